What follows belongs to an exercise in optimizing a design on an open flow for small area; a production flow would make more cautious choices. At most, simulation tests tie the RTL to the original design; equivalence was not proved. The runs stand in the order in which they began. Some may have run side by side, so a run need not build on the results above it, and the first need not be the original design. Not every run is shown, and edits may drop behaviour that the tests do not exercise. No functional check of the RTL was part of runs 3 to 12. No driver is modelled on the clock port, so clocking that relies on it looks cheaper here than on a real chip. Power is estimated from default activity; no workload was simulated.

**design/flow/run.sh**
```bash
#!/bin/bash
# synth_recipe.tcl (not shown) runs the flow's synth.tcl, then flattens the netlist and writes it again
# the make line also repeats each setting of config.mk as NAME=value (left out here)
make -C /OpenROAD-flow-scripts/flow DESIGN_CONFIG=/design/flow/config.mk WORK_HOME=/design/flow/orfs CLKGATE_MAP_FILE= SYNTH_SCRIPT=/design/flow/synth_recipe.tcl finish
```
**design/flow/config.mk**
```make
export PLATFORM = sky130hd
export DESIGN_NAME = calc2_top
export DESIGN_NICKNAME = calc2_top
export VERILOG_FILES = /design/flow/design.v
export SDC_FILE = /design/flow/constraint.sdc
export NUM_CORES = 8
export LEC_CHECK = 0
export CAP_MARGIN = 20
export CORE_MARGIN = 2
export CORE_UTILIZATION = 40
export SLEW_MARGIN = 20
```
**design/flow/constraint.sdc**
```tcl
create_clock -name core_clock -period 7.0 [get_ports {c_clk}]
set_input_delay 1.4000 -clock core_clock [delete_from_list [all_inputs] [get_ports {c_clk}]]
set_output_delay 1.4000 -clock core_clock [all_outputs]
set_load 0.01 [all_outputs]
```
**design/flow/design.v**
```verilog
module adder (bin_ovfl, bin_sum, alu_cmd, fxu_areg_q,fxu_breg_q);
   output bin_ovfl;
   output [0:63] bin_sum;
   wire 		 bin_ovfl;
   wire[0:63] 	 bin_sum;
   input [0:3] 	 alu_cmd;
   input [0:63]  fxu_areg_q, fxu_breg_q;
   wire [0:63] 	 p, p_n, g, h_n, d, a, a_n, b, b_n;
   wire [0:63] 	 fxu_areg_n_q, fxu_breg_n_q;
   wire [0:64] 	 c, c_n;
   wire [0:31] 	 G2, P2;
   wire [0:15] 	 Gn, Pn;
   wire [0:7] 	 Gb, Pb, d8;
   wire [0:5] 	 G2b, P2b;
   wire 	 ds;
   wire 		 bin_a_z_q, bin_add_45_q;
   wire [0:7] 	 bin_by_f_e_q;
   wire 		 bin_cin_q, bin_ex_sign_q, bin_ex_sign_op_q;
   wire 		 bin_sub_45_q, bin_sub_q;
   wire 			 bin_c_0;
   wire 			 bin_c_32;
   wire		 bin_sum_0_63_z, bin_sum_32_63_z, bin_sum_33_63_z;
   wire [0:63] 	 bruce_bin_sum;
   integer 	 A, B, C, D, E, F, G, H, I, J, K, L, M, N, O, P, Q, R, S;
   assign 	 bin_a_z_q = 1'b0;
   assign 	 bin_add_45_q = (alu_cmd[0:3] == 4'b0001) ? 1'b1: 1'b0;
   assign 	 bin_by_f_e_q = 8'b0;
   assign 	 bin_cin_q = 1'b0;
   assign 	 bin_ex_sign_q = 1'b0;
   assign 	 bin_ex_sign_op_q = 1'b0;
   assign 	 bin_sub_45_q = ( alu_cmd[0:3] == 4'b0010) ? 1'b1 : 1'b0;
   assign 	 bin_sub_q = (alu_cmd[0:3] == 4'b0010) ? 1'b1 : 1'b0;
   assign 	 fxu_areg_n_q[0] = ~fxu_areg_q[0];
   assign 	 fxu_breg_n_q[0] = ~fxu_breg_q[0];
   assign 	 fxu_areg_n_q[1] = ~fxu_areg_q[1];
   assign 	 fxu_breg_n_q[1] = ~fxu_breg_q[1];
   assign 	 fxu_areg_n_q[2] = ~fxu_areg_q[2];
   assign 	 fxu_breg_n_q[2] = ~fxu_breg_q[2];
   assign 	 fxu_areg_n_q[3] = ~fxu_areg_q[3];
   assign 	 fxu_breg_n_q[3] = ~fxu_breg_q[3];
   assign 	 fxu_areg_n_q[4] = ~fxu_areg_q[4];
   assign 	 fxu_breg_n_q[4] = ~fxu_breg_q[4];
   assign 	 fxu_areg_n_q[5] = ~fxu_areg_q[5];
   assign 	 fxu_breg_n_q[5] = ~fxu_breg_q[5];
   assign 	 fxu_areg_n_q[6] = ~fxu_areg_q[6];
   assign 	 fxu_breg_n_q[6] = ~fxu_breg_q[6];
   assign 	 fxu_areg_n_q[7] = ~fxu_areg_q[7];
   assign 	 fxu_breg_n_q[7] = ~fxu_breg_q[7];
   assign 	 fxu_areg_n_q[8] = ~fxu_areg_q[8];
   assign 	 fxu_breg_n_q[8] = ~fxu_breg_q[8];
   assign 	 fxu_areg_n_q[9] = ~fxu_areg_q[9];
   assign 	 fxu_breg_n_q[9] = ~fxu_breg_q[9];
   assign 	 fxu_areg_n_q[10] = ~fxu_areg_q[10];
   assign 	 fxu_breg_n_q[10] = ~fxu_breg_q[10];
   assign 	 fxu_areg_n_q[11] = ~fxu_areg_q[11];
   assign 	 fxu_breg_n_q[11] = ~fxu_breg_q[1];
   assign 	 fxu_areg_n_q[12] = ~fxu_areg_q[12];
   assign 	 fxu_breg_n_q[12] = ~fxu_breg_q[12];
   assign 	 fxu_areg_n_q[13] = ~fxu_areg_q[13];
   assign 	 fxu_breg_n_q[13] = ~fxu_breg_q[13];
   assign 	 fxu_areg_n_q[14] = ~fxu_areg_q[14];
   assign 	 fxu_breg_n_q[14] = ~fxu_breg_q[14];
   assign 	 fxu_areg_n_q[15] = ~fxu_areg_q[15];
   assign 	 fxu_breg_n_q[15] = ~fxu_breg_q[15];
   assign 	 fxu_areg_n_q[16] = ~fxu_areg_q[16];
   assign 	 fxu_breg_n_q[16] = ~fxu_breg_q[16];
   assign 	 fxu_areg_n_q[17] = ~fxu_areg_q[17];
   assign 	 fxu_breg_n_q[17] = ~fxu_breg_q[17];
   assign 	 fxu_areg_n_q[18] = ~fxu_areg_q[18];
   assign 	 fxu_breg_n_q[18] = ~fxu_breg_q[18];
   assign 	 fxu_areg_n_q[19] = ~fxu_areg_q[19];
   assign 	 fxu_breg_n_q[19] = ~fxu_breg_q[19];
   assign 	 fxu_areg_n_q[20] = ~fxu_areg_q[20];
   assign 	 fxu_breg_n_q[20] = ~fxu_breg_q[20];
   assign 	 fxu_areg_n_q[21] = ~fxu_areg_q[21];
   assign 	 fxu_breg_n_q[21] = ~fxu_breg_q[21];
   assign 	 fxu_areg_n_q[22] = ~fxu_areg_q[22];
   assign 	 fxu_breg_n_q[22] = ~fxu_breg_q[22];
   assign 	 fxu_areg_n_q[23] = ~fxu_areg_q[23];
   assign 	 fxu_breg_n_q[23] = ~fxu_breg_q[23];
   assign 	 fxu_areg_n_q[24] = ~fxu_areg_q[24];
   assign 	 fxu_breg_n_q[24] = ~fxu_breg_q[24];
   assign 	 fxu_areg_n_q[25] = ~fxu_areg_q[25];
   assign 	 fxu_breg_n_q[25] = ~fxu_breg_q[25];
   assign 	 fxu_areg_n_q[26] = ~fxu_areg_q[26];
   assign 	 fxu_breg_n_q[26] = ~fxu_breg_q[26];
   assign 	 fxu_areg_n_q[27] = ~fxu_areg_q[27];
   assign 	 fxu_breg_n_q[27] = ~fxu_breg_q[27];
   assign 	 fxu_areg_n_q[28] = ~fxu_areg_q[28];
   assign 	 fxu_breg_n_q[28] = ~fxu_breg_q[28];
   assign 	 fxu_areg_n_q[29] = ~fxu_areg_q[29];
   assign 	 fxu_breg_n_q[29] = ~fxu_breg_q[29];
   assign 	 fxu_areg_n_q[30] = ~fxu_areg_q[30];
   assign 	 fxu_breg_n_q[30] = ~fxu_breg_q[30];
   assign 	 fxu_areg_n_q[31] = ~fxu_areg_q[31];
   assign 	 fxu_breg_n_q[31] = ~fxu_breg_q[31];
   assign 	 fxu_areg_n_q[32] = ~fxu_areg_q[32];
   assign 	 fxu_breg_n_q[32] = ~fxu_breg_q[32];
   assign 	 fxu_areg_n_q[33] = ~fxu_areg_q[33];
   assign 	 fxu_breg_n_q[33] = ~fxu_breg_q[33];
   assign 	 fxu_areg_n_q[34] = ~fxu_areg_q[34];
   assign 	 fxu_breg_n_q[34] = ~fxu_breg_q[34];
   assign 	 fxu_areg_n_q[35] = ~fxu_areg_q[35];
   assign 	 fxu_breg_n_q[35] = ~fxu_breg_q[35];
   assign 	 fxu_areg_n_q[36] = ~fxu_areg_q[36];
   assign 	 fxu_breg_n_q[36] = ~fxu_breg_q[36];
   assign 	 fxu_areg_n_q[37] = ~fxu_areg_q[37];
   assign 	 fxu_breg_n_q[37] = ~fxu_breg_q[37];
   assign 	 fxu_areg_n_q[38] = ~fxu_areg_q[38];
   assign 	 fxu_breg_n_q[38] = ~fxu_breg_q[38];
   assign 	 fxu_areg_n_q[39] = ~fxu_areg_q[39];
   assign 	 fxu_breg_n_q[39] = ~fxu_breg_q[39];
   assign 	 fxu_areg_n_q[40] = ~fxu_areg_q[40];
   assign 	 fxu_breg_n_q[40] = ~fxu_breg_q[40];
   assign 	 fxu_areg_n_q[41] = ~fxu_areg_q[41];
   assign 	 fxu_breg_n_q[41] = ~fxu_breg_q[41];
   assign 	 fxu_areg_n_q[42] = ~fxu_areg_q[42];
   assign 	 fxu_breg_n_q[42] = ~fxu_breg_q[42];
   assign 	 fxu_areg_n_q[43] = ~fxu_areg_q[43];
   assign 	 fxu_breg_n_q[43] = ~fxu_breg_q[43];
   assign 	 fxu_areg_n_q[44] = ~fxu_areg_q[44];
   assign 	 fxu_breg_n_q[44] = ~fxu_breg_q[44];
   assign 	 fxu_areg_n_q[45] = ~fxu_areg_q[45];
   assign 	 fxu_breg_n_q[45] = ~fxu_breg_q[45];
   assign 	 fxu_areg_n_q[46] = ~fxu_areg_q[46];
   assign 	 fxu_breg_n_q[46] = ~fxu_breg_q[46];
   assign 	 fxu_areg_n_q[47] = ~fxu_areg_q[47];
   assign 	 fxu_breg_n_q[47] = ~fxu_breg_q[47];
   assign 	 fxu_areg_n_q[48] = ~fxu_areg_q[48];
   assign 	 fxu_breg_n_q[48] = ~fxu_breg_q[48];
   assign 	 fxu_areg_n_q[49] = ~fxu_areg_q[49];
   assign 	 fxu_breg_n_q[49] = ~fxu_breg_q[49];
   assign 	 fxu_areg_n_q[50] = ~fxu_areg_q[50];
   assign 	 fxu_breg_n_q[50] = ~fxu_breg_q[50];
   assign 	 fxu_areg_n_q[51] = ~fxu_areg_q[51];
   assign 	 fxu_breg_n_q[51] = ~fxu_breg_q[51];
   assign 	 fxu_areg_n_q[52] = ~fxu_areg_q[52];
   assign 	 fxu_breg_n_q[52] = ~fxu_breg_q[52];
   assign 	 fxu_areg_n_q[53] = ~fxu_areg_q[53];
   assign 	 fxu_breg_n_q[53] = ~fxu_breg_q[53];
   assign 	 fxu_areg_n_q[54] = ~fxu_areg_q[54];
   assign 	 fxu_breg_n_q[54] = ~fxu_breg_q[54];
   assign 	 fxu_areg_n_q[55] = ~fxu_areg_q[55];
   assign 	 fxu_breg_n_q[55] = ~fxu_breg_q[55];
   assign 	 fxu_areg_n_q[56] = ~fxu_areg_q[56];
   assign 	 fxu_breg_n_q[56] = ~fxu_breg_q[56];
   assign 	 fxu_areg_n_q[57] = ~fxu_areg_q[57];
   assign 	 fxu_breg_n_q[57] = ~fxu_breg_q[57];
   assign 	 fxu_areg_n_q[58] = ~fxu_areg_q[58];
   assign 	 fxu_breg_n_q[58] = ~fxu_breg_q[58];
   assign 	 fxu_areg_n_q[59] = ~fxu_areg_q[59];
   assign 	 fxu_breg_n_q[59] = ~fxu_breg_q[59];
   assign 	 fxu_areg_n_q[60] = ~fxu_areg_q[60];
   assign 	 fxu_breg_n_q[60] = ~fxu_breg_q[60];
   assign 	 fxu_areg_n_q[61] = ~fxu_areg_q[61];
   assign 	 fxu_breg_n_q[61] = ~fxu_breg_q[61];
   assign 	 fxu_areg_n_q[62] = ~fxu_areg_q[62];
   assign 	 fxu_breg_n_q[62] = ~fxu_breg_q[62];
   assign 	 fxu_areg_n_q[63] = ~fxu_areg_q[63];
   assign 	 fxu_breg_n_q[63] = ~fxu_breg_q[63];
   assign 	 a[8*0] = (bin_a_z_q || bin_by_f_e_q[0]) ? 1'b0 : fxu_areg_q[8*0];
   assign 	 a[8*0+1] = (bin_a_z_q || bin_by_f_e_q[0]) ? 1'b0 : fxu_areg_q[8*0+1];
   assign 	 a[8*0+2] = (bin_a_z_q || bin_by_f_e_q[0]) ? 1'b0 : fxu_areg_q[8*0+2];
   assign 	 a[8*0+3] = (bin_a_z_q || bin_by_f_e_q[0]) ? 1'b0 : fxu_areg_q[8*0+3];
   assign 	 a[8*0+4] = (bin_a_z_q || bin_by_f_e_q[0]) ? 1'b0 : fxu_areg_q[8*0+4];
   assign 	 a[8*0+5] = (bin_a_z_q || bin_by_f_e_q[0]) ? 1'b0 : fxu_areg_q[8*0+5];
   assign 	 a[8*0+6] = (bin_a_z_q || bin_by_f_e_q[0]) ? 1'b0 : fxu_areg_q[8*0+6];
   assign 	 a[8*0+7] = (bin_a_z_q || bin_by_f_e_q[0]) ? 1'b0 : fxu_areg_q[8*0+7];
   assign 	 a_n[8*0] = (bin_a_z_q || bin_by_f_e_q[0]) ? 1'b1 : fxu_areg_n_q[8*0];
   assign 	 a_n[8*0+1] = (bin_a_z_q || bin_by_f_e_q[0]) ? 1'b1 : fxu_areg_n_q[8*0+1];
   assign 	 a_n[8*0+2] = (bin_a_z_q || bin_by_f_e_q[0]) ? 1'b1 : fxu_areg_n_q[8*0+2];
   assign 	 a_n[8*0+3] = (bin_a_z_q || bin_by_f_e_q[0]) ? 1'b1 : fxu_areg_n_q[8*0+3];
   assign 	 a_n[8*0+4] = (bin_a_z_q || bin_by_f_e_q[0]) ? 1'b1 : fxu_areg_n_q[8*0+4];
   assign 	 a_n[8*0+5] = (bin_a_z_q || bin_by_f_e_q[0]) ? 1'b1 : fxu_areg_n_q[8*0+5];
   assign 	 a_n[8*0+6] = (bin_a_z_q || bin_by_f_e_q[0]) ? 1'b1 : fxu_areg_n_q[8*0+6];
   assign 	 a_n[8*0+7] = (bin_a_z_q || bin_by_f_e_q[0]) ? 1'b1 : fxu_areg_n_q[8*0+7];
   assign 	 a[8*1] = (bin_a_z_q || bin_by_f_e_q[1]) ? 1'b0 : fxu_areg_q[8*1];
   assign 	 a[8*1+1] = (bin_a_z_q || bin_by_f_e_q[1]) ? 1'b0 : fxu_areg_q[8*1+1];
   assign 	 a[8*1+2] = (bin_a_z_q || bin_by_f_e_q[1]) ? 1'b0 : fxu_areg_q[8*1+2];
   assign 	 a[8*1+3] = (bin_a_z_q || bin_by_f_e_q[1]) ? 1'b0 : fxu_areg_q[8*1+3];
   assign 	 a[8*1+4] = (bin_a_z_q || bin_by_f_e_q[1]) ? 1'b0 : fxu_areg_q[8*1+4];
   assign 	 a[8*1+5] = (bin_a_z_q || bin_by_f_e_q[1]) ? 1'b0 : fxu_areg_q[8*1+5];
   assign 	 a[8*1+6] = (bin_a_z_q || bin_by_f_e_q[1]) ? 1'b0 : fxu_areg_q[8*1+6];
   assign 	 a[8*1+7] = (bin_a_z_q || bin_by_f_e_q[1]) ? 1'b0 : fxu_areg_q[8*1+7];
   assign 	 a_n[8*1] = (bin_a_z_q || bin_by_f_e_q[1]) ? 1'b1 : fxu_areg_n_q[8*1];
   assign 	 a_n[8*1+1] = (bin_a_z_q || bin_by_f_e_q[1]) ? 1'b1 : fxu_areg_n_q[8*1+1];
   assign 	 a_n[8*1+2] = (bin_a_z_q || bin_by_f_e_q[1]) ? 1'b1 : fxu_areg_n_q[8*1+2];
   assign 	 a_n[8*1+3] = (bin_a_z_q || bin_by_f_e_q[1]) ? 1'b1 : fxu_areg_n_q[8*1+3];
   assign 	 a_n[8*1+4] = (bin_a_z_q || bin_by_f_e_q[1]) ? 1'b1 : fxu_areg_n_q[8*1+4];
   assign 	 a_n[8*1+5] = (bin_a_z_q || bin_by_f_e_q[1]) ? 1'b1 : fxu_areg_n_q[8*1+5];
   assign 	 a_n[8*1+6] = (bin_a_z_q || bin_by_f_e_q[1]) ? 1'b1 : fxu_areg_n_q[8*1+6];
   assign 	 a_n[8*1+7] = (bin_a_z_q || bin_by_f_e_q[1]) ? 1'b1 : fxu_areg_n_q[8*1+7];
   assign 	 a[8*2] = (bin_a_z_q || bin_by_f_e_q[2]) ? 1'b0 : fxu_areg_q[8*2];
   assign 	 a[8*2+1] = (bin_a_z_q || bin_by_f_e_q[2]) ? 1'b0 : fxu_areg_q[8*2+1];
   assign 	 a[8*2+2] = (bin_a_z_q || bin_by_f_e_q[2]) ? 1'b0 : fxu_areg_q[8*2+2];
   assign 	 a[8*2+3] = (bin_a_z_q || bin_by_f_e_q[2]) ? 1'b0 : fxu_areg_q[8*2+3];
   assign 	 a[8*2+4] = (bin_a_z_q || bin_by_f_e_q[2]) ? 1'b0 : fxu_areg_q[8*2+4];
   assign 	 a[8*2+5] = (bin_a_z_q || bin_by_f_e_q[2]) ? 1'b0 : fxu_areg_q[8*2+5];
   assign 	 a[8*2+6] = (bin_a_z_q || bin_by_f_e_q[2]) ? 1'b0 : fxu_areg_q[8*2+6];
   assign 	 a[8*2+7] = (bin_a_z_q || bin_by_f_e_q[2]) ? 1'b0 : fxu_areg_q[8*2+7];
   assign 	 a_n[8*2] = (bin_a_z_q || bin_by_f_e_q[2]) ? 1'b1 : fxu_areg_n_q[8*2];
   assign 	 a_n[8*2+1] = (bin_a_z_q || bin_by_f_e_q[2]) ? 1'b1 : fxu_areg_n_q[8*2+1];
   assign 	 a_n[8*2+2] = (bin_a_z_q || bin_by_f_e_q[2]) ? 1'b1 : fxu_areg_n_q[8*2+2];
   assign 	 a_n[8*2+3] = (bin_a_z_q || bin_by_f_e_q[2]) ? 1'b1 : fxu_areg_n_q[8*2+3];
   assign 	 a_n[8*2+4] = (bin_a_z_q || bin_by_f_e_q[2]) ? 1'b1 : fxu_areg_n_q[8*2+4];
   assign 	 a_n[8*2+5] = (bin_a_z_q || bin_by_f_e_q[2]) ? 1'b1 : fxu_areg_n_q[8*2+5];
   assign 	 a_n[8*2+6] = (bin_a_z_q || bin_by_f_e_q[2]) ? 1'b1 : fxu_areg_n_q[8*2+6];
   assign 	 a_n[8*2+7] = (bin_a_z_q || bin_by_f_e_q[2]) ? 1'b1 : fxu_areg_n_q[8*2+7];
   assign 	 a[8*3] = (bin_a_z_q || bin_by_f_e_q[3]) ? 1'b0 : fxu_areg_q[8*3];
   assign 	 a[8*3+1] = (bin_a_z_q || bin_by_f_e_q[3]) ? 1'b0 : fxu_areg_q[8*3+1];
   assign 	 a[8*3+2] = (bin_a_z_q || bin_by_f_e_q[3]) ? 1'b0 : fxu_areg_q[8*3+2];
   assign 	 a[8*3+3] = (bin_a_z_q || bin_by_f_e_q[3]) ? 1'b0 : fxu_areg_q[8*3+3];
   assign 	 a[8*3+4] = (bin_a_z_q || bin_by_f_e_q[3]) ? 1'b0 : fxu_areg_q[8*3+4];
   assign 	 a[8*3+5] = (bin_a_z_q || bin_by_f_e_q[3]) ? 1'b0 : fxu_areg_q[8*3+5];
   assign 	 a[8*3+6] = (bin_a_z_q || bin_by_f_e_q[3]) ? 1'b0 : fxu_areg_q[8*3+6];
   assign 	 a[8*3+7] = (bin_a_z_q || bin_by_f_e_q[3]) ? 1'b0 : fxu_areg_q[8*3+7];
   assign 	 a_n[8*3] = (bin_a_z_q || bin_by_f_e_q[3]) ? 1'b1 : fxu_areg_n_q[8*3];
   assign 	 a_n[8*3+1] = (bin_a_z_q || bin_by_f_e_q[3]) ? 1'b1 : fxu_areg_n_q[8*3+1];
   assign 	 a_n[8*3+2] = (bin_a_z_q || bin_by_f_e_q[3]) ? 1'b1 : fxu_areg_n_q[8*3+2];
   assign 	 a_n[8*3+3] = (bin_a_z_q || bin_by_f_e_q[3]) ? 1'b1 : fxu_areg_n_q[8*3+3];
   assign 	 a_n[8*3+4] = (bin_a_z_q || bin_by_f_e_q[3]) ? 1'b1 : fxu_areg_n_q[8*3+4];
   assign 	 a_n[8*3+5] = (bin_a_z_q || bin_by_f_e_q[3]) ? 1'b1 : fxu_areg_n_q[8*3+5];
   assign 	 a_n[8*3+6] = (bin_a_z_q || bin_by_f_e_q[3]) ? 1'b1 : fxu_areg_n_q[8*3+6];
   assign 	 a_n[8*3+7] = (bin_a_z_q || bin_by_f_e_q[3]) ? 1'b1 : fxu_areg_n_q[8*3+7];
   assign 	 a[8*4] = (bin_a_z_q || bin_by_f_e_q[4]) ? 1'b0 : fxu_areg_q[8*4];
   assign 	 a[8*4+1] = (bin_a_z_q || bin_by_f_e_q[4]) ? 1'b0 : fxu_areg_q[8*4+1];
   assign 	 a[8*4+2] = (bin_a_z_q || bin_by_f_e_q[4]) ? 1'b0 : fxu_areg_q[8*4+2];
   assign 	 a[8*4+3] = (bin_a_z_q || bin_by_f_e_q[4]) ? 1'b0 : fxu_areg_q[8*4+3];
   assign 	 a[8*4+4] = (bin_a_z_q || bin_by_f_e_q[4]) ? 1'b0 : fxu_areg_q[8*4+4];
   assign 	 a[8*4+5] = (bin_a_z_q || bin_by_f_e_q[4]) ? 1'b0 : fxu_areg_q[8*4+5];
   assign 	 a[8*4+6] = (bin_a_z_q || bin_by_f_e_q[4]) ? 1'b0 : fxu_areg_q[8*4+6];
   assign 	 a[8*4+7] = (bin_a_z_q || bin_by_f_e_q[4]) ? 1'b0 : fxu_areg_q[8*4+7];
   assign 	 a_n[8*4] = (bin_a_z_q || bin_by_f_e_q[4]) ? 1'b1 : fxu_areg_n_q[8*4];
   assign 	 a_n[8*4+1] = (bin_a_z_q || bin_by_f_e_q[4]) ? 1'b1 : fxu_areg_n_q[8*4+1];
   assign 	 a_n[8*4+2] = (bin_a_z_q || bin_by_f_e_q[4]) ? 1'b1 : fxu_areg_n_q[8*4+2];
   assign 	 a_n[8*4+3] = (bin_a_z_q || bin_by_f_e_q[4]) ? 1'b1 : fxu_areg_n_q[8*4+3];
   assign 	 a_n[8*4+4] = (bin_a_z_q || bin_by_f_e_q[4]) ? 1'b1 : fxu_areg_n_q[8*4+4];
   assign 	 a_n[8*4+5] = (bin_a_z_q || bin_by_f_e_q[4]) ? 1'b1 : fxu_areg_n_q[8*4+5];
   assign 	 a_n[8*4+6] = (bin_a_z_q || bin_by_f_e_q[4]) ? 1'b1 : fxu_areg_n_q[8*4+6];
   assign 	 a_n[8*4+7] = (bin_a_z_q || bin_by_f_e_q[4]) ? 1'b1 : fxu_areg_n_q[8*4+7];
   assign 	 a[8*5] = (bin_a_z_q || bin_by_f_e_q[5]) ? 1'b0 : fxu_areg_q[8*5];
   assign 	 a[8*5+1] = (bin_a_z_q || bin_by_f_e_q[5]) ? 1'b0 : fxu_areg_q[8*5+1];
   assign 	 a[8*5+2] = (bin_a_z_q || bin_by_f_e_q[5]) ? 1'b0 : fxu_areg_q[8*5+2];
   assign 	 a[8*5+3] = (bin_a_z_q || bin_by_f_e_q[5]) ? 1'b0 : fxu_areg_q[8*5+3];
   assign 	 a[8*5+4] = (bin_a_z_q || bin_by_f_e_q[5]) ? 1'b0 : fxu_areg_q[8*5+4];
   assign 	 a[8*5+5] = (bin_a_z_q || bin_by_f_e_q[5]) ? 1'b0 : fxu_areg_q[8*5+5];
   assign 	 a[8*5+6] = (bin_a_z_q || bin_by_f_e_q[5]) ? 1'b0 : fxu_areg_q[8*5+6];
   assign 	 a[8*5+7] = (bin_a_z_q || bin_by_f_e_q[5]) ? 1'b0 : fxu_areg_q[8*5+7];
   assign 	 a_n[8*5] = (bin_a_z_q || bin_by_f_e_q[5]) ? 1'b1 : fxu_areg_n_q[8*5];
   assign 	 a_n[8*5+1] = (bin_a_z_q || bin_by_f_e_q[5]) ? 1'b1 : fxu_areg_n_q[8*5+1];
   assign 	 a_n[8*5+2] = (bin_a_z_q || bin_by_f_e_q[5]) ? 1'b1 : fxu_areg_n_q[8*5+2];
   assign 	 a_n[8*5+3] = (bin_a_z_q || bin_by_f_e_q[5]) ? 1'b1 : fxu_areg_n_q[8*5+3];
   assign 	 a_n[8*5+4] = (bin_a_z_q || bin_by_f_e_q[5]) ? 1'b1 : fxu_areg_n_q[8*5+4];
   assign 	 a_n[8*5+5] = (bin_a_z_q || bin_by_f_e_q[5]) ? 1'b1 : fxu_areg_n_q[8*5+5];
   assign 	 a_n[8*5+6] = (bin_a_z_q || bin_by_f_e_q[5]) ? 1'b1 : fxu_areg_n_q[8*5+6];
   assign 	 a_n[8*5+7] = (bin_a_z_q || bin_by_f_e_q[5]) ? 1'b1 : fxu_areg_n_q[8*5+7];
   assign 	 a[8*6] = (bin_a_z_q || bin_by_f_e_q[6]) ? 1'b0 : fxu_areg_q[8*6];
   assign 	 a[8*6+1] = (bin_a_z_q || bin_by_f_e_q[6]) ? 1'b0 : fxu_areg_q[8*6+1];
   assign 	 a[8*6+2] = (bin_a_z_q || bin_by_f_e_q[6]) ? 1'b0 : fxu_areg_q[8*6+2];
   assign 	 a[8*6+3] = (bin_a_z_q || bin_by_f_e_q[6]) ? 1'b0 : fxu_areg_q[8*6+3];
   assign 	 a[8*6+4] = (bin_a_z_q || bin_by_f_e_q[6]) ? 1'b0 : fxu_areg_q[8*6+4];
   assign 	 a[8*6+5] = (bin_a_z_q || bin_by_f_e_q[6]) ? 1'b0 : fxu_areg_q[8*6+5];
   assign 	 a[8*6+6] = (bin_a_z_q || bin_by_f_e_q[6]) ? 1'b0 : fxu_areg_q[8*6+6];
   assign 	 a[8*6+7] = (bin_a_z_q || bin_by_f_e_q[6]) ? 1'b0 : fxu_areg_q[8*6+7];
   assign 	 a_n[8*6] = (bin_a_z_q || bin_by_f_e_q[6]) ? 1'b1 : fxu_areg_n_q[8*6];
   assign 	 a_n[8*6+1] = (bin_a_z_q || bin_by_f_e_q[6]) ? 1'b1 : fxu_areg_n_q[8*6+1];
   assign 	 a_n[8*6+2] = (bin_a_z_q || bin_by_f_e_q[6]) ? 1'b1 : fxu_areg_n_q[8*6+2];
   assign 	 a_n[8*6+3] = (bin_a_z_q || bin_by_f_e_q[6]) ? 1'b1 : fxu_areg_n_q[8*6+3];
   assign 	 a_n[8*6+4] = (bin_a_z_q || bin_by_f_e_q[6]) ? 1'b1 : fxu_areg_n_q[8*6+4];
   assign 	 a_n[8*6+5] = (bin_a_z_q || bin_by_f_e_q[6]) ? 1'b1 : fxu_areg_n_q[8*6+5];
   assign 	 a_n[8*6+6] = (bin_a_z_q || bin_by_f_e_q[6]) ? 1'b1 : fxu_areg_n_q[8*6+6];
   assign 	 a_n[8*6+7] = (bin_a_z_q || bin_by_f_e_q[6]) ? 1'b1 : fxu_areg_n_q[8*6+7];
   assign 	 a[8*7] = (bin_a_z_q || bin_by_f_e_q[7]) ? 1'b0 : fxu_areg_q[8*7];
   assign 	 a[8*7+1] = (bin_a_z_q || bin_by_f_e_q[7]) ? 1'b0 : fxu_areg_q[8*7+1];
   assign 	 a[8*7+2] = (bin_a_z_q || bin_by_f_e_q[7]) ? 1'b0 : fxu_areg_q[8*7+2];
   assign 	 a[8*7+3] = (bin_a_z_q || bin_by_f_e_q[7]) ? 1'b0 : fxu_areg_q[8*7+3];
   assign 	 a[8*7+4] = (bin_a_z_q || bin_by_f_e_q[7]) ? 1'b0 : fxu_areg_q[8*7+4];
   assign 	 a[8*7+5] = (bin_a_z_q || bin_by_f_e_q[7]) ? 1'b0 : fxu_areg_q[8*7+5];
   assign 	 a[8*7+6] = (bin_a_z_q || bin_by_f_e_q[7]) ? 1'b0 : fxu_areg_q[8*7+6];
   assign 	 a[8*7+7] = (bin_a_z_q || bin_by_f_e_q[7]) ? 1'b0 : fxu_areg_q[8*7+7];
   assign 	 a_n[8*7] = (bin_a_z_q || bin_by_f_e_q[7]) ? 1'b1 : fxu_areg_n_q[8*7];
   assign 	 a_n[8*7+1] = (bin_a_z_q || bin_by_f_e_q[7]) ? 1'b1 : fxu_areg_n_q[8*7+1];
   assign 	 a_n[8*7+2] = (bin_a_z_q || bin_by_f_e_q[7]) ? 1'b1 : fxu_areg_n_q[8*7+2];
   assign 	 a_n[8*7+3] = (bin_a_z_q || bin_by_f_e_q[7]) ? 1'b1 : fxu_areg_n_q[8*7+3];
   assign 	 a_n[8*7+4] = (bin_a_z_q || bin_by_f_e_q[7]) ? 1'b1 : fxu_areg_n_q[8*7+4];
   assign 	 a_n[8*7+5] = (bin_a_z_q || bin_by_f_e_q[7]) ? 1'b1 : fxu_areg_n_q[8*7+5];
   assign 	 a_n[8*7+6] = (bin_a_z_q || bin_by_f_e_q[7]) ? 1'b1 : fxu_areg_n_q[8*7+6];
   assign 	 a_n[8*7+7] = (bin_a_z_q || bin_by_f_e_q[7]) ? 1'b1 : fxu_areg_n_q[8*7+7];
   assign 	 b[8*0] = (bin_by_f_e_q[0]) ? 1'b1 : (bin_sub_q) ? fxu_breg_n_q[8*0] : fxu_breg_q[8*0];
   assign 	 b[8*0+1] = (bin_by_f_e_q[0]) ? 1'b1 : (bin_sub_q) ? fxu_breg_n_q[8*0+1] : fxu_breg_q[8*0+1];
   assign 	 b[8*0+2] = (bin_by_f_e_q[0]) ? 1'b1 : (bin_sub_q) ? fxu_breg_n_q[8*0+2] : fxu_breg_q[8*0+2];
   assign 	 b[8*0+3] = (bin_by_f_e_q[0]) ? 1'b1 : (bin_sub_q) ? fxu_breg_n_q[8*0+3] : fxu_breg_q[8*0+3];
   assign 	 b[8*0+4] = (bin_by_f_e_q[0]) ? 1'b1 : (bin_sub_q) ? fxu_breg_n_q[8*0+4] : fxu_breg_q[8*0+4];
   assign 	 b[8*0+5] = (bin_by_f_e_q[0]) ? 1'b1 : (bin_sub_q) ? fxu_breg_n_q[8*0+5] : fxu_breg_q[8*0+5];
   assign 	 b[8*0+6] = (bin_by_f_e_q[0]) ? 1'b1 : (bin_sub_q) ? fxu_breg_n_q[8*0+6] : fxu_breg_q[8*0+6];
   assign 	 b[8*0+7] = (bin_by_f_e_q[0]) ? 1'b1 : (bin_sub_q) ? fxu_breg_n_q[8*0+7] : fxu_breg_q[8*0+7];
   assign  	 b_n[8*0] = (bin_by_f_e_q[0]) ? 1'b0 : (bin_sub_q) ? fxu_breg_q[8*0] : fxu_breg_n_q[8*0];
   assign 	 b_n[8*0+1] = (bin_by_f_e_q[0]) ? 1'b0 : (bin_sub_q) ? fxu_breg_q[8*0+1] : fxu_breg_n_q[8*0+1];
   assign 	 b_n[8*0+2] = (bin_by_f_e_q[0]) ? 1'b0 : (bin_sub_q) ? fxu_breg_q[8*0+2] : fxu_breg_n_q[8*0+2];
   assign 	 b_n[8*0+3] = (bin_by_f_e_q[0]) ? 1'b0 : (bin_sub_q) ? fxu_breg_q[8*0+3] : fxu_breg_n_q[8*0+3];
   assign 	 b_n[8*0+4] = (bin_by_f_e_q[0]) ? 1'b0 : (bin_sub_q) ? fxu_breg_q[8*0+4] : fxu_breg_n_q[8*0+4];
   assign 	 b_n[8*0+5] = (bin_by_f_e_q[0]) ? 1'b0 : (bin_sub_q) ? fxu_breg_q[8*0+5] : fxu_breg_n_q[8*0+5];
   assign 	 b_n[8*0+6] = (bin_by_f_e_q[0]) ? 1'b0 : (bin_sub_q) ? fxu_breg_q[8*0+6] : fxu_breg_n_q[8*0+6];
   assign 	 b_n[8*0+7] = (bin_by_f_e_q[0]) ? 1'b0 : (bin_sub_q) ? fxu_breg_q[8*0+7] : fxu_breg_n_q[8*0+7];
   assign 	 b[8*1] = (bin_by_f_e_q[1]) ? 1'b1 : (bin_sub_q) ? fxu_breg_n_q[8*1] : fxu_breg_q[8*1];
   assign 	 b[8*1+1] = (bin_by_f_e_q[1]) ? 1'b1 : (bin_sub_q) ? fxu_breg_n_q[8*1+1] : fxu_breg_q[8*1+1];
   assign 	 b[8*1+2] = (bin_by_f_e_q[1]) ? 1'b1 : (bin_sub_q) ? fxu_breg_n_q[8*1+2] : fxu_breg_q[8*1+2];
   assign 	 b[8*1+3] = (bin_by_f_e_q[1]) ? 1'b1 : (bin_sub_q) ? fxu_breg_n_q[8*1+3] : fxu_breg_q[8*1+3];
   assign 	 b[8*1+4] = (bin_by_f_e_q[1]) ? 1'b1 : (bin_sub_q) ? fxu_breg_n_q[8*1+4] : fxu_breg_q[8*1+4];
   assign 	 b[8*1+5] = (bin_by_f_e_q[1]) ? 1'b1 : (bin_sub_q) ? fxu_breg_n_q[8*1+5] : fxu_breg_q[8*1+5];
   assign 	 b[8*1+6] = (bin_by_f_e_q[1]) ? 1'b1 : (bin_sub_q) ? fxu_breg_n_q[8*1+6] : fxu_breg_q[8*1+6];
   assign 	 b[8*1+7] = (bin_by_f_e_q[1]) ? 1'b1 : (bin_sub_q) ? fxu_breg_n_q[8*1+7] : fxu_breg_q[8*1+7];
   assign  	 b_n[8*1] = (bin_by_f_e_q[1]) ? 1'b0 : (bin_sub_q) ? fxu_breg_q[8*1] : fxu_breg_n_q[8*1];
   assign 	 b_n[8*1+1] = (bin_by_f_e_q[1]) ? 1'b0 : (bin_sub_q) ? fxu_breg_q[8*1+1] : fxu_breg_n_q[8*1+1];
   assign 	 b_n[8*1+2] = (bin_by_f_e_q[1]) ? 1'b0 : (bin_sub_q) ? fxu_breg_q[8*1+2] : fxu_breg_n_q[8*1+2];
   assign 	 b_n[8*1+3] = (bin_by_f_e_q[1]) ? 1'b0 : (bin_sub_q) ? fxu_breg_q[8*1+3] : fxu_breg_n_q[8*1+3];
   assign 	 b_n[8*1+4] = (bin_by_f_e_q[1]) ? 1'b0 : (bin_sub_q) ? fxu_breg_q[8*1+4] : fxu_breg_n_q[8*1+4];
   assign 	 b_n[8*1+5] = (bin_by_f_e_q[1]) ? 1'b0 : (bin_sub_q) ? fxu_breg_q[8*1+5] : fxu_breg_n_q[8*1+5];
   assign 	 b_n[8*1+6] = (bin_by_f_e_q[1]) ? 1'b0 : (bin_sub_q) ? fxu_breg_q[8*1+6] : fxu_breg_n_q[8*1+6];
   assign 	 b_n[8*1+7] = (bin_by_f_e_q[1]) ? 1'b0 : (bin_sub_q) ? fxu_breg_q[8*1+7] : fxu_breg_n_q[8*1+7];
   assign 	 b[8*2] = (bin_by_f_e_q[2]) ? 1'b1 : (bin_sub_q) ? fxu_breg_n_q[8*2] : fxu_breg_q[8*2];
   assign 	 b[8*2+1] = (bin_by_f_e_q[2]) ? 1'b1 : (bin_sub_q) ? fxu_breg_n_q[8*2+1] : fxu_breg_q[8*2+1];
   assign 	 b[8*2+2] = (bin_by_f_e_q[2]) ? 1'b1 : (bin_sub_q) ? fxu_breg_n_q[8*2+2] : fxu_breg_q[8*2+2];
   assign 	 b[8*2+3] = (bin_by_f_e_q[2]) ? 1'b1 : (bin_sub_q) ? fxu_breg_n_q[8*2+3] : fxu_breg_q[8*2+3];
   assign 	 b[8*2+4] = (bin_by_f_e_q[2]) ? 1'b1 : (bin_sub_q) ? fxu_breg_n_q[8*2+4] : fxu_breg_q[8*2+4];
   assign 	 b[8*2+5] = (bin_by_f_e_q[2]) ? 1'b1 : (bin_sub_q) ? fxu_breg_n_q[8*2+5] : fxu_breg_q[8*2+5];
   assign 	 b[8*2+6] = (bin_by_f_e_q[2]) ? 1'b1 : (bin_sub_q) ? fxu_breg_n_q[8*2+6] : fxu_breg_q[8*2+6];
   assign 	 b[8*2+7] = (bin_by_f_e_q[2]) ? 1'b1 : (bin_sub_q) ? fxu_breg_n_q[8*2+7] : fxu_breg_q[8*2+7];
   assign  	 b_n[8*2] = (bin_by_f_e_q[2]) ? 1'b0 : (bin_sub_q) ? fxu_breg_q[8*2] : fxu_breg_n_q[8*2];
   assign 	 b_n[8*2+1] = (bin_by_f_e_q[2]) ? 1'b0 : (bin_sub_q) ? fxu_breg_q[8*2+1] : fxu_breg_n_q[8*2+1];
   assign 	 b_n[8*2+2] = (bin_by_f_e_q[2]) ? 1'b0 : (bin_sub_q) ? fxu_breg_q[8*2+2] : fxu_breg_n_q[8*2+2];
   assign 	 b_n[8*2+3] = (bin_by_f_e_q[2]) ? 1'b0 : (bin_sub_q) ? fxu_breg_q[8*2+3] : fxu_breg_n_q[8*2+3];
   assign 	 b_n[8*2+4] = (bin_by_f_e_q[2]) ? 1'b0 : (bin_sub_q) ? fxu_breg_q[8*2+4] : fxu_breg_n_q[8*2+4];
   assign 	 b_n[8*2+5] = (bin_by_f_e_q[2]) ? 1'b0 : (bin_sub_q) ? fxu_breg_q[8*2+5] : fxu_breg_n_q[8*2+5];
   assign 	 b_n[8*2+6] = (bin_by_f_e_q[2]) ? 1'b0 : (bin_sub_q) ? fxu_breg_q[8*2+6] : fxu_breg_n_q[8*2+6];
   assign 	 b_n[8*2+7] = (bin_by_f_e_q[2]) ? 1'b0 : (bin_sub_q) ? fxu_breg_q[8*2+7] : fxu_breg_n_q[8*2+7];
   assign 	 b[8*3] = (bin_by_f_e_q[3]) ? 1'b1 : (bin_sub_q) ? fxu_breg_n_q[8*3] : fxu_breg_q[8*3];
   assign 	 b[8*3+1] = (bin_by_f_e_q[3]) ? 1'b1 : (bin_sub_q) ? fxu_breg_n_q[8*3+1] : fxu_breg_q[8*3+1];
   assign 	 b[8*3+2] = (bin_by_f_e_q[3]) ? 1'b1 : (bin_sub_q) ? fxu_breg_n_q[8*3+2] : fxu_breg_q[8*3+2];
   assign 	 b[8*3+3] = (bin_by_f_e_q[3]) ? 1'b1 : (bin_sub_q) ? fxu_breg_n_q[8*3+3] : fxu_breg_q[8*3+3];
   assign 	 b[8*3+4] = (bin_by_f_e_q[3]) ? 1'b1 : (bin_sub_q) ? fxu_breg_n_q[8*3+4] : fxu_breg_q[8*3+4];
   assign 	 b[8*3+5] = (bin_by_f_e_q[3]) ? 1'b1 : (bin_sub_q) ? fxu_breg_n_q[8*3+5] : fxu_breg_q[8*3+5];
   assign 	 b[8*3+6] = (bin_by_f_e_q[3]) ? 1'b1 : (bin_sub_q) ? fxu_breg_n_q[8*3+6] : fxu_breg_q[8*3+6];
   assign 	 b[8*3+7] = (bin_by_f_e_q[3]) ? 1'b1 : (bin_sub_q) ? fxu_breg_n_q[8*3+7] : fxu_breg_q[8*3+7];
   assign  	 b_n[8*3] = (bin_by_f_e_q[3]) ? 1'b0 : (bin_sub_q) ? fxu_breg_q[8*3] : fxu_breg_n_q[8*3];
   assign 	 b_n[8*3+1] = (bin_by_f_e_q[3]) ? 1'b0 : (bin_sub_q) ? fxu_breg_q[8*3+1] : fxu_breg_n_q[8*3+1];
   assign 	 b_n[8*3+2] = (bin_by_f_e_q[3]) ? 1'b0 : (bin_sub_q) ? fxu_breg_q[8*3+2] : fxu_breg_n_q[8*3+2];
   assign 	 b_n[8*3+3] = (bin_by_f_e_q[3]) ? 1'b0 : (bin_sub_q) ? fxu_breg_q[8*3+3] : fxu_breg_n_q[8*3+3];
   assign 	 b_n[8*3+4] = (bin_by_f_e_q[3]) ? 1'b0 : (bin_sub_q) ? fxu_breg_q[8*3+4] : fxu_breg_n_q[8*3+4];
   assign 	 b_n[8*3+5] = (bin_by_f_e_q[3]) ? 1'b0 : (bin_sub_q) ? fxu_breg_q[8*3+5] : fxu_breg_n_q[8*3+5];
   assign 	 b_n[8*3+6] = (bin_by_f_e_q[3]) ? 1'b0 : (bin_sub_q) ? fxu_breg_q[8*3+6] : fxu_breg_n_q[8*3+6];
   assign 	 b_n[8*3+7] = (bin_by_f_e_q[3]) ? 1'b0 : (bin_sub_q) ? fxu_breg_q[8*3+7] : fxu_breg_n_q[8*3+7];
   assign 	 b[8*6] = (bin_by_f_e_q[6]) ? 1'b1 : (bin_sub_q) ? fxu_breg_n_q[8*6] : fxu_breg_q[8*6];
   assign  	 b[8*6+1] = (bin_by_f_e_q[6]) ? 1'b1 : (bin_sub_q) ? fxu_breg_n_q[8*6+1] : fxu_breg_q[8*6+1];
   assign 	 b[8*6+2] = (bin_by_f_e_q[6]) ? 1'b1 : (bin_sub_q) ? fxu_breg_n_q[8*6+2] : fxu_breg_q[8*6+2];
   assign 	 b[8*6+3] = (bin_by_f_e_q[6]) ? 1'b1 : (bin_sub_q) ? fxu_breg_n_q[8*6+3] : fxu_breg_q[8*6+3];
   assign 	 b[8*6+4] = (bin_by_f_e_q[6]) ? 1'b1 : (bin_sub_q) ? fxu_breg_n_q[8*6+4] : fxu_breg_q[8*6+4];
   assign 	 b[8*6+5] = (bin_by_f_e_q[6]) ? 1'b1 : (bin_sub_q) ? fxu_breg_n_q[8*6+5] : fxu_breg_q[8*6+5];
   assign 	 b[8*6+6] = (bin_by_f_e_q[6]) ? 1'b1 : (bin_sub_q) ? fxu_breg_n_q[8*6+6] : fxu_breg_q[8*6+6];
   assign 	 b[8*6+7] = (bin_by_f_e_q[6]) ? 1'b1 : (bin_sub_q) ? fxu_breg_n_q[8*6+7] : fxu_breg_q[8*6+7];
   assign 	 b_n[8*6] = (bin_by_f_e_q[6]) ? 1'b0 : (bin_sub_q) ? fxu_breg_q[8*6] : fxu_breg_n_q[8*6];
   assign 	 b_n[8*6+1] = (bin_by_f_e_q[6]) ? 1'b0 : (bin_sub_q) ? fxu_breg_q[8*6+1] : fxu_breg_n_q[8*6+1];
   assign 	 b_n[8*6+2] = (bin_by_f_e_q[6]) ? 1'b0 : (bin_sub_q) ? fxu_breg_q[8*6+2] : fxu_breg_n_q[8*6+2];
   assign 	 b_n[8*6+3] = (bin_by_f_e_q[6]) ? 1'b0 : (bin_sub_q) ? fxu_breg_q[8*6+3] : fxu_breg_n_q[8*6+3];
   assign 	 b_n[8*6+4] = (bin_by_f_e_q[6]) ? 1'b0 : (bin_sub_q) ? fxu_breg_q[8*6+4] : fxu_breg_n_q[8*6+4];
   assign 	 b_n[8*6+5] = (bin_by_f_e_q[6]) ? 1'b0 : (bin_sub_q) ? fxu_breg_q[8*6+5] : fxu_breg_n_q[8*6+5];
   assign 	 b_n[8*6+6] = (bin_by_f_e_q[6]) ? 1'b0 : (bin_sub_q) ? fxu_breg_q[8*6+6] : fxu_breg_n_q[8*6+6];
   assign 	 b_n[8*6+7] = (bin_by_f_e_q[6]) ? 1'b0 : (bin_sub_q) ? fxu_breg_q[8*6+7] : fxu_breg_n_q[8*6+7];
   assign 	 b[8*7+0] = (bin_by_f_e_q[7]) ? 1'b1 : (bin_sub_q) ? fxu_breg_n_q[8*7+0] : fxu_breg_q[8*7+0];
   assign  	 b[8*7+1] = (bin_by_f_e_q[7]) ? 1'b1 : (bin_sub_q) ? fxu_breg_n_q[8*7+1] : fxu_breg_q[8*7+1];
   assign 	 b[8*7+2] = (bin_by_f_e_q[7]) ? 1'b1 : (bin_sub_q) ? fxu_breg_n_q[8*7+2] : fxu_breg_q[8*7+2];
   assign 	 b[8*7+3] = (bin_by_f_e_q[7]) ? 1'b1 : (bin_sub_q) ? fxu_breg_n_q[8*7+3] : fxu_breg_q[8*7+3];
   assign 	 b[8*7+4] = (bin_by_f_e_q[7]) ? 1'b1 : (bin_sub_q) ? fxu_breg_n_q[8*7+4] : fxu_breg_q[8*7+4];
   assign 	 b[8*7+5] = (bin_by_f_e_q[7]) ? 1'b1 : (bin_sub_q) ? fxu_breg_n_q[8*7+5] : fxu_breg_q[8*7+5];
   assign 	 b[8*7+6] = (bin_by_f_e_q[7]) ? 1'b1 : (bin_sub_q) ? fxu_breg_n_q[8*7+6] : fxu_breg_q[8*7+6];
   assign 	 b[8*7+7] = (bin_by_f_e_q[7]) ? 1'b1 : (bin_sub_q) ? fxu_breg_n_q[8*7+7] : fxu_breg_q[8*7+7];
   assign 	 b_n[8*7+0] = (bin_by_f_e_q[7]) ? 1'b0 : (bin_sub_q) ? fxu_breg_q[8*7+0] : fxu_breg_n_q[8*7+0];
   assign 	 b_n[8*7+1] = (bin_by_f_e_q[7]) ? 1'b0 : (bin_sub_q) ? fxu_breg_q[8*7+1] : fxu_breg_n_q[8*7+1];
   assign 	 b_n[8*7+2] = (bin_by_f_e_q[7]) ? 1'b0 : (bin_sub_q) ? fxu_breg_q[8*7+2] : fxu_breg_n_q[8*7+2];
   assign 	 b_n[8*7+3] = (bin_by_f_e_q[7]) ? 1'b0 : (bin_sub_q) ? fxu_breg_q[8*7+3] : fxu_breg_n_q[8*7+3];
   assign 	 b_n[8*7+4] = (bin_by_f_e_q[7]) ? 1'b0 : (bin_sub_q) ? fxu_breg_q[8*7+4] : fxu_breg_n_q[8*7+4];
   assign 	 b_n[8*7+5] = (bin_by_f_e_q[7]) ? 1'b0 : (bin_sub_q) ? fxu_breg_q[8*7+5] : fxu_breg_n_q[8*7+5];
   assign 	 b_n[8*7+6] = (bin_by_f_e_q[7]) ? 1'b0 : (bin_sub_q) ? fxu_breg_q[8*7+6] : fxu_breg_n_q[8*7+6];
   assign 	 b_n[8*7+7] = (bin_by_f_e_q[7]) ? 1'b0 : (bin_sub_q) ? fxu_breg_q[8*7+7] : fxu_breg_n_q[8*7+7];
   assign   	 b[8*4] = (bin_ex_sign_op_q) ? bin_ex_sign_q : (bin_by_f_e_q[4]) ? 1'b1 : (bin_sub_45_q) ? fxu_breg_n_q[8*4] : (bin_add_45_q) ? fxu_breg_q[8*4] : 1'b0;
   assign 	 b[8*4+1] = (bin_ex_sign_op_q) ? bin_ex_sign_q : (bin_by_f_e_q[4]) ? 1'b1 : (bin_sub_45_q) ? fxu_breg_n_q[8*4+1] : (bin_add_45_q) ? fxu_breg_q[8*4+1] : 1'b0;
   assign 	 b[8*4+2] = (bin_ex_sign_op_q) ? bin_ex_sign_q : (bin_by_f_e_q[4]) ? 1'b1 : (bin_sub_45_q) ? fxu_breg_n_q[8*4+2] : (bin_add_45_q) ? fxu_breg_q[8*4+2] : 1'b0;
   assign 	 b[8*4+3] = (bin_ex_sign_op_q) ? bin_ex_sign_q : (bin_by_f_e_q[4]) ? 1'b1 : (bin_sub_45_q) ? fxu_breg_n_q[8*4+3] : (bin_add_45_q) ? fxu_breg_q[8*4+3] : 1'b0;
   assign 	 b[8*4+4] = (bin_ex_sign_op_q) ? bin_ex_sign_q : (bin_by_f_e_q[4]) ? 1'b1 : (bin_sub_45_q) ? fxu_breg_n_q[8*4+4] : (bin_add_45_q) ? fxu_breg_q[8*4+4] : 1'b0;
   assign 	 b[8*4+5] = (bin_ex_sign_op_q) ? bin_ex_sign_q : (bin_by_f_e_q[4]) ? 1'b1 : (bin_sub_45_q) ? fxu_breg_n_q[8*4+5] : (bin_add_45_q) ? fxu_breg_q[8*4+5] : 1'b0;
   assign 	 b[8*4+6] = (bin_ex_sign_op_q) ? bin_ex_sign_q : (bin_by_f_e_q[4]) ? 1'b1 : (bin_sub_45_q) ? fxu_breg_n_q[8*4+6] : (bin_add_45_q) ? fxu_breg_q[8*4+6] : 1'b0;
   assign 	 b[8*4+7] = (bin_ex_sign_op_q) ? bin_ex_sign_q : (bin_by_f_e_q[4]) ? 1'b1 : (bin_sub_45_q) ? fxu_breg_n_q[8*4+7] : (bin_add_45_q) ? fxu_breg_q[8*4+7] : 1'b0;
   assign 	 b_n[8*4] = (bin_ex_sign_op_q) ? ~bin_ex_sign_q : (bin_by_f_e_q[4]) ? 1'b0 : (bin_sub_45_q) ? fxu_breg_q[8*4] : (bin_add_45_q) ? fxu_breg_n_q[8*4] : 1'b0;
   assign 	 b_n[8*4+1] = (bin_ex_sign_op_q) ? ~bin_ex_sign_q : (bin_by_f_e_q[4]) ? 1'b0 : (bin_sub_45_q) ? fxu_breg_q[8*4+1] : (bin_add_45_q) ? fxu_breg_n_q[8*4+1] : 1'b0;
   assign 	 b_n[8*4+2] = (bin_ex_sign_op_q) ? ~bin_ex_sign_q : (bin_by_f_e_q[4]) ? 1'b0 : (bin_sub_45_q) ? fxu_breg_q[8*4+2] : (bin_add_45_q) ? fxu_breg_n_q[8*4+2] : 1'b0;
   assign 	 b_n[8*4+3] = (bin_ex_sign_op_q) ? ~bin_ex_sign_q : (bin_by_f_e_q[4]) ? 1'b0 : (bin_sub_45_q) ? fxu_breg_q[8*4+3] : (bin_add_45_q) ? fxu_breg_n_q[8*4+3] : 1'b0;
   assign 	 b_n[8*4+4] = (bin_ex_sign_op_q) ? ~bin_ex_sign_q : (bin_by_f_e_q[4]) ? 1'b0 : (bin_sub_45_q) ? fxu_breg_q[8*4+4] : (bin_add_45_q) ? fxu_breg_n_q[8*4+4] : 1'b0;
   assign 	 b_n[8*4+5] = (bin_ex_sign_op_q) ? ~bin_ex_sign_q : (bin_by_f_e_q[4]) ? 1'b0 : (bin_sub_45_q) ? fxu_breg_q[8*4+5] : (bin_add_45_q) ? fxu_breg_n_q[8*4+5] : 1'b0;
   assign 	 b_n[8*4+6] = (bin_ex_sign_op_q) ? ~bin_ex_sign_q : (bin_by_f_e_q[4]) ? 1'b0 : (bin_sub_45_q) ? fxu_breg_q[8*4+6] : (bin_add_45_q) ? fxu_breg_n_q[8*4+6] : 1'b0;
   assign 	 b_n[8*4+7] = (bin_ex_sign_op_q) ? ~bin_ex_sign_q : (bin_by_f_e_q[4]) ? 1'b0 : (bin_sub_45_q) ? fxu_breg_q[8*4+7] : (bin_add_45_q) ? fxu_breg_n_q[8*4+7] : 1'b0;
   assign   	 b[8*5] = (bin_ex_sign_op_q) ? bin_ex_sign_q : (bin_by_f_e_q[5]) ? 1'b1 : (bin_sub_45_q) ? fxu_breg_n_q[8*5] : (bin_add_45_q) ? fxu_breg_q[8*5] : 1'b0;
   assign 	 b[8*5+1] = (bin_ex_sign_op_q) ? bin_ex_sign_q : (bin_by_f_e_q[5]) ? 1'b1 : (bin_sub_45_q) ? fxu_breg_n_q[8*5+1] : (bin_add_45_q) ? fxu_breg_q[8*5+1] : 1'b0;
   assign 	 b[8*5+2] = (bin_ex_sign_op_q) ? bin_ex_sign_q : (bin_by_f_e_q[5]) ? 1'b1 : (bin_sub_45_q) ? fxu_breg_n_q[8*5+2] : (bin_add_45_q) ? fxu_breg_q[8*5+2] : 1'b0;
   assign 	 b[8*5+3] = (bin_ex_sign_op_q) ? bin_ex_sign_q : (bin_by_f_e_q[5]) ? 1'b1 : (bin_sub_45_q) ? fxu_breg_n_q[8*5+3] : (bin_add_45_q) ? fxu_breg_q[8*5+3] : 1'b0;
   assign 	 b[8*5+4] = (bin_ex_sign_op_q) ? bin_ex_sign_q : (bin_by_f_e_q[5]) ? 1'b1 : (bin_sub_45_q) ? fxu_breg_n_q[8*5+4] : (bin_add_45_q) ? fxu_breg_q[8*5+4] : 1'b0;
   assign 	 b[8*5+5] = (bin_ex_sign_op_q) ? bin_ex_sign_q : (bin_by_f_e_q[5]) ? 1'b1 : (bin_sub_45_q) ? fxu_breg_n_q[8*5+5] : (bin_add_45_q) ? fxu_breg_q[8*5+5] : 1'b0;
   assign 	 b[8*5+6] = (bin_ex_sign_op_q) ? bin_ex_sign_q : (bin_by_f_e_q[5]) ? 1'b1 : (bin_sub_45_q) ? fxu_breg_n_q[8*5+6] : (bin_add_45_q) ? fxu_breg_q[8*5+6] : 1'b0;
   assign 	 b[8*5+7] = (bin_ex_sign_op_q) ? bin_ex_sign_q : (bin_by_f_e_q[5]) ? 1'b1 : (bin_sub_45_q) ? fxu_breg_n_q[8*5+7] : (bin_add_45_q) ? fxu_breg_q[8*5+7] : 1'b0;
   assign 	 b_n[8*5] = (bin_ex_sign_op_q) ? ~bin_ex_sign_q : (bin_by_f_e_q[5]) ? 1'b0 : (bin_sub_45_q) ? fxu_breg_q[8*5] : (bin_add_45_q) ? fxu_breg_n_q[8*5] : 1'b0;
   assign 	 b_n[8*5+1] = (bin_ex_sign_op_q) ? ~bin_ex_sign_q : (bin_by_f_e_q[5]) ? 1'b0 : (bin_sub_45_q) ? fxu_breg_q[8*5+1] : (bin_add_45_q) ? fxu_breg_n_q[8*5+1] : 1'b0;
   assign 	 b_n[8*5+2] = (bin_ex_sign_op_q) ? ~bin_ex_sign_q : (bin_by_f_e_q[5]) ? 1'b0 : (bin_sub_45_q) ? fxu_breg_q[8*5+2] : (bin_add_45_q) ? fxu_breg_n_q[8*5+2] : 1'b0;
   assign 	 b_n[8*5+3] = (bin_ex_sign_op_q) ? ~bin_ex_sign_q : (bin_by_f_e_q[5]) ? 1'b0 : (bin_sub_45_q) ? fxu_breg_q[8*5+3] : (bin_add_45_q) ? fxu_breg_n_q[8*5+3] : 1'b0;
   assign 	 b_n[8*5+4] = (bin_ex_sign_op_q) ? ~bin_ex_sign_q : (bin_by_f_e_q[5]) ? 1'b0 : (bin_sub_45_q) ? fxu_breg_q[8*5+4] : (bin_add_45_q) ? fxu_breg_n_q[8*5+4] : 1'b0;
   assign 	 b_n[8*5+5] = (bin_ex_sign_op_q) ? ~bin_ex_sign_q : (bin_by_f_e_q[5]) ? 1'b0 : (bin_sub_45_q) ? fxu_breg_q[8*5+5] : (bin_add_45_q) ? fxu_breg_n_q[8*5+5] : 1'b0;
   assign 	 b_n[8*5+6] = (bin_ex_sign_op_q) ? ~bin_ex_sign_q : (bin_by_f_e_q[5]) ? 1'b0 : (bin_sub_45_q) ? fxu_breg_q[8*5+6] : (bin_add_45_q) ? fxu_breg_n_q[8*5+6] : 1'b0;
   assign 	 b_n[8*5+7] = (bin_ex_sign_op_q) ? ~bin_ex_sign_q : (bin_by_f_e_q[5]) ? 1'b0 : (bin_sub_45_q) ? fxu_breg_q[8*5+7] : (bin_add_45_q) ? fxu_breg_n_q[8*5+7] : 1'b0;
   assign 	 c[64] = bin_cin_q;
   assign 	 c_n[64] = (~bin_cin_q);
   assign	 bruce_bin_sum[0] = (b_n[0] & a_n[0] & c[0+1]) | (b_n[0] & a[0] & c_n[0+1]) | (b[0] & a_n[0] & c_n[0+1]) | (b[0] & a[0] & c[0+1]);
   assign 	 p[0] = a[0] | b[0];
   assign	 p_n[0] = ~p[0];
   assign 	 g[0] = a[0] & b[0];
   assign	 h_n[0] = g[0] | p_n[0];
    assign	 bruce_bin_sum[1] = (b_n[1] & a_n[1] & c[1+1]) | (b_n[1] & a[1] & c_n[1+1]) | (b[1] & a_n[1] & c_n[1+1]) | (b[1] & a[1] & c[1+1]);
   assign 	 p[1] = a[1] | b[1];
   assign	 p_n[1] = ~p[1];
   assign 	 g[1] = a[1] & b[1];
   assign	 h_n[1] = g[1] | p_n[1];
    assign	 bruce_bin_sum[2] = (b_n[2] & a_n[2] & c[2+1]) | (b_n[2] & a[2] & c_n[2+1]) | (b[2] & a_n[2] & c_n[2+1]) | (b[2] & a[2] & c[2+1]);
   assign 	 p[2] = a[2] | b[2];
   assign	 p_n[2] = ~p[2];
   assign 	 g[2] = a[2] & b[2];
   assign	 h_n[2] = g[2] | p_n[2];
    assign	 bruce_bin_sum[3] = (b_n[3] & a_n[3] & c[3+1]) | (b_n[3] & a[3] & c_n[3+1]) | (b[3] & a_n[3] & c_n[3+1]) | (b[3] & a[3] & c[3+1]);
   assign 	 p[3] = a[3] | b[3];
   assign	 p_n[3] = ~p[3];
   assign 	 g[3] = a[3] & b[3];
   assign	 h_n[3] = g[3] | p_n[3];
    assign	 bruce_bin_sum[4] = (b_n[4] & a_n[4] & c[4+1]) | (b_n[4] & a[4] & c_n[4+1]) | (b[4] & a_n[4] & c_n[4+1]) | (b[4] & a[4] & c[4+1]);
   assign 	 p[4] = a[4] | b[4];
   assign	 p_n[4] = ~p[4];
   assign 	 g[4] = a[4] & b[4];
   assign	 h_n[4] = g[4] | p_n[4];
   assign	 bruce_bin_sum[5] = (b_n[5] & a_n[5] & c[5+1]) | (b_n[5] & a[5] & c_n[5+1]) | (b[5] & a_n[5] & c_n[5+1]) | (b[5] & a[5] & c[5+1]);
   assign 	 p[5] = a[5] | b[5];
   assign	 p_n[5] = ~p[5];
   assign 	 g[5] = a[5] & b[5];
   assign	 h_n[5] = g[5] | p_n[5];
   assign	 bruce_bin_sum[6] = (b_n[6] & a_n[6] & c[6+1]) | (b_n[6] & a[6] & c_n[6+1]) | (b[6] & a_n[6] & c_n[6+1]) | (b[6] & a[6] & c[6+1]);
   assign 	 p[6] = a[6] | b[6];
   assign	 p_n[6] = ~p[6];
   assign 	 g[6] = a[6] & b[6];
   assign	 h_n[6] = g[6] | p_n[6];
   assign	 bruce_bin_sum[7] = (b_n[7] & a_n[7] & c[7+1]) | (b_n[7] & a[7] & c_n[7+1]) | (b[7] & a_n[7] & c_n[7+1]) | (b[7] & a[7] & c[7+1]);
   assign 	 p[7] = a[7] | b[7];
   assign	 p_n[7] = ~p[7];
   assign 	 g[7] = a[7] & b[7];
   assign	 h_n[7] = g[7] | p_n[7];
   assign	 bruce_bin_sum[8] = (b_n[8] & a_n[8] & c[8+1]) | (b_n[8] & a[8] & c_n[8+1]) | (b[8] & a_n[8] & c_n[8+1]) | (b[8] & a[8] & c[8+1]);
   assign 	 p[8] = a[8] | b[8];
   assign	 p_n[8] = ~p[8];
   assign 	 g[8] = a[8] & b[8];
   assign	 h_n[8] = g[8] | p_n[8];
   assign	 bruce_bin_sum[9] = (b_n[9] & a_n[9] & c[9+1]) | (b_n[9] & a[9] & c_n[9+1]) | (b[9] & a_n[9] & c_n[9+1]) | (b[9] & a[9] & c[9+1]);
   assign 	 p[9] = a[9] | b[9];
   assign	 p_n[9] = ~p[9];
   assign 	 g[9] = a[9] & b[9];
   assign	 h_n[9] = g[9] | p_n[9];
   assign	 bruce_bin_sum[10] = (b_n[10] & a_n[10] & c[10+1]) | (b_n[10] & a[10] & c_n[10+1]) | (b[10] & a_n[10] & c_n[10+1]) | (b[10] & a[10] & c[10+1]);
   assign 	 p[10] = a[10] | b[10];
   assign	 p_n[10] = ~p[10];
   assign 	 g[10] = a[10] & b[10];
   assign	 h_n[10] = g[10] | p_n[10];
   assign	 bruce_bin_sum[11] = (b_n[11] & a_n[11] & c[11+1]) | (b_n[11] & a[11] & c_n[11+1]) | (b[11] & a_n[11] & c_n[11+1]) | (b[11] & a[11] & c[11+1]);
   assign 	 p[11] = a[11] | b[11];
   assign	 p_n[11] = ~p[11];
   assign 	 g[11] = a[11] & b[11];
   assign	 h_n[11] = g[11] | p_n[11];
   assign	 bruce_bin_sum[12] = (b_n[12] & a_n[12] & c[12+1]) | (b_n[12] & a[12] & c_n[12+1]) | (b[12] & a_n[12] & c_n[12+1]) | (b[12] & a[12] & c[12+1]);
   assign 	 p[12] = a[12] | b[12];
   assign	 p_n[12] = ~p[12];
   assign 	 g[12] = a[12] & b[12];
   assign	 h_n[12] = g[12] | p_n[12];
   assign	 bruce_bin_sum[13] = (b_n[13] & a_n[13] & c[13+1]) | (b_n[13] & a[13] & c_n[13+1]) | (b[13] & a_n[13] & c_n[13+1]) | (b[13] & a[13] & c[13+1]);
   assign 	 p[13] = a[13] | b[13];
   assign	 p_n[13] = ~p[13];
   assign 	 g[13] = a[13] & b[13];
   assign	 h_n[13] = g[13] | p_n[13];
   assign	 bruce_bin_sum[14] = (b_n[14] & a_n[14] & c[14+1]) | (b_n[14] & a[14] & c_n[14+1]) | (b[14] & a_n[14] & c_n[14+1]) | (b[14] & a[14] & c[14+1]);
   assign 	 p[14] = a[14] | b[14];
   assign	 p_n[14] = ~p[14];
   assign 	 g[14] = a[14] & b[14];
   assign	 h_n[14] = g[14] | p_n[14];
   assign	 bruce_bin_sum[15] = (b_n[15] & a_n[15] & c[15+1]) | (b_n[15] & a[15] & c_n[15+1]) | (b[15] & a_n[15] & c_n[15+1]) | (b[15] & a[15] & c[15+1]);
   assign 	 p[15] = a[15] | b[15];
   assign	 p_n[15] = ~p[15];
   assign 	 g[15] = a[15] & b[15];
   assign	 h_n[15] = g[15] | p_n[15];
   assign	 bruce_bin_sum[16] = (b_n[16] & a_n[16] & c[16+1]) | (b_n[16] & a[16] & c_n[16+1]) | (b[16] & a_n[16] & c_n[16+1]) | (b[16] & a[16] & c[16+1]);
   assign 	 p[16] = a[16] | b[16];
   assign	 p_n[16] = ~p[16];
   assign 	 g[16] = a[16] & b[16];
   assign	 h_n[16] = g[16] | p_n[16];
   assign	 bruce_bin_sum[17] = (b_n[17] & a_n[17] & c[17+1]) | (b_n[17] & a[17] & c_n[17+1]) | (b[17] & a_n[17] & c_n[17+1]) | (b[17] & a[17] & c[17+1]);
   assign 	 p[17] = a[17] | b[17];
   assign	 p_n[17] = ~p[17];
   assign 	 g[17] = a[17] & b[17];
   assign	 h_n[17] = g[17] | p_n[17];
   assign	 bruce_bin_sum[18] = (b_n[18] & a_n[18] & c[18+1]) | (b_n[18] & a[18] & c_n[18+1]) | (b[18] & a_n[18] & c_n[18+1]) | (b[18] & a[18] & c[18+1]);
   assign 	 p[18] = a[18] | b[18];
   assign	 p_n[18] = ~p[18];
   assign 	 g[18] = a[18] & b[18];
   assign	 h_n[18] = g[18] | p_n[18];
   assign	 bruce_bin_sum[19] = (b_n[19] & a_n[19] & c[19+1]) | (b_n[19] & a[19] & c_n[19+1]) | (b[19] & a_n[19] & c_n[19+1]) | (b[19] & a[19] & c[19+1]);
   assign 	 p[19] = a[19] | b[19];
   assign	 p_n[19] = ~p[19];
   assign 	 g[19] = a[19] & b[19];
   assign	 h_n[19] = g[19] | p_n[19];
   assign	 bruce_bin_sum[20] = (b_n[20] & a_n[20] & c[20+1]) | (b_n[20] & a[20] & c_n[20+1]) | (b[20] & a_n[20] & c_n[20+1]) | (b[20] & a[20] & c[20+1]);
   assign 	 p[20] = a[20] | b[20];
   assign	 p_n[20] = ~p[20];
   assign 	 g[20] = a[20] & b[20];
   assign	 h_n[20] = g[20] | p_n[20];
   assign	 bruce_bin_sum[21] = (b_n[21] & a_n[21] & c[21+1]) | (b_n[21] & a[21] & c_n[21+1]) | (b[21] & a_n[21] & c_n[21+1]) | (b[21] & a[21] & c[21+1]);
   assign 	 p[21] = a[21] | b[21];
   assign	 p_n[21] = ~p[21];
   assign 	 g[21] = a[21] & b[21];
   assign	 h_n[21] = g[21] | p_n[21];
   assign	 bruce_bin_sum[22] = (b_n[22] & a_n[22] & c[22+1]) | (b_n[22] & a[22] & c_n[22+1]) | (b[22] & a_n[22] & c_n[22+1]) | (b[22] & a[22] & c[22+1]);
   assign 	 p[22] = a[22] | b[22];
   assign	 p_n[22] = ~p[22];
   assign 	 g[22] = a[22] & b[22];
   assign	 h_n[22] = g[22] | p_n[22];
   assign	 bruce_bin_sum[23] = (b_n[23] & a_n[23] & c[23+1]) | (b_n[23] & a[23] & c_n[23+1]) | (b[23] & a_n[23] & c_n[23+1]) | (b[23] & a[23] & c[23+1]);
   assign 	 p[23] = a[23] | b[23];
   assign	 p_n[23] = ~p[23];
   assign 	 g[23] = a[23] & b[23];
   assign	 h_n[23] = g[23] | p_n[23];
   assign	 bruce_bin_sum[24] = (b_n[24] & a_n[24] & c[24+1]) | (b_n[24] & a[24] & c_n[24+1]) | (b[24] & a_n[24] & c_n[24+1]) | (b[24] & a[24] & c[24+1]);
   assign 	 p[24] = a[24] | b[24];
   assign	 p_n[24] = ~p[24];
   assign 	 g[24] = a[24] & b[24];
   assign	 h_n[24] = g[24] | p_n[24];
   assign	 bruce_bin_sum[25] = (b_n[25] & a_n[25] & c[25+1]) | (b_n[25] & a[25] & c_n[25+1]) | (b[25] & a_n[25] & c_n[25+1]) | (b[25] & a[25] & c[25+1]);
   assign 	 p[25] = a[25] | b[25];
   assign	 p_n[25] = ~p[25];
   assign 	 g[25] = a[25] & b[25];
   assign	 h_n[25] = g[25] | p_n[25];
   assign	 bruce_bin_sum[26] = (b_n[26] & a_n[26] & c[26+1]) | (b_n[26] & a[26] & c_n[26+1]) | (b[26] & a_n[26] & c_n[26+1]) | (b[26] & a[26] & c[26+1]);
   assign 	 p[26] = a[26] | b[26];
   assign	 p_n[26] = ~p[26];
   assign 	 g[26] = a[26] & b[26];
   assign	 h_n[26] = g[26] | p_n[26];
   assign	 bruce_bin_sum[27] = (b_n[27] & a_n[27] & c[27+1]) | (b_n[27] & a[27] & c_n[27+1]) | (b[27] & a_n[27] & c_n[27+1]) | (b[27] & a[27] & c[27+1]);
   assign 	 p[27] = a[27] | b[27];
   assign	 p_n[27] = ~p[27];
   assign 	 g[27] = a[27] & b[27];
   assign	 h_n[27] = g[27] | p_n[27];
   assign	 bruce_bin_sum[28] = (b_n[28] & a_n[28] & c[28+1]) | (b_n[28] & a[28] & c_n[28+1]) | (b[28] & a_n[28] & c_n[28+1]) | (b[28] & a[28] & c[28+1]);
   assign 	 p[28] = a[28] | b[28];
   assign	 p_n[28] = ~p[28];
   assign 	 g[28] = a[28] & b[28];
   assign	 h_n[28] = g[28] | p_n[28];
   assign	 bruce_bin_sum[29] = (b_n[29] & a_n[29] & c[29+1]) | (b_n[29] & a[29] & c_n[29+1]) | (b[29] & a_n[29] & c_n[29+1]) | (b[29] & a[29] & c[29+1]);
   assign 	 p[29] = a[29] | b[29];
   assign	 p_n[29] = ~p[29];
   assign 	 g[29] = a[29] & b[29];
   assign	 h_n[29] = g[29] | p_n[29];
   assign	 bruce_bin_sum[30] = (b_n[30] & a_n[30] & c[30+1]) | (b_n[30] & a[30] & c_n[30+1]) | (b[30] & a_n[30] & c_n[30+1]) | (b[30] & a[30] & c[30+1]);
   assign 	 p[30] = a[30] | b[30];
   assign	 p_n[30] = ~p[30];
   assign 	 g[30] = a[30] & b[30];
   assign	 h_n[30] = g[30] | p_n[30];
   assign	 bruce_bin_sum[31] = (b_n[31] & a_n[31] & c[31+1]) | (b_n[31] & a[31] & c_n[31+1]) | (b[31] & a_n[31] & c_n[31+1]) | (b[31] & a[31] & c[31+1]);
   assign 	 p[31] = a[31] | b[31];
   assign	 p_n[31] = ~p[31];
   assign 	 g[31] = a[31] & b[31];
   assign	 h_n[31] = g[31] | p_n[31];
   assign	 bruce_bin_sum[32] = (b_n[32] & a_n[32] & c[32+1]) | (b_n[32] & a[32] & c_n[32+1]) | (b[32] & a_n[32] & c_n[32+1]) | (b[32] & a[32] & c[32+1]);
   assign 	 p[32] = a[32] | b[32];
   assign	 p_n[32] = ~p[32];
   assign 	 g[32] = a[32] & b[32];
   assign	 h_n[32] = g[32] | p_n[32];
   assign	 bruce_bin_sum[33] = (b_n[33] & a_n[33] & c[33+1]) | (b_n[33] & a[33] & c_n[33+1]) | (b[33] & a_n[33] & c_n[33+1]) | (b[33] & a[33] & c[33+1]);
   assign 	 p[33] = a[33] | b[33];
   assign	 p_n[33] = ~p[33];
   assign 	 g[33] = a[33] & b[33];
   assign	 h_n[33] = g[33] | p_n[33];
   assign	 bruce_bin_sum[34] = (b_n[34] & a_n[34] & c[34+1]) | (b_n[34] & a[34] & c_n[34+1]) | (b[34] & a_n[34] & c_n[34+1]) | (b[34] & a[34] & c[34+1]);
   assign 	 p[34] = a[34] | b[34];
   assign	 p_n[34] = ~p[34];
   assign 	 g[34] = a[34] & b[34];
   assign	 h_n[34] = g[34] | p_n[34];
   assign	 bruce_bin_sum[35] = (b_n[35] & a_n[35] & c[35+1]) | (b_n[35] & a[35] & c_n[35+1]) | (b[35] & a_n[35] & c_n[35+1]) | (b[35] & a[35] & c[35+1]);
   assign 	 p[35] = a[35] | b[35];
   assign	 p_n[35] = ~p[35];
   assign 	 g[35] = a[35] & b[35];
   assign	 h_n[35] = g[35] | p_n[35];
   assign	 bruce_bin_sum[36] = (b_n[36] & a_n[36] & c[36+1]) | (b_n[36] & a[36] & c_n[36+1]) | (b[36] & a_n[36] & c_n[36+1]) | (b[36] & a[36] & c[36+1]);
   assign 	 p[36] = a[36] | b[36];
   assign	 p_n[36] = ~p[36];
   assign 	 g[36] = a[36] & b[36];
   assign	 h_n[36] = g[36] | p_n[36];
   assign	 bruce_bin_sum[37] = (b_n[37] & a_n[37] & c[37+1]) | (b_n[37] & a[37] & c_n[37+1]) | (b[37] & a_n[37] & c_n[37+1]) | (b[37] & a[37] & c[37+1]);
   assign 	 p[37] = a[37] | b[37];
   assign	 p_n[37] = ~p[37];
   assign 	 g[37] = a[37] & b[37];
   assign	 h_n[37] = g[37] | p_n[37];
   assign	 bruce_bin_sum[38] = (b_n[38] & a_n[38] & c[38+1]) | (b_n[38] & a[38] & c_n[38+1]) | (b[38] & a_n[38] & c_n[38+1]) | (b[38] & a[38] & c[38+1]);
   assign 	 p[38] = a[38] | b[38];
   assign	 p_n[38] = ~p[38];
   assign 	 g[38] = a[38] & b[38];
   assign	 h_n[38] = g[38] | p_n[38];
   assign	 bruce_bin_sum[39] = (b_n[39] & a_n[39] & c[39+1]) | (b_n[39] & a[39] & c_n[39+1]) | (b[39] & a_n[39] & c_n[39+1]) | (b[39] & a[39] & c[39+1]);
   assign 	 p[39] = a[39] | b[39];
   assign	 p_n[39] = ~p[39];
   assign 	 g[39] = a[39] & b[39];
   assign	 h_n[39] = g[39] | p_n[39];
   assign	 bruce_bin_sum[40] = (b_n[40] & a_n[40] & c[40+1]) | (b_n[40] & a[40] & c_n[40+1]) | (b[40] & a_n[40] & c_n[40+1]) | (b[40] & a[40] & c[40+1]);
   assign 	 p[40] = a[40] | b[40];
   assign	 p_n[40] = ~p[40];
   assign 	 g[40] = a[40] & b[40];
   assign	 h_n[40] = g[40] | p_n[40];
   assign	 bruce_bin_sum[41] = (b_n[41] & a_n[41] & c[41+1]) | (b_n[41] & a[41] & c_n[41+1]) | (b[41] & a_n[41] & c_n[41+1]) | (b[41] & a[41] & c[41+1]);
   assign 	 p[41] = a[41] | b[41];
   assign	 p_n[41] = ~p[41];
   assign 	 g[41] = a[41] & b[41];
   assign	 h_n[41] = g[41] | p_n[41];
   assign	 bruce_bin_sum[42] = (b_n[42] & a_n[42] & c[42+1]) | (b_n[42] & a[42] & c_n[42+1]) | (b[42] & a_n[42] & c_n[42+1]) | (b[42] & a[42] & c[42+1]);
   assign 	 p[42] = a[42] | b[42];
   assign	 p_n[42] = ~p[42];
   assign 	 g[42] = a[42] & b[42];
   assign	 h_n[42] = g[42] | p_n[42];
   assign	 bruce_bin_sum[43] = (b_n[43] & a_n[43] & c[43+1]) | (b_n[43] & a[43] & c_n[43+1]) | (b[43] & a_n[43] & c_n[43+1]) | (b[43] & a[43] & c[43+1]);
   assign 	 p[43] = a[43] | b[43];
   assign	 p_n[43] = ~p[43];
   assign 	 g[43] = a[43] & b[43];
   assign	 h_n[43] = g[43] | p_n[43];
   assign	 bruce_bin_sum[44] = (b_n[44] & a_n[44] & c[44+1]) | (b_n[44] & a[44] & c_n[44+1]) | (b[44] & a_n[44] & c_n[44+1]) | (b[44] & a[44] & c[44+1]);
   assign 	 p[44] = a[44] | b[44];
   assign	 p_n[44] = ~p[44];
   assign 	 g[44] = a[44] & b[44];
   assign	 h_n[44] = g[44] | p_n[44];
   assign	 bruce_bin_sum[45] = (b_n[45] & a_n[45] & c[45+1]) | (b_n[45] & a[45] & c_n[45+1]) | (b[45] & a_n[45] & c_n[45+1]) | (b[45] & a[45] & c[45+1]);
   assign 	 p[45] = a[45] | b[45];
   assign	 p_n[45] = ~p[45];
   assign 	 g[45] = a[45] & b[45];
   assign	 h_n[45] = g[45] | p_n[45];
   assign	 bruce_bin_sum[46] = (b_n[46] & a_n[46] & c[46+1]) | (b_n[46] & a[46] & c_n[46+1]) | (b[46] & a_n[46] & c_n[46+1]) | (b[46] & a[46] & c[46+1]);
   assign 	 p[46] = a[46] | b[46];
   assign	 p_n[46] = ~p[46];
   assign 	 g[46] = a[46] & b[46];
   assign	 h_n[46] = g[46] | p_n[46];
   assign	 bruce_bin_sum[47] = (b_n[47] & a_n[47] & c[47+1]) | (b_n[47] & a[47] & c_n[47+1]) | (b[47] & a_n[47] & c_n[47+1]) | (b[47] & a[47] & c[47+1]);
   assign 	 p[47] = a[47] | b[47];
   assign	 p_n[47] = ~p[47];
   assign 	 g[47] = a[47] & b[47];
   assign	 h_n[47] = g[47] | p_n[47];
   assign	 bruce_bin_sum[48] = (b_n[48] & a_n[48] & c[48+1]) | (b_n[48] & a[48] & c_n[48+1]) | (b[48] & a_n[48] & c_n[48+1]) | (b[48] & a[48] & c[48+1]);
   assign 	 p[48] = a[48] | b[48];
   assign	 p_n[48] = ~p[48];
   assign 	 g[48] = a[48] & b[48];
   assign	 h_n[48] = g[48] | p_n[48];
   assign	 bruce_bin_sum[49] = (b_n[49] & a_n[49] & c[49+1]) | (b_n[49] & a[49] & c_n[49+1]) | (b[49] & a_n[49] & c_n[49+1]) | (b[49] & a[49] & c[49+1]);
   assign 	 p[49] = a[49] | b[49];
   assign	 p_n[49] = ~p[49];
   assign 	 g[49] = a[49] & b[49];
   assign	 h_n[49] = g[49] | p_n[49];
   assign	 bruce_bin_sum[50] = (b_n[50] & a_n[50] & c[50+1]) | (b_n[50] & a[50] & c_n[50+1]) | (b[50] & a_n[50] & c_n[50+1]) | (b[50] & a[50] & c[50+1]);
   assign 	 p[50] = a[50] | b[50];
   assign	 p_n[50] = ~p[50];
   assign 	 g[50] = a[50] & b[50];
   assign	 h_n[50] = g[50] | p_n[50];
   assign	 bruce_bin_sum[51] = (b_n[51] & a_n[51] & c[51+1]) | (b_n[51] & a[51] & c_n[51+1]) | (b[51] & a_n[51] & c_n[51+1]) | (b[51] & a[51] & c[51+1]);
   assign 	 p[51] = a[51] | b[51];
   assign	 p_n[51] = ~p[51];
   assign 	 g[51] = a[51] & b[51];
   assign	 h_n[51] = g[51] | p_n[51];
   assign	 bruce_bin_sum[52] = (b_n[52] & a_n[52] & c[52+1]) | (b_n[52] & a[52] & c_n[52+1]) | (b[52] & a_n[52] & c_n[52+1]) | (b[52] & a[52] & c[52+1]);
   assign 	 p[52] = a[52] | b[52];
   assign	 p_n[52] = ~p[52];
   assign 	 g[52] = a[52] & b[52];
   assign	 h_n[52] = g[52] | p_n[52];
   assign	 bruce_bin_sum[53] = (b_n[53] & a_n[53] & c[53+1]) | (b_n[53] & a[53] & c_n[53+1]) | (b[53] & a_n[53] & c_n[53+1]) | (b[53] & a[53] & c[53+1]);
   assign 	 p[53] = a[53] | b[53];
   assign	 p_n[53] = ~p[53];
   assign 	 g[53] = a[53] & b[53];
   assign	 h_n[53] = g[53] | p_n[53];
   assign	 bruce_bin_sum[54] = (b_n[54] & a_n[54] & c[54+1]) | (b_n[54] & a[54] & c_n[54+1]) | (b[54] & a_n[54] & c_n[54+1]) | (b[54] & a[54] & c[54+1]);
   assign 	 p[54] = a[54] | b[54];
   assign	 p_n[54] = ~p[54];
   assign 	 g[54] = a[54] & b[54];
   assign	 h_n[54] = g[54] | p_n[54];
   assign	 bruce_bin_sum[55] = (b_n[55] & a_n[55] & c[55+1]) | (b_n[55] & a[55] & c_n[55+1]) | (b[55] & a_n[55] & c_n[55+1]) | (b[55] & a[55] & c[55+1]);
   assign 	 p[55] = a[55] | b[55];
   assign	 p_n[55] = ~p[55];
   assign 	 g[55] = a[55] & b[55];
   assign	 h_n[55] = g[55] | p_n[55];
   assign	 bruce_bin_sum[56] = (b_n[56] & a_n[56] & c[56+1]) | (b_n[56] & a[56] & c_n[56+1]) | (b[56] & a_n[56] & c_n[56+1]) | (b[56] & a[56] & c[56+1]);
   assign 	 p[56] = a[56] | b[56];
   assign	 p_n[56] = ~p[56];
   assign 	 g[56] = a[56] & b[56];
   assign	 h_n[56] = g[56] | p_n[56];
   assign	 bruce_bin_sum[57] = (b_n[57] & a_n[57] & c[57+1]) | (b_n[57] & a[57] & c_n[57+1]) | (b[57] & a_n[57] & c_n[57+1]) | (b[57] & a[57] & c[57+1]);
   assign 	 p[57] = a[57] | b[57];
   assign	 p_n[57] = ~p[57];
   assign 	 g[57] = a[57] & b[57];
   assign	 h_n[57] = g[57] | p_n[57];
   assign	 bruce_bin_sum[58] = (b_n[58] & a_n[58] & c[58+1]) | (b_n[58] & a[58] & c_n[58+1]) | (b[58] & a_n[58] & c_n[58+1]) | (b[58] & a[58] & c[58+1]);
   assign 	 p[58] = a[58] | b[58];
   assign	 p_n[58] = ~p[58];
   assign 	 g[58] = a[58] & b[58];
   assign	 h_n[58] = g[58] | p_n[58];
   assign	 bruce_bin_sum[59] = (b_n[59] & a_n[59] & c[59+1]) | (b_n[59] & a[59] & c_n[59+1]) | (b[59] & a_n[59] & c_n[59+1]) | (b[59] & a[59] & c[59+1]);
   assign 	 p[59] = a[59] | b[59];
   assign	 p_n[59] = ~p[59];
   assign 	 g[59] = a[59] & b[59];
   assign	 h_n[59] = g[59] | p_n[59];
   assign	 bruce_bin_sum[60] = (b_n[60] & a_n[60] & c[60+1]) | (b_n[60] & a[60] & c_n[60+1]) | (b[60] & a_n[60] & c_n[60+1]) | (b[60] & a[60] & c[60+1]);
   assign 	 p[60] = a[60] | b[60];
   assign	 p_n[60] = ~p[60];
   assign 	 g[60] = a[60] & b[60];
   assign	 h_n[60] = g[60] | p_n[60];
   assign	 bruce_bin_sum[61] = (b_n[61] & a_n[61] & c[61+1]) | (b_n[61] & a[61] & c_n[61+1]) | (b[61] & a_n[61] & c_n[61+1]) | (b[61] & a[61] & c[61+1]);
   assign 	 p[61] = a[61] | b[61];
   assign	 p_n[61] = ~p[61];
   assign 	 g[61] = a[61] & b[61];
   assign	 h_n[61] = g[61] | p_n[61];
   assign	 bruce_bin_sum[62] = (b_n[62] & a_n[62] & c[62+1]) | (b_n[62] & a[62] & c_n[62+1]) | (b[62] & a_n[62] & c_n[62+1]) | (b[62] & a[62] & c[62+1]);
   assign 	 p[62] = a[62] | b[62];
   assign	 p_n[62] = ~p[62];
   assign 	 g[62] = a[62] & b[62];
   assign	 h_n[62] = g[62] | p_n[62];
   assign	 bruce_bin_sum[63] = (b_n[63] & a_n[63] & c[63+1]) | (b_n[63] & a[63] & c_n[63+1]) | (b[63] & a_n[63] & c_n[63+1]) | (b[63] & a[63] & c[63+1]);
   assign 	 p[63] = a[63] | b[63];
   assign	 p_n[63] = ~p[63];
   assign 	 g[63] = a[63] & b[63];
   assign	 h_n[63] = g[63] | p_n[63];
   assign 	 bin_sum[0:63] = (alu_cmd[0:3] == 4'b0010) ? bruce_bin_sum[0:63] + 2'b01 : bruce_bin_sum[0:63];
   assign 	 d[0] = h_n[0] ^ p[0+1];
   assign 	 d[1] = h_n[1] ^ p[1+1];
   assign 	 d[2] = h_n[2] ^ p[2+1];
   assign 	 d[3] = h_n[3] ^ p[3+1];
   assign 	 d[4] = h_n[4] ^ p[4+1];
   assign 	 d[5] = h_n[5] ^ p[5+1];
   assign 	 d[6] = h_n[6] ^ p[6+1];
   assign 	 d[7] = h_n[7] ^ p[7+1];
   assign 	 d[8] = h_n[8] ^ p[8+1];
   assign 	 d[9] = h_n[9] ^ p[9+1];
   assign 	 d[10] = h_n[10] ^ p[10+1];
   assign 	 d[11] = h_n[11] ^ p[11+1];
   assign 	 d[12] = h_n[12] ^ p[12+1];
   assign 	 d[13] = h_n[13] ^ p[13+1];
   assign 	 d[14] = h_n[14] ^ p[14+1];
   assign 	 d[15] = h_n[15] ^ p[15+1];
   assign 	 d[16] = h_n[16] ^ p[16+1];
   assign 	 d[17] = h_n[17] ^ p[17+1];
   assign 	 d[18] = h_n[18] ^ p[18+1];
   assign 	 d[19] = h_n[19] ^ p[19+1];
   assign 	 d[20] = h_n[20] ^ p[20+1];
   assign 	 d[21] = h_n[21] ^ p[21+1];
   assign 	 d[22] = h_n[22] ^ p[22+1];
   assign 	 d[23] = h_n[23] ^ p[23+1];
   assign 	 d[24] = h_n[24] ^ p[24+1];
   assign 	 d[25] = h_n[25] ^ p[25+1];
   assign 	 d[26] = h_n[26] ^ p[26+1];
   assign 	 d[27] = h_n[27] ^ p[27+1];
   assign 	 d[28] = h_n[28] ^ p[28+1];
   assign 	 d[29] = h_n[29] ^ p[29+1];
   assign 	 d[30] = h_n[30] ^ p[30+1];
   assign 	 d[31] = h_n[31] ^ p[31+1];
   assign 	 d[32] = h_n[32] ^ p[32+1];
   assign 	 d[33] = h_n[33] ^ p[33+1];
   assign 	 d[34] = h_n[34] ^ p[34+1];
   assign 	 d[35] = h_n[35] ^ p[35+1];
   assign 	 d[36] = h_n[36] ^ p[36+1];
   assign 	 d[37] = h_n[37] ^ p[37+1];
   assign 	 d[38] = h_n[38] ^ p[38+1];
   assign 	 d[39] = h_n[39] ^ p[39+1];
   assign 	 d[40] = h_n[40] ^ p[40+1];
   assign 	 d[41] = h_n[41] ^ p[41+1];
   assign 	 d[42] = h_n[42] ^ p[42+1];
   assign 	 d[43] = h_n[43] ^ p[43+1];
   assign 	 d[44] = h_n[44] ^ p[44+1];
   assign 	 d[45] = h_n[45] ^ p[45+1];
   assign 	 d[46] = h_n[46] ^ p[46+1];
   assign 	 d[47] = h_n[47] ^ p[47+1];
   assign 	 d[48] = h_n[48] ^ p[48+1];
   assign 	 d[49] = h_n[49] ^ p[49+1];
   assign 	 d[50] = h_n[50] ^ p[50+1];
   assign 	 d[51] = h_n[51] ^ p[51+1];
   assign 	 d[52] = h_n[52] ^ p[52+1];
   assign 	 d[53] = h_n[53] ^ p[53+1];
   assign 	 d[54] = h_n[54] ^ p[54+1];
   assign 	 d[55] = h_n[55] ^ p[55+1];
   assign 	 d[56] = h_n[56] ^ p[56+1];
   assign 	 d[57] = h_n[57] ^ p[57+1];
   assign 	 d[58] = h_n[58] ^ p[58+1];
   assign 	 d[59] = h_n[59] ^ p[59+1];
   assign 	 d[60] = h_n[60] ^ p[60+1];
   assign 	 d[61] = h_n[61] ^ p[61+1];
   assign 	 d[62] = h_n[62] ^ p[62+1];
   assign 	 d[63] = h_n[63] ^ bin_sub_q;
   assign 	 d8[0] = d[8*0] & d[8*0+1] & d[8*0+2] & d[8*0+3] & d[8*0+4] & d[8*0+5] & d[8*0+6] & d[8*0+7];
   assign 	 d8[1] = d[8*1] & d[8*1+1] & d[8*1+2] & d[8*1+3] & d[8*1+4] & d[8*1+5] & d[8*1+6] & d[8*1+7];
   assign 	 d8[2] = d[8*2] & d[8*2+1] & d[8*2+2] & d[8*2+3] & d[8*2+4] & d[8*2+5] & d[8*2+6] & d[8*2+7];
   assign 	 d8[3] = d[8*3] & d[8*3+1] & d[8*3+2] & d[8*3+3] & d[8*3+4] & d[8*3+5] & d[8*3+6] & d[8*3+7];
   assign 	 d8[4] = d[8*4] & d[8*4+1] & d[8*4+2] & d[8*4+3] & d[8*4+4] & d[8*4+5] & d[8*4+6] & d[8*4+7];
   assign 	 d8[5] = d[8*5] & d[8*5+1] & d[8*5+2] & d[8*5+3] & d[8*5+4] & d[8*5+5] & d[8*5+6] & d[8*5+7];
   assign 	 d8[6] = d[8*6] & d[8*6+1] & d[8*6+2] & d[8*6+3] & d[8*6+4] & d[8*6+5] & d[8*6+6] & d[8*6+7];
   assign 	 d8[7] = d[8*7] & d[8*7+1] & d[8*7+2] & d[8*7+3] & d[8*7+4] & d[8*7+5] & d[8*7+6] & d[8*7+7];
   assign 	 ds = d[33] & d[34] & d[35] & d[36] & d[37] & d[38] & d[39];
   assign 	 bin_sum_0_63_z = d8[0] & d8[1] & d8[2] & d8[3] & d8[4] & d8[5] & d8[6] & d8[7];
   assign 	 bin_sum_32_63_z = d8[4] & d8[5] & d8[6] & d8[7];
   assign 	 bin_sum_33_63_z = ds & d8[5] & d8[6] & d8[7];
   assign 	 G2[0] = g[2*0] | (p[2*0] & g[2*0+1]);
   assign 	 P2[0] = p[2*0] & p[2*0+1];
   assign 	 G2[1] = g[2*1] | (p[2*1] & g[2*1+1]);
   assign 	 P2[1] = p[2*1] & p[2*1+1];
   assign 	 G2[2] = g[2*2] | (p[2*2] & g[2*2+1]);
   assign 	 P2[2] = p[2*2] & p[2*2+1];
   assign 	 G2[3] = g[2*3] | (p[2*3] & g[2*3+1]);
   assign 	 P2[3] = p[2*3] & p[2*3+1];
   assign 	 G2[4] = g[2*4] | (p[2*4] & g[2*4+1]);
   assign 	 P2[4] = p[2*4] & p[2*4+1];
   assign 	 G2[5] = g[2*5] | (p[2*5] & g[2*5+1]);
   assign 	 P2[5] = p[2*5] & p[2*5+1];
   assign 	 G2[6] = g[2*6] | (p[2*6] & g[2*6+1]);
   assign 	 P2[6] = p[2*6] & p[2*6+1];
   assign 	 G2[7] = g[2*7] | (p[2*7] & g[2*7+1]);
   assign 	 P2[7] = p[2*7] & p[2*7+1];
   assign 	 G2[8] = g[2*8] | (p[2*8] & g[2*8+1]);
   assign 	 P2[8] = p[2*8] & p[2*8+1];
   assign 	 G2[9] = g[2*9] | (p[2*9] & g[2*9+1]);
   assign 	 P2[9] = p[2*9] & p[2*9+1];
   assign 	 G2[10] = g[2*10] | (p[2*10] & g[2*10+1]);
   assign 	 P2[10] = p[2*10] & p[2*10+1];
   assign 	 G2[11] = g[2*11] | (p[2*11] & g[2*11+1]);
   assign 	 P2[11] = p[2*11] & p[2*11+1];
   assign 	 G2[12] = g[2*12] | (p[2*12] & g[2*12+1]);
   assign 	 P2[12] = p[2*12] & p[2*12+1];
   assign 	 G2[13] = g[2*13] | (p[2*13] & g[2*13+1]);
   assign 	 P2[13] = p[2*13] & p[2*13+1];
   assign 	 G2[14] = g[2*14] | (p[2*14] & g[2*14+1]);
   assign 	 P2[14] = p[2*14] & p[2*14+1];
   assign 	 G2[15] = g[2*15] | (p[2*15] & g[2*15+1]);
   assign 	 P2[15] = p[2*15] & p[2*15+1];
   assign 	 G2[16] = g[2*16] | (p[2*16] & g[2*16+1]);
   assign 	 P2[16] = p[2*16] & p[2*16+1];
   assign 	 G2[17] = g[2*17] | (p[2*17] & g[2*17+1]);
   assign 	 P2[17] = p[2*17] & p[2*17+1];
   assign 	 G2[18] = g[2*18] | (p[2*18] & g[2*18+1]);
   assign 	 P2[18] = p[2*18] & p[2*18+1];
   assign 	 G2[19] = g[2*19] | (p[2*19] & g[2*19+1]);
   assign 	 P2[19] = p[2*19] & p[2*19+1];
   assign 	 G2[20] = g[2*20] | (p[2*20] & g[2*20+1]);
   assign 	 P2[20] = p[2*20] & p[2*20+1];
   assign 	 G2[21] = g[2*21] | (p[2*21] & g[2*21+1]);
   assign 	 P2[21] = p[2*21] & p[2*21+1];
   assign 	 G2[22] = g[2*22] | (p[2*22] & g[2*22+1]);
   assign 	 P2[22] = p[2*22] & p[2*22+1];
   assign 	 G2[23] = g[2*23] | (p[2*23] & g[2*23+1]);
   assign 	 P2[23] = p[2*23] & p[2*23+1];
   assign 	 G2[24] = g[2*24] | (p[2*24] & g[2*24+1]);
   assign 	 P2[24] = p[2*24] & p[2*24+1];
   assign 	 G2[25] = g[2*25] | (p[2*25] & g[2*25+1]);
   assign 	 P2[25] = p[2*25] & p[2*25+1];
   assign 	 G2[26] = g[2*26] | (p[2*26] & g[2*26+1]);
   assign 	 P2[26] = p[2*26] & p[2*26+1];
   assign 	 G2[27] = g[2*27] | (p[2*27] & g[2*27+1]);
   assign 	 P2[27] = p[2*27] & p[2*27+1];
   assign 	 G2[28] = g[2*28] | (p[2*28] & g[2*28+1]);
   assign 	 P2[28] = p[2*28] & p[2*28+1];
   assign 	 G2[29] = g[2*29] | (p[2*29] & g[2*29+1]);
   assign 	 P2[29] = p[2*29] & p[2*29+1];
   assign 	 G2[30] = g[2*30] | (p[2*30] & g[2*30+1]);
   assign 	 P2[30] = p[2*30] & p[2*30+1];
   assign 	 G2[31] = g[2*31] | (p[2*31] & g[2*31+1]);
   assign 	 P2[31] = p[2*31] & p[2*31+1];
   assign 	 Gn[0] = G2[2*0] | (P2[2*0] & G2[2*0+1]);
   assign 	 Pn[0] = P2[2*0] & P2[2*0+1];
   assign 	 Gn[1] = G2[2*1] | (P2[2*1] & G2[2*1+1]);
   assign 	 Pn[1] = P2[2*1] & P2[2*1+1];
   assign 	 Gn[2] = G2[2*2] | (P2[2*2] & G2[2*2+1]);
   assign 	 Pn[2] = P2[2*2] & P2[2*2+1];
   assign 	 Gn[3] = G2[2*3] | (P2[2*3] & G2[2*3+1]);
   assign 	 Pn[3] = P2[2*3] & P2[2*3+1];
   assign 	 Gn[4] = G2[2*4] | (P2[2*4] & G2[2*4+1]);
   assign 	 Pn[4] = P2[2*4] & P2[2*4+1];
   assign 	 Gn[5] = G2[2*5] | (P2[2*5] & G2[2*5+1]);
   assign 	 Pn[5] = P2[2*5] & P2[2*5+1];
   assign 	 Gn[6] = G2[2*6] | (P2[2*6] & G2[2*6+1]);
   assign 	 Pn[6] = P2[2*6] & P2[2*6+1];
   assign 	 Gn[7] = G2[2*7] | (P2[2*7] & G2[2*7+1]);
   assign 	 Pn[7] = P2[2*7] & P2[2*7+1];
   assign 	 Gn[8] = G2[2*8] | (P2[2*8] & G2[2*8+1]);
   assign 	 Pn[8] = P2[2*8] & P2[2*8+1];
   assign 	 Gn[9] = G2[2*9] | (P2[2*9] & G2[2*9+1]);
   assign 	 Pn[9] = P2[2*9] & P2[2*9+1];
   assign 	 Gn[10] = G2[2*10] | (P2[2*10] & G2[2*10+1]);
   assign 	 Pn[10] = P2[2*10] & P2[2*10+1];
   assign 	 Gn[11] = G2[2*11] | (P2[2*11] & G2[2*11+1]);
   assign 	 Pn[11] = P2[2*11] & P2[2*11+1];
   assign 	 Gn[12] = G2[2*12] | (P2[2*12] & G2[2*12+1]);
   assign 	 Pn[12] = P2[2*12] & P2[2*12+1];
   assign 	 Gn[13] = G2[2*13] | (P2[2*13] & G2[2*13+1]);
   assign 	 Pn[13] = P2[2*13] & P2[2*13+1];
   assign 	 Gn[14] = G2[2*14] | (P2[2*14] & G2[2*14+1]);
   assign 	 Pn[14] = P2[2*14] & P2[2*14+1];
   assign 	 Gn[15] = G2[2*15] | (P2[2*15] & G2[2*15+1]);
   assign 	 Pn[15] = P2[2*15] & P2[2*15+1];
   assign 	 Gb[0] = Gn[2*0] | (Pn[2*0] & Gn[2*0+1]);
   assign 	 Pb[0] = Pn[2*0] & Pn[2*0+1];
   assign 	 Gb[1] = Gn[2*1] | (Pn[2*1] & Gn[2*1+1]);
   assign 	 Pb[1] = Pn[2*1] & Pn[2*1+1];
   assign 	 Gb[2] = Gn[2*2] | (Pn[2*2] & Gn[2*2+1]);
   assign 	 Pb[2] = Pn[2*2] & Pn[2*2+1];
   assign 	 Gb[3] = Gn[2*3] | (Pn[2*3] & Gn[2*3+1]);
   assign 	 Pb[3] = Pn[2*3] & Pn[2*3+1];
   assign 	 Gb[4] = Gn[2*4] | (Pn[2*4] & Gn[2*4+1]);
   assign 	 Pb[4] = Pn[2*4] & Pn[2*4+1];
   assign 	 Gb[5] = Gn[2*5] | (Pn[2*5] & Gn[2*5+1]);
   assign 	 Pb[5] = Pn[2*5] & Pn[2*5+1];
   assign 	 Gb[6] = Gn[2*6] | (Pn[2*6] & Gn[2*6+1]);
   assign 	 Pb[6] = Pn[2*6] & Pn[2*6+1];
   assign 	 Gb[7] = Gn[2*7] | (Pn[2*7] & Gn[2*7+1]);
   assign 	 Pb[7] = Pn[2*7] & Pn[2*7+1];
   assign G2b[2] = Gb[2+1] | (Pb[2+1] & Gb[2+2]);
   assign P2b[2] = Pb[2+1] & Pb[2+2];
   assign G2b[3] = Gb[3+1] | (Pb[3+1] & Gb[3+2]);
   assign P2b[3] = Pb[3+1] & Pb[3+2];
   assign G2b[4] = Gb[4+1] | (Pb[4+1] & Gb[4+2]);
   assign P2b[4] = Pb[4+1] & Pb[4+2];
   assign G2b[5] = Gb[5+1] | (Pb[5+1] & Gb[5+2]);
   assign P2b[5] = Pb[5+1] & Pb[5+2];
   assign G2b[0] = Gb[1] | (Pb[1] & Gb[2]);
   assign P2b[0] = Pb[1] & Pb[2]; 	
   assign G2b[1] = Gb[2] | (Pb[2] & Gb[3]);
   assign P2b[1] = Pb[2] & Pb[3];
   assign c[56] = Gb[7] | (Pb[7] & c[64]);
   assign c[48] = G2b[5] | (P2b[5] & c[64]);
   assign c[40] = G2b[4] | (P2b[4] & c[56]);
   assign c[32] = G2b[3] | (P2b[3] & c[48]);
   assign bin_c_32 = Gb[4] | (Pb[4] & c[40]);
   assign c[24] = G2b[2] | (P2b[2] & c[40]);
   assign c[16] = G2b[1] | (P2b[1] & c[24]);
   assign c[8] = G2b[0] | (P2b[0] & c[24]);
   assign c[0] = Gb[0] | (Pb[0] & c[8]);
   assign c[8*0+4] = Gn[2*0+1] | (Pn[2*0+1] & c[8*0+8]);
   assign c[8*1+4] = Gn[2*1+1] | (Pn[2*1+1] & c[8*1+8]);
   assign c[8*2+4] = Gn[2*2+1] | (Pn[2*2+1] & c[8*2+8]);
   assign c[8*3+4] = Gn[2*3+1] | (Pn[2*3+1] & c[8*3+8]);
   assign c[8*4+4] = Gn[2*4+1] | (Pn[2*4+1] & c[8*4+8]);
   assign c[8*5+4] = Gn[2*5+1] | (Pn[2*5+1] & c[8*5+8]);
   assign c[8*6+4] = Gn[2*6+1] | (Pn[2*6+1] & c[8*6+8]);
   assign c[8*7+4] = Gn[2*7+1] | (Pn[2*7+1] & c[8*7+8]);
   assign c[4*0+2] = G2[2*0+1] | (P2[2*0+1] & c[4*0+4]);
   assign c[4*1+2] = G2[2*1+1] | (P2[2*1+1] & c[4*1+4]);
   assign c[4*2+2] = G2[2*2+1] | (P2[2*2+1] & c[4*2+4]);
   assign c[4*3+2] = G2[2*3+1] | (P2[2*3+1] & c[4*3+4]);
   assign c[4*4+2] = G2[2*4+1] | (P2[2*4+1] & c[4*4+4]);
   assign c[4*5+2] = G2[2*5+1] | (P2[2*5+1] & c[4*5+4]);
   assign c[4*6+2] = G2[2*6+1] | (P2[2*6+1] & c[4*6+4]);
   assign c[4*7+2] = G2[2*7+1] | (P2[2*7+1] & c[4*7+4]);
   assign c[4*8+2] = G2[2*8+1] | (P2[2*8+1] & c[4*8+4]);
   assign c[4*9+2] = G2[2*9+1] | (P2[2*9+1] & c[4*9+4]);
   assign c[4*10+2] = G2[2*10+1] | (P2[2*10+1] & c[4*10+4]);
   assign c[4*11+2] = G2[2*11+1] | (P2[2*11+1] & c[4*11+4]);
   assign c[4*12+2] = G2[2*12+1] | (P2[2*12+1] & c[4*12+4]);
   assign c[4*13+2] = G2[2*13+1] | (P2[2*13+1] & c[4*13+4]);
   assign c[4*14+2] = G2[2*14+1] | (P2[2*14+1] & c[4*14+4]);
   assign c[4*15+2] = G2[2*15+1] | (P2[2*15+1] & c[4*15+4]);
   assign c[2*0+1] = g[2*0+1] | (p[2*0+1] & c[2*0+2]);
   assign c[2*1+1] = g[2*1+1] | (p[2*1+1] & c[2*1+2]);
   assign c[2*2+1] = g[2*2+1] | (p[2*2+1] & c[2*2+2]);
   assign c[2*3+1] = g[2*3+1] | (p[2*3+1] & c[2*3+2]);
   assign c[2*4+1] = g[2*4+1] | (p[2*4+1] & c[2*4+2]);
   assign c[2*5+1] = g[2*5+1] | (p[2*5+1] & c[2*5+2]);
   assign c[2*6+1] = g[2*6+1] | (p[2*6+1] & c[2*6+2]);
   assign c[2*7+1] = g[2*7+1] | (p[2*7+1] & c[2*7+2]);
   assign c[2*8+1] = g[2*8+1] | (p[2*8+1] & c[2*8+2]);
   assign c[2*9+1] = g[2*9+1] | (p[2*9+1] & c[2*9+2]);
   assign c[2*10+1] = g[2*10+1] | (p[2*10+1] & c[2*10+2]);
   assign c[2*11+1] = g[2*11+1] | (p[2*11+1] & c[2*11+2]);
   assign c[2*12+1] = g[2*12+1] | (p[2*12+1] & c[2*12+2]);
   assign c[2*13+1] = g[2*13+1] | (p[2*13+1] & c[2*13+2]);
   assign c[2*14+1] = g[2*14+1] | (p[2*14+1] & c[2*14+2]);
   assign c[2*15+1] = g[2*15+1] | (p[2*15+1] & c[2*15+2]);
   assign c[2*16+1] = g[2*16+1] | (p[2*16+1] & c[2*16+2]);
   assign c[2*17+1] = g[2*17+1] | (p[2*17+1] & c[2*17+2]);
   assign c[2*18+1] = g[2*18+1] | (p[2*18+1] & c[2*18+2]);
   assign c[2*19+1] = g[2*19+1] | (p[2*19+1] & c[2*19+2]);
   assign c[2*20+1] = g[2*20+1] | (p[2*20+1] & c[2*20+2]);
   assign c[2*21+1] = g[2*21+1] | (p[2*21+1] & c[2*21+2]);
   assign c[2*22+1] = g[2*22+1] | (p[2*22+1] & c[2*22+2]);
   assign c[2*23+1] = g[2*23+1] | (p[2*23+1] & c[2*23+2]);
   assign c[2*24+1] = g[2*24+1] | (p[2*24+1] & c[2*24+2]);
   assign c[2*25+1] = g[2*25+1] | (p[2*25+1] & c[2*25+2]);
   assign c[2*26+1] = g[2*26+1] | (p[2*26+1] & c[2*26+2]);
   assign c[2*27+1] = g[2*27+1] | (p[2*27+1] & c[2*27+2]);
   assign c[2*28+1] = g[2*28+1] | (p[2*28+1] & c[2*28+2]);
   assign c[2*29+1] = g[2*29+1] | (p[2*29+1] & c[2*29+2]);
   assign c[2*30+1] = g[2*30+1] | (p[2*30+1] & c[2*30+2]);
   assign c[2*31+1] = g[2*31+1] | (p[2*31+1] & c[2*31+2]);
   assign c_n[0] = ~c[0];
   assign c_n[1] = ~c[1];
   assign c_n[2] = ~c[2];
   assign c_n[3] = ~c[3];
   assign c_n[4] = ~c[4];
   assign c_n[5] = ~c[5];
   assign c_n[6] = ~c[6];
   assign c_n[7] = ~c[7];
   assign c_n[8] = ~c[8];
   assign c_n[9] = ~c[9];
   assign c_n[10] = ~c[10];
   assign c_n[11] = ~c[11];
   assign c_n[12] = ~c[12];
   assign c_n[13] = ~c[13];
   assign c_n[14] = ~c[14];
   assign c_n[15] = ~c[15];
   assign c_n[16] = ~c[16];
   assign c_n[17] = ~c[17];
   assign c_n[18] = ~c[18];
   assign c_n[19] = ~c[19];
   assign c_n[20] = ~c[20];
   assign c_n[21] = ~c[21];
   assign c_n[22] = ~c[22];
   assign c_n[23] = ~c[23];
   assign c_n[24] = ~c[24];
   assign c_n[25] = ~c[25];
   assign c_n[26] = ~c[26];
   assign c_n[27] = ~c[27];
   assign c_n[28] = ~c[28];
   assign c_n[29] = ~c[29];
   assign c_n[30] = ~c[30];
   assign c_n[31] = ~c[31];
   assign c_n[32] = ~c[32];
   assign c_n[33] = ~c[33];
   assign c_n[34] = ~c[34];
   assign c_n[35] = ~c[35];
   assign c_n[36] = ~c[36];
   assign c_n[37] = ~c[37];
   assign c_n[38] = ~c[38];
   assign c_n[39] = ~c[39];
   assign c_n[40] = ~c[40];
   assign c_n[41] = ~c[41];
   assign c_n[42] = ~c[42];
   assign c_n[43] = ~c[43];
   assign c_n[44] = ~c[44];
   assign c_n[45] = ~c[45];
   assign c_n[46] = ~c[46];
   assign c_n[47] = ~c[47];
   assign c_n[48] = ~c[48];
   assign c_n[49] = ~c[49];
   assign c_n[50] = ~c[50];
   assign c_n[51] = ~c[51];
   assign c_n[52] = ~c[52];
   assign c_n[53] = ~c[53];
   assign c_n[54] = ~c[54];
   assign c_n[55] = ~c[55];
   assign c_n[56] = ~c[56];
   assign c_n[57] = ~c[57];
   assign c_n[58] = ~c[58];
   assign c_n[59] = ~c[59];
   assign c_n[60] = ~c[60];
   assign c_n[61] = ~c[61];
   assign c_n[62] = ~c[62];
   assign c_n[63] = ~c[63];
   assign bin_c_0 = c[0];
   assign bin_ovfl = (c[32] & c_n[33]) | (c_n[32] & c[33]);
endmodule  
module alu_input_stage (alu_data1, alu_data2, prio_cmd, prio_data1, prio_data2, alu_cmd);
   output [0:63] alu_data1, alu_data2;
   input [0:3] 	 prio_cmd;
   output [0:3]  alu_cmd;
   input [0:31]  prio_data1, prio_data2;
   assign 	 alu_data1[32:63] = prio_data1[0:31];
   assign 	 alu_data2[32:63] = prio_data2[0:31];
   assign 	 alu_data1[0:31] = 32'b0;
   assign 	 alu_data2[0:31] = 32'b0;
   assign 	 alu_cmd[0:3] = prio_cmd[0:3];
endmodule  
module alu_output_stage(out_data1, out_resp1, out_tag1, out_data2, out_resp2, out_tag2, out_data3, out_resp3, out_tag3, out_data4, out_tag4, out_resp4, scan_out, alu_overflow, alu_result, prio_alu_out_vld, prio_alu_tag, reset, scan_in, a_clk, b_clk, c_clk);
   output [0:31] out_data1, out_data2, out_data3, out_data4;
   output [0:1]  out_resp1, out_resp2, out_resp3, out_resp4, out_tag1, out_tag2, out_tag3, out_tag4;
   output 	 scan_out;
   input [0:63]  alu_result;
   input 	 a_clk, alu_overflow, b_clk, c_clk, prio_alu_out_vld, scan_in, reset;
   input [0:3] 	 prio_alu_tag;
   reg [0:31] 	 hold_data;
   reg [0:1] 	 hold_resp;
   reg [0:2] 	 hold_extension;
   reg [0:3] 	 hold_tag;
   always
     @ (posedge c_clk) begin
	hold_tag[0:3] <= (reset || ~prio_alu_out_vld) ? 4'b0 :
			 prio_alu_tag[0:3];
	hold_resp[0:1] <=
			(reset || ~prio_alu_out_vld) ? 2'b0 :
			(alu_result[31]) ? 2'b10 :
			2'b01;
	hold_data[0:31] <= (reset || ~prio_alu_out_vld) ? 32'b0 :
			   alu_result[32:63];
	hold_extension[0] <= (reset) ? 1'b0 : hold_extension[0];
	hold_extension[1:2] <= (reset) ? 2'b0 : hold_tag[2:3];
     end  
   assign out_resp1[0:1] = (hold_tag[0:1] == 2'b00) ? hold_resp[0:1] : 2'b00;
   assign   out_resp2[0:1] = (hold_tag[0:1] == 2'b01) ? hold_resp[0:1] : 2'b00;
   assign   out_resp3[0:1] = (hold_tag[0:1] == 2'b10) ? hold_resp[0:1] : 2'b00;
   assign   out_resp4[0:1] = (hold_tag[0:1] == 2'b11) ? hold_resp[0:1] : 2'b00;
   assign   out_data1[0:31] = (hold_tag[0:1] == 2'b00) ? hold_data[0:31] : 32'b0;
   assign   out_data2[0:31] = (hold_tag[0:1] == 2'b01) ? hold_data[0:31] : 32'b0;
   assign   out_data3[0:31] = (hold_tag[0:1] == 2'b10) ? hold_data[0:31] : 32'b0;
   assign   out_data4[0:31] = (hold_tag[0:1] == 2'b11) ? hold_data[0:31] : 32'b0;
   assign out_tag1[0:1] = 
	  ((hold_tag[0:1] == 2'b00) || (hold_extension[0:2] == 3'b000)) ? hold_tag[2:3] : 2'b00;
   assign out_tag2[0:1] =
	  ((hold_tag[0:1] == 2'b01) || (hold_extension[0:2] == 3'b001)) ? hold_tag[2:3] : 2'b00;
   assign out_tag3[0:1] = 
	  ((hold_tag[0:1] == 2'b10) || (hold_extension[0:2] == 3'b010)) ? hold_tag[2:3] : 2'b00;
   assign out_tag4[0:1] =
	  ((hold_tag[0:1] == 2'b11) || (hold_extension[0:2] == 3'b011)) ? hold_tag[2:3] : 2'b00;
endmodule
module holdreg(hold_data1, hold_data2, hold_prio_req, hold_prio_tag, scan_out, req_cmd_in, req_data_in, req_tag_in, reset, scan_in, a_clk, b_clk, c_clk);
   input a_clk, b_clk, c_clk, scan_in;
   input [0:3] req_cmd_in;
   input       reset;
   input [0:31] req_data_in;
   input [0:1] 	req_tag_in;
   output scan_out;
   output [0:3] hold_prio_req;
   output [0:1] hold_prio_tag;
   output [0:31] hold_data1, hold_data2;
   reg [0:3] 	 cmd_hold, cmd_hold_buf;
   wire [0:3] 	 cmd_hold_q;
   reg [0:31] 	 hold_data1_q, hold_data2_q;
   reg [0:1] 	 tag_hold, tag_hold_buf;
   always 
     @ (posedge c_clk) begin
	   cmd_hold <= (reset) ?  4'b0 : req_cmd_in;
	   cmd_hold_buf <= (reset) ? 4'b0 : cmd_hold;
	   tag_hold <= (reset) ? 2'b0 : req_tag_in;
	   tag_hold_buf <= (reset) ? 2'b0 : tag_hold;
     end
   always
     @ (posedge c_clk) begin
	   hold_data1_q <= 
			   (reset) ? 32'b0 :
			   (req_cmd_in != 4'b0) ? req_data_in :
			   hold_data1_q;
	   hold_data2_q <=
			  (reset) ? 32'b0 :
			  (cmd_hold != 4'b0) ? req_data_in :
			  hold_data2_q;
     end  
   assign hold_data1 = hold_data1_q;
   assign hold_data2 = hold_data2_q;
   assign hold_prio_req = cmd_hold_buf;
   assign hold_prio_tag = tag_hold_buf;
endmodule  
module mux_out(req_data, req_resp, req_tag, adder_data, adder_resp, adder_tag, shift_data, shift_resp, shift_tag, invalid_op, invalid_op_tag, reset, scan_in, a_clk, b_clk, c_clk, scan_out);
   output [0:31] req_data;
   output [0:1]  req_resp;
   output [0:1]  req_tag;
   output 	 scan_out;
   input [0:31]  adder_data, shift_data;
   input [0:1] 	 adder_resp, adder_tag, shift_resp, shift_tag, invalid_op_tag;
   input 	 invalid_op, reset, scan_in, a_clk, b_clk, c_clk;
   reg [0:2] 	 inv_op1_tag, inv_op2_tag;
   wire 	 inv_tag = 1'b0;   
   always @ 
     (posedge c_clk) begin
	inv_op1_tag[0:2] <=
		      (reset) ? 3'b0:
		      (invalid_op && (~inv_op1_tag[0] || ((shift_resp == 'b00) && adder_resp == 'b00))) ? { 1'b1 , invalid_op_tag[0:1] } :
		      ((shift_resp != 'b00) || (adder_resp != 'b00)) ? inv_op1_tag[0:2] :
		      inv_op2_tag[0:2];
	inv_op2_tag <= 
		       (reset) ? 3'b0 :
		       (invalid_op && inv_op1_tag[0] && inv_tag && ((shift_resp != 'b00) || (adder_resp != 'b00))) ? { 1'b1, invalid_op_tag[0:1] } :
		       ((shift_resp != 'b00) || (adder_resp != 'b00)) ? inv_op2_tag[0:2] :
		       3'b0;
     end
   assign req_resp[0:1] = ((adder_resp != 'b00) || (shift_resp != 'b00)) ? adder_resp[0:1] | shift_resp[0:1] :
		     (inv_op1_tag[0]) ? 'b10 :
		     'b00;
   assign req_data = 
	  ((adder_resp != 'b00) || (shift_resp != 'b00)) ? (adder_data | shift_data)  :
	  32'b0;
   assign req_tag =
	  (adder_resp != 'b00) ? adder_tag :
	  (shift_resp != 'b00) ? shift_tag :
	  (inv_op1_tag[0]) ? inv_op1_tag [1:2] :
	  adder_tag | shift_tag;
endmodule  
module priority_1 (prio_adder_cmd, 
prio_adder_tag, 
prio_adder_out_vld, 
prio_adder_data1, prio_adder_data2, prio_shift_cmd, prio_shift_tag, prio_shift_out_vld, prio_shift_data1, prio_shift_data2, port1_invalid_op, port1_invalid_tag, port2_invalid_op, port2_invalid_tag, port3_invalid_op, port3_invalid_tag, port4_invalid_op, port4_invalid_tag, scan_out, hold1_data1, hold1_data2, hold2_data1, hold2_data2, hold3_data1, hold3_data2, hold4_data1, hold4_data2, hold1_tag, hold2_tag, hold3_tag, hold4_tag, hold1_cmd, hold2_cmd, hold3_cmd, hold4_cmd, reset, scan_in, a_clk, b_clk, c_clk);
   output[0:3] prio_adder_cmd, prio_adder_tag;
   output      prio_adder_out_vld, prio_shift_out_vld, port1_invalid_op, port2_invalid_op, port3_invalid_op, port4_invalid_op, scan_out;
   output [0:1] port1_invalid_tag, port2_invalid_tag, port3_invalid_tag, port4_invalid_tag;
   output [0:31] prio_adder_data1, prio_adder_data2, prio_shift_data1, prio_shift_data2;
   output [0:3]  prio_shift_cmd, prio_shift_tag;
   input [0:31]  hold1_data1, hold1_data2, hold2_data1, hold2_data2, hold3_data1, hold3_data2, hold4_data1, hold4_data2;
   input [0:1] 	 hold1_tag, hold2_tag, hold3_tag, hold4_tag;
   input [0:3] 	 hold1_cmd, hold2_cmd, hold3_cmd, hold4_cmd;
   input 	 reset, scan_in, a_clk, b_clk, c_clk;
   reg [0:71] addqueue1, addqueue2, addqueue3, addqueue4, addqueue5, addqueue6, addqueue7, addqueue8, addqueue9, addqueue10, addqueue11, addqueue12, addqueue13, addqueue14, addqueue15, addqueue16, shiftqueue1, shiftqueue2, shiftqueue3, shiftqueue4, shiftqueue5, shiftqueue6, shiftqueue7, shiftqueue8, shiftqueue9, shiftqueue10, shiftqueue11, shiftqueue12, shiftqueue13, shiftqueue14, shiftqueue15, shiftqueue16;
   reg 	      block_add, block_shift, block_none, block_toggle, out_of_order;
   reg [0:1]  hold1_next_tag, hold2_next_tag, hold3_next_tag, hold4_next_tag;
   wire [0:71] hold1_newentry, hold2_newentry, hold3_newentry, hold4_newentry;
   wire [0:4]  hold1_add_pos, hold2_add_pos, hold3_add_pos, hold4_add_pos;
   wire [0:4]  hold1_shift_pos, hold2_shift_pos, hold3_shift_pos, hold4_shift_pos;
   wire        hold_shift_one = 1'b1;   
   wire [0:4]  hold1_add_valid, hold2_add_valid, hold3_add_valid, hold4_add_valid;
   wire [0:4]  hold1_shift_valid, hold2_shift_valid, hold3_shift_valid, hold4_shift_valid;
   reg [0:2]   hold1_invalid, hold2_invalid, hold3_invalid, hold4_invalid;
   reg [0:4]   addqueue_curpos;
   reg [0:4]   shiftqueue_curpos;
   always
     @ (posedge c_clk) begin
	addqueue1[0:71] <= (reset) ? 72'b0 : 
			   (hold1_add_pos[0:4] == 5'b1) ? hold1_newentry[0:71] : 
			   (hold2_add_pos[0:4] == 5'b1) ? hold2_newentry[0:71] : 
			   (hold3_add_pos[0:4] == 5'b1) ? hold3_newentry[0:71] : 
			   (hold4_add_pos[0:4] == 5'b1) ? hold4_newentry[0:71] : 
			   (block_add) ? addqueue1[0:71] : 
			   addqueue2[0:71];
	addqueue2[0:71] <= (reset) ? 72'b0 : 
			   (hold1_add_pos[0:4] == 5'b10) ? hold1_newentry[0:71] : 
			   (hold2_add_pos[0:4] == 5'b10) ? hold2_newentry[0:71] : 
			   (hold3_add_pos[0:4] == 5'b10) ? hold3_newentry[0:71] : 
			   (hold4_add_pos[0:4] == 5'b10) ? hold4_newentry[0:71] : 
			   (block_add) ? addqueue2[0:71] : 
			   addqueue3[0:71];
	addqueue3[0:71] <= (reset) ? 72'b0 : 
			   (hold1_add_pos[0:4] == 5'b11) ? hold1_newentry[0:71] : 
			   (hold2_add_pos[0:4] == 5'b11) ? hold2_newentry[0:71] : 
			   (hold3_add_pos[0:4] == 5'b11) ? hold3_newentry[0:71] : 
			   (hold4_add_pos[0:4] == 5'b11) ? hold4_newentry[0:71] : 
			   (block_add) ? addqueue3[0:71] : 
			   addqueue4[0:71];
	addqueue4[0:71] <= (reset) ? 72'b0 : 
			   (hold1_add_pos[0:4] == 5'b100) ? hold1_newentry[0:71] : 
			   (hold2_add_pos[0:4] == 5'b100) ? hold2_newentry[0:71] : 
			   (hold3_add_pos[0:4] == 5'b100) ? hold3_newentry[0:71] : 
			   (hold4_add_pos[0:4] == 5'b100) ? hold4_newentry[0:71] : 
			   (block_add) ? addqueue4[0:71] : 
			   addqueue5[0:71];
	addqueue5[0:71] <= (reset) ? 72'b0 : 
			   (hold1_add_pos[0:4] == 5'b101) ? hold1_newentry[0:71] : 
			   (hold2_add_pos[0:4] == 5'b101) ? hold2_newentry[0:71] : 
			   (hold3_add_pos[0:4] == 5'b101) ? hold3_newentry[0:71] : 
			   (hold4_add_pos[0:4] == 5'b101) ? hold4_newentry[0:71] : 
			   (block_add) ? addqueue5[0:71] : 
			   addqueue6[0:71];
	addqueue6[0:71] <= (reset) ? 72'b0 : 
			   (hold1_add_pos[0:4] == 5'b110) ? hold1_newentry[0:71] : 
			   (hold2_add_pos[0:4] == 5'b110) ? hold2_newentry[0:71] : 
			   (hold3_add_pos[0:4] == 5'b110) ? hold3_newentry[0:71] : 
			   (hold4_add_pos[0:4] == 5'b110) ? hold4_newentry[0:71] : 
			   (block_add) ? addqueue6[0:71] : 
			   addqueue7[0:71];
	addqueue7[0:71] <= (reset) ? 72'b0 : 
			   (hold1_add_pos[0:4] == 5'b111) ? hold1_newentry[0:71] : 
			   (hold2_add_pos[0:4] == 5'b111) ? hold2_newentry[0:71] : 
			   (hold3_add_pos[0:4] == 5'b111) ? hold3_newentry[0:71] : 
			   (hold4_add_pos[0:4] == 5'b111) ? hold4_newentry[0:71] : 
			   (block_add) ? addqueue7[0:71] : 
			   addqueue8[0:71];
	addqueue8[0:71] <= (reset) ? 72'b0 : 
			   (hold1_add_pos[0:4] == 5'b1000) ? hold1_newentry[0:71] : 
			   (hold2_add_pos[0:4] == 5'b1000) ? hold2_newentry[0:71] : 
			   (hold3_add_pos[0:4] == 5'b1000) ? hold3_newentry[0:71] : 
			   (hold4_add_pos[0:4] == 5'b1000) ? hold4_newentry[0:71] : 
			   (block_add) ? addqueue8[0:71] : 
			   addqueue9[0:71];
	addqueue9[0:71] <= (reset) ? 72'b0 : 
			   (hold1_add_pos[0:4] == 5'b1001) ? hold1_newentry[0:71] : 
			   (hold2_add_pos[0:4] == 5'b1001) ? hold2_newentry[0:71] : 
			   (hold3_add_pos[0:4] == 5'b1001) ? hold3_newentry[0:71] : 
			   (hold4_add_pos[0:4] == 5'b1001) ? hold4_newentry[0:71] : 
			   (block_add) ? addqueue9[0:71] : 
			   addqueue10[0:71];
	addqueue10[0:71] <= (reset) ? 72'b0 : 
			    (hold1_add_pos[0:4] == 5'b1010) ? hold1_newentry[0:71] : 
			    (hold2_add_pos[0:4] == 5'b1010) ? hold2_newentry[0:71] : 
			    (hold3_add_pos[0:4] == 5'b1010) ? hold3_newentry[0:71] : 
			    (hold4_add_pos[0:4] == 5'b1010) ? hold4_newentry[0:71] : 
			    (block_add) ? addqueue10[0:71] : 
			    addqueue11[0:71];
	addqueue11[0:71] <= (reset) ? 72'b0 : 
			    (hold1_add_pos[0:4] == 5'b1011) ? hold1_newentry[0:71] : 
			    (hold2_add_pos[0:4] == 5'b1011) ? hold2_newentry[0:71] : 
			    (hold3_add_pos[0:4] == 5'b1011) ? hold3_newentry[0:71] : 
			    (hold4_add_pos[0:4] == 5'b1011) ? hold4_newentry[0:71] : 
			    (block_add) ? addqueue11[0:71] : 
			    addqueue12[0:71];
	addqueue12[0:71] <= (reset) ? 72'b0 : 
			    (hold1_add_pos[0:4] == 5'b1100) ? hold1_newentry[0:71] : 
			    (hold2_add_pos[0:4] == 5'b1100) ? hold2_newentry[0:71] : 
			    (hold3_add_pos[0:4] == 5'b1100) ? hold3_newentry[0:71] : 
			    (hold4_add_pos[0:4] == 5'b1100) ? hold4_newentry[0:71] : 
			    (block_add) ? addqueue12[0:71] : 
			    addqueue13[0:71];
	addqueue13[0:71] <= (reset) ? 72'b0 : 
			    (hold1_add_pos[0:4] == 5'b1101) ? hold1_newentry[0:71] : 
			    (hold2_add_pos[0:4] == 5'b1101) ? hold2_newentry[0:71] : 
			    (hold3_add_pos[0:4] == 5'b1101) ? hold3_newentry[0:71] : 
			    (hold4_add_pos[0:4] == 5'b1101) ? hold4_newentry[0:71] : 
			    (block_add) ? addqueue13[0:71] : 
			    addqueue14[0:71];
	addqueue14[0:71] <= (reset) ? 72'b0 : 
			    (hold1_add_pos[0:4] == 5'b1110) ? hold1_newentry[0:71] : 
			    (hold2_add_pos[0:4] == 5'b1110) ? hold2_newentry[0:71] : 
			    (hold3_add_pos[0:4] == 5'b1110) ? hold3_newentry[0:71] : 
			    (hold4_add_pos[0:4] == 5'b1110) ? hold4_newentry[0:71] : 
			    (block_add) ? addqueue14[0:71] : 
			    addqueue15[0:71];
	addqueue15[0:71] <= (reset) ? 72'b0 : 
			    (hold1_add_pos[0:4] == 5'b1111) ? hold1_newentry[0:71] : 
			    (hold2_add_pos[0:4] == 5'b1111) ? hold2_newentry[0:71] : 
			    (hold3_add_pos[0:4] == 5'b1111) ? hold3_newentry[0:71] : 
			    (hold4_add_pos[0:4] == 5'b1111) ? hold4_newentry[0:71] : 
			    (block_add) ? addqueue15[0:71] : 
			    addqueue16[0:71];
	addqueue16[0:71] <= (reset) ? 72'b0 : 
			    (hold1_add_pos[0:4] == 5'b10000) ? hold1_newentry[0:71] : 
			    (hold2_add_pos[0:4] == 5'b10000) ? hold2_newentry[0:71] : 
			    (hold3_add_pos[0:4] == 5'b10000) ? hold3_newentry[0:71] : 
			    (hold4_add_pos[0:4] == 5'b10000) ? hold4_newentry[0:71] : 
			    72'b0;
     end
   always 
     @ (posedge c_clk) begin
	shiftqueue1[0:71] <= (reset) ? 72'b0 : 
			     (hold1_shift_pos[0:4] == 5'b1) ? hold1_newentry[0:71] : 
			     (hold2_shift_pos[0:4] == 5'b1) ? hold2_newentry[0:71] : 
			     (hold3_shift_pos[0:4] == 5'b1) ? hold3_newentry[0:71] : 
			     (hold4_shift_pos[0:4] == 5'b1) ? hold4_newentry[0:71] : 
			     (block_shift) ? shiftqueue1[0:71] : 
			     shiftqueue2[0:71];
	shiftqueue2[0:71] <= (reset) ? 72'b0 : 
			     (hold1_shift_pos[0:4] == 5'b10) ? hold1_newentry[0:71] : 
			     (hold2_shift_pos[0:4] == 5'b10) ? hold2_newentry[0:71] : 
			     (hold3_shift_pos[0:4] == 5'b10) ? hold3_newentry[0:71] : 
			     (hold4_shift_pos[0:4] == 5'b10) ? hold4_newentry[0:71] : 
			     (block_shift) ? shiftqueue2[0:71] : 
			     shiftqueue3[0:71];
	shiftqueue3[0:71] <= (reset) ? 72'b0 : 
			     (hold1_shift_pos[0:4] == 5'b11) ? hold1_newentry[0:71] : 
			     (hold2_shift_pos[0:4] == 5'b11) ? hold2_newentry[0:71] : 
			     (hold3_shift_pos[0:4] == 5'b11) ? hold3_newentry[0:71] : 
			     (hold4_shift_pos[0:4] == 5'b11) ? hold4_newentry[0:71] : 
			     (block_shift) ? shiftqueue3[0:71] : 
			     shiftqueue4[0:71];
	shiftqueue4[0:71] <= (reset) ? 72'b0 : 
			     (hold1_shift_pos[0:4] == 5'b100) ? hold1_newentry[0:71] : 
			     (hold2_shift_pos[0:4] == 5'b100) ? hold2_newentry[0:71] : 
			     (hold3_shift_pos[0:4] == 5'b100) ? hold3_newentry[0:71] : 
			     (hold4_shift_pos[0:4] == 5'b100) ? hold4_newentry[0:71] : 
			     (block_shift) ? shiftqueue4[0:71] : 
			     shiftqueue5[0:71];
	shiftqueue5[0:71] <= (reset) ? 72'b0 : 
			     (hold1_shift_pos[0:4] == 5'b101) ? hold1_newentry[0:71] : 
			     (hold2_shift_pos[0:4] == 5'b101) ? hold2_newentry[0:71] : 
			     (hold3_shift_pos[0:4] == 5'b101) ? hold3_newentry[0:71] : 
			     (hold4_shift_pos[0:4] == 5'b101) ? hold4_newentry[0:71] : 
			     (block_shift) ? shiftqueue5[0:71] : 
			     shiftqueue6[0:71];
	shiftqueue6[0:71] <= (reset) ? 72'b0 : 
			     (hold1_shift_pos[0:4] == 5'b110) ? hold1_newentry[0:71] : 
			     (hold2_shift_pos[0:4] == 5'b110) ? hold2_newentry[0:71] : 
			     (hold3_shift_pos[0:4] == 5'b110) ? hold3_newentry[0:71] : 
			     (hold4_shift_pos[0:4] == 5'b110) ? hold4_newentry[0:71] : 
			     (block_shift) ? shiftqueue6[0:71] : 
			     shiftqueue7[0:71];
	shiftqueue7[0:71] <= (reset) ? 72'b0 : 
			     (hold1_shift_pos[0:4] == 5'b111) ? hold1_newentry[0:71] : 
			     (hold2_shift_pos[0:4] == 5'b111) ? hold2_newentry[0:71] : 
			     (hold3_shift_pos[0:4] == 5'b111) ? hold3_newentry[0:71] : 
			     (hold4_shift_pos[0:4] == 5'b111) ? hold4_newentry[0:71] : 
			     (block_shift) ? shiftqueue7[0:71] : 
			     shiftqueue8[0:71];
	shiftqueue8[0:71] <= (reset) ? 72'b0 : 
			     (hold1_shift_pos[0:4] == 5'b1000) ? hold1_newentry[0:71] : 
			     (hold2_shift_pos[0:4] == 5'b1000) ? hold2_newentry[0:71] : 
			     (hold3_shift_pos[0:4] == 5'b1000) ? hold3_newentry[0:71] : 
			     (hold4_shift_pos[0:4] == 5'b1000) ? hold4_newentry[0:71] : 
			     (block_shift) ? shiftqueue8[0:71] : 
			     shiftqueue9[0:71];
	shiftqueue9[0:71] <= (reset) ? 72'b0 : 
			     (hold1_shift_pos[0:4] == 5'b1001) ? hold1_newentry[0:71] : 
			     (hold2_shift_pos[0:4] == 5'b1001) ? hold2_newentry[0:71] : 
			     (hold3_shift_pos[0:4] == 5'b1001) ? hold3_newentry[0:71] : 
			     (hold4_shift_pos[0:4] == 5'b1001) ? hold4_newentry[0:71] : 
			     (block_shift) ? shiftqueue9[0:71] : 
			     shiftqueue10[0:71];
	shiftqueue10[0:71] <= (reset) ? 72'b0 : 
			      (hold1_shift_pos[0:4] == 5'b1010) ? hold1_newentry[0:71] : 
			      (hold2_shift_pos[0:4] == 5'b1010) ? hold2_newentry[0:71] : 
			      (hold3_shift_pos[0:4] == 5'b1010) ? hold3_newentry[0:71] : 
			      (hold4_shift_pos[0:4] == 5'b1010) ? hold4_newentry[0:71] : 
			      (block_shift) ? shiftqueue10[0:71] : 
			      shiftqueue11[0:71];
	shiftqueue11[0:71] <= (reset) ? 72'b0 :
			      (hold1_shift_pos[0:4] == 5'b1011) ? hold1_newentry[0:71] : 
			      (hold2_shift_pos[0:4] == 5'b1011) ? hold2_newentry[0:71] : 
			      (hold3_shift_pos[0:4] == 5'b1011) ? hold3_newentry[0:71] : 
			      (hold4_shift_pos[0:4] == 5'b1011) ? hold4_newentry[0:71] : 
			      (block_shift) ? shiftqueue11[0:71] :
			      (~hold_shift_one) ? shiftqueue11[0:71] :
			      shiftqueue12[0:71];
	shiftqueue12[0:71] <= (reset) ? 72'b0 : 
			      (hold1_shift_pos[0:4] == 5'b1100) ? hold1_newentry[0:71] : 
			      (hold2_shift_pos[0:4] == 5'b1100) ? hold2_newentry[0:71] : 
			      (hold3_shift_pos[0:4] == 5'b1100) ? hold3_newentry[0:71] : 
			      (hold4_shift_pos[0:4] == 5'b1100) ? hold4_newentry[0:71] : 
			      (block_shift) ? shiftqueue12[0:71] : 
			      shiftqueue13[0:71];
	shiftqueue13[0:71] <= (reset) ? 72'b0 : 
			      (hold1_shift_pos[0:4] == 5'b1101) ? hold1_newentry[0:71] : 
			      (hold2_shift_pos[0:4] == 5'b1101) ? hold2_newentry[0:71] : 
			      (hold3_shift_pos[0:4] == 5'b1101) ? hold3_newentry[0:71] : 
			      (hold4_shift_pos[0:4] == 5'b1101) ? hold4_newentry[0:71] : 
			      (block_shift) ? shiftqueue13[0:71] : 
			      shiftqueue14[0:71];
	shiftqueue14[0:71] <= (reset) ? 72'b0 : 
			      (hold1_shift_pos[0:4] == 5'b1110) ? hold1_newentry[0:71] : 
			      (hold2_shift_pos[0:4] == 5'b1110) ? hold2_newentry[0:71] : 
			      (hold3_shift_pos[0:4] == 5'b1110) ? hold3_newentry[0:71] : 
			      (hold4_shift_pos[0:4] == 5'b1110) ? hold4_newentry[0:71] : 
			      (block_shift) ? shiftqueue14[0:71] : 
			      shiftqueue15[0:71];
	shiftqueue15[0:71] <= (reset) ? 72'b0 : 
			      (hold1_shift_pos[0:4] == 5'b1111) ? hold1_newentry[0:71] : 
			      (hold2_shift_pos[0:4] == 5'b1111) ? hold2_newentry[0:71] : 
			      (hold3_shift_pos[0:4] == 5'b1111) ? hold3_newentry[0:71] : 
			      (hold4_shift_pos[0:4] == 5'b1111) ? hold4_newentry[0:71] : 
			      (block_shift) ? shiftqueue15[0:71] : 
			      shiftqueue16[0:71];
	shiftqueue16[0:71] <= (reset) ? 72'b0 : 
			      (hold1_shift_pos[0:4] == 5'b10000) ? hold1_newentry[0:71] : 
			      (hold2_shift_pos[0:4] == 5'b10000) ? hold2_newentry[0:71] : 
			      (hold3_shift_pos[0:4] == 5'b10000) ? hold3_newentry[0:71] : 
			      (hold4_shift_pos[0:4] == 5'b10000) ? hold4_newentry[0:71] : 
			      72'b0;
     end  
   assign hold1_add_valid = ((hold1_cmd == 4'b0001 || hold1_cmd == 4'b0010) && ((hold1_tag[0:1] == hold1_next_tag[0:1]) || (hold1_next_tag[0:1] == 2'b00) || ~out_of_order)) ? 5'b00001 : 5'b0;
   assign hold2_add_valid = ((hold2_cmd == 4'b0001 || hold2_cmd == 4'b0010) && ((hold2_tag[0:1] == hold2_next_tag[0:1]) || (hold2_next_tag[0:1] == 2'b00) || ~out_of_order)) ? 5'b00001 : 5'b0;
   assign hold3_add_valid = ((hold3_cmd == 4'b0001 || hold3_cmd == 4'b0010) && ((hold3_tag[0:1] == hold3_next_tag[0:1]) || (hold3_next_tag[0:1] == 2'b00) || ~out_of_order)) ? 5'b00001 : 5'b0;
   assign hold4_add_valid = ((hold4_cmd == 4'b0001 || hold4_cmd == 4'b0010) && ((hold4_tag[0:1] == hold4_next_tag[0:1]) || (hold4_next_tag[0:1] == 2'b00) || ~out_of_order)) ? 5'b00001 : 5'b0;
   assign hold1_shift_valid = ((hold1_cmd == 4'b0101 || hold1_cmd == 4'b0110) && ((hold1_tag[0:1] == hold1_next_tag[0:1]) || (hold1_next_tag[0:1] == 2'b00) || ~out_of_order)) ? 5'b00001 : 5'b0;
   assign hold2_shift_valid = ((hold2_cmd == 4'b0101 || hold2_cmd == 4'b0110) && ((hold2_tag[0:1] == hold2_next_tag[0:1]) || (hold2_next_tag[0:1] == 2'b00) || ~out_of_order)) ? 5'b00001 : 5'b0;
   assign hold3_shift_valid = ((hold3_cmd == 4'b0101 || hold3_cmd == 4'b0110) && ((hold3_tag[0:1] == hold3_next_tag[0:1]) || (hold3_next_tag[0:1] == 2'b00) || ~out_of_order)) ? 5'b00001 : 5'b0;
   assign hold4_shift_valid = ((hold4_cmd == 4'b0101 || hold4_cmd == 4'b0110) && ((hold4_tag[0:1] == hold4_next_tag[0:1]) || (hold4_next_tag[0:1] == 2'b00) || ~out_of_order)) ? 5'b00001 : 5'b0;
   assign hold1_newentry = {
			    hold1_cmd[0:3] , 
			    2'b00 , 
			    hold1_tag[0:1] , 
			    hold1_data1[0:31] , 
			    hold1_data2[0:31] 
			    };
   assign hold2_newentry = {
			    hold2_cmd[0:3] , 
			    2'b01 ,  
			    hold2_tag[0:1] , 
			    hold2_data1[0:31] , 
			    hold2_data2[0:31] 
			    };
   assign hold3_newentry = { 
			     hold3_cmd[0:3] ,
			     2'b10 ,
			     hold3_tag[0:1] ,
			     hold3_data1[0:31] ,
			     hold3_data2[0:31]
			     };
   assign hold4_newentry = {
			    hold4_cmd[0:3] ,
			    2'b11 ,
			    hold4_tag[0:1] ,
			    hold4_data1[0:31] ,
			    hold4_data2[0:31]
			    };
   assign hold1_add_pos = (hold1_add_valid == 5'b0) ? 5'b0 : 
	  ((addqueue_curpos == 5'b0) || (block_add)) ? addqueue_curpos + 1 : 
	  addqueue_curpos;
   assign hold2_add_pos = (hold2_add_valid == 5'b0) ? 5'b0 : 
	  ((addqueue_curpos == 5'b0) || (block_add)) ? addqueue_curpos + hold1_add_valid + 1 : 
	  addqueue_curpos + hold1_add_valid;
   assign hold3_add_pos = (hold3_add_valid == 5'b0) ? 5'b0 : 
	  ((addqueue_curpos == 5'b0) || (block_add)) ? addqueue_curpos + hold1_add_valid + hold2_add_valid + 1 : 
	  addqueue_curpos + hold1_add_valid + hold2_add_valid;
   assign hold4_add_pos = (hold4_add_valid == 5'b0) ? 5'b0 : 
	  ((addqueue_curpos == 5'b0) || (block_add)) ? addqueue_curpos + hold1_add_valid + hold2_add_valid + hold3_add_valid + 1 : 
	  addqueue_curpos + hold1_add_valid + hold2_add_valid + hold3_add_valid;
   assign hold1_shift_pos = (hold1_shift_valid == 5'b0) ? 5'b0 : 
	  ((shiftqueue_curpos == 5'b0) || (block_shift)) ? shiftqueue_curpos + 1 : 
	  shiftqueue_curpos;
   assign hold2_shift_pos = (hold2_shift_valid == 5'b0) ? 5'b0 : 
	  ((shiftqueue_curpos == 5'b0) || (block_shift)) ? shiftqueue_curpos + hold1_shift_valid + 1 :
	  shiftqueue_curpos + hold1_shift_valid;
   assign hold3_shift_pos = (hold3_shift_valid == 5'b0) ? 5'b0 : 
	  ((shiftqueue_curpos == 5'b0) || (block_shift)) ? shiftqueue_curpos + hold1_shift_valid + hold2_shift_valid + 1 : 
	  shiftqueue_curpos + hold1_shift_valid + hold2_shift_valid;
   assign hold4_shift_pos = (hold4_shift_valid == 5'b0) ? 5'b0 : 
	  ((shiftqueue_curpos == 5'b0) || (block_shift)) ? shiftqueue_curpos + hold1_shift_valid + hold2_shift_valid + hold3_shift_valid + 1 : 
	  shiftqueue_curpos + hold1_shift_valid + hold2_shift_valid + hold3_shift_valid;
   always 
     @ (posedge c_clk) begin
	addqueue_curpos <= (reset) ? 5'b0 : ((addqueue_curpos == 5'b0) || block_add) ? addqueue_curpos + hold1_add_valid + hold2_add_valid + hold3_add_valid + hold4_add_valid : addqueue_curpos + hold1_add_valid + hold2_add_valid + hold3_add_valid + hold4_add_valid -1;
	shiftqueue_curpos <= (reset) ? 5'b0 : ((shiftqueue_curpos == 5'b0) || block_shift) ? shiftqueue_curpos + hold1_shift_valid + hold2_shift_valid + hold3_shift_valid + hold4_shift_valid : shiftqueue_curpos + hold1_shift_valid + hold2_shift_valid + hold3_shift_valid + hold4_shift_valid -1;
	block_add <= ((~block_shift) && (addqueue2[4:5] == shiftqueue2[4:5]) && 
		      (addqueue2[0:3] != 4'b0) && (shiftqueue2[0:3] != 4'b0) && 
		      ~block_add && block_none && block_toggle) ? 
		     1'b1 : 
		     (block_shift && (addqueue2[4:5] == shiftqueue1[4:5])  && 
		      (addqueue2[0:3] != 4'b0) && (shiftqueue1[0:3] != 4'b0) && 
		      ~block_add && block_none && block_toggle) ?
		     1'b1 : 
		     (((hold1_add_pos == 5'b00001) && block_none && 
		       ((shiftqueue2[4:5] == 2'b0 && (shiftqueue2[0:3] != 4'b0) && ~block_shift) || 
			((shiftqueue1[4:5] == 2'b00) && (shiftqueue1[0:3] != 4'b0) && block_shift)))  || 
		      ((hold2_add_pos == 5'b00001) && block_none && 
		       ((shiftqueue2[4:5] == 2'b01 && (shiftqueue2[0:3] != 4'b0) && ~block_shift) || 
			((shiftqueue1[4:5] == 2'b01) && (shiftqueue1[0:3] != 4'b0) && block_shift))) || 
		      ((hold3_add_pos == 5'b00001) && block_none && 
		       ((shiftqueue2[4:5] == 2'b10 && (shiftqueue2[0:3] != 4'b0) && ~block_shift) || 
			((shiftqueue1[4:5] == 2'b10) && (shiftqueue1[0:3] != 4'b0) && block_shift))) || 
		      ((hold4_add_pos == 5'b00001) && block_none && 
		       ((shiftqueue2[4:5] == 2'b11 && (shiftqueue2[0:3] != 4'b0) && ~block_shift) || 
			((shiftqueue1[4:5] == 2'b11) && (shiftqueue1[0:3] != 4'b0) && block_shift)))) ? 
		     1'b1 : 1'b0;
	block_shift <=  ((~block_add) && (addqueue2[4:5] == shiftqueue2[4:5]) && 
			 (addqueue2[0:3] != 4'b0) && (shiftqueue2[0:3] != 4'b0) && 
			 ~block_shift && block_none && ~block_toggle) ? 
			1'b1 : 
			(block_add && (addqueue1[4:5] == shiftqueue2[4:5])  && 
			 (addqueue1[0:3] != 4'b0) && (shiftqueue2[0:3] != 4'b0) && 
			 ~block_shift && block_none && ~block_toggle)  ? 
			1'b1 : 
			(((hold1_shift_pos == 5'b00001) && block_none && 
			  ((addqueue2[4:5] == 2'b0 && (addqueue2[0:3] != 4'b0) && ~block_add) || 
			   ((addqueue1[4:5] == 2'b00) && (addqueue1[0:3] != 4'b0) && block_add)))  || 
			 ((hold2_shift_pos == 5'b00001) && block_none && 
			  ((addqueue2[4:5] == 2'b01 && (addqueue2[0:3] != 4'b0) && ~block_add) || 
			   ((addqueue1[4:5] == 2'b01) && (addqueue1[0:3] != 4'b0) && block_add))) || 
			 ((hold3_shift_pos == 5'b00001) && block_none && 
			  ((addqueue2[4:5] == 2'b10 && (addqueue2[0:3] != 4'b0) && ~block_add) || 
			   ((addqueue1[4:5] == 2'b10) && (addqueue1[0:3] != 4'b0) && block_add))) || 
			 ((hold4_shift_pos == 5'b00001) && block_none && 
			  ((addqueue2[4:5] == 2'b11 && (addqueue2[0:3] != 4'b0) && ~block_add) || 
			   ((addqueue1[4:5] == 2'b11) && (addqueue1[0:3] != 4'b0) && block_add)))) ? 
			1'b1 : 1'b0;
	block_none <= (reset) ? 1'b0 : (block_shift && block_add) ? 1'b1 : block_none;
	block_toggle <= (reset) ? 1'b0 :  
			( ~block_shift  && (addqueue2[4:5] == shiftqueue2[4:5]) && 
			  (addqueue2[0:3] != 4'b0 ) && (shiftqueue2[0:3]  != 4'b0) && 
			  ~block_add && block_toggle  ) ? 
			1'b0 : 
			( block_shift && (addqueue2[4:5] == shiftqueue1[4: 5]) && 
			  (addqueue2[0:3] != 4'b0) && (shiftqueue1[0:3] != 4'b0) && 
			  ~block_add && block_toggle) ? 
			1'b0 :  
			( ~block_add  && (addqueue2[4:5] == shiftqueue2[4:5]) && 
			  (addqueue2[0:3] != 4'b0) && (shiftqueue2[0:3] != 4'b0) && 
			  ~block_shift && ~block_toggle ) ? 
			1'b1 :  
			( block_add  && (addqueue1[4:5] == shiftqueue2[4:5]) && 
			  (addqueue1[0:3] != 4'b0) && (shiftqueue2[0:3] != 4'b0) && 
			  ~block_shift && ~block_toggle ) ? 
			1'b1 : block_toggle;
	hold1_next_tag <= (reset) ? 2'b00 : 
			  ( (hold1_cmd != 4'b0) && (hold1_tag == 2'b00)) ? 2'b01 : 
			  ( (hold1_cmd != 4'b0) && (hold1_tag == 2'b01)) ? 2'b10 : 
			  ( (hold1_cmd != 4'b0) && (hold1_tag == 2'b10) ) ? 2'b11 : 
			  ((hold1_cmd != 4'b0) && (hold1_tag == 2'b11)) ? 2'b00 : 
			  hold1_next_tag;
	hold2_next_tag <= (reset) ? 2'b00 : 
			  ( (hold2_cmd != 4'b0) && (hold2_tag == 2'b00)) ? 2'b01 : 
			  ( (hold2_cmd != 4'b0) && (hold2_tag == 2'b01)) ? 2'b10 : 
			  ( (hold2_cmd != 4'b0) && (hold2_tag == 2'b10) ) ? 2'b11 : 
			  ((hold2_cmd != 4'b0) && (hold2_tag == 2'b11)) ? 2'b00 : 
			  hold2_next_tag;
	hold3_next_tag <= (reset) ? 2'b00 : 
			  ( (hold3_cmd != 4'b0) && (hold3_tag == 2'b00)) ? 2'b01 : 
			  ( (hold3_cmd != 4'b0) && (hold3_tag == 2'b01)) ? 2'b10 : 
			  ( (hold3_cmd != 4'b0) && (hold3_tag == 2'b10) ) ? 2'b11 : 
			  ((hold3_cmd != 4'b0) && (hold3_tag == 2'b11)) ? 2'b00 : 
			  hold3_next_tag;
	hold4_next_tag <= (reset) ? 2'b00 : 
			  ( (hold4_cmd != 4'b0) && (hold4_tag == 2'b00)) ? 2'b01 : 
			  ( (hold4_cmd != 4'b0) && (hold4_tag == 2'b01)) ? 2'b10 : 
			  ( (hold4_cmd != 4'b0) && (hold4_tag == 2'b10) ) ? 2'b11 : 
			  ((hold4_cmd != 4'b0) && (hold4_tag == 2'b11)) ? 2'b00 : 
			  hold4_next_tag;
	out_of_order <= (reset) ? 1'b1 : out_of_order;
	hold1_invalid <= ( ( hold1_add_valid == 5'b0) && 
			   (hold1_shift_valid == 5'b0) && 
			   (hold1_cmd != 4'b0) ) ?  { 1'b1,  hold1_tag[0:1] } : 
			 3'b0;
	hold2_invalid <= ( ( hold2_add_valid == 5'b0) && 
			   (hold2_shift_valid == 5'b0) && 
			   (hold2_cmd != 4'b0) ) ? { 1'b1, hold2_tag[0:1] } : 
			 3'b0;
	hold3_invalid <= ( ( hold3_add_valid == 5'b0) && 
			   (hold3_shift_valid == 5'b0) && 
			   (hold3_cmd != 4'b0) ) ? {1'b1, hold3_tag[0:1] } : 
			 3'b0;
	hold4_invalid <= ( ( hold4_add_valid == 5'b0) && 
			   (hold4_shift_valid == 5'b0) && 
			   (hold4_cmd != 4'b0) ) ? { 1'b1, hold4_tag[0:1] } : 
			 3'b0;
     end  
   assign port1_invalid_op = hold1_invalid[0];
   assign port1_invalid_tag = hold1_invalid[1:2];
   assign port2_invalid_op = hold2_invalid[0];
   assign port2_invalid_tag = hold2_invalid[1:2];
   assign port3_invalid_op = hold3_invalid[0];
   assign port3_invalid_tag = hold3_invalid[1:2];
   assign port4_invalid_op = hold4_invalid[0];
   assign port4_invalid_tag = hold4_invalid[1:2];
   assign prio_adder_cmd = addqueue1[0:3];
   assign prio_adder_tag = addqueue1[4:7];
   assign prio_adder_out_vld = ( (addqueue1[0:3] != 4'b0) && ~block_add) ? 1'b1 : 1'b0;
   assign prio_adder_data1 = addqueue1[8:39];
   assign prio_adder_data2 = addqueue1[40:71];
   assign prio_shift_cmd = shiftqueue1[0:3];
   assign prio_shift_tag = shiftqueue1[4:7];
   assign prio_shift_out_vld = ( (shiftqueue1[0:3] != 4'b0) && ~block_shift) ? 1'b1 : 1'b0;
   assign prio_shift_data1 = shiftqueue1[8:39];
   assign prio_shift_data2 = shiftqueue1[40:71];
endmodule  
module shifter ( bin_ovfl, shift_out, scan_out, shift_cmd, shift_places, shift_val, reset, scan_in, a_clk, b_clk, c_clk);
   output bin_ovfl, scan_out;
   output [0:63] shift_out;
   input [0:3] 	 shift_cmd;
   input [0:63]  shift_places, shift_val;
   input 	 reset, scan_in, a_clk, b_clk, c_clk;
   reg [0:4] 	 pos;
   wire [0:63] 	 shiftleft, shiftright;
   reg [0:63] 	 tempshiftl;
   reg [0:31] 	 tempshift_gate;
   wire 	 bin_ovfl;
   wire [0:63] 	 shift_out;
   always 
     @  (shift_places) begin
	pos[0:4] <= shift_places[59:63];
     end
   always
     @ (shift_val) begin
	tempshiftl[0:31] <= shift_val[32:63];
	tempshiftl[32:63] <= 32'b0;
     end
   always
     @ (posedge c_clk) begin
	tempshift_gate[0:15] <= 
			       (reset) ? { 16{1'b1} } :
			       tempshift_gate[0:15];
	tempshift_gate[16:31] <= 
				(reset) ? {1'b0, {15{1'b1}} } :
				tempshift_gate[16:31];
     end
   assign shiftleft[0] =  
			  ( pos[0:4] == 5'b00000 ) ? tempshiftl[0] :
   			  ( pos[0:4] == 5'b00001 ) ? tempshiftl[0+1]:
			  ( pos[0:4] == 5'b00010 ) ? tempshiftl[0+2]:     
			  ( pos[0:4] == 5'b00011 ) ? tempshiftl[0+3]:
			  ( pos[0:4] == 5'b00100 ) ? tempshiftl[0+4]:
			  ( pos[0:4] == 5'b00101 ) ? tempshiftl[0+5]:
			  ( pos[0:4] == 5'b00110 ) ? tempshiftl[0+6]:
			  ( pos[0:4] == 5'b00111 ) ? tempshiftl[0+7]:
			  ( pos[0:4] == 5'b01000 ) ? tempshiftl[0+8] :
			  ( pos[0:4] == 5'b01001 ) ? tempshiftl[0+9] :
			  ( pos[0:4] == 5'b01010 ) ? tempshiftl[0+10] :
			  ( pos[0:4] == 5'b01011 ) ? tempshiftl[0+11] :
			  ( pos[0:4] == 5'b01100 ) ? tempshiftl[0+12] :
			  ( pos[0:4] == 5'b01101 ) ? tempshiftl[0+13] :
			  ( pos[0:4] == 5'b01110 ) ? tempshiftl[0+14] :
			  ( pos[0:4] == 5'b01111 ) ? tempshiftl[0+15] :
			  ( pos[0:4] == 5'b10000 ) ? tempshiftl[0+16] :
			  ( pos[0:4] == 5'b10001 ) ? tempshiftl[0+17] :
			  ( pos[0:4] == 5'b10010 ) ? tempshiftl[0+18] :   
			  ( pos[0:4] == 5'b10011 ) ? tempshiftl[0+19] :
			  ( pos[0:4] == 5'b10100 ) ? tempshiftl[0+20] :
			  ( pos[0:4] == 5'b10101 ) ? tempshiftl[0+21] :
			  ( pos[0:4] == 5'b10110 ) ? tempshiftl[0+22] :
			  ( pos[0:4] == 5'b10111 ) ? tempshiftl[0+23] :
			  ( pos[0:4] == 5'b11000 ) ? tempshiftl[0+24] :
			  ( pos[0:4] == 5'b11001 ) ? tempshiftl[0+25] :
			  ( pos[0:4] == 5'b11010 ) ? tempshiftl[0+26] :
			  ( pos[0:4] == 5'b11011 ) ? tempshiftl[0+27] :
			  ( pos[0:4] == 5'b11100 ) ? tempshiftl[0+28] :
			  ( pos[0:4] == 5'b11101 ) ? tempshiftl[0+29] :
			  ( pos[0:4] == 5'b11110 ) ? tempshiftl[0+30] :
			  ( pos[0:4] == 5'b11111 ) ? tempshiftl[0+31] :
			  0;
   assign shiftleft[1] = 
	  ( pos[0:4] == 5'b00000) ? tempshiftl[1] :
	  ( pos[0:4] == 5'b00001 ) ? tempshiftl[1+1]:
	  ( pos[0:4] == 5'b00010 ) ? tempshiftl[1+2]:     
	  ( pos[0:4] == 5'b00011 ) ? tempshiftl[1+3]:
	  ( pos[0:4] == 5'b00100 ) ? tempshiftl[1+4]:
	  ( pos[0:4] == 5'b00101 ) ? tempshiftl[1+5]:
	  ( pos[0:4] == 5'b00110 ) ? tempshiftl[1+6]:
	  ( pos[0:4] == 5'b00111 ) ? tempshiftl[1+7]:
	  ( pos[0:4] == 5'b01000 ) ? tempshiftl[1+8] :
	  ( pos[0:4] == 5'b01001 ) ? tempshiftl[1+9] :
	  ( pos[0:4] == 5'b01010 ) ? tempshiftl[1+10] :
	  ( pos[0:4] == 5'b01011 ) ? tempshiftl[1+11] :
	  ( pos[0:4] == 5'b01100 ) ? tempshiftl[1+12] :
	  ( pos[0:4] == 5'b01101 ) ? tempshiftl[1+13] :
	  ( pos[0:4] == 5'b01110 ) ? tempshiftl[1+14] :
	  ( pos[0:4] == 5'b01111 ) ? tempshiftl[1+15] :
	  ( pos[0:4] == 5'b10000 ) ? tempshiftl[1+16] :
	  ( pos[0:4] == 5'b10001 ) ? tempshiftl[1+17] :
	  ( pos[0:4] == 5'b10010 ) ? tempshiftl[1+18] :   
	  ( pos[0:4] == 5'b10011 ) ? tempshiftl[1+19] :
	  ( pos[0:4] == 5'b10100 ) ? tempshiftl[1+20] :
	  ( pos[0:4] == 5'b10101 ) ? tempshiftl[1+21] :
	  ( pos[0:4] == 5'b10110 ) ? tempshiftl[1+22] :
	  ( pos[0:4] == 5'b10111 ) ? tempshiftl[1+23] :
	  ( pos[0:4] == 5'b11000 ) ? tempshiftl[1+24] :
	  ( pos[0:4] == 5'b11001 ) ? tempshiftl[1+25] :
	  ( pos[0:4] == 5'b11010 ) ? tempshiftl[1+26] :
	  ( pos[0:4] == 5'b11011 ) ? tempshiftl[1+27] :
	  ( pos[0:4] == 5'b11100 ) ? tempshiftl[1+28] :
	  ( pos[0:4] == 5'b11101 ) ? tempshiftl[1+29] :
	  ( pos[0:4] == 5'b11110 ) ? tempshiftl[1+30] :
	  ( pos[0:4] == 5'b11111 ) ? tempshiftl[1+31] :
	  0;
   assign shiftleft[2] = 
	  (pos[0:4] == 5'b00000) ? tempshiftl[2] :
	  ( pos[0:4] == 5'b00001 ) ? tempshiftl[2+1]:
	  ( pos[0:4] == 5'b00010 ) ? tempshiftl[2+2]:     
	  ( pos[0:4] == 5'b00011 ) ? tempshiftl[2+3]:
	  ( pos[0:4] == 5'b00100 ) ? tempshiftl[2+4]:
	  ( pos[0:4] == 5'b00101 ) ? tempshiftl[2+5]:
	  ( pos[0:4] == 5'b00110 ) ? tempshiftl[2+6]:
	  ( pos[0:4] == 5'b00111 ) ? tempshiftl[2+7]:
	  ( pos[0:4] == 5'b01000 ) ? tempshiftl[2+8] :
	  ( pos[0:4] == 5'b01001 ) ? tempshiftl[2+9] :
	  ( pos[0:4] == 5'b01010 ) ? tempshiftl[2+10] :
	  ( pos[0:4] == 5'b01011 ) ? tempshiftl[2+11] :
	  ( pos[0:4] == 5'b01100 ) ? tempshiftl[2+12] :
	  ( pos[0:4] == 5'b01101 ) ? tempshiftl[2+13] :
	  ( pos[0:4] == 5'b01110 ) ? tempshiftl[2+14] :
	  ( pos[0:4] == 5'b01111 ) ? tempshiftl[2+15] :
	  ( pos[0:4] == 5'b10000 ) ? tempshiftl[2+16] :
	  ( pos[0:4] == 5'b10001 ) ? tempshiftl[2+17] :
	  ( pos[0:4] == 5'b10010 ) ? tempshiftl[2+18] :   
	  ( pos[0:4] == 5'b10011 ) ? tempshiftl[2+19] :
	  ( pos[0:4] == 5'b10100 ) ? tempshiftl[2+20] :
	  ( pos[0:4] == 5'b10101 ) ? tempshiftl[2+21] :
	  ( pos[0:4] == 5'b10110 ) ? tempshiftl[2+22] :
	  ( pos[0:4] == 5'b10111 ) ? tempshiftl[2+23] :
	  ( pos[0:4] == 5'b11000 ) ? tempshiftl[2+24] :
	  ( pos[0:4] == 5'b11001 ) ? tempshiftl[2+25] :
	  ( pos[0:4] == 5'b11010 ) ? tempshiftl[2+26] :
	  ( pos[0:4] == 5'b11011 ) ? tempshiftl[2+27] :
	  ( pos[0:4] == 5'b11100 ) ? tempshiftl[2+28] :
	  ( pos[0:4] == 5'b11101 ) ? tempshiftl[2+29] :
	  ( pos[0:4] == 5'b11110 ) ? tempshiftl[2+30] :
	  ( pos[0:4] == 5'b11111 ) ? tempshiftl[2+31] :
	  0;
   assign shiftleft[3] = 
	  (pos[0:4] == 5'b00000) ? tempshiftl[3] :
	  ( pos[0:4] == 5'b00001 ) ? tempshiftl[3+1]:
	  ( pos[0:4] == 5'b00010 ) ? tempshiftl[3+2]:     
	  ( pos[0:4] == 5'b00011 ) ? tempshiftl[3+3]:
	  ( pos[0:4] == 5'b00100 ) ? tempshiftl[3+4]:
	  ( pos[0:4] == 5'b00101 ) ? tempshiftl[3+5]:
	  ( pos[0:4] == 5'b00110 ) ? tempshiftl[3+6]:
	  ( pos[0:4] == 5'b00111 ) ? tempshiftl[3+7]:
	  ( pos[0:4] == 5'b01000 ) ? tempshiftl[3+8] :
	  ( pos[0:4] == 5'b01001 ) ? tempshiftl[3+9] :
	  ( pos[0:4] == 5'b01010 ) ? tempshiftl[3+10] :
	  ( pos[0:4] == 5'b01011 ) ? tempshiftl[3+11] :
	  ( pos[0:4] == 5'b01100 ) ? tempshiftl[3+12] :
	  ( pos[0:4] == 5'b01101 ) ? tempshiftl[3+13] :
	  ( pos[0:4] == 5'b01110 ) ? tempshiftl[3+14] :
	  ( pos[0:4] == 5'b01111 ) ? tempshiftl[3+15] :
	  ( pos[0:4] == 5'b10000 ) ? tempshiftl[3+16] :
	  ( pos[0:4] == 5'b10001 ) ? tempshiftl[3+17] :
	  ( pos[0:4] == 5'b10010 ) ? tempshiftl[3+18] :   
	  ( pos[0:4] == 5'b10011 ) ? tempshiftl[3+19] :
	  ( pos[0:4] == 5'b10100 ) ? tempshiftl[3+20] :
	  ( pos[0:4] == 5'b10101 ) ? tempshiftl[3+21] :
	  ( pos[0:4] == 5'b10110 ) ? tempshiftl[3+22] :
	  ( pos[0:4] == 5'b10111 ) ? tempshiftl[3+23] :
	  ( pos[0:4] == 5'b11000 ) ? tempshiftl[3+24] :
	  ( pos[0:4] == 5'b11001 ) ? tempshiftl[3+25] :
	  ( pos[0:4] == 5'b11010 ) ? tempshiftl[3+26] :
	  ( pos[0:4] == 5'b11011 ) ? tempshiftl[3+27] :
	  ( pos[0:4] == 5'b11100 ) ? tempshiftl[3+28] :
	  ( pos[0:4] == 5'b11101 ) ? tempshiftl[3+29] :
	  ( pos[0:4] == 5'b11110 ) ? tempshiftl[3+30] :
	  ( pos[0:4] == 5'b11111 ) ? tempshiftl[3+31] :
	  0;
   assign shiftleft[4] = 
	  (pos[0:4] == 5'b00000) ? tempshiftl[4] :
	  ( pos[0:4] == 5'b00001 ) ? tempshiftl[4+1]:
	  ( pos[0:4] == 5'b00010 ) ? tempshiftl[4+2]:     
	  ( pos[0:4] == 5'b00011 ) ? tempshiftl[4+3]:
	  ( pos[0:4] == 5'b00100 ) ? tempshiftl[4+4]:
	  ( pos[0:4] == 5'b00101 ) ? tempshiftl[4+5]:
	  ( pos[0:4] == 5'b00110 ) ? tempshiftl[4+6]:
	  ( pos[0:4] == 5'b00111 ) ? tempshiftl[4+7]:
	  ( pos[0:4] == 5'b01000 ) ? tempshiftl[4+8] :
	  ( pos[0:4] == 5'b01001 ) ? tempshiftl[4+9] :
	  ( pos[0:4] == 5'b01010 ) ? tempshiftl[4+10] :
	  ( pos[0:4] == 5'b01011 ) ? tempshiftl[4+11] :
	  ( pos[0:4] == 5'b01100 ) ? tempshiftl[4+12] :
	  ( pos[0:4] == 5'b01101 ) ? tempshiftl[4+13] :
	  ( pos[0:4] == 5'b01110 ) ? tempshiftl[4+14] :
	  ( pos[0:4] == 5'b01111 ) ? tempshiftl[4+15] :
	  ( pos[0:4] == 5'b10000 ) ? tempshiftl[4+16] :
	  ( pos[0:4] == 5'b10001 ) ? tempshiftl[4+17] :
	  ( pos[0:4] == 5'b10010 ) ? tempshiftl[4+18] :   
	  ( pos[0:4] == 5'b10011 ) ? tempshiftl[4+19] :
	  ( pos[0:4] == 5'b10100 ) ? tempshiftl[4+20] :
	  ( pos[0:4] == 5'b10101 ) ? tempshiftl[4+21] :
	  ( pos[0:4] == 5'b10110 ) ? tempshiftl[4+22] :
	  ( pos[0:4] == 5'b10111 ) ? tempshiftl[4+23] :
	  ( pos[0:4] == 5'b11000 ) ? tempshiftl[4+24] :
	  ( pos[0:4] == 5'b11001 ) ? tempshiftl[4+25] :
	  ( pos[0:4] == 5'b11010 ) ? tempshiftl[4+26] :
	  ( pos[0:4] == 5'b11011 ) ? tempshiftl[4+27] :
	  ( pos[0:4] == 5'b11100 ) ? tempshiftl[4+28] :
	  ( pos[0:4] == 5'b11101 ) ? tempshiftl[4+29] :
	  ( pos[0:4] == 5'b11110 ) ? tempshiftl[4+30] :
	  ( pos[0:4] == 5'b11111 ) ? tempshiftl[4+31] :
	  0;
   assign shiftleft[5] = 
	  (pos[0:4] == 5'b00000) ? tempshiftl[5] :
	  ( pos[0:4] == 5'b00001 ) ? tempshiftl[5+1]:
	  ( pos[0:4] == 5'b00010 ) ? tempshiftl[5+2]:     
	  ( pos[0:4] == 5'b00011 ) ? tempshiftl[5+3]:
	  ( pos[0:4] == 5'b00100 ) ? tempshiftl[5+4]:
	  ( pos[0:4] == 5'b00101 ) ? tempshiftl[5+5]:
	  ( pos[0:4] == 5'b00110 ) ? tempshiftl[5+6]:
	  ( pos[0:4] == 5'b00111 ) ? tempshiftl[5+7]:
	  ( pos[0:4] == 5'b01000 ) ? tempshiftl[5+8] :
	  ( pos[0:4] == 5'b01001 ) ? tempshiftl[5+9] :
	  ( pos[0:4] == 5'b01010 ) ? tempshiftl[5+10] :
	  ( pos[0:4] == 5'b01011 ) ? tempshiftl[5+11] :
	  ( pos[0:4] == 5'b01100 ) ? tempshiftl[5+12] :
	  ( pos[0:4] == 5'b01101 ) ? tempshiftl[5+13] :
	  ( pos[0:4] == 5'b01110 ) ? tempshiftl[5+14] :
	  ( pos[0:4] == 5'b01111 ) ? tempshiftl[5+15] :
	  ( pos[0:4] == 5'b10000 ) ? tempshiftl[5+16] :
	  ( pos[0:4] == 5'b10001 ) ? tempshiftl[5+17] :
	  ( pos[0:4] == 5'b10010 ) ? tempshiftl[5+18] :   
	  ( pos[0:4] == 5'b10011 ) ? tempshiftl[5+19] :
	  ( pos[0:4] == 5'b10100 ) ? tempshiftl[5+20] :
	  ( pos[0:4] == 5'b10101 ) ? tempshiftl[5+21] :
	  ( pos[0:4] == 5'b10110 ) ? tempshiftl[5+22] :
	  ( pos[0:4] == 5'b10111 ) ? tempshiftl[5+23] :
	  ( pos[0:4] == 5'b11000 ) ? tempshiftl[5+24] :
	  ( pos[0:4] == 5'b11001 ) ? tempshiftl[5+25] :
	  ( pos[0:4] == 5'b11010 ) ? tempshiftl[5+26] :
	  ( pos[0:4] == 5'b11011 ) ? tempshiftl[5+27] :
	  ( pos[0:4] == 5'b11100 ) ? tempshiftl[5+28] :
	  ( pos[0:4] == 5'b11101 ) ? tempshiftl[5+29] :
	  ( pos[0:4] == 5'b11110 ) ? tempshiftl[5+30] :
	  ( pos[0:4] == 5'b11111 ) ? tempshiftl[5+31] :
	  0;
   assign shiftleft[6] = 
	  (pos[0:4] == 5'b00000) ? tempshiftl[6] :
	  ( pos[0:4] == 5'b00001 ) ? tempshiftl[6+1]:
	  ( pos[0:4] == 5'b00010 ) ? tempshiftl[6+2]:     
	  ( pos[0:4] == 5'b00011 ) ? tempshiftl[6+3]:
	  ( pos[0:4] == 5'b00100 ) ? tempshiftl[6+4]:
	  ( pos[0:4] == 5'b00101 ) ? tempshiftl[6+5]:
	  ( pos[0:4] == 5'b00110 ) ? tempshiftl[6+6]:
	  ( pos[0:4] == 5'b00111 ) ? tempshiftl[6+7]:
	  ( pos[0:4] == 5'b01000 ) ? tempshiftl[6+8] :
	  ( pos[0:4] == 5'b01001 ) ? tempshiftl[6+9] :
	  ( pos[0:4] == 5'b01010 ) ? tempshiftl[6+10] :
	  ( pos[0:4] == 5'b01011 ) ? tempshiftl[6+11] :
	  ( pos[0:4] == 5'b01100 ) ? tempshiftl[6+12] :
	  ( pos[0:4] == 5'b01101 ) ? tempshiftl[6+13] :
	  ( pos[0:4] == 5'b01110 ) ? tempshiftl[6+14] :
	  ( pos[0:4] == 5'b01111 ) ? tempshiftl[6+15] :
	  ( pos[0:4] == 5'b10000 ) ? tempshiftl[6+16] :
	  ( pos[0:4] == 5'b10001 ) ? tempshiftl[6+17] :
	  ( pos[0:4] == 5'b10010 ) ? tempshiftl[6+18] :   
	  ( pos[0:4] == 5'b10011 ) ? tempshiftl[6+19] :
	  ( pos[0:4] == 5'b10100 ) ? tempshiftl[6+20] :
	  ( pos[0:4] == 5'b10101 ) ? tempshiftl[6+21] :
	  ( pos[0:4] == 5'b10110 ) ? tempshiftl[6+22] :
	  ( pos[0:4] == 5'b10111 ) ? tempshiftl[6+23] :
	  ( pos[0:4] == 5'b11000 ) ? tempshiftl[6+24] :
	  ( pos[0:4] == 5'b11001 ) ? tempshiftl[6+25] :
	  ( pos[0:4] == 5'b11010 ) ? tempshiftl[6+26] :
	  ( pos[0:4] == 5'b11011 ) ? tempshiftl[6+27] :
	  ( pos[0:4] == 5'b11100 ) ? tempshiftl[6+28] :
	  ( pos[0:4] == 5'b11101 ) ? tempshiftl[6+29] :
	  ( pos[0:4] == 5'b11110 ) ? tempshiftl[6+30] :
	  ( pos[0:4] == 5'b11111 ) ? tempshiftl[6+31] :
	  0;
   assign shiftleft[7] = 
	  (pos[0:4] == 5'b00000) ? tempshiftl[7] :
	  ( pos[0:4] == 5'b00001 ) ? tempshiftl[7+1]:
	  ( pos[0:4] == 5'b00010 ) ? tempshiftl[7+2]:     
	  ( pos[0:4] == 5'b00011 ) ? tempshiftl[7+3]:
	  ( pos[0:4] == 5'b00100 ) ? tempshiftl[7+4]:
	  ( pos[0:4] == 5'b00101 ) ? tempshiftl[7+5]:
	  ( pos[0:4] == 5'b00110 ) ? tempshiftl[7+6]:
	  ( pos[0:4] == 5'b00111 ) ? tempshiftl[7+7]:
	  ( pos[0:4] == 5'b01000 ) ? tempshiftl[7+8] :
	  ( pos[0:4] == 5'b01001 ) ? tempshiftl[7+9] :
	  ( pos[0:4] == 5'b01010 ) ? tempshiftl[7+10] :
	  ( pos[0:4] == 5'b01011 ) ? tempshiftl[7+11] :
	  ( pos[0:4] == 5'b01100 ) ? tempshiftl[7+12] :
	  ( pos[0:4] == 5'b01101 ) ? tempshiftl[7+13] :
	  ( pos[0:4] == 5'b01110 ) ? tempshiftl[7+14] :
	  ( pos[0:4] == 5'b01111 ) ? tempshiftl[7+15] :
	  ( pos[0:4] == 5'b10000 ) ? tempshiftl[7+16] :
	  ( pos[0:4] == 5'b10001 ) ? tempshiftl[7+17] :
	  ( pos[0:4] == 5'b10010 ) ? tempshiftl[7+18] :   
	  ( pos[0:4] == 5'b10011 ) ? tempshiftl[7+19] :
	  ( pos[0:4] == 5'b10100 ) ? tempshiftl[7+20] :
	  ( pos[0:4] == 5'b10101 ) ? tempshiftl[7+21] :
	  ( pos[0:4] == 5'b10110 ) ? tempshiftl[7+22] :
	  ( pos[0:4] == 5'b10111 ) ? tempshiftl[7+23] :
	  ( pos[0:4] == 5'b11000 ) ? tempshiftl[7+24] :
	  ( pos[0:4] == 5'b11001 ) ? tempshiftl[7+25] :
	  ( pos[0:4] == 5'b11010 ) ? tempshiftl[7+26] :
	  ( pos[0:4] == 5'b11011 ) ? tempshiftl[7+27] :
	  ( pos[0:4] == 5'b11100 ) ? tempshiftl[7+28] :
	  ( pos[0:4] == 5'b11101 ) ? tempshiftl[7+29] :
	  ( pos[0:4] == 5'b11110 ) ? tempshiftl[7+30] :
	  ( pos[0:4] == 5'b11111 ) ? tempshiftl[7+31] :
	  0;
   assign shiftleft[8] = 
	  (pos[0:4] == 5'b00000) ? tempshiftl[8] :
	  ( pos[0:4] == 5'b00001 ) ? tempshiftl[8+1]:
	  ( pos[0:4] == 5'b00010 ) ? tempshiftl[8+2]:     
	  ( pos[0:4] == 5'b00011 ) ? tempshiftl[8+3]:
	  ( pos[0:4] == 5'b00100 ) ? tempshiftl[8+4]:
	  ( pos[0:4] == 5'b00101 ) ? tempshiftl[8+5]:
	  ( pos[0:4] == 5'b00110 ) ? tempshiftl[8+6]:
	  ( pos[0:4] == 5'b00111 ) ? tempshiftl[8+7]:
	  ( pos[0:4] == 5'b01000 ) ? tempshiftl[8+8] :
	  ( pos[0:4] == 5'b01001 ) ? tempshiftl[8+9] :
	  ( pos[0:4] == 5'b01010 ) ? tempshiftl[8+10] :
	  ( pos[0:4] == 5'b01011 ) ? tempshiftl[8+11] :
	  ( pos[0:4] == 5'b01100 ) ? tempshiftl[8+12] :
	  ( pos[0:4] == 5'b01101 ) ? tempshiftl[8+13] :
	  ( pos[0:4] == 5'b01110 ) ? tempshiftl[8+14] :
	  ( pos[0:4] == 5'b01111 ) ? tempshiftl[8+15] :
	  ( pos[0:4] == 5'b10000 ) ? tempshiftl[8+16] :
	  ( pos[0:4] == 5'b10001 ) ? tempshiftl[8+17] :
	  ( pos[0:4] == 5'b10010 ) ? tempshiftl[8+18] :   
	  ( pos[0:4] == 5'b10011 ) ? tempshiftl[8+19] :
	  ( pos[0:4] == 5'b10100 ) ? tempshiftl[8+20] :
	  ( pos[0:4] == 5'b10101 ) ? tempshiftl[8+21] :
	  ( pos[0:4] == 5'b10110 ) ? tempshiftl[8+22] :
	  ( pos[0:4] == 5'b10111 ) ? tempshiftl[8+23] :
	  ( pos[0:4] == 5'b11000 ) ? tempshiftl[8+24] :
	  ( pos[0:4] == 5'b11001 ) ? tempshiftl[8+25] :
	  ( pos[0:4] == 5'b11010 ) ? tempshiftl[8+26] :
	  ( pos[0:4] == 5'b11011 ) ? tempshiftl[8+27] :
	  ( pos[0:4] == 5'b11100 ) ? tempshiftl[8+28] :
	  ( pos[0:4] == 5'b11101 ) ? tempshiftl[8+29] :
	  ( pos[0:4] == 5'b11110 ) ? tempshiftl[8+30] :
	  ( pos[0:4] == 5'b11111 ) ? tempshiftl[8+31] :
	  0;
   assign shiftleft[9] = 
	  (pos[0:4] == 5'b00000) ? tempshiftl[9] :
	  ( pos[0:4] == 5'b00001 ) ? tempshiftl[9+1]:
	  ( pos[0:4] == 5'b00010 ) ? tempshiftl[9+2]:     
	  ( pos[0:4] == 5'b00011 ) ? tempshiftl[9+3]:
	  ( pos[0:4] == 5'b00100 ) ? tempshiftl[9+4]:
	  ( pos[0:4] == 5'b00101 ) ? tempshiftl[9+5]:
	  ( pos[0:4] == 5'b00110 ) ? tempshiftl[9+6]:
	  ( pos[0:4] == 5'b00111 ) ? tempshiftl[9+7]:
	  ( pos[0:4] == 5'b01000 ) ? tempshiftl[9+8] :
	  ( pos[0:4] == 5'b01001 ) ? tempshiftl[9+9] :
	  ( pos[0:4] == 5'b01010 ) ? tempshiftl[9+10] :
	  ( pos[0:4] == 5'b01011 ) ? tempshiftl[9+11] :
	  ( pos[0:4] == 5'b01100 ) ? tempshiftl[9+12] :
	  ( pos[0:4] == 5'b01101 ) ? tempshiftl[9+13] :
	  ( pos[0:4] == 5'b01110 ) ? tempshiftl[9+14] :
	  ( pos[0:4] == 5'b01111 ) ? tempshiftl[9+15] :
	  ( pos[0:4] == 5'b10000 ) ? tempshiftl[9+16] :
	  ( pos[0:4] == 5'b10001 ) ? tempshiftl[9+17] :
	  ( pos[0:4] == 5'b10010 ) ? tempshiftl[9+18] :   
	  ( pos[0:4] == 5'b10011 ) ? tempshiftl[9+19] :
	  ( pos[0:4] == 5'b10100 ) ? tempshiftl[9+20] :
	  ( pos[0:4] == 5'b10101 ) ? tempshiftl[9+21] :
	  ( pos[0:4] == 5'b10110 ) ? tempshiftl[9+22] :
	  ( pos[0:4] == 5'b10111 ) ? tempshiftl[9+23] :
	  ( pos[0:4] == 5'b11000 ) ? tempshiftl[9+24] :
	  ( pos[0:4] == 5'b11001 ) ? tempshiftl[9+25] :
	  ( pos[0:4] == 5'b11010 ) ? tempshiftl[9+26] :
	  ( pos[0:4] == 5'b11011 ) ? tempshiftl[9+27] :
	  ( pos[0:4] == 5'b11100 ) ? tempshiftl[9+28] :
	  ( pos[0:4] == 5'b11101 ) ? tempshiftl[9+29] :
	  ( pos[0:4] == 5'b11110 ) ? tempshiftl[9+30] :
	  ( pos[0:4] == 5'b11111 ) ? tempshiftl[9+31] :
	  0;
   assign shiftleft[10] = 
	  (pos[0:4] == 5'b00000) ? tempshiftl[10] :
	  ( pos[0:4] == 5'b00001 ) ? tempshiftl[10+1]:
	  ( pos[0:4] == 5'b00010 ) ? tempshiftl[10+2]:     
	  ( pos[0:4] == 5'b00011 ) ? tempshiftl[10+3]:
	  ( pos[0:4] == 5'b00100 ) ? tempshiftl[10+4]:
	  ( pos[0:4] == 5'b00101 ) ? tempshiftl[10+5]:
	  ( pos[0:4] == 5'b00110 ) ? tempshiftl[10+6]:
	  ( pos[0:4] == 5'b00111 ) ? tempshiftl[10+7]:
	  ( pos[0:4] == 5'b01000 ) ? tempshiftl[10+8] :
	  ( pos[0:4] == 5'b01001 ) ? tempshiftl[10+9] :
	  ( pos[0:4] == 5'b01010 ) ? tempshiftl[10+10] :
	  ( pos[0:4] == 5'b01011 ) ? tempshiftl[10+11] :
	  ( pos[0:4] == 5'b01100 ) ? tempshiftl[10+12] :
	  ( pos[0:4] == 5'b01101 ) ? tempshiftl[10+13] :
	  ( pos[0:4] == 5'b01110 ) ? tempshiftl[10+14] :
	  ( pos[0:4] == 5'b01111 ) ? tempshiftl[10+15] :
	  ( pos[0:4] == 5'b10000 ) ? tempshiftl[10+16] :
	  ( pos[0:4] == 5'b10001 ) ? tempshiftl[10+17] :
	  ( pos[0:4] == 5'b10010 ) ? tempshiftl[10+18] :   
	  ( pos[0:4] == 5'b10011 ) ? tempshiftl[10+19] :
	  ( pos[0:4] == 5'b10100 ) ? tempshiftl[10+20] :
	  ( pos[0:4] == 5'b10101 ) ? tempshiftl[10+21] :
	  ( pos[0:4] == 5'b10110 ) ? tempshiftl[10+22] :
	  ( pos[0:4] == 5'b10111 ) ? tempshiftl[10+23] :
	  ( pos[0:4] == 5'b11000 ) ? tempshiftl[10+24] :
	  ( pos[0:4] == 5'b11001 ) ? tempshiftl[10+25] :
	  ( pos[0:4] == 5'b11010 ) ? tempshiftl[10+26] :
	  ( pos[0:4] == 5'b11011 ) ? tempshiftl[10+27] :
	  ( pos[0:4] == 5'b11100 ) ? tempshiftl[10+28] :
	  ( pos[0:4] == 5'b11101 ) ? tempshiftl[10+29] :
	  ( pos[0:4] == 5'b11110 ) ? tempshiftl[10+30] :
	  ( pos[0:4] == 5'b11111 ) ? tempshiftl[10+31] :
	  0;
   assign shiftleft[11] = 
	  (pos[0:4] == 5'b00000) ? tempshiftl[11] :
	  ( pos[0:4] == 5'b00001 ) ? tempshiftl[11+1]:
	  ( pos[0:4] == 5'b00010 ) ? tempshiftl[11+2]:     
	  ( pos[0:4] == 5'b00011 ) ? tempshiftl[11+3]:
	  ( pos[0:4] == 5'b00100 ) ? tempshiftl[11+4]:
	  ( pos[0:4] == 5'b00101 ) ? tempshiftl[11+5]:
	  ( pos[0:4] == 5'b00110 ) ? tempshiftl[11+6]:
	  ( pos[0:4] == 5'b00111 ) ? tempshiftl[11+7]:
	  ( pos[0:4] == 5'b01000 ) ? tempshiftl[11+8] :
	  ( pos[0:4] == 5'b01001 ) ? tempshiftl[11+9] :
	  ( pos[0:4] == 5'b01010 ) ? tempshiftl[11+10] :
	  ( pos[0:4] == 5'b01011 ) ? tempshiftl[11+11] :
	  ( pos[0:4] == 5'b01100 ) ? tempshiftl[11+12] :
	  ( pos[0:4] == 5'b01101 ) ? tempshiftl[11+13] :
	  ( pos[0:4] == 5'b01110 ) ? tempshiftl[11+14] :
	  ( pos[0:4] == 5'b01111 ) ? tempshiftl[11+15] :
	  ( pos[0:4] == 5'b10000 ) ? tempshiftl[11+16] :
	  ( pos[0:4] == 5'b10001 ) ? tempshiftl[11+17] :
	  ( pos[0:4] == 5'b10010 ) ? tempshiftl[11+18] :   
	  ( pos[0:4] == 5'b10011 ) ? tempshiftl[11+19] :
	  ( pos[0:4] == 5'b10100 ) ? tempshiftl[11+20] :
	  ( pos[0:4] == 5'b10101 ) ? tempshiftl[11+21] :
	  ( pos[0:4] == 5'b10110 ) ? tempshiftl[11+22] :
	  ( pos[0:4] == 5'b10111 ) ? tempshiftl[11+23] :
	  ( pos[0:4] == 5'b11000 ) ? tempshiftl[11+24] :
	  ( pos[0:4] == 5'b11001 ) ? tempshiftl[11+25] :
	  ( pos[0:4] == 5'b11010 ) ? tempshiftl[11+26] :
	  ( pos[0:4] == 5'b11011 ) ? tempshiftl[11+27] :
	  ( pos[0:4] == 5'b11100 ) ? tempshiftl[11+28] :
	  ( pos[0:4] == 5'b11101 ) ? tempshiftl[11+29] :
	  ( pos[0:4] == 5'b11110 ) ? tempshiftl[11+30] :
	  ( pos[0:4] == 5'b11111 ) ? tempshiftl[11+31] :
	  0;
   assign shiftleft[12] = 
	  (pos[0:4] == 5'b00000) ? tempshiftl[12] :
	  ( pos[0:4] == 5'b00001 ) ? tempshiftl[12+1]:
	  ( pos[0:4] == 5'b00010 ) ? tempshiftl[12+2]:     
	  ( pos[0:4] == 5'b00011 ) ? tempshiftl[12+3]:
	  ( pos[0:4] == 5'b00100 ) ? tempshiftl[12+4]:
	  ( pos[0:4] == 5'b00101 ) ? tempshiftl[12+5]:
	  ( pos[0:4] == 5'b00110 ) ? tempshiftl[12+6]:
	  ( pos[0:4] == 5'b00111 ) ? tempshiftl[12+7]:
	  ( pos[0:4] == 5'b01000 ) ? tempshiftl[12+8] :
	  ( pos[0:4] == 5'b01001 ) ? tempshiftl[12+9] :
	  ( pos[0:4] == 5'b01010 ) ? tempshiftl[12+10] :
	  ( pos[0:4] == 5'b01011 ) ? tempshiftl[12+11] :
	  ( pos[0:4] == 5'b01100 ) ? tempshiftl[12+12] :
	  ( pos[0:4] == 5'b01101 ) ? tempshiftl[12+13] :
	  ( pos[0:4] == 5'b01110 ) ? tempshiftl[12+14] :
	  ( pos[0:4] == 5'b01111 ) ? tempshiftl[12+15] :
	  ( pos[0:4] == 5'b10000 ) ? tempshiftl[12+16] :
	  ( pos[0:4] == 5'b10001 ) ? tempshiftl[12+17] :
	  ( pos[0:4] == 5'b10010 ) ? tempshiftl[12+18] :   
	  ( pos[0:4] == 5'b10011 ) ? tempshiftl[12+19] :
	  ( pos[0:4] == 5'b10100 ) ? tempshiftl[12+20] :
	  ( pos[0:4] == 5'b10101 ) ? tempshiftl[12+21] :
	  ( pos[0:4] == 5'b10110 ) ? tempshiftl[12+22] :
	  ( pos[0:4] == 5'b10111 ) ? tempshiftl[12+23] :
	  ( pos[0:4] == 5'b11000 ) ? tempshiftl[12+24] :
	  ( pos[0:4] == 5'b11001 ) ? tempshiftl[12+25] :
	  ( pos[0:4] == 5'b11010 ) ? tempshiftl[12+26] :
	  ( pos[0:4] == 5'b11011 ) ? tempshiftl[12+27] :
	  ( pos[0:4] == 5'b11100 ) ? tempshiftl[12+28] :
	  ( pos[0:4] == 5'b11101 ) ? tempshiftl[12+29] :
	  ( pos[0:4] == 5'b11110 ) ? tempshiftl[12+30] :
	  ( pos[0:4] == 5'b11111 ) ? tempshiftl[12+31] :
	  0;
   assign shiftleft[13] = 
	  (pos[0:4] == 5'b00000) ? tempshiftl[13] :
	  ( pos[0:4] == 5'b00001 ) ? tempshiftl[13+1]:
	  ( pos[0:4] == 5'b00010 ) ? tempshiftl[13+2]:     
	  ( pos[0:4] == 5'b00011 ) ? tempshiftl[13+3]:
	  ( pos[0:4] == 5'b00100 ) ? tempshiftl[13+4]:
	  ( pos[0:4] == 5'b00101 ) ? tempshiftl[13+5]:
	  ( pos[0:4] == 5'b00110 ) ? tempshiftl[13+6]:
	  ( pos[0:4] == 5'b00111 ) ? tempshiftl[13+7]:
	  ( pos[0:4] == 5'b01000 ) ? tempshiftl[13+8] :
	  ( pos[0:4] == 5'b01001 ) ? tempshiftl[13+9] :
	  ( pos[0:4] == 5'b01010 ) ? tempshiftl[13+10] :
	  ( pos[0:4] == 5'b01011 ) ? tempshiftl[13+11] :
	  ( pos[0:4] == 5'b01100 ) ? tempshiftl[13+12] :
	  ( pos[0:4] == 5'b01101 ) ? tempshiftl[13+13] :
	  ( pos[0:4] == 5'b01110 ) ? tempshiftl[13+14] :
	  ( pos[0:4] == 5'b01111 ) ? tempshiftl[13+15] :
	  ( pos[0:4] == 5'b10000 ) ? tempshiftl[13+16] :
	  ( pos[0:4] == 5'b10001 ) ? tempshiftl[13+17] :
	  ( pos[0:4] == 5'b10010 ) ? tempshiftl[13+18] :   
	  ( pos[0:4] == 5'b10011 ) ? tempshiftl[13+19] :
	  ( pos[0:4] == 5'b10100 ) ? tempshiftl[13+20] :
	  ( pos[0:4] == 5'b10101 ) ? tempshiftl[13+21] :
	  ( pos[0:4] == 5'b10110 ) ? tempshiftl[13+22] :
	  ( pos[0:4] == 5'b10111 ) ? tempshiftl[13+23] :
	  ( pos[0:4] == 5'b11000 ) ? tempshiftl[13+24] :
	  ( pos[0:4] == 5'b11001 ) ? tempshiftl[13+25] :
	  ( pos[0:4] == 5'b11010 ) ? tempshiftl[13+26] :
	  ( pos[0:4] == 5'b11011 ) ? tempshiftl[13+27] :
	  ( pos[0:4] == 5'b11100 ) ? tempshiftl[13+28] :
	  ( pos[0:4] == 5'b11101 ) ? tempshiftl[13+29] :
	  ( pos[0:4] == 5'b11110 ) ? tempshiftl[13+30] :
	  ( pos[0:4] == 5'b11111 ) ? tempshiftl[13+31] :
	  0;
   assign shiftleft[14] = 
	  (pos[0:4] == 5'b00000) ? tempshiftl[14] :
	  ( pos[0:4] == 5'b00001 ) ? tempshiftl[14+1]:
	  ( pos[0:4] == 5'b00010 ) ? tempshiftl[14+2]:     
	  ( pos[0:4] == 5'b00011 ) ? tempshiftl[14+3]:
	  ( pos[0:4] == 5'b00100 ) ? tempshiftl[14+4]:
	  ( pos[0:4] == 5'b00101 ) ? tempshiftl[14+5]:
	  ( pos[0:4] == 5'b00110 ) ? tempshiftl[14+6]:
	  ( pos[0:4] == 5'b00111 ) ? tempshiftl[14+7]:
	  ( pos[0:4] == 5'b01000 ) ? tempshiftl[14+8] :
	  ( pos[0:4] == 5'b01001 ) ? tempshiftl[14+9] :
	  ( pos[0:4] == 5'b01010 ) ? tempshiftl[14+10] :
	  ( pos[0:4] == 5'b01011 ) ? tempshiftl[14+11] :
	  ( pos[0:4] == 5'b01100 ) ? tempshiftl[14+12] :
	  ( pos[0:4] == 5'b01101 ) ? tempshiftl[14+13] :
	  ( pos[0:4] == 5'b01110 ) ? tempshiftl[14+14] :
	  ( pos[0:4] == 5'b01111 ) ? tempshiftl[14+15] :
	  ( pos[0:4] == 5'b10000 ) ? tempshiftl[14+16] :
	  ( pos[0:4] == 5'b10001 ) ? tempshiftl[14+17] :
	  ( pos[0:4] == 5'b10010 ) ? tempshiftl[14+18] :   
	  ( pos[0:4] == 5'b10011 ) ? tempshiftl[14+19] :
	  ( pos[0:4] == 5'b10100 ) ? tempshiftl[14+20] :
	  ( pos[0:4] == 5'b10101 ) ? tempshiftl[14+21] :
	  ( pos[0:4] == 5'b10110 ) ? tempshiftl[14+22] :
	  ( pos[0:4] == 5'b10111 ) ? tempshiftl[14+23] :
	  ( pos[0:4] == 5'b11000 ) ? tempshiftl[14+24] :
	  ( pos[0:4] == 5'b11001 ) ? tempshiftl[14+25] :
	  ( pos[0:4] == 5'b11010 ) ? tempshiftl[14+26] :
	  ( pos[0:4] == 5'b11011 ) ? tempshiftl[14+27] :
	  ( pos[0:4] == 5'b11100 ) ? tempshiftl[14+28] :
	  ( pos[0:4] == 5'b11101 ) ? tempshiftl[14+29] :
	  ( pos[0:4] == 5'b11110 ) ? tempshiftl[14+30] :
	  ( pos[0:4] == 5'b11111 ) ? tempshiftl[14+31] :
	  0;
   assign shiftleft[15] = 
	  (pos[0:4] == 5'b00000) ? tempshiftl[15] :
	  ( pos[0:4] == 5'b00001 ) ? tempshiftl[15+1]:
	  ( pos[0:4] == 5'b00010 ) ? tempshiftl[15+2]:     
	  ( pos[0:4] == 5'b00011 ) ? tempshiftl[15+3]:
	  ( pos[0:4] == 5'b00100 ) ? tempshiftl[15+4]:
	  ( pos[0:4] == 5'b00101 ) ? tempshiftl[15+5]:
	  ( pos[0:4] == 5'b00110 ) ? tempshiftl[15+6]:
	  ( pos[0:4] == 5'b00111 ) ? tempshiftl[15+7]:
	  ( pos[0:4] == 5'b01000 ) ? tempshiftl[15+8] :
	  ( pos[0:4] == 5'b01001 ) ? tempshiftl[15+9] :
	  ( pos[0:4] == 5'b01010 ) ? tempshiftl[15+10] :
	  ( pos[0:4] == 5'b01011 ) ? tempshiftl[15+11] :
	  ( pos[0:4] == 5'b01100 ) ? tempshiftl[15+12] :
	  ( pos[0:4] == 5'b01101 ) ? tempshiftl[15+13] :
	  ( pos[0:4] == 5'b01110 ) ? tempshiftl[15+14] :
	  ( pos[0:4] == 5'b01111 ) ? tempshiftl[15+15] :
	  ( pos[0:4] == 5'b10000 ) ? tempshiftl[15+16] :
	  ( pos[0:4] == 5'b10001 ) ? tempshiftl[15+17] :
	  ( pos[0:4] == 5'b10010 ) ? tempshiftl[15+18] :   
	  ( pos[0:4] == 5'b10011 ) ? tempshiftl[15+19] :
	  ( pos[0:4] == 5'b10100 ) ? tempshiftl[15+20] :
	  ( pos[0:4] == 5'b10101 ) ? tempshiftl[15+21] :
	  ( pos[0:4] == 5'b10110 ) ? tempshiftl[15+22] :
	  ( pos[0:4] == 5'b10111 ) ? tempshiftl[15+23] :
	  ( pos[0:4] == 5'b11000 ) ? tempshiftl[15+24] :
	  ( pos[0:4] == 5'b11001 ) ? tempshiftl[15+25] :
	  ( pos[0:4] == 5'b11010 ) ? tempshiftl[15+26] :
	  ( pos[0:4] == 5'b11011 ) ? tempshiftl[15+27] :
	  ( pos[0:4] == 5'b11100 ) ? tempshiftl[15+28] :
	  ( pos[0:4] == 5'b11101 ) ? tempshiftl[15+29] :
	  ( pos[0:4] == 5'b11110 ) ? tempshiftl[15+30] :
	  ( pos[0:4] == 5'b11111 ) ? tempshiftl[15+31] :
	  0;
   assign shiftleft[16] = 
	  (pos[0:4] == 5'b00000) ? tempshiftl[16] :
	  ( pos[0:4] == 5'b00001 ) ? tempshiftl[16+1]:
	  ( pos[0:4] == 5'b00010 ) ? tempshiftl[16+2]:     
	  ( pos[0:4] == 5'b00011 ) ? tempshiftl[16+3]:
	  ( pos[0:4] == 5'b00100 ) ? tempshiftl[16+4]:
	  ( pos[0:4] == 5'b00101 ) ? tempshiftl[16+5]:
	  ( pos[0:4] == 5'b00110 ) ? tempshiftl[16+6]:
	  ( pos[0:4] == 5'b00111 ) ? tempshiftl[16+7]:
	  ( pos[0:4] == 5'b01000 ) ? tempshiftl[16+8] :
	  ( pos[0:4] == 5'b01001 ) ? tempshiftl[16+9] :
	  ( pos[0:4] == 5'b01010 ) ? tempshiftl[16+10] :
	  ( pos[0:4] == 5'b01011 ) ? tempshiftl[16+11] :
	  ( pos[0:4] == 5'b01100 ) ? tempshiftl[16+12] :
	  ( pos[0:4] == 5'b01101 ) ? tempshiftl[16+13] :
	  ( pos[0:4] == 5'b01110 ) ? tempshiftl[16+14] :
	  ( pos[0:4] == 5'b01111 ) ? tempshiftl[16+15] :
	  ( pos[0:4] == 5'b10000 ) ? tempshiftl[16+16] :
	  ( pos[0:4] == 5'b10001 ) ? tempshiftl[16+17] :
	  ( pos[0:4] == 5'b10010 ) ? tempshiftl[16+18] :   
	  ( pos[0:4] == 5'b10011 ) ? tempshiftl[16+19] :
	  ( pos[0:4] == 5'b10100 ) ? tempshiftl[16+20] :
	  ( pos[0:4] == 5'b10101 ) ? tempshiftl[16+21] :
	  ( pos[0:4] == 5'b10110 ) ? tempshiftl[16+22] :
	  ( pos[0:4] == 5'b10111 ) ? tempshiftl[16+23] :
	  ( pos[0:4] == 5'b11000 ) ? tempshiftl[16+24] :
	  ( pos[0:4] == 5'b11001 ) ? tempshiftl[16+25] :
	  ( pos[0:4] == 5'b11010 ) ? tempshiftl[16+26] :
	  ( pos[0:4] == 5'b11011 ) ? tempshiftl[16+27] :
	  ( pos[0:4] == 5'b11100 ) ? tempshiftl[16+28] :
	  ( pos[0:4] == 5'b11101 ) ? tempshiftl[16+29] :
	  ( pos[0:4] == 5'b11110 ) ? tempshiftl[16+30] :
	  ( pos[0:4] == 5'b11111 ) ? tempshiftl[16+31] :
	  0;
   assign shiftleft[17] = 
	  (pos[0:4] == 5'b00000) ? tempshiftl[17] :
	  ( pos[0:4] == 5'b00001 ) ? tempshiftl[17+1]:
	  ( pos[0:4] == 5'b00010 ) ? tempshiftl[17+2]:     
	  ( pos[0:4] == 5'b00011 ) ? tempshiftl[17+3]:
	  ( pos[0:4] == 5'b00100 ) ? tempshiftl[17+4]:
	  ( pos[0:4] == 5'b00101 ) ? tempshiftl[17+5]:
	  ( pos[0:4] == 5'b00110 ) ? tempshiftl[17+6]:
	  ( pos[0:4] == 5'b00111 ) ? tempshiftl[17+7]:
	  ( pos[0:4] == 5'b01000 ) ? tempshiftl[17+8] :
	  ( pos[0:4] == 5'b01001 ) ? tempshiftl[17+9] :
	  ( pos[0:4] == 5'b01010 ) ? tempshiftl[17+10] :
	  ( pos[0:4] == 5'b01011 ) ? tempshiftl[17+11] :
	  ( pos[0:4] == 5'b01100 ) ? tempshiftl[17+12] :
	  ( pos[0:4] == 5'b01101 ) ? tempshiftl[17+13] :
	  ( pos[0:4] == 5'b01110 ) ? tempshiftl[17+14] :
	  ( pos[0:4] == 5'b01111 ) ? tempshiftl[17+15] :
	  ( pos[0:4] == 5'b10000 ) ? tempshiftl[17+16] :
	  ( pos[0:4] == 5'b10001 ) ? tempshiftl[17+17] :
	  ( pos[0:4] == 5'b10010 ) ? tempshiftl[17+18] :   
	  ( pos[0:4] == 5'b10011 ) ? tempshiftl[17+19] :
	  ( pos[0:4] == 5'b10100 ) ? tempshiftl[17+20] :
	  ( pos[0:4] == 5'b10101 ) ? tempshiftl[17+21] :
	  ( pos[0:4] == 5'b10110 ) ? tempshiftl[17+22] :
	  ( pos[0:4] == 5'b10111 ) ? tempshiftl[17+23] :
	  ( pos[0:4] == 5'b11000 ) ? tempshiftl[17+24] :
	  ( pos[0:4] == 5'b11001 ) ? tempshiftl[17+25] :
	  ( pos[0:4] == 5'b11010 ) ? tempshiftl[17+26] :
	  ( pos[0:4] == 5'b11011 ) ? tempshiftl[17+27] :
	  ( pos[0:4] == 5'b11100 ) ? tempshiftl[17+28] :
	  ( pos[0:4] == 5'b11101 ) ? tempshiftl[17+29] :
	  ( pos[0:4] == 5'b11110 ) ? tempshiftl[17+30] :
	  ( pos[0:4] == 5'b11111 ) ? tempshiftl[17+31] :
	  0;
   assign shiftleft[18] = 
	  (pos[0:4] == 5'b00000) ? tempshiftl[18] :
	  ( pos[0:4] == 5'b00001 ) ? tempshiftl[18+1]:
	  ( pos[0:4] == 5'b00010 ) ? tempshiftl[18+2]:     
	  ( pos[0:4] == 5'b00011 ) ? tempshiftl[18+3]:
	  ( pos[0:4] == 5'b00100 ) ? tempshiftl[18+4]:
	  ( pos[0:4] == 5'b00101 ) ? tempshiftl[18+5]:
	  ( pos[0:4] == 5'b00110 ) ? tempshiftl[18+6]:
	  ( pos[0:4] == 5'b00111 ) ? tempshiftl[18+7]:
	  ( pos[0:4] == 5'b01000 ) ? tempshiftl[18+8] :
	  ( pos[0:4] == 5'b01001 ) ? tempshiftl[18+9] :
	  ( pos[0:4] == 5'b01010 ) ? tempshiftl[18+10] :
	  ( pos[0:4] == 5'b01011 ) ? tempshiftl[18+11] :
	  ( pos[0:4] == 5'b01100 ) ? tempshiftl[18+12] :
	  ( pos[0:4] == 5'b01101 ) ? tempshiftl[18+13] :
	  ( pos[0:4] == 5'b01110 ) ? tempshiftl[18+14] :
	  ( pos[0:4] == 5'b01111 ) ? tempshiftl[18+15] :
	  ( pos[0:4] == 5'b10000 ) ? tempshiftl[18+16] :
	  ( pos[0:4] == 5'b10001 ) ? tempshiftl[18+17] :
	  ( pos[0:4] == 5'b10010 ) ? tempshiftl[18+18] :   
	  ( pos[0:4] == 5'b10011 ) ? tempshiftl[18+19] :
	  ( pos[0:4] == 5'b10100 ) ? tempshiftl[18+20] :
	  ( pos[0:4] == 5'b10101 ) ? tempshiftl[18+21] :
	  ( pos[0:4] == 5'b10110 ) ? tempshiftl[18+22] :
	  ( pos[0:4] == 5'b10111 ) ? tempshiftl[18+23] :
	  ( pos[0:4] == 5'b11000 ) ? tempshiftl[18+24] :
	  ( pos[0:4] == 5'b11001 ) ? tempshiftl[18+25] :
	  ( pos[0:4] == 5'b11010 ) ? tempshiftl[18+26] :
	  ( pos[0:4] == 5'b11011 ) ? tempshiftl[18+27] :
	  ( pos[0:4] == 5'b11100 ) ? tempshiftl[18+28] :
	  ( pos[0:4] == 5'b11101 ) ? tempshiftl[18+29] :
	  ( pos[0:4] == 5'b11110 ) ? tempshiftl[18+30] :
	  ( pos[0:4] == 5'b11111 ) ? tempshiftl[18+31] :
	  0;
   assign shiftleft[19] = 
	  (pos[0:4] == 5'b00000) ? tempshiftl[19] :
	  ( pos[0:4] == 5'b00001 ) ? tempshiftl[19+1]:
	  ( pos[0:4] == 5'b00010 ) ? tempshiftl[19+2]:     
	  ( pos[0:4] == 5'b00011 ) ? tempshiftl[19+3]:
	  ( pos[0:4] == 5'b00100 ) ? tempshiftl[19+4]:
	  ( pos[0:4] == 5'b00101 ) ? tempshiftl[19+5]:
	  ( pos[0:4] == 5'b00110 ) ? tempshiftl[19+6]:
	  ( pos[0:4] == 5'b00111 ) ? tempshiftl[19+7]:
	  ( pos[0:4] == 5'b01000 ) ? tempshiftl[19+8] :
	  ( pos[0:4] == 5'b01001 ) ? tempshiftl[19+9] :
	  ( pos[0:4] == 5'b01010 ) ? tempshiftl[19+10] :
	  ( pos[0:4] == 5'b01011 ) ? tempshiftl[19+11] :
	  ( pos[0:4] == 5'b01100 ) ? tempshiftl[19+12] :
	  ( pos[0:4] == 5'b01101 ) ? tempshiftl[19+13] :
	  ( pos[0:4] == 5'b01110 ) ? tempshiftl[19+14] :
	  ( pos[0:4] == 5'b01111 ) ? tempshiftl[19+15] :
	  ( pos[0:4] == 5'b10000 ) ? tempshiftl[19+16] :
	  ( pos[0:4] == 5'b10001 ) ? tempshiftl[19+17] :
	  ( pos[0:4] == 5'b10010 ) ? tempshiftl[19+18] :   
	  ( pos[0:4] == 5'b10011 ) ? tempshiftl[19+19] :
	  ( pos[0:4] == 5'b10100 ) ? tempshiftl[19+20] :
	  ( pos[0:4] == 5'b10101 ) ? tempshiftl[19+21] :
	  ( pos[0:4] == 5'b10110 ) ? tempshiftl[19+22] :
	  ( pos[0:4] == 5'b10111 ) ? tempshiftl[19+23] :
	  ( pos[0:4] == 5'b11000 ) ? tempshiftl[19+24] :
	  ( pos[0:4] == 5'b11001 ) ? tempshiftl[19+25] :
	  ( pos[0:4] == 5'b11010 ) ? tempshiftl[19+26] :
	  ( pos[0:4] == 5'b11011 ) ? tempshiftl[19+27] :
	  ( pos[0:4] == 5'b11100 ) ? tempshiftl[19+28] :
	  ( pos[0:4] == 5'b11101 ) ? tempshiftl[19+29] :
	  ( pos[0:4] == 5'b11110 ) ? tempshiftl[19+30] :
	  ( pos[0:4] == 5'b11111 ) ? tempshiftl[19+31] :
	  0;
   assign shiftleft[20] = 
	  (pos[0:4] == 5'b00000) ? tempshiftl[20] :
	  ( pos[0:4] == 5'b00001 ) ? tempshiftl[20+1]:
	  ( pos[0:4] == 5'b00010 ) ? tempshiftl[20+2]:     
	  ( pos[0:4] == 5'b00011 ) ? tempshiftl[20+3]:
	  ( pos[0:4] == 5'b00100 ) ? tempshiftl[20+4]:
	  ( pos[0:4] == 5'b00101 ) ? tempshiftl[20+5]:
	  ( pos[0:4] == 5'b00110 ) ? tempshiftl[20+6]:
	  ( pos[0:4] == 5'b00111 ) ? tempshiftl[20+7]:
	  ( pos[0:4] == 5'b01000 ) ? tempshiftl[20+8] :
	  ( pos[0:4] == 5'b01001 ) ? tempshiftl[20+9] :
	  ( pos[0:4] == 5'b01010 ) ? tempshiftl[20+10] :
	  ( pos[0:4] == 5'b01011 ) ? tempshiftl[20+11] :
	  ( pos[0:4] == 5'b01100 ) ? tempshiftl[20+12] :
	  ( pos[0:4] == 5'b01101 ) ? tempshiftl[20+13] :
	  ( pos[0:4] == 5'b01110 ) ? tempshiftl[20+14] :
	  ( pos[0:4] == 5'b01111 ) ? tempshiftl[20+15] :
	  ( pos[0:4] == 5'b10000 ) ? tempshiftl[20+16] :
	  ( pos[0:4] == 5'b10001 ) ? tempshiftl[20+17] :
	  ( pos[0:4] == 5'b10010 ) ? tempshiftl[20+18] :   
	  ( pos[0:4] == 5'b10011 ) ? tempshiftl[20+19] :
	  ( pos[0:4] == 5'b10100 ) ? tempshiftl[20+20] :
	  ( pos[0:4] == 5'b10101 ) ? tempshiftl[20+21] :
	  ( pos[0:4] == 5'b10110 ) ? tempshiftl[20+22] :
	  ( pos[0:4] == 5'b10111 ) ? tempshiftl[20+23] :
	  ( pos[0:4] == 5'b11000 ) ? tempshiftl[20+24] :
	  ( pos[0:4] == 5'b11001 ) ? tempshiftl[20+25] :
	  ( pos[0:4] == 5'b11010 ) ? tempshiftl[20+26] :
	  ( pos[0:4] == 5'b11011 ) ? tempshiftl[20+27] :
	  ( pos[0:4] == 5'b11100 ) ? tempshiftl[20+28] :
	  ( pos[0:4] == 5'b11101 ) ? tempshiftl[20+29] :
	  ( pos[0:4] == 5'b11110 ) ? tempshiftl[20+30] :
	  ( pos[0:4] == 5'b11111 ) ? tempshiftl[20+31] :
	  0;
   assign shiftleft[21] = 
	  (pos[0:4] == 5'b00000) ? tempshiftl[21] :
	  ( pos[0:4] == 5'b00001 ) ? tempshiftl[21+1]:
	  ( pos[0:4] == 5'b00010 ) ? tempshiftl[21+2]:     
	  ( pos[0:4] == 5'b00011 ) ? tempshiftl[21+3]:
	  ( pos[0:4] == 5'b00100 ) ? tempshiftl[21+4]:
	  ( pos[0:4] == 5'b00101 ) ? tempshiftl[21+5]:
	  ( pos[0:4] == 5'b00110 ) ? tempshiftl[21+6]:
	  ( pos[0:4] == 5'b00111 ) ? tempshiftl[21+7]:
	  ( pos[0:4] == 5'b01000 ) ? tempshiftl[21+8] :
	  ( pos[0:4] == 5'b01001 ) ? tempshiftl[21+9] :
	  ( pos[0:4] == 5'b01010 ) ? tempshiftl[21+10] :
	  ( pos[0:4] == 5'b01011 ) ? tempshiftl[21+11] :
	  ( pos[0:4] == 5'b01100 ) ? tempshiftl[21+12] :
	  ( pos[0:4] == 5'b01101 ) ? tempshiftl[21+13] :
	  ( pos[0:4] == 5'b01110 ) ? tempshiftl[21+14] :
	  ( pos[0:4] == 5'b01111 ) ? tempshiftl[21+15] :
	  ( pos[0:4] == 5'b10000 ) ? tempshiftl[21+16] :
	  ( pos[0:4] == 5'b10001 ) ? tempshiftl[21+17] :
	  ( pos[0:4] == 5'b10010 ) ? tempshiftl[21+18] :   
	  ( pos[0:4] == 5'b10011 ) ? tempshiftl[21+19] :
	  ( pos[0:4] == 5'b10100 ) ? tempshiftl[21+20] :
	  ( pos[0:4] == 5'b10101 ) ? tempshiftl[21+21] :
	  ( pos[0:4] == 5'b10110 ) ? tempshiftl[21+22] :
	  ( pos[0:4] == 5'b10111 ) ? tempshiftl[21+23] :
	  ( pos[0:4] == 5'b11000 ) ? tempshiftl[21+24] :
	  ( pos[0:4] == 5'b11001 ) ? tempshiftl[21+25] :
	  ( pos[0:4] == 5'b11010 ) ? tempshiftl[21+26] :
	  ( pos[0:4] == 5'b11011 ) ? tempshiftl[21+27] :
	  ( pos[0:4] == 5'b11100 ) ? tempshiftl[21+28] :
	  ( pos[0:4] == 5'b11101 ) ? tempshiftl[21+29] :
	  ( pos[0:4] == 5'b11110 ) ? tempshiftl[21+30] :
	  ( pos[0:4] == 5'b11111 ) ? tempshiftl[21+31] :
	  0;
   assign shiftleft[22] = 
	  (pos[0:4] == 5'b00000) ? tempshiftl[22] :
	  ( pos[0:4] == 5'b00001 ) ? tempshiftl[22+1]:
	  ( pos[0:4] == 5'b00010 ) ? tempshiftl[22+2]:     
	  ( pos[0:4] == 5'b00011 ) ? tempshiftl[22+3]:
	  ( pos[0:4] == 5'b00100 ) ? tempshiftl[22+4]:
	  ( pos[0:4] == 5'b00101 ) ? tempshiftl[22+5]:
	  ( pos[0:4] == 5'b00110 ) ? tempshiftl[22+6]:
	  ( pos[0:4] == 5'b00111 ) ? tempshiftl[22+7]:
	  ( pos[0:4] == 5'b01000 ) ? tempshiftl[22+8] :
	  ( pos[0:4] == 5'b01001 ) ? tempshiftl[22+9] :
	  ( pos[0:4] == 5'b01010 ) ? tempshiftl[22+10] :
	  ( pos[0:4] == 5'b01011 ) ? tempshiftl[22+11] :
	  ( pos[0:4] == 5'b01100 ) ? tempshiftl[22+12] :
	  ( pos[0:4] == 5'b01101 ) ? tempshiftl[22+13] :
	  ( pos[0:4] == 5'b01110 ) ? tempshiftl[22+14] :
	  ( pos[0:4] == 5'b01111 ) ? tempshiftl[22+15] :
	  ( pos[0:4] == 5'b10000 ) ? tempshiftl[22+16] :
	  ( pos[0:4] == 5'b10001 ) ? tempshiftl[22+17] :
	  ( pos[0:4] == 5'b10010 ) ? tempshiftl[22+18] :   
	  ( pos[0:4] == 5'b10011 ) ? tempshiftl[22+19] :
	  ( pos[0:4] == 5'b10100 ) ? tempshiftl[22+20] :
	  ( pos[0:4] == 5'b10101 ) ? tempshiftl[22+21] :
	  ( pos[0:4] == 5'b10110 ) ? tempshiftl[22+22] :
	  ( pos[0:4] == 5'b10111 ) ? tempshiftl[22+23] :
	  ( pos[0:4] == 5'b11000 ) ? tempshiftl[22+24] :
	  ( pos[0:4] == 5'b11001 ) ? tempshiftl[22+25] :
	  ( pos[0:4] == 5'b11010 ) ? tempshiftl[22+26] :
	  ( pos[0:4] == 5'b11011 ) ? tempshiftl[22+27] :
	  ( pos[0:4] == 5'b11100 ) ? tempshiftl[22+28] :
	  ( pos[0:4] == 5'b11101 ) ? tempshiftl[22+29] :
	  ( pos[0:4] == 5'b11110 ) ? tempshiftl[22+30] :
	  ( pos[0:4] == 5'b11111 ) ? tempshiftl[22+31] :
	  0;
   assign shiftleft[23] = 
	  (pos[0:4] == 5'b00000) ? tempshiftl[23] :
	  ( pos[0:4] == 5'b00001 ) ? tempshiftl[23+1]:
	  ( pos[0:4] == 5'b00010 ) ? tempshiftl[23+2]:     
	  ( pos[0:4] == 5'b00011 ) ? tempshiftl[23+3]:
	  ( pos[0:4] == 5'b00100 ) ? tempshiftl[23+4]:
	  ( pos[0:4] == 5'b00101 ) ? tempshiftl[23+5]:
	  ( pos[0:4] == 5'b00110 ) ? tempshiftl[23+6]:
	  ( pos[0:4] == 5'b00111 ) ? tempshiftl[23+7]:
	  ( pos[0:4] == 5'b01000 ) ? tempshiftl[23+8] :
	  ( pos[0:4] == 5'b01001 ) ? tempshiftl[23+9] :
	  ( pos[0:4] == 5'b01010 ) ? tempshiftl[23+10] :
	  ( pos[0:4] == 5'b01011 ) ? tempshiftl[23+11] :
	  ( pos[0:4] == 5'b01100 ) ? tempshiftl[23+12] :
	  ( pos[0:4] == 5'b01101 ) ? tempshiftl[23+13] :
	  ( pos[0:4] == 5'b01110 ) ? tempshiftl[23+14] :
	  ( pos[0:4] == 5'b01111 ) ? tempshiftl[23+15] :
	  ( pos[0:4] == 5'b10000 ) ? tempshiftl[23+16] :
	  ( pos[0:4] == 5'b10001 ) ? tempshiftl[23+17] :
	  ( pos[0:4] == 5'b10010 ) ? tempshiftl[23+18] :   
	  ( pos[0:4] == 5'b10011 ) ? tempshiftl[23+19] :
	  ( pos[0:4] == 5'b10100 ) ? tempshiftl[23+20] :
	  ( pos[0:4] == 5'b10101 ) ? tempshiftl[23+21] :
	  ( pos[0:4] == 5'b10110 ) ? tempshiftl[23+22] :
	  ( pos[0:4] == 5'b10111 ) ? tempshiftl[23+23] :
	  ( pos[0:4] == 5'b11000 ) ? tempshiftl[23+24] :
	  ( pos[0:4] == 5'b11001 ) ? tempshiftl[23+25] :
	  ( pos[0:4] == 5'b11010 ) ? tempshiftl[23+26] :
	  ( pos[0:4] == 5'b11011 ) ? tempshiftl[23+27] :
	  ( pos[0:4] == 5'b11100 ) ? tempshiftl[23+28] :
	  ( pos[0:4] == 5'b11101 ) ? tempshiftl[23+29] :
	  ( pos[0:4] == 5'b11110 ) ? tempshiftl[23+30] :
	  ( pos[0:4] == 5'b11111 ) ? tempshiftl[23+31] :
	  0;
   assign shiftleft[24] = 
	  (pos[0:4] == 5'b00000) ? tempshiftl[24] :
	  ( pos[0:4] == 5'b00001 ) ? tempshiftl[24+1]:
	  ( pos[0:4] == 5'b00010 ) ? tempshiftl[24+2]:     
	  ( pos[0:4] == 5'b00011 ) ? tempshiftl[24+3]:
	  ( pos[0:4] == 5'b00100 ) ? tempshiftl[24+4]:
	  ( pos[0:4] == 5'b00101 ) ? tempshiftl[24+5]:
	  ( pos[0:4] == 5'b00110 ) ? tempshiftl[24+6]:
	  ( pos[0:4] == 5'b00111 ) ? tempshiftl[24+7]:
	  ( pos[0:4] == 5'b01000 ) ? tempshiftl[24+8] :
	  ( pos[0:4] == 5'b01001 ) ? tempshiftl[24+9] :
	  ( pos[0:4] == 5'b01010 ) ? tempshiftl[24+10] :
	  ( pos[0:4] == 5'b01011 ) ? tempshiftl[24+11] :
	  ( pos[0:4] == 5'b01100 ) ? tempshiftl[24+12] :
	  ( pos[0:4] == 5'b01101 ) ? tempshiftl[24+13] :
	  ( pos[0:4] == 5'b01110 ) ? tempshiftl[24+14] :
	  ( pos[0:4] == 5'b01111 ) ? tempshiftl[24+15] :
	  ( pos[0:4] == 5'b10000 ) ? tempshiftl[24+16] :
	  ( pos[0:4] == 5'b10001 ) ? tempshiftl[24+17] :
	  ( pos[0:4] == 5'b10010 ) ? tempshiftl[24+18] :   
	  ( pos[0:4] == 5'b10011 ) ? tempshiftl[24+19] :
	  ( pos[0:4] == 5'b10100 ) ? tempshiftl[24+20] :
	  ( pos[0:4] == 5'b10101 ) ? tempshiftl[24+21] :
	  ( pos[0:4] == 5'b10110 ) ? tempshiftl[24+22] :
	  ( pos[0:4] == 5'b10111 ) ? tempshiftl[24+23] :
	  ( pos[0:4] == 5'b11000 ) ? tempshiftl[24+24] :
	  ( pos[0:4] == 5'b11001 ) ? tempshiftl[24+25] :
	  ( pos[0:4] == 5'b11010 ) ? tempshiftl[24+26] :
	  ( pos[0:4] == 5'b11011 ) ? tempshiftl[24+27] :
	  ( pos[0:4] == 5'b11100 ) ? tempshiftl[24+28] :
	  ( pos[0:4] == 5'b11101 ) ? tempshiftl[24+29] :
	  ( pos[0:4] == 5'b11110 ) ? tempshiftl[24+30] :
	  ( pos[0:4] == 5'b11111 ) ? tempshiftl[24+31] :
	  0;
   assign shiftleft[25] = 
	  (pos[0:4] == 5'b00000) ? tempshiftl[25] :
	  ( pos[0:4] == 5'b00001 ) ? tempshiftl[25+1]:
	  ( pos[0:4] == 5'b00010 ) ? tempshiftl[25+2]:     
	  ( pos[0:4] == 5'b00011 ) ? tempshiftl[25+3]:
	  ( pos[0:4] == 5'b00100 ) ? tempshiftl[25+4]:
	  ( pos[0:4] == 5'b00101 ) ? tempshiftl[25+5]:
	  ( pos[0:4] == 5'b00110 ) ? tempshiftl[25+6]:
	  ( pos[0:4] == 5'b00111 ) ? tempshiftl[25+7]:
	  ( pos[0:4] == 5'b01000 ) ? tempshiftl[25+8] :
	  ( pos[0:4] == 5'b01001 ) ? tempshiftl[25+9] :
	  ( pos[0:4] == 5'b01010 ) ? tempshiftl[25+10] :
	  ( pos[0:4] == 5'b01011 ) ? tempshiftl[25+11] :
	  ( pos[0:4] == 5'b01100 ) ? tempshiftl[25+12] :
	  ( pos[0:4] == 5'b01101 ) ? tempshiftl[25+13] :
	  ( pos[0:4] == 5'b01110 ) ? tempshiftl[25+14] :
	  ( pos[0:4] == 5'b01111 ) ? tempshiftl[25+15] :
	  ( pos[0:4] == 5'b10000 ) ? tempshiftl[25+16] :
	  ( pos[0:4] == 5'b10001 ) ? tempshiftl[25+17] :
	  ( pos[0:4] == 5'b10010 ) ? tempshiftl[25+18] :   
	  ( pos[0:4] == 5'b10011 ) ? tempshiftl[25+19] :
	  ( pos[0:4] == 5'b10100 ) ? tempshiftl[25+20] :
	  ( pos[0:4] == 5'b10101 ) ? tempshiftl[25+21] :
	  ( pos[0:4] == 5'b10110 ) ? tempshiftl[25+22] :
	  ( pos[0:4] == 5'b10111 ) ? tempshiftl[25+23] :
	  ( pos[0:4] == 5'b11000 ) ? tempshiftl[25+24] :
	  ( pos[0:4] == 5'b11001 ) ? tempshiftl[25+25] :
	  ( pos[0:4] == 5'b11010 ) ? tempshiftl[25+26] :
	  ( pos[0:4] == 5'b11011 ) ? tempshiftl[25+27] :
	  ( pos[0:4] == 5'b11100 ) ? tempshiftl[25+28] :
	  ( pos[0:4] == 5'b11101 ) ? tempshiftl[25+29] :
	  ( pos[0:4] == 5'b11110 ) ? tempshiftl[25+30] :
	  ( pos[0:4] == 5'b11111 ) ? tempshiftl[25+31] :
	  0;
   assign shiftleft[26] = 
	  (pos[0:4] == 5'b00000) ? tempshiftl[26] :
	  ( pos[0:4] == 5'b00001 ) ? tempshiftl[26+1]:
	  ( pos[0:4] == 5'b00010 ) ? tempshiftl[26+2]:     
	  ( pos[0:4] == 5'b00011 ) ? tempshiftl[26+3]:
	  ( pos[0:4] == 5'b00100 ) ? tempshiftl[26+4]:
	  ( pos[0:4] == 5'b00101 ) ? tempshiftl[26+5]:
	  ( pos[0:4] == 5'b00110 ) ? tempshiftl[26+6]:
	  ( pos[0:4] == 5'b00111 ) ? tempshiftl[26+7]:
	  ( pos[0:4] == 5'b01000 ) ? tempshiftl[26+8] :
	  ( pos[0:4] == 5'b01001 ) ? tempshiftl[26+9] :
	  ( pos[0:4] == 5'b01010 ) ? tempshiftl[26+10] :
	  ( pos[0:4] == 5'b01011 ) ? tempshiftl[26+11] :
	  ( pos[0:4] == 5'b01100 ) ? tempshiftl[26+12] :
	  ( pos[0:4] == 5'b01101 ) ? tempshiftl[26+13] :
	  ( pos[0:4] == 5'b01110 ) ? tempshiftl[26+14] :
	  ( pos[0:4] == 5'b01111 ) ? tempshiftl[26+15] :
	  ( pos[0:4] == 5'b10000 ) ? tempshiftl[26+16] :
	  ( pos[0:4] == 5'b10001 ) ? tempshiftl[26+17] :
	  ( pos[0:4] == 5'b10010 ) ? tempshiftl[26+18] :   
	  ( pos[0:4] == 5'b10011 ) ? tempshiftl[26+19] :
	  ( pos[0:4] == 5'b10100 ) ? tempshiftl[26+20] :
	  ( pos[0:4] == 5'b10101 ) ? tempshiftl[26+21] :
	  ( pos[0:4] == 5'b10110 ) ? tempshiftl[26+22] :
	  ( pos[0:4] == 5'b10111 ) ? tempshiftl[26+23] :
	  ( pos[0:4] == 5'b11000 ) ? tempshiftl[26+24] :
	  ( pos[0:4] == 5'b11001 ) ? tempshiftl[26+25] :
	  ( pos[0:4] == 5'b11010 ) ? tempshiftl[26+26] :
	  ( pos[0:4] == 5'b11011 ) ? tempshiftl[26+27] :
	  ( pos[0:4] == 5'b11100 ) ? tempshiftl[26+28] :
	  ( pos[0:4] == 5'b11101 ) ? tempshiftl[26+29] :
	  ( pos[0:4] == 5'b11110 ) ? tempshiftl[26+30] :
	  ( pos[0:4] == 5'b11111 ) ? tempshiftl[26+31] :
	  0;
   assign shiftleft[27] = 
	  (pos[0:4] == 5'b00000) ? tempshiftl[27] :
	  ( pos[0:4] == 5'b00001 ) ? tempshiftl[27+1]:
	  ( pos[0:4] == 5'b00010 ) ? tempshiftl[27+2]:     
	  ( pos[0:4] == 5'b00011 ) ? tempshiftl[27+3]:
	  ( pos[0:4] == 5'b00100 ) ? tempshiftl[27+4]:
	  ( pos[0:4] == 5'b00101 ) ? tempshiftl[27+5]:
	  ( pos[0:4] == 5'b00110 ) ? tempshiftl[27+6]:
	  ( pos[0:4] == 5'b00111 ) ? tempshiftl[27+7]:
	  ( pos[0:4] == 5'b01000 ) ? tempshiftl[27+8] :
	  ( pos[0:4] == 5'b01001 ) ? tempshiftl[27+9] :
	  ( pos[0:4] == 5'b01010 ) ? tempshiftl[27+10] :
	  ( pos[0:4] == 5'b01011 ) ? tempshiftl[27+11] :
	  ( pos[0:4] == 5'b01100 ) ? tempshiftl[27+12] :
	  ( pos[0:4] == 5'b01101 ) ? tempshiftl[27+13] :
	  ( pos[0:4] == 5'b01110 ) ? tempshiftl[27+14] :
	  ( pos[0:4] == 5'b01111 ) ? tempshiftl[27+15] :
	  ( pos[0:4] == 5'b10000 ) ? tempshiftl[27+16] :
	  ( pos[0:4] == 5'b10001 ) ? tempshiftl[27+17] :
	  ( pos[0:4] == 5'b10010 ) ? tempshiftl[27+18] :   
	  ( pos[0:4] == 5'b10011 ) ? tempshiftl[27+19] :
	  ( pos[0:4] == 5'b10100 ) ? tempshiftl[27+20] :
	  ( pos[0:4] == 5'b10101 ) ? tempshiftl[27+21] :
	  ( pos[0:4] == 5'b10110 ) ? tempshiftl[27+22] :
	  ( pos[0:4] == 5'b10111 ) ? tempshiftl[27+23] :
	  ( pos[0:4] == 5'b11000 ) ? tempshiftl[27+24] :
	  ( pos[0:4] == 5'b11001 ) ? tempshiftl[27+25] :
	  ( pos[0:4] == 5'b11010 ) ? tempshiftl[27+26] :
	  ( pos[0:4] == 5'b11011 ) ? tempshiftl[27+27] :
	  ( pos[0:4] == 5'b11100 ) ? tempshiftl[27+28] :
	  ( pos[0:4] == 5'b11101 ) ? tempshiftl[27+29] :
	  ( pos[0:4] == 5'b11110 ) ? tempshiftl[27+30] :
	  ( pos[0:4] == 5'b11111 ) ? tempshiftl[27+31] :
	  0;
   assign shiftleft[28] = 
	  (pos[0:4] == 5'b00000) ? tempshiftl[28] :
	  ( pos[0:4] == 5'b00001 ) ? tempshiftl[28+1]:
	  ( pos[0:4] == 5'b00010 ) ? tempshiftl[28+2]:     
	  ( pos[0:4] == 5'b00011 ) ? tempshiftl[28+3]:
	  ( pos[0:4] == 5'b00100 ) ? tempshiftl[28+4]:
	  ( pos[0:4] == 5'b00101 ) ? tempshiftl[28+5]:
	  ( pos[0:4] == 5'b00110 ) ? tempshiftl[28+6]:
	  ( pos[0:4] == 5'b00111 ) ? tempshiftl[28+7]:
	  ( pos[0:4] == 5'b01000 ) ? tempshiftl[28+8] :
	  ( pos[0:4] == 5'b01001 ) ? tempshiftl[28+9] :
	  ( pos[0:4] == 5'b01010 ) ? tempshiftl[28+10] :
	  ( pos[0:4] == 5'b01011 ) ? tempshiftl[28+11] :
	  ( pos[0:4] == 5'b01100 ) ? tempshiftl[28+12] :
	  ( pos[0:4] == 5'b01101 ) ? tempshiftl[28+13] :
	  ( pos[0:4] == 5'b01110 ) ? tempshiftl[28+14] :
	  ( pos[0:4] == 5'b01111 ) ? tempshiftl[28+15] :
	  ( pos[0:4] == 5'b10000 ) ? tempshiftl[28+16] :
	  ( pos[0:4] == 5'b10001 ) ? tempshiftl[28+17] :
	  ( pos[0:4] == 5'b10010 ) ? tempshiftl[28+18] :   
	  ( pos[0:4] == 5'b10011 ) ? tempshiftl[28+19] :
	  ( pos[0:4] == 5'b10100 ) ? tempshiftl[28+20] :
	  ( pos[0:4] == 5'b10101 ) ? tempshiftl[28+21] :
	  ( pos[0:4] == 5'b10110 ) ? tempshiftl[28+22] :
	  ( pos[0:4] == 5'b10111 ) ? tempshiftl[28+23] :
	  ( pos[0:4] == 5'b11000 ) ? tempshiftl[28+24] :
	  ( pos[0:4] == 5'b11001 ) ? tempshiftl[28+25] :
	  ( pos[0:4] == 5'b11010 ) ? tempshiftl[28+26] :
	  ( pos[0:4] == 5'b11011 ) ? tempshiftl[28+27] :
	  ( pos[0:4] == 5'b11100 ) ? tempshiftl[28+28] :
	  ( pos[0:4] == 5'b11101 ) ? tempshiftl[28+29] :
	  ( pos[0:4] == 5'b11110 ) ? tempshiftl[28+30] :
	  ( pos[0:4] == 5'b11111 ) ? tempshiftl[28+31] :
	  0;
   assign shiftleft[29] = 
	  (pos[0:4] == 5'b00000) ? tempshiftl[29] :
	  ( pos[0:4] == 5'b00001 ) ? tempshiftl[29+1]:
	  ( pos[0:4] == 5'b00010 ) ? tempshiftl[29+2]:     
	  ( pos[0:4] == 5'b00011 ) ? tempshiftl[29+3]:
	  ( pos[0:4] == 5'b00100 ) ? tempshiftl[29+4]:
	  ( pos[0:4] == 5'b00101 ) ? tempshiftl[29+5]:
	  ( pos[0:4] == 5'b00110 ) ? tempshiftl[29+6]:
	  ( pos[0:4] == 5'b00111 ) ? tempshiftl[29+7]:
	  ( pos[0:4] == 5'b01000 ) ? tempshiftl[29+8] :
	  ( pos[0:4] == 5'b01001 ) ? tempshiftl[29+9] :
	  ( pos[0:4] == 5'b01010 ) ? tempshiftl[29+10] :
	  ( pos[0:4] == 5'b01011 ) ? tempshiftl[29+11] :
	  ( pos[0:4] == 5'b01100 ) ? tempshiftl[29+12] :
	  ( pos[0:4] == 5'b01101 ) ? tempshiftl[29+13] :
	  ( pos[0:4] == 5'b01110 ) ? tempshiftl[29+14] :
	  ( pos[0:4] == 5'b01111 ) ? tempshiftl[29+15] :
	  ( pos[0:4] == 5'b10000 ) ? tempshiftl[29+16] :
	  ( pos[0:4] == 5'b10001 ) ? tempshiftl[29+17] :
	  ( pos[0:4] == 5'b10010 ) ? tempshiftl[29+18] :   
	  ( pos[0:4] == 5'b10011 ) ? tempshiftl[29+19] :
	  ( pos[0:4] == 5'b10100 ) ? tempshiftl[29+20] :
	  ( pos[0:4] == 5'b10101 ) ? tempshiftl[29+21] :
	  ( pos[0:4] == 5'b10110 ) ? tempshiftl[29+22] :
	  ( pos[0:4] == 5'b10111 ) ? tempshiftl[29+23] :
	  ( pos[0:4] == 5'b11000 ) ? tempshiftl[29+24] :
	  ( pos[0:4] == 5'b11001 ) ? tempshiftl[29+25] :
	  ( pos[0:4] == 5'b11010 ) ? tempshiftl[29+26] :
	  ( pos[0:4] == 5'b11011 ) ? tempshiftl[29+27] :
	  ( pos[0:4] == 5'b11100 ) ? tempshiftl[29+28] :
	  ( pos[0:4] == 5'b11101 ) ? tempshiftl[29+29] :
	  ( pos[0:4] == 5'b11110 ) ? tempshiftl[29+30] :
	  ( pos[0:4] == 5'b11111 ) ? tempshiftl[29+31] :
	  0;
   assign shiftleft[30] = 
	  ( pos[0:4] == 5'b00000 ) ? tempshiftl[30] :
	  ( pos[0:4] == 5'b00001 ) ? tempshiftl[30+1]:
	  ( pos[0:4] == 5'b00010 ) ? tempshiftl[30+2]:     
	  ( pos[0:4] == 5'b00011 ) ? tempshiftl[30+3]:
	  ( pos[0:4] == 5'b00100 ) ? tempshiftl[30+4]:
	  ( pos[0:4] == 5'b00101 ) ? tempshiftl[30+5]:
	  ( pos[0:4] == 5'b00110 ) ? tempshiftl[30+6]:
	  ( pos[0:4] == 5'b00111 ) ? tempshiftl[30+7]:
	  ( pos[0:4] == 5'b01000 ) ? tempshiftl[30+8] :
	  ( pos[0:4] == 5'b01001 ) ? tempshiftl[30+9] :
	  ( pos[0:4] == 5'b01010 ) ? tempshiftl[30+10] :
	  ( pos[0:4] == 5'b01011 ) ? tempshiftl[30+11] :
	  ( pos[0:4] == 5'b01100 ) ? tempshiftl[30+12] :
	  ( pos[0:4] == 5'b01101 ) ? tempshiftl[30+13] :
	  ( pos[0:4] == 5'b01110 ) ? tempshiftl[30+14] :
	  ( pos[0:4] == 5'b01111 ) ? tempshiftl[30+15] :
	  ( pos[0:4] == 5'b10000 ) ? tempshiftl[30+16] :
	  ( pos[0:4] == 5'b10001 ) ? tempshiftl[30+17] :
	  ( pos[0:4] == 5'b10010 ) ? tempshiftl[30+18] :   
	  ( pos[0:4] == 5'b10011 ) ? tempshiftl[30+19] :
	  ( pos[0:4] == 5'b10100 ) ? tempshiftl[30+20] :
	  ( pos[0:4] == 5'b10101 ) ? tempshiftl[30+21] :
	  ( pos[0:4] == 5'b10110 ) ? tempshiftl[30+22] :
	  ( pos[0:4] == 5'b10111 ) ? tempshiftl[30+23] :
	  ( pos[0:4] == 5'b11000 ) ? tempshiftl[30+24] :
	  ( pos[0:4] == 5'b11001 ) ? tempshiftl[30+25] :
	  ( pos[0:4] == 5'b11010 ) ? tempshiftl[30+26] :
	  ( pos[0:4] == 5'b11011 ) ? tempshiftl[30+27] :
	  ( pos[0:4] == 5'b11100 ) ? tempshiftl[30+28] :
	  ( pos[0:4] == 5'b11101 ) ? tempshiftl[30+29] :
	  ( pos[0:4] == 5'b11110 ) ? tempshiftl[30+30] :
	  ( pos[0:4] == 5'b11111 ) ? tempshiftl[30+31] :
	  0;
   assign shiftleft[31] = 
	  (pos[0:4] == 5'b00000) ? tempshiftl[31] :
	  ( pos[0:4] == 5'b00001 ) ? tempshiftl[31+1]:
	  ( pos[0:4] == 5'b00010 ) ? tempshiftl[31+2]:     
	  ( pos[0:4] == 5'b00011 ) ? tempshiftl[31+3]:
	  ( pos[0:4] == 5'b00100 ) ? tempshiftl[31+4]:
	  ( pos[0:4] == 5'b00101 ) ? tempshiftl[31+5]:
	  ( pos[0:4] == 5'b00110 ) ? tempshiftl[31+6]:
	  ( pos[0:4] == 5'b00111 ) ? tempshiftl[31+7]:
	  ( pos[0:4] == 5'b01000 ) ? tempshiftl[31+8] :
	  ( pos[0:4] == 5'b01001 ) ? tempshiftl[31+9] :
	  ( pos[0:4] == 5'b01010 ) ? tempshiftl[31+10] :
	  ( pos[0:4] == 5'b01011 ) ? tempshiftl[31+11] :
	  ( pos[0:4] == 5'b01100 ) ? tempshiftl[31+12] :
	  ( pos[0:4] == 5'b01101 ) ? tempshiftl[31+13] :
	  ( pos[0:4] == 5'b01110 ) ? tempshiftl[31+14] :
	  ( pos[0:4] == 5'b01111 ) ? tempshiftl[31+15] :
	  ( pos[0:4] == 5'b10000 ) ? tempshiftl[31+16] :
	  ( pos[0:4] == 5'b10001 ) ? tempshiftl[31+17] :
	  ( pos[0:4] == 5'b10010 ) ? tempshiftl[31+18] :   
	  ( pos[0:4] == 5'b10011 ) ? tempshiftl[31+19] :
	  ( pos[0:4] == 5'b10100 ) ? tempshiftl[31+20] :
	  ( pos[0:4] == 5'b10101 ) ? tempshiftl[31+21] :
	  ( pos[0:4] == 5'b10110 ) ? tempshiftl[31+22] :
	  ( pos[0:4] == 5'b10111 ) ? tempshiftl[31+23] :
	  ( pos[0:4] == 5'b11000 ) ? tempshiftl[31+24] :
	  ( pos[0:4] == 5'b11001 ) ? tempshiftl[31+25] :
	  ( pos[0:4] == 5'b11010 ) ? tempshiftl[31+26] :
	  ( pos[0:4] == 5'b11011 ) ? tempshiftl[31+27] :
	  ( pos[0:4] == 5'b11100 ) ? tempshiftl[31+28] :
	  ( pos[0:4] == 5'b11101 ) ? tempshiftl[31+29] :
	  ( pos[0:4] == 5'b11110 ) ? tempshiftl[31+30] :
	   ( pos[0:4] == 5'b11111 ) ? tempshiftl[31+31] :
	   0;
   assign shiftright[32] = 
	  ( pos[0:4] == 5'b00000 ) ? shift_val[32] :
	  ( pos[0:4] == 5'b00001 ) ? shift_val[32-1]:
	  ( pos[0:4] == 5'b00010 ) ? shift_val[32-2]:     
	  ( pos[0:4] == 5'b00011 ) ? shift_val[32-3]:
	  ( pos[0:4] == 5'b00100 ) ? shift_val[32-4]:
	  ( pos[0:4] == 5'b00101 ) ? shift_val[32-5]:
	  ( pos[0:4] == 5'b00110 ) ? shift_val[32-6]:
	  ( pos[0:4] == 5'b00111 ) ? shift_val[32-7]:
	  ( pos[0:4] == 5'b01000 ) ? shift_val[32-8] :
	  ( pos[0:4] == 5'b01001 ) ? shift_val[32-9] :
	  ( pos[0:4] == 5'b01010 ) ? shift_val[32-10] :
	  ( pos[0:4] == 5'b01011 ) ? shift_val[32-11] :
	  ( pos[0:4] == 5'b01100 ) ? shift_val[32-12] :
	  ( pos[0:4] == 5'b01101 ) ? shift_val[32-13] :
	  ( pos[0:4] == 5'b01110 ) ? shift_val[32-14] :
	  ( pos[0:4] == 5'b01111 ) ? shift_val[32-15] :
	  ( pos[0:4] == 5'b10000 ) ? shift_val[32-16] :
	  ( pos[0:4] == 5'b10001 ) ? shift_val[32-17] :
	  ( pos[0:4] == 5'b10010 ) ? shift_val[32-18] :   
	  ( pos[0:4] == 5'b10011 ) ? shift_val[32-19] :
	  ( pos[0:4] == 5'b10100 ) ? shift_val[32-20] :
	  ( pos[0:4] == 5'b10101 ) ? shift_val[32-21] :
	  ( pos[0:4] == 5'b10110 ) ? shift_val[32-22] :
	  ( pos[0:4] == 5'b10111 ) ? shift_val[32-23] :
	  ( pos[0:4] == 5'b11000 ) ? shift_val[32-24] :
	  ( pos[0:4] == 5'b11001 ) ? shift_val[32-25] :
	  ( pos[0:4] == 5'b11010 ) ? shift_val[32-26] :
	  ( pos[0:4] == 5'b11011 ) ? shift_val[32-27] :
	  ( pos[0:4] == 5'b11100 ) ? shift_val[32-28] :
	  ( pos[0:4] == 5'b11101 ) ? shift_val[32-29] :
	  ( pos[0:4] == 5'b11110 ) ? shift_val[32-30] :
	  ( pos[0:4] == 5'b11111 ) ? shift_val[32-31] :
	  0;
     assign shiftright[33] = 
	  ( pos[0:4] == 5'b00000 ) ? shift_val[33] :
	  ( pos[0:4] == 5'b00001 ) ? shift_val[33-1]:
	  ( pos[0:4] == 5'b00010 ) ? shift_val[33-2]:     
	  ( pos[0:4] == 5'b00011 ) ? shift_val[33-3]:
	  ( pos[0:4] == 5'b00100 ) ? shift_val[33-4]:
	  ( pos[0:4] == 5'b00101 ) ? shift_val[33-5]:
	  ( pos[0:4] == 5'b00110 ) ? shift_val[33-6]:
	  ( pos[0:4] == 5'b00111 ) ? shift_val[33-7]:
	  ( pos[0:4] == 5'b01000 ) ? shift_val[33-8] :
	  ( pos[0:4] == 5'b01001 ) ? shift_val[33-9] :
	  ( pos[0:4] == 5'b01010 ) ? shift_val[33-10] :
	  ( pos[0:4] == 5'b01011 ) ? shift_val[33-11] :
	  ( pos[0:4] == 5'b01100 ) ? shift_val[33-12] :
	  ( pos[0:4] == 5'b01101 ) ? shift_val[33-13] :
	  ( pos[0:4] == 5'b01110 ) ? shift_val[33-14] :
	  ( pos[0:4] == 5'b01111 ) ? shift_val[33-15] :
	  ( pos[0:4] == 5'b10000 ) ? shift_val[33-16] :
	  ( pos[0:4] == 5'b10001 ) ? shift_val[33-17] :
	  ( pos[0:4] == 5'b10010 ) ? shift_val[33-18] :   
	  ( pos[0:4] == 5'b10011 ) ? shift_val[33-19] :
	  ( pos[0:4] == 5'b10100 ) ? shift_val[33-20] :
	  ( pos[0:4] == 5'b10101 ) ? shift_val[33-21] :
	  ( pos[0:4] == 5'b10110 ) ? shift_val[33-22] :
	  ( pos[0:4] == 5'b10111 ) ? shift_val[33-23] :
	  ( pos[0:4] == 5'b11000 ) ? shift_val[33-24] :
	  ( pos[0:4] == 5'b11001 ) ? shift_val[33-25] :
	  ( pos[0:4] == 5'b11010 ) ? shift_val[33-26] :
	  ( pos[0:4] == 5'b11011 ) ? shift_val[33-27] :
	  ( pos[0:4] == 5'b11100 ) ? shift_val[33-28] :
	  ( pos[0:4] == 5'b11101 ) ? shift_val[33-29] :
	  ( pos[0:4] == 5'b11110 ) ? shift_val[33-30] :
	  ( pos[0:4] == 5'b11111 ) ? shift_val[33-31] :
	  0;
     assign shiftright[34] = 
	  ( pos[0:4] == 5'b00000 ) ? shift_val[34] :
	  ( pos[0:4] == 5'b00001 ) ? shift_val[34-1]:
	  ( pos[0:4] == 5'b00010 ) ? shift_val[34-2]:     
	  ( pos[0:4] == 5'b00011 ) ? shift_val[34-3]:
	  ( pos[0:4] == 5'b00100 ) ? shift_val[34-4]:
	  ( pos[0:4] == 5'b00101 ) ? shift_val[34-5]:
	  ( pos[0:4] == 5'b00110 ) ? shift_val[34-6]:
	  ( pos[0:4] == 5'b00111 ) ? shift_val[34-7]:
	  ( pos[0:4] == 5'b01000 ) ? shift_val[34-8] :
	  ( pos[0:4] == 5'b01001 ) ? shift_val[34-9] :
	  ( pos[0:4] == 5'b01010 ) ? shift_val[34-10] :
	  ( pos[0:4] == 5'b01011 ) ? shift_val[34-11] :
	  ( pos[0:4] == 5'b01100 ) ? shift_val[34-12] :
	  ( pos[0:4] == 5'b01101 ) ? shift_val[34-13] :
	  ( pos[0:4] == 5'b01110 ) ? shift_val[34-14] :
	  ( pos[0:4] == 5'b01111 ) ? shift_val[34-15] :
	  ( pos[0:4] == 5'b10000 ) ? shift_val[34-16] :
	  ( pos[0:4] == 5'b10001 ) ? shift_val[34-17] :
	  ( pos[0:4] == 5'b10010 ) ? shift_val[34-18] :   
	  ( pos[0:4] == 5'b10011 ) ? shift_val[34-19] :
	  ( pos[0:4] == 5'b10100 ) ? shift_val[34-20] :
	  ( pos[0:4] == 5'b10101 ) ? shift_val[34-21] :
	  ( pos[0:4] == 5'b10110 ) ? shift_val[34-22] :
	  ( pos[0:4] == 5'b10111 ) ? shift_val[34-23] :
	  ( pos[0:4] == 5'b11000 ) ? shift_val[34-24] :
	  ( pos[0:4] == 5'b11001 ) ? shift_val[34-25] :
	  ( pos[0:4] == 5'b11010 ) ? shift_val[34-26] :
	  ( pos[0:4] == 5'b11011 ) ? shift_val[34-27] :
	  ( pos[0:4] == 5'b11100 ) ? shift_val[34-28] :
	  ( pos[0:4] == 5'b11101 ) ? shift_val[34-29] :
	  ( pos[0:4] == 5'b11110 ) ? shift_val[34-30] :
	  ( pos[0:4] == 5'b11111 ) ? shift_val[34-31] :
	  0;
     assign shiftright[35] = 
	  ( pos[0:4] == 5'b00000 ) ? shift_val[35] :
	  ( pos[0:4] == 5'b00001 ) ? shift_val[35-1]:
	  ( pos[0:4] == 5'b00010 ) ? shift_val[35-2]:     
	  ( pos[0:4] == 5'b00011 ) ? shift_val[35-3]:
	  ( pos[0:4] == 5'b00100 ) ? shift_val[35-4]:
	  ( pos[0:4] == 5'b00101 ) ? shift_val[35-5]:
	  ( pos[0:4] == 5'b00110 ) ? shift_val[35-6]:
	  ( pos[0:4] == 5'b00111 ) ? shift_val[35-7]:
	  ( pos[0:4] == 5'b01000 ) ? shift_val[35-8] :
	  ( pos[0:4] == 5'b01001 ) ? shift_val[35-9] :
	  ( pos[0:4] == 5'b01010 ) ? shift_val[35-10] :
	  ( pos[0:4] == 5'b01011 ) ? shift_val[35-11] :
	  ( pos[0:4] == 5'b01100 ) ? shift_val[35-12] :
	  ( pos[0:4] == 5'b01101 ) ? shift_val[35-13] :
	  ( pos[0:4] == 5'b01110 ) ? shift_val[35-14] :
	  ( pos[0:4] == 5'b01111 ) ? shift_val[35-15] :
	  ( pos[0:4] == 5'b10000 ) ? shift_val[35-16] :
	  ( pos[0:4] == 5'b10001 ) ? shift_val[35-17] :
	  ( pos[0:4] == 5'b10010 ) ? shift_val[35-18] :   
	  ( pos[0:4] == 5'b10011 ) ? shift_val[35-19] :
	  ( pos[0:4] == 5'b10100 ) ? shift_val[35-20] :
	  ( pos[0:4] == 5'b10101 ) ? shift_val[35-21] :
	  ( pos[0:4] == 5'b10110 ) ? shift_val[35-22] :
	  ( pos[0:4] == 5'b10111 ) ? shift_val[35-23] :
	  ( pos[0:4] == 5'b11000 ) ? shift_val[35-24] :
	  ( pos[0:4] == 5'b11001 ) ? shift_val[35-25] :
	  ( pos[0:4] == 5'b11010 ) ? shift_val[35-26] :
	  ( pos[0:4] == 5'b11011 ) ? shift_val[35-27] :
	  ( pos[0:4] == 5'b11100 ) ? shift_val[35-28] :
	  ( pos[0:4] == 5'b11101 ) ? shift_val[35-29] :
	  ( pos[0:4] == 5'b11110 ) ? shift_val[35-30] :
	  ( pos[0:4] == 5'b11111 ) ? shift_val[35-31] :
	  0;
     assign shiftright[36] = 
	  ( pos[0:4] == 5'b00000 ) ? shift_val[36] :
	  ( pos[0:4] == 5'b00001 ) ? shift_val[36-1]:
	  ( pos[0:4] == 5'b00010 ) ? shift_val[36-2]:     
	  ( pos[0:4] == 5'b00011 ) ? shift_val[36-3]:
	  ( pos[0:4] == 5'b00100 ) ? shift_val[36-4]:
	  ( pos[0:4] == 5'b00101 ) ? shift_val[36-5]:
	  ( pos[0:4] == 5'b00110 ) ? shift_val[36-6]:
	  ( pos[0:4] == 5'b00111 ) ? shift_val[36-7]:
	  ( pos[0:4] == 5'b01000 ) ? shift_val[36-8] :
	  ( pos[0:4] == 5'b01001 ) ? shift_val[36-9] :
	  ( pos[0:4] == 5'b01010 ) ? shift_val[36-10] :
	  ( pos[0:4] == 5'b01011 ) ? shift_val[36-11] :
	  ( pos[0:4] == 5'b01100 ) ? shift_val[36-12] :
	  ( pos[0:4] == 5'b01101 ) ? shift_val[36-13] :
	  ( pos[0:4] == 5'b01110 ) ? shift_val[36-14] :
	  ( pos[0:4] == 5'b01111 ) ? shift_val[36-15] :
	  ( pos[0:4] == 5'b10000 ) ? shift_val[36-16] :
	  ( pos[0:4] == 5'b10001 ) ? shift_val[36-17] :
	  ( pos[0:4] == 5'b10010 ) ? shift_val[36-18] :   
	  ( pos[0:4] == 5'b10011 ) ? shift_val[36-19] :
	  ( pos[0:4] == 5'b10100 ) ? shift_val[36-20] :
	  ( pos[0:4] == 5'b10101 ) ? shift_val[36-21] :
	  ( pos[0:4] == 5'b10110 ) ? shift_val[36-22] :
	  ( pos[0:4] == 5'b10111 ) ? shift_val[36-23] :
	  ( pos[0:4] == 5'b11000 ) ? shift_val[36-24] :
	  ( pos[0:4] == 5'b11001 ) ? shift_val[36-25] :
	  ( pos[0:4] == 5'b11010 ) ? shift_val[36-26] :
	  ( pos[0:4] == 5'b11011 ) ? shift_val[36-27] :
	  ( pos[0:4] == 5'b11100 ) ? shift_val[36-28] :
	  ( pos[0:4] == 5'b11101 ) ? shift_val[36-29] :
	  ( pos[0:4] == 5'b11110 ) ? shift_val[36-30] :
	  ( pos[0:4] == 5'b11111 ) ? shift_val[36-31] :
	  0;
     assign shiftright[37] = 
	  ( pos[0:4] == 5'b00000 ) ? shift_val[37] :
	  ( pos[0:4] == 5'b00001 ) ? shift_val[37-1]:
	  ( pos[0:4] == 5'b00010 ) ? shift_val[37-2]:     
	  ( pos[0:4] == 5'b00011 ) ? shift_val[37-3]:
	  ( pos[0:4] == 5'b00100 ) ? shift_val[37-4]:
	  ( pos[0:4] == 5'b00101 ) ? shift_val[37-5]:
	  ( pos[0:4] == 5'b00110 ) ? shift_val[37-6]:
	  ( pos[0:4] == 5'b00111 ) ? shift_val[37-7]:
	  ( pos[0:4] == 5'b01000 ) ? shift_val[37-8] :
	  ( pos[0:4] == 5'b01001 ) ? shift_val[37-9] :
	  ( pos[0:4] == 5'b01010 ) ? shift_val[37-10] :
	  ( pos[0:4] == 5'b01011 ) ? shift_val[37-11] :
	  ( pos[0:4] == 5'b01100 ) ? shift_val[37-12] :
	  ( pos[0:4] == 5'b01101 ) ? shift_val[37-13] :
	  ( pos[0:4] == 5'b01110 ) ? shift_val[37-14] :
	  ( pos[0:4] == 5'b01111 ) ? shift_val[37-15] :
	  ( pos[0:4] == 5'b10000 ) ? shift_val[37-16] :
	  ( pos[0:4] == 5'b10001 ) ? shift_val[37-17] :
	  ( pos[0:4] == 5'b10010 ) ? shift_val[37-18] :   
	  ( pos[0:4] == 5'b10011 ) ? shift_val[37-19] :
	  ( pos[0:4] == 5'b10100 ) ? shift_val[37-20] :
	  ( pos[0:4] == 5'b10101 ) ? shift_val[37-21] :
	  ( pos[0:4] == 5'b10110 ) ? shift_val[37-22] :
	  ( pos[0:4] == 5'b10111 ) ? shift_val[37-23] :
	  ( pos[0:4] == 5'b11000 ) ? shift_val[37-24] :
	  ( pos[0:4] == 5'b11001 ) ? shift_val[37-25] :
	  ( pos[0:4] == 5'b11010 ) ? shift_val[37-26] :
	  ( pos[0:4] == 5'b11011 ) ? shift_val[37-27] :
	  ( pos[0:4] == 5'b11100 ) ? shift_val[37-28] :
	  ( pos[0:4] == 5'b11101 ) ? shift_val[37-29] :
	  ( pos[0:4] == 5'b11110 ) ? shift_val[37-30] :
	  ( pos[0:4] == 5'b11111 ) ? shift_val[37-31] :
	  0;
     assign shiftright[38] = 
	  ( pos[0:4] == 5'b00000 ) ? shift_val[38] :
	  ( pos[0:4] == 5'b00001 ) ? shift_val[38-1]:
	  ( pos[0:4] == 5'b00010 ) ? shift_val[38-2]:     
	  ( pos[0:4] == 5'b00011 ) ? shift_val[38-3]:
	  ( pos[0:4] == 5'b00100 ) ? shift_val[38-4]:
	  ( pos[0:4] == 5'b00101 ) ? shift_val[38-5]:
	  ( pos[0:4] == 5'b00110 ) ? shift_val[38-6]:
	  ( pos[0:4] == 5'b00111 ) ? shift_val[38-7]:
	  ( pos[0:4] == 5'b01000 ) ? shift_val[38-8] :
	  ( pos[0:4] == 5'b01001 ) ? shift_val[38-9] :
	  ( pos[0:4] == 5'b01010 ) ? shift_val[38-10] :
	  ( pos[0:4] == 5'b01011 ) ? shift_val[38-11] :
	  ( pos[0:4] == 5'b01100 ) ? shift_val[38-12] :
	  ( pos[0:4] == 5'b01101 ) ? shift_val[38-13] :
	  ( pos[0:4] == 5'b01110 ) ? shift_val[38-14] :
	  ( pos[0:4] == 5'b01111 ) ? shift_val[38-15] :
	  ( pos[0:4] == 5'b10000 ) ? shift_val[38-16] :
	  ( pos[0:4] == 5'b10001 ) ? shift_val[38-17] :
	  ( pos[0:4] == 5'b10010 ) ? shift_val[38-18] :   
	  ( pos[0:4] == 5'b10011 ) ? shift_val[38-19] :
	  ( pos[0:4] == 5'b10100 ) ? shift_val[38-20] :
	  ( pos[0:4] == 5'b10101 ) ? shift_val[38-21] :
	  ( pos[0:4] == 5'b10110 ) ? shift_val[38-22] :
	  ( pos[0:4] == 5'b10111 ) ? shift_val[38-23] :
	  ( pos[0:4] == 5'b11000 ) ? shift_val[38-24] :
	  ( pos[0:4] == 5'b11001 ) ? shift_val[38-25] :
	  ( pos[0:4] == 5'b11010 ) ? shift_val[38-26] :
	  ( pos[0:4] == 5'b11011 ) ? shift_val[38-27] :
	  ( pos[0:4] == 5'b11100 ) ? shift_val[38-28] :
	  ( pos[0:4] == 5'b11101 ) ? shift_val[38-29] :
	  ( pos[0:4] == 5'b11110 ) ? shift_val[38-30] :
	  ( pos[0:4] == 5'b11111 ) ? shift_val[38-31] :
	  0;
     assign shiftright[39] = 
	  ( pos[0:4] == 5'b00000 ) ? shift_val[39] :
	  ( pos[0:4] == 5'b00001 ) ? shift_val[39-1]:
	  ( pos[0:4] == 5'b00010 ) ? shift_val[39-2]:     
	  ( pos[0:4] == 5'b00011 ) ? shift_val[39-3]:
	  ( pos[0:4] == 5'b00100 ) ? shift_val[39-4]:
	  ( pos[0:4] == 5'b00101 ) ? shift_val[39-5]:
	  ( pos[0:4] == 5'b00110 ) ? shift_val[39-6]:
	  ( pos[0:4] == 5'b00111 ) ? shift_val[39-7]:
	  ( pos[0:4] == 5'b01000 ) ? shift_val[39-8] :
	  ( pos[0:4] == 5'b01001 ) ? shift_val[39-9] :
	  ( pos[0:4] == 5'b01010 ) ? shift_val[39-10] :
	  ( pos[0:4] == 5'b01011 ) ? shift_val[39-11] :
	  ( pos[0:4] == 5'b01100 ) ? shift_val[39-12] :
	  ( pos[0:4] == 5'b01101 ) ? shift_val[39-13] :
	  ( pos[0:4] == 5'b01110 ) ? shift_val[39-14] :
	  ( pos[0:4] == 5'b01111 ) ? shift_val[39-15] :
	  ( pos[0:4] == 5'b10000 ) ? shift_val[39-16] :
	  ( pos[0:4] == 5'b10001 ) ? shift_val[39-17] :
	  ( pos[0:4] == 5'b10010 ) ? shift_val[39-18] :   
	  ( pos[0:4] == 5'b10011 ) ? shift_val[39-19] :
	  ( pos[0:4] == 5'b10100 ) ? shift_val[39-20] :
	  ( pos[0:4] == 5'b10101 ) ? shift_val[39-21] :
	  ( pos[0:4] == 5'b10110 ) ? shift_val[39-22] :
	  ( pos[0:4] == 5'b10111 ) ? shift_val[39-23] :
	  ( pos[0:4] == 5'b11000 ) ? shift_val[39-24] :
	  ( pos[0:4] == 5'b11001 ) ? shift_val[39-25] :
	  ( pos[0:4] == 5'b11010 ) ? shift_val[39-26] :
	  ( pos[0:4] == 5'b11011 ) ? shift_val[39-27] :
	  ( pos[0:4] == 5'b11100 ) ? shift_val[39-28] :
	  ( pos[0:4] == 5'b11101 ) ? shift_val[39-29] :
	  ( pos[0:4] == 5'b11110 ) ? shift_val[39-30] :
	  ( pos[0:4] == 5'b11111 ) ? shift_val[39-31] :
	  0;
     assign shiftright[40] = 
	  ( pos[0:4] == 5'b00000 ) ? shift_val[40] :
	  ( pos[0:4] == 5'b00001 ) ? shift_val[40-1]:
	  ( pos[0:4] == 5'b00010 ) ? shift_val[40-2]:     
	  ( pos[0:4] == 5'b00011 ) ? shift_val[40-3]:
	  ( pos[0:4] == 5'b00100 ) ? shift_val[40-4]:
	  ( pos[0:4] == 5'b00101 ) ? shift_val[40-5]:
	  ( pos[0:4] == 5'b00110 ) ? shift_val[40-6]:
	  ( pos[0:4] == 5'b00111 ) ? shift_val[40-7]:
	  ( pos[0:4] == 5'b01000 ) ? shift_val[40-8] :
	  ( pos[0:4] == 5'b01001 ) ? shift_val[40-9] :
	  ( pos[0:4] == 5'b01010 ) ? shift_val[40-10] :
	  ( pos[0:4] == 5'b01011 ) ? shift_val[40-11] :
	  ( pos[0:4] == 5'b01100 ) ? shift_val[40-12] :
	  ( pos[0:4] == 5'b01101 ) ? shift_val[40-13] :
	  ( pos[0:4] == 5'b01110 ) ? shift_val[40-14] :
	  ( pos[0:4] == 5'b01111 ) ? shift_val[40-15] :
	  ( pos[0:4] == 5'b10000 ) ? shift_val[40-16] :
	  ( pos[0:4] == 5'b10001 ) ? shift_val[40-17] :
	  ( pos[0:4] == 5'b10010 ) ? shift_val[40-18] :   
	  ( pos[0:4] == 5'b10011 ) ? shift_val[40-19] :
	  ( pos[0:4] == 5'b10100 ) ? shift_val[40-20] :
	  ( pos[0:4] == 5'b10101 ) ? shift_val[40-21] :
	  ( pos[0:4] == 5'b10110 ) ? shift_val[40-22] :
	  ( pos[0:4] == 5'b10111 ) ? shift_val[40-23] :
	  ( pos[0:4] == 5'b11000 ) ? shift_val[40-24] :
	  ( pos[0:4] == 5'b11001 ) ? shift_val[40-25] :
	  ( pos[0:4] == 5'b11010 ) ? shift_val[40-26] :
	  ( pos[0:4] == 5'b11011 ) ? shift_val[40-27] :
	  ( pos[0:4] == 5'b11100 ) ? shift_val[40-28] :
	  ( pos[0:4] == 5'b11101 ) ? shift_val[40-29] :
	  ( pos[0:4] == 5'b11110 ) ? shift_val[40-30] :
	  ( pos[0:4] == 5'b11111 ) ? shift_val[40-31] :
	  0;
     assign shiftright[41] = 
	  ( pos[0:4] == 5'b00000 ) ? shift_val[41] :
	  ( pos[0:4] == 5'b00001 ) ? shift_val[41-1]:
	  ( pos[0:4] == 5'b00010 ) ? shift_val[41-2]:     
	  ( pos[0:4] == 5'b00011 ) ? shift_val[41-3]:
	  ( pos[0:4] == 5'b00100 ) ? shift_val[41-4]:
	  ( pos[0:4] == 5'b00101 ) ? shift_val[41-5]:
	  ( pos[0:4] == 5'b00110 ) ? shift_val[41-6]:
	  ( pos[0:4] == 5'b00111 ) ? shift_val[41-7]:
	  ( pos[0:4] == 5'b01000 ) ? shift_val[41-8] :
	  ( pos[0:4] == 5'b01001 ) ? shift_val[41-9] :
	  ( pos[0:4] == 5'b01010 ) ? shift_val[41-10] :
	  ( pos[0:4] == 5'b01011 ) ? shift_val[41-11] :
	  ( pos[0:4] == 5'b01100 ) ? shift_val[41-12] :
	  ( pos[0:4] == 5'b01101 ) ? shift_val[41-13] :
	  ( pos[0:4] == 5'b01110 ) ? shift_val[41-14] :
	  ( pos[0:4] == 5'b01111 ) ? shift_val[41-15] :
	  ( pos[0:4] == 5'b10000 ) ? shift_val[41-16] :
	  ( pos[0:4] == 5'b10001 ) ? shift_val[41-17] :
	  ( pos[0:4] == 5'b10010 ) ? shift_val[41-18] :   
	  ( pos[0:4] == 5'b10011 ) ? shift_val[41-19] :
	  ( pos[0:4] == 5'b10100 ) ? shift_val[41-20] :
	  ( pos[0:4] == 5'b10101 ) ? shift_val[41-21] :
	  ( pos[0:4] == 5'b10110 ) ? shift_val[41-22] :
	  ( pos[0:4] == 5'b10111 ) ? shift_val[41-23] :
	  ( pos[0:4] == 5'b11000 ) ? shift_val[41-24] :
	  ( pos[0:4] == 5'b11001 ) ? shift_val[41-25] :
	  ( pos[0:4] == 5'b11010 ) ? shift_val[41-26] :
	  ( pos[0:4] == 5'b11011 ) ? shift_val[41-27] :
	  ( pos[0:4] == 5'b11100 ) ? shift_val[41-28] :
	  ( pos[0:4] == 5'b11101 ) ? shift_val[41-29] :
	  ( pos[0:4] == 5'b11110 ) ? shift_val[41-30] :
	  ( pos[0:4] == 5'b11111 ) ? shift_val[41-31] :
	  0;
     assign shiftright[42] = 
	  ( pos[0:4] == 5'b00000 ) ? shift_val[42] :
	  ( pos[0:4] == 5'b00001 ) ? shift_val[42-1]:
	  ( pos[0:4] == 5'b00010 ) ? shift_val[42-2]:     
	  ( pos[0:4] == 5'b00011 ) ? shift_val[42-3]:
	  ( pos[0:4] == 5'b00100 ) ? shift_val[42-4]:
	  ( pos[0:4] == 5'b00101 ) ? shift_val[42-5]:
	  ( pos[0:4] == 5'b00110 ) ? shift_val[42-6]:
	  ( pos[0:4] == 5'b00111 ) ? shift_val[42-7]:
	  ( pos[0:4] == 5'b01000 ) ? shift_val[42-8] :
	  ( pos[0:4] == 5'b01001 ) ? shift_val[42-9] :
	  ( pos[0:4] == 5'b01010 ) ? shift_val[42-10] :
	  ( pos[0:4] == 5'b01011 ) ? shift_val[42-11] :
	  ( pos[0:4] == 5'b01100 ) ? shift_val[42-12] :
	  ( pos[0:4] == 5'b01101 ) ? shift_val[42-13] :
	  ( pos[0:4] == 5'b01110 ) ? shift_val[42-14] :
	  ( pos[0:4] == 5'b01111 ) ? shift_val[42-15] :
	  ( pos[0:4] == 5'b10000 ) ? shift_val[42-16] :
	  ( pos[0:4] == 5'b10001 ) ? shift_val[42-17] :
	  ( pos[0:4] == 5'b10010 ) ? shift_val[42-18] :   
	  ( pos[0:4] == 5'b10011 ) ? shift_val[42-19] :
	  ( pos[0:4] == 5'b10100 ) ? shift_val[42-20] :
	  ( pos[0:4] == 5'b10101 ) ? shift_val[42-21] :
	  ( pos[0:4] == 5'b10110 ) ? shift_val[42-22] :
	  ( pos[0:4] == 5'b10111 ) ? shift_val[42-23] :
	  ( pos[0:4] == 5'b11000 ) ? shift_val[42-24] :
	  ( pos[0:4] == 5'b11001 ) ? shift_val[42-25] :
	  ( pos[0:4] == 5'b11010 ) ? shift_val[42-26] :
	  ( pos[0:4] == 5'b11011 ) ? shift_val[42-27] :
	  ( pos[0:4] == 5'b11100 ) ? shift_val[42-28] :
	  ( pos[0:4] == 5'b11101 ) ? shift_val[42-29] :
	  ( pos[0:4] == 5'b11110 ) ? shift_val[42-30] :
	  ( pos[0:4] == 5'b11111 ) ? shift_val[42-31] :
	  0;
   assign shiftright[43] = 
	  ( pos[0:4] == 5'b00000 ) ? shift_val[43] :
	  ( pos[0:4] == 5'b00001 ) ? shift_val[43-1]:
	  ( pos[0:4] == 5'b00010 ) ? shift_val[43-2]:     
	  ( pos[0:4] == 5'b00011 ) ? shift_val[43-3]:
	  ( pos[0:4] == 5'b00100 ) ? shift_val[43-4]:
	  ( pos[0:4] == 5'b00101 ) ? shift_val[43-5]:
	  ( pos[0:4] == 5'b00110 ) ? shift_val[43-6]:
	  ( pos[0:4] == 5'b00111 ) ? shift_val[43-7]:
	  ( pos[0:4] == 5'b01000 ) ? shift_val[43-8] :
	  ( pos[0:4] == 5'b01001 ) ? shift_val[43-9] :
	  ( pos[0:4] == 5'b01010 ) ? shift_val[43-10] :
	  ( pos[0:4] == 5'b01011 ) ? shift_val[43-11] :
	  ( pos[0:4] == 5'b01100 ) ? shift_val[43-12] :
	  ( pos[0:4] == 5'b01101 ) ? shift_val[43-13] :
	  ( pos[0:4] == 5'b01110 ) ? shift_val[43-14] :
	  ( pos[0:4] == 5'b01111 ) ? shift_val[43-15] :
	  ( pos[0:4] == 5'b10000 ) ? shift_val[43-16] :
	  ( pos[0:4] == 5'b10001 ) ? shift_val[43-17] :
	  ( pos[0:4] == 5'b10010 ) ? shift_val[43-18] :   
	  ( pos[0:4] == 5'b10011 ) ? shift_val[43-19] :
	  ( pos[0:4] == 5'b10100 ) ? shift_val[43-20] :
	  ( pos[0:4] == 5'b10101 ) ? shift_val[43-21] :
	  ( pos[0:4] == 5'b10110 ) ? shift_val[43-22] :
	  ( pos[0:4] == 5'b10111 ) ? shift_val[43-23] :
	  ( pos[0:4] == 5'b11000 ) ? shift_val[43-24] :
	  ( pos[0:4] == 5'b11001 ) ? shift_val[43-25] :
	  ( pos[0:4] == 5'b11010 ) ? shift_val[43-26] :
	  ( pos[0:4] == 5'b11011 ) ? shift_val[43-27] :
	  ( pos[0:4] == 5'b11100 ) ? shift_val[43-28] :
	  ( pos[0:4] == 5'b11101 ) ? shift_val[43-29] :
	  ( pos[0:4] == 5'b11110 ) ? shift_val[43-30] :
	  ( pos[0:4] == 5'b11111 ) ? shift_val[43-31] :
	  0;
     assign shiftright[44] = 
	  ( pos[0:4] == 5'b00000 ) ? shift_val[44] :
	  ( pos[0:4] == 5'b00001 ) ? shift_val[44-1]:
	  ( pos[0:4] == 5'b00010 ) ? shift_val[44-2]:     
	  ( pos[0:4] == 5'b00011 ) ? shift_val[44-3]:
	  ( pos[0:4] == 5'b00100 ) ? shift_val[44-4]:
	  ( pos[0:4] == 5'b00101 ) ? shift_val[44-5]:
	  ( pos[0:4] == 5'b00110 ) ? shift_val[44-6]:
	  ( pos[0:4] == 5'b00111 ) ? shift_val[44-7]:
	  ( pos[0:4] == 5'b01000 ) ? shift_val[44-8] :
	  ( pos[0:4] == 5'b01001 ) ? shift_val[44-9] :
	  ( pos[0:4] == 5'b01010 ) ? shift_val[44-10] :
	  ( pos[0:4] == 5'b01011 ) ? shift_val[44-11] :
	  ( pos[0:4] == 5'b01100 ) ? shift_val[44-12] :
	  ( pos[0:4] == 5'b01101 ) ? shift_val[44-13] :
	  ( pos[0:4] == 5'b01110 ) ? shift_val[44-14] :
	  ( pos[0:4] == 5'b01111 ) ? shift_val[44-15] :
	  ( pos[0:4] == 5'b10000 ) ? shift_val[44-16] :
	  ( pos[0:4] == 5'b10001 ) ? shift_val[44-17] :
	  ( pos[0:4] == 5'b10010 ) ? shift_val[44-18] :   
	  ( pos[0:4] == 5'b10011 ) ? shift_val[44-19] :
	  ( pos[0:4] == 5'b10100 ) ? shift_val[44-20] :
	  ( pos[0:4] == 5'b10101 ) ? shift_val[44-21] :
	  ( pos[0:4] == 5'b10110 ) ? shift_val[44-22] :
	  ( pos[0:4] == 5'b10111 ) ? shift_val[44-23] :
	  ( pos[0:4] == 5'b11000 ) ? shift_val[44-24] :
	  ( pos[0:4] == 5'b11001 ) ? shift_val[44-25] :
	  ( pos[0:4] == 5'b11010 ) ? shift_val[44-26] :
	  ( pos[0:4] == 5'b11011 ) ? shift_val[44-27] :
	  ( pos[0:4] == 5'b11100 ) ? shift_val[44-28] :
	  ( pos[0:4] == 5'b11101 ) ? shift_val[44-29] :
	  ( pos[0:4] == 5'b11110 ) ? shift_val[44-30] :
	  ( pos[0:4] == 5'b11111 ) ? shift_val[44-31] :
	  0;
     assign shiftright[45] = 
	  ( pos[0:4] == 5'b00000 ) ? shift_val[45] :
	  ( pos[0:4] == 5'b00001 ) ? shift_val[45-1]:
	  ( pos[0:4] == 5'b00010 ) ? shift_val[45-2]:     
	  ( pos[0:4] == 5'b00011 ) ? shift_val[45-3]:
	  ( pos[0:4] == 5'b00100 ) ? shift_val[45-4]:
	  ( pos[0:4] == 5'b00101 ) ? shift_val[45-5]:
	  ( pos[0:4] == 5'b00110 ) ? shift_val[45-6]:
	  ( pos[0:4] == 5'b00111 ) ? shift_val[45-7]:
	  ( pos[0:4] == 5'b01000 ) ? shift_val[45-8] :
	  ( pos[0:4] == 5'b01001 ) ? shift_val[45-9] :
	  ( pos[0:4] == 5'b01010 ) ? shift_val[45-10] :
	  ( pos[0:4] == 5'b01011 ) ? shift_val[45-11] :
	  ( pos[0:4] == 5'b01100 ) ? shift_val[45-12] :
	  ( pos[0:4] == 5'b01101 ) ? shift_val[45-13] :
	  ( pos[0:4] == 5'b01110 ) ? shift_val[45-14] :
	  ( pos[0:4] == 5'b01111 ) ? shift_val[45-15] :
	  ( pos[0:4] == 5'b10000 ) ? shift_val[45-16] :
	  ( pos[0:4] == 5'b10001 ) ? shift_val[45-17] :
	  ( pos[0:4] == 5'b10010 ) ? shift_val[45-18] :   
	  ( pos[0:4] == 5'b10011 ) ? shift_val[45-19] :
	  ( pos[0:4] == 5'b10100 ) ? shift_val[45-20] :
	  ( pos[0:4] == 5'b10101 ) ? shift_val[45-21] :
	  ( pos[0:4] == 5'b10110 ) ? shift_val[45-22] :
	  ( pos[0:4] == 5'b10111 ) ? shift_val[45-23] :
	  ( pos[0:4] == 5'b11000 ) ? shift_val[45-24] :
	  ( pos[0:4] == 5'b11001 ) ? shift_val[45-25] :
	  ( pos[0:4] == 5'b11010 ) ? shift_val[45-26] :
	  ( pos[0:4] == 5'b11011 ) ? shift_val[45-27] :
	  ( pos[0:4] == 5'b11100 ) ? shift_val[45-28] :
	  ( pos[0:4] == 5'b11101 ) ? shift_val[45-29] :
	  ( pos[0:4] == 5'b11110 ) ? shift_val[45-30] :
	  ( pos[0:4] == 5'b11111 ) ? shift_val[45-31] :
	  0;
     assign shiftright[46] = 
	  ( pos[0:4] == 5'b00000 ) ? shift_val[46] :
	  ( pos[0:4] == 5'b00001 ) ? shift_val[46-1]:
	  ( pos[0:4] == 5'b00010 ) ? shift_val[46-2]:     
	  ( pos[0:4] == 5'b00011 ) ? shift_val[46-3]:
	  ( pos[0:4] == 5'b00100 ) ? shift_val[46-4]:
	  ( pos[0:4] == 5'b00101 ) ? shift_val[46-5]:
	  ( pos[0:4] == 5'b00110 ) ? shift_val[46-6]:
	  ( pos[0:4] == 5'b00111 ) ? shift_val[46-7]:
	  ( pos[0:4] == 5'b01000 ) ? shift_val[46-8] :
	  ( pos[0:4] == 5'b01001 ) ? shift_val[46-9] :
	  ( pos[0:4] == 5'b01010 ) ? shift_val[46-10] :
	  ( pos[0:4] == 5'b01011 ) ? shift_val[46-11] :
	  ( pos[0:4] == 5'b01100 ) ? shift_val[46-12] :
	  ( pos[0:4] == 5'b01101 ) ? shift_val[46-13] :
	  ( pos[0:4] == 5'b01110 ) ? shift_val[46-14] :
	  ( pos[0:4] == 5'b01111 ) ? shift_val[46-15] :
	  ( pos[0:4] == 5'b10000 ) ? shift_val[46-16] :
	  ( pos[0:4] == 5'b10001 ) ? shift_val[46-17] :
	  ( pos[0:4] == 5'b10010 ) ? shift_val[46-18] :   
	  ( pos[0:4] == 5'b10011 ) ? shift_val[46-19] :
	  ( pos[0:4] == 5'b10100 ) ? shift_val[46-20] :
	  ( pos[0:4] == 5'b10101 ) ? shift_val[46-21] :
	  ( pos[0:4] == 5'b10110 ) ? shift_val[46-22] :
	  ( pos[0:4] == 5'b10111 ) ? shift_val[46-23] :
	  ( pos[0:4] == 5'b11000 ) ? shift_val[46-24] :
	  ( pos[0:4] == 5'b11001 ) ? shift_val[46-25] :
	  ( pos[0:4] == 5'b11010 ) ? shift_val[46-26] :
	  ( pos[0:4] == 5'b11011 ) ? shift_val[46-27] :
	  ( pos[0:4] == 5'b11100 ) ? shift_val[46-28] :
	  ( pos[0:4] == 5'b11101 ) ? shift_val[46-29] :
	  ( pos[0:4] == 5'b11110 ) ? shift_val[46-30] :
	  ( pos[0:4] == 5'b11111 ) ? shift_val[46-31] :
	  0;
     assign shiftright[47] = 
	  ( pos[0:4] == 5'b00000 ) ? shift_val[47] :
	  ( pos[0:4] == 5'b00001 ) ? shift_val[47-1]:
	  ( pos[0:4] == 5'b00010 ) ? shift_val[47-2]:     
	  ( pos[0:4] == 5'b00011 ) ? shift_val[47-3]:
	  ( pos[0:4] == 5'b00100 ) ? shift_val[47-4]:
	  ( pos[0:4] == 5'b00101 ) ? shift_val[47-5]:
	  ( pos[0:4] == 5'b00110 ) ? shift_val[47-6]:
	  ( pos[0:4] == 5'b00111 ) ? shift_val[47-7]:
	  ( pos[0:4] == 5'b01000 ) ? shift_val[47-8] :
	  ( pos[0:4] == 5'b01001 ) ? shift_val[47-9] :
	  ( pos[0:4] == 5'b01010 ) ? shift_val[47-10] :
	  ( pos[0:4] == 5'b01011 ) ? shift_val[47-11] :
	  ( pos[0:4] == 5'b01100 ) ? shift_val[47-12] :
	  ( pos[0:4] == 5'b01101 ) ? shift_val[47-13] :
	  ( pos[0:4] == 5'b01110 ) ? shift_val[47-14] :
	  ( pos[0:4] == 5'b01111 ) ? shift_val[47-15] :
	  ( pos[0:4] == 5'b10000 ) ? shift_val[47-16] :
	  ( pos[0:4] == 5'b10001 ) ? shift_val[47-17] :
	  ( pos[0:4] == 5'b10010 ) ? shift_val[47-18] :   
	  ( pos[0:4] == 5'b10011 ) ? shift_val[47-19] :
	  ( pos[0:4] == 5'b10100 ) ? shift_val[47-20] :
	  ( pos[0:4] == 5'b10101 ) ? shift_val[47-21] :
	  ( pos[0:4] == 5'b10110 ) ? shift_val[47-22] :
	  ( pos[0:4] == 5'b10111 ) ? shift_val[47-23] :
	  ( pos[0:4] == 5'b11000 ) ? shift_val[47-24] :
	  ( pos[0:4] == 5'b11001 ) ? shift_val[47-25] :
	  ( pos[0:4] == 5'b11010 ) ? shift_val[47-26] :
	  ( pos[0:4] == 5'b11011 ) ? shift_val[47-27] :
	  ( pos[0:4] == 5'b11100 ) ? shift_val[47-28] :
	  ( pos[0:4] == 5'b11101 ) ? shift_val[47-29] :
	  ( pos[0:4] == 5'b11110 ) ? shift_val[47-30] :
	  ( pos[0:4] == 5'b11111 ) ? shift_val[47-31] :
	  0;
     assign shiftright[48] = 
	  ( pos[0:4] == 5'b00000 ) ? shift_val[48] :
	  ( pos[0:4] == 5'b00001 ) ? shift_val[48-1]:
	  ( pos[0:4] == 5'b00010 ) ? shift_val[48-2]:     
	  ( pos[0:4] == 5'b00011 ) ? shift_val[48-3]:
	  ( pos[0:4] == 5'b00100 ) ? shift_val[48-4]:
	  ( pos[0:4] == 5'b00101 ) ? shift_val[48-5]:
	  ( pos[0:4] == 5'b00110 ) ? shift_val[48-6]:
	  ( pos[0:4] == 5'b00111 ) ? shift_val[48-7]:
	  ( pos[0:4] == 5'b01000 ) ? shift_val[48-8] :
	  ( pos[0:4] == 5'b01001 ) ? shift_val[48-9] :
	  ( pos[0:4] == 5'b01010 ) ? shift_val[48-10] :
	  ( pos[0:4] == 5'b01011 ) ? shift_val[48-11] :
	  ( pos[0:4] == 5'b01100 ) ? shift_val[48-12] :
	  ( pos[0:4] == 5'b01101 ) ? shift_val[48-13] :
	  ( pos[0:4] == 5'b01110 ) ? shift_val[48-14] :
	  ( pos[0:4] == 5'b01111 ) ? shift_val[48-15] :
	  ( pos[0:4] == 5'b10000 ) ? shift_val[48-16] :
	  ( pos[0:4] == 5'b10001 ) ? shift_val[48-17] :
	  ( pos[0:4] == 5'b10010 ) ? shift_val[48-18] :   
	  ( pos[0:4] == 5'b10011 ) ? shift_val[48-19] :
	  ( pos[0:4] == 5'b10100 ) ? shift_val[48-20] :
	  ( pos[0:4] == 5'b10101 ) ? shift_val[48-21] :
	  ( pos[0:4] == 5'b10110 ) ? shift_val[48-22] :
	  ( pos[0:4] == 5'b10111 ) ? shift_val[48-23] :
	  ( pos[0:4] == 5'b11000 ) ? shift_val[48-24] :
	  ( pos[0:4] == 5'b11001 ) ? shift_val[48-25] :
	  ( pos[0:4] == 5'b11010 ) ? shift_val[48-26] :
	  ( pos[0:4] == 5'b11011 ) ? shift_val[48-27] :
	  ( pos[0:4] == 5'b11100 ) ? shift_val[48-28] :
	  ( pos[0:4] == 5'b11101 ) ? shift_val[48-29] :
	  ( pos[0:4] == 5'b11110 ) ? shift_val[48-30] :
	  ( pos[0:4] == 5'b11111 ) ? shift_val[48-31] :
	  0;
   assign   shiftright[49] = 
	  ( pos[0:4] == 5'b00000 ) ? shift_val[49] :
	  ( pos[0:4] == 5'b00001 ) ? shift_val[49-1]:
	  ( pos[0:4] == 5'b00010 ) ? shift_val[49-2]:     
	  ( pos[0:4] == 5'b00011 ) ? shift_val[49-3]:
	  ( pos[0:4] == 5'b00100 ) ? shift_val[49-4]:
	  ( pos[0:4] == 5'b00101 ) ? shift_val[49-5]:
	  ( pos[0:4] == 5'b00110 ) ? shift_val[49-6]:
	  ( pos[0:4] == 5'b00111 ) ? shift_val[49-7]:
	  ( pos[0:4] == 5'b01000 ) ? shift_val[49-8] :
	  ( pos[0:4] == 5'b01001 ) ? shift_val[49-9] :
	  ( pos[0:4] == 5'b01010 ) ? shift_val[49-10] :
	  ( pos[0:4] == 5'b01011 ) ? shift_val[49-11] :
	  ( pos[0:4] == 5'b01100 ) ? shift_val[49-12] :
	  ( pos[0:4] == 5'b01101 ) ? shift_val[49-13] :
	  ( pos[0:4] == 5'b01110 ) ? shift_val[49-14] :
	  ( pos[0:4] == 5'b01111 ) ? shift_val[49-15] :
	  ( pos[0:4] == 5'b10000 ) ? shift_val[49-16] :
	  ( pos[0:4] == 5'b10001 ) ? shift_val[49-17] :
	  ( pos[0:4] == 5'b10010 ) ? shift_val[49-18] :   
	  ( pos[0:4] == 5'b10011 ) ? shift_val[49-19] :
	  ( pos[0:4] == 5'b10100 ) ? shift_val[49-20] :
	  ( pos[0:4] == 5'b10101 ) ? shift_val[49-21] :
	  ( pos[0:4] == 5'b10110 ) ? shift_val[49-22] :
	  ( pos[0:4] == 5'b10111 ) ? shift_val[49-23] :
	  ( pos[0:4] == 5'b11000 ) ? shift_val[49-24] :
	  ( pos[0:4] == 5'b11001 ) ? shift_val[49-25] :
	  ( pos[0:4] == 5'b11010 ) ? shift_val[49-26] :
	  ( pos[0:4] == 5'b11011 ) ? shift_val[49-27] :
	  ( pos[0:4] == 5'b11100 ) ? shift_val[49-28] :
	  ( pos[0:4] == 5'b11101 ) ? shift_val[49-29] :
	  ( pos[0:4] == 5'b11110 ) ? shift_val[49-30] :
	  ( pos[0:4] == 5'b11111 ) ? shift_val[49-31] :
	  0;
   assign   shiftright[50] = 
	  ( pos[0:4] == 5'b00000 ) ? shift_val[50] :
	  ( pos[0:4] == 5'b00001 ) ? shift_val[50-1]:
	  ( pos[0:4] == 5'b00010 ) ? shift_val[50-2]:     
	  ( pos[0:4] == 5'b00011 ) ? shift_val[50-3]:
	  ( pos[0:4] == 5'b00100 ) ? shift_val[50-4]:
	  ( pos[0:4] == 5'b00101 ) ? shift_val[50-5]:
	  ( pos[0:4] == 5'b00110 ) ? shift_val[50-6]:
	  ( pos[0:4] == 5'b00111 ) ? shift_val[50-7]:
	  ( pos[0:4] == 5'b01000 ) ? shift_val[50-8] :
	  ( pos[0:4] == 5'b01001 ) ? shift_val[50-9] :
	  ( pos[0:4] == 5'b01010 ) ? shift_val[50-10] :
	  ( pos[0:4] == 5'b01011 ) ? shift_val[50-11] :
	  ( pos[0:4] == 5'b01100 ) ? shift_val[50-12] :
	  ( pos[0:4] == 5'b01101 ) ? shift_val[50-13] :
	  ( pos[0:4] == 5'b01110 ) ? shift_val[50-14] :
	  ( pos[0:4] == 5'b01111 ) ? shift_val[50-15] :
	  ( pos[0:4] == 5'b10000 ) ? shift_val[50-16] :
	  ( pos[0:4] == 5'b10001 ) ? shift_val[50-17] :
	  ( pos[0:4] == 5'b10010 ) ? shift_val[50-18] :   
	  ( pos[0:4] == 5'b10011 ) ? shift_val[50-19] :
	  ( pos[0:4] == 5'b10100 ) ? shift_val[50-20] :
	  ( pos[0:4] == 5'b10101 ) ? shift_val[50-21] :
	  ( pos[0:4] == 5'b10110 ) ? shift_val[50-22] :
	  ( pos[0:4] == 5'b10111 ) ? shift_val[50-23] :
	  ( pos[0:4] == 5'b11000 ) ? shift_val[50-24] :
	  ( pos[0:4] == 5'b11001 ) ? shift_val[50-25] :
	  ( pos[0:4] == 5'b11010 ) ? shift_val[50-26] :
	  ( pos[0:4] == 5'b11011 ) ? shift_val[50-27] :
	  ( pos[0:4] == 5'b11100 ) ? shift_val[50-28] :
	  ( pos[0:4] == 5'b11101 ) ? shift_val[50-29] :
	  ( pos[0:4] == 5'b11110 ) ? shift_val[50-30] :
	  ( pos[0:4] == 5'b11111 ) ? shift_val[50-31] :
	  0;
   assign   shiftright[51] = 
	  ( pos[0:4] == 5'b00000 ) ? shift_val[51] :
	  ( pos[0:4] == 5'b00001 ) ? shift_val[51-1]:
	  ( pos[0:4] == 5'b00010 ) ? shift_val[51-2]:     
	  ( pos[0:4] == 5'b00011 ) ? shift_val[51-3]:
	  ( pos[0:4] == 5'b00100 ) ? shift_val[51-4]:
	  ( pos[0:4] == 5'b00101 ) ? shift_val[51-5]:
	  ( pos[0:4] == 5'b00110 ) ? shift_val[51-6]:
	  ( pos[0:4] == 5'b00111 ) ? shift_val[51-7]:
	  ( pos[0:4] == 5'b01000 ) ? shift_val[51-8] :
	  ( pos[0:4] == 5'b01001 ) ? shift_val[51-9] :
	  ( pos[0:4] == 5'b01010 ) ? shift_val[51-10] :
	  ( pos[0:4] == 5'b01011 ) ? shift_val[51-11] :
	  ( pos[0:4] == 5'b01100 ) ? shift_val[51-12] :
	  ( pos[0:4] == 5'b01101 ) ? shift_val[51-13] :
	  ( pos[0:4] == 5'b01110 ) ? shift_val[51-14] :
	  ( pos[0:4] == 5'b01111 ) ? shift_val[51-15] :
	  ( pos[0:4] == 5'b10000 ) ? shift_val[51-16] :
	  ( pos[0:4] == 5'b10001 ) ? shift_val[51-17] :
	  ( pos[0:4] == 5'b10010 ) ? shift_val[51-18] :   
	  ( pos[0:4] == 5'b10011 ) ? shift_val[51-19] :
	  ( pos[0:4] == 5'b10100 ) ? shift_val[51-20] :
	  ( pos[0:4] == 5'b10101 ) ? shift_val[51-21] :
	  ( pos[0:4] == 5'b10110 ) ? shift_val[51-22] :
	  ( pos[0:4] == 5'b10111 ) ? shift_val[51-23] :
	  ( pos[0:4] == 5'b11000 ) ? shift_val[51-24] :
	  ( pos[0:4] == 5'b11001 ) ? shift_val[51-25] :
	  ( pos[0:4] == 5'b11010 ) ? shift_val[51-26] :
	  ( pos[0:4] == 5'b11011 ) ? shift_val[51-27] :
	  ( pos[0:4] == 5'b11100 ) ? shift_val[51-28] :
	  ( pos[0:4] == 5'b11101 ) ? shift_val[51-29] :
	  ( pos[0:4] == 5'b11110 ) ? shift_val[51-30] :
	  ( pos[0:4] == 5'b11111 ) ? shift_val[51-31] :
	  0;
   assign   shiftright[52] = 
	  ( pos[0:4] == 5'b00000 ) ? shift_val[52] :
	  ( pos[0:4] == 5'b00001 ) ? shift_val[52-1]:
	  ( pos[0:4] == 5'b00010 ) ? shift_val[52-2]:     
	  ( pos[0:4] == 5'b00011 ) ? shift_val[52-3]:
	  ( pos[0:4] == 5'b00100 ) ? shift_val[52-4]:
	  ( pos[0:4] == 5'b00101 ) ? shift_val[52-5]:
	  ( pos[0:4] == 5'b00110 ) ? shift_val[52-6]:
	  ( pos[0:4] == 5'b00111 ) ? shift_val[52-7]:
	  ( pos[0:4] == 5'b01000 ) ? shift_val[52-8] :
	  ( pos[0:4] == 5'b01001 ) ? shift_val[52-9] :
	  ( pos[0:4] == 5'b01010 ) ? shift_val[52-10] :
	  ( pos[0:4] == 5'b01011 ) ? shift_val[52-11] :
	  ( pos[0:4] == 5'b01100 ) ? shift_val[52-12] :
	  ( pos[0:4] == 5'b01101 ) ? shift_val[52-13] :
	  ( pos[0:4] == 5'b01110 ) ? shift_val[52-14] :
	  ( pos[0:4] == 5'b01111 ) ? shift_val[52-15] :
	  ( pos[0:4] == 5'b10000 ) ? shift_val[52-16] :
	  ( pos[0:4] == 5'b10001 ) ? shift_val[52-17] :
	  ( pos[0:4] == 5'b10010 ) ? shift_val[52-18] :   
	  ( pos[0:4] == 5'b10011 ) ? shift_val[52-19] :
	  ( pos[0:4] == 5'b10100 ) ? shift_val[52-20] :
	  ( pos[0:4] == 5'b10101 ) ? shift_val[52-21] :
	  ( pos[0:4] == 5'b10110 ) ? shift_val[52-22] :
	  ( pos[0:4] == 5'b10111 ) ? shift_val[52-23] :
	  ( pos[0:4] == 5'b11000 ) ? shift_val[52-24] :
	  ( pos[0:4] == 5'b11001 ) ? shift_val[52-25] :
	  ( pos[0:4] == 5'b11010 ) ? shift_val[52-26] :
	  ( pos[0:4] == 5'b11011 ) ? shift_val[52-27] :
	  ( pos[0:4] == 5'b11100 ) ? shift_val[52-28] :
	  ( pos[0:4] == 5'b11101 ) ? shift_val[52-29] :
	  ( pos[0:4] == 5'b11110 ) ? shift_val[52-30] :
	  ( pos[0:4] == 5'b11111 ) ? shift_val[52-31] :
	  0;
   assign   shiftright[53] = 
	  ( pos[0:4] == 5'b00000 ) ? shift_val[53] :
	  ( pos[0:4] == 5'b00001 ) ? shift_val[53-1]:
	  ( pos[0:4] == 5'b00010 ) ? shift_val[53-2]:     
	  ( pos[0:4] == 5'b00011 ) ? shift_val[53-3]:
	  ( pos[0:4] == 5'b00100 ) ? shift_val[53-4]:
	  ( pos[0:4] == 5'b00101 ) ? shift_val[53-5]:
	  ( pos[0:4] == 5'b00110 ) ? shift_val[53-6]:
	  ( pos[0:4] == 5'b00111 ) ? shift_val[53-7]:
	  ( pos[0:4] == 5'b01000 ) ? shift_val[53-8] :
	  ( pos[0:4] == 5'b01001 ) ? shift_val[53-9] :
	  ( pos[0:4] == 5'b01010 ) ? shift_val[53-10] :
	  ( pos[0:4] == 5'b01011 ) ? shift_val[53-11] :
	  ( pos[0:4] == 5'b01100 ) ? shift_val[53-12] :
	  ( pos[0:4] == 5'b01101 ) ? shift_val[53-13] :
	  ( pos[0:4] == 5'b01110 ) ? shift_val[53-14] :
	  ( pos[0:4] == 5'b01111 ) ? shift_val[53-15] :
	  ( pos[0:4] == 5'b10000 ) ? shift_val[53-16] :
	  ( pos[0:4] == 5'b10001 ) ? shift_val[53-17] :
	  ( pos[0:4] == 5'b10010 ) ? shift_val[53-18] :   
	  ( pos[0:4] == 5'b10011 ) ? shift_val[53-19] :
	  ( pos[0:4] == 5'b10100 ) ? shift_val[53-20] :
	  ( pos[0:4] == 5'b10101 ) ? shift_val[53-21] :
	  ( pos[0:4] == 5'b10110 ) ? shift_val[53-22] :
	  ( pos[0:4] == 5'b10111 ) ? shift_val[53-23] :
	  ( pos[0:4] == 5'b11000 ) ? shift_val[53-24] :
	  ( pos[0:4] == 5'b11001 ) ? shift_val[53-25] :
	  ( pos[0:4] == 5'b11010 ) ? shift_val[53-26] :
	  ( pos[0:4] == 5'b11011 ) ? shift_val[53-27] :
	  ( pos[0:4] == 5'b11100 ) ? shift_val[53-28] :
	  ( pos[0:4] == 5'b11101 ) ? shift_val[53-29] :
	  ( pos[0:4] == 5'b11110 ) ? shift_val[53-30] :
	  ( pos[0:4] == 5'b11111 ) ? shift_val[53-31] :
	  0;
   assign   shiftright[54] = 
	  ( pos[0:4] == 5'b00000 ) ? shift_val[54] :
	  ( pos[0:4] == 5'b00001 ) ? shift_val[54-1]:
	  ( pos[0:4] == 5'b00010 ) ? shift_val[54-2]:     
	  ( pos[0:4] == 5'b00011 ) ? shift_val[54-3]:
	  ( pos[0:4] == 5'b00100 ) ? shift_val[54-4]:
	  ( pos[0:4] == 5'b00101 ) ? shift_val[54-5]:
	  ( pos[0:4] == 5'b00110 ) ? shift_val[54-6]:
	  ( pos[0:4] == 5'b00111 ) ? shift_val[54-7]:
	  ( pos[0:4] == 5'b01000 ) ? shift_val[54-8] :
	  ( pos[0:4] == 5'b01001 ) ? shift_val[54-9] :
	  ( pos[0:4] == 5'b01010 ) ? shift_val[54-10] :
	  ( pos[0:4] == 5'b01011 ) ? shift_val[54-11] :
	  ( pos[0:4] == 5'b01100 ) ? shift_val[54-12] :
	  ( pos[0:4] == 5'b01101 ) ? shift_val[54-13] :
	  ( pos[0:4] == 5'b01110 ) ? shift_val[54-14] :
	  ( pos[0:4] == 5'b01111 ) ? shift_val[54-15] :
	  ( pos[0:4] == 5'b10000 ) ? shift_val[54-16] :
	  ( pos[0:4] == 5'b10001 ) ? shift_val[54-17] :
	  ( pos[0:4] == 5'b10010 ) ? shift_val[54-18] :   
	  ( pos[0:4] == 5'b10011 ) ? shift_val[54-19] :
	  ( pos[0:4] == 5'b10100 ) ? shift_val[54-20] :
	  ( pos[0:4] == 5'b10101 ) ? shift_val[54-21] :
	  ( pos[0:4] == 5'b10110 ) ? shift_val[54-22] :
	  ( pos[0:4] == 5'b10111 ) ? shift_val[54-23] :
	  ( pos[0:4] == 5'b11000 ) ? shift_val[54-24] :
	  ( pos[0:4] == 5'b11001 ) ? shift_val[54-25] :
	  ( pos[0:4] == 5'b11010 ) ? shift_val[54-26] :
	  ( pos[0:4] == 5'b11011 ) ? shift_val[54-27] :
	  ( pos[0:4] == 5'b11100 ) ? shift_val[54-28] :
	  ( pos[0:4] == 5'b11101 ) ? shift_val[54-29] :
	  ( pos[0:4] == 5'b11110 ) ? shift_val[54-30] :
	  ( pos[0:4] == 5'b11111 ) ? shift_val[54-31] :
	  0;
   assign   shiftright[55] = 
	  ( pos[0:4] == 5'b00000 ) ? shift_val[55] :
	  ( pos[0:4] == 5'b00001 ) ? shift_val[55-1]:
	  ( pos[0:4] == 5'b00010 ) ? shift_val[55-2]:     
	  ( pos[0:4] == 5'b00011 ) ? shift_val[55-3]:
	  ( pos[0:4] == 5'b00100 ) ? shift_val[55-4]:
	  ( pos[0:4] == 5'b00101 ) ? shift_val[55-5]:
	  ( pos[0:4] == 5'b00110 ) ? shift_val[55-6]:
	  ( pos[0:4] == 5'b00111 ) ? shift_val[55-7]:
	  ( pos[0:4] == 5'b01000 ) ? shift_val[55-8] :
	  ( pos[0:4] == 5'b01001 ) ? shift_val[55-9] :
	  ( pos[0:4] == 5'b01010 ) ? shift_val[55-10] :
	  ( pos[0:4] == 5'b01011 ) ? shift_val[55-11] :
	  ( pos[0:4] == 5'b01100 ) ? shift_val[55-12] :
	  ( pos[0:4] == 5'b01101 ) ? shift_val[55-13] :
	  ( pos[0:4] == 5'b01110 ) ? shift_val[55-14] :
	  ( pos[0:4] == 5'b01111 ) ? shift_val[55-15] :
	  ( pos[0:4] == 5'b10000 ) ? shift_val[55-16] :
	  ( pos[0:4] == 5'b10001 ) ? shift_val[55-17] :
	  ( pos[0:4] == 5'b10010 ) ? shift_val[55-18] :   
	  ( pos[0:4] == 5'b10011 ) ? shift_val[55-19] :
	  ( pos[0:4] == 5'b10100 ) ? shift_val[55-20] :
	  ( pos[0:4] == 5'b10101 ) ? shift_val[55-21] :
	  ( pos[0:4] == 5'b10110 ) ? shift_val[55-22] :
	  ( pos[0:4] == 5'b10111 ) ? shift_val[55-23] :
	  ( pos[0:4] == 5'b11000 ) ? shift_val[55-24] :
	  ( pos[0:4] == 5'b11001 ) ? shift_val[55-25] :
	  ( pos[0:4] == 5'b11010 ) ? shift_val[55-26] :
	  ( pos[0:4] == 5'b11011 ) ? shift_val[55-27] :
	  ( pos[0:4] == 5'b11100 ) ? shift_val[55-28] :
	  ( pos[0:4] == 5'b11101 ) ? shift_val[55-29] :
	  ( pos[0:4] == 5'b11110 ) ? shift_val[55-30] :
	  ( pos[0:4] == 5'b11111 ) ? shift_val[55-31] :
	  0;
   assign   shiftright[56] = 
	  ( pos[0:4] == 5'b00000 ) ? shift_val[56] :
	  ( pos[0:4] == 5'b00001 ) ? shift_val[56-1]:
	  ( pos[0:4] == 5'b00010 ) ? shift_val[56-2]:     
	  ( pos[0:4] == 5'b00011 ) ? shift_val[56-3]:
	  ( pos[0:4] == 5'b00100 ) ? shift_val[56-4]:
	  ( pos[0:4] == 5'b00101 ) ? shift_val[56-5]:
	  ( pos[0:4] == 5'b00110 ) ? shift_val[56-6]:
	  ( pos[0:4] == 5'b00111 ) ? shift_val[56-7]:
	  ( pos[0:4] == 5'b01000 ) ? shift_val[56-8] :
	  ( pos[0:4] == 5'b01001 ) ? shift_val[56-9] :
	  ( pos[0:4] == 5'b01010 ) ? shift_val[56-10] :
	  ( pos[0:4] == 5'b01011 ) ? shift_val[56-11] :
	  ( pos[0:4] == 5'b01100 ) ? shift_val[56-12] :
	  ( pos[0:4] == 5'b01101 ) ? shift_val[56-13] :
	  ( pos[0:4] == 5'b01110 ) ? shift_val[56-14] :
	  ( pos[0:4] == 5'b01111 ) ? shift_val[56-15] :
	  ( pos[0:4] == 5'b10000 ) ? shift_val[56-16] :
	  ( pos[0:4] == 5'b10001 ) ? shift_val[56-17] :
	  ( pos[0:4] == 5'b10010 ) ? shift_val[56-18] :   
	  ( pos[0:4] == 5'b10011 ) ? shift_val[56-19] :
	  ( pos[0:4] == 5'b10100 ) ? shift_val[56-20] :
	  ( pos[0:4] == 5'b10101 ) ? shift_val[56-21] :
	  ( pos[0:4] == 5'b10110 ) ? shift_val[56-22] :
	  ( pos[0:4] == 5'b10111 ) ? shift_val[56-23] :
	  ( pos[0:4] == 5'b11000 ) ? shift_val[56-24] :
	  ( pos[0:4] == 5'b11001 ) ? shift_val[56-25] :
	  ( pos[0:4] == 5'b11010 ) ? shift_val[56-26] :
	  ( pos[0:4] == 5'b11011 ) ? shift_val[56-27] :
	  ( pos[0:4] == 5'b11100 ) ? shift_val[56-28] :
	  ( pos[0:4] == 5'b11101 ) ? shift_val[56-29] :
	  ( pos[0:4] == 5'b11110 ) ? shift_val[56-30] :
	  ( pos[0:4] == 5'b11111 ) ? shift_val[56-31] :
	  0;
   assign   shiftright[57] = 
	  ( pos[0:4] == 5'b00000 ) ? shift_val[57] :
	  ( pos[0:4] == 5'b00001 ) ? shift_val[57-1]:
	  ( pos[0:4] == 5'b00010 ) ? shift_val[57-2]:     
	  ( pos[0:4] == 5'b00011 ) ? shift_val[57-3]:
	  ( pos[0:4] == 5'b00100 ) ? shift_val[57-4]:
	  ( pos[0:4] == 5'b00101 ) ? shift_val[57-5]:
	  ( pos[0:4] == 5'b00110 ) ? shift_val[57-6]:
	  ( pos[0:4] == 5'b00111 ) ? shift_val[57-7]:
	  ( pos[0:4] == 5'b01000 ) ? shift_val[57-8] :
	  ( pos[0:4] == 5'b01001 ) ? shift_val[57-9] :
	  ( pos[0:4] == 5'b01010 ) ? shift_val[57-10] :
	  ( pos[0:4] == 5'b01011 ) ? shift_val[57-11] :
	  ( pos[0:4] == 5'b01100 ) ? shift_val[57-12] :
	  ( pos[0:4] == 5'b01101 ) ? shift_val[57-13] :
	  ( pos[0:4] == 5'b01110 ) ? shift_val[57-14] :
	  ( pos[0:4] == 5'b01111 ) ? shift_val[57-15] :
	  ( pos[0:4] == 5'b10000 ) ? shift_val[57-16] :
	  ( pos[0:4] == 5'b10001 ) ? shift_val[57-17] :
	  ( pos[0:4] == 5'b10010 ) ? shift_val[57-18] :   
	  ( pos[0:4] == 5'b10011 ) ? shift_val[57-19] :
	  ( pos[0:4] == 5'b10100 ) ? shift_val[57-20] :
	  ( pos[0:4] == 5'b10101 ) ? shift_val[57-21] :
	  ( pos[0:4] == 5'b10110 ) ? shift_val[57-22] :
	  ( pos[0:4] == 5'b10111 ) ? shift_val[57-23] :
	  ( pos[0:4] == 5'b11000 ) ? shift_val[57-24] :
	  ( pos[0:4] == 5'b11001 ) ? shift_val[57-25] :
	  ( pos[0:4] == 5'b11010 ) ? shift_val[57-26] :
	  ( pos[0:4] == 5'b11011 ) ? shift_val[57-27] :
	  ( pos[0:4] == 5'b11100 ) ? shift_val[57-28] :
	  ( pos[0:4] == 5'b11101 ) ? shift_val[57-29] :
	  ( pos[0:4] == 5'b11110 ) ? shift_val[57-30] :
	  ( pos[0:4] == 5'b11111 ) ? shift_val[57-31] :
	  0;
   assign   shiftright[58] = 
	  ( pos[0:4] == 5'b00000 ) ? shift_val[58] :
	  ( pos[0:4] == 5'b00001 ) ? shift_val[58-1]:
	  ( pos[0:4] == 5'b00010 ) ? shift_val[58-2]:     
	  ( pos[0:4] == 5'b00011 ) ? shift_val[58-3]:
	  ( pos[0:4] == 5'b00100 ) ? shift_val[58-4]:
	  ( pos[0:4] == 5'b00101 ) ? shift_val[58-5]:
	  ( pos[0:4] == 5'b00110 ) ? shift_val[58-6]:
	  ( pos[0:4] == 5'b00111 ) ? shift_val[58-7]:
	  ( pos[0:4] == 5'b01000 ) ? shift_val[58-8] :
	  ( pos[0:4] == 5'b01001 ) ? shift_val[58-9] :
	  ( pos[0:4] == 5'b01010 ) ? shift_val[58-10] :
	  ( pos[0:4] == 5'b01011 ) ? shift_val[58-11] :
	  ( pos[0:4] == 5'b01100 ) ? shift_val[58-12] :
	  ( pos[0:4] == 5'b01101 ) ? shift_val[58-13] :
	  ( pos[0:4] == 5'b01110 ) ? shift_val[58-14] :
	  ( pos[0:4] == 5'b01111 ) ? shift_val[58-15] :
	  ( pos[0:4] == 5'b10000 ) ? shift_val[58-16] :
	  ( pos[0:4] == 5'b10001 ) ? shift_val[58-17] :
	  ( pos[0:4] == 5'b10010 ) ? shift_val[58-18] :   
	  ( pos[0:4] == 5'b10011 ) ? shift_val[58-19] :
	  ( pos[0:4] == 5'b10100 ) ? shift_val[58-20] :
	  ( pos[0:4] == 5'b10101 ) ? shift_val[58-21] :
	  ( pos[0:4] == 5'b10110 ) ? shift_val[58-22] :
	  ( pos[0:4] == 5'b10111 ) ? shift_val[58-23] :
	  ( pos[0:4] == 5'b11000 ) ? shift_val[58-24] :
	  ( pos[0:4] == 5'b11001 ) ? shift_val[58-25] :
	  ( pos[0:4] == 5'b11010 ) ? shift_val[58-26] :
	  ( pos[0:4] == 5'b11011 ) ? shift_val[58-27] :
	  ( pos[0:4] == 5'b11100 ) ? shift_val[58-28] :
	  ( pos[0:4] == 5'b11101 ) ? shift_val[58-29] :
	  ( pos[0:4] == 5'b11110 ) ? shift_val[58-30] :
	  ( pos[0:4] == 5'b11111 ) ? shift_val[58-31] :
	  0;
   assign   shiftright[59] = 
	  ( pos[0:4] == 5'b00000 ) ? shift_val[59] :
	  ( pos[0:4] == 5'b00001 ) ? shift_val[59-1]:
	  ( pos[0:4] == 5'b00010 ) ? shift_val[59-2]:     
	  ( pos[0:4] == 5'b00011 ) ? shift_val[59-3]:
	  ( pos[0:4] == 5'b00100 ) ? shift_val[59-4]:
	  ( pos[0:4] == 5'b00101 ) ? shift_val[59-5]:
	  ( pos[0:4] == 5'b00110 ) ? shift_val[59-6]:
	  ( pos[0:4] == 5'b00111 ) ? shift_val[59-7]:
	  ( pos[0:4] == 5'b01000 ) ? shift_val[59-8] :
	  ( pos[0:4] == 5'b01001 ) ? shift_val[59-9] :
	  ( pos[0:4] == 5'b01010 ) ? shift_val[59-10] :
	  ( pos[0:4] == 5'b01011 ) ? shift_val[59-11] :
	  ( pos[0:4] == 5'b01100 ) ? shift_val[59-12] :
	  ( pos[0:4] == 5'b01101 ) ? shift_val[59-13] :
	  ( pos[0:4] == 5'b01110 ) ? shift_val[59-14] :
	  ( pos[0:4] == 5'b01111 ) ? shift_val[59-15] :
	  ( pos[0:4] == 5'b10000 ) ? shift_val[59-16] :
	  ( pos[0:4] == 5'b10001 ) ? shift_val[59-17] :
	  ( pos[0:4] == 5'b10010 ) ? shift_val[59-18] :   
	  ( pos[0:4] == 5'b10011 ) ? shift_val[59-19] :
	  ( pos[0:4] == 5'b10100 ) ? shift_val[59-20] :
	  ( pos[0:4] == 5'b10101 ) ? shift_val[59-21] :
	  ( pos[0:4] == 5'b10110 ) ? shift_val[59-22] :
	  ( pos[0:4] == 5'b10111 ) ? shift_val[59-23] :
	  ( pos[0:4] == 5'b11000 ) ? shift_val[59-24] :
	  ( pos[0:4] == 5'b11001 ) ? shift_val[59-25] :
	  ( pos[0:4] == 5'b11010 ) ? shift_val[59-26] :
	  ( pos[0:4] == 5'b11011 ) ? shift_val[59-27] :
	  ( pos[0:4] == 5'b11100 ) ? shift_val[59-28] :
	  ( pos[0:4] == 5'b11101 ) ? shift_val[59-29] :
	  ( pos[0:4] == 5'b11110 ) ? shift_val[59-30] :
	  ( pos[0:4] == 5'b11111 ) ? shift_val[59-31] :
	  0;
   assign   shiftright[60] = 
	  ( pos[0:4] == 5'b00000 ) ? shift_val[60] :
	  ( pos[0:4] == 5'b00001 ) ? shift_val[60-1]:
	  ( pos[0:4] == 5'b00010 ) ? shift_val[60-2]:     
	  ( pos[0:4] == 5'b00011 ) ? shift_val[60-3]:
	  ( pos[0:4] == 5'b00100 ) ? shift_val[60-4]:
	  ( pos[0:4] == 5'b00101 ) ? shift_val[60-5]:
	  ( pos[0:4] == 5'b00110 ) ? shift_val[60-6]:
	  ( pos[0:4] == 5'b00111 ) ? shift_val[60-7]:
	  ( pos[0:4] == 5'b01000 ) ? shift_val[60-8] :
	  ( pos[0:4] == 5'b01001 ) ? shift_val[60-9] :
	  ( pos[0:4] == 5'b01010 ) ? shift_val[60-10] :
	  ( pos[0:4] == 5'b01011 ) ? shift_val[60-11] :
	  ( pos[0:4] == 5'b01100 ) ? shift_val[60-12] :
	  ( pos[0:4] == 5'b01101 ) ? shift_val[60-13] :
	  ( pos[0:4] == 5'b01110 ) ? shift_val[60-14] :
	  ( pos[0:4] == 5'b01111 ) ? shift_val[60-15] :
	  ( pos[0:4] == 5'b10000 ) ? shift_val[60-16] :
	  ( pos[0:4] == 5'b10001 ) ? shift_val[60-17] :
	  ( pos[0:4] == 5'b10010 ) ? shift_val[60-18] :   
	  ( pos[0:4] == 5'b10011 ) ? shift_val[60-19] :
	  ( pos[0:4] == 5'b10100 ) ? shift_val[60-20] :
	  ( pos[0:4] == 5'b10101 ) ? shift_val[60-21] :
	  ( pos[0:4] == 5'b10110 ) ? shift_val[60-22] :
	  ( pos[0:4] == 5'b10111 ) ? shift_val[60-23] :
	  ( pos[0:4] == 5'b11000 ) ? shift_val[60-24] :
	  ( pos[0:4] == 5'b11001 ) ? shift_val[60-25] :
	  ( pos[0:4] == 5'b11010 ) ? shift_val[60-26] :
	  ( pos[0:4] == 5'b11011 ) ? shift_val[60-27] :
	  ( pos[0:4] == 5'b11100 ) ? shift_val[60-28] :
	  ( pos[0:4] == 5'b11101 ) ? shift_val[60-29] :
	  ( pos[0:4] == 5'b11110 ) ? shift_val[60-30] :
	  ( pos[0:4] == 5'b11111 ) ? shift_val[60-31] :
	  0;
   assign   shiftright[61] = 
	  ( pos[0:4] == 5'b00000 ) ? shift_val[61] :
	  ( pos[0:4] == 5'b00001 ) ? shift_val[61-1]:
	  ( pos[0:4] == 5'b00010 ) ? shift_val[61-2]:     
	  ( pos[0:4] == 5'b00011 ) ? shift_val[61-3]:
	  ( pos[0:4] == 5'b00100 ) ? shift_val[61-4]:
	  ( pos[0:4] == 5'b00101 ) ? shift_val[61-5]:
	  ( pos[0:4] == 5'b00110 ) ? shift_val[61-6]:
	  ( pos[0:4] == 5'b00111 ) ? shift_val[61-7]:
	  ( pos[0:4] == 5'b01000 ) ? shift_val[61-8] :
	  ( pos[0:4] == 5'b01001 ) ? shift_val[61-9] :
	  ( pos[0:4] == 5'b01010 ) ? shift_val[61-10] :
	  ( pos[0:4] == 5'b01011 ) ? shift_val[61-11] :
	  ( pos[0:4] == 5'b01100 ) ? shift_val[61-12] :
	  ( pos[0:4] == 5'b01101 ) ? shift_val[61-13] :
	  ( pos[0:4] == 5'b01110 ) ? shift_val[61-14] :
	  ( pos[0:4] == 5'b01111 ) ? shift_val[61-15] :
	  ( pos[0:4] == 5'b10000 ) ? shift_val[61-16] :
	  ( pos[0:4] == 5'b10001 ) ? shift_val[61-17] :
	  ( pos[0:4] == 5'b10010 ) ? shift_val[61-18] :   
	  ( pos[0:4] == 5'b10011 ) ? shift_val[61-19] :
	  ( pos[0:4] == 5'b10100 ) ? shift_val[61-20] :
	  ( pos[0:4] == 5'b10101 ) ? shift_val[61-21] :
	  ( pos[0:4] == 5'b10110 ) ? shift_val[61-22] :
	  ( pos[0:4] == 5'b10111 ) ? shift_val[61-23] :
	  ( pos[0:4] == 5'b11000 ) ? shift_val[61-24] :
	  ( pos[0:4] == 5'b11001 ) ? shift_val[61-25] :
	  ( pos[0:4] == 5'b11010 ) ? shift_val[61-26] :
	  ( pos[0:4] == 5'b11011 ) ? shift_val[61-27] :
	  ( pos[0:4] == 5'b11100 ) ? shift_val[61-28] :
	  ( pos[0:4] == 5'b11101 ) ? shift_val[61-29] :
	  ( pos[0:4] == 5'b11110 ) ? shift_val[61-30] :
	  ( pos[0:4] == 5'b11111 ) ? shift_val[61-31] :
	  0;
   assign   shiftright[62] = 
	  ( pos[0:4] == 5'b00000 ) ? shift_val[62] :
	  ( pos[0:4] == 5'b00001 ) ? shift_val[62-1]:
	  ( pos[0:4] == 5'b00010 ) ? shift_val[62-2]:     
	  ( pos[0:4] == 5'b00011 ) ? shift_val[62-3]:
	  ( pos[0:4] == 5'b00100 ) ? shift_val[62-4]:
	  ( pos[0:4] == 5'b00101 ) ? shift_val[62-5]:
	  ( pos[0:4] == 5'b00110 ) ? shift_val[62-6]:
	  ( pos[0:4] == 5'b00111 ) ? shift_val[62-7]:
	  ( pos[0:4] == 5'b01000 ) ? shift_val[62-8] :
	  ( pos[0:4] == 5'b01001 ) ? shift_val[62-9] :
	  ( pos[0:4] == 5'b01010 ) ? shift_val[62-10] :
	  ( pos[0:4] == 5'b01011 ) ? shift_val[62-11] :
	  ( pos[0:4] == 5'b01100 ) ? shift_val[62-12] :
	  ( pos[0:4] == 5'b01101 ) ? shift_val[62-13] :
	  ( pos[0:4] == 5'b01110 ) ? shift_val[62-14] :
	  ( pos[0:4] == 5'b01111 ) ? shift_val[62-15] :
	  ( pos[0:4] == 5'b10000 ) ? shift_val[62-16] :
	  ( pos[0:4] == 5'b10001 ) ? shift_val[62-17] :
	  ( pos[0:4] == 5'b10010 ) ? shift_val[62-18] :   
	  ( pos[0:4] == 5'b10011 ) ? shift_val[62-19] :
	  ( pos[0:4] == 5'b10100 ) ? shift_val[62-20] :
	  ( pos[0:4] == 5'b10101 ) ? shift_val[62-21] :
	  ( pos[0:4] == 5'b10110 ) ? shift_val[62-22] :
	  ( pos[0:4] == 5'b10111 ) ? shift_val[62-23] :
	  ( pos[0:4] == 5'b11000 ) ? shift_val[62-24] :
	  ( pos[0:4] == 5'b11001 ) ? shift_val[62-25] :
	  ( pos[0:4] == 5'b11010 ) ? shift_val[62-26] :
	  ( pos[0:4] == 5'b11011 ) ? shift_val[62-27] :
	  ( pos[0:4] == 5'b11100 ) ? shift_val[62-28] :
	  ( pos[0:4] == 5'b11101 ) ? shift_val[62-29] :
	  ( pos[0:4] == 5'b11110 ) ? shift_val[62-30] :
	  ( pos[0:4] == 5'b11111 ) ? shift_val[62-31] :
	  0;
   assign   shiftright[63] = 
	 ( pos[0:4] == 5'b00000 ) ? shift_val[63] :
	  ( pos[0:4] == 5'b00001 ) ? shift_val[63-1]:
	  ( pos[0:4] == 5'b00010 ) ? shift_val[63-2]:     
	  ( pos[0:4] == 5'b00011 ) ? shift_val[63-3]:
	  ( pos[0:4] == 5'b00100 ) ? shift_val[63-4]:
	  ( pos[0:4] == 5'b00101 ) ? shift_val[63-5]:
	  ( pos[0:4] == 5'b00110 ) ? shift_val[63-6]:
	  ( pos[0:4] == 5'b00111 ) ? shift_val[63-7]:
	  ( pos[0:4] == 5'b01000 ) ? shift_val[63-8] :
	  ( pos[0:4] == 5'b01001 ) ? shift_val[63-9] :
	  ( pos[0:4] == 5'b01010 ) ? shift_val[63-10] :
	  ( pos[0:4] == 5'b01011 ) ? shift_val[63-11] :
	  ( pos[0:4] == 5'b01100 ) ? shift_val[63-12] :
	  ( pos[0:4] == 5'b01101 ) ? shift_val[63-13] :
	  ( pos[0:4] == 5'b01110 ) ? shift_val[63-14] :
	  ( pos[0:4] == 5'b01111 ) ? shift_val[63-15] :
	  ( pos[0:4] == 5'b10000 ) ? shift_val[63-16] :
	  ( pos[0:4] == 5'b10001 ) ? shift_val[63-17] :
	  ( pos[0:4] == 5'b10010 ) ? shift_val[63-18] :   
	  ( pos[0:4] == 5'b10011 ) ? shift_val[63-19] :
	  ( pos[0:4] == 5'b10100 ) ? shift_val[63-20] :
	  ( pos[0:4] == 5'b10101 ) ? shift_val[63-21] :
	  ( pos[0:4] == 5'b10110 ) ? shift_val[63-22] :
	  ( pos[0:4] == 5'b10111 ) ? shift_val[63-23] :
	  ( pos[0:4] == 5'b11000 ) ? shift_val[63-24] :
	  ( pos[0:4] == 5'b11001 ) ? shift_val[63-25] :
	  ( pos[0:4] == 5'b11010 ) ? shift_val[63-26] :
	  ( pos[0:4] == 5'b11011 ) ? shift_val[63-27] :
	  ( pos[0:4] == 5'b11100 ) ? shift_val[63-28] :
	  ( pos[0:4] == 5'b11101 ) ? shift_val[63-29] :
	  ( pos[0:4] == 5'b11110 ) ? shift_val[63-30] :
	  ( pos[0:4] == 5'b11111 ) ? shift_val[63-31] :
	  0;
   assign   shift_out[0:31] = 32'b0;
   assign   shift_out[32:63] =  
	    ( shift_cmd[0:3] == 4'b0101 ) ? shiftleft[0:31]  & tempshift_gate[0:31]  :
	    ( shift_cmd[0:3] == 4'b0110 ) ? shiftright[32:63] :
	    32'b0;
   assign   bin_ovfl = 'b0;
endmodule  
module calc2_top ( out_data1, out_data2, out_data3, out_data4, out_resp1, out_resp2, out_resp3, out_resp4, out_tag1, out_tag2, out_tag3, out_tag4, c_clk, req1_cmd_in, req1_data_in, req1_tag_in, req2_cmd_in, req2_data_in, req2_tag_in, req3_cmd_in, req3_data_in, req3_tag_in, req4_cmd_in, req4_data_in, req4_tag_in, reset);
   output [0:31] out_data1, out_data2, out_data3, out_data4;
   output [0:1]  out_resp1, out_resp2, out_resp3, out_resp4, out_tag1, out_tag2, out_tag3, out_tag4;
   input 	 c_clk, reset;
   wire 	 a_clk = 1'b0;
   wire 	 b_clk = 1'b0;
   wire 	 scan_in = 1'b0;
   input [0:3] 	 req1_cmd_in, req2_cmd_in, req3_cmd_in, req4_cmd_in;
   input [0:1] 	 req1_tag_in, req2_tag_in, req3_tag_in, req4_tag_in;
   input [0:31]  req1_data_in, req2_data_in, req3_data_in, req4_data_in;
   wire 	 out_adder_overflow, port1_invalid_op, port2_invalid_op, port3_invalid_op, port4_invalid_op, prio_adder_out_vld, prio_shift_out_vld, scan_ring1, scan_ring2, scan_ring3, scan_ring4, scan_ring5, scan_ring6, scan_ring7, scan_ring8, scan_ring9, scan_ring10, scan_ring11, shift_overflow;
   wire [0:31] 	 addmux_out_data1, addmux_out_data2, addmux_out_data3, addmux_out_data4 , hold1_prio_data1, hold1_prio_data2,  hold2_prio_data1, hold2_prio_data2 ,  hold3_prio_data1, hold3_prio_data2, hold4_prio_data1, hold4_prio_data2;
   wire [0:1] 	 addmux_out_resp1, addmux_out_resp2, addmux_out_resp3, addmux_out_resp4, addmux_out_tag1, addmux_out_tag2, addmux_out_tag3, addmux_out_tag4,  hold1_prio_tag,hold2_prio_tag , hold3_prio_tag, hold4_prio_tag;
   wire [0:3] 	 hold1_prio_cmd, hold2_prio_cmd,hold3_prio_cmd, hold4_prio_cmd;
   wire [0:3] 	 instage_adder_cmd, instage_shift_cmd;
   wire [0:63] 	 instage_adder_data1, instage_adder_data2, instage_shift_data1, instage_shift_data2, out_adder_data, shift_out_data;
   wire [0:1] 	 port1_invalid_tag, port2_invalid_tag, port3_invalid_tag, port4_invalid_tag;
   wire [0:3] 	 prio_adder_cmd, prio_adder_tag, prio_shift_cmd, prio_shift_tag;
   wire [0:31] 	 prio_adder_data1, prio_adder_data2, prio_shift_data1, prio_shift_data2;
   wire [0:31] 	 shiftmux_out_data1, shiftmux_out_data2, shiftmux_out_data3, shiftmux_out_data4;
   wire [0:1] 	 shiftmux_out_resp1, shiftmux_out_resp2, shiftmux_out_resp3,shiftmux_out_resp4, shiftmux_out_tag1, shiftmux_out_tag2, shiftmux_out_tag3, shiftmux_out_tag4;
   adder adder1( 
		 .alu_cmd(instage_adder_cmd), 
		 .bin_ovfl(out_adder_overflow), 
		 .bin_sum(out_adder_data[0:63]), 
		 .fxu_areg_q(instage_adder_data1) , 
		 .fxu_breg_q(instage_adder_data2)
		 );
   alu_input_stage adder_input(
			       .alu_cmd(instage_adder_cmd), 
			       .alu_data1(instage_adder_data1), 
			       .alu_data2(instage_adder_data2) , 
			       .prio_cmd(prio_adder_cmd)  , 
			       .prio_data1(prio_adder_data1), 
			       .prio_data2(prio_adder_data2)
			       );
   alu_output_stage adder_output_stage( 
					.a_clk(a_clk), 
					.alu_overflow(out_adder_overflow), 
					.alu_result(out_adder_data), 
					.b_clk(b_clk), 
					.c_clk(c_clk), 
					.out_data1(addmux_out_data1), 
					.out_data2(addmux_out_data2), 
					.out_data3(addmux_out_data3), 
					.out_data4(addmux_out_data4), 
					.out_resp1(addmux_out_resp1), 
					.out_resp2(addmux_out_resp2), 
					.out_resp3(addmux_out_resp3), 
					.out_resp4(addmux_out_resp4), 
					.out_tag1(addmux_out_tag1), 
					.out_tag2(addmux_out_tag2), 
					.out_tag3(addmux_out_tag3), 
					.out_tag4(addmux_out_tag4), 
					.prio_alu_out_vld(prio_adder_out_vld), 
					.prio_alu_tag (prio_adder_tag), 
					.reset(reset), 
					.scan_in(1'b0), 
					.scan_out()
					);
   holdreg holdreg1(
		    .a_clk(a_clk), 
		    .b_clk(b_clk), 
		    .c_clk(c_clk), 
		    .hold_data1(hold1_prio_data1), 
		    .hold_data2(hold1_prio_data2), 
		    .hold_prio_req(hold1_prio_cmd), 
		    .hold_prio_tag(hold1_prio_tag), 
		    .req_cmd_in(req1_cmd_in), 
		    .req_data_in(req1_data_in), 
		    .req_tag_in(req1_tag_in), 
		    .reset(reset), 
		    .scan_in(1'b0), 
		    .scan_out()
		    );
   holdreg holdreg2(
		    .a_clk(a_clk), 
		    .b_clk(b_clk), 
		    .c_clk(c_clk), 
		    .hold_data1(hold2_prio_data1), 
		    .hold_data2(hold2_prio_data2), 
		    .hold_prio_req(hold2_prio_cmd), 
		    .hold_prio_tag(hold2_prio_tag), 
		    .req_cmd_in(req2_cmd_in), 
		    .req_data_in(req2_data_in), 
		    .req_tag_in(req2_tag_in), 
		    .reset(reset), 
		    .scan_in(1'b0), 
		    .scan_out()
		    );
   holdreg holdreg3(
		    .a_clk(a_clk), 
		    .b_clk(b_clk), 
		    .c_clk(c_clk), 
		    .hold_data1(hold3_prio_data1), 
		    .hold_data2(hold3_prio_data2), 
		    .hold_prio_req(hold3_prio_cmd), 
		    .hold_prio_tag(hold3_prio_tag), 
		    .req_cmd_in(req3_cmd_in), 
		    .req_data_in(req3_data_in), 
		    .req_tag_in(req3_tag_in), 
		    .reset(reset), 
		    .scan_in(1'b0), 
		    .scan_out()
		    );
   holdreg holdreg4(
		    .a_clk(a_clk), 
		    .b_clk(b_clk), 
		    .c_clk(c_clk), 
		    .hold_data1(hold4_prio_data1), 
		    .hold_data2(hold4_prio_data2), 
		    .hold_prio_req(hold4_prio_cmd), 
		    .hold_prio_tag(hold4_prio_tag), 
		    .req_cmd_in(req4_cmd_in), 
		    .req_data_in(req4_data_in), 
		    .req_tag_in(req4_tag_in), 
		    .reset(reset), 
		    .scan_in(1'b0), 
		    .scan_out()
		    );
   mux_out mux_out4(
		    .a_clk(a_clk), 
		    .adder_data(addmux_out_data4), 
		    .adder_resp(addmux_out_resp4), 
		    .adder_tag(addmux_out_tag4), 
		    .b_clk(b_clk), 
		    .c_clk(c_clk), 
		    .invalid_op(port4_invalid_op), 
		    .invalid_op_tag(port4_invalid_tag), 
		    .req_data(out_data4), 
		    .req_resp(out_resp4), 
		    .req_tag(out_tag4), 
		    .reset(reset), 
		    .scan_in(1'b0), 
		    .scan_out(), 
		    .shift_data(shiftmux_out_data4), 
		    .shift_resp(shiftmux_out_resp4), 
		    .shift_tag(shiftmux_out_tag4)
		    );
      mux_out mux_out3(
		       .a_clk(a_clk), 
		       .adder_data(addmux_out_data3), 
		       .adder_resp(addmux_out_resp3), 
		       .adder_tag(addmux_out_tag3), 
		       .b_clk(b_clk), 
		       .c_clk(c_clk), 
		       .invalid_op(port3_invalid_op), 
		       .invalid_op_tag(port3_invalid_tag), 
		       .req_data(out_data3), 
		       .req_resp(out_resp3), 
		       .req_tag(out_tag3), 
		       .reset(reset), 
		       .scan_in(1'b0), 
		       .scan_out(), 
		       .shift_data(shiftmux_out_data3), 
		       .shift_resp(shiftmux_out_resp3), 
		       .shift_tag(shiftmux_out_tag3)
		       );
   mux_out mux_out2(
		    .a_clk(a_clk), 
		    .adder_data(addmux_out_data2), 
		    .adder_resp(addmux_out_resp2), 
		    .adder_tag(addmux_out_tag2), 
		    .b_clk(b_clk), 
		    .c_clk(c_clk), 
		    .invalid_op(port2_invalid_op), 
		    .invalid_op_tag(port2_invalid_tag), 
		    .req_data(out_data2), 
		    .req_resp(out_resp2), 
		    .req_tag(out_tag2), 
		    .reset(reset), 
		    .scan_in(1'b0), 
		    .scan_out(), 
		    .shift_data(shiftmux_out_data2), 
		    .shift_resp(shiftmux_out_resp2), 
		    .shift_tag(shiftmux_out_tag2)
		    );
      mux_out mux_out1(.
		       a_clk(a_clk), 
		       .adder_data(addmux_out_data1), 
		       .adder_resp(addmux_out_resp1), 
		       .adder_tag(addmux_out_tag1), 
		       .b_clk(b_clk), 
		       .c_clk(c_clk), 
		       .invalid_op(port1_invalid_op), 
		       .invalid_op_tag(port1_invalid_tag), 
		       .req_data(out_data1), 
		       .req_resp(out_resp1), 
		       .req_tag(out_tag1), 
		       .reset(reset), 
		       .scan_in(1'b0), 
		       .scan_out(), 
		       .shift_data(shiftmux_out_data1), 
		       .shift_resp(shiftmux_out_resp1), 
		       .shift_tag(shiftmux_out_tag1)
		       );
   priority_1 priority1( 
		       .a_clk(a_clk), 
		       .b_clk(b_clk),  
		       .c_clk(c_clk), 
		       .hold1_cmd(hold1_prio_cmd), 
		       .hold1_data1( hold1_prio_data1), 
		       .hold1_data2(hold1_prio_data2), 
		       .hold1_tag(hold1_prio_tag), 
		       .hold2_cmd(hold2_prio_cmd), 
		       .hold2_data1(hold2_prio_data1), 
		       .hold2_data2(hold2_prio_data2), 
		       .hold2_tag(hold2_prio_tag), 
		       .hold3_cmd(hold3_prio_cmd),
		       .hold3_data1(hold3_prio_data1), 
		       .hold3_data2(hold3_prio_data2), 
		       .hold3_tag(hold3_prio_tag), 
		       .hold4_cmd(hold4_prio_cmd), 
		       .hold4_data1(hold4_prio_data1), 
		       .hold4_data2(hold4_prio_data2),  
		       .hold4_tag(hold4_prio_tag), 
		       .port1_invalid_op(port1_invalid_op), 
		       .port1_invalid_tag(port1_invalid_tag), 
		       .port2_invalid_op(port2_invalid_op), 
		       .port2_invalid_tag(port2_invalid_tag), 
		       .port3_invalid_op(port3_invalid_op), 
		       .port3_invalid_tag(port3_invalid_tag), 
		       .port4_invalid_op(port4_invalid_op), 
		       .port4_invalid_tag(port4_invalid_tag), 
		       .prio_adder_cmd(prio_adder_cmd), 
		       .prio_adder_data1(prio_adder_data1), 
		       .prio_adder_data2(prio_adder_data2), 
		       .prio_adder_out_vld(prio_adder_out_vld), 
		       .prio_adder_tag(prio_adder_tag), 
		       .prio_shift_cmd(prio_shift_cmd), 
		       .prio_shift_data1(prio_shift_data1), 
		       .prio_shift_data2(prio_shift_data2), 
		       .prio_shift_out_vld(prio_shift_out_vld), 
		       .prio_shift_tag(prio_shift_tag), 
		       .reset(reset), 
		       .scan_in(1'b0), 
		       .scan_out()
		       );
   shifter shifter1( 
		     .a_clk (a_clk) , 
		     .b_clk(b_clk), 
		     .c_clk(c_clk), 
		     .bin_ovfl(bin_ovfl), 
		     .shift_out(shift_out_data), 
		     .shift_cmd(instage_shift_cmd), 
		     .shift_places(instage_shift_data2), 
		     .shift_val(instage_shift_data1), 
		     .reset(reset), 
		     .scan_in(1'b0), 
		     .scan_out()
		     );
   alu_input_stage shifter_input ( 
				   .alu_cmd(instage_shift_cmd), 
				   .alu_data1(instage_shift_data1), 
				   .alu_data2(instage_shift_data2), 
				   .prio_cmd(prio_shift_cmd), 
				   .prio_data1(prio_shift_data1), 
				   .prio_data2(prio_shift_data2)
				   );
   alu_output_stage shifter_output_stage (
					  .a_clk (a_clk),
					  .alu_overflow ( shift_overflow),
					  .alu_result ( shift_out_data),
					  .b_clk ( b_clk),
					  .c_clk ( c_clk),
					  .out_data1( shiftmux_out_data1),
					  .out_data2(shiftmux_out_data2),
					  .out_data3(shiftmux_out_data3),
					  .out_data4 (shiftmux_out_data4),
					  .out_resp1 (shiftmux_out_resp1),
					  .out_resp2(shiftmux_out_resp2),
					  .out_resp3 ( shiftmux_out_resp3),
					  .out_resp4 ( shiftmux_out_resp4),
					  .out_tag1 ( shiftmux_out_tag1),
					  .out_tag2 ( shiftmux_out_tag2),
					  .out_tag3 ( shiftmux_out_tag3),
					  .out_tag4 ( shiftmux_out_tag4),
					  .prio_alu_out_vld ( prio_shift_out_vld),
					  .prio_alu_tag ( prio_shift_tag),
					  .reset ( reset),
					  .scan_in(1'b0),
					  .scan_out()
					  );
endmodule
```
==> results.yml, run 1 <==
critical_path:
  end_kind: "register"
  timing.rr.end: "priority1.addqueue14[42]"
  crit_fanout: 112
  cp-start-kind: "register"
  critPathArrivalTime_ns: 7.57
  cp_top_family: "simple AND/OR/NAND/NOR gates"
  reg2reg_from: "holdreg1.tag_hold_buf[1]"
  r2r_cells: 23
  cp_slowest_cell: "nor2_1"
  path_class: "register to register"
  critPathBufInv: 3
  cp_data_required_time_ns: 7.90
  cp_slowest_stage_delay_ns: 0.55
  cp_cell_sequence: "inv_1 > o21ai_0 > a211oi_1 > nand2_1 > or2_2 > inv_1 > ha_1 > ha_1 > ha_1 > a21boi_0 > o21ai_0 > nand2_1 > a21oi_1 > xnor2_1 > or3_1 > nor2_1 > nand2_4 > nand4_1 > buf_12 > nor2_1 > a211oi_1 > a21oi_1 > nor2_1"
  r2r_setup_slack_ns: 0.34
synthesis:
  synth_compound_area_share_pct: 30.4
  synth_fa_ha_area_share_pct: 0.256
  synth_common_cells: "nor2_1 (4898), a21oi_1 (3032), clkbuf_1 (2781)"
  synthArstFlopShare_pct: 0
  synth_most_common_cell: "nor2_1"
  synth.area.top_cells: "dfxtp_1 (29%), nor2_1 (12%), mux2i_1 (10%), a211oi_1 (10%), a21oi_1 (9.5%)"
  ys.flop_type: "dfxtp_1"
  yosys_warnings: 6
  ys_seq_area_share_pct: 29.0
  synth-simple-area-share_pct: 21.5
  synth_top_family_by_area: "compound AO/OA/AOI/OAI gates"
  syn_avg_cell_area_um2: 6.85
  synth_area_um2: 159000
  synth_enable_flop_cells: 0
  synth_top_area_share_pct: 29.0
  muxShareOfSynthArea_pct: 10.3
  synth-xor-area-share_pct: 1.04
  syn_inst: 23200
  synth.distinct_cells: 105
  ys_ff_latch: 2301
  synth_top_area_cell: "dfxtp_1"
drt:
  routed_wl_um: 821000
  wire_per_inst_um: 30.5
  drt_first_pass_iters: 10
  drt_iter0_markers: 26300
  final_antenna_net_count: 0
  vias: 182000
  route.detailed.drc: 0
  routed_via_density: 6.78
power_and_ir_drop:
  p_sw_mw: 12.2
  internal-power_mw: 24.8
  pwr-share-seq_pct: 39.5
  leakage_nw: 67.7
  power_frac_clock_pct: 42.6
  powerDensity_nw_per_um2: 211
  ir_drop_v: 0.000197
  pwr-share-comb_pct: 17.9
  p_sw_share_pct: 33.1
global_routing:
  grt_pass1_wl_um: 1170000
  antenna_found_initial: 53
  track_usage_pct: 38.8
  grt_max_degree: 193
  grt_overflow: 0
  first_global_vias: 165000
cts:
  clk-insertion-delay-late_ns: 1.00
  clock-sinks: 2301
  cts_max_level: 5
  cts_tree: "built"
  clkSlewWorstSetupHoldPaths_ns: 0.05
  cts_root_buffer: "clkbuf_16"
  numCtsBuffers: 288
  ctsLongestPathBuffers: 4
  cts_hold_buf: 0
finish:
  fillers: 40000
  layout.nets: 21600
  post_route_cells_drive_above_1_share_pct: 7.27
  instances_no_fill: 26900
  syn_to_final_growth_pct: 10.2
sta:
  slew_violations: 0
  tightest_slew_ns: 1.33
  setup-violations-final: 0
  skew_ns: 0.0720
  relSlewSlack_pct: 10.8
  min_period_ns: 6.66
  hold_viol_final: 0
  fmax_ghz: 0.150
  whs_ns: 0.440
  grt_setup_unrepaired: "false"
  fin_crit_sh_pct: 95.2
  tns_ns: 0
die:
  rows: 231
  die_area_um2: 402000
  die_h_um: 634
  fp.dieW_um: 634
  start_util_pct: 40.2
  coreArea_um2: 396000
  io_pins: 298
status:
  outcome: "complete, no violations"
place:
  hpwl_um: 501000
  place_congestion: 1.03
  io_buffers: 297
  dp.cells: 26400
hold_path:
  hold_start: "holdreg3.tag_hold[0]"
  hold_class: "register to register"
  hold_depth: 1
  min_to: "holdreg3.tag_hold_buf[0]"
flow_run:
  maxCapViolCount: 0
==> cell usage in the layout, fill, tap and decap left out, types with 26 or more instances in the layout <==
cell type,n
and3_1,40
a22oi_1,228
nand2b_1,37
buf_4,563
diode_2,40
clkbuf_1,68
and2_1,48
a221oi_1,85
o211ai_1,544
clkinv_2,34
clkbuf_8,73
a222oi_1,113
clkbuf_16,294
xor2_1,53
nand3_1,269
nand2_1,2339
ha_1,29
o22ai_1,42
nand4_1,67
nor3_1,372
buf_12,129
a311oi_1,520
dfxtp_1,2165
clkdlybuf4s50_1,296
inv_1,84
a21o_1,26
nor2_1,4802
xnor2_1,120
nor2_4,84
or3_1,30
mux2i_1,1601
a211oi_1,2116
a21oi_1,3027
o21ai_0,412
nor4_1,84
nand2_4,36
dfxtp_2,134
a31oi_1,58
nor2b_1,90
==> power groups by stage <==
stage	logic, mW	registers (mW)	clock network, mW
finish	6.61	14.6	15.8
CTS	6.31	14.6	15.8
global route	6.99	14.7	16.3
floorplan	4.58	14.1	0
global placement	6.22	14.8	0
detailed placement	6.28	14.9	0
==> logic make-up (layout without fill, tap and decap cells) <==
kind of cell | Yosys count | after routing
compound gates | 7419 | 7419
xor+xnor | 179 | 179
fa+ha+maj | 33 | 33
buf+inv | 3164 | 1593
flops | 2301 | 2301
mux | 1625 | 1625
other cells | 1 | 43
simple gates | 8473 | 8473
==> worst reg2reg max path: stages (launching register included) <==
cell and delay, ns:
dfxtp_2 0.32, inv_1 0.07, o21ai_0 0.09, a211oi_1 0.30, nand2_1 0.23, or2_2 0.37
inv_1 0.12, ha_1 0.36, ha_1 0.27, ha_1 0.25, a21boi_0 0.15, o21ai_0 0.18
nand2_1 0.07, a21oi_1 0.27, xnor2_1 0.29, or3_1 0.44, nor2_1 0.55, nand2_4 0.55
nand4_1 0.41, buf_12 0.36, nor2_1 0.51, a211oi_1 0.27, a21oi_1 0.07, nor2_1 0.10
==> worst max-delay path by stage <==
stage,start,to,slack (ns),depth (start not counted)
2_1_floorplan,holdreg1.tag_hold_buf[1],priority1.shiftqueue3[2],1.39,27
3_3_place_gp,holdreg1.tag_hold_buf[1],priority1.addqueue9[54],0.52,21
3_5_place_dp,holdreg1.tag_hold_buf[1],priority1.addqueue9[22],0.43,21
4_1_cts,holdreg1.tag_hold_buf[1],priority1.addqueue9[60],0.40,21
5_1_grt,priority1.hold1_next_tag[1],priority1.shiftqueue2[22],0.02,22
6_report,holdreg1.tag_hold_buf[1],priority1.addqueue14[42],0.34,23
==> stage by stage <==
step / power, mW / setup slack [ns] / area (um2) / util (%)
after floorplan: 18.7 / 1.39 / 159000 / -
after global placement: 21.1 / 0.519 / 165000 / 41.7
after detailed placement: 21.1 / 0.428 / 165000 / 41.8
after CTS: 36.6 / 0.404 / 175000 / 44.2
after global routing: 37.9 / 0.0193 / 175000 / 44.2
final: 37.0 / 0.338 / 175000 / 44.2
==> layer usage <==
metal	up-vias	track usage, %	wire length, um
met5	-	0.0121	264
met4	40	28.6	69400
met3	3587	11.4	108000
met2	13100	58.0	341000
met1	86500	47.2	302000
li1	79100	-	-
==> what timing repair did <==
item / in CTS / in global routing
gates resized for setup: 0 / 4
buffers inserted: 0 / 1
endpoints found under the setup margin: 0 / 79
==> layout make-up <==
| class | count | area [um2] | area share (%) |
|---|---|---|---|
| multi-input combinational | 17700 | 102000 | 58.5 |
| clock inverter | 78 | 1010 | 0.579 |
| tap | 5242 | 6560 | 3.75 |
| timing repair buffer | 992 | 9870 | 5.64 |
| inverter | 88 | 330 | 0.189 |
| sequential | 2301 | 46200 | 26.4 |
| antenna | 40 | 100 | 0.0572 |
| clock buffer | 435 | 8620 | 4.92 |
==> run 2: changes to the inputs <==
==> design/flow/design.v (replaced) <==
module calc2_port (
   input             clk,
   input             reset,
   input [3:0]       cmd_in,
   input [31:0]      data_in,
   input [1:0]       tag_in,
   output            q_add,       
   output            q_sh,        
   input [4:0]       pos_add,     
   input [4:0]       pos_sh,      
   output reg [1:0]  resp,
   output reg [31:0] data,
   output reg [1:0]  tag
   );
   reg [31:0] a;
   reg        c_add, c_sh, c_op, c_inv;
   reg [1:0]  c_tag;
   reg [1:0]  exp_tag;
   reg        i2_v, i3_v, inv_v;
   reg [1:0]  i2_tag, i3_tag, inv_tag;
   wire       cmd_nz  = |cmd_in;
   wire       tag_ok  = (tag_in == exp_tag) || (exp_tag == 2'd0);
   wire       is_add  = (cmd_in == 4'b0001) || (cmd_in == 4'b0010);
   wire       is_sh   = (cmd_in == 4'b0101) || (cmd_in == 4'b0110);
   always @(posedge clk) begin
      a     <= data_in;
      c_tag <= tag_in;
      c_op  <= cmd_in[1];         
      if (reset) begin
         c_add   <= 1'b0;
         c_sh    <= 1'b0;
         c_inv   <= 1'b0;
         exp_tag <= 2'd0;
      end else begin
         c_add <= is_add & tag_ok;
         c_sh  <= is_sh & tag_ok;
         c_inv <= cmd_nz & ~((is_add | is_sh) & tag_ok);
         if (cmd_nz) exp_tag <= tag_in + 2'd1;
      end
   end
   assign q_add = c_add;
   assign q_sh  = c_sh;
   wire [31:0] b = data_in;
   wire [32:0] sum = {1'b0, a} + {1'b0, c_op ? ~b : b} + {32'd0, c_op};
   wire        ovf = sum[32] ^ c_op;
   wire [31:0] shl = (a << b[4:0]) & 32'hffff7fff;
   wire [31:0] shr = a >> b[4:0];
   wire [31:0] res = c_sh ? (c_op ? shr : shl) : sum[31:0];
   wire [4:0]  pos = c_sh ? pos_sh : pos_add;
   reg [31:0] s_data [0:3];
   reg [4:0]  s_t    [0:3];     
   reg        s_ovf  [0:3];
   reg        s_add  [0:3];
   reg [1:0]  s_tag  [0:3];
   wire [3:0] fire, free;
   genvar k;
   generate for (k = 0; k < 4; k = k + 1) begin : g_slot
      assign fire[k] = (s_t[k] == 5'd1);
      assign free[k] = (s_t[k][4:1] == 4'd0);
   end endgenerate
   wire [3:0] sel = free[0] ? 4'b0001 : free[1] ? 4'b0010 : free[2] ? 4'b0100 : 4'b1000;
   wire       wr  = c_add | c_sh;
   generate for (k = 0; k < 4; k = k + 1) begin : g_slot_reg
      always @(posedge clk) begin
         if (wr & sel[k]) begin
            s_data[k] <= res;
            s_ovf[k]  <= c_add & ovf;
            s_add[k]  <= c_add;
            s_tag[k]  <= c_tag;
         end
         if (reset)
           s_t[k] <= 5'd0;
         else if (wr & sel[k])
           s_t[k] <= pos + 5'd2;
         else if (s_t[k] != 5'd0)
           s_t[k] <= s_t[k] - 5'd1;
      end
   end endgenerate
   integer j;
   reg        u_add, u_sh, r_hi, r_lo;
   reg [1:0]  t_add, t_sh;
   reg [31:0] d_or;
   always @* begin
      u_add = 1'b0; u_sh = 1'b0; r_hi = 1'b0; r_lo = 1'b0;
      t_add = 2'd0; t_sh = 2'd0; d_or = 32'd0;
      for (j = 0; j < 4; j = j + 1) begin
         if (fire[j]) begin
            d_or = d_or | s_data[j];
            r_hi = r_hi | s_ovf[j];
            r_lo = r_lo | ~s_ovf[j];
            if (s_add[j]) begin u_add = 1'b1; t_add = t_add | s_tag[j]; end
            else begin u_sh = 1'b1; t_sh = t_sh | s_tag[j]; end
         end
      end
   end
   wire unit = u_add | u_sh;
   always @* begin
      data = d_or;
      if (unit) begin
         resp = {r_hi, r_lo};
         tag  = u_add ? t_add : t_sh;
      end else begin
         resp = {inv_v, 1'b0};
         tag  = inv_tag;
      end
   end
   always @(posedge clk) begin
      i2_tag <= c_tag;
      i3_tag <= i2_tag;
      if (reset) begin
         i2_v  <= 1'b0;
         i3_v  <= 1'b0;
         inv_v <= 1'b0;
      end else begin
         i2_v <= c_inv;
         i3_v <= i2_v;
         if (i3_v && (!inv_v || !unit)) begin
            inv_v   <= 1'b1;
            inv_tag <= i3_tag;
         end else if (!unit)
           inv_v <= 1'b0;
      end
   end
endmodule
module calc2_top ( out_data1, out_data2, out_data3, out_data4, out_resp1, out_resp2, out_resp3, out_resp4, out_tag1, out_tag2, out_tag3, out_tag4, c_clk, req1_cmd_in, req1_data_in, req1_tag_in, req2_cmd_in, req2_data_in, req2_tag_in, req3_cmd_in, req3_data_in, req3_tag_in, req4_cmd_in, req4_data_in, req4_tag_in, reset);
   output [0:31] out_data1, out_data2, out_data3, out_data4;
   output [0:1]  out_resp1, out_resp2, out_resp3, out_resp4, out_tag1, out_tag2, out_tag3, out_tag4;
   input         c_clk, reset;
   input [0:3]   req1_cmd_in, req2_cmd_in, req3_cmd_in, req4_cmd_in;
   input [0:1]   req1_tag_in, req2_tag_in, req3_tag_in, req4_tag_in;
   input [0:31]  req1_data_in, req2_data_in, req3_data_in, req4_data_in;
   wire [3:0] q_add, q_sh;
   reg  [4:0] len_add, len_sh;     
   wire [4:0] base_add = (len_add == 5'd0) ? 5'd1 : len_add;
   wire [4:0] base_sh  = (len_sh == 5'd0) ? 5'd1 : len_sh;
   wire [4:0] pa1 = base_add;
   wire [4:0] pa2 = pa1 + q_add[0];
   wire [4:0] pa3 = pa2 + q_add[1];
   wire [4:0] pa4 = pa3 + q_add[2];
   wire [4:0] ps1 = base_sh;
   wire [4:0] ps2 = ps1 + q_sh[0];
   wire [4:0] ps3 = ps2 + q_sh[1];
   wire [4:0] ps4 = ps3 + q_sh[2];
   always @(posedge c_clk) begin
      if (reset) begin
         len_add <= 5'd0;
         len_sh  <= 5'd0;
      end else begin
         len_add <= len_add + q_add[0] + q_add[1] + q_add[2] + q_add[3] - (len_add != 5'd0);
         len_sh  <= len_sh + q_sh[0] + q_sh[1] + q_sh[2] + q_sh[3] - (len_sh != 5'd0);
      end
   end
   calc2_port p1 (.clk(c_clk), .reset(reset), .cmd_in(req1_cmd_in), .data_in(req1_data_in), .tag_in(req1_tag_in),
                  .q_add(q_add[0]), .q_sh(q_sh[0]), .pos_add(pa1), .pos_sh(ps1),
                  .resp(out_resp1), .data(out_data1), .tag(out_tag1));
   calc2_port p2 (.clk(c_clk), .reset(reset), .cmd_in(req2_cmd_in), .data_in(req2_data_in), .tag_in(req2_tag_in),
                  .q_add(q_add[1]), .q_sh(q_sh[1]), .pos_add(pa2), .pos_sh(ps2),
                  .resp(out_resp2), .data(out_data2), .tag(out_tag2));
   calc2_port p3 (.clk(c_clk), .reset(reset), .cmd_in(req3_cmd_in), .data_in(req3_data_in), .tag_in(req3_tag_in),
                  .q_add(q_add[2]), .q_sh(q_sh[2]), .pos_add(pa3), .pos_sh(ps3),
                  .resp(out_resp3), .data(out_data3), .tag(out_tag3));
   calc2_port p4 (.clk(c_clk), .reset(reset), .cmd_in(req4_cmd_in), .data_in(req4_data_in), .tag_in(req4_tag_in),
                  .q_add(q_add[3]), .q_sh(q_sh[3]), .pos_add(pa4), .pos_sh(ps4),
                  .resp(out_resp4), .data(out_data4), .tag(out_tag4));
endmodule
==> run 2 against run 1 <==
Still clean on timing, DRC and antenna. Sequential power fell by 55%. Worst setup slack improved by 1.6 ns. Global-route usage fell by 16 points. Sequential share of layout area rose by 12 points. Area after synthesis fell by 67%. Via count fell by 77%. Clock skew fell by 0.043 ns. Routed wire length fell by 81%. First-iteration DRC count fell by 85%. Synthesized cell count fell by 77%. Final area fell by 65%. Critical path type is now register to output pin. Critical endpoint is now out_resp2[0]. Largest cell class unchanged.
==> results.yml, run 2 <==
status:
  outcome: "complete, no violations"
cts:
  clock-sinks: 862
  cts_max_level: 3
  cts_setup_buffers: 0
  numCtsBuffers: 95
  cts_hold_buf: 0
  cts_tree: "built"
  cts_root_buffer: "clkbuf_16"
  cts_resized: 0
synthesis:
  synth_top_area_share_pct: 33.2
  muxShareOfSynthArea_pct: 10.4
  synth_area_um2: 52800
  ys.flop_type: "edfxtp_1"
  synth_enable_flop_cells: 584
  synth_top_area_cell: "edfxtp_1"
  ys_seq_area_share_pct: 43.7
  synth-simple-area-share_pct: 12.9
  synth_fa_ha_area_share_pct: 5.28
  syn_inst: 5366
  yosys_warnings: 7
  syn_avg_cell_area_um2: 9.84
global_routing:
  met1_usage_pct: 32.0
  grt_use_met2_pct: 35.5
  met3_usage_pct: 3.53
  first_global_vias: 40300
  busiest_layer: "met2"
  grt_pass1_wl_um: 241000
  track_usage_pct: 22.6
drt:
  drt_first_pass_iters: 6
  routed_via_density: 5.83
  routed_wl_um: 157000
  drt_iter0_markers: 4039
power_and_ir_drop:
  pwr-share-comb_pct: 43.0
  p_sw_share_pct: 37.4
  maxPowerGroup: "combinational cells"
  ir_drop_v: 0.000225
  p_total_mw: 20.7
  power_frac_clock_pct: 25.2
  p_clk_mw: 5.21
  p_sw_mw: 7.75
  leakage_nw: 22.6
  p_comb_mw: 8.90
  internal-power_mw: 12.9
critical_path:
  path_class: "register to output pin"
  cp_top_family: "simple AND/OR/NAND/NOR gates"
  cp-start-kind: "register"
  end_kind: "output pin"
  cp_data_required_time_ns: 5.60
  critPathArrivalTime_ns: 3.70
  cp_slowest_stage_delay_ns: 0.66
  critPathBufInv: 3
finish:
  layout_commonest_cell: "edfxtp_1"
  n_antenna_cell: 0
  fillers: 12300
  finish.instance_area_um2: 60600
  post_route_cells_drive_above_1_share_pct: 7.64
flow_run:
  maxCapViolCount: 0
hold_path:
  hold_class: "register to register"
die:
  die_h_um: 367
  fp.dieW_um: 367
  coreArea_um2: 131000
  rows: 133
place:
  dp.cells: 7141
  io_buffers: 297
  place_congestion: 0.937
sta:
  grt_setup_unrepaired: "false"
  tightest_slew_ns: 1.08
  setup-violations-final: 0
  fin_crit_sh_pct: 72.9
  min_period_ns: 5.10
  fmax_ghz: 0.196
==> run 2: changes by cell type after synthesis, moves of 494 or more <==
cell / before / now
nor2_1: 4898 / 494
a21oi_1: 3032 / 328
clkbuf_1: 2781 / 257
dfxtp_1: 2301 / 278
a211oi_1: 2116 / 101
nand2_1: 2388 / 439
mux2i_1: 1601 / 321
edfxtp_1: 0 / 584
a311oi_1: 520 / 5
o211ai_1: 544 / 50
==> run 2: path summary, 6_finish.rpt <==
check                             startpoint                to  slack, ns  cells after the start
worst max-delay path            p2.s_t[3][2]      out_resp2[0]       1.90                      9
worst min-delay path            p2.i2_tag[0]      p2.i3_tag[0]       0.32                      0
worst max register to register       p1.c_op  p1.s_data[1][30]       2.45                     12
worst min register to register  p2.i2_tag[0]      p2.i3_tag[0]       0.32                      0
==> run 2: per-stage QoR <==
stage               utilization [%]  hold WS [ns]  setup WS [ns]
floorplan                         -         0.310           1.79
detailed placement             43.6         0.313           1.42
global route                   46.1         0.329           1.55
CTS                            46.1         0.318           1.74
global placement               43.6         0.310           1.46
finish                         46.1         0.319           1.90
==> run 2: metal layers <==
metal / wire length, um / vias up
li1: - / 20300
met3: 10100 / 246
met1: 71600 / 20700
met5: 15 / -
met2: 71100 / 1476
met4: 4630 / 2
==> run 2: layout make-up <==
cell class | instances | area (um2) | area share [%]
Timing Repair Buffer | 374 | 3500 | 5.78
Sequential cell | 862 | 23100 | 38.2
Clock inverter | 55 | 646 | 1.07
Clock buffer | 124 | 2610 | 4.30
Multi-Input combinational cell | 4028 | 28000 | 46.3
Tap cell | 1755 | 2200 | 3.63
Inverter | 123 | 462 | 0.762
==> run 3: changes to the inputs <==
--- a/design/flow/design.v
+++ b/design/flow/design.v
@@ -45,5 +45,7 @@
    wire        ovf = sum[32] ^ c_op;
-   wire [31:0] shl = (a << b[4:0]) & 32'hffff7fff;
-   wire [31:0] shr = a >> b[4:0];
-   wire [31:0] res = c_sh ? (c_op ? shr : shl) : sum[31:0];
+   wire [4:0]  ramt = c_op ? b[4:0] : 5'd0 - b[4:0];
+   wire [63:0] aa   = {a, a};
+   wire [31:0] rot  = aa >> ramt;
+   wire [31:0] mask = (c_op ? (32'hffffffff >> b[4:0]) : (32'hffffffff << b[4:0])) & {16'hffff, c_op, 15'h7fff};
+   wire [31:0] res  = c_sh ? (rot & mask) : sum[31:0];
    wire [4:0]  pos = c_sh ? pos_sh : pos_add;
==> run 3 against run 2 <==
Global-route usage is 1.0 points lower. Critical path depth is 1 lower. Non-clock buffer count is 16 higher. Largest cell class unchanged.
==> results.yml, run 3 <==
hold_path:
  hold_start: "p2.i2_tag[0]"
  hold_class: "register to register"
synthesis:
  ys_seq_area_share_pct: 46.1
  synth_top_area_share_pct: 35.0
  syn_inst: 4844
  ys.flop_type: "edfxtp_1"
  synth_most_common_cell: "edfxtp_1"
  yosys_warnings: 7
  synth.distinct_cells: 86
  ys_ff_latch: 862
  synth_area_um2: 50200
  synth.area.top_cells: "edfxtp_1 (35%), mux2i_1 (11%), dfxtp_1 (11%), ha_1 (5.6%), a22oi_1 (4.2%)"
  synth_enable_flop_cells: 584
  synth_top_area_cell: "edfxtp_1"
  synthArstFlopShare_pct: 0
  synth_common_cells: "edfxtp_1 (584), mux2i_1 (563), nand2_1 (383)"
  syn_avg_cell_area_um2: 10.4
cts:
  cts_hold_buf: 0
  ctsLongestPathBuffers: 3
  clock-sinks: 862
  cts_tree: "built"
  clk-insertion-delay-late_ns: 0.68
  cts_setup_buffers: 0
  cts_resized: 0
  cts_root_buffer: "clkbuf_16"
  cts_max_level: 3
  numCtsBuffers: 94
  clkSlewWorstSetupHoldPaths_ns: 0.06
die:
  rows: 129
  start_util_pct: 40.4
  fp.dieW_um: 358
  coreArea_um2: 124000
  io_pins: 298
  die_h_um: 358
  die_area_um2: 128000
drt:
  drt_iter0_markers: 3005
  vias: 38000
  wl_met1_um: 65500
  routed_via_density: 5.61
  highest_layer: "met5"
  wl_met3_um: 8610
  routed_wl_um: 142000
  route.detailed.drc: 0
  dr_wl_met2_um: 65100
  final_antenna_net_count: 0
  wire_per_inst_um: 21.0
  drt_first_pass_iters: 6
flow_run:
  maxCapViolCount: 0
global_routing:
  met3_usage_pct: 3.28
  grt_overflow: 0
  grt_max_degree: 131
  track_usage_pct: 21.6
  grt_pass1_wl_um: 216000
  busiest_layer: "met2"
  first_global_vias: 36300
  antenna_found_initial: 4
  grt_use_met2_pct: 34.2
  met1_usage_pct: 30.7
place:
  dp_slack_ns: 1.04
  dp.cells: 6585
  io_buffers: 297
  hpwl_um: 102000
  placed_area_um2: 55100
  place_congestion: 0.923
finish:
  finish.instance_area_um2: 58200
  layout_commonest_cell: "edfxtp_1"
  fillers: 11500
  instances_no_fill: 6764
  syn_to_final_growth_pct: 16.0
  layout.nets: 5432
  post_route_cells_drive_above_1_share_pct: 6.52
  final_cell_mix: "edfxtp_1 (584), mux2i_1 (555), nand2_1 (383)"
  utilization_pct: 46.9
sta:
  setup-violations-final: 0
  hold_viol_final: 0
  skew_ns: 0.0218
  fmax_ghz: 0.188
  tightest_slew_ns: 1.15
  relSlewSlack_pct: 22.3
  whs_ns: 0.325
  fin_crit_sh_pct: 76.0
  grt_setup_unrepaired: "false"
  min_period_ns: 5.32
  worst_slack_ns: 1.68
  tns_ns: 0
  slew_violations: 0
power_and_ir_drop:
  powerDensity_nw_per_um2: 353
  p_total_mw: 20.6
  leakage_nw: 22.6
  ir_drop_v: 0.000217
critical_path:
  end_kind: "output pin"
  cp-start-kind: "register"
  path_class: "register to output pin"
  crit_fanout: 19
  cp-startpoint: "p4.s_t[3][2]"
  cp_data_required_time_ns: 5.60
  reg2reg_from: "p3.c_op"
  critPathArrivalTime_ns: 3.92
status:
  outcome: "complete, no violations"
## run 3: final cells by class
| type | instances | area, um2 | share of cell area, % |
|---|---|---|---|
| Timing Repair Buffer | 390 | 3680 | 6.32 |
| Sequential cell | 862 | 23100 | 39.7 |
| Multi-Input combinational cell | 3556 | 25700 | 44.2 |
| Clock buffer | 123 | 2540 | 4.37 |
| Inverter | 140 | 526 | 0.903 |
| Tap cell | 1637 | 2050 | 3.52 |
| Antenna cell | 2 | 5.00 | 0.00860 |
| Clock inverter | 54 | 537 | 0.923 |
## run 3: path summary, 6_finish.rpt
path,endpoint,slack (ns),cells after the start
worst max-delay path,out_tag4[0],1.68,8
worst min-delay path,p2.i3_tag[0],0.33,0
worst max register to register,p3.s_data[3][29],2.30,13
worst min register to register,p2.i3_tag[0],0.33,0
## run 3: power breakdown
group | internal [mW] | switching (mW)
clock network | 2.87 | 2.08
logic | 3.72 | 5.32
registers | 6.21 | 0.351
## run 3: worst max-delay path, stage by stage, from the launching register on
cell	delay (ns)
dfxtp_1	0.35
nor3_1	0.39
and2_1	0.80
buf_4	0.41
a22oi_1	0.13
nand2_1	0.19
o21ai_0	0.12
o21ai_0	0.11
clkdlybuf4s50_1	0.73
## run 3: cells by family after synthesis
| family | count (synthesis) | share of synthesized area, % |
|---|---|---|
| and+or+nand+nor | 1179 | 10.9 |
| buffers and inverters | 426 | 3.27 |
| muxes | 585 | 11.7 |
| xor gates and xnor gates | 345 | 6.09 |
| adders and majority gates | 234 | 5.99 |
| AOI/OAI and AO/OA | 1213 | 16.0 |
| DFF | 862 | 46.1 |
==> run 4: changes to the inputs <==
--- a/design/flow/design.v
+++ b/design/flow/design.v
@@ -10,2 +10,12 @@
    input [4:0]       pos_sh,      
+   input             busy,        
+   output reg [31:0] a,           
+   output reg [31:0] a2,          
+   output reg        c_sh,        
+   output reg        c_op,        
+   output reg        d_v,         
+   output reg        d_sh,
+   output reg        d_op,
+   input [31:0]      res,
+   input             ovf,
    output reg [1:0]  resp,
@@ -14,6 +24,6 @@
    );
-   reg [31:0] a;
-   reg        c_add, c_sh, c_op, c_inv;
+   reg        c_add, c_inv;
    reg [1:0]  c_tag;
    reg [1:0]  exp_tag;
+   reg [3:0]  d_slot;
    reg        i2_v, i3_v, inv_v;
@@ -26,2 +36,3 @@
       a     <= data_in;
+      a2    <= a;
       c_tag <= tag_in;
@@ -40,13 +51,6 @@
    end
+   wire       req = c_add | c_sh;
    assign q_add = c_add;
    assign q_sh  = c_sh;
-   wire [31:0] b = data_in;
-   wire [32:0] sum = {1'b0, a} + {1'b0, c_op ? ~b : b} + {32'd0, c_op};
-   wire        ovf = sum[32] ^ c_op;
-   wire [4:0]  ramt = c_op ? b[4:0] : 5'd0 - b[4:0];
-   wire [63:0] aa   = {a, a};
-   wire [31:0] rot  = aa >> ramt;
-   wire [31:0] mask = (c_op ? (32'hffffffff >> b[4:0]) : (32'hffffffff << b[4:0])) & {16'hffff, c_op, 15'h7fff};
-   wire [31:0] res  = c_sh ? (rot & mask) : sum[31:0];
-   wire [4:0]  pos = c_sh ? pos_sh : pos_add;
+   wire [4:0] pos = c_sh ? pos_sh : pos_add;
    reg [31:0] s_data [0:3];
@@ -63,8 +67,17 @@
    wire [3:0] sel = free[0] ? 4'b0001 : free[1] ? 4'b0010 : free[2] ? 4'b0100 : 4'b1000;
-   wire       wr  = c_add | c_sh;
+   wire [3:0] wr_data = d_v ? d_slot : (req & ~busy) ? sel : 4'b0000;
+   always @(posedge clk) begin
+      d_slot <= sel;
+      d_sh   <= c_sh;
+      d_op   <= c_op;
+      if (reset) d_v <= 1'b0;
+      else d_v <= req & busy;
+   end
    generate for (k = 0; k < 4; k = k + 1) begin : g_slot_reg
       always @(posedge clk) begin
-         if (wr & sel[k]) begin
+         if (wr_data[k]) begin
             s_data[k] <= res;
-            s_ovf[k]  <= c_add & ovf;
+            s_ovf[k]  <= ovf;
+         end
+         if (req & sel[k]) begin
             s_add[k]  <= c_add;
@@ -74,3 +87,3 @@
            s_t[k] <= 5'd0;
-         else if (wr & sel[k])
+         else if (req & sel[k])
            s_t[k] <= pos + 5'd2;
@@ -125,2 +138,47 @@
    end
+endmodule
+module calc2_alu (
+   input [31:0]  x,
+   input [31:0]  y,
+   input         sh,       
+   input         op,       
+   output [31:0] res,
+   output        ovf       
+   );
+   wire [32:0] sum = {1'b0, x} + {1'b0, op ? ~y : y} + {32'd0, op};
+   wire [4:0]  ramt = op ? y[4:0] : 5'd0 - y[4:0];
+   wire [63:0] xx   = {x, x};
+   wire [31:0] rot  = xx >> ramt;
+   wire [31:0] mask = (op ? (32'hffffffff >> y[4:0]) : (32'hffffffff << y[4:0])) & {16'hffff, op, 15'h7fff};
+   assign res = sh ? (rot & mask) : sum[31:0];
+   assign ovf = ~sh & (sum[32] ^ op);
+endmodule
+module calc2_pair (
+   input         clk,
+   input         reset,
+   input [3:0]   f_cmd_in, s_cmd_in,
+   input [31:0]  f_data_in, s_data_in,
+   input [1:0]   f_tag_in, s_tag_in,
+   output        f_q_add, f_q_sh, s_q_add, s_q_sh,
+   input [4:0]   f_pos_add, f_pos_sh, s_pos_add, s_pos_sh,
+   output [1:0]  f_resp, s_resp,
+   output [31:0] f_data, s_data,
+   output [1:0]  f_tag, s_tag
+   );
+   wire [31:0] f_a, s_a, s_a2, res;
+   wire        f_sh, f_op, s_sh, s_op, s_dv, s_dsh, s_dop, ovf;
+   wire        f_req = f_q_add | f_q_sh;
+   calc2_port pf (.clk(clk), .reset(reset), .cmd_in(f_cmd_in), .data_in(f_data_in), .tag_in(f_tag_in),
+                  .q_add(f_q_add), .q_sh(f_q_sh), .pos_add(f_pos_add), .pos_sh(f_pos_sh),
+                  .busy(1'b0), .a(f_a), .a2(), .c_sh(f_sh), .c_op(f_op), .d_v(), .d_sh(), .d_op(),
+                  .res(res), .ovf(ovf), .resp(f_resp), .data(f_data), .tag(f_tag));
+   calc2_port ps (.clk(clk), .reset(reset), .cmd_in(s_cmd_in), .data_in(s_data_in), .tag_in(s_tag_in),
+                  .q_add(s_q_add), .q_sh(s_q_sh), .pos_add(s_pos_add), .pos_sh(s_pos_sh),
+                  .busy(f_req), .a(s_a), .a2(s_a2), .c_sh(s_sh), .c_op(s_op), .d_v(s_dv), .d_sh(s_dsh), .d_op(s_dop),
+                  .res(res), .ovf(ovf), .resp(s_resp), .data(s_data), .tag(s_tag));
+   wire [31:0] x  = f_req ? f_a : s_dv ? s_a2 : s_a;
+   wire [31:0] y  = f_req ? f_data_in : s_dv ? s_a : s_data_in;
+   wire        sh = f_req ? f_sh : s_dv ? s_dsh : s_sh;
+   wire        op = f_req ? f_op : s_dv ? s_dop : s_op;
+   calc2_alu alu (.x(x), .y(y), .sh(sh), .op(op), .res(res), .ovf(ovf));
 endmodule
@@ -154,14 +212,16 @@
    end
-   calc2_port p1 (.clk(c_clk), .reset(reset), .cmd_in(req1_cmd_in), .data_in(req1_data_in), .tag_in(req1_tag_in),
-                  .q_add(q_add[0]), .q_sh(q_sh[0]), .pos_add(pa1), .pos_sh(ps1),
-                  .resp(out_resp1), .data(out_data1), .tag(out_tag1));
-   calc2_port p2 (.clk(c_clk), .reset(reset), .cmd_in(req2_cmd_in), .data_in(req2_data_in), .tag_in(req2_tag_in),
-                  .q_add(q_add[1]), .q_sh(q_sh[1]), .pos_add(pa2), .pos_sh(ps2),
-                  .resp(out_resp2), .data(out_data2), .tag(out_tag2));
-   calc2_port p3 (.clk(c_clk), .reset(reset), .cmd_in(req3_cmd_in), .data_in(req3_data_in), .tag_in(req3_tag_in),
-                  .q_add(q_add[2]), .q_sh(q_sh[2]), .pos_add(pa3), .pos_sh(ps3),
-                  .resp(out_resp3), .data(out_data3), .tag(out_tag3));
-   calc2_port p4 (.clk(c_clk), .reset(reset), .cmd_in(req4_cmd_in), .data_in(req4_data_in), .tag_in(req4_tag_in),
-                  .q_add(q_add[3]), .q_sh(q_sh[3]), .pos_add(pa4), .pos_sh(ps4),
-                  .resp(out_resp4), .data(out_data4), .tag(out_tag4));
-endmodule
+   calc2_pair p12 (.clk(c_clk), .reset(reset),
+                   .f_cmd_in(req1_cmd_in), .f_data_in(req1_data_in), .f_tag_in(req1_tag_in),
+                   .s_cmd_in(req2_cmd_in), .s_data_in(req2_data_in), .s_tag_in(req2_tag_in),
+                   .f_q_add(q_add[0]), .f_q_sh(q_sh[0]), .s_q_add(q_add[1]), .s_q_sh(q_sh[1]),
+                   .f_pos_add(pa1), .f_pos_sh(ps1), .s_pos_add(pa2), .s_pos_sh(ps2),
+                   .f_resp(out_resp1), .s_resp(out_resp2), .f_data(out_data1), .s_data(out_data2),
+                   .f_tag(out_tag1), .s_tag(out_tag2));
+   calc2_pair p34 (.clk(c_clk), .reset(reset),
+                   .f_cmd_in(req3_cmd_in), .f_data_in(req3_data_in), .f_tag_in(req3_tag_in),
+                   .s_cmd_in(req4_cmd_in), .s_data_in(req4_data_in), .s_tag_in(req4_tag_in),
+                   .f_q_add(q_add[2]), .f_q_sh(q_sh[2]), .s_q_add(q_add[3]), .s_q_sh(q_sh[3]),
+                   .f_pos_add(pa3), .f_pos_sh(ps3), .s_pos_add(pa4), .s_pos_sh(ps4),
+                   .f_resp(out_resp3), .s_resp(out_resp4), .f_data(out_data3), .s_data(out_data4),
+                   .f_tag(out_tag3), .s_tag(out_tag4));
+endmodule
==> run 4 against run 3 <==
Combinational power up 2.5%. Highest routed layer unchanged. Synthesized cell count down 15%. Maximum frequency down 7.3%. Largest cell class is now flip-flops and latches.
==> results.yml, run 4 <==
finish:
  layout.nets: 4704
  layout_commonest_cell: "edfxtp_1"
  finish.instance_area_um2: 53600
  fillers: 10300
  final_cell_mix: "edfxtp_1 (584), nand2_1 (505), mux2i_1 (385)"
  instances_no_fill: 5988
  syn_to_final_growth_pct: 18.0
  post_route_cells_drive_above_1_share_pct: 8.39
  utilization_pct: 47.6
cts:
  cts_resized: 0
  cts_root_buffer: "clkbuf_16"
  clock-sinks: 940
  ctsLongestPathBuffers: 3
  cts_tree: "built"
  cts_max_level: 3
  cts_hold_buf: 0
  clk-insertion-delay-late_ns: 0.69
  clkSlewWorstSetupHoldPaths_ns: 0.06
  cts_setup_buffers: 0
  numCtsBuffers: 98
sta:
  tightest_slew_ns: 1.21
  fin_crit_sh_pct: 81.9
  skew_ns: 0.0256
  relSlewSlack_pct: 18.3
  min_period_ns: 5.73
  tns_ns: 0
  whs_ns: 0.325
  hold_viol_final: 0
  worst_slack_ns: 1.27
  setup-violations-final: 0
  slew_violations: 0
  grt_setup_unrepaired: "false"
  fmax_ghz: 0.174
place:
  io_buffers: 297
  dp.cells: 5795
  placed_area_um2: 50300
  place_congestion: 0.920
  hpwl_um: 88300
  dp_slack_ns: 0.673
synthesis:
  ys.flop_type: "edfxtp_1"
  synth_enable_flop_cells: 584
  synth_common_cells: "edfxtp_1 (584), nand2_1 (505), mux2i_1 (387)"
  syn_inst: 4123
  yosys_warnings: 7
  synthArstFlopShare_pct: 0
  ys_seq_area_share_pct: 54.3
  syn_avg_cell_area_um2: 11.0
  synth_top_area_cell: "edfxtp_1"
  synth.area.top_cells: "edfxtp_1 (39%), dfxtp_1 (16%), mux2i_1 (8.5%), nand2_1 (4.2%), ha_1 (4.0%)"
  synth_top_area_share_pct: 38.6
  synth_most_common_cell: "edfxtp_1"
  synth_area_um2: 45500
  synth.distinct_cells: 89
  ys_ff_latch: 940
drt:
  drt_first_pass_iters: 9
  routed_via_density: 5.52
  route.detailed.drc: 0
  vias: 33100
  final_antenna_net_count: 0
  routed_wl_um: 128000
  wire_per_inst_um: 21.4
  drt_iter0_markers: 3327
critical_path:
  cp-start-kind: "register"
  reg2reg_from: "p34.pf.c_sh"
  cp_data_required_time_ns: 7.35
  crit_end: "p34.ps.s_data[2][28]"
  cp-startpoint: "p34.pf.c_sh"
  end_kind: "register"
  timing.rr.end: "p34.ps.s_data[2][28]"
  crit_fanout: 25
  r2r_cells: 14
  r2r_setup_slack_ns: 1.27
  path_class: "register to register"
  critPathArrivalTime_ns: 6.08
flow_run:
  maxCapViolCount: 0
die:
  fp.dieW_um: 341
  start_util_pct: 40.4
  coreArea_um2: 113000
  die_h_um: 341
  io_pins: 298
  rows: 123
  die_area_um2: 116000
power_and_ir_drop:
  leakage_nw: 20.7
  powerDensity_nw_per_um2: 406
  ir_drop_v: 0.000220
  p_total_mw: 21.8
hold_path:
  hold_class: "register to register"
  min_to: "p34.ps.i3_tag[0]"
  hold_start: "p34.ps.i2_tag[0]"
  hold_depth: 0
status:
  outcome: "complete, no violations"
global_routing:
  grt_overflow: 0
  grt_pass1_wl_um: 192000
  grt_max_degree: 75
  track_usage_pct: 21.4
  antenna_found_initial: 15
  first_global_vias: 31800
## run 4: routing by layer
metal | share of wire, % | global-route usage [%]
met3 | 6.0 | 2.86
met2 | 48 | 35.5
met5 | 0.027 | 0
met4 | 2.1 | 5.69
met1 | 44 | 29.4
## run 4: cell families (layout without fill, tap and decap cells)
logic type | after synthesis | in the layout | share of synthesized area [%]
AOI/OAI and AO/OA | 829 | 829 | 12.4
xor gates and xnor gates | 205 | 205 | 3.98
adders and majority gates | 153 | 153 | 4.34
buffers and inverters | 376 | 733 | 3.33
DFF | 940 | 940 | 54.3
muxes | 462 | 462 | 10.5
other | 0 | 8 | 0
and+or+nand+nor | 1158 | 1158 | 11.1
## run 4: worst max-delay path, stage by stage (launching register included)
cell     delay [ns]
dfxtp_1        0.68
or2_2          0.60
o21a_1         0.83
mux2_2         0.36
fa_1           0.23
nor2b_1        0.06
o21a_1         0.17
o21ai_0        0.34
a21oi_1        0.16
o21ai_0        0.26
a21oi_1        0.18
or3_1          0.44
a31oi_1        0.22
xor2_1         0.10
o21ai_0        0.74
## run 4: power by group
group	switching [mW]	internal [mW]	leakage, nW
Combinational	5.57	3.69	10.8
Sequential	0.345	6.94	8.26
Clock	2.19	3.05	1.60
Total	8.11	13.7	20.7
## run 4: area by class of cell
cell class              count  area, um2  area share [%]
flip-flops and latches    940      24700            46.0
clock buffers             139       2740            5.11
multi-input cells        2807      19500            36.4
clock inverters            44        534           0.996
diodes                      8       20.0          0.0373
repair buffers            382       3620            6.75
inverters                 168        631            1.18
well taps                1500       1880            3.50
==> run 5: changes to the inputs <==
--- a/design/flow/design.v
+++ b/design/flow/design.v
@@ -147,3 +147,12 @@
    );
-   wire [32:0] sum = {1'b0, x} + {1'b0, op ? ~y : y} + {32'd0, op};
+   wire [31:0] yy = y ^ {32{op}};
+   wire [32:0] cc;
+   wire [32:0] sum;
+   assign cc[0] = op;
+   genvar i;
+   generate for (i = 0; i < 32; i = i + 1) begin : g_fa
+      assign sum[i]  = x[i] ^ yy[i] ^ cc[i];
+      assign cc[i+1] = (x[i] & yy[i]) | (cc[i] & (x[i] ^ yy[i]));
+   end endgenerate
+   assign sum[32] = cc[32];
    wire [4:0]  ramt = op ? y[4:0] : 5'd0 - y[4:0];
==> run 5 against run 4 <==
The layout now fails its checks (negative setup slack). Worst setup slack got worse by 8.1 ns. Routed wire length shrank 2.2%. Largest power group unchanged. Area after synthesis shrank 3.7%. Register-to-register slack worse by 7.8 ns. Sequential cell count unchanged.
==> results.yml, run 5 <==
sta:
  setup-violations-final: 320
  min_period_ns: 13.84
  hold_viol_final: 0
  fin_crit_sh_pct: 198
  worst_slack_ns: -6.84
  skew_ns: 0.0325
synthesis:
  syn_avg_cell_area_um2: 12.0
  ys.flop_type: "edfxtp_1"
  synth_top_area_cell: "edfxtp_1"
  synthArstFlopShare_pct: 0
  synth_top_area_share_pct: 40.1
  synth_common_cells: "edfxtp_1 (584), mux2i_1 (368), dfxtp_1 (356)"
  ys_ff_latch: 940
  ys_seq_area_share_pct: 56.4
power_and_ir_drop:
  p_comb_mw: 9.03
  power_frac_clock_pct: 24.1
  leakage_nw: 19.9
  p_sw_mw: 7.77
  p_sw_share_pct: 36.4
  p_clk_mw: 5.14
  ir_drop_v: 0.000193
  pwr-share-seq_pct: 33.6
  pwr-share-comb_pct: 42.3
  powerDensity_nw_per_um2: 398
  internal-power_mw: 13.6
cts:
  cts_hold_buf: 0
  cts_root_buffer: "clkbuf_16"
  cts_resized: 43
  cts_setup_buffers: 4
  ctsLongestPathBuffers: 3
  clk-insertion-delay-late_ns: 0.69
  cts_tree: "built"
  clock-sinks: 940
  cts_max_level: 3
drt:
  route.detailed.drc: 0
  wl_met3_um: 7020
  drt_iter0_markers: 2499
  routed_via_density: 5.52
  vias: 30600
  final_antenna_net_count: 0
  routed_wl_um: 125000
  drt_first_pass_iters: 6
critical_path:
  path_class: "primary input to register"
  cp_slowest_cell: "fa_2"
  cp_data_required_time_ns: 7.36
  crit_fanout: 8
  cp_top_family: "adder cells"
  cp_common_cell: "fa_2"
  critPathArrivalTime_ns: 14.20
finish:
  final_cell_mix: "edfxtp_1 (584), mux2i_1 (363), dfxtp_1 (354)"
  post_route_cells_drive_above_1_share_pct: 16.0
  multi_input_area_um2: 18900
  layout.nets: 4348
  utilization_pct: 49.3
  n_antenna_cell: 0
  syn_to_final_growth_pct: 22.4
  layout_commonest_cell: "edfxtp_1"
  regArea_um2: 24700
hold_path:
  hold_class: "register to register"
global_routing:
  met1_usage_pct: 29.1
  track_usage_pct: 22.0
  grt_overflow: 0
  grt_max_degree: 71
  met3_usage_pct: 2.82
  first_global_vias: 29900
die:
  die_h_um: 335
  coreArea_um2: 109000
place:
  hpwl_um: 87200
  io_buffers: 297
status:
  check.faults: "negative setup slack"
  outcome: "failed layout checks"
## run 5: cell count changes after synthesis, moves of 69 or more
cell / delta
a22oi_1: +210
nand2_1: -176
inv_1: -78
o21ai_0: -78
ha_1: -69
a222oi_1: -101
## run 5: area by class of cell
cell class / count / share of cell area (%)
tap: 1414 / 3.30
inverter: 95 / 0.666
clock buffer: 133 / 5.18
timing repair buffer: 504 / 8.65
multi-input combinational: 2408 / 35.3
clock inverter: 53 / 0.822
sequential: 940 / 46.1
## run 5: cell families after synthesis
group                    count (synthesis)  share of synthesized area [%]
AO/OA/AOI/OAI                          761                           11.8
XOR/XNOR                               134                           2.72
AND/OR/NAND/NOR                        877                           8.95
adder cells (fa/ha/maj)                144                           5.28
multiplexers                           492                           12.1
buffers and inverters                  294                           2.84
flip-flops                             940                           56.4
## run 5: per-stage QoR
step                cell area (um2)  instances  setup TNS (ns)  hold WS, ns  setup slack [ns]
global placement              50200       5358        -1538.50        0.311             -8.12
finish                        53600       5547        -1155.41        0.326             -6.84
floorplan                     44500       3642        -1307.92        0.310             -7.14
CTS                           53500       5546        -1157.04        0.326             -6.85
detailed placement            50200       5358        -1556.72        0.314             -8.21
global route                  53600       5547        -1229.71        0.335             -7.18
## run 5: final timing paths
| kind | from | end | slack, ns | cells after the start |
|---|---|---|---|---|
| max | req2_data_in[31] | p12.pf.s_data[0][31] | -6.84 | 38 |
| min | p12.ps.i2_tag[0] | p12.ps.i3_tag[0] | 0.33 | 0 |
| max reg2reg | p12.pf.c_sh | p12.pf.s_data[0][31] | -6.58 | 37 |
| min reg2reg | p12.ps.i2_tag[0] | p12.ps.i3_tag[0] | 0.33 | 0 |
==> run 6: changes to the inputs <==
--- a/design/flow/design.v
+++ b/design/flow/design.v
@@ -147,12 +147,3 @@
    );
-   wire [31:0] yy = y ^ {32{op}};
-   wire [32:0] cc;
-   wire [32:0] sum;
-   assign cc[0] = op;
-   genvar i;
-   generate for (i = 0; i < 32; i = i + 1) begin : g_fa
-      assign sum[i]  = x[i] ^ yy[i] ^ cc[i];
-      assign cc[i+1] = (x[i] & yy[i]) | (cc[i] & (x[i] ^ yy[i]));
-   end endgenerate
-   assign sum[32] = cc[32];
+   wire [32:0] sum = {1'b0, x} + {1'b0, op ? ~y : y} + {32'd0, op};
    wire [4:0]  ramt = op ? y[4:0] : 5'd0 - y[4:0];
--- a/design/flow/config.mk
+++ b/design/flow/config.mk
@@ -10,2 +10,3 @@
 export CORE_UTILIZATION = 40
+export CTS_BUF_LIST = sky130_fd_sc_hd__clkbuf_4 sky130_fd_sc_hd__clkbuf_8
 export SLEW_MARGIN = 20
==> run 6 against run 5 <==
The run now finishes clean. Register-to-register slack gained 7.9 ns. Combinational power is 2.5% higher. Clock skew rose by 0.017 ns. Routed wire length rose by 3.0%. Sequential power rose by 2%. Area after synthesis up 3.9%. Via count is 8.8% higher. Largest cell class unchanged.
==> results.yml, run 6 <==
status:
  outcome: "complete, no violations"
critical_path:
  cp-start-kind: "register"
  cp_top_family: "compound AO/OA/AOI/OAI gates"
  critPathArrivalTime_ns: 6.22
  cp_data_required_time_ns: 7.50
  cp_slowest_stage_delay_ns: 0.75
  path_class: "register to register"
  cp_slowest_cell: "o21ai_0"
synthesis:
  yosys_warnings: 7
  synth_area_um2: 45500
  ys_seq_area_share_pct: 54.3
  syn_avg_cell_area_um2: 11.0
  synth_most_common_cell: "edfxtp_1"
  synth.distinct_cells: 89
finish:
  instances_no_fill: 6086
  multi_input_area_um2: 19500
  fillers: 10400
  syn_to_final_growth_pct: 18.0
  final_cell_mix: "edfxtp_1 (584), nand2_1 (505), mux2i_1 (385)"
  layout.nets: 4761
power_and_ir_drop:
  p_sw_share_pct: 37.9
  powerDensity_nw_per_um2: 403
  p_sw_mw: 8.19
  ir_drop_v: 0.000219
  maxPowerGroup: "combinational cells"
  p_total_mw: 21.6
  p_comb_mw: 9.26
  p_clk_mw: 5.06
  pwr-share-comb_pct: 42.9
  power_frac_clock_pct: 23.4
sta:
  worst_slack_ns: 1.28
  grt_setup_unrepaired: "false"
  skew_ns: 0.0494
  fmax_ghz: 0.175
  slew_violations: 0
  relSlewSlack_pct: 23.5
  whs_ns: 0.303
  tightest_slew_ns: 1.14
  tns_ns: 0
  fin_crit_sh_pct: 81.8
  setup-violations-final: 0
  hold_viol_final: 0
global_routing:
  antenna_found_initial: 15
  busiest_layer: "met2"
  grt_use_met2_pct: 35.1
  met3_usage_pct: 3.30
  grt_overflow: 0
  track_usage_pct: 21.6
cts:
  cts_resized: 0
  clk-insertion-delay-late_ns: 0.85
  clkSlewWorstSetupHoldPaths_ns: 0.06
  cts_tree: "built"
  cts_root_buffer: "clkbuf_8"
  cts_setup_buffers: 0
  cts_hold_buf: 0
  numCtsBuffers: 155
drt:
  drt_first_pass_iters: 7
  route.detailed.drc: 0
  routed_via_density: 5.47
  final_antenna_net_count: 0
  wire_per_inst_um: 21.2
  routed_wl_um: 129000
place:
  dp.cells: 5795
  place_congestion: 0.920
  hpwl_um: 88300
flow_run:
  maxCapViolCount: 0
die:
  fp.dieW_um: 341
  coreArea_um2: 113000
  die_area_um2: 116000
  die_h_um: 341
  rows: 123
-- run 6: cell count changes in the layout (fill, tap and decap cells not counted), moves of 69 or more --
cell       before  now
a22oi_1       227   17
nand2_1       327  505
clkbuf_8        8  172
buf_4         199   83
clkbuf_16     103    0
a222oi_1       36  137
inv_1          83  165
o21ai_0        69  146
ha_1           76  145
-- run 6: layout make-up --
type / instances / area share, %
sequential: 940 / 46.0
multi-input combinational: 2807 / 36.4
timing repair buffer: 382 / 6.75
clock buffer: 228 / 5.20
tap: 1500 / 3.50
inverter: 168 / 1.18
clock inverter: 52 / 0.903
antenna: 9 / 0.0420
-- run 6: path summary, 6_finish.rpt --
kind / startpoint / end / slack (ns) / cells after the start
setup / recovery: p12.pf.c_add / p12.pf.s_data[0][23] / 1.28 / 14
hold / removal: p12.ps.i2_tag[0] / p12.ps.i3_tag[0] / 0.30 / 0
setup reg to reg: p12.pf.c_add / p12.pf.s_data[0][23] / 1.28 / 14
hold reg to reg: p12.ps.i2_tag[0] / p12.ps.i3_tag[0] / 0.30 / 0
-- run 6: per-layer routing --
| metal | part of all wire [%] | routed length, um |
|---|---|---|
| met1 | 44 | 56900 |
| met2 | 47 | 60900 |
| met3 | 6.2 | 8000 |
| met4 | 2.3 | 3020 |
| met5 | 0.017 | 22 |
-- run 6: cells by family after synthesis --
group,Yosys count,synth area share [%]
buffers and inverters,376,3.33
XOR/XNOR,205,3.98
AND/OR/NAND/NOR,1158,11.1
adder cells (fa/ha/maj),153,4.34
flip-flops,940,54.3
multiplexers,462,10.5
AO/OA/AOI/OAI,829,12.4
==> run 7: changes to the inputs <==
--- a/design/flow/config.mk
+++ b/design/flow/config.mk
@@ -9,4 +9,3 @@
 export CORE_MARGIN = 2
-export CORE_UTILIZATION = 40
-export CTS_BUF_LIST = sky130_fd_sc_hd__clkbuf_4 sky130_fd_sc_hd__clkbuf_8
+export CORE_UTILIZATION = 65
 export SLEW_MARGIN = 20
==> run 7 against run 6 <==
Via count grew 1.3%. Global-route usage increased by 12 points. Final area shrank 1.9%. Power down 0.69%. Worst setup slack worse by 0.21 ns. Die area decreased by 38%. Clock-buffer cell count shrank 112. Area after synthesis did not move. Critical endpoint is now p12.ps.s_data[3][30]. Largest cell class unchanged. Largest power group unchanged. Highest routed layer is now met4.
==> results.yml, run 7 <==
finish:
  utilization_pct: 76.3
  syn_to_final_growth_pct: 15.7
  post_route_cells_drive_above_1_share_pct: 7.84
  layout_commonest_cell: "edfxtp_1"
  multi_input_area_um2: 19500
  regArea_um2: 24700
  finish.instance_area_um2: 52600
  layout.nets: 4698
die:
  die_h_um: 268
  coreArea_um2: 68900
  die_area_um2: 72100
  io_pins: 298
sta:
  slew_violations: 0
  min_period_ns: 5.93
  relSlewSlack_pct: 18.5
  tightest_slew_ns: 1.21
  tns_ns: 0
  fmax_ghz: 0.169
  grt_setup_unrepaired: "false"
  fin_crit_sh_pct: 84.8
  worst_slack_ns: 1.07
  hold_viol_final: 0
place:
  dp_slack_ns: 0.457
  dp.cells: 5228
  io_buffers: 297
  placed_area_um2: 49600
synthesis:
  synth_compound_area_share_pct: 12.4
  synth_top_area_share_pct: 38.6
  synth_area_um2: 45500
  synth_top_area_cell: "edfxtp_1"
  synth_enable_flop_cells: 584
  ys_ff_latch: 940
  ys.flop_type: "edfxtp_1"
  synth.area.top_cells: "edfxtp_1 (39%), dfxtp_1 (16%), mux2i_1 (8.5%), nand2_1 (4.2%), ha_1 (4.0%)"
  synth.distinct_cells: 89
  syn_inst: 4123
  synth_top_family_by_area: "compound AO/OA/AOI/OAI gates"
  syn_avg_cell_area_um2: 11.0
  muxShareOfSynthArea_pct: 10.5
  synth-xor-area-share_pct: 3.98
  ys_seq_area_share_pct: 54.3
global_routing:
  track_usage_pct: 33.4
  first_global_vias: 32300
  grt_overflow: 0
  grt_use_met2_pct: 57.4
  busiest_layer: "met2"
  met3_usage_pct: 5.23
  grt_max_degree: 77
cts:
  clk-insertion-delay-late_ns: 0.67
  cts_resized: 0
  cts_hold_buf: 0
  cts_root_buffer: "clkbuf_16"
  clock-sinks: 940
  cts_tree: "built"
  cts_max_level: 3
  clkSlewWorstSetupHoldPaths_ns: 0.06
  numCtsBuffers: 91
  ctsLongestPathBuffers: 3
critical_path:
  cp_slowest_stage_delay_ns: 0.82
  critPathArrivalTime_ns: 6.25
  cp_common_cell: "o21ai_0"
  cp_data_required_time_ns: 7.32
  cp_slowest_cell: "o21ai_0"
  critPathBufInv: 3
  cp_cell_sequence: "clkdlybuf4s50_1 > mux2_2 > mux2i_1 > xor2_1 > inv_1 > fa_1 > nor2b_1 > o21a_1 > o21ai_0 > a21oi_1 > o211ai_1 > o21ai_0 > a21oi_1 > o21ai_0 > buf_4 > xnor2_1 > o21ai_0"
drt:
  routed_wl_um: 123000
  routed_via_density: 6.25
  wire_per_inst_um: 22.7
  vias: 33700
status:
  outcome: "complete, no violations"
flow_run:
  maxCapViolCount: 0
## run 7: cell counts after synthesis
No cell type changed its count.
## run 7: path summary, 6_finish.rpt
path                     from              endpoint  slack (ns)  depth (start not counted)
max          req2_data_in[30]  p12.ps.s_data[3][30]        1.07                         17
min          p12.pf.i2_tag[0]      p12.pf.i3_tag[0]        0.33                          0
min reg2reg  p12.pf.i2_tag[0]      p12.pf.i3_tag[0]        0.33                          0
max reg2reg      p12.pf.c_add  p12.ps.s_data[0][24]        1.22                         16
## run 7: worst reg2reg max path, delay by kind of cell (launching register included)
kind            cells  cell delay (ns)
compound gates      9             2.68
simple gates        3             0.91
flops               1             0.62
buf+inv             1             0.47
fa+ha+maj           1             0.39
xor+xnor            2             0.35
## run 7: cell type report
| type | instances | share of cell area [%] |
|---|---|---|
| antenna | 1 | 0.00476 |
| clock buffer | 116 | 4.55 |
| clock inverter | 50 | 1.04 |
| inverter | 168 | 1.20 |
| multi-input combinational | 2807 | 37.1 |
| sequential | 940 | 46.9 |
| tap | 931 | 2.22 |
| timing repair buffer | 383 | 6.95 |
## run 7: kinds of logic (layout without fill, tap and decap cells)
group,after synthesis,after routing
simple gates,1158,1158
flops,940,940
compound gates,829,829
mux,462,462
buf+inv,376,717
xor+xnor,205,205
fa+ha+maj,153,153
other cells,0,1
## run 7: layer usage
layer | part of all wire, % | routed length (um)
met1 | 39 | 47900
met2 | 49 | 60300
met3 | 7.8 | 9590
met4 | 4.0 | 4850
met5 | 0 | 0
## run 7: report_power, final
group          total, mW  internal [mW]  switching (mW)
Clock               4.81           2.70            2.11
Sequential          7.30           6.94           0.361
Combinational       9.34           3.69            5.65
Total               21.5           13.3            8.12
==> run 8: changes to the inputs <==
==> design/flow/flow/run.sh (new file) <==
#!/bin/bash
# Own layout flow: the standard flow (standard.sh, standard synthesis unchanged), with
# plain buf_1 port buffers and a clock tree built without dummy loads.
set -euo pipefail
export BUFFER_PORTS_ARGS="-buffer_cell sky130_fd_sc_hd__buf_1"
export CTS_ARGS="-sink_clustering_enable -repair_clock_nets -dont_use_dummy_load"
bash standard.sh > flow_make.log 2>&1
==> design/flow/standard.sh (new file) <==
#!/bin/bash
# synth_recipe.tcl (not shown) runs the flow's synth.tcl, then flattens the netlist and writes it again
# the make line also repeats each setting of config.mk as NAME=value (left out here)
make -C /OpenROAD-flow-scripts/flow DESIGN_CONFIG=/design/flow/config.mk WORK_HOME=/design/flow/orfs CLKGATE_MAP_FILE= SYNTH_SCRIPT=/design/flow/synth_recipe.tcl "${@:-finish}"
--- a/design/flow/config.mk
+++ b/design/flow/config.mk
@@ -9,3 +9,3 @@
 export CORE_MARGIN = 2
-export CORE_UTILIZATION = 65
+export CORE_UTILIZATION = 40
 export SLEW_MARGIN = 20
removed: design/flow/run.sh
==> run 8 against run 7 <==
Still clean on timing, DRC and antenna. Clock power fell by 11%. Clock skew is 0.056 ns higher. Sequential share of layout area up 1.6 points. Synthesized cell count unchanged. Core utilization fell by 31 points. Combinational power fell by about 10%. Register-to-register slack better by 0.13 ns. Maximum frequency up 5.0%. First-iteration DRC count decreased by 18%. Sequential power barely moved. Power shrank 7.0%. Die area up 61%. Critical path type is now register to register. Highest routed layer is now met5.
==> results.yml, run 8 <==
synthesis:
  synth_top_area_cell: "edfxtp_1"
  synth_top_area_share_pct: 38.6
  ys_seq_area_share_pct: 54.3
  syn_inst: 4123
  synth_area_um2: 45500
  synth.distinct_cells: 89
  synthArstFlopShare_pct: 0
  ys_ff_latch: 940
  syn_avg_cell_area_um2: 11.0
  ys.flop_type: "edfxtp_1"
  yosys_warnings: 7
  synth_common_cells: "edfxtp_1 (584), nand2_1 (505), mux2i_1 (387)"
global_routing:
  grt_overflow: 0
  grt_pass1_wl_um: 189000
  grt_max_degree: 72
  track_usage_pct: 21.1
  antenna_found_initial: 13
  first_global_vias: 30900
cts:
  ctsLongestPathBuffers: 3
  cts_max_level: 3
  cts_setup_buffers: 0
  cts_hold_buf: 0
  cts_resized: 0
  clock-sinks: 940
  clk-insertion-delay-late_ns: 0.69
sta:
  worst_slack_ns: 1.35
  whs_ns: 0.275
  slew_violations: 0
  skew_ns: 0.0910
  grt_setup_unrepaired: "false"
  setup-violations-final: 0
  relSlewSlack_pct: 25.4
  tns_ns: 0
  fmax_ghz: 0.177
  min_period_ns: 5.65
  fin_crit_sh_pct: 80.7
place:
  dp.cells: 5792
  placed_area_um2: 48400
  dp_slack_ns: 1.32
  io_buffers: 297
  hpwl_um: 88000
die:
  die_h_um: 341
  rows: 123
  io_pins: 298
critical_path:
  cp_data_required_time_ns: 7.32
  r2r_setup_slack_ns: 1.35
  cp-start-kind: "register"
  cp_slowest_stage_delay_ns: 0.80
  critPathArrivalTime_ns: 5.97
  cp_cell_sequence: "buf_4 > or2_4 > buf_4 > nor2_1 > a21oi_1 > xnor2_1 > ha_1 > and3_1 > a31oi_1 > o21ai_0 > a2111oi_0 > o21ai_0 > o21ai_2 > o21ai_1 > o21ai_0 > xor2_1 > o21ai_0"
finish:
  layout.nets: 4697
  utilization_pct: 45.1
  instances_no_fill: 5893
  layout_commonest_cell: "edfxtp_1"
  final_cell_mix: "edfxtp_1 (584), nand2_1 (505), mux2i_1 (385)"
power_and_ir_drop:
  ir_drop_v: 0.000214
  powerDensity_nw_per_um2: 393
  leakage_nw: 19.5
  p_total_mw: 20.0
drt:
  drt_iter0_markers: 3381
  wire_per_inst_um: 21.5
  routed_wl_um: 127000
  final_antenna_net_count: 0
  dr_wl_met2_um: 60200
  vias: 32700
  drt_first_pass_iters: 9
  wl_met1_um: 55800
  route.detailed.drc: 0
  routed_via_density: 5.55
status:
  outcome: "complete, no violations"
hold_path:
  hold_class: "register to register"
## run 8: critical path, delay by kind of cell, from the launching register on
family / cells / cell delay (ns)
and+or+nand+nor: 3 / 0.85
adders and majority gates: 1 / 0.39
DFF: 1 / 0.31
AOI/OAI and AO/OA: 9 / 2.70
xor gates and xnor gates: 2 / 0.24
buffers and inverters: 2 / 0.72
## run 8: worst paths after layout
| kind | startpoint | endpoint | depth (start not counted) |
|---|---|---|---|
| worst min-delay path | p12.ps.i2_tag[0] | p12.ps.i3_tag[0] | 0 |
| worst min register to register | p12.ps.i2_tag[0] | p12.ps.i3_tag[0] | 0 |
| worst max register to register | p12.pf.c_sh | p12.pf.s_data[2][27] | 17 |
| worst max-delay path | p12.pf.c_sh | p12.pf.s_data[2][27] | 17 |
## run 8: routing by layer
layer,GRT usage (%),vias up
met2,34.8,1061
met3,2.67,169
met1,29.2,15800
met4,5.68,6
li1,-,15600
met5,0,-
## run 8: final cells by class
class	instances	area, um2
diodes	5	12.5
clock buffers	96	2400
repair buffers	377	1730
fillers	10600	61800
multi-input cells	2807	19500
inverters	168	631
flip-flops and latches	940	24700
well taps	1500	1880
## run 8: logic make-up (layout without fill, tap and decap cells)
group | Yosys count | in the layout | synth area share, %
and+or+nand+nor | 1158 | 1158 | 11.1
xor gates and xnor gates | 205 | 205 | 3.98
buffers and inverters | 376 | 641 | 3.33
muxes | 462 | 462 | 10.5
AOI/OAI and AO/OA | 829 | 829 | 12.4
adders and majority gates | 153 | 153 | 4.34
other | 0 | 5 | 0
DFF | 940 | 940 | 54.3
## run 8: report_power, final
part	total (mW)	switching [mW]	internal, mW
registers	7.29	0.345	6.94
logic	8.37	5.57	2.80
clock network	4.30	1.91	2.39
==> run 9: changes to the inputs <==
==> design/flow/flow/run.sh (replaced) <==
#!/bin/bash
set -euo pipefail
export BUFFER_PORTS_ARGS="-buffer_cell sky130_fd_sc_hd__buf_1"
export CTS_ARGS="-sink_clustering_enable -repair_clock_nets -dont_use_dummy_load -buf_list {sky130_fd_sc_hd__clkbuf_4 sky130_fd_sc_hd__clkbuf_8}"
bash standard.sh > flow_make.log 2>&1
==> run 9 against run 8 <==
Die area is the same. Synthesized cell count unchanged. Core utilization down 0.21 points. Highest routed layer unchanged. Largest power group unchanged. Sequential share of layout area grew 0.23 points. Power shrank 2.0%. Clock power down 9.8%. Global-route usage is 0.22 points higher. Critical endpoint is now p12.pf.s_data[3][27]. Via count up 1.2%. Maximum frequency is 0.91% lower. Routed wire length increased by 1.0%. Clock skew about the same. Largest cell class unchanged.
==> results.yml, run 9 <==
status:
  outcome: "complete, no violations"
drt:
  drt_iter0_markers: 3329
  routed_wl_um: 128000
  wire_per_inst_um: 21.5
  vias: 33100
sta:
  fin_crit_sh_pct: 81.5
  skew_ns: 0.0908
  tns_ns: 0
  grt_setup_unrepaired: "false"
  slew_violations: 0
  worst_slack_ns: 1.30
  relSlewSlack_pct: 25.3
place:
  io_buffers: 297
  hpwl_um: 88000
  place_congestion: 0.940
  dp_slack_ns: 1.32
finish:
  final_cell_mix: "edfxtp_1 (584), nand2_1 (505), mux2i_1 (385)"
  post_route_cells_drive_above_1_share_pct: 8.45
  layout.nets: 4758
  syn_to_final_growth_pct: 11.3
die:
  rows: 123
  die_area_um2: 116000
  die_h_um: 341
  fp.dieW_um: 341
  io_pins: 298
  start_util_pct: 40.4
global_routing:
  first_global_vias: 31400
  grt_overflow: 0
  track_usage_pct: 21.3
  grt_max_degree: 72
critical_path:
  crit_end: "p12.pf.s_data[3][27]"
  cp-startpoint: "p12.pf.c_sh"
  crit_fanout: 50
  timing.rr.end: "p12.pf.s_data[3][27]"
  cp_data_required_time_ns: 7.44
  r2r_cells: 17
  cp-start-kind: "register"
  reg2reg_from: "p12.pf.c_sh"
  end_kind: "register"
synthesis:
  synth_most_common_cell: "edfxtp_1"
  muxShareOfSynthArea_pct: 10.5
  synth.area.top_cells: "edfxtp_1 (39%), dfxtp_1 (16%), mux2i_1 (8.5%), nand2_1 (4.2%), ha_1 (4.0%)"
  yosys_warnings: 7
  synth_top_area_cell: "edfxtp_1"
  synth_top_area_share_pct: 38.6
  synth_top_family_by_area: "compound AO/OA/AOI/OAI gates"
  syn_inst: 4123
  syn_avg_cell_area_um2: 11.0
  ys_seq_area_share_pct: 54.3
  ys.flop_type: "edfxtp_1"
  synth_area_um2: 45500
  synth-xor-area-share_pct: 3.98
  synth-simple-area-share_pct: 11.1
hold_path:
  hold_class: "register to register"
  hold_start: "p12.ps.i2_tag[0]"
  hold_depth: 0
  min_to: "p12.ps.i3_tag[0]"
power_and_ir_drop:
  p_sw_share_pct: 40.1
  p_seq_mw: 7.29
  maxPowerGroup: "combinational cells"
  powerDensity_nw_per_um2: 387
  internal-power_mw: 11.7
  pwr-share-comb_pct: 42.9
  p_sw_mw: 7.85
  p_clk_mw: 3.88
cts:
  clkSlewWorstSetupHoldPaths_ns: 0.06
  cts_max_level: 4
  clk-insertion-delay-late_ns: 0.83
  cts_root_buffer: "clkbuf_8"
  ctsLongestPathBuffers: 3
  cts_tree: "built"
-- run 9: layout make-up --
class | count | area, um2 | share of cell area, %
multi-input cells | 2807 | 19500 | 38.6
repair buffers | 377 | 1730 | 3.42
well taps | 1500 | 1880 | 3.71
inverters | 168 | 631 | 1.25
flip-flops and latches | 940 | 24700 | 48.8
diodes | 7 | 17.5 | 0.0346
clock buffers | 157 | 2160 | 4.27
-- run 9: per-stage QoR --
stage / utilization, % / hold WS (ns) / area (um2) / power, mW / cells
after floorplan: - / 0.310 / 45500 / 12.8 / 4123
after global placement: 43.0 / 0.310 / 48400 / 15.7 / 5792
after detailed placement: 43.0 / 0.312 / 48400 / 15.7 / 5792
after CTS: 44.9 / 0.277 / 50600 / 19.7 / 5949
after global routing: 44.9 / 0.264 / 50600 / 20.7 / 5952
final: 44.9 / 0.281 / 50600 / 19.6 / 5956
-- run 9: logic make-up after synthesis --
group / count (synthesis)
xor+xnor: 205
simple gates: 1158
buf+inv: 376
compound gates: 829
flops: 940
mux: 462
fa+ha+maj: 153
-- run 9: critical path: stages (launching register included) --
cell	delay (ns)
dfxtp_1	0.31
buf_4	0.24
or2_4	0.54
buf_4	0.49
nor2_1	0.09
a21oi_1	0.22
xnor2_1	0.11
ha_1	0.39
and3_1	0.24
a31oi_1	0.16
o21ai_0	0.10
a2111oi_0	0.62
o21ai_0	0.20
o21ai_2	0.34
o21ai_1	0.13
o21ai_0	0.13
xor2_1	0.13
o21ai_0	0.79
-- run 9: routing by layer --
layer	vias to the layer above	global-route usage [%]	wire [um]
met1	16100	28.9	56500
met4	6	6.51	3100
li1	15700	-	-
met3	202	3.32	7780
met5	-	0	44
met2	1071	35.0	60600
==> run 10: changes to the inputs <==
==> design/flow/flow/run.sh (replaced) <==
#!/bin/bash
set -euo pipefail
export BUFFER_PORTS_ARGS="-buffer_cell sky130_fd_sc_hd__buf_1"
export CTS_ARGS="-sink_clustering_enable -repair_clock_nets -dont_use_dummy_load -sink_clustering_size 30 -sink_clustering_max_diameter 120"
bash standard.sh > flow_make.log 2>&1
==> run 10 against run 9 <==
Die area unchanged. Critical path depth unchanged. Clock skew increased by 0.014 ns. Critical endpoint is now p12.pf.s_data[2][27]. Sequential power about the same. Final area decreased by 2.3%. Critical path type unchanged. Register-to-register slack improved by 0.05 ns. Maximum frequency increased by 0.93%. Sequential cell count unchanged. Clock-buffer cell count decreased by 118. Sequential share of layout area increased by 1.2 points. Via count decreased by 2.0%. Final cell count decreased by 1.9%.
==> results.yml, run 10 <==
drt:
  drt_iter0_markers: 3362
  routed_via_density: 5.55
  drt_first_pass_iters: 10
  routed_wl_um: 126000
  route.detailed.drc: 0
  wire_per_inst_um: 21.5
hold_path:
  hold_depth: 0
  hold_start: "p12.ps.i2_tag[0]"
status:
  outcome: "complete, no violations"
die:
  die_h_um: 341
  io_pins: 298
  die_area_um2: 116000
  fp.dieW_um: 341
  rows: 123
cts:
  cts_max_level: 2
  cts_resized: 0
  cts_tree: "built"
  clkSlewWorstSetupHoldPaths_ns: 0.10
  cts_root_buffer: "clkbuf_16"
place:
  io_buffers: 297
  hpwl_um: 88000
  place_congestion: 0.940
  dp.cells: 5792
sta:
  fin_crit_sh_pct: 80.7
  worst_slack_ns: 1.35
  fmax_ghz: 0.177
  whs_ns: 0.283
  grt_setup_unrepaired: "false"
  tns_ns: 0
  relSlewSlack_pct: 22.8
  hold_viol_final: 0
  setup-violations-final: 0
  skew_ns: 0.105
  tightest_slew_ns: 1.15
finish:
  n_antenna_cell: 10
  regArea_um2: 24700
  multi_input_area_um2: 19500
  clkCellAreaFrac_pct: 1.97
  sh_seq_area_pct: 49.9
  post_route_cells_drive_above_1_share_pct: 5.96
  buffer_area_share_pct: 3.50
  signal_buffers: 377
  finish.instance_area_um2: 49400
  final_cell_mix: "edfxtp_1 (584), nand2_1 (505), mux2i_1 (385)"
  layout_commonest_cell: "edfxtp_1"
  multi_input_area_share_pct: 39.5
synthesis:
  synth_enable_flop_cells: 584
  ys.flop_type: "edfxtp_1"
  synth.distinct_cells: 89
  synth_area_um2: 45500
  ys_seq_area_share_pct: 54.3
  synthArstFlopShare_pct: 0
  synth_most_common_cell: "edfxtp_1"
  syn_avg_cell_area_um2: 11.0
  ys_ff_latch: 940
  syn_inst: 4123
critical_path:
  crit_fanout: 50
  end_kind: "register"
  critPathArrivalTime_ns: 5.98
  cp_data_required_time_ns: 7.33
  cp-start-kind: "register"
power_and_ir_drop:
  pwr-share-comb_pct: 45.8
  p_clk_mw: 2.63
  maxPowerGroup: "combinational cells"
  p_total_mw: 18.3
  powerDensity_nw_per_um2: 370
global_routing:
  track_usage_pct: 20.8
  grt_overflow: 0
  grt_max_degree: 72
  grt_pass1_wl_um: 186000
flow_run:
  maxCapViolCount: 0
[run 10: kinds of logic (layout without fill, tap and decap cells)]
kind of cell,after synthesis,count (layout),share of synthesized area [%]
adders and majority gates,153,153,4.34
xor gates and xnor gates,205,205,3.98
DFF,940,940,54.3
buffers and inverters,376,584,3.33
other,0,10,0
AOI/OAI and AO/OA,829,829,12.4
muxes,462,462,10.5
and+or+nand+nor,1158,1158,11.1
[run 10: how the worst max path moves through the flow]
stage | depth (start not counted) | endpoint | startpoint | slack, ns
after global routing | 12 | p34.ps.s_data[0][2] | p34.pf.c_add | 0.97
after floorplan | 14 | p12.pf.s_data[0][30] | req2_data_in[31] | 2.12
after detailed placement | 15 | p12.ps.s_data[3][7] | req2_data_in[31] | 1.32
after global placement | 15 | p12.pf.s_data[0][10] | req2_data_in[31] | 1.37
after CTS | 17 | p12.ps.s_data[3][27] | p12.pf.c_sh | 1.38
final | 17 | p12.pf.s_data[2][27] | p12.pf.c_sh | 1.35
[run 10: critical path, stage by stage (launching register included)]
cell and delay [ns]:
dfxtp_1 0.33, buf_4 0.23, or2_4 0.54, buf_4 0.49
nor2_1 0.09, a21oi_1 0.23, xnor2_1 0.10, ha_1 0.39
and3_1 0.24, a31oi_1 0.16, o21ai_0 0.11, a2111oi_0 0.62
o21ai_0 0.20, o21ai_2 0.33, o21ai_1 0.13, o21ai_0 0.13
xor2_1 0.13, o21ai_0 0.79
[run 10: layer usage]
layer / vias to the layer above / share of wire [%] / track usage (%)
met5: - / 0.052 / 0
met4: 10 / 2.4 / 6.08
met3: 152 / 6.0 / 2.67
met2: 986 / 47 / 34.1
met1: 15800 / 44 / 28.7
li1: 15500 / - / -
==> run 11: changes to the inputs <==
--- a/design/flow/design.v
+++ b/design/flow/design.v
@@ -147,3 +147,23 @@
    );
-   wire [32:0] sum = {1'b0, x} + {1'b0, op ? ~y : y} + {32'd0, op};
+   wire [31:0] yy = y ^ {32{op}};
+   wire [31:0] p0 = x ^ yy;
+   wire [31:0] g0 = x & yy;
+   reg  [31:0] gg, pp;
+   integer i, l;
+   always @* begin
+      gg = g0; pp = p0;
+      gg[0] = g0[0] | (p0[0] & op);
+      for (l = 1; l <= 5; l = l + 1)
+        for (i = (1 << l) - 1; i < 32; i = i + (1 << l)) begin
+           gg[i] = gg[i] | (pp[i] & gg[i - (1 << (l - 1))]);
+           pp[i] = pp[i] & pp[i - (1 << (l - 1))];
+        end
+      for (l = 4; l >= 1; l = l - 1)
+        for (i = (1 << l) + (1 << (l - 1)) - 1; i < 32; i = i + (1 << l)) begin
+           gg[i] = gg[i] | (pp[i] & gg[i - (1 << (l - 1))]);
+           pp[i] = pp[i] & pp[i - (1 << (l - 1))];
+        end
+   end
+   wire [32:0] cy  = {gg, op};             
+   wire [32:0] sum = {cy[32], p0 ^ cy[31:0]};
    wire [4:0]  ramt = op ? y[4:0] : 5'd0 - y[4:0];
==> design/flow/flow/run.sh (replaced) <==
#!/bin/bash
set -euo pipefail
export BUFFER_PORTS_ARGS="-buffer_cell sky130_fd_sc_hd__buf_1"
export CTS_ARGS="-sink_clustering_enable -repair_clock_nets -dont_use_dummy_load -sink_clustering_size 24 -sink_clustering_max_diameter 100"
bash standard.sh > flow_make.log 2>&1
==> run 11 against run 10 <==
Still clean. Die area decreased by 1.0%. Power about the same. Clock skew decreased by 0.028 ns. Maximum frequency decreased by 8.7%. Routed wire length increased by 0.11%.
==> results.yml, run 11 <==
sta:
  min_period_ns: 6.19
  slew_violations: 0
  skew_ns: 0.0767
  setup-violations-final: 0
  fmax_ghz: 0.161
  tightest_slew_ns: 1.15
  grt_setup_unrepaired: "false"
  hold_viol_final: 0
  tns_ns: 0
critical_path:
  cp-start-kind: "register"
  cp_cell_sequence: "nor2_4 > buf_4 > mux2i_1 > inv_1 > ha_1 > nand4_1 > or2_2 > a211oi_1 > o21ai_0 > o311ai_0 > nand2_1 > fa_1 > xor2_1 > o21ai_0"
  critPathBufInv: 2
  cp_slowest_stage_delay_ns: 0.72
  reg2reg_from: "p12.pf.c_sh"
  critPathArrivalTime_ns: 6.53
  cp_common_cell: "o21ai_0"
  cp_slowest_cell: "nor2_4"
  path_class: "register to register"
  crit_fanout: 21
global_routing:
  track_usage_pct: 21.2
  grt_pass1_wl_um: 189000
  grt_max_degree: 63
  busiest_layer: "met2"
  grt_overflow: 0
  antenna_found_initial: 5
  first_global_vias: 30500
finish:
  layout_commonest_cell: "edfxtp_1"
  finish.instance_area_um2: 49300
  final_cell_mix: "edfxtp_1 (584), mux2i_1 (374), nor2_1 (366)"
  layout.nets: 4539
  post_route_cells_drive_above_1_share_pct: 6.82
cts:
  clk-insertion-delay-late_ns: 0.67
  clock-sinks: 940
  cts_hold_buf: 0
  cts_max_level: 2
  cts_resized: 0
  ctsLongestPathBuffers: 3
  cts_root_buffer: "clkbuf_16"
  cts_setup_buffers: 0
drt:
  route.detailed.drc: 0
  wire_per_inst_um: 22.0
  vias: 31400
status:
  outcome: "complete, no violations"
place:
  placed_area_um2: 48000
  io_buffers: 297
  place_congestion: 0.945
  hpwl_um: 88800
synthesis:
  syn_inst: 3968
  synth.area.top_cells: "edfxtp_1 (39%), dfxtp_1 (16%), mux2i_1 (8.3%), a22oi_1 (4.9%), ha_1 (3.8%)"
  ys_ff_latch: 940
  synth_area_um2: 45000
  synth_top_area_cell: "edfxtp_1"
  ys_seq_area_share_pct: 54.8
  synth.distinct_cells: 72
  ys.flop_type: "edfxtp_1"
  yosys_warnings: 8
die:
  start_util_pct: 40.2
  die_area_um2: 115000
  coreArea_um2: 112000
  fp.dieW_um: 339
power_and_ir_drop:
  p_sw_mw: 7.46
  maxPowerGroup: "combinational cells"
  power_frac_clock_pct: 16.0
  pwr-share-comb_pct: 44.8
  leakage_nw: 18.6
  p_sw_share_pct: 40.8
  powerDensity_nw_per_um2: 371
hold_path:
  hold_start: "p12.ps.i2_tag[1]"
  hold_class: "register to register"
  hold_depth: 0
  min_to: "p12.ps.i3_tag[1]"
## run 11: changes by cell type after synthesis, moves of 18 or more
cell,change
fa_1,+30
nor2_1,+25
nand2_1,-183
nand3_1,-18
a222oi_1,-135
a22oi_1,+278
a21oi_1,-23
## run 11: layout make-up
class | count | area [um2]
diodes | 4 | 10.0
clock buffers | 48 | 1200
fillers | 10500 | 62700
inverters | 162 | 608
multi-input cells | 2665 | 19100
flip-flops and latches | 940 | 24700
well taps | 1500 | 1880
repair buffers | 394 | 1890
## run 11: cell families (layout without fill, tap and decap cells)
logic type	count (synthesis)	count (layout)	share of synthesized area (%)
flip-flops	940	940	54.8
other	0	4	0
buffers and inverters	363	604	3.34
XOR/XNOR	177	177	3.48
AND/OR/NAND/NOR	948	948	9.20
AO/OA/AOI/OAI	903	903	13.0
adder cells (fa/ha/maj)	174	174	5.47
multiplexers	463	463	10.7
## run 11: routing by layer
metal / up-vias / wire length (um)
li1: 15000 / -
met1: 15300 / 53100
met2: 973 / 61100
met3: 156 / 8390
met4: 2 / 3210
met5: - / 16
## run 11: per-stage QoR
| stage | setup slack [ns] | hold WS, ns | power [mW] | cells |
|---|---|---|---|---|
| 2_1_floorplan | 1.15 | 0.310 | 12.4 | 3968 |
| 3_3_place_gp | 1.02 | 0.311 | 15.4 | 5659 |
| 3_5_place_dp | 0.890 | 0.312 | 15.5 | 5659 |
| 4_1_cts | 0.818 | 0.274 | 18.4 | 5707 |
| 5_1_grt | 0.492 | 0.282 | 19.5 | 5709 |
| 6_report | 0.807 | 0.273 | 18.3 | 5713 |
==> run 12: changes to the inputs <==
--- a/design/flow/flow/run.sh
+++ b/design/flow/flow/run.sh
@@ -4,2 +4,3 @@
 export CTS_ARGS="-sink_clustering_enable -repair_clock_nets -dont_use_dummy_load -sink_clustering_size 24 -sink_clustering_max_diameter 100"
+export RECOVER_POWER=100
 bash standard.sh > flow_make.log 2>&1
==> run 12 against run 11 <==
The layout now fails its checks (max-capacitance violations, max-slew violations). Critical path type unchanged. Global-route usage stayed put. Worst hold slack gained 0.0013 ns. Die area stayed put. Largest cell class unchanged. Register-to-register slack got worse by 0.13 ns. Maximum frequency shrank 2.1%. Clock-buffer cell count unchanged.
==> results.yml, run 12 <==
cts:
  cts_root_buffer: "clkbuf_16"
  clock-sinks: 940
  cts_tree: "built"
  cts_setup_buffers: 0
  ctsLongestPathBuffers: 3
  clk-insertion-delay-late_ns: 0.67
  numCtsBuffers: 48
finish:
  multi_input_area_um2: 18900
  inv_count: 162
  utilization_pct: 43.8
  sh_seq_area_pct: 50.3
  final_cell_mix: "edfxtp_1 (584), mux2i_1 (374), nor2_1 (366)"
  layout.nets: 4539
  multi_input_area_share_pct: 38.6
  signal_buffers: 394
  buffer_area_share_pct: 3.52
  n_antenna_cell: 3
power_and_ir_drop:
  power_frac_clock_pct: 16.1
  pwr-share-comb_pct: 44.5
  internal-power_mw: 10.8
  maxPowerGroup: "combinational cells"
  p_sw_mw: 7.44
  p_sw_share_pct: 40.9
critical_path:
  r2r_cells: 15
  crit_fanout: 38
  critPathArrivalTime_ns: 6.63
  cp_slowest_cell: "o31ai_1"
  critPathBufInv: 4
  cp_top_family: "multiplexers"
  cp_slowest_stage_delay_ns: 0.88
  r2r_setup_slack_ns: 0.68
  reg2reg_from: "p34.ps.d_v"
  cp-start-kind: "register"
  cp_data_required_time_ns: 7.31
place:
  place_congestion: 0.945
  hpwl_um: 88800
  io_buffers: 297
sta:
  fmax_ghz: 0.158
  slew_violations: 909
  hold_viol_final: 0
  min_period_ns: 6.32
  grt_setup_unrepaired: "false"
  tightest_slew_ns: 3.12
hold_path:
  hold_class: "register to register"
  hold_depth: 0
synthesis:
  muxShareOfSynthArea_pct: 10.7
  synth.distinct_cells: 72
  synth_enable_flop_cells: 584
  synth_top_area_share_pct: 39.0
  synth_top_family_by_area: "compound AO/OA/AOI/OAI gates"
  ys_seq_area_share_pct: 54.8
  synth-simple-area-share_pct: 9.20
  syn_inst: 3968
  ys.flop_type: "edfxtp_1"
  synthArstFlopShare_pct: 0
  synth_common_cells: "edfxtp_1 (584), mux2i_1 (375), nor2_1 (367)"
status:
  outcome: "failed layout checks"
  check.faults: "max-capacitance violations, max-slew violations"
die:
  start_util_pct: 40.2
  io_pins: 298
  coreArea_um2: 112000
  rows: 123
  die_area_um2: 115000
global_routing:
  grt_overflow: 0
  first_global_vias: 30500
drt:
  wire_per_inst_um: 22.1
  routed_via_density: 5.50
  drt_first_pass_iters: 5
  wl_met1_um: 53400
  final_antenna_net_count: 0
flow_run:
  maxCapViolCount: 24
## run 12: cell count changes in the layout (fill, tap and decap cells not counted), moves of 4 or more
cell      before  now
clkbuf_1       0   65
buf_4         93   50
buf_1        296  275
a22o_1         3   11
a22o_2         8    0
o21ai_0      144  151
o21ai_1       14    7
and2_0         0    6
and2_1        16   10
mux2_1         2    7
nor4_1         4    9
mux2_2        77   73
## run 12: stage by stage
step / cell area [um2] / hold WS (ns) / setup slack (ns) / std cells
finish: 49000 / 0.274 / 0.676 / 5712
global route: 49000 / 0.282 / 0.275 / 5709
CTS: 49200 / 0.274 / 0.818 / 5707
detailed placement: 48000 / 0.312 / 0.890 / 5659
global placement: 48000 / 0.311 / 1.02 / 5659
floorplan: 45000 / 0.310 / 1.15 / 3968
## run 12: how the worst max path moves through the flow
stage	from	endpoint	slack (ns)
2_1_floorplan	p12.pf.c_add	p12.pf.s_t[1][4]	1.15
3_3_place_gp	req4_data_in[27]	p34.pf.s_data[2][31]	1.02
3_5_place_dp	p12.pf.c_add	p12.ps.s_data[2][31]	0.89
4_1_cts	p12.pf.c_add	p12.ps.s_data[2][31]	0.82
5_1_grt	p34.ps.d_v	p34.ps.s_data[0][24]	0.27
6_report	p34.ps.d_v	p34.ps.s_data[2][27]	0.68
## run 12: cells by family after synthesis
group                      count (synthesis)
AOI/OAI and AO/OA                        903
xor gates and xnor gates                 177
adders and majority gates                174
muxes                                    463
and+or+nand+nor                          948
DFF                                      940
buffers and inverters                    363
## run 12: per-layer routing
metal	vias up	track usage, %
met1	15400	28.0
met5	-	0
met3	161	3.19
li1	15000	-
met2	910	36.2
met4	4	5.98
==> run 13: changes to the inputs <==
--- a/design/flow/design.v
+++ b/design/flow/design.v
@@ -8,4 +8,4 @@
    output            q_sh,        
-   input [4:0]       pos_add,     
-   input [4:0]       pos_sh,      
+   input [4:0]       st_add,      
+   input [4:0]       st_sh,       
    input             busy,        
@@ -54,3 +54,3 @@
    assign q_sh  = c_sh;
-   wire [4:0] pos = c_sh ? pos_sh : pos_add;
+   wire [4:0] t0 = c_sh ? st_sh : st_add;
    reg [31:0] s_data [0:3];
@@ -88,3 +88,3 @@
          else if (req & sel[k])
-           s_t[k] <= pos + 5'd2;
+           s_t[k] <= t0;
          else if (s_t[k] != 5'd0)
@@ -182,3 +182,3 @@
    output        f_q_add, f_q_sh, s_q_add, s_q_sh,
-   input [4:0]   f_pos_add, f_pos_sh, s_pos_add, s_pos_sh,
+   input [4:0]   f_t_add, f_t_sh, s_t_add, s_t_sh,
    output [1:0]  f_resp, s_resp,
@@ -191,3 +191,3 @@
    calc2_port pf (.clk(clk), .reset(reset), .cmd_in(f_cmd_in), .data_in(f_data_in), .tag_in(f_tag_in),
-                  .q_add(f_q_add), .q_sh(f_q_sh), .pos_add(f_pos_add), .pos_sh(f_pos_sh),
+                  .q_add(f_q_add), .q_sh(f_q_sh), .st_add(f_t_add), .st_sh(f_t_sh),
                   .busy(1'b0), .a(f_a), .a2(), .c_sh(f_sh), .c_op(f_op), .d_v(), .d_sh(), .d_op(),
@@ -195,3 +195,3 @@
    calc2_port ps (.clk(clk), .reset(reset), .cmd_in(s_cmd_in), .data_in(s_data_in), .tag_in(s_tag_in),
-                  .q_add(s_q_add), .q_sh(s_q_sh), .pos_add(s_pos_add), .pos_sh(s_pos_sh),
+                  .q_add(s_q_add), .q_sh(s_q_sh), .st_add(s_t_add), .st_sh(s_t_sh),
                   .busy(f_req), .a(s_a), .a2(s_a2), .c_sh(s_sh), .c_op(s_op), .d_v(s_dv), .d_sh(s_dsh), .d_op(s_dop),
@@ -212,22 +212,24 @@
    wire [3:0] q_add, q_sh;
-   reg  [4:0] len_add, len_sh;     
-   wire [4:0] base_add = (len_add == 5'd0) ? 5'd1 : len_add;
-   wire [4:0] base_sh  = (len_sh == 5'd0) ? 5'd1 : len_sh;
-   wire [4:0] pa1 = base_add;
-   wire [4:0] pa2 = pa1 + q_add[0];
-   wire [4:0] pa3 = pa2 + q_add[1];
-   wire [4:0] pa4 = pa3 + q_add[2];
-   wire [4:0] ps1 = base_sh;
-   wire [4:0] ps2 = ps1 + q_sh[0];
-   wire [4:0] ps3 = ps2 + q_sh[1];
-   wire [4:0] ps4 = ps3 + q_sh[2];
+   reg  [4:0] ta, ts;
+   wire [2:0] na = q_add[0] + q_add[1] + q_add[2] + q_add[3];
+   wire [2:0] ns = q_sh[0] + q_sh[1] + q_sh[2] + q_sh[3];
+   wire [4:0] ta_n = ta + na - 5'd1;
+   wire [4:0] ts_n = ts + ns - 5'd1;
    always @(posedge c_clk) begin
       if (reset) begin
-         len_add <= 5'd0;
-         len_sh  <= 5'd0;
-      end else begin
-         len_add <= len_add + q_add[0] + q_add[1] + q_add[2] + q_add[3] - (len_add != 5'd0);
-         len_sh  <= len_sh + q_sh[0] + q_sh[1] + q_sh[2] + q_sh[3] - (len_sh != 5'd0);
-      end
-   end
+         ta <= 5'd3;
+         ts <= 5'd3;
+      end else begin
+         if (ta != 5'd3 || na != 3'd0) ta <= ta_n;
+         if (ts != 5'd3 || ns != 3'd0) ts <= ts_n;
+      end
+   end
+   wire [4:0] ta1 = ta;
+   wire [4:0] ta2 = ta1 + q_add[0];
+   wire [4:0] ta3 = ta2 + q_add[1];
+   wire [4:0] ta4 = ta3 + q_add[2];
+   wire [4:0] ts1 = ts;
+   wire [4:0] ts2 = ts1 + q_sh[0];
+   wire [4:0] ts3 = ts2 + q_sh[1];
+   wire [4:0] ts4 = ts3 + q_sh[2];
    calc2_pair p12 (.clk(c_clk), .reset(reset),
@@ -236,3 +238,3 @@
                    .f_q_add(q_add[0]), .f_q_sh(q_sh[0]), .s_q_add(q_add[1]), .s_q_sh(q_sh[1]),
-                   .f_pos_add(pa1), .f_pos_sh(ps1), .s_pos_add(pa2), .s_pos_sh(ps2),
+                   .f_t_add(ta1), .f_t_sh(ts1), .s_t_add(ta2), .s_t_sh(ts2),
                    .f_resp(out_resp1), .s_resp(out_resp2), .f_data(out_data1), .s_data(out_data2),
@@ -243,3 +245,3 @@
                    .f_q_add(q_add[2]), .f_q_sh(q_sh[2]), .s_q_add(q_add[3]), .s_q_sh(q_sh[3]),
-                   .f_pos_add(pa3), .f_pos_sh(ps3), .s_pos_add(pa4), .s_pos_sh(ps4),
+                   .f_t_add(ta3), .f_t_sh(ts3), .s_t_add(ta4), .s_t_sh(ts4),
                    .f_resp(out_resp3), .s_resp(out_resp4), .f_data(out_data3), .s_data(out_data4),
==> design/flow/flow/run.sh (replaced) <==
#!/bin/bash
# Layout flow: the standard flow (standard.sh, with the standard synthesis unchanged),
# with two changes: ports get plain buf_1 buffers, and the clock tree is built from larger
# sink clusters without dummy loads. make's output goes to flow_make.log; each step's own
# log is under orfs/logs/.
set -euo pipefail
export BUFFER_PORTS_ARGS="-buffer_cell sky130_fd_sc_hd__buf_1"
export CTS_ARGS="-sink_clustering_enable -repair_clock_nets -dont_use_dummy_load -sink_clustering_size 24 -sink_clustering_max_diameter 100"
bash standard.sh > flow_make.log 2>&1
==> run 13 against run 12 <==
Power is 5.8% lower. Core utilization is 0.15 points higher. Final area is 1.3% lower. Combinational power is 12% lower. Highest routed layer unchanged. Register-to-register slack better by 0.32 ns. Now clean on timing, DRC and antenna. Clock-buffer cell count stayed put. Critical endpoint is now p34.ps.s_ovf[0]. Final cell count is 2.3% lower. Critical path type unchanged. Clock skew is 0.050 ns higher.
==> results.yml, run 13 <==
global_routing:
  grt_overflow: 0
  first_global_vias: 29200
  grt_pass1_wl_um: 184000
  grt_max_degree: 66
  antenna_found_initial: 6
synthesis:
  ys_seq_area_share_pct: 55.7
  syn_inst: 3869
  synth_enable_flop_cells: 584
  synth_area_um2: 44300
  synthArstFlopShare_pct: 0
  synth_fa_ha_area_share_pct: 5.24
  synth_most_common_cell: "edfxtp_1"
  synth_top_area_cell: "edfxtp_1"
  synth.distinct_cells: 77
  synth-xor-area-share_pct: 3.36
drt:
  routed_wl_um: 123000
  wire_per_inst_um: 22.1
  drt_iter0_markers: 2921
  vias: 30900
sta:
  skew_ns: 0.127
  relSlewSlack_pct: 24.9
  slew_violations: 0
  hold_viol_final: 0
  tightest_slew_ns: 1.11
  fmax_ghz: 0.166
  tns_ns: 0
  min_period_ns: 6.01
  worst_slack_ns: 0.991
place:
  io_buffers: 297
  dp.cells: 5530
  place_congestion: 0.948
  dp_slack_ns: 0.995
finish:
  instances_no_fill: 5580
  buffer_area_share_pct: 3.47
  layout_commonest_cell: "edfxtp_1"
  regArea_um2: 24700
  clkCellAreaFrac_pct: 2.48
  final_cell_mix: "edfxtp_1 (584), mux2i_1 (359), dfxtp_1 (354)"
  utilization_pct: 43.9
  seq_cell_count: 940
  finish.instance_area_um2: 48400
  post_route_cells_drive_above_1_share_pct: 6.43
  sh_seq_area_pct: 51.0
  n_antenna_cell: 2
critical_path:
  cp-startpoint: "p34.ps.d_v"
  cp_cell_sequence: "mux2_4 > mux2_4 > xnor2_1 > ha_1 > a21oi_1 > nand2_1 > a221o_1 > a221oi_1 > o21ai_0 > a31oi_1 > o31ai_1 > or3_1 > a21oi_1"
  r2r_setup_slack_ns: 0.99
  end_kind: "register"
  timing.rr.end: "p34.ps.s_ovf[0]"
  critPathArrivalTime_ns: 6.28
  crit_cells: 13
  crit_fanout: 54
  reg2reg_from: "p34.ps.d_v"
cts:
  cts_root_buffer: "clkbuf_16"
  clk-insertion-delay-late_ns: 0.69
  cts_max_level: 2
  numCtsBuffers: 48
  cts_setup_buffers: 0
  cts_hold_buf: 0
  clock-sinks: 940
  clkSlewWorstSetupHoldPaths_ns: 0.09
die:
  die_h_um: 337
  rows: 122
  die_area_um2: 113000
  start_util_pct: 40.2
power_and_ir_drop:
  ir_drop_v: 0.000197
  powerDensity_nw_per_um2: 355
  p_total_mw: 17.2
hold_path:
  hold_class: "register to register"
status:
  outcome: "complete, no violations"
flow_run:
  maxCapViolCount: 0
run 13: changes by cell type in the layout (fill, tap and decap cells not counted), sizes merged, moves of 17 or more:
cell and delta:
a222oi +36, a22oi -68, buf +41, clkbuf -65
mux2i -17, nand2 +19, nand3 +18, nor2 -25
o21ai -30, o221ai +18
run 13: kinds of logic (layout without fill, tap and decap cells):
kind of cell,after synthesis,after routing
AOI/OAI and AO/OA,861,861
xor gates and xnor gates,166,166
adders and majority gates,164,164
buffers and inverters,363,584
DFF,940,940
muxes,447,447
other,0,2
and+or+nand+nor,928,928
run 13: how the worst min path moves through the flow:
stage / start / to / slack (ns) / depth (start not counted)
2_1_floorplan: p12.pf.i2_tag[0] / p12.pf.i3_tag[0] / 0.31 / 0
4_1_cts: p34.ps.i2_tag[1] / p34.ps.i3_tag[1] / 0.26 / 0
6_report: p34.ps.i2_tag[1] / p34.ps.i3_tag[1] / 0.26 / 0
3_5_place_dp: p12.pf.i2_tag[0] / p12.pf.i3_tag[0] / 0.31 / 0
3_3_place_gp: p34.ps.i2_tag[1] / p34.ps.i3_tag[1] / 0.31 / 0
5_1_grt: p34.ps.i2_tag[1] / p34.ps.i3_tag[1] / 0.27 / 0
run 13: layer usage:
metal | wire [um] | part of all wire (%) | GRT usage (%)
met1 | 56200 | 46 | 30.2
met2 | 57700 | 47 | 34.6
met3 | 6720 | 5.4 | 2.44
met4 | 2760 | 2.2 | 5.24
met5 | 27 | 0.022 | 0
run 13: where the power goes:
group	total [mW]	switching [mW]	internal [mW]	leakage, nW
clock network	2.90	1.67	1.22	0.592
logic	7.17	4.84	2.33	9.23
registers	7.09	0.270	6.81	8.26
==> run 14: changes to the inputs <==
--- a/design/flow/config.mk
+++ b/design/flow/config.mk
@@ -9,3 +9,3 @@
 export CORE_MARGIN = 2
-export CORE_UTILIZATION = 40
+export CORE_UTILIZATION = 65
 export SLEW_MARGIN = 20
==> run 14 against run 13 <==
Still clean on timing, DRC and antenna. Area after synthesis unchanged. Non-clock buffer count increased by 1. Worst setup slack got worse by 0.096 ns. Sequential power about the same. Die area decreased by 38%. Clock power decreased by 5%. Final cell count decreased by 11%. Global-route usage increased by 12 points. Worst hold slack improved by 0.076 ns. Final area decreased by 1.7%. Synthesized cell count unchanged.
==> results.yml, run 14 <==
synthesis:
  ys_seq_area_share_pct: 55.7
  ys_ff_latch: 940
  synth_common_cells: "edfxtp_1 (584), mux2i_1 (361), dfxtp_1 (356)"
  synth_top_area_share_pct: 39.6
  synth_most_common_cell: "edfxtp_1"
  synth_top_area_cell: "edfxtp_1"
  syn_inst: 3869
  synth_enable_flop_cells: 584
  synth_area_um2: 44300
  synth.area.top_cells: "edfxtp_1 (40%), dfxtp_1 (16%), mux2i_1 (8.2%), a22oi_1 (3.8%), ha_1 (3.6%)"
sta:
  tns_ns: 0
  hold_viol_final: 0
  tightest_slew_ns: 1.12
  grt_setup_unrepaired: "false"
  setup-violations-final: 0
critical_path:
  cp_data_required_time_ns: 7.31
  crit_fanout: 54
  timing.rr.end: "p34.pf.s_data[0][26]"
  end_kind: "register"
  path_class: "register to register"
  crit_end: "p34.pf.s_data[0][26]"
  r2r_setup_slack_ns: 0.90
  cp_cell_sequence: "mux2_4 > mux2_4 > xnor2_1 > ha_1 > a21oi_1 > nand2_1 > a221o_1 > a221oi_1 > o21ai_0 > a31oi_1 > o21bai_1 > a21oi_1 > fa_1 > o221ai_1"
  crit_cells: 14
  cp_top_family: "compound AO/OA/AOI/OAI gates"
  critPathBufInv: 0
drt:
  dr_wl_met2_um: 55300
  wl_met1_um: 50200
  routed_via_density: 6.48
  final_antenna_net_count: 0
  drt_first_pass_iters: 12
  highest_layer: "met4"
  wire_per_inst_um: 24.3
  vias: 32200
power_and_ir_drop:
  powerDensity_nw_per_um2: 360
  p_total_mw: 17.1
  power_frac_clock_pct: 16.1
  internal-power_mw: 10.3
  leakage_nw: 18.1
  p_sw_share_pct: 39.9
finish:
  finish.instance_area_um2: 47500
  regArea_um2: 24700
  syn_to_final_growth_pct: 7.36
  utilization_pct: 70.7
  instances_no_fill: 4962
  layout_commonest_cell: "edfxtp_1"
  multi_input_area_um2: 18300
place:
  place_congestion: 0.986
  dp.cells: 4915
  placed_area_um2: 46400
flow_run:
  maxCapViolCount: 0
global_routing:
  grt_use_met2_pct: 52.9
  antenna_found_initial: 1
  met3_usage_pct: 5.12
  met1_usage_pct: 48.6
  grt_pass1_wl_um: 181000
  grt_max_degree: 83
  first_global_vias: 30800
  busiest_layer: "met2"
  track_usage_pct: 33.6
cts:
  clk-insertion-delay-late_ns: 0.63
  cts_root_buffer: "clkbuf_16"
  cts_tree: "built"
  clock-sinks: 940
  cts_resized: 0
  cts_hold_buf: 0
die:
  coreArea_um2: 67300
  start_util_pct: 65.8
  io_pins: 298
hold_path:
  hold_class: "register to register"
status:
  outcome: "complete, no violations"
==> run 14: how the worst min path moves through the flow <==
stage | cells past startpoint | slack [ns] | to | start
after CTS | 0 | 0.34 | p12.pf.i3_tag[1] | p12.pf.i2_tag[1]
after detailed placement | 0 | 0.32 | p12.pf.i3_tag[0] | p12.pf.i2_tag[0]
after global routing | 0 | 0.34 | p34.pf.i3_tag[1] | p34.pf.i2_tag[1]
after floorplan | 0 | 0.31 | p12.pf.i3_tag[0] | p12.pf.i2_tag[0]
final | 0 | 0.34 | p12.pf.i3_tag[1] | p12.pf.i2_tag[1]
after global placement | 0 | 0.31 | p12.pf.i3_tag[1] | p12.pf.i2_tag[1]
==> run 14: cells by family (layout without fill, tap and decap cells) <==
group                      count (synthesis)  count (layout)  synth area share [%]
DFF                                      940             940                  55.7
AOI/OAI and AO/OA                        861             861                  12.9
other                                      0               1                     0
muxes                                    447             447                  10.4
buffers and inverters                    363             582                  3.33
and+or+nand+nor                          928             928                  9.04
adders and majority gates                164             164                  5.24
xor gates and xnor gates                 166             166                  3.36
==> run 14: power by group through the flow <==
stage                     clock, mW  combinational, mW  sequential [mW]
after floorplan                   0               4.55             7.13
after global placement            0               6.86             7.18
after detailed placement          0               7.10             7.22
after CTS                      2.79               7.14             7.09
after global routing           2.95               7.82             7.15
final                          2.75               7.27             7.10
==> run 14: cell type report <==
cell class                 count  share of cell area (%)
sequential                   940                    51.9
multi-input combinational   2566                    38.6
timing repair buffer         371                    3.57
clock buffer                  45                    2.37
tap                          873                    2.30
inverter                     166                    1.31
antenna                        1                 0.00526
==> run 15: changes to the inputs <==
--- a/design/flow/flow/run.sh
+++ b/design/flow/flow/run.sh
@@ -7,3 +7,3 @@
 export BUFFER_PORTS_ARGS="-buffer_cell sky130_fd_sc_hd__buf_1"
-export CTS_ARGS="-sink_clustering_enable -repair_clock_nets -dont_use_dummy_load -sink_clustering_size 24 -sink_clustering_max_diameter 100"
+export CTS_ARGS="-sink_clustering_enable -repair_clock_nets -dont_use_dummy_load -sink_clustering_size 30 -sink_clustering_max_diameter 80"
 bash standard.sh > flow_make.log 2>&1
==> run 15 against run 14 <==
Global-route usage about the same. Core utilization fell by 0.21 points. Worst setup slack lost 0.038 ns. Still clean. Routed wire length about the same. Die area is the same. Sequential cell count is the same. Critical endpoint unchanged. Non-clock buffer count shrank 1. Via count decreased by 0.73%. Combinational power about the same. Critical path depth unchanged. Register-to-register slack lost 0.04 ns. Highest routed layer is now met5.
==> results.yml, run 15 <==
place:
  hpwl_um: 86500
  placed_area_um2: 46400
  place_congestion: 0.986
  io_buffers: 297
finish:
  layout.nets: 4402
  multi_input_area_um2: 18300
  final_cell_mix: "edfxtp_1 (584), mux2i_1 (359), dfxtp_1 (354)"
  layout_commonest_cell: "edfxtp_1"
  fillers: 4716
  syn_to_final_growth_pct: 7.05
  post_route_cells_drive_above_1_share_pct: 6.15
cts:
  cts_max_level: 2
  cts_hold_buf: 0
  cts_setup_buffers: 0
  clk-insertion-delay-late_ns: 0.64
  cts_root_buffer: "clkbuf_16"
  cts_tree: "built"
  clkSlewWorstSetupHoldPaths_ns: 0.10
  numCtsBuffers: 40
synthesis:
  synthArstFlopShare_pct: 0
  synth_top_area_cell: "edfxtp_1"
  synth_enable_flop_cells: 584
  ys.flop_type: "edfxtp_1"
  synth.area.top_cells: "edfxtp_1 (40%), dfxtp_1 (16%), mux2i_1 (8.2%), a22oi_1 (3.8%), ha_1 (3.6%)"
  yosys_warnings: 8
  synth_most_common_cell: "edfxtp_1"
  synth_common_cells: "edfxtp_1 (584), mux2i_1 (361), dfxtp_1 (356)"
  synth.distinct_cells: 77
  ys_ff_latch: 940
  syn_inst: 3869
die:
  io_pins: 298
  fp.dieW_um: 265
  die_area_um2: 70200
  die_h_um: 265
  coreArea_um2: 67300
critical_path:
  path_class: "register to register"
  cp-start-kind: "register"
  crit_fanout: 54
  end_kind: "register"
  reg2reg_from: "p34.ps.d_v"
  r2r_setup_slack_ns: 0.86
sta:
  worst_slack_ns: 0.858
  min_period_ns: 6.14
  fin_crit_sh_pct: 87.7
  relSlewSlack_pct: 17.4
  grt_setup_unrepaired: "false"
  hold_viol_final: 0
  setup-violations-final: 0
hold_path:
  hold_class: "register to register"
drt:
  dr_wl_met2_um: 55700
  route.detailed.drc: 0
  final_antenna_net_count: 0
  drt_first_pass_iters: 7
  wl_met3_um: 11200
  routed_via_density: 6.44
  highest_layer: "met5"
  routed_wl_um: 121000
  wl_met1_um: 50700
global_routing:
  met1_usage_pct: 48.7
  antenna_found_initial: 2
  grt_use_met2_pct: 53.5
  met3_usage_pct: 4.55
  busiest_layer: "met2"
  track_usage_pct: 33.6
power_and_ir_drop:
  p_total_mw: 17.0
  p_clk_mw: 2.60
  pwr-share-comb_pct: 42.8
  p_sw_share_pct: 40.1
  pwr-share-seq_pct: 41.9
status:
  outcome: "complete, no violations"
flow_run:
  maxCapViolCount: 0
[run 15: cell types whose count changed in the layout (fill, tap and decap cells not counted)]
cell       delta
buf_4         -1
clkbuf_16     -5
o221ai_1      +1
o221ai_2      -1
[run 15: kinds of logic after synthesis]
kind of cell / Yosys count / share of synthesized area, %
compound gates: 861 / 12.9
xor+xnor: 166 / 3.36
fa+ha+maj: 164 / 5.24
buf+inv: 363 / 3.33
flops: 940 / 55.7
mux: 447 / 10.4
simple gates: 928 / 9.04
[run 15: how the worst min path moves through the flow]
stage                startpoint               end  slack [ns]  cells past startpoint
2_1_floorplan  p12.pf.i2_tag[0]  p12.pf.i3_tag[0]        0.31                      0
3_3_place_gp   p12.pf.i2_tag[1]  p12.pf.i3_tag[1]        0.31                      0
3_5_place_dp   p12.pf.i2_tag[0]  p12.pf.i3_tag[0]        0.32                      0
4_1_cts        p34.pf.i2_tag[1]  p34.pf.i3_tag[1]        0.34                      0
5_1_grt        p34.pf.i2_tag[1]  p34.pf.i3_tag[1]        0.34                      0
6_report       p12.ps.i2_tag[1]  p12.ps.i3_tag[1]        0.34                      0
[run 15: layout make-up]
cell class	count	area share (%)
diodes	1	0.00528
clock buffers	40	2.11
inverters	166	1.31
multi-input cells	2566	38.7
flip-flops and latches	940	52.0
well taps	873	2.30
repair buffers	370	3.57
[run 15: critical path, cell delays in order (launching register included)]
cell      delay [ns]
dfxtp_4         0.85
mux2_4          0.31
mux2_4          0.71
xnor2_1         0.25
ha_1            0.38
a21oi_1         0.16
nand2_1         0.06
a221o_1         0.38
a221oi_1        0.26
o21ai_0         0.25
a31oi_1         0.72
o21bai_1        0.12
a21oi_1         0.25
fa_1            0.44
o221ai_1        0.59
==> run 16: changes to the inputs <==
--- a/design/flow/design.v
+++ b/design/flow/design.v
@@ -30,2 +30,6 @@
    reg [1:0]  i2_tag, i3_tag, inv_tag;
+   localparam [4:0] FIRE = 5'b00001;
+   function [4:0] fwd(input [4:0] v);
+      fwd = {v[3:0], v[4] ^ v[2]};
+   endfunction
    wire       cmd_nz  = |cmd_in;
@@ -63,4 +67,4 @@
    generate for (k = 0; k < 4; k = k + 1) begin : g_slot
-      assign fire[k] = (s_t[k] == 5'd1);
-      assign free[k] = (s_t[k][4:1] == 4'd0);
+      assign fire[k] = (s_t[k] == FIRE);
+      assign free[k] = (s_t[k] == 5'd0) | fire[k];
    end endgenerate
@@ -89,4 +93,6 @@
            s_t[k] <= t0;
-         else if (s_t[k] != 5'd0)
-           s_t[k] <= s_t[k] - 5'd1;
+         else if (fire[k])
+           s_t[k] <= 5'd0;
+         else
+           s_t[k] <= fwd(s_t[k]);
       end
@@ -212,24 +218,29 @@
    wire [3:0] q_add, q_sh;
+   localparam [4:0] T3 = 5'b01000;    
+   function [4:0] fwd(input [4:0] v);
+      fwd = {v[3:0], v[4] ^ v[2]};
+   endfunction
+   function [4:0] back(input [4:0] v);
+      back = {v[0] ^ v[3], v[4:1]};
+   endfunction
    reg  [4:0] ta, ts;
-   wire [2:0] na = q_add[0] + q_add[1] + q_add[2] + q_add[3];
-   wire [2:0] ns = q_sh[0] + q_sh[1] + q_sh[2] + q_sh[3];
-   wire [4:0] ta_n = ta + na - 5'd1;
-   wire [4:0] ts_n = ts + ns - 5'd1;
+   wire [4:0] ta1 = ta;
+   wire [4:0] ta2 = q_add[0] ? back(ta1) : ta1;
+   wire [4:0] ta3 = q_add[1] ? back(ta2) : ta2;
+   wire [4:0] ta4 = q_add[2] ? back(ta3) : ta3;
+   wire [4:0] ta5 = q_add[3] ? back(ta4) : ta4;
+   wire [4:0] ts1 = ts;
+   wire [4:0] ts2 = q_sh[0] ? back(ts1) : ts1;
+   wire [4:0] ts3 = q_sh[1] ? back(ts2) : ts2;
+   wire [4:0] ts4 = q_sh[2] ? back(ts3) : ts3;
+   wire [4:0] ts5 = q_sh[3] ? back(ts4) : ts4;
    always @(posedge c_clk) begin
       if (reset) begin
-         ta <= 5'd3;
-         ts <= 5'd3;
-      end else begin
-         if (ta != 5'd3 || na != 3'd0) ta <= ta_n;
-         if (ts != 5'd3 || ns != 3'd0) ts <= ts_n;
-      end
-   end
-   wire [4:0] ta1 = ta;
-   wire [4:0] ta2 = ta1 + q_add[0];
-   wire [4:0] ta3 = ta2 + q_add[1];
-   wire [4:0] ta4 = ta3 + q_add[2];
-   wire [4:0] ts1 = ts;
-   wire [4:0] ts2 = ts1 + q_sh[0];
-   wire [4:0] ts3 = ts2 + q_sh[1];
-   wire [4:0] ts4 = ts3 + q_sh[2];
+         ta <= T3;
+         ts <= T3;
+      end else begin
+         if (ta != T3 || q_add != 4'd0) ta <= fwd(ta5);
+         if (ts != T3 || q_sh != 4'd0) ts <= fwd(ts5);
+      end
+   end
    calc2_pair p12 (.clk(c_clk), .reset(reset),
==> run 16 against run 15 <==
Maximum frequency shrank 2.7%. Worst hold slack lost 0.0077 ns. Clock skew shrank 0.028 ns.
==> results.yml, run 16 <==
power_and_ir_drop:
  p_comb_mw: 3.41
  pwr-share-comb_pct: 26.9
  internal-power_mw: 8.63
  ir_drop_v: 0.000263
  p_total_mw: 12.7
  p_seq_mw: 6.67
  leakage_nw: 16.9
  p_sw_share_pct: 31.9
  powerDensity_nw_per_um2: 274
status:
  outcome: "complete, no violations"
place:
  dp_slack_ns: 0.881
  io_buffers: 297
  placed_area_um2: 45200
  dp.cells: 4754
sta:
  grt_setup_unrepaired: "false"
  setup-violations-final: 0
  whs_ns: 0.332
  slew_violations: 0
  min_period_ns: 6.31
  skew_ns: 0.0468
  fmax_ghz: 0.158
drt:
  route.detailed.drc: 0
  wire_per_inst_um: 25.0
  drt_first_pass_iters: 7
  drt_iter0_markers: 4164
  routed_wl_um: 120000
  vias: 31500
  routed_via_density: 6.56
  final_antenna_net_count: 0
global_routing:
  grt_pass1_wl_um: 178000
  track_usage_pct: 34.0
  first_global_vias: 29400
  antenna_found_initial: 3
  grt_overflow: 0
synthesis:
  synth.area.top_cells: "edfxtp_1 (41%), dfxtp_1 (16%), mux2i_1 (8.0%), a22oi_1 (5.2%), a21oi_1 (2.8%)"
  synth_common_cells: "edfxtp_1 (584), dfxtp_1 (356), mux2i_1 (345)"
  synthArstFlopShare_pct: 0
  syn_avg_cell_area_um2: 11.5
  synth_most_common_cell: "edfxtp_1"
  ys_seq_area_share_pct: 57.1
  synth_top_area_cell: "edfxtp_1"
  synth.distinct_cells: 82
critical_path:
  cp_top_family: "compound AO/OA/AOI/OAI gates"
  cp_slowest_stage_delay_ns: 0.92
  path_class: "register to register"
  crit_fanout: 27
  critPathArrivalTime_ns: 6.63
  cp_data_required_time_ns: 7.32
finish:
  layout_commonest_cell: "edfxtp_1"
  multi_input_area_um2: 17400
  layout.nets: 4189
  utilization_pct: 70.3
  final_cell_mix: "edfxtp_1 (584), dfxtp_1 (354), mux2i_1 (343)"
  syn_to_final_growth_pct: 6.91
  instances_no_fill: 4798
cts:
  cts_resized: 0
  clkSlewWorstSetupHoldPaths_ns: 0.10
  clock-sinks: 940
  cts_tree: "built"
  cts_root_buffer: "clkbuf_16"
  clk-insertion-delay-late_ns: 0.62
  cts_max_level: 2
  cts_hold_buf: 0
  ctsLongestPathBuffers: 3
die:
  die_h_um: 262
  rows: 94
  io_pins: 298
  start_util_pct: 65.7
  fp.dieW_um: 262
  coreArea_um2: 65700
hold_path:
  hold_class: "register to register"
run 16: final timing paths:
| kind | start | to | slack (ns) | cells past startpoint |
|---|---|---|---|---|
| worst max-delay path | p34.pf.c_sh | p34.pf.s_data[1][30] | 0.69 | 16 |
| worst min-delay path | p34.pf.i2_tag[0] | p34.pf.i3_tag[0] | 0.33 | 0 |
| worst max register to register | p34.pf.c_sh | p34.pf.s_data[1][30] | 0.69 | 16 |
| worst min register to register | p34.pf.i2_tag[0] | p34.pf.i3_tag[0] | 0.33 | 0 |
run 16: final cells by class:
class                           count  share of cell area, %
Antenna cell                        1                0.00542
Tap cell                          864                   2.34
Inverter                          104                  0.850
Sequential cell                   940                   53.4
Timing Repair Buffer              374                   3.67
Multi-Input combinational cell   2475                   37.6
Clock buffer                       40                   2.17
run 16: logic make-up after synthesis:
kind of cell | Yosys count | synth area share [%]
buffers and inverters | 328 | 3.25
multiplexers | 428 | 10.3
AND/OR/NAND/NOR | 851 | 8.73
AO/OA/AOI/OAI | 965 | 14.5
adder cells (fa/ha/maj) | 100 | 3.45
XOR/XNOR | 131 | 2.72
flip-flops | 940 | 57.1
run 16: layer usage:
| metal | share of wire, % | vias to the layer above | track usage [%] | routed length (um) |
|---|---|---|---|---|
| met2 | 45 | 1691 | 53.0 | 54500 |
| li1 | - | 14200 | - | - |
| met5 | 0.015 | - | 0 | 18 |
| met1 | 43 | 15400 | 51.7 | 51600 |
| met4 | 2.2 | 4 | 7.24 | 2580 |
| met3 | 9.5 | 173 | 4.12 | 11400 |
==> run 17: changes to the inputs <==
--- a/design/flow/flow/run.sh
+++ b/design/flow/flow/run.sh
@@ -7,3 +7,3 @@
 export BUFFER_PORTS_ARGS="-buffer_cell sky130_fd_sc_hd__buf_1"
-export CTS_ARGS="-sink_clustering_enable -repair_clock_nets -dont_use_dummy_load -sink_clustering_size 30 -sink_clustering_max_diameter 80"
+export CTS_ARGS="-sink_clustering_enable -repair_clock_nets -dont_use_dummy_load -sink_clustering_size 20 -sink_clustering_max_diameter 60 -buf_list {sky130_fd_sc_hd__clkbuf_8}"
 bash standard.sh > flow_make.log 2>&1
==> run 17 against run 16 <==
Final area shrank 0.47%. Critical path depth is the same. Clock skew grew 0.030 ns. First-iteration DRC count grew 4.1%. Still clean on timing, DRC and antenna. Maximum frequency grew 1.9%. Routed wire length shrank 0.26%. Clock power shrank 12%. Via count is essentially flat.
==> results.yml, run 17 <==
critical_path:
  cp_slowest_stage_delay_ns: 0.92
  cp_data_required_time_ns: 7.42
  crit_cells: 16
  cp_cell_sequence: "or2_2 > buf_4 > nor2_1 > a21oi_1 > xnor2_1 > ha_1 > a21oi_1 > nand2_1 > a221o_1 > a221oi_1 > o21ai_0 > a31oi_1 > o21a_1 > o21a_1 > fa_1 > o221ai_1"
  cp-start-kind: "register"
  cp_top_family: "compound AO/OA/AOI/OAI gates"
  cp_slowest_cell: "dfxtp_1"
  critPathArrivalTime_ns: 6.61
  critPathBufInv: 1
place:
  io_buffers: 297
  dp_slack_ns: 0.881
  placed_area_um2: 45200
  place_congestion: 1.01
  dp.cells: 4754
synthesis:
  synth_enable_flop_cells: 584
  ys_seq_area_share_pct: 57.1
  synth.area.top_cells: "edfxtp_1 (41%), dfxtp_1 (16%), mux2i_1 (8.0%), a22oi_1 (5.2%), a21oi_1 (2.8%)"
  synth.distinct_cells: 82
  synth_area_um2: 43200
  synth_common_cells: "edfxtp_1 (584), dfxtp_1 (356), mux2i_1 (345)"
  ys_ff_latch: 940
  syn_avg_cell_area_um2: 11.5
  synth_top_area_share_pct: 40.6
  synthArstFlopShare_pct: 0
  synth_top_area_cell: "edfxtp_1"
sta:
  worst_slack_ns: 0.804
  fmax_ghz: 0.161
  grt_setup_unrepaired: "false"
  skew_ns: 0.0763
  whs_ns: 0.339
  min_period_ns: 6.20
  setup-violations-final: 0
  relSlewSlack_pct: 19.4
  fin_crit_sh_pct: 88.5
flow_run:
  maxCapViolCount: 0
drt:
  routed_wl_um: 120000
  final_antenna_net_count: 0
  routed_via_density: 6.54
  route.detailed.drc: 0
  drt_iter0_markers: 4335
  wire_per_inst_um: 24.9
die:
  fp.dieW_um: 262
  die_h_um: 262
  die_area_um2: 68600
global_routing:
  track_usage_pct: 34.1
  antenna_found_initial: 5
  grt_max_degree: 85
  grt_overflow: 0
  grt_pass1_wl_um: 178000
cts:
  cts_hold_buf: 0
  cts_root_buffer: "clkbuf_8"
  cts_setup_buffers: 0
  clock-sinks: 940
  clk-insertion-delay-late_ns: 0.74
  ctsLongestPathBuffers: 3
  cts_max_level: 2
  clkSlewWorstSetupHoldPaths_ns: 0.11
  cts_tree: "built"
  numCtsBuffers: 57
  cts_resized: 0
finish:
  layout_commonest_cell: "edfxtp_1"
  fillers: 4707
  final_cell_mix: "edfxtp_1 (584), dfxtp_1 (354), mux2i_1 (343)"
  instances_no_fill: 4815
  post_route_cells_drive_above_1_share_pct: 7.32
  layout.nets: 4205
hold_path:
  hold_depth: 0
  hold_class: "register to register"
power_and_ir_drop:
  ir_drop_v: 0.000229
  powerDensity_nw_per_um2: 268
status:
  outcome: "complete, no violations"
-- run 17: cell counts after synthesis --
No cell type changed its count.
-- run 17: logic make-up (layout without fill, tap and decap cells) --
| family | count (synthesis) | after routing | synth area share (%) |
|---|---|---|---|
| adders and majority gates | 100 | 100 | 3.45 |
| DFF | 940 | 940 | 57.1 |
| muxes | 428 | 428 | 10.3 |
| other | 0 | 2 | 0 |
| xor gates and xnor gates | 131 | 131 | 2.72 |
| and+or+nand+nor | 851 | 851 | 8.73 |
| buffers and inverters | 328 | 534 | 3.25 |
| AOI/OAI and AO/OA | 965 | 965 | 14.5 |
-- run 17: power breakdown --
group          internal [mW]  switching [mW]
clock network          0.729            1.55
registers               6.56           0.106
logic                   1.04            2.36
total                   8.33            4.01
-- run 17: final timing paths --
check | start | end
max | p34.pf.c_sh | p34.pf.s_data[3][30]
min | p34.ps.i2_tag[1] | p34.ps.i3_tag[1]
max reg2reg | p34.pf.c_sh | p34.pf.s_data[3][30]
min reg2reg | p34.ps.i2_tag[1] | p34.ps.i3_tag[1]
-- run 17: routing by layer --
metal  routed length (um)  GRT usage, %  up-vias  part of all wire (%)
met2                54300          52.5     1607                    45
met5                   35             0        -                 0.029
met4                 2750          7.75        6                   2.3
met1                51600          51.9    15500                    43
li1                     -             -    14200                     -
met3                11100          4.41      185                   9.2
-- run 17: cell type report --
class                      count  area (um2)  area share [%]
inverter                     104         393           0.854
sequential                   940       24700            53.6
tap                          864        1080            2.35
antenna                        2        5.00          0.0109
timing repair buffer         373        1690            3.67
clock buffer                  57         785            1.71
multi-input combinational   2475       17400            37.8
==> run 18: changes to the inputs <==
--- a/design/flow/design.v
+++ b/design/flow/design.v
@@ -29,3 +29,3 @@
    reg        i2_v, i3_v, inv_v;
-   reg [1:0]  i2_tag, i3_tag, inv_tag;
+   reg [1:0]  i_tag, inv_tag;
    localparam [4:0] FIRE = 5'b00001;
@@ -76,4 +76,3 @@
       d_op   <= c_op;
-      if (reset) d_v <= 1'b0;
-      else d_v <= req & busy;
+      d_v    <= req & busy;      
    end
@@ -128,6 +127,5 @@
    always @(posedge clk) begin
-      i2_tag <= c_tag;
-      i3_tag <= i2_tag;
+      if (c_inv) i_tag <= c_tag;
+      i2_v <= c_inv;              
       if (reset) begin
-         i2_v  <= 1'b0;
          i3_v  <= 1'b0;
@@ -135,3 +133,2 @@
       end else begin
-         i2_v <= c_inv;
          i3_v <= i2_v;
@@ -139,3 +136,3 @@
             inv_v   <= 1'b1;
-            inv_tag <= i3_tag;
+            inv_tag <= i_tag;
          end else if (!unit)
--- a/design/flow/flow/run.sh
+++ b/design/flow/flow/run.sh
@@ -7,3 +7,3 @@
 export BUFFER_PORTS_ARGS="-buffer_cell sky130_fd_sc_hd__buf_1"
-export CTS_ARGS="-sink_clustering_enable -repair_clock_nets -dont_use_dummy_load -sink_clustering_size 20 -sink_clustering_max_diameter 60 -buf_list {sky130_fd_sc_hd__clkbuf_8}"
+export CTS_ARGS="-sink_clustering_enable -repair_clock_nets -dont_use_dummy_load -sink_clustering_size 16 -sink_clustering_max_diameter 50 -buf_list {sky130_fd_sc_hd__clkbuf_8}"
 bash standard.sh > flow_make.log 2>&1
==> run 18 against run 17 <==
Still clean. Register-to-register slack better by 0.16 ns. Final cell count down 1.9%. Maximum frequency up 2.6%. Power up 2.6%. Routed wire length up 1.0%. Non-clock buffer count up 3. Final area up 0.51%. Clock skew up 0.029 ns. Combinational power about the same. Global-route usage up 0.59 points.
==> results.yml, run 18 <==
sta:
  tightest_slew_ns: 1.12
  slew_violations: 0
  min_period_ns: 6.04
  relSlewSlack_pct: 25.2
  grt_setup_unrepaired: "false"
  tns_ns: 0
  skew_ns: 0.105
  whs_ns: 0.324
  setup-violations-final: 0
  hold_viol_final: 0
power_and_ir_drop:
  p_total_mw: 12.7
synthesis:
  synth_compound_area_share_pct: 13.2
  ys_seq_area_share_pct: 57.1
  ys_ff_latch: 932
  synthArstFlopShare_pct: 0
  yosys_warnings: 8
  synth_top_area_cell: "edfxtp_1"
  ys.flop_type: "edfxtp_1"
  synth_top_area_share_pct: 41.3
  synth_fa_ha_area_share_pct: 3.47
  synth_enable_flop_cells: 592
  synth_most_common_cell: "edfxtp_1"
  syn_inst: 3607
  synth.distinct_cells: 75
  muxShareOfSynthArea_pct: 12.0
  synth_area_um2: 43000
  synth-xor-area-share_pct: 2.75
die:
  die_h_um: 261
  io_pins: 298
  rows: 94
  die_area_um2: 68300
  fp.dieW_um: 261
  coreArea_um2: 65600
drt:
  final_antenna_net_count: 0
  wire_per_inst_um: 25.6
  routed_wl_um: 121000
  routed_via_density: 6.63
  drt_first_pass_iters: 7
  drt_iter0_markers: 4171
cts:
  numCtsBuffers: 81
  cts_max_level: 3
  clkSlewWorstSetupHoldPaths_ns: 0.09
  ctsLongestPathBuffers: 3
  clock-sinks: 932
  cts_hold_buf: 0
  clk-insertion-delay-late_ns: 0.72
global_routing:
  grt_max_degree: 73
  grt_overflow: 0
  first_global_vias: 30000
  track_usage_pct: 34.7
  grt_pass1_wl_um: 179000
place:
  hpwl_um: 85800
  place_congestion: 0.972
  dp_slack_ns: 1.08
  io_buffers: 297
critical_path:
  path_class: "register to register"
  crit_fanout: 34
  cp-start-kind: "register"
  cp-startpoint: "p34.ps.d_v"
  reg2reg_from: "p34.ps.d_v"
  end_kind: "register"
finish:
  instances_no_fill: 4723
  utilization_pct: 70.4
  post_route_cells_drive_above_1_share_pct: 8.71
  finish.instance_area_um2: 46200
  final_cell_mix: "edfxtp_1 (592), dfxtp_1 (338), mux2i_1 (336)"
  layout_commonest_cell: "edfxtp_1"
hold_path:
  hold_start: "p12.ps.a[4]"
  hold_class: "register to register"
status:
  outcome: "complete, no violations"
flow_run:
  maxCapViolCount: 0
## run 18: kinds of logic (layout without fill, tap and decap cells)
kind of cell / Yosys count / count (layout)
buffers and inverters: 312 / 561
xor gates and xnor gates: 133 / 133
AOI/OAI and AO/OA: 855 / 855
adders and majority gates: 100 / 100
and+or+nand+nor: 808 / 808
muxes: 467 / 467
DFF: 932 / 932
other: 0 / 3
## run 18: worst max-delay path: stages (launching register included)
cell      delay [ns]
dfxtp_4         0.73
mux2i_1         0.94
o21ai_4         0.47
buf_4           0.35
xnor2_1         0.14
ha_1            0.36
a21o_1          0.22
a21o_1          0.18
a21oi_1         0.29
nor2_1          0.07
a211oi_1        0.32
nand2_1         0.12
a31oi_1         0.31
o21ba_2         0.22
fa_1            0.43
o221ai_1        0.53
## run 18: power breakdown
group          switching (mW)  total [mW]  internal [mW]
registers               0.104        6.63           6.53
clock network            1.60        2.64           1.03
logic                    2.29        3.39           1.10
total                    4.00        12.7           8.66
## run 18: cell type report
class                   instances  area (um2)
diodes                          3        7.51
fillers                      4525       19400
multi-input cells            2363       17300
repair buffers                376        1710
well taps                     864        1080
clock buffers                  81        1110
flip-flops and latches        932       24600
inverters                     104         390
## run 18: path summary, 6_finish.rpt
kind                                to  slack (ns)  cells after the start
setup / recovery  p34.ps.s_data[0][30]        0.96                     15
hold / removal            p12.ps.a2[4]        0.32                      0
setup reg to reg  p34.ps.s_data[0][30]        0.96                     15
hold reg to reg           p12.ps.a2[4]        0.32                      0
## run 18: layer usage
metal	routed length, um	vias up	track usage, %
met5	13	-	0
met1	50500	15400	50.2
li1	-	13900	-
met4	3820	2	11.2
met3	11200	247	5.64
met2	55500	1766	54.1
==> run 19: changes to the inputs <==
--- a/design/flow/flow/run.sh
+++ b/design/flow/flow/run.sh
@@ -7,3 +7,3 @@
 export BUFFER_PORTS_ARGS="-buffer_cell sky130_fd_sc_hd__buf_1"
-export CTS_ARGS="-sink_clustering_enable -repair_clock_nets -dont_use_dummy_load -sink_clustering_size 16 -sink_clustering_max_diameter 50 -buf_list {sky130_fd_sc_hd__clkbuf_8}"
+export CTS_ARGS="-sink_clustering_enable -repair_clock_nets -dont_use_dummy_load -sink_clustering_size 20 -sink_clustering_max_diameter 50 -buf_list {sky130_fd_sc_hd__clkbuf_8 sky130_fd_sc_hd__clkbuf_16}"
 bash standard.sh > flow_make.log 2>&1
==> run 19 against run 18 <==
Largest cell class unchanged. Via count up 0.71%. Sequential power about the same. Worst hold slack worse by 0.0094 ns. Final cell count fell by 0.11%. Die area unchanged. Critical path type unchanged. Maximum frequency down 0.72%. Critical endpoint unchanged.
==> results.yml, run 19 <==
global_routing:
  first_global_vias: 30500
  grt_overflow: 0
  antenna_found_initial: 3
  grt_pass1_wl_um: 182000
  track_usage_pct: 35.5
cts:
  cts_setup_buffers: 0
  cts_root_buffer: "clkbuf_16"
  numCtsBuffers: 77
  cts_tree: "built"
  ctsLongestPathBuffers: 3
  cts_resized: 0
  clkSlewWorstSetupHoldPaths_ns: 0.06
  clock-sinks: 932
  cts_max_level: 3
place:
  hpwl_um: 85800
  dp_slack_ns: 1.08
synthesis:
  ys_seq_area_share_pct: 57.1
  ys.flop_type: "edfxtp_1"
  synth_enable_flop_cells: 592
  ys_ff_latch: 932
  yosys_warnings: 8
  syn_avg_cell_area_um2: 11.9
  synth.area.top_cells: "edfxtp_1 (41%), dfxtp_1 (16%), mux2i_1 (7.9%), a22oi_1 (5.2%), nand2_1 (2.6%)"
  synthArstFlopShare_pct: 0
  synth_area_um2: 43000
  synth.distinct_cells: 75
  synth_common_cells: "edfxtp_1 (592), dfxtp_1 (340), mux2i_1 (338)"
  syn_inst: 3607
power_and_ir_drop:
  leakage_nw: 17.4
  powerDensity_nw_per_um2: 292
  ir_drop_v: 0.000276
critical_path:
  critPathBufInv: 1
  reg2reg_from: "p34.ps.d_v"
  cp_cell_sequence: "mux2i_1 > o21ai_4 > buf_4 > xnor2_1 > ha_1 > a21o_1 > a21o_1 > a21oi_1 > nor2_1 > a211oi_1 > nand2_1 > a31oi_1 > o21ba_2 > fa_1 > o221ai_1"
  path_class: "register to register"
  crit_fanout: 34
  cp_common_cell: "a21o_1"
  cp_slowest_cell: "mux2i_1"
  cp_top_family: "compound AO/OA/AOI/OAI gates"
  cp-startpoint: "p34.ps.d_v"
  critPathArrivalTime_ns: 6.37
  cp_data_required_time_ns: 7.28
sta:
  setup-violations-final: 0
  worst_slack_ns: 0.915
  fmax_ghz: 0.164
  tightest_slew_ns: 1.16
  fin_crit_sh_pct: 86.9
  skew_ns: 0.107
  grt_setup_unrepaired: "false"
  tns_ns: 0
  hold_viol_final: 0
  whs_ns: 0.315
die:
  die_h_um: 261
  io_pins: 298
  fp.dieW_um: 261
  start_util_pct: 65.6
  coreArea_um2: 65600
drt:
  drt_iter0_markers: 3966
  vias: 31500
  routed_wl_um: 124000
  drt_first_pass_iters: 8
  routed_via_density: 6.68
  wire_per_inst_um: 26.3
  route.detailed.drc: 0
finish:
  post_route_cells_drive_above_1_share_pct: 8.64
  final_cell_mix: "edfxtp_1 (592), dfxtp_1 (338), mux2i_1 (336)"
  layout.nets: 4108
flow_run:
  maxCapViolCount: 0
hold_path:
  hold_class: "register to register"
  hold_start: "p12.ps.a[15]"
status:
  outcome: "complete, no violations"
==> run 19: cell counts after synthesis <==
No cell type changed its count.
==> run 19: cell type report <==
class / instances / area (um2)
multi-input combinational: 2363 / 17300
sequential: 932 / 24600
fill: 4391 / 18600
tap: 864 / 1080
timing repair buffer: 376 / 1710
antenna: 2 / 5.00
clock buffer: 77 / 1930
inverter: 104 / 390
==> run 19: logic make-up after synthesis <==
family                   synth area share, %
AND/OR/NAND/NOR                         8.33
XOR/XNOR                                2.75
flip-flops                              57.1
AO/OA/AOI/OAI                           13.2
adder cells (fa/ha/maj)                 3.47
multiplexers                            12.0
buffers and inverters                   3.06
==> run 19: through the flow <==
stage	area (um2)	std cells
floorplan	43000	3607
global placement	45100	4638
detailed placement	45100	4638
CTS	47000	4715
global route	47000	4718
finish	47000	4718
==> run 19: worst paths after layout <==
kind | slack (ns) | end
setup / recovery | 0.91 | p34.ps.s_data[0][30]
hold / removal | 0.31 | p12.ps.a2[15]
hold reg to reg | 0.31 | p12.ps.a2[15]
setup reg to reg | 0.91 | p34.ps.s_data[0][30]
==> run 19: routing by layer <==
layer  vias to the layer above  track usage (%)  part of all wire, %
li1                      13900                -                    -
met1                     15400             50.1                   41
met2                      1887             56.5                   47
met3                       268             6.31                  9.7
met4                         2             11.2                  3.0
met5                         -                0               0.0032
==> run 19: report_power, final <==
| group | switching [mW] | total [mW] | internal [mW] |
|---|---|---|---|
| sequential | 0.108 | 6.64 | 6.54 |
| combinational | 2.31 | 3.41 | 1.10 |
| clock | 1.76 | 3.69 | 1.93 |
==> run 20: changes to the inputs <==
--- a/design/flow/flow/run.sh
+++ b/design/flow/flow/run.sh
@@ -7,3 +7,3 @@
 export BUFFER_PORTS_ARGS="-buffer_cell sky130_fd_sc_hd__buf_1"
-export CTS_ARGS="-sink_clustering_enable -repair_clock_nets -dont_use_dummy_load -sink_clustering_size 20 -sink_clustering_max_diameter 50 -buf_list {sky130_fd_sc_hd__clkbuf_8 sky130_fd_sc_hd__clkbuf_16}"
+export CTS_ARGS="-sink_clustering_enable -repair_clock_nets -dont_use_dummy_load -sink_clustering_size 36 -sink_clustering_max_diameter 60"
 bash standard.sh > flow_make.log 2>&1
==> run 20 against run 19 <==
Highest routed layer is now met4. Core utilization is 1.1 points lower. Sequential cell count stayed put. Worst hold slack worse by 0.028 ns. Worst setup slack better by 0.012 ns. First-iteration DRC count is 1.3% higher. Largest power group unchanged. Global-route usage is 0.94 points lower.
==> results.yml, run 20 <==
status:
  outcome: "complete, no violations"
synthesis:
  synth_enable_flop_cells: 592
  synthArstFlopShare_pct: 0
  syn_avg_cell_area_um2: 11.9
  ys_ff_latch: 932
  syn_inst: 3607
  synth.distinct_cells: 75
  synth_area_um2: 43000
  yosys_warnings: 8
  synth_most_common_cell: "edfxtp_1"
critical_path:
  cp_top_family: "compound AO/OA/AOI/OAI gates"
  timing.rr.end: "p34.ps.s_data[0][30]"
  critPathArrivalTime_ns: 6.35
  cp_common_cell: "a21o_1"
  end_kind: "register"
  crit_fanout: 34
  cp-startpoint: "p34.ps.d_v"
  crit_cells: 15
  cp_slowest_cell: "mux2i_1"
  cp-start-kind: "register"
  cp_data_required_time_ns: 7.28
  r2r_setup_slack_ns: 0.93
  cp_slowest_stage_delay_ns: 0.94
cts:
  cts_max_level: 2
  cts_resized: 0
  clkSlewWorstSetupHoldPaths_ns: 0.09
  clk-insertion-delay-late_ns: 0.66
  cts_hold_buf: 0
  numCtsBuffers: 48
  cts_root_buffer: "clkbuf_16"
  clock-sinks: 932
die:
  die_h_um: 261
  start_util_pct: 65.6
  die_area_um2: 68300
  io_pins: 298
  fp.dieW_um: 261
  coreArea_um2: 65600
sta:
  tightest_slew_ns: 1.06
  setup-violations-final: 0
  relSlewSlack_pct: 27.0
  fin_crit_sh_pct: 86.8
  grt_setup_unrepaired: "false"
  min_period_ns: 6.07
  hold_viol_final: 0
place:
  hpwl_um: 85800
  io_buffers: 297
  placed_area_um2: 45100
  dp.cells: 4638
  dp_slack_ns: 1.08
drt:
  route.detailed.drc: 0
  drt_iter0_markers: 4017
  final_antenna_net_count: 0
  routed_via_density: 6.66
  vias: 31200
  routed_wl_um: 121000
  wire_per_inst_um: 25.9
finish:
  layout_commonest_cell: "edfxtp_1"
  final_cell_mix: "edfxtp_1 (592), dfxtp_1 (338), mux2i_1 (336)"
  post_route_cells_drive_above_1_share_pct: 7.95
  layout.nets: 4078
  finish.instance_area_um2: 46300
  regArea_um2: 24600
  syn_to_final_growth_pct: 7.65
  utilization_pct: 70.6
  fillers: 4509
global_routing:
  track_usage_pct: 34.6
  grt_pass1_wl_um: 178000
  grt_overflow: 0
  first_global_vias: 29800
power_and_ir_drop:
  p_total_mw: 12.8
  powerDensity_nw_per_um2: 277
[run 20: worst min-delay path by stage]
stage | start | to | depth (start not counted)
floorplan | p34.ps.c_sh | p34.ps.d_sh | 0
global placement | p12.ps.a[0] | p12.ps.a2[0] | 0
detailed placement | p12.ps.a[21] | p12.ps.a2[21] | 0
CTS | p12.ps.a[4] | p12.ps.a2[4] | 0
global route | p34.ps.a[20] | p34.ps.a2[20] | 0
finish | p12.ps.a[4] | p12.ps.a2[4] | 0
[run 20: logic make-up (layout without fill, tap and decap cells)]
| group | after synthesis | after routing | synth area share, % |
|---|---|---|---|
| AO/OA/AOI/OAI | 855 | 855 | 13.2 |
| XOR/XNOR | 133 | 133 | 2.75 |
| adder cells (fa/ha/maj) | 100 | 100 | 3.47 |
| buffers and inverters | 312 | 527 | 3.06 |
| flip-flops | 932 | 932 | 57.1 |
| multiplexers | 467 | 467 | 12.0 |
| other | 0 | 2 | 0 |
| AND/OR/NAND/NOR | 808 | 808 | 8.33 |
[run 20: metal layers]
| layer | global-route usage, % | up-vias | wire [um] |
|---|---|---|---|
| met5 | 0 | - | 0 |
| met4 | 10.7 | 0 | 3570 |
| met3 | 5.24 | 205 | 11600 |
| met2 | 54.5 | 1786 | 56200 |
| met1 | 49.9 | 15400 | 49900 |
| li1 | - | 13900 | - |
[run 20: layout make-up]
cell class / count / share of cell area [%]
clock buffer: 48 / 2.59
tap: 864 / 2.33
inverter: 104 / 0.843
antenna: 2 / 0.0108
sequential: 932 / 53.1
multi-input combinational: 2363 / 37.4
timing repair buffer: 375 / 3.68
[run 20: power breakdown]
group	internal, mW	switching [mW]
registers	6.53	0.105
clock network	1.22	1.58
logic	1.10	2.29
total	8.85	3.98
==> run 21: changes to the inputs <==
--- a/design/flow/flow/run.sh
+++ b/design/flow/flow/run.sh
@@ -7,3 +7,3 @@
 export BUFFER_PORTS_ARGS="-buffer_cell sky130_fd_sc_hd__buf_1"
-export CTS_ARGS="-sink_clustering_enable -repair_clock_nets -dont_use_dummy_load -sink_clustering_size 36 -sink_clustering_max_diameter 60"
+export CTS_ARGS="-sink_clustering_enable -repair_clock_nets -dont_use_dummy_load -sink_clustering_size 30 -sink_clustering_max_diameter 80"
 bash standard.sh > flow_make.log 2>&1
--- a/design/flow/config.mk
+++ b/design/flow/config.mk
@@ -10,2 +10,3 @@
 export CORE_UTILIZATION = 65
+export GPL_TIMING_DRIVEN = 0
 export SLEW_MARGIN = 20
==> run 21 against run 20 <==
Global-route usage up 4.4 points. Largest power group unchanged. Routed wire length increased by 12%. Combinational power rose by 6.2%. Power rose by 0.34%. Critical path depth increased by 4. Core utilization increased by 0.80 points. Clock power decreased by 6%. Register-to-register slack got worse by 0.72 ns.
==> results.yml, run 21 <==
power_and_ir_drop:
  p_sw_share_pct: 32.4
  maxPowerGroup: "registers"
  pwr-share-comb_pct: 28.0
  p_comb_mw: 3.60
  power_frac_clock_pct: 20.5
  internal-power_mw: 8.71
  powerDensity_nw_per_um2: 275
  p_sw_mw: 4.16
  pwr-share-seq_pct: 51.6
place:
  place_congestion: 0.972
  io_buffers: 296
drt:
  final_antenna_net_count: 0
  routed_wl_um: 136000
  wire_per_inst_um: 28.0
  vias: 33000
  routed_via_density: 6.81
  drt_iter0_markers: 4858
  route.detailed.drc: 0
synthesis:
  synthArstFlopShare_pct: 0
  syn_inst: 3607
  ys_seq_area_share_pct: 57.1
  synth_top_area_cell: "edfxtp_1"
  synth_common_cells: "edfxtp_1 (592), dfxtp_1 (340), mux2i_1 (338)"
  synth.area.top_cells: "edfxtp_1 (41%), dfxtp_1 (16%), mux2i_1 (7.9%), a22oi_1 (5.2%), nand2_1 (2.6%)"
  syn_avg_cell_area_um2: 11.9
  synth_most_common_cell: "edfxtp_1"
die:
  io_pins: 298
  die_area_um2: 68300
  die_h_um: 261
  start_util_pct: 65.6
  rows: 94
critical_path:
  cp_slowest_cell: "a2111oi_1"
  cp-start-kind: "register"
  cp_slowest_stage_delay_ns: 0.61
  critPathBufInv: 3
  cp_cell_sequence: "or2_1 > buf_6 > o21ai_1 > clkbuf_2 > buf_2 > nand2_1 > o21ai_0 > fa_1 > a21o_1 > a31o_2 > nand4_1 > a2111oi_1 > o211ai_1 > nand2_1 > a31oi_1 > o21ba_2 > fa_1 > xor2_1 > o221ai_1"
  path_class: "register to register"
  cp_top_family: "compound AO/OA/AOI/OAI gates"
  crit_fanout: 10
  critPathArrivalTime_ns: 6.98
finish:
  fillers: 4303
  instances_no_fill: 4840
  final_cell_mix: "edfxtp_1 (592), dfxtp_1 (340), mux2i_1 (338)"
  post_route_cells_drive_above_1_share_pct: 7.55
  multi_input_area_um2: 17300
  layout_commonest_cell: "edfxtp_1"
  syn_to_final_growth_pct: 8.87
  layout.nets: 4228
sta:
  tns_ns: 0
  fmax_ghz: 0.147
  tightest_slew_ns: 1.16
  hold_viol_final: 0
  min_period_ns: 6.79
  slew_violations: 0
  skew_ns: 0.0801
  setup-violations-final: 0
  grt_setup_unrepaired: "false"
  whs_ns: 0.340
cts:
  cts_max_level: 2
  cts_tree: "built"
  clock-sinks: 932
  numCtsBuffers: 41
  cts_root_buffer: "clkbuf_16"
  cts_setup_buffers: 0
  ctsLongestPathBuffers: 3
flow_run:
  maxCapViolCount: 0
hold_path:
  hold_class: "register to register"
status:
  outcome: "complete, no violations"
global_routing:
  grt_pass1_wl_um: 198000
  antenna_found_initial: 9
  track_usage_pct: 39.0
## run 21: final timing paths
path,start,end,slack (ns),depth (start not counted)
setup / recovery,p34.pf.c_add,p34.ps.s_data[2][31],0.21,19
setup reg to reg,p34.pf.c_add,p34.ps.s_data[2][31],0.21,19
hold / removal,p34.ps.a[4],p34.ps.a2[4],0.34,0
hold reg to reg,p34.ps.a[4],p34.ps.a2[4],0.34,0
## run 21: layer usage
layer | share of wire (%) | track usage (%)
met5 | 0.0066 | 0
met2 | 46 | 61.5
met3 | 11 | 7.21
met1 | 39 | 54.8
met4 | 3.7 | 13.1
## run 21: layout make-up
class                           count  area share [%]
Sequential cell                   932            52.5
Multi-Input combinational cell   2363            36.9
Timing Repair Buffer              325            3.32
Tap cell                          864            2.31
Clock buffer                       41            2.19
Buffer                            207            1.98
Inverter                          104           0.833
Antenna cell                        4          0.0214
## run 21: per-stage QoR
step | setup slack [ns] | cell area [um2]
2_1_floorplan | 1.55 | 43000
3_3_place_gp | -0.544 | 45200
3_5_place_dp | -0.353 | 45700
4_1_cts | 0.0585 | 46800
5_1_grt | 0.0105 | 46800
6_report | 0.206 | 46800
## run 21: cell families after synthesis
group	after synthesis	share of synthesized area (%)
AO/OA/AOI/OAI	855	13.2
flip-flops	932	57.1
adder cells (fa/ha/maj)	100	3.47
buffers and inverters	312	3.06
XOR/XNOR	133	2.75
multiplexers	467	12.0
AND/OR/NAND/NOR	808	8.33
## run 21: repair_timing
item,4_1_cts,5_1_grt
resized for setup,6,8
setup endpoints to repair,131,64
cloned,0,0
hold buffers,0,0
==> run 22: changes to the inputs <==
--- a/design/flow/config.mk
+++ b/design/flow/config.mk
@@ -10,3 +10,2 @@
 export CORE_UTILIZATION = 65
-export GPL_TIMING_DRIVEN = 0
 export SLEW_MARGIN = 20
==> run 22 against run 21 <==
Worst hold slack got worse by 0.024 ns. Critical endpoint is now p34.ps.s_data[2][30]. Sequential cell count did not move. Final cell count decreased by 3.3%. Still clean. Register-to-register slack better by 0.73 ns. Die area stayed put. Largest power group unchanged. Largest cell class unchanged. Routed wire length decreased by 11%. Combinational power shrank 6.1%.
==> results.yml, run 22 <==
status:
  outcome: "complete, no violations"
power_and_ir_drop:
  internal-power_mw: 8.66
  pwr-share-comb_pct: 26.9
  ir_drop_v: 0.000257
  p_sw_share_pct: 31.3
  p_total_mw: 12.6
critical_path:
  timing.rr.end: "p34.ps.s_data[2][30]"
  r2r_setup_slack_ns: 0.93
  end_kind: "register"
  critPathArrivalTime_ns: 6.35
  reg2reg_from: "p34.ps.d_v"
  cp-startpoint: "p34.ps.d_v"
  crit_fanout: 34
  r2r_cells: 14
  cp-start-kind: "register"
drt:
  drt_iter0_markers: 3867
  final_antenna_net_count: 0
  wl_met1_um: 50200
  wl_met3_um: 11300
  drt_first_pass_iters: 6
  vias: 31200
  highest_layer: "met4"
  routed_wl_um: 121000
synthesis:
  synth_common_cells: "edfxtp_1 (592), dfxtp_1 (340), mux2i_1 (338)"
  synthArstFlopShare_pct: 0
  synth_top_area_share_pct: 41.3
  yosys_warnings: 8
  ys.flop_type: "edfxtp_1"
  ys_ff_latch: 932
  syn_inst: 3607
  synth-xor-area-share_pct: 2.75
  synth_area_um2: 43000
  synth_top_area_cell: "edfxtp_1"
  syn_avg_cell_area_um2: 11.9
  synth-simple-area-share_pct: 8.33
  synth_fa_ha_area_share_pct: 3.47
cts:
  cts_root_buffer: "clkbuf_16"
  cts_tree: "built"
  cts_setup_buffers: 0
  clock-sinks: 932
  clk-insertion-delay-late_ns: 0.62
  numCtsBuffers: 40
  cts_max_level: 2
  cts_hold_buf: 0
  clkSlewWorstSetupHoldPaths_ns: 0.10
  cts_resized: 0
sta:
  fmax_ghz: 0.165
  grt_setup_unrepaired: "false"
  worst_slack_ns: 0.933
  setup-violations-final: 0
  fin_crit_sh_pct: 86.7
  hold_viol_final: 0
  skew_ns: 0.0782
die:
  start_util_pct: 65.6
  fp.dieW_um: 261
  coreArea_um2: 65600
  io_pins: 298
hold_path:
  hold_start: "p12.ps.a[4]"
  hold_class: "register to register"
  hold_depth: 0
  min_to: "p12.ps.a2[4]"
finish:
  post_route_cells_drive_above_1_share_pct: 7.73
  syn_to_final_growth_pct: 7.16
  utilization_pct: 70.2
  layout.nets: 4070
  finish.instance_area_um2: 46100
  layout_commonest_cell: "edfxtp_1"
place:
  placed_area_um2: 45100
  io_buffers: 297
flow_run:
  maxCapViolCount: 0
global_routing:
  first_global_vias: 29700
[run 22: cell counts after synthesis]
No cell type changed its count.
[run 22: final cells by class]
type                            count  area [um2]  share of cell area [%]
Multi-Input combinational cell   2363       17300                    37.6
Timing Repair Buffer              375        1700                    3.70
Inverter                          104         390                   0.847
Tap cell                          864        1080                    2.34
Sequential cell                   932       24600                    53.3
Clock buffer                       40        1000                    2.17
Antenna cell                        2        5.00                  0.0109
[run 22: cells by family after synthesis]
group,Yosys count
adder cells (fa/ha/maj),100
AO/OA/AOI/OAI,855
XOR/XNOR,133
buffers and inverters,312
multiplexers,467
flip-flops,932
AND/OR/NAND/NOR,808
[run 22: power by group through the flow]
stage                     sequential [mW]  combinational, mW  clock (mW)
after floorplan                      6.71               2.08           0
after global placement               6.74               3.18           0
after detailed placement             6.75               3.27           0
after CTS                            6.63               3.29        2.60
after global routing                 6.65               3.59        2.75
final                                6.63               3.38        2.57
[run 22: worst max-delay path, cell delays in order (launching register included)]
cell       delay (ns)
dfxtp_4          0.73
mux2i_1          0.96
o21ai_4          0.48
xnor2_1          0.52
ha_1             0.21
nand2_1          0.06
nor2_1           0.16
a31oi_1          0.16
a2111oi_0        0.65
o211ai_1         0.20
nand2_1          0.12
a31oi_1          0.14
o21ba_2          0.26
fa_1             0.51
o221ai_1         0.54
[run 22: metal layers]
| layer | vias up | track usage, % |
|---|---|---|
| met5 | - | 0 |
| met4 | 0 | 10.5 |
| met3 | 239 | 5.49 |
| met2 | 1746 | 54.5 |
| met1 | 15400 | 49.5 |
| li1 | 13900 | - |
==> run 23: changes to the inputs <==
==> design/flow/flow/run.sh (replaced) <==
#!/bin/bash
# Layout flow: the standard flow (standard.sh, with the standard synthesis unchanged),
# with three changes: ports get plain buf_1 buffers; the clock tree is built from larger
# sink clusters without dummy loads; after clock tree synthesis, cells on paths with slack
# to spare are downsized (flow/post_cts.tcl). make's output goes to flow_make.log; each
# step's own log is under orfs/logs/.
set -euo pipefail
export BUFFER_PORTS_ARGS="-buffer_cell sky130_fd_sc_hd__buf_1"
export CTS_ARGS="-sink_clustering_enable -repair_clock_nets -dont_use_dummy_load -sink_clustering_size 30 -sink_clustering_max_diameter 80"
export POST_CTS_TCL="$(pwd)/flow/post_cts.tcl"
bash standard.sh > flow_make.log 2>&1
==> design/flow/flow/post_cts.tcl (new file) <==
# After clock tree synthesis: give back area on paths with slack to spare (smaller
# drive strengths), then fix any slew or capacitance this leaves, and legalize.
estimate_parasitics -placement
repair_timing -recover_power 100 -setup_margin 0.3 -verbose
repair_design -slew_margin $::env(SLEW_MARGIN) -cap_margin $::env(CAP_MARGIN) -verbose
detailed_placement
check_placement -verbose
==> run 23 against run 22 <==
Combinational power about the same. Global-route usage up 0.66 points. Register-to-register slack got worse by 0.30 ns. Clock power is essentially flat. Final cell count grew 0.56%. Area after synthesis did not move. Worst setup slack worse by 0.30 ns. Core utilization is 0.62 points higher. Still clean on timing, DRC and antenna. Maximum frequency down 4.7%. Highest routed layer unchanged. Routed wire length is 1.5% higher. Clock skew increased by 0.011 ns. Critical endpoint is now p12.pf.s_data[0][30]. Clock-buffer cell count unchanged.
==> results.yml, run 23 <==
finish:
  syn_to_final_growth_pct: 8.10
  final_cell_mix: "edfxtp_1 (592), dfxtp_1 (338), mux2i_1 (336)"
  post_route_cells_drive_above_1_share_pct: 7.86
  utilization_pct: 70.9
  finish.instance_area_um2: 46500
  layout.nets: 4096
critical_path:
  r2r_cells: 15
  critPathArrivalTime_ns: 6.65
  end_kind: "register"
  path_class: "register to register"
  cp_slowest_cell: "or2_0"
  cp_common_cell: "nor2_1"
  reg2reg_from: "p12.pf.c_sh"
  crit_fanout: 55
  critPathBufInv: 1
  cp_top_family: "compound AO/OA/AOI/OAI gates"
  r2r_setup_slack_ns: 0.63
synthesis:
  synth.area.top_cells: "edfxtp_1 (41%), dfxtp_1 (16%), mux2i_1 (7.9%), a22oi_1 (5.2%), nand2_1 (2.6%)"
  synth_common_cells: "edfxtp_1 (592), dfxtp_1 (340), mux2i_1 (338)"
  synth_enable_flop_cells: 592
  ys_ff_latch: 932
  synth_top_area_share_pct: 41.3
  synthArstFlopShare_pct: 0
  ys_seq_area_share_pct: 57.1
  synth_most_common_cell: "edfxtp_1"
  synth_top_area_cell: "edfxtp_1"
  synth_area_um2: 43000
  synth.distinct_cells: 75
power_and_ir_drop:
  p_sw_mw: 3.96
  pwr-share-seq_pct: 52.6
  ir_drop_v: 0.000258
  p_total_mw: 12.6
  leakage_nw: 17.1
  pwr-share-comb_pct: 27.0
  power_frac_clock_pct: 20.5
  p_sw_share_pct: 31.4
die:
  rows: 94
  fp.dieW_um: 261
  coreArea_um2: 65600
  die_area_um2: 68300
  die_h_um: 261
sta:
  skew_ns: 0.0889
  fmax_ghz: 0.157
  tns_ns: 0
  setup-violations-final: 0
  grt_setup_unrepaired: "false"
  relSlewSlack_pct: 23.0
  worst_slack_ns: 0.635
  slew_violations: 0
  tightest_slew_ns: 1.14
  whs_ns: 0.309
  min_period_ns: 6.37
hold_path:
  hold_class: "register to register"
  hold_start: "p12.ps.a[4]"
  min_to: "p12.ps.a2[4]"
drt:
  vias: 31400
  drt_first_pass_iters: 9
  final_antenna_net_count: 0
  drt_iter0_markers: 4057
cts:
  cts_tree: "built"
  clk-insertion-delay-late_ns: 0.63
  clkSlewWorstSetupHoldPaths_ns: 0.10
flow_run:
  maxCapViolCount: 0
global_routing:
  grt_pass1_wl_um: 181000
  first_global_vias: 30100
  track_usage_pct: 35.1
place:
  hpwl_um: 85800
  place_congestion: 0.972
  placed_area_um2: 45100
  dp.cells: 4638
status:
  outcome: "complete, no violations"
## run 23: area by class of cell
cell class | instances | area (um2) | area share (%)
flip-flops and latches | 932 | 24600 | 52.9
multi-input cells | 2363 | 17300 | 37.2
repair buffers | 401 | 2160 | 4.64
well taps | 864 | 1080 | 2.32
clock buffers | 40 | 1000 | 2.15
inverters | 104 | 390 | 0.839
diodes | 2 | 5.00 | 0.0108
## run 23: power groups by stage
stage / Combinational [mW] / Clock, mW / Sequential (mW)
5_1_grt: 3.61 / 2.76 / 6.65
2_1_floorplan: 2.08 / 0 / 6.71
3_3_place_gp: 3.18 / 0 / 6.74
6_report: 3.41 / 2.58 / 6.64
3_5_place_dp: 3.27 / 0 / 6.75
## run 23: cells by family after synthesis
logic type / share of synthesized area, %
XOR/XNOR: 2.75
multiplexers: 12.0
adder cells (fa/ha/maj): 3.47
AO/OA/AOI/OAI: 13.2
flip-flops: 57.1
buffers and inverters: 3.06
AND/OR/NAND/NOR: 8.33
## run 23: worst max path at each step
stage / startpoint / end / slack [ns] / cells past startpoint
3_5_place_dp: req4_data_in[31] / p34.pf.s_data[1][21] / 1.08 / 14
3_3_place_gp: req4_data_in[31] / p34.pf.s_data[2][21] / 1.17 / 14
2_1_floorplan: req4_data_in[31] / p34.pf.s_data[0][22] / 1.55 / 17
6_report: p12.pf.c_sh / p12.pf.s_data[0][30] / 0.63 / 15
5_1_grt: p12.pf.c_sh / p12.pf.s_data[0][30] / 0.40 / 15
## run 23: per-layer routing
metal / share of wire [%] / track usage, %
met5: 0 / 0
met4: 3.1 / 11.4
met1: 42 / 50.4
met2: 46 / 55.6
met3: 9.0 / 5.20
==> run 24: changes to the inputs <==
--- a/design/flow/design.v
+++ b/design/flow/design.v
@@ -8,4 +8,4 @@
    output            q_sh,        
-   input [4:0]       st_add,      
-   input [4:0]       st_sh,       
+   input [3:0]       st_add,      
+   input [3:0]       st_sh,       
    input             busy,        
@@ -30,5 +30,5 @@
    reg [1:0]  i_tag, inv_tag;
-   localparam [4:0] FIRE = 5'b00001;
-   function [4:0] fwd(input [4:0] v);
-      fwd = {v[3:0], v[4] ^ v[2]};
+   localparam [3:0] FIRE = 4'b0001;
+   function [3:0] fwd(input [3:0] v);
+      fwd = {v[2:0], v[3] ^ v[2]};
    endfunction
@@ -58,5 +58,5 @@
    assign q_sh  = c_sh;
-   wire [4:0] t0 = c_sh ? st_sh : st_add;
+   wire [3:0] t0 = c_sh ? st_sh : st_add;
    reg [31:0] s_data [0:3];
-   reg [4:0]  s_t    [0:3];     
+   reg [3:0]  s_t    [0:3];     
    reg        s_ovf  [0:3];
@@ -68,3 +68,3 @@
       assign fire[k] = (s_t[k] == FIRE);
-      assign free[k] = (s_t[k] == 5'd0) | fire[k];
+      assign free[k] = (s_t[k] == 4'd0) | fire[k];
    end endgenerate
@@ -89,3 +89,3 @@
          if (reset)
-           s_t[k] <= 5'd0;
+           s_t[k] <= 4'd0;
          else if (req & sel[k])
@@ -93,3 +93,3 @@
          else if (fire[k])
-           s_t[k] <= 5'd0;
+           s_t[k] <= 4'd0;
          else
@@ -185,3 +185,3 @@
    output        f_q_add, f_q_sh, s_q_add, s_q_sh,
-   input [4:0]   f_t_add, f_t_sh, s_t_add, s_t_sh,
+   input [3:0]   f_t_add, f_t_sh, s_t_add, s_t_sh,
    output [1:0]  f_resp, s_resp,
@@ -215,20 +215,20 @@
    wire [3:0] q_add, q_sh;
-   localparam [4:0] T3 = 5'b01000;    
-   function [4:0] fwd(input [4:0] v);
-      fwd = {v[3:0], v[4] ^ v[2]};
+   localparam [3:0] T3 = 4'b1100;    
+   function [3:0] fwd(input [3:0] v);
+      fwd = {v[2:0], v[3] ^ v[2]};
    endfunction
-   function [4:0] back(input [4:0] v);
-      back = {v[0] ^ v[3], v[4:1]};
+   function [3:0] back(input [3:0] v);
+      back = {v[0] ^ v[3], v[3:1]};
    endfunction
-   reg  [4:0] ta, ts;
-   wire [4:0] ta1 = ta;
-   wire [4:0] ta2 = q_add[0] ? back(ta1) : ta1;
-   wire [4:0] ta3 = q_add[1] ? back(ta2) : ta2;
-   wire [4:0] ta4 = q_add[2] ? back(ta3) : ta3;
-   wire [4:0] ta5 = q_add[3] ? back(ta4) : ta4;
-   wire [4:0] ts1 = ts;
-   wire [4:0] ts2 = q_sh[0] ? back(ts1) : ts1;
-   wire [4:0] ts3 = q_sh[1] ? back(ts2) : ts2;
-   wire [4:0] ts4 = q_sh[2] ? back(ts3) : ts3;
-   wire [4:0] ts5 = q_sh[3] ? back(ts4) : ts4;
+   reg  [3:0] ta, ts;
+   wire [3:0] ta1 = ta;
+   wire [3:0] ta2 = q_add[0] ? back(ta1) : ta1;
+   wire [3:0] ta3 = q_add[1] ? back(ta2) : ta2;
+   wire [3:0] ta4 = q_add[2] ? back(ta3) : ta3;
+   wire [3:0] ta5 = q_add[3] ? back(ta4) : ta4;
+   wire [3:0] ts1 = ts;
+   wire [3:0] ts2 = q_sh[0] ? back(ts1) : ts1;
+   wire [3:0] ts3 = q_sh[1] ? back(ts2) : ts2;
+   wire [3:0] ts4 = q_sh[2] ? back(ts3) : ts3;
+   wire [3:0] ts5 = q_sh[3] ? back(ts4) : ts4;
    always @(posedge c_clk) begin
==> design/flow/flow/run.sh (replaced) <==
#!/bin/bash
# Layout flow: the standard flow (standard.sh, with the standard synthesis unchanged),
# with two changes: ports get plain buf_1 buffers, and the clock tree is built from larger
# sink clusters without dummy loads. make's output goes to flow_make.log; each step's own
# log is under orfs/logs/.
set -euo pipefail
export BUFFER_PORTS_ARGS="-buffer_cell sky130_fd_sc_hd__buf_1"
export CTS_ARGS="-sink_clustering_enable -repair_clock_nets -dont_use_dummy_load -sink_clustering_size 30 -sink_clustering_max_diameter 80"
bash standard.sh > flow_make.log 2>&1
removed: design/flow/flow/post_cts.tcl
==> run 24 against run 23 <==
Area after synthesis shrank 0.72%. Worst setup slack improved by 0.28 ns. Die area decreased by 0.71%. Non-clock buffer count down 33. Sequential share of layout area is 0.15 points higher. Highest routed layer is now met5.
==> results.yml, run 24 <==
place:
  dp.cells: 4606
  place_congestion: 0.943
  hpwl_um: 85700
  dp_slack_ns: 0.704
cts:
  numCtsBuffers: 40
  cts_setup_buffers: 0
  clk-insertion-delay-late_ns: 0.62
  cts_max_level: 2
  cts_tree: "built"
  cts_hold_buf: 0
  ctsLongestPathBuffers: 3
  clkSlewWorstSetupHoldPaths_ns: 0.10
die:
  fp.dieW_um: 260
  rows: 93
  die_h_um: 260
  io_pins: 298
  coreArea_um2: 64700
  die_area_um2: 67800
drt:
  final_antenna_net_count: 0
  vias: 30900
  drt_iter0_markers: 4091
  wire_per_inst_um: 25.9
  routed_via_density: 6.64
  route.detailed.drc: 0
synthesis:
  synth_top_area_share_pct: 41.6
  ys.flop_type: "edfxtp_1"
  synth.area.top_cells: "edfxtp_1 (42%), dfxtp_1 (15%), mux2i_1 (7.5%), a22oi_1 (5.2%), mux2_2 (2.7%)"
  synth.distinct_cells: 80
  ys_seq_area_share_pct: 56.7
  syn_avg_cell_area_um2: 11.9
  synth_most_common_cell: "edfxtp_1"
  synth_common_cells: "edfxtp_1 (592), dfxtp_1 (322), mux2i_1 (318)"
critical_path:
  crit_end: "p12.pf.s_data[0][30]"
  timing.rr.end: "p12.pf.s_data[0][30]"
  cp_slowest_cell: "a2111oi_0"
  end_kind: "register"
  reg2reg_from: "p12.pf.c_add"
  r2r_cells: 14
  crit_fanout: 39
  critPathBufInv: 2
  cp_cell_sequence: "buf_4 > or2_2 > o21ai_4 > buf_4 > xnor2_1 > ha_1 > a21oi_1 > a21boi_0 > a211o_1 > a22oi_1 > a21oi_1 > a2111oi_0 > fa_1 > o221ai_1"
  critPathArrivalTime_ns: 6.40
  cp_slowest_stage_delay_ns: 0.82
  cp_top_family: "compound AO/OA/AOI/OAI gates"
  cp-startpoint: "p12.pf.c_add"
  crit_cells: 14
global_routing:
  grt_overflow: 0
  antenna_found_initial: 3
  grt_pass1_wl_um: 179000
  track_usage_pct: 34.9
  grt_max_degree: 86
sta:
  tightest_slew_ns: 1.14
  fin_crit_sh_pct: 86.9
  worst_slack_ns: 0.914
  hold_viol_final: 0
  relSlewSlack_pct: 23.4
  skew_ns: 0.0741
  grt_setup_unrepaired: "false"
  setup-violations-final: 0
  min_period_ns: 6.09
  whs_ns: 0.328
hold_path:
  hold_class: "register to register"
finish:
  layout.nets: 4063
  layout_commonest_cell: "edfxtp_1"
  final_cell_mix: "edfxtp_1 (592), dfxtp_1 (320), mux2i_1 (317)"
  instances_no_fill: 4649
  finish.instance_area_um2: 45700
status:
  outcome: "complete, no violations"
power_and_ir_drop:
  ir_drop_v: 0.000244
  p_total_mw: 12.3
flow_run:
  maxCapViolCount: 0
-- run 24: changes by cell type in the layout (fill, tap and decap cells not counted), moves of 20 or more --
cell / delta
xor2_1: -20
inv_1: +28
nor2_1: -25
o21ai_1: +21
buf_4: +21
a21oi_1: -45
-- run 24: cell families after synthesis --
logic type               count (synthesis)  synth area share, %
adder cells (fa/ha/maj)                116                 3.96
AND/OR/NAND/NOR                        767                 7.99
flip-flops                             914                 56.7
multiplexers                           460                 11.8
buffers and inverters                  337                 3.32
XOR/XNOR                               119                 2.51
AO/OA/AOI/OAI                          874                 13.7
-- run 24: per-layer routing --
| layer | vias to the layer above | share of wire [%] | global-route usage, % |
|---|---|---|---|
| li1 | 13700 | - | - |
| met1 | 15200 | 41 | 50.6 |
| met2 | 1722 | 46 | 55.2 |
| met3 | 203 | 10 | 6.01 |
| met4 | 2 | 2.6 | 8.59 |
| met5 | - | 0.011 | 0 |
-- run 24: power breakdown --
group | internal [mW] | total [mW] | switching (mW)
Combinational | 1.05 | 3.29 | 2.24
Clock | 1.03 | 2.57 | 1.54
Sequential | 6.41 | 6.49 | 0.0796
Total | 8.49 | 12.3 | 3.85
-- run 24: layout make-up --
cell class / count / area, um2
flip-flops and latches: 914 / 24200
fillers: 4502 / 19000
multi-input cells: 2336 / 17200
repair buffers: 368 / 1650
well taps: 855 / 1070
clock buffers: 40 / 1000
inverters: 133 / 499
diodes: 3 / 7.51
==> run 25: changes to the inputs <==
--- a/design/flow/design.v
+++ b/design/flow/design.v
@@ -12,3 +12,4 @@
    output reg [31:0] a,           
-   output reg [31:0] a2,          
+   input             alt_ld,      
+   input [31:0]      alt,
    output reg        c_sh,        
@@ -39,4 +40,3 @@
    always @(posedge clk) begin
-      a     <= data_in;
-      a2    <= a;
+      a     <= alt_ld ? alt : data_in;
       c_tag <= tag_in;
@@ -190,8 +190,9 @@
    );
-   wire [31:0] f_a, s_a, s_a2, res;
+   wire [31:0] f_a, s_a, res;
    wire        f_sh, f_op, s_sh, s_op, s_dv, s_dsh, s_dop, ovf;
    wire        f_req = f_q_add | f_q_sh;
+   wire        s_req = s_q_add | s_q_sh;
    calc2_port pf (.clk(clk), .reset(reset), .cmd_in(f_cmd_in), .data_in(f_data_in), .tag_in(f_tag_in),
                   .q_add(f_q_add), .q_sh(f_q_sh), .st_add(f_t_add), .st_sh(f_t_sh),
-                  .busy(1'b0), .a(f_a), .a2(), .c_sh(f_sh), .c_op(f_op), .d_v(), .d_sh(), .d_op(),
+                  .busy(1'b0), .a(f_a), .alt_ld(f_req & s_req), .alt(s_a), .c_sh(f_sh), .c_op(f_op), .d_v(), .d_sh(), .d_op(),
                   .res(res), .ovf(ovf), .resp(f_resp), .data(f_data), .tag(f_tag));
@@ -199,5 +200,5 @@
                   .q_add(s_q_add), .q_sh(s_q_sh), .st_add(s_t_add), .st_sh(s_t_sh),
-                  .busy(f_req), .a(s_a), .a2(s_a2), .c_sh(s_sh), .c_op(s_op), .d_v(s_dv), .d_sh(s_dsh), .d_op(s_dop),
+                  .busy(f_req), .a(s_a), .alt_ld(1'b0), .alt(32'd0), .c_sh(s_sh), .c_op(s_op), .d_v(s_dv), .d_sh(s_dsh), .d_op(s_dop),
                   .res(res), .ovf(ovf), .resp(s_resp), .data(s_data), .tag(s_tag));
-   wire [31:0] x  = f_req ? f_a : s_dv ? s_a2 : s_a;
+   wire [31:0] x  = (f_req | s_dv) ? f_a : s_a;
    wire [31:0] y  = f_req ? f_data_in : s_dv ? s_a : s_data_in;
==> run 25 against run 24 <==
Still clean on timing, DRC and antenna. Register-to-register slack gained 0.25 ns. Critical path depth grew 1. First-iteration DRC count shrank 8.3%. Worst hold slack gained 0.060 ns. Non-clock buffer count grew 5. Area after synthesis shrank 0.61%. Sequential cell count shrank 64. Core utilization shrank 0.16 points. Maximum frequency grew 4.3%. Die area shrank 0.60%. Largest cell class unchanged.
==> results.yml, run 25 <==
place:
  dp_slack_ns: 1.03
  io_buffers: 297
  placed_area_um2: 44400
  hpwl_um: 84400
die:
  io_pins: 298
  die_h_um: 260
  coreArea_um2: 64500
  start_util_pct: 65.9
  die_area_um2: 67400
finish:
  multi_input_area_um2: 18200
  largest_cell_class: "flip-flops and latches"
  inv_count: 135
  layout.nets: 4153
  syn_to_final_growth_pct: 7.00
  multi_input_area_share_pct: 40.0
  layout_commonest_cell: "edfxtp_1"
  buffer_area_share_pct: 3.77
  n_antenna_cell: 3
  finish.instance_area_um2: 45400
  clkbuf_count: 40
  fillers: 4566
  seq_cell_count: 850
  signal_buffers: 373
critical_path:
  reg2reg_from: "p12.pf.c_sh"
  r2r_setup_slack_ns: 1.16
  timing.rr.end: "p12.pf.s_data[3][26]"
  cp-startpoint: "p12.pf.c_sh"
  crit_cells: 15
  r2r_cells: 15
  cp_slowest_cell: "o221ai_1"
  cp_common_cell: "a21oi_1"
  cp_data_required_time_ns: 7.25
cts:
  clock-sinks: 850
  cts_resized: 0
  cts_root_buffer: "clkbuf_16"
  cts_max_level: 2
  ctsLongestPathBuffers: 3
  cts_setup_buffers: 0
  clkSlewWorstSetupHoldPaths_ns: 0.11
sta:
  skew_ns: 0.0994
  slew_violations: 0
  tightest_slew_ns: 1.17
  tns_ns: 0
  worst_slack_ns: 1.16
  whs_ns: 0.388
  fmax_ghz: 0.171
  fin_crit_sh_pct: 83.4
synthesis:
  synthArstFlopShare_pct: 0
  ys.flop_type: "edfxtp_1"
  syn_inst: 3693
  synth_top_area_share_pct: 41.9
  synth_most_common_cell: "edfxtp_1"
  synth_common_cells: "edfxtp_1 (592), nand2_1 (402), mux2i_1 (395)"
  synth_enable_flop_cells: 592
  yosys_warnings: 8
  ys_ff_latch: 850
drt:
  drt_first_pass_iters: 8
  vias: 31400
  wire_per_inst_um: 25.4
  drt_iter0_markers: 3753
  final_antenna_net_count: 0
  routed_wl_um: 120000
power_and_ir_drop:
  ir_drop_v: 0.000234
  p_total_mw: 11.8
  powerDensity_nw_per_um2: 259
hold_path:
  hold_class: "register to register"
  hold_depth: 0
status:
  outcome: "complete, no violations"
global_routing:
  antenna_found_initial: 8
  first_global_vias: 29900
  grt_max_degree: 100
-- run 25: cell types whose count changed after synthesis, moves of 10 or more --
cell and delta:
clkbuf_1 +22, o21ai_0 -32, o21ai_1 -20, nor2_1 -12
mux2i_1 +77, a22oi_1 +35, mux4_2 -10, nand2_1 +112
nand3_1 -10, xor2_1 +12, mux2_1 -11, dfxtp_1 -64
mux2_2 +25
-- run 25: metal layers --
metal  vias up  track usage (%)  share of wire [%]
met5         -                0              0.047
met3       197             5.32                9.7
met2      1729             54.3                 45
met4        10             9.39                2.7
met1     15400             51.8                 42
li1      14100                -                  -
-- run 25: power breakdown --
part | switching, mW | leakage [nW] | internal, mW
clock network | 1.44 | 0.493 | 1.03
logic | 2.14 | 8.84 | 1.02
registers | 0.101 | 7.49 | 6.03
-- run 25: kinds of logic (layout without fill, tap and decap cells) --
| group | count (synthesis) | after routing | synth area share [%] |
|---|---|---|---|
| fa+ha+maj | 116 | 116 | 3.98 |
| simple gates | 862 | 862 | 8.87 |
| buf+inv | 360 | 548 | 3.49 |
| flops | 850 | 850 | 54.0 |
| mux | 541 | 541 | 13.6 |
| other cells | 0 | 3 | 0 |
| xor+xnor | 121 | 121 | 2.53 |
| compound gates | 843 | 843 | 13.5 |
-- run 25: worst reg2reg max path, delay by kind of cell (launching register included) --
kind	cells	cell delay, ns
AOI/OAI and AO/OA	8	2.05
adders and majority gates	2	0.91
buffers and inverters	1	0.58
DFF	1	0.59
muxes	1	0.60
and+or+nand+nor	3	0.74
==> run 26: changes to the inputs <==
--- a/design/flow/config.mk
+++ b/design/flow/config.mk
@@ -9,3 +9,3 @@
 export CORE_MARGIN = 2
-export CORE_UTILIZATION = 65
+export CORE_UTILIZATION = 72
 export SLEW_MARGIN = 20
==> run 26 against run 25 <==
Still clean. Core utilization rose by 6.8 points. Clock skew rose by 0.011 ns. Clock power fell by 2%. Worst hold slack got worse by 0.0031 ns. Routed wire length rose by 7.4%. Non-clock buffer count rose by 6. Sequential share of layout area rose by 0.12 points. Worst setup slack got worse by 0.036 ns. Via count rose by 5.2%. Combinational power rose by 3%. Critical endpoint is now p34.pf.s_data[1][12]. Largest cell class unchanged.
==> results.yml, run 26 <==
status:
  outcome: "complete, no violations"
place:
  dp_slack_ns: 1.06
  place_congestion: 1.00
  placed_area_um2: 44300
synthesis:
  syn_avg_cell_area_um2: 11.5
  ys_ff_latch: 850
  muxShareOfSynthArea_pct: 13.6
  synth.area.top_cells: "edfxtp_1 (42%), dfxtp_1 (12%), mux2i_1 (9.3%), a22oi_1 (5.9%), nand2_1 (3.6%)"
  synth-xor-area-share_pct: 2.53
  synth_enable_flop_cells: 592
  synth.distinct_cells: 82
  ys_seq_area_share_pct: 54.0
  yosys_warnings: 8
  synth_top_area_share_pct: 41.9
  synth_top_family_by_area: "multiplexers"
  syn_inst: 3693
  synth_area_um2: 42500
  synth_most_common_cell: "edfxtp_1"
  synthArstFlopShare_pct: 0
critical_path:
  reg2reg_from: "p34.pf.c_sh"
  timing.rr.end: "p34.pf.s_data[1][12]"
  cp_data_required_time_ns: 7.26
  crit_end: "p34.pf.s_data[1][12]"
  critPathArrivalTime_ns: 6.13
  cp-startpoint: "p34.pf.c_sh"
  end_kind: "register"
  crit_fanout: 17
  r2r_setup_slack_ns: 1.13
  path_class: "register to register"
power_and_ir_drop:
  pwr-share-comb_pct: 27.5
  power_frac_clock_pct: 20.5
  p_sw_share_pct: 32.0
  powerDensity_nw_per_um2: 261
  internal-power_mw: 8.03
  leakage_nw: 16.8
  pwr-share-seq_pct: 52.0
sta:
  setup-violations-final: 0
  grt_setup_unrepaired: "false"
  tightest_slew_ns: 1.19
  fmax_ghz: 0.170
  relSlewSlack_pct: 20.8
  fin_crit_sh_pct: 83.9
  min_period_ns: 5.87
  worst_slack_ns: 1.13
die:
  coreArea_um2: 58700
  start_util_pct: 72.3
  die_h_um: 247
  io_pins: 298
cts:
  clkSlewWorstSetupHoldPaths_ns: 0.11
  clock-sinks: 850
  cts_hold_buf: 0
  clk-insertion-delay-late_ns: 0.63
  cts_max_level: 2
  numCtsBuffers: 38
finish:
  layout.nets: 4157
  instances_no_fill: 4662
  post_route_cells_drive_above_1_share_pct: 8.16
  utilization_pct: 77.2
  syn_to_final_growth_pct: 6.76
drt:
  route.detailed.drc: 0
  drt_iter0_markers: 4837
  final_antenna_net_count: 0
  routed_wl_um: 129000
hold_path:
  hold_class: "register to register"
  hold_start: "p12.ps.c_op"
  hold_depth: 0
  min_to: "p12.ps.d_op"
global_routing:
  first_global_vias: 31800
  grt_overflow: 0
  antenna_found_initial: 5
flow_run:
  maxCapViolCount: 0
-- run 26: cells by family (layout without fill, tap and decap cells) --
family | Yosys count | in the layout
adder cells (fa/ha/maj) | 116 | 116
XOR/XNOR | 121 | 121
buffers and inverters | 360 | 552
AND/OR/NAND/NOR | 862 | 862
flip-flops | 850 | 850
AO/OA/AOI/OAI | 843 | 843
other | 0 | 4
multiplexers | 541 | 541
-- run 26: critical path, cell delays in order, from the launching register on --
cell and delay [ns]:
dfxtp_1 0.57, o21ai_0 0.89, o21ai_4 0.41, buf_4 0.38, nand2_1 0.09, o21ai_0 0.12, fa_1 0.51, a21o_1 0.20
nand4_1 0.12, a21oi_1 0.11, o21ai_0 0.31, nand2b_1 0.09, a21oi_1 0.26, fa_1 0.51, o21ai_0 0.94
-- run 26: cell type report --
cell class	instances	area, um2
multi-input cells	2483	18200
inverters	135	507
repair buffers	379	1760
well taps	773	967
clock buffers	38	951
diodes	4	10.0
fillers	3467	13400
flip-flops and latches	850	22900
-- run 26: layer usage --
layer / vias to the layer above / GRT usage, % / routed length [um]
li1: 14100 / - / -
met1: 16000 / 58.5 / 48600
met5: - / 0 / 13
met3: 399 / 8.23 / 16300
met4: 2 / 15.5 / 5120
met2: 2582 / 65.8 / 59300
-- run 26: power by group through the flow --
stage	clock network, mW	logic (mW)	registers [mW]
4_1_cts	2.42	3.10	6.14
5_1_grt	2.57	3.42	6.15
2_1_floorplan	0	1.98	6.19
6_report	2.42	3.24	6.14
3_5_place_dp	0	3.07	6.25
3_3_place_gp	0	2.96	6.23
==> run 27: changes to the inputs <==
--- a/design/flow/design.v
+++ b/design/flow/design.v
@@ -12,4 +12,4 @@
    output reg [31:0] a,           
-   input             alt_ld,      
-   input [31:0]      alt,
+   input [31:0]      a_in,
+   output            v_now,       
    output reg        c_sh,        
@@ -39,4 +39,5 @@
    wire       is_sh   = (cmd_in == 4'b0101) || (cmd_in == 4'b0110);
+   assign v_now = (is_add | is_sh) & tag_ok;
    always @(posedge clk) begin
-      a     <= alt_ld ? alt : data_in;
+      a     <= a_in;
       c_tag <= tag_in;
@@ -194,5 +195,7 @@
    wire        s_req = s_q_add | s_q_sh;
+   wire        f_vnow;
+   wire [31:0] f_a_in = (f_req & s_req) ? s_a : f_vnow ? f_data_in : s_data_in;
    calc2_port pf (.clk(clk), .reset(reset), .cmd_in(f_cmd_in), .data_in(f_data_in), .tag_in(f_tag_in),
                   .q_add(f_q_add), .q_sh(f_q_sh), .st_add(f_t_add), .st_sh(f_t_sh),
-                  .busy(1'b0), .a(f_a), .alt_ld(f_req & s_req), .alt(s_a), .c_sh(f_sh), .c_op(f_op), .d_v(), .d_sh(), .d_op(),
+                  .busy(1'b0), .a(f_a), .a_in(f_a_in), .v_now(f_vnow), .c_sh(f_sh), .c_op(f_op), .d_v(), .d_sh(), .d_op(),
                   .res(res), .ovf(ovf), .resp(f_resp), .data(f_data), .tag(f_tag));
@@ -200,5 +203,5 @@
                   .q_add(s_q_add), .q_sh(s_q_sh), .st_add(s_t_add), .st_sh(s_t_sh),
-                  .busy(f_req), .a(s_a), .alt_ld(1'b0), .alt(32'd0), .c_sh(s_sh), .c_op(s_op), .d_v(s_dv), .d_sh(s_dsh), .d_op(s_dop),
+                  .busy(f_req), .a(s_a), .a_in(s_data_in), .v_now(), .c_sh(s_sh), .c_op(s_op), .d_v(s_dv), .d_sh(s_dsh), .d_op(s_dop),
                   .res(res), .ovf(ovf), .resp(s_resp), .data(s_data), .tag(s_tag));
-   wire [31:0] x  = (f_req | s_dv) ? f_a : s_a;
+   wire [31:0] x  = f_a;
    wire [31:0] y  = f_req ? f_data_in : s_dv ? s_a : s_data_in;
--- a/design/flow/config.mk
+++ b/design/flow/config.mk
@@ -9,3 +9,3 @@
 export CORE_MARGIN = 2
-export CORE_UTILIZATION = 72
+export CORE_UTILIZATION = 65
 export SLEW_MARGIN = 20
==> run 27 against run 26 <==
Routed wire length fell by 11%. Final cell count decreased by 4.7%. Power shrank 0.15%. Sequential share of layout area increased by 1.6 points. Register-to-register slack got worse by 0.02 ns. Combinational power fell by 1%. Critical path type is now primary input to register. Largest cell class unchanged.
==> results.yml, run 27 <==
status:
  outcome: "complete, no violations"
sta:
  whs_ns: 0.371
  relSlewSlack_pct: 22.9
  min_period_ns: 5.91
  tns_ns: 0
  fin_crit_sh_pct: 84.4
  worst_slack_ns: 1.09
  skew_ns: 0.0575
synthesis:
  synth_top_family_by_area: "compound AO/OA/AOI/OAI gates"
  synth_enable_flop_cells: 592
  syn_inst: 3401
  synthArstFlopShare_pct: 0
  synth_compound_area_share_pct: 13.9
  synth_top_area_cell: "edfxtp_1"
  synth_fa_ha_area_share_pct: 4.14
  synth.distinct_cells: 76
  synth-xor-area-share_pct: 2.61
  synth_common_cells: "edfxtp_1 (592), nand2_1 (336), a22oi_1 (297)"
  synth_top_area_share_pct: 43.5
  synth-simple-area-share_pct: 8.43
  muxShareOfSynthArea_pct: 11.8
global_routing:
  grt_overflow: 0
  antenna_found_initial: 0
  first_global_vias: 28000
  grt_pass1_wl_um: 169000
place:
  dp.cells: 4402
  hpwl_um: 79700
  placed_area_um2: 42800
  dp_slack_ns: 0.651
  io_buffers: 297
cts:
  ctsLongestPathBuffers: 3
  numCtsBuffers: 37
  cts_root_buffer: "clkbuf_16"
  cts_tree: "built"
  cts_resized: 0
  clock-sinks: 850
  cts_hold_buf: 0
  cts_setup_buffers: 0
  clk-insertion-delay-late_ns: 0.61
power_and_ir_drop:
  powerDensity_nw_per_um2: 269
  p_total_mw: 11.8
  leakage_nw: 15.4
finish:
  fillers: 4376
  layout.nets: 3878
  multi_input_area_um2: 16900
  layout_commonest_cell: "edfxtp_1"
  regArea_um2: 22900
  final_cell_mix: "edfxtp_1 (592), nand2_1 (335), a22oi_1 (297)"
  finish.instance_area_um2: 43900
  syn_to_final_growth_pct: 7.35
die:
  rows: 91
  die_h_um: 255
  die_area_um2: 64900
  coreArea_um2: 61900
  io_pins: 298
  fp.dieW_um: 255
drt:
  wire_per_inst_um: 25.8
  vias: 29900
  route.detailed.drc: 0
critical_path:
  end_kind: "register"
  cp_data_required_time_ns: 7.29
  r2r_setup_slack_ns: 1.11
  path_class: "primary input to register"
  crit_fanout: 18
  crit_end: "p12.pf.s_data[1][23]"
  cp-start-kind: "primary input"
  timing.rr.end: "p12.pf.s_data[1][23]"
  cp-startpoint: "req2_data_in[31]"
  critPathArrivalTime_ns: 6.20
hold_path:
  hold_class: "register to register"
flow_run:
  maxCapViolCount: 0
-- run 27: how the worst min path moves through the flow --
stage                        endpoint  slack [ns]  cells past startpoint
after floorplan           p12.ps.d_sh        0.33                      0
after global placement    p12.ps.d_op        0.35                      0
after detailed placement  p12.ps.d_op        0.36                      0
after CTS                 p12.ps.d_op        0.37                      0
after global routing      p12.ps.d_op        0.38                      0
final                     p12.ps.d_op        0.37                      0
-- run 27: cell type report --
cell class,count,share of cell area (%)
Multi-Input combinational cell,2251,38.5
Sequential cell,850,52.3
Tap cell,837,2.39
Inverter,101,0.864
Timing Repair Buffer,367,3.89
Clock buffer,37,2.11
-- run 27: report_power, final --
part           total, mW  switching [mW]  internal [mW]
logic               3.20            2.15           1.06
clock network       2.39            1.43          0.954
registers           6.20           0.143           6.06
total               11.8            3.72           8.07
-- run 27: per-layer routing --
metal | global-route usage, % | vias up | part of all wire (%)
met5 | 0 | - | 0
met4 | 7.85 | 0 | 2.2
met1 | 52.6 | 14900 | 42
met3 | 6.79 | 144 | 11
met2 | 51.7 | 1778 | 44
li1 | - | 13200 | -
-- run 27: worst max-delay path, stage by stage --
cell       delay [ns]
buf_1            0.13
mux2i_1          0.09
o21a_1           0.24
inv_2            0.40
a21oi_1          0.17
fa_1             0.43
nor2b_1          0.17
o2111ai_1        0.16
a2111oi_0        0.57
nor2_1           0.14
o311ai_0         0.71
a31oi_1          0.28
fa_1             0.46
xor2_1           0.17
o221ai_1         0.66
-- run 27: cell families after synthesis --
group	count (synthesis)
flip-flops	850
AO/OA/AOI/OAI	846
AND/OR/NAND/NOR	782
multiplexers	387
buffers and inverters	300
XOR/XNOR	120
adder cells (fa/ha/maj)	116
==> run 28: changes to the inputs <==
--- a/design/flow/config.mk
+++ b/design/flow/config.mk
@@ -7,5 +7,5 @@
 export LEC_CHECK = 0
-export CAP_MARGIN = 20
+export CAP_MARGIN = 5
 export CORE_MARGIN = 2
 export CORE_UTILIZATION = 65
-export SLEW_MARGIN = 20
+export SLEW_MARGIN = 5
==> run 28 against run 27 <==
Worst hold slack got worse by 0.011 ns. Final area fell by 0.28%. Sequential share of layout area rose by 0.14 points. Clock-buffer cell count stayed put. Area after synthesis unchanged. First-iteration DRC count is 1.3% lower. Critical path depth stayed put. Die area did not move. Via count down 0.52%. Power down 0.35%. Critical path type unchanged.
==> results.yml, run 28 <==
critical_path:
  critPathBufInv: 2
  end_kind: "register"
  cp_cell_sequence: "buf_1 > mux2i_1 > o21a_1 > inv_2 > a21oi_1 > fa_1 > nor2b_1 > o2111ai_1 > a2111oi_0 > nor2_1 > o311ai_0 > a31oi_1 > fa_1 > xor2_1 > o221ai_1"
  cp_slowest_stage_delay_ns: 0.73
  cp_common_cell: "fa_1"
  path_class: "primary input to register"
  crit_fanout: 18
  cp_slowest_cell: "o311ai_0"
  cp-start-kind: "primary input"
  cp_data_required_time_ns: 7.31
  r2r_cells: 14
synthesis:
  synth_top_area_cell: "edfxtp_1"
  synth_enable_flop_cells: 592
  muxShareOfSynthArea_pct: 11.8
  synth-xor-area-share_pct: 2.61
  synth.area.top_cells: "edfxtp_1 (43%), dfxtp_1 (13%), mux2i_1 (6.3%), a22oi_1 (5.5%), mux4_2 (3.6%)"
  ys.flop_type: "edfxtp_1"
  synth_most_common_cell: "edfxtp_1"
  synth_top_area_share_pct: 43.5
  synth_fa_ha_area_share_pct: 4.14
  synth_area_um2: 40900
  syn_inst: 3401
  synth_common_cells: "edfxtp_1 (592), nand2_1 (336), a22oi_1 (297)"
  synth.distinct_cells: 76
  synthArstFlopShare_pct: 0
  ys_seq_area_share_pct: 56.1
  synth_compound_area_share_pct: 13.9
  syn_avg_cell_area_um2: 12.0
power_and_ir_drop:
  p_total_mw: 11.7
  pwr-share-seq_pct: 52.8
  p_sw_mw: 3.69
  power_frac_clock_pct: 20.3
  ir_drop_v: 0.000235
place:
  place_congestion: 1.02
  io_buffers: 297
  hpwl_um: 79600
cts:
  cts_root_buffer: "clkbuf_16"
  ctsLongestPathBuffers: 3
  cts_tree: "built"
  clock-sinks: 850
  clk-insertion-delay-late_ns: 0.60
  cts_setup_buffers: 0
  cts_resized: 0
die:
  fp.dieW_um: 255
  die_area_um2: 64900
  start_util_pct: 66.0
  io_pins: 298
sta:
  slew_violations: 0
  grt_setup_unrepaired: "false"
  fin_crit_sh_pct: 83.1
  fmax_ghz: 0.172
  setup-violations-final: 0
  worst_slack_ns: 1.18
  tns_ns: 0
finish:
  layout_commonest_cell: "edfxtp_1"
  fillers: 4387
  syn_to_final_growth_pct: 7.05
  instances_no_fill: 4439
  finish.instance_area_um2: 43800
  n_antenna_cell: 0
  layout.nets: 3874
drt:
  vias: 29800
  route.detailed.drc: 0
  drt_iter0_markers: 4385
global_routing:
  track_usage_pct: 34.6
  antenna_found_initial: 1
  grt_max_degree: 95
  first_global_vias: 28000
  grt_pass1_wl_um: 170000
status:
  outcome: "complete, no violations"
hold_path:
  hold_depth: 0
run 28: cell counts after synthesis:
No cell type changed its count.
run 28: worst paths after layout:
check                                       from                   end  slack [ns]
worst max register to register      p34.pf.c_add  p34.ps.s_data[1][30]        1.19
worst min register to register       p12.ps.c_op           p12.ps.d_op        0.36
worst max-delay path            req2_data_in[31]  p12.ps.s_data[2][23]        1.18
worst min-delay path                 p12.ps.c_op           p12.ps.d_op        0.36
run 28: power groups by stage:
stage / combinational [mW] / sequential [mW] / clock, mW
floorplan: 1.96 / 6.24 / 0
global placement: 2.95 / 6.30 / 0
detailed placement: 3.05 / 6.31 / 0
CTS: 3.07 / 6.19 / 2.41
global route: 3.38 / 6.22 / 2.56
finish: 3.17 / 6.20 / 2.38
run 28: cells by family (layout without fill, tap and decap cells):
| group | after synthesis | count (layout) |
|---|---|---|
| DFF | 850 | 850 |
| AOI/OAI and AO/OA | 846 | 846 |
| and+or+nand+nor | 782 | 782 |
| muxes | 387 | 387 |
| buffers and inverters | 300 | 501 |
| xor gates and xnor gates | 120 | 120 |
| adders and majority gates | 116 | 116 |
run 28: layout make-up:
class / count / area (um2) / share of cell area, %
tap: 837 / 1050 / 2.39
timing repair buffer: 363 / 1630 / 3.72
sequential: 850 / 22900 / 52.4
inverter: 101 / 379 / 0.866
multi-input combinational: 2251 / 16800 / 38.5
clock buffer: 37 / 926 / 2.12
run 28: layer usage:
metal,up-vias,part of all wire (%),global-route usage [%]
met4,0,2.6,8.47
li1,13200,-,-
met5,-,0,0
met1,14600,42,52.8
met3,180,11,7.02
met2,1781,44,51.4
==> run 29: changes to the inputs <==
--- a/design/flow/config.mk
+++ b/design/flow/config.mk
@@ -7,5 +7,5 @@
 export LEC_CHECK = 0
-export CAP_MARGIN = 5
+export CAP_MARGIN = 0
 export CORE_MARGIN = 2
 export CORE_UTILIZATION = 65
-export SLEW_MARGIN = 5
+export SLEW_MARGIN = 0
==> run 29 against run 28 <==
Area after synthesis unchanged. Die area unchanged. Via count increased by 0.25%. Core utilization about the same. Sequential power about the same. Maximum frequency decreased by 1.2%. Still clean. Global-route usage unchanged. Largest power group unchanged.
==> results.yml, run 29 <==
hold_path:
  hold_class: "register to register"
die:
  die_area_um2: 64900
  start_util_pct: 66.0
  coreArea_um2: 61900
  io_pins: 298
  rows: 91
  fp.dieW_um: 255
cts:
  cts_root_buffer: "clkbuf_16"
  cts_max_level: 2
  clkSlewWorstSetupHoldPaths_ns: 0.11
  cts_setup_buffers: 0
  clk-insertion-delay-late_ns: 0.60
  numCtsBuffers: 37
  ctsLongestPathBuffers: 3
  cts_tree: "built"
  cts_hold_buf: 0
drt:
  routed_wl_um: 114000
  routed_via_density: 6.73
  wire_per_inst_um: 25.7
  drt_iter0_markers: 4300
  vias: 29900
  final_antenna_net_count: 0
  route.detailed.drc: 0
critical_path:
  cp_data_required_time_ns: 7.30
  critPathArrivalTime_ns: 6.19
  cp_slowest_stage_delay_ns: 0.76
  cp_top_family: "compound AO/OA/AOI/OAI gates"
  end_kind: "register"
  cp-start-kind: "primary input"
synthesis:
  synthArstFlopShare_pct: 0
  synth_top_area_share_pct: 43.5
  syn_avg_cell_area_um2: 12.0
  ys_seq_area_share_pct: 56.1
  yosys_warnings: 8
  ys.flop_type: "edfxtp_1"
  syn_inst: 3401
  synth_common_cells: "edfxtp_1 (592), nand2_1 (336), a22oi_1 (297)"
  synth.distinct_cells: 76
  synth_enable_flop_cells: 592
  synth_area_um2: 40900
  synth_top_area_cell: "edfxtp_1"
sta:
  fin_crit_sh_pct: 84.1
  grt_setup_unrepaired: "false"
  hold_viol_final: 0
  worst_slack_ns: 1.11
  tightest_slew_ns: 1.33
  slew_violations: 0
  tns_ns: 0
status:
  outcome: "complete, no violations"
global_routing:
  first_global_vias: 28000
  met1_usage_pct: 52.8
  grt_use_met2_pct: 51.4
  track_usage_pct: 34.6
  grt_overflow: 0
  antenna_found_initial: 1
  grt_max_degree: 95
  met3_usage_pct: 7.02
  grt_pass1_wl_um: 170000
  busiest_layer: "met1"
finish:
  syn_to_final_growth_pct: 7.00
  layout_commonest_cell: "edfxtp_1"
  utilization_pct: 70.6
  post_route_cells_drive_above_1_share_pct: 7.89
  layout.nets: 3873
  finish.instance_area_um2: 43800
place:
  place_congestion: 1.02
  hpwl_um: 79600
  io_buffers: 297
  placed_area_um2: 42800
flow_run:
  maxCapViolCount: 0
power_and_ir_drop:
  p_total_mw: 11.8
-- run 29: cell count changes in the layout (fill, tap and decap cells not counted) --
cell and delta:
buf_12 -1, o21ai_0 +1, o21ai_1 -1
-- run 29: power breakdown --
group	switching [mW]	leakage [nW]	total (mW)	internal, mW
combinational	2.13	7.42	3.17	1.04
clock	1.43	0.456	2.39	0.954
sequential	0.144	7.50	6.20	6.06
total	3.70	15.4	11.8	8.06
-- run 29: kinds of logic after synthesis --
logic type | count (synthesis) | share of synthesized area [%]
and+or+nand+nor | 782 | 8.43
DFF | 850 | 56.1
xor gates and xnor gates | 120 | 2.61
muxes | 387 | 11.8
buffers and inverters | 300 | 3.07
AOI/OAI and AO/OA | 846 | 13.9
adders and majority gates | 116 | 4.14
-- run 29: area by class of cell --
cell class | count | area (um2)
clock buffers | 37 | 926
multi-input cells | 2251 | 16800
fillers | 4389 | 18200
flip-flops and latches | 850 | 22900
inverters | 101 | 379
repair buffers | 362 | 1610
well taps | 837 | 1050
-- run 29: worst paths after layout --
check / end / startpoint / slack (ns) / depth (start not counted)
max: p12.ps.s_data[2][23] / req2_data_in[31] / 1.11 / 15
min: p12.ps.d_op / p12.ps.c_op / 0.36 / 0
max reg2reg: p12.ps.s_data[2][23] / p12.pf.c_sh / 1.13 / 15
min reg2reg: p12.ps.d_op / p12.ps.c_op / 0.36 / 0
-- run 29: layer usage --
layer	vias up	routed length (um)
met5	-	0
met4	0	3040
met3	190	13800
met1	14700	47300
li1	13200	-
met2	1832	50100
-- run 29: stage by stage --
stage,instances,hold slack [ns]
after detailed placement,4401,0.350
after floorplan,3401,0.329
final,4438,0.364
after CTS,4438,0.363
after global placement,4401,0.348
after global routing,4438,0.383

[afterwards: timing with drivers on the ports]
No port has a modelled driver above. Below, the same layouts with a new extraction and two added sets of constraints.
Step 1: set_driving_cell puts a clkbuf_16 on c_clk and a buf_2 on each other input, an assumption about the parent block.
Step 2, shift: input delay + t, output delay - t, t = (earliest + latest rising clock arrival at the registers) / 2. This alone moves slack from input paths to output paths.
Three values: no drivers, after step 1, after step 2; two values: the first two.
| run | t (ns) | setup WS [ns] | pins driven straight from the clock port |
|---|---|---|---|
| run 1 | 1.098 | 0.338 / 0.338 / 0.338 | 1 |
| run 2 | 0.760 | 1.895 / 1.832 / 1.321 | 1 |
| run 3 | 0.738 | 1.683 / 1.616 / 1.046 | 1 |
| run 4 | 0.746 | 1.267 / 1.267 / 0.635 | 1 |
| run 5 | 0.742 | -6.840 / -6.866 / -7.608 | 1 |
| run 6 | 0.892 | 1.276 / 1.276 / 0.559 | 1 |
| run 7 | 0.720 | 1.067 / 1.113 / 0.393 | 1 |
| run 8 | 0.712 | 1.348 / 1.348 / 1.204 | 1 |
| run 9 | 0.863 | 1.296 / 1.296 / 1.209 | 1 |
| run 10 | 0.683 | 1.349 / 1.349 / 1.259 | 1 |
| run 11 | 0.698 | 0.807 / 0.807 / 0.807 | 1 |
| run 12 | 0.699 | 0.676 / 0.676 / 0.676 | 1 |
| run 13 | 0.697 | 0.991 / 0.991 / 0.970 | 1 |
| run 14 | 0.671 | 0.896 / 0.896 / 0.896 | 1 |
| run 15 | 0.674 | 0.858 / 0.858 / 0.858 | 1 |
| run 16 | 0.662 | 0.687 / 0.687 / 0.687 | 1 |
| run 17 | 0.766 | 0.804 / 0.804 / 0.804 | 1 |
| run 18 | 0.734 | 0.959 / 0.959 / 0.959 | 1 |
| run 19 | 0.675 | 0.915 / 0.915 / 0.915 | 1 |
| run 20 | 0.670 | 0.927 / 0.927 / 0.927 | 1 |
| run 21 | 0.655 | 0.206 / 0.206 / -0.189 | 1 |
| run 22 | 0.654 | 0.933 / 0.933 / 0.933 | 1 |
| run 23 | 0.653 | 0.635 / 0.635 / 0.635 | 1 |
| run 24 | 0.651 | 0.914 / 0.914 / 0.555 | 1 |
| run 25 | 0.629 | 1.164 / 1.164 / 0.768 | 1 |
| run 26 | 0.641 | 1.129 / 1.129 / 1.019 | 1 |
| run 27 | 0.646 | 1.089 / 1.107 / 0.485 | 1 |
| run 28 | 0.641 | 1.183 / 1.187 / 0.588 | 1 |
| run 29 | 0.643 | 1.112 / 1.132 / 0.516 | 1 |
Met with ideal ports but missed after step 2: setup timing in run 21. The setup slack of run 5, which loses most, moves by -0.026 ns with the drivers and by -0.768 ns with both steps.
